Context: an optimization exercise on an open-source flow, tuned for small area. The choices shown serve that exercise and are no tape-out recipe. The RTL was checked by simulation tests, not by an equivalence proof against the original design. Order is by start time. A run may have started before the one above it ended, and the first run may already hold edits. Some runs may be left out. An edit can pass the tests and still lose a function that they never use. Power is estimated from default activity; no workload was simulated.

## flow/run.sh

```bash
#!/bin/bash
# synth_recipe.tcl (not shown) runs the flow's synth.tcl, then flattens the netlist and writes it again
# the make line also repeats each setting of config.mk as NAME=value (left out here)
make -C /OpenROAD-flow-scripts/flow DESIGN_CONFIG=/design/flow/config.mk WORK_HOME=/design/flow/orfs CLKGATE_MAP_FILE= SYNTH_SCRIPT=/design/flow/synth_recipe.tcl finish
```

## flow/config.mk

```make
export PLATFORM = sky130hd
export DESIGN_NAME = pcie_app_7x
export DESIGN_NICKNAME = pcie_app_7x
export VERILOG_FILES = /design/flow/design.v
export SDC_FILE = /design/flow/constraint.sdc
export NUM_CORES = 4
export LEC_CHECK = 0
export CAP_MARGIN = 20
export CORE_MARGIN = 2
export CORE_UTILIZATION = 40
export SLEW_MARGIN = 20
```

## flow/constraint.sdc

```tcl
create_clock -name core_clock -period 10.0 [get_ports {user_clk}]
set_input_delay 2.0000 -clock core_clock [delete_from_list [all_inputs] [get_ports {user_clk}]]
set_output_delay 2.0000 -clock core_clock [all_outputs]
set_load 0.01 [all_outputs]
```

## flow/design.v

```verilog
`timescale 1ns / 1ps
module  pcie_app_7x#(
   parameter C_DATA_WIDTH = 128,             
   parameter KEEP_WIDTH = C_DATA_WIDTH / 8  ,              
   parameter REM_WIDTH  = (C_DATA_WIDTH == 128) ? 2 : 1  
)(
  input                         user_clk,
  input                         user_reset,
  input                         user_lnk_up, 
  input  [5:0]                  tx_buf_av,
  input                         tx_cfg_req,
  input                         tx_err_drop,
  output                        tx_cfg_gnt,
  input                         s_axis_tx_tready,
  output  [C_DATA_WIDTH-1:0]    s_axis_tx_tdata,
  output  [KEEP_WIDTH-1:0]      s_axis_tx_tkeep,
  output  [3:0]                 s_axis_tx_tuser,
  output                        s_axis_tx_tlast,
  output                        s_axis_tx_tvalid, 
  output                        rx_np_ok,
  output                        rx_np_req,
  input  [C_DATA_WIDTH-1:0]     m_axis_rx_tdata,
  input  [KEEP_WIDTH-1:0]       m_axis_rx_tkeep,
  input                         m_axis_rx_tlast,
  input                         m_axis_rx_tvalid,
  output                        m_axis_rx_tready,
  input    [21:0]               m_axis_rx_tuser,
  input  [11:0]                 fc_cpld,
  input  [7:0]                  fc_cplh,
  input  [11:0]                 fc_npd,
  input  [7:0]                  fc_nph,
  input  [11:0]                 fc_pd,
  input  [7:0]                  fc_ph,
  output [2:0]                  fc_sel,  
  input  [31:0]                 cfg_do,
  input                         cfg_rd_wr_done,
  output [31:0]                 cfg_di,
  output [3:0]                  cfg_byte_en,
  output [9:0]                  cfg_dwaddr,
  output                        cfg_wr_en,
  output                        cfg_rd_en,
  output                        cfg_err_cor,
  output                        cfg_err_ur,
  output                        cfg_err_ecrc,
  output                        cfg_err_cpl_timeout,
  output                        cfg_err_cpl_abort,
  output                        cfg_err_cpl_unexpect,
  output                        cfg_err_posted,
  output                        cfg_err_locked,
  output [47:0]                 cfg_err_tlp_cpl_header,
  input                         cfg_err_cpl_rdy,
  output                        cfg_interrupt,
  input                         cfg_interrupt_rdy,
  output                        cfg_interrupt_assert,
  output [7:0]                  cfg_interrupt_di,
  input  [7:0]                  cfg_interrupt_do,
  input  [2:0]                  cfg_interrupt_mmenable,
  input                         cfg_interrupt_msienable,
  input                         cfg_interrupt_msixenable,
  input                         cfg_interrupt_msixfm,
  output                        cfg_turnoff_ok,
  input                         cfg_to_turnoff,
  output                        cfg_trn_pending,
  output                        cfg_pm_wake,
  input   [7:0]                 cfg_bus_number,
  input   [4:0]                 cfg_device_number,
  input   [2:0]                 cfg_function_number,
  input  [15:0]                 cfg_status,
  input  [15:0]                 cfg_command,
  input  [15:0]                 cfg_dstatus,
  input  [15:0]                 cfg_dcommand,
  input  [15:0]                 cfg_lstatus,
  input  [15:0]                 cfg_lcommand,
  input  [15:0]                 cfg_dcommand2,
  input   [2:0]                 cfg_pcie_link_state,
  output [1:0]                  pl_directed_link_change,
  input  [5:0]                  pl_ltssm_state,
  output [1:0]                  pl_directed_link_width,
  output                        pl_directed_link_speed,
  output                        pl_directed_link_auton,
  output                        pl_upstream_prefer_deemph,
  input  [1:0]                  pl_sel_link_width,
  input                         pl_sel_link_rate,
  input                         pl_link_gen2_capable,
  input                         pl_link_partner_gen2_supported,
  input  [2:0]                  pl_initial_link_width,
  input                         pl_link_upcfg_capable,
  input  [1:0]                  pl_lane_reversal_mode,
  input                         pl_received_hot_rst,
  output [63:0]                 cfg_dsn
);
   wire [REM_WIDTH-1:0]    trn_trem_n;
   wire [REM_WIDTH-1:0]    trn_rrem;
   wire [C_DATA_WIDTH-1:0] trn_td;
   wire [C_DATA_WIDTH-1:0] trn_rd;
   wire                    trn_tsof_n;
   wire                    trn_teof_n;
   wire                    trn_tsrc_rdy_n;
   wire                    trn_tdst_rdy;
   wire                    trn_tstr_n;
   wire                    trn_rsof;
   wire                    trn_reof;
   wire                    trn_rsrc_rdy;
   wire                    trn_rdst_rdy_n;
   wire                    trn_rsrc_dsc;
   wire  [7:0]             trn_rbar_hit;
   wire                    trn_rnp_ok_n;
  assign fc_sel               = 3'b0; 
  assign rx_np_ok             = 1'b1;
  assign rx_np_req            = 1'b1; 
  assign tx_cfg_gnt           = 1'b1;
  assign cfg_err_cor          = 1'b0;
  assign cfg_err_ur           = 1'b0;
  assign cfg_err_ecrc         = 1'b0;
  assign cfg_err_cpl_timeout  = 1'b0;
  assign cfg_err_cpl_abort    = 1'b0;
  assign cfg_err_cpl_unexpect = 1'b0;
  assign cfg_err_posted       = 1'b0;
  assign cfg_err_locked       = 1'b0;
  assign cfg_pm_wake          = 1'b0;
  assign cfg_trn_pending      = 1'b0;
  assign pl_upstream_prefer_deemph = 1'b1;   
  assign cfg_interrupt_di          = 8'b0;
  assign cfg_err_tlp_cpl_header    = 47'h0;
  assign cfg_di                    = 0;
  assign cfg_byte_en               = 4'h0;
  assign cfg_wr_en                 = 0;
  assign cfg_dsn                   = {32'h00000001, {{8'h1},24'h000A35}};
  wire [15:0] cfg_completer_id        = { cfg_bus_number, cfg_device_number, cfg_function_number };
  wire        cfg_bus_mstr_enable     = cfg_command[2];  
  wire        cfg_rd_en_n;
  wire        cfg_interrupt_n;
  wire        cfg_interrupt_assert_n;
  wire        cfg_turnoff_ok_n;
  assign      cfg_rd_en               = ~cfg_rd_en_n;
  assign      cfg_interrupt           = ~cfg_interrupt_n;
  assign      cfg_interrupt_assert    = ~cfg_interrupt_assert_n;
  assign      cfg_turnoff_ok          = ~cfg_turnoff_ok_n;
  wire        cfg_ext_tag_en          = cfg_dcommand[8];
  wire        cfg_phant_func_en       = cfg_dcommand[9];
  wire  [1:0] cfg_phant_func_supported= cfg_dstatus[4:3];
  wire  [5:0] cfg_neg_max_lnk_width   = cfg_lstatus[9:4];
  wire  [2:0] cfg_prg_max_payload_size= cfg_dcommand[7:5];
  wire  [2:0] cfg_max_rd_req_size     = cfg_dcommand[14:12];
  wire        cfg_rd_comp_bound       = cfg_lcommand[3];
  BMD BMD (
        .trn_clk     ( user_clk ),                          
        .trn_reset_n ( ~user_reset ),                       
        .trn_lnk_up_n (~user_lnk_up ),                      
        .trn_td ( trn_td ),                                 
        .trn_trem_n ( trn_trem_n ),                         
        .trn_tsof_n ( trn_tsof_n ),                         
        .trn_teof_n ( trn_teof_n ),                         
        .trn_tsrc_rdy_n ( trn_tsrc_rdy_n ),                 
        .trn_tsrc_dsc_n ( trn_tsrc_dsc_n ),                 
        .trn_tdst_rdy_n ( ~trn_tdst_rdy ),                  
        .trn_tdst_dsc_n ( 1'b1 ),                           
        .trn_tbuf_av ( tx_buf_av ),                         
        .trn_tstr_n (trn_tstr_n ),                          
        .trn_rd ( trn_rd ),                                 
        .trn_rrem_n ( ~trn_rrem),                           
        .trn_rsof_n ( ~trn_rsof ),                          
        .trn_reof_n ( ~trn_reof ),                          
        .trn_rsrc_rdy_n ( ~trn_rsrc_rdy ),                  
        .trn_rsrc_dsc_n ( ~trn_rsrc_dsc ),                  
        .trn_rdst_rdy_n ( trn_rdst_rdy_n ),                 
        .trn_rbar_hit_n ( ~trn_rbar_hit[6:0] ),             
        .trn_rnp_ok_n ( trn_rnp_ok_n ),                     
        .cfg_to_turnoff_n ( ~cfg_to_turnoff ),              
        .cfg_turnoff_ok_n ( cfg_turnoff_ok_n ),             
        .cfg_interrupt_n(cfg_interrupt_n),                  
        .cfg_interrupt_rdy_n(~cfg_interrupt_rdy),           
        .cfg_interrupt_msienable(cfg_interrupt_msienable),  
        .cfg_interrupt_do(cfg_interrupt_do),                
        .cfg_interrupt_mmenable(cfg_interrupt_mmenable),    
        .cfg_interrupt_assert_n(cfg_interrupt_assert_n),    
        .cfg_ext_tag_en(cfg_ext_tag_en),                    
        .cfg_phant_func_en(cfg_phant_func_en),              
        .cfg_phant_func_supported(cfg_phant_func_supported),    
        .cfg_interrupt_di( ),                                   
        .cfg_neg_max_lnk_width(cfg_neg_max_lnk_width),          
        .cfg_prg_max_payload_size(cfg_prg_max_payload_size),    
        .cfg_max_rd_req_size(cfg_max_rd_req_size),              
        .cfg_rd_comp_bound(cfg_rd_comp_bound),                  
        .cfg_dwaddr(cfg_dwaddr),                                
        .cfg_rd_en_n(cfg_rd_en_n),                              
        .cfg_do(cfg_do),                                        
        .cfg_rd_wr_done_n(~cfg_rd_wr_done),                     
        .pl_initial_link_width( pl_initial_link_width ),        
        .pl_lane_reversal_mode( pl_lane_reversal_mode ),        
        .pl_link_gen2_capable( pl_link_gen2_capable ),          
        .pl_link_partner_gen2_supported( pl_link_partner_gen2_supported ),  
        .pl_link_upcfg_capable( pl_link_upcfg_capable ),                    
        .pl_ltssm_state( pl_ltssm_state ),                                  
        .pl_sel_link_width( pl_sel_link_width ),                            
        .pl_sel_link_rate( pl_sel_link_rate ),                              
        .pl_directed_link_auton( pl_directed_link_auton ),                  
        .pl_directed_link_change( pl_directed_link_change ),                
        .pl_directed_link_speed( pl_directed_link_speed ),                  
        .pl_directed_link_width( pl_directed_link_width ),                  
        .pl_upstream_preemph_src( ),                                        
        .cpld_data_size_hwm( ),                                             
        .cur_rd_count_hwm( ),                                               
        .cpld_size( ),                                                      
        .cur_mrd_count( ),                                                  
        .cfg_completer_id ( cfg_completer_id ),                             
        .cfg_bus_mstr_enable (cfg_bus_mstr_enable )                         
);
axi_trn_top #(
  .C_DATA_WIDTH     (C_DATA_WIDTH),                  
  .C_FAMILY         ("X7"),                
  .C_ROOT_PORT      ("FALSE"),             
  .C_PM_PRIORITY    ("FALSE")              
  ) axi_trn_top (
  .s_axis_tx_tdata          (s_axis_tx_tdata),           
  .s_axis_tx_tvalid         (s_axis_tx_tvalid),          
  .s_axis_tx_tready         (s_axis_tx_tready),          
  .s_axis_tx_tkeep          (s_axis_tx_tkeep),           
  .s_axis_tx_tlast          (s_axis_tx_tlast),           
  .s_axis_tx_tuser          (s_axis_tx_tuser),           
  .m_axis_rx_tdata          (m_axis_rx_tdata),           
  .m_axis_rx_tvalid         (m_axis_rx_tvalid),          
  .m_axis_rx_tready         (m_axis_rx_tready),          
  .m_axis_rx_tkeep          (m_axis_rx_tkeep),           
  .m_axis_rx_tlast          (m_axis_rx_tlast),           
  .m_axis_rx_tuser          (m_axis_rx_tuser),           
  .trn_td                   (trn_td),                    
  .trn_tsof                 (~trn_tsof_n),               
  .trn_teof                 (~trn_teof_n),               
  .trn_tsrc_rdy             (~trn_tsrc_rdy_n),           
  .trn_tdst_rdy             (trn_tdst_rdy),              
  .trn_tsrc_dsc             (~trn_tsrc_dsc_n),           
  .trn_trem                 (~trn_trem_n),               
  .trn_terrfwd              (0),                         
  .trn_tstr                 (~trn_tstr_n),               
  .trn_rd                   (trn_rd),                    
  .trn_rsof                 (trn_rsof),                  
  .trn_reof                 (trn_reof),                  
  .trn_rsrc_rdy             (trn_rsrc_rdy),              
  .trn_rdst_rdy             (~trn_rdst_rdy_n),           
  .trn_rsrc_dsc             (trn_rsrc_dsc),              
  .trn_rrem                 (trn_rrem),                  
  .trn_rbar_hit             (trn_rbar_hit),              
  .trn_lnk_up               (user_lnk_up),               
  .user_clk                 (user_clk),                  
  .user_rst                 (user_reset)                 
);
endmodule  
`timescale 1ps/1ps
module axi_trn_top #(
  parameter C_DATA_WIDTH = 64,             
  parameter C_FAMILY = "X7",               
  parameter C_ROOT_PORT = "FALSE",         
  parameter C_PM_PRIORITY = "FALSE",       
  parameter TCQ = 1,                       
  parameter REM_WIDTH  = (C_DATA_WIDTH == 128) ? 2 : 1,  
  parameter RBAR_WIDTH = (C_FAMILY == "X7") ? 8 : 7,     
  parameter KEEP_WIDTH = C_DATA_WIDTH / 8                
  ) (
  input                       s_axis_tx_tready,        
  output   [C_DATA_WIDTH-1:0] s_axis_tx_tdata,         
  output                      s_axis_tx_tvalid,        
  output     [KEEP_WIDTH-1:0] s_axis_tx_tkeep,         
  output                      s_axis_tx_tlast,         
  output                [3:0] s_axis_tx_tuser,         
  input  [C_DATA_WIDTH-1:0] m_axis_rx_tdata,         
  input                     m_axis_rx_tvalid,        
  output                    m_axis_rx_tready,        
  input    [KEEP_WIDTH-1:0] m_axis_rx_tkeep,         
  input                     m_axis_rx_tlast,         
  input              [21:0] m_axis_rx_tuser,         
  input [C_DATA_WIDTH-1:0] trn_td,                   
  input                    trn_tsof,                 
  input                    trn_teof,                 
  input                    trn_tsrc_rdy,             
  output                   trn_tdst_rdy,             
  input                    trn_tsrc_dsc,             
  input    [REM_WIDTH-1:0] trn_trem,                 
  input                    trn_terrfwd,              
  input                    trn_tstr,                 
  output  [C_DATA_WIDTH-1:0] trn_rd,                   
  output                     trn_rsof,                 
  output                     trn_reof,                 
  output                     trn_rsrc_rdy,             
  input                      trn_rdst_rdy,             
  output                     trn_rsrc_dsc,             
  output     [REM_WIDTH-1:0] trn_rrem,                 
  output    [RBAR_WIDTH-1:0] trn_rbar_hit,             
  input                       trn_lnk_up,              
  input                      user_clk,                 
  input                      user_rst                  
  );
  axi_trn_rx #(
    .C_DATA_WIDTH( C_DATA_WIDTH ),
    .C_FAMILY( C_FAMILY ),
    .REM_WIDTH( REM_WIDTH ),
    .RBAR_WIDTH( RBAR_WIDTH ),
    .KEEP_WIDTH( KEEP_WIDTH )
  ) rx_inst (
    .m_axis_rx_tdata( m_axis_rx_tdata ),
    .m_axis_rx_tvalid( m_axis_rx_tvalid ),
    .m_axis_rx_tready( m_axis_rx_tready ),
    .m_axis_rx_tkeep( m_axis_rx_tkeep ),
    .m_axis_rx_tlast( m_axis_rx_tlast ),
    .m_axis_rx_tuser( m_axis_rx_tuser ),
    .trn_rd( trn_rd ),
    .trn_rsof( trn_rsof ),
    .trn_reof( trn_reof ),
    .trn_rsrc_rdy( trn_rsrc_rdy ),
    .trn_rdst_rdy( trn_rdst_rdy ),
    .trn_rsrc_dsc( trn_rsrc_dsc ),
    .trn_rrem( trn_rrem ),
    .trn_rbar_hit( trn_rbar_hit ),
    .trn_rerrfwd(),
    .trn_lnk_up(trn_lnk_up),
    .user_clk( user_clk ),
    .user_rst( user_rst )
  );
  axi_trn_tx #(
    .C_DATA_WIDTH( C_DATA_WIDTH ),
    .C_FAMILY( C_FAMILY ),
    .C_ROOT_PORT( C_ROOT_PORT ),
    .C_PM_PRIORITY( C_PM_PRIORITY ),
    .REM_WIDTH( REM_WIDTH ),
    .KEEP_WIDTH( KEEP_WIDTH )
  ) tx_inst (
    .s_axis_tx_tdata( s_axis_tx_tdata ),
    .s_axis_tx_tvalid( s_axis_tx_tvalid ),
    .s_axis_tx_tready( s_axis_tx_tready ),
    .s_axis_tx_tkeep( s_axis_tx_tkeep ),
    .s_axis_tx_tlast( s_axis_tx_tlast ),
    .s_axis_tx_tuser( s_axis_tx_tuser ),
    .trn_td( trn_td ),
    .trn_tsof( trn_tsof ),
    .trn_teof( trn_teof ),
    .trn_tsrc_rdy( trn_tsrc_rdy ),
    .trn_tdst_rdy( trn_tdst_rdy ),
    .trn_tsrc_dsc( trn_tsrc_dsc ),
    .trn_trem( trn_trem ),
    .trn_terrfwd( trn_terrfwd ),
    .trn_tstr( trn_tstr ),
    .trn_lnk_up( trn_lnk_up ),
    .user_clk( user_clk ),
    .user_rst( user_rst )
  );
endmodule
`timescale 1ps/1ps
module axi_trn_rx #(
  parameter C_DATA_WIDTH = 128,            
  parameter C_FAMILY = "X7",               
  parameter C_ROOT_PORT = "FALSE",         
  parameter C_PM_PRIORITY = "FALSE",       
  parameter TCQ = 1,                       
  parameter REM_WIDTH  = (C_DATA_WIDTH == 128) ? 2 : 1,  
  parameter RBAR_WIDTH = (C_FAMILY == "X7") ? 8 : 7,     
  parameter KEEP_WIDTH = C_DATA_WIDTH / 8                
  ) (
  input  [C_DATA_WIDTH-1:0] m_axis_rx_tdata,         
  input                     m_axis_rx_tvalid,        
  output                    m_axis_rx_tready,        
  input    [KEEP_WIDTH-1:0] m_axis_rx_tkeep,         
  input                     m_axis_rx_tlast,         
  input              [21:0] m_axis_rx_tuser,         
  output  [C_DATA_WIDTH-1:0] trn_rd,                   
  output                     trn_rsof,                 
  output                     trn_reof,                 
  output                     trn_rsrc_rdy,             
  input                      trn_rdst_rdy,             
  output reg                 trn_rsrc_dsc,             
  output     [REM_WIDTH-1:0] trn_rrem,                 
  output                     trn_rerrfwd,              
  output    [RBAR_WIDTH-1:0] trn_rbar_hit,             
  input                     trn_lnk_up,               
  input                     user_clk,                 
  input                     user_rst                  
  );
reg                     trn_in_packet;
    assign trn_rbar_hit = m_axis_rx_tuser[9:2];
generate begin : m_axis_trn_rd
  if(C_DATA_WIDTH == 128) begin : rd_DW_swap_128
    assign trn_rd[127:0] = {m_axis_rx_tdata[31:0],
                     m_axis_rx_tdata[63:32],
                     m_axis_rx_tdata[95:64],
                     m_axis_rx_tdata[127:96]};
  end
  else if(C_DATA_WIDTH == 64) begin : rd_DW_swap_64
    assign trn_rd = {m_axis_rx_tdata[31:0], 
                     m_axis_rx_tdata[63:32]};
  end
 end  
endgenerate
always @(posedge user_clk) begin
  if(user_rst) begin
    trn_in_packet <= #TCQ 1'b0;
  end
  else begin
    if(m_axis_rx_tvalid && trn_rdst_rdy) begin
      trn_in_packet <= #TCQ !m_axis_rx_tlast;
    end
  end
end
generate begin : m_axis_to_trn_rsof
  if(C_DATA_WIDTH == 128) begin : rx_tuser_to_rsof 
    assign trn_rsof = m_axis_rx_tuser[14]; 
  end
  else begin : m_axis_to_trn_rsof
    assign trn_rsof = m_axis_rx_tvalid && !trn_in_packet;
  end
end  
endgenerate 
generate begin : m_axis_trn_rrem
  if(C_DATA_WIDTH == 128) begin : rkeep_to_rrem_128
    wire [4:0] is_sof  = m_axis_rx_tuser[14:10];
    wire [4:0] is_eof  = m_axis_rx_tuser[21:17];
        assign trn_rrem[1] = (is_eof[4] || is_sof[4] )  ?  ( (is_sof[4] && is_eof[4] && is_eof[3]) || 
                                                             (!is_sof[4] && is_eof[4] && is_eof[3]) || 
                                                             (is_sof[4] && !is_eof[4] && !is_sof[3]) )  
                                                        :   1'b1;
    assign trn_rrem[0] = is_eof[2];
  end
  else if(C_DATA_WIDTH == 64) begin : rkeep_to_rrem_64
    assign trn_rrem    = (m_axis_rx_tkeep[7:4] == 4'hF) ? 1 : 0;
  end
end  
endgenerate
generate begin : m_axis_to_trn_reof
  if(C_DATA_WIDTH == 128) begin : rx_tuser_to_reof 
    assign trn_reof = m_axis_rx_tuser[21]; 
  end
  else begin : m_axis_to_trn_teof
    assign trn_reof         = m_axis_rx_tlast;
  end
end  
endgenerate 
assign trn_recrc_gen    = m_axis_rx_tuser[0];
assign trn_rerrfwd      = m_axis_rx_tuser[1];
assign trn_rsrc_rdy     = m_axis_rx_tvalid;
assign m_axis_rx_tready = trn_rdst_rdy;
always @(posedge user_clk) begin
 if(user_rst) begin
  trn_rsrc_dsc     <= #TCQ 1'b0;
 end
 else begin 
   trn_rsrc_dsc     <= #TCQ trn_lnk_up;
   end
end
endmodule
`timescale 1ps/1ps
module axi_trn_tx #(
  parameter C_DATA_WIDTH = 64,             
  parameter C_FAMILY = "X7",               
  parameter C_ROOT_PORT = "FALSE",         
  parameter C_PM_PRIORITY = "FALSE",       
  parameter TCQ = 1,                       
  parameter REM_WIDTH  = (C_DATA_WIDTH == 128) ? 2 : 1,  
  parameter KEEP_WIDTH = C_DATA_WIDTH / 8                
  ) (
  output   [C_DATA_WIDTH-1:0] s_axis_tx_tdata,         
  output                      s_axis_tx_tvalid,        
  input                       s_axis_tx_tready,        
  output     [KEEP_WIDTH-1:0] s_axis_tx_tkeep,         
  output                      s_axis_tx_tlast,         
  output                [3:0] s_axis_tx_tuser,         
  input [C_DATA_WIDTH-1:0] trn_td,                   
  input                    trn_tsof,                 
  input                    trn_teof,                 
  input                    trn_tsrc_rdy,             
  output                   trn_tdst_rdy,             
  input                    trn_tsrc_dsc,             
  input    [REM_WIDTH-1:0] trn_trem,                 
  input                    trn_terrfwd,              
  input                    trn_tstr,                 
  input                     trn_lnk_up,              
  input                     user_clk,                 
  input                     user_rst                  
  );
wire   [KEEP_WIDTH-1:0] tkeep;
reg                     trn_in_packet;
generate begin : s_axis_tdata
  if(C_DATA_WIDTH == 128) begin : td_DW_swap_128
    assign s_axis_tx_tdata    = {trn_td[31:0],
                                trn_td[63:32],
                                trn_td[95:64],
                                trn_td[127:96]};
  end
  else if(C_DATA_WIDTH == 64) begin : td_DW_swap_64
    assign s_axis_tx_tdata    = {trn_td[31:0], trn_td[63:32]};
  end
  else if(C_DATA_WIDTH == 32) begin : td_DW_swap_32
    assign s_axis_tx_tdata = trn_td;
  end
end  
endgenerate
    assign s_axis_tx_tvalid = trn_tsrc_rdy ||
                             (trn_tsrc_dsc && trn_in_packet);
    assign s_axis_tx_tlast  = trn_teof;
    assign s_axis_tx_tkeep  = tkeep;
    assign s_axis_tx_tuser  = {trn_tsrc_dsc,
                              1'b0,  
                              trn_terrfwd,
                              1'b0};       
generate begin : s_axis_tkeep
  if(C_DATA_WIDTH == 128) begin : trem_to_tkeep_128
    assign tkeep      = (trn_trem[1:0] == 2'b11) ? 16'hFFFF : 
                        (trn_trem[1:0] == 2'b10) ? 16'h0FFF :
                        (trn_trem[1:0] == 2'b01) ? 16'h00FF :
                        (trn_trem[1:0] == 2'b00) ? 16'h000F : 0 ;
  end
  else if(C_DATA_WIDTH == 64) begin : trem_to_tkeep_64
    assign tkeep      = trn_trem      ? 8'hFF : 8'h0F;
  end
  else begin : trem_to_tkeep_32
    assign tkeep      = 4'hF;
  end
 end  
endgenerate
    assign trn_tdst_rdy = s_axis_tx_tready;
always @(posedge user_clk) begin
  if(user_rst) begin
    trn_in_packet <= #TCQ 1'b0;
  end
  else begin
    if(!trn_in_packet && trn_tsof && !trn_teof && trn_tsrc_rdy && trn_tdst_rdy)
    begin
      trn_in_packet <= 1'b1;
    end
    else if(trn_in_packet && trn_teof && !trn_tsof && trn_tsrc_rdy &&
                                                             trn_tdst_rdy) begin
      trn_in_packet <= 1'b0;
    end
  end
end
endmodule
`timescale 1ns/1ns
module BMD #( parameter NUM_GP_PORTS = 20 ) (
                  trn_clk,
                  trn_reset_n,
                  trn_lnk_up_n,
                  trn_td,
                  trn_trem_n,
                  trn_tsof_n,
                  trn_teof_n,
                  trn_tsrc_rdy_n,
                  trn_tsrc_dsc_n,
                  trn_tdst_rdy_n,
                  trn_tdst_dsc_n,
                  trn_tbuf_av,
                  trn_tstr_n,
                  trn_rd,
                  trn_rrem_n,
                  trn_rsof_n,
                  trn_reof_n,
                  trn_rsrc_rdy_n,
                  trn_rsrc_dsc_n,
                  trn_rdst_rdy_n,
                  trn_rbar_hit_n,
                  trn_rnp_ok_n,
                  cfg_to_turnoff_n,
                  cfg_turnoff_ok_n,
                  cfg_interrupt_n,
                  cfg_interrupt_rdy_n,
                  cfg_interrupt_msienable,
                  cfg_interrupt_do,
                  cfg_interrupt_mmenable,
                  cfg_interrupt_assert_n,
                  cfg_ext_tag_en,
                  cfg_phant_func_en,
                  cfg_phant_func_supported,
                  cfg_interrupt_di,
                  cfg_neg_max_lnk_width,
                  cfg_prg_max_payload_size,
                  cfg_max_rd_req_size,
                  cfg_rd_comp_bound,
                  cfg_dwaddr,
                  cfg_rd_en_n,
                  cfg_do,
                  cfg_rd_wr_done_n,
                  pl_initial_link_width,
                  pl_lane_reversal_mode,
                  pl_link_gen2_capable,
                  pl_link_partner_gen2_supported,
                  pl_link_upcfg_capable,
                  pl_ltssm_state,
                  pl_directed_link_width,
                  pl_sel_link_rate,
                  pl_directed_link_auton,
                  pl_directed_link_change,
                  pl_directed_link_speed,
                  pl_sel_link_width,
                  pl_upstream_preemph_src,
                  cpld_data_size_hwm,      
                  cur_rd_count_hwm,        
                  cpld_size,
                  cur_mrd_count,
                  cfg_completer_id,
                  cfg_bus_mstr_enable
                  );  
    input         trn_clk;         
    input         trn_reset_n;
    input         trn_lnk_up_n;
       output [127:0] trn_td;
       output [1:0]  trn_trem_n;
    output        trn_tsof_n;
    output        trn_teof_n;
    output        trn_tsrc_rdy_n;
    output        trn_tsrc_dsc_n;
    input         trn_tdst_rdy_n;
    input         trn_tdst_dsc_n;
    input  [5:0]  trn_tbuf_av;
    output        trn_tstr_n;
       input [127:0]  trn_rd;
       input [1:0]   trn_rrem_n;
    input         trn_rsof_n;
    input         trn_reof_n;
    input         trn_rsrc_rdy_n;
    input         trn_rsrc_dsc_n;
    output        trn_rdst_rdy_n;
    input [6:0]   trn_rbar_hit_n;
    output        trn_rnp_ok_n;
    input         cfg_to_turnoff_n;
    output        cfg_turnoff_ok_n;
    output        cfg_interrupt_n;
    input         cfg_interrupt_rdy_n;
    output        cfg_interrupt_assert_n;
    output  [7:0] cfg_interrupt_di;
    input   [7:0] cfg_interrupt_do;
    input   [2:0] cfg_interrupt_mmenable;
    input         cfg_interrupt_msienable;
    input [15:0]  cfg_completer_id;
    input         cfg_ext_tag_en;
    input         cfg_bus_mstr_enable;
    input [5:0]   cfg_neg_max_lnk_width;
    input [2:0]   cfg_prg_max_payload_size;
    input [2:0]   cfg_max_rd_req_size;
    input         cfg_rd_comp_bound;
    input         cfg_phant_func_en;
    input [1:0]   cfg_phant_func_supported;
    output [9:0]  cfg_dwaddr;
    output        cfg_rd_en_n;
    input  [31:0] cfg_do;
    input         cfg_rd_wr_done_n;
    output [1:0]  pl_directed_link_change;
    input  [5:0]  pl_ltssm_state;
    output [1:0]  pl_directed_link_width;
    output        pl_directed_link_speed;
    output        pl_directed_link_auton;
    output        pl_upstream_preemph_src;
    input  [1:0]  pl_sel_link_width;
    input         pl_sel_link_rate;
    input         pl_link_gen2_capable;
    input         pl_link_partner_gen2_supported;
    input  [2:0]  pl_initial_link_width;
    input         pl_link_upcfg_capable;
    input  [1:0]  pl_lane_reversal_mode;
    output [31:0] cpld_data_size_hwm;      
    output [15:0] cur_rd_count_hwm;        
    output [31:0] cpld_size;
    output [15:0] cur_mrd_count;
    wire   [(NUM_GP_PORTS*32-1):0] gp_data_upstream = 0;
    wire   [(NUM_GP_PORTS*32-1):0] gp_data_dnstream;
    wire          req_compl;
    wire          compl_done;
    wire          bmd_reset_n = trn_reset_n & ~trn_lnk_up_n;
    wire [5:0]    cfg_cap_max_lnk_width;
    wire [2:0]    cfg_cap_max_payload_size;
    BMD_EP #( .NUM_GP_PORTS(NUM_GP_PORTS) ) BMD_EP (
                  .clk  ( trn_clk ),                            
                  .rst_n ( bmd_reset_n ),                       
                  .trn_td ( trn_td ),                           
                  .trn_trem_n ( trn_trem_n ),                   
                  .trn_tsof_n ( trn_tsof_n ),                   
                  .trn_teof_n ( trn_teof_n ),                   
                  .trn_tsrc_rdy_n ( trn_tsrc_rdy_n ),           
                  .trn_tsrc_dsc_n ( trn_tsrc_dsc_n ),           
                  .trn_tdst_rdy_n ( trn_tdst_rdy_n ),           
                  .trn_tdst_dsc_n ( trn_tdst_dsc_n ),           
                  .trn_tbuf_av ( trn_tbuf_av ),                 
                  .trn_tstr_n ( trn_tstr_n ),                   
                  .trn_rd ( trn_rd ),                           
                  .trn_rrem_n ( trn_rrem_n ),                   
                  .trn_rsof_n ( trn_rsof_n ),                   
                  .trn_reof_n ( trn_reof_n ),                   
                  .trn_rsrc_rdy_n ( trn_rsrc_rdy_n ),           
                  .trn_rsrc_dsc_n ( trn_rsrc_dsc_n ),           
                  .trn_rdst_rdy_n ( trn_rdst_rdy_n ),           
                  .trn_rbar_hit_n ( trn_rbar_hit_n ),           
                  .trn_rnp_ok_n ( trn_rnp_ok_n ),               
                  .pl_directed_link_change( pl_directed_link_change ),
                  .pl_ltssm_state( pl_ltssm_state ),
                  .pl_directed_link_width( pl_directed_link_width ),
                  .pl_directed_link_speed( pl_directed_link_speed ),
                  .pl_directed_link_auton( pl_directed_link_auton ),
                  .pl_upstream_preemph_src( pl_upstream_preemph_src ),
                  .pl_sel_link_width( pl_sel_link_width ),
                  .pl_sel_link_rate( pl_sel_link_rate ),
                  .pl_link_gen2_capable( pl_link_gen2_capable ),
                  .pl_link_partner_gen2_supported( pl_link_partner_gen2_supported ),
                  .pl_initial_link_width( pl_initial_link_width ),
                  .pl_link_upcfg_capable( pl_link_upcfg_capable ),
                  .pl_lane_reversal_mode( pl_lane_reversal_mode ),
                  .req_compl_o(req_compl),                      
                  .compl_done_o(compl_done),                    
                  .cfg_interrupt_n(cfg_interrupt_n),            
                  .cfg_interrupt_rdy_n(cfg_interrupt_rdy_n),    
                  .cfg_interrupt_assert_n(cfg_interrupt_assert_n),  
                  .cfg_interrupt_di ( cfg_interrupt_di ),       
                  .cfg_interrupt_do ( cfg_interrupt_do ),       
                  .cfg_interrupt_mmenable ( cfg_interrupt_mmenable ),      
                  .cfg_interrupt_msienable ( cfg_interrupt_msienable ),    
                  .cfg_completer_id ( cfg_completer_id ),       
                  .cfg_ext_tag_en ( cfg_ext_tag_en ),               
                  .cfg_cap_max_lnk_width( cfg_cap_max_lnk_width ),  
                  .cfg_neg_max_lnk_width( cfg_neg_max_lnk_width ),  
                  .cfg_cap_max_payload_size( cfg_cap_max_payload_size ),  
                  .cfg_prg_max_payload_size( cfg_prg_max_payload_size ),  
                  .cfg_max_rd_req_size( cfg_max_rd_req_size ),            
                  .cfg_msi_enable(cfg_interrupt_msienable),               
                  .cfg_rd_comp_bound( cfg_rd_comp_bound ),                
                  .cfg_phant_func_en(cfg_phant_func_en),                  
                  .cfg_phant_func_supported(cfg_phant_func_supported),    
                  .cpld_data_size_hwm(cpld_data_size_hwm),
                  .cur_rd_count_hwm(cur_rd_count_hwm),       
                  .cpld_size(cpld_size),
                  .cur_mrd_count(cur_mrd_count),
                  .cfg_bus_mstr_enable ( cfg_bus_mstr_enable ),     
                  .gp_data_upstream ( gp_data_upstream ),           
                  .gp_data_dnstream ( gp_data_dnstream )            
                  );
    BMD_TO_CTRL BMD_TO  (
                  .clk( trn_clk ),                              
                  .rst_n( bmd_reset_n ),                        
                  .req_compl_i( req_compl ),                    
                  .compl_done_i( compl_done ),                  
                  .cfg_to_turnoff_n( cfg_to_turnoff_n ),        
                  .cfg_turnoff_ok_n( cfg_turnoff_ok_n )         
                  );
    BMD_CFG_CTRL BMD_CF  (
                  .clk( trn_clk ),                              
                  .rst_n( bmd_reset_n ),                        
                  .cfg_bus_mstr_enable( cfg_bus_mstr_enable ),  
                  .cfg_dwaddr( cfg_dwaddr ),                     
                  .cfg_rd_en_n( cfg_rd_en_n ),                   
                  .cfg_do( cfg_do ),                             
                  .cfg_rd_wr_done_n( cfg_rd_wr_done_n ),         
                  .cfg_cap_max_lnk_width( cfg_cap_max_lnk_width ),        
                  .cfg_cap_max_payload_size( cfg_cap_max_payload_size )   
                  );
endmodule  
`timescale 1ns/1ns
module BMD_EP #( parameter NUM_GP_PORTS = 20 ) (
                        clk,                 
                        rst_n,              
                        trn_td,
                        trn_trem_n,
                        trn_tsof_n,
                        trn_teof_n,
                        trn_tsrc_dsc_n,
                        trn_tsrc_rdy_n,
                        trn_tdst_dsc_n,
                        trn_tdst_rdy_n,
                        trn_tbuf_av,
                        trn_tstr_n,
                        trn_rd,
                        trn_rrem_n,
                        trn_rsof_n,
                        trn_reof_n,
                        trn_rsrc_rdy_n,
                        trn_rsrc_dsc_n,
                        trn_rdst_rdy_n,
                        trn_rbar_hit_n,
                        trn_rnp_ok_n,
                        pl_directed_link_change,
                        pl_ltssm_state,
                        pl_directed_link_width,
                        pl_directed_link_speed,
                        pl_directed_link_auton,
                        pl_upstream_preemph_src,
                        pl_sel_link_width,
                        pl_sel_link_rate,
                        pl_link_gen2_capable,
                        pl_link_partner_gen2_supported,
                        pl_initial_link_width,
                        pl_link_upcfg_capable,
                        pl_lane_reversal_mode,
                        req_compl_o,
                        compl_done_o,
                        cfg_interrupt_n,
                        cfg_interrupt_rdy_n,
                        cfg_interrupt_assert_n,
                        cfg_interrupt_di,
                        cfg_interrupt_do,
                        cfg_interrupt_mmenable,
                        cfg_interrupt_msienable,
                        cfg_completer_id,
                        cfg_ext_tag_en,
                        cfg_cap_max_lnk_width,
                        cfg_neg_max_lnk_width,
                        cfg_cap_max_payload_size,
                        cfg_prg_max_payload_size,
                        cfg_max_rd_req_size,
                        cfg_msi_enable,
                        cfg_rd_comp_bound,
                        cfg_phant_func_en,
                        cfg_phant_func_supported,
                        cpld_data_size_hwm,
                        cur_rd_count_hwm,
                        cpld_size,
                        cur_mrd_count,
                        cfg_bus_mstr_enable,
                        gp_data_upstream,
                        gp_data_dnstream
                       );
    input              clk;
    input              rst_n;
       output [127:0]     trn_td;
       output [1:0]      trn_trem_n;
    output            trn_tsof_n;
    output            trn_teof_n;
    output            trn_tsrc_dsc_n;
    output            trn_tsrc_rdy_n;
    input             trn_tdst_dsc_n;
    input             trn_tdst_rdy_n;
    input  [5:0]      trn_tbuf_av;
    output            trn_tstr_n;
       input [127:0]     trn_rd;
       input [1:0]       trn_rrem_n;
    input             trn_rsof_n;
    input             trn_reof_n;
    input             trn_rsrc_rdy_n;
    input             trn_rsrc_dsc_n;
    output            trn_rdst_rdy_n;
    input [6:0]       trn_rbar_hit_n;
    output            trn_rnp_ok_n;
    output [1:0]      pl_directed_link_change;
    input  [5:0]      pl_ltssm_state; 
    output [1:0]      pl_directed_link_width;
    output            pl_directed_link_speed;
    output            pl_directed_link_auton;
    output            pl_upstream_preemph_src;
    input  [1:0]      pl_sel_link_width;
    input             pl_sel_link_rate;
    input             pl_link_gen2_capable;
    input             pl_link_partner_gen2_supported;
    input  [2:0]      pl_initial_link_width;
    input             pl_link_upcfg_capable;
    input  [1:0]      pl_lane_reversal_mode;
    output            req_compl_o;
    output            compl_done_o;
    output            cfg_interrupt_n;
    input             cfg_interrupt_rdy_n;
    output            cfg_interrupt_assert_n;
    output [7:0]      cfg_interrupt_di;
    input  [7:0]      cfg_interrupt_do;
    input  [2:0]      cfg_interrupt_mmenable;
    input             cfg_interrupt_msienable;
    input [15:0]      cfg_completer_id;
    input             cfg_ext_tag_en;
    input             cfg_bus_mstr_enable;
    input [5:0]       cfg_cap_max_lnk_width;
    input [5:0]       cfg_neg_max_lnk_width;
    input [2:0]       cfg_cap_max_payload_size;
    input [2:0]       cfg_prg_max_payload_size;
    input [2:0]       cfg_max_rd_req_size;
    input             cfg_msi_enable;
    input             cfg_rd_comp_bound;
    input             cfg_phant_func_en;
    input [1:0]       cfg_phant_func_supported;
    output [31:0]     cpld_data_size_hwm;      
    output [15:0]     cur_rd_count_hwm;        
    output [31:0]     cpld_size;
    output [15:0]     cur_mrd_count;
    input  [(NUM_GP_PORTS*32-1):0] gp_data_upstream;
    output [(NUM_GP_PORTS*32-1):0] gp_data_dnstream;
    wire  [10:0]      rd_addr; 
    wire  [3:0]       rd_be; 
    wire  [31:0]      rd_data; 
    wire  [10:0]      req_addr; 
    wire  [7:0]       wr_be; 
    wire  [31:0]      wr_data; 
    wire              wr_en;
    wire              wr_busy;
    wire              req_compl;
    wire              compl_done;
    wire  [2:0]       req_tc;
    wire              req_td; 
    wire              req_ep; 
    wire  [1:0]       req_attr; 
    wire  [9:0]       req_len;
    wire  [15:0]      req_rid;
    wire  [7:0]       req_tag;
    wire  [7:0]       req_be;
    wire              init_rst;
    wire              mwr_start;
    wire              mwr_int_dis_o; 
    wire              mwr_done;
    wire  [31:0]      mwr_len;
    wire  [7:0]       mwr_tag;
    wire  [3:0]       mwr_lbe;
    wire  [3:0]       mwr_fbe;
    wire  [31:0]      mwr_addr;
    wire  [31:0]      mwr_count;
    wire  [31:0]      mwr_data;
    wire  [2:0]       mwr_tlp_tc_o;  
    wire              mwr_64b_en_o;
    wire              mwr_phant_func_en1;
    wire  [7:0]       mwr_up_addr_o;
    wire              mwr_relaxed_order;
    wire              mwr_nosnoop;
    wire  [7:0]       mwr_wrr_cnt;
    wire              mrd_start;
    wire              mrd_int_dis_o; 
    wire              mrd_done;
    wire  [31:0]      mrd_len;
    wire  [7:0]       mrd_tag;
    wire  [3:0]       mrd_lbe;
    wire  [3:0]       mrd_fbe;
    wire  [31:0]      mrd_addr;
    wire  [31:0]      mrd_count;
    wire  [2:0]       mrd_tlp_tc_o;  
    wire              mrd_64b_en_o;
    wire              mrd_phant_func_en1;
    wire  [7:0]       mrd_up_addr_o;
    wire              mrd_relaxed_order;
    wire              mrd_nosnoop;
    wire  [7:0]       mrd_wrr_cnt;
    wire              mwr_zerolen_en_o;
    wire  [7:0]       cpl_ur_found;
    wire  [7:0]       cpl_ur_tag;
    wire  [31:0]      cpld_data;
    wire  [31:0]      cpld_found;
    wire  [31:0]      cpld_size;
    wire              cpld_malformed;
    wire              cpld_data_err;
    wire              mrd_start_o;
    wire [15:0]       cur_mrd_count;
    wire              cpl_streaming;              
    wire              rd_metering;
    wire              trn_rnp_ok_n_o;
    wire              trn_tstr_n_o;
    wire              cfg_interrupt_legacyclr;
    wire [3:0]        trn_wait_count;
    wire [1:0]        pl_directed_link_change_o;
    wire [1:0]        pl_directed_link_width_o;
    wire              pl_directed_link_speed_o;
    wire              pl_directed_link_auton_o;
    reg  [5:0]        pl_ltssm_state_user; 
    reg  [1:0]        pl_sel_link_width_user;
    reg               pl_sel_link_rate_user;
    reg               pl_link_gen2_capable_user;
    reg               pl_link_partner_gen2_supported_user;
    reg  [2:0]        pl_initial_link_width_user;
    reg               pl_link_upcfg_capable_user;
    reg  [1:0]        pl_lane_reversal_mode_user;
    assign            trn_rnp_ok_n = trn_rnp_ok_n_o;
    assign            trn_tstr_n = trn_tstr_n_o;
   always @(posedge clk) begin
     if (!rst_n) begin
       pl_ltssm_state_user <= 6'b0; 
       pl_sel_link_width_user <= 2'b0;
       pl_sel_link_rate_user <= 1'b0;
       pl_link_gen2_capable_user <= 1'b0;
       pl_link_partner_gen2_supported_user <= 1'b0;
       pl_initial_link_width_user <= 3'b0;
       pl_link_upcfg_capable_user <= 1'b0;
       pl_lane_reversal_mode_user <= 2'b0;
     end else begin
       pl_ltssm_state_user <= pl_ltssm_state; 
       pl_sel_link_width_user <= pl_sel_link_width;
       pl_sel_link_rate_user <= pl_sel_link_rate;
       pl_link_gen2_capable_user <= pl_link_gen2_capable;
       pl_link_partner_gen2_supported_user <= pl_link_partner_gen2_supported;
       pl_initial_link_width_user <= pl_initial_link_width;
       pl_link_upcfg_capable_user <= pl_link_upcfg_capable;
       pl_lane_reversal_mode_user <= pl_lane_reversal_mode;
     end
   end
    BMD_EP_MEM_ACCESS #( .NUM_GP_PORTS(NUM_GP_PORTS) ) EP_MEM (
                   .clk(clk),                            
                   .rst_n(rst_n),                        
                   .cfg_cap_max_lnk_width(cfg_cap_max_lnk_width),  
                   .cfg_neg_max_lnk_width(cfg_neg_max_lnk_width),  
                   .cfg_cap_max_payload_size(cfg_cap_max_payload_size),  
                   .cfg_prg_max_payload_size(cfg_prg_max_payload_size),  
                   .cfg_max_rd_req_size(cfg_max_rd_req_size),            
                   .addr_i(req_addr[6:0]),               
                   .rd_be_i(rd_be),                      
                   .rd_data_o(rd_data),                  
                   .wr_be_i(wr_be),                      
                   .wr_data_i(wr_data),                  
                   .wr_en_i(wr_en),                      
                   .wr_busy_o(wr_busy),                  
                   .init_rst_o(init_rst),                
                   .mrd_start_o(mrd_start),              
                   .mrd_int_dis_o(mrd_int_dis_o),        
                   .mrd_done_o(mrd_done),                
                   .mrd_addr_o(mrd_addr),                
                   .mrd_len_o(mrd_len),                  
                   .mrd_count_o(mrd_count),              
                   .mrd_tlp_tc_o(mrd_tlp_tc_o),          
                   .mrd_64b_en_o(mrd_64b_en_o),          
                   .mrd_phant_func_dis1_o(mrd_phant_func_dis1),  
                   .mrd_up_addr_o(mrd_up_addr_o),        
                   .mrd_relaxed_order_o(mrd_relaxed_order),  
                   .mrd_nosnoop_o(mrd_nosnoop),          
                   .mrd_wrr_cnt_o(mrd_wrr_cnt),          
                   .mwr_start_o(mwr_start),              
                   .mwr_int_dis_o(mwr_int_dis_o),        
                   .mwr_done_i(mwr_done),                
                   .mwr_addr_o(mwr_addr),                
                   .mwr_len_o(mwr_len),                  
                   .mwr_count_o(mwr_count),              
                   .mwr_data_o(mwr_data),                
                   .mwr_tlp_tc_o(mwr_tlp_tc_o),          
                   .mwr_64b_en_o(mwr_64b_en_o),          
                   .mwr_phant_func_dis1_o(mwr_phant_func_dis1),  
                   .mwr_up_addr_o(mwr_up_addr_o),        
                   .mwr_relaxed_order_o(mwr_relaxed_order),  
                   .mwr_nosnoop_o(mwr_nosnoop),          
                   .mwr_wrr_cnt_o(mwr_wrr_cnt),          
                   .mwr_zerolen_en_o(mwr_zerolen_en_o),  
                   .cpl_ur_found_i(cpl_ur_found),        
                   .cpl_ur_tag_i(cpl_ur_tag),            
                   .pl_directed_link_change( pl_directed_link_change ),
                   .pl_ltssm_state( pl_ltssm_state_user ),
                   .pl_directed_link_width( pl_directed_link_width ),
                   .pl_directed_link_speed( pl_directed_link_speed ),
                   .pl_directed_link_auton( pl_directed_link_auton ),
                   .pl_upstream_preemph_src( pl_upstream_preemph_src ),
                   .pl_sel_link_width( pl_sel_link_width_user ),
                   .pl_sel_link_rate( pl_sel_link_rate_user ),
                   .pl_link_gen2_capable( pl_link_gen2_capable_user ),
                   .pl_link_partner_gen2_supported( pl_link_partner_gen2_supported_user ),
                   .pl_initial_link_width( pl_initial_link_width_user ),
                   .pl_link_upcfg_capable( pl_link_upcfg_capable_user ),
                   .pl_lane_reversal_mode( pl_lane_reversal_mode_user ),
                   .pl_width_change_err( pl_width_change_err ),
                   .pl_speed_change_err( pl_speed_change_err ),
                   .clr_pl_width_change_err( clr_pl_width_change_err ),
                   .clr_pl_speed_change_err( clr_pl_speed_change_err ),
                   .clear_directed_speed_change( clear_directed_speed_change ),
                   .cpld_data_o(cpld_data),              
                   .cpld_found_i(cpld_found),            
                   .cpld_data_size_i(cpld_size),         
                   .cpld_malformed_i(cpld_malformed),    
                   .cpld_data_err_i(cpld_data_err),      
                   .cpl_streaming_o(cpl_streaming),      
                   .rd_metering_o(rd_metering),          
                   .cfg_interrupt_di(cfg_interrupt_di),          
                   .cfg_interrupt_do(cfg_interrupt_do),          
                   .cfg_interrupt_mmenable(cfg_interrupt_mmenable),      
                   .cfg_interrupt_msienable(cfg_interrupt_msienable),    
                   .cfg_interrupt_legacyclr(cfg_interrupt_legacyclr),    
                   .trn_rnp_ok_n_o(trn_rnp_ok_n_o),       
                   .trn_tstr_n_o ( trn_tstr_n_o  ),       
                   .gp_data_upstream(gp_data_upstream),   
                   .gp_data_dnstream(gp_data_dnstream),   
                   .trn_wait_count(trn_wait_count)
                   );
   BMD_GEN2 BMD_GEN2_I (
                   .pl_directed_link_change(pl_directed_link_change),
                   .pl_directed_link_width(pl_directed_link_width),
                   .pl_directed_link_speed(pl_directed_link_speed),
                   .pl_directed_link_auton(pl_directed_link_auton),
                   .pl_sel_link_width(pl_sel_link_width_user),
                   .pl_sel_link_rate(pl_sel_link_rate_user),
                   .pl_ltssm_state( pl_ltssm_state_user ),
                   .clk(clk),
                   .rst_n(rst_n),
                   .pl_width_change_err(pl_width_change_err),
                   .pl_speed_change_err(pl_speed_change_err),
                   .clr_pl_width_change_err(clr_pl_width_change_err),
                   .clr_pl_speed_change_err(clr_pl_speed_change_err),
                   .clear_directed_speed_change(clear_directed_speed_change)
                   );
    BMD_128_RX_ENGINE EP_RX (
                   .clk(clk),                            
                   .rst_n(rst_n),                        
                   .init_rst_i(init_rst),                
                   .trn_rd(trn_rd),                      
                   .trn_rrem_n(trn_rrem_n),              
                   .trn_rsof_n(trn_rsof_n),              
                   .trn_reof_n(trn_reof_n),              
                   .trn_rsrc_rdy_n(trn_rsrc_rdy_n),      
                   .trn_rsrc_dsc_n(trn_rsrc_dsc_n),      
                   .trn_rdst_rdy_n(trn_rdst_rdy_n),      
                   .trn_rbar_hit_n (trn_rbar_hit_n),     
                   .req_compl_o(req_compl),              
                   .compl_done_i(compl_done),            
                   .addr_o(req_addr),                    
                   .req_tc_o(req_tc),                    
                   .req_td_o(req_td),                    
                   .req_ep_o(req_ep),                    
                   .req_attr_o(req_attr),                
                   .req_len_o(req_len),                  
                   .req_rid_o(req_rid),                  
                   .req_tag_o(req_tag),                  
                   .req_be_o(req_be),                    
                   .wr_be_o(wr_be),                      
                   .wr_data_o(wr_data),                  
                   .wr_en_o(wr_en),                      
                   .wr_busy_i(wr_busy),                  
                   .cpl_ur_found_o(cpl_ur_found),        
                   .cpl_ur_tag_o(cpl_ur_tag),            
                   .cpld_data_i(cpld_data),              
                   .cpld_found_o(cpld_found),            
                   .cpld_data_size_o(cpld_size),         
                   .cpld_malformed_o(cpld_malformed),    
                   .cpld_data_err_o(cpld_data_err)       
                   );
    BMD_128_TX_ENGINE EP_TX (
                   .clk(clk),                          
                   .rst_n(rst_n),                      
                   .trn_td(trn_td),                    
                   .trn_trem_n(trn_trem_n),            
                   .trn_tsof_n(trn_tsof_n),            
                   .trn_teof_n(trn_teof_n),            
                   .trn_tsrc_dsc_n(trn_tsrc_dsc_n),    
                   .trn_tsrc_rdy_n(trn_tsrc_rdy_n),    
                   .trn_tdst_dsc_n(trn_tdst_dsc_n),    
                   .trn_tdst_rdy_n(trn_tdst_rdy_n),    
                   .trn_tbuf_av(trn_tbuf_av),          
                   .req_compl_i(req_compl),            
                   .compl_done_o(compl_done),          
                   .req_tc_i(req_tc),                  
                   .req_td_i(req_td),                  
                   .req_ep_i(req_ep),                  
                   .req_attr_i(req_attr),              
                   .req_len_i(req_len),                
                   .req_rid_i(req_rid),                
                   .req_tag_i(req_tag),                
                   .req_be_i(req_be),                  
                   .req_addr_i(req_addr),              
                   .rd_addr_o(rd_addr[6:0]),          
                   .rd_be_o(rd_be),                   
                   .rd_data_i(rd_data),               
                   .init_rst_i(init_rst),             
                   .mwr_start_i(mwr_start),           
                   .mwr_int_dis_i(mwr_int_dis_o),     
                   .mwr_done_o(mwr_done),             
                   .mwr_addr_i(mwr_addr),             
                   .mwr_len_i(mwr_len),               
                   .mwr_count_i(mwr_count),           
                   .mwr_data_i(mwr_data),             
                   .mwr_tlp_tc_i(mwr_tlp_tc_o),       
                   .mwr_64b_en_i(mwr_64b_en_o),       
                   .mwr_phant_func_dis1_i(1'b1),      
                   .mwr_up_addr_i(mwr_up_addr_o),     
                   .mwr_lbe_i(4'hF),
                   .mwr_fbe_i(4'hF),
                   .mwr_tag_i(8'h0),
                   .mwr_relaxed_order_i(mwr_relaxed_order),  
                   .mwr_nosnoop_i(mwr_nosnoop),              
                   .mwr_wrr_cnt_i(mwr_wrr_cnt),        
                   .mwr_zerolen_en_i(mwr_zerolen_en_o),  
                   .mrd_start_i(mrd_start_o),         
                   .mrd_int_dis_i(mrd_int_dis_o),     
                   .mrd_done_i(mrd_done),             
                   .mrd_addr_i(mrd_addr),             
                   .mrd_len_i(mrd_len),               
                   .mrd_count_i(mrd_count),           
                   .mrd_tlp_tc_i(mrd_tlp_tc_o),       
                   .mrd_64b_en_i(mrd_64b_en_o),       
                   .mrd_phant_func_dis1_i(1'b1),      
                   .mrd_up_addr_i(mrd_up_addr_o),     
                   .mrd_lbe_i(4'hF),        
                   .mrd_fbe_i(4'hF),
                   .mrd_tag_i(8'h0),
                   .mrd_relaxed_order_i(mrd_relaxed_order),  
                   .mrd_nosnoop_i(mrd_nosnoop),              
                   .mrd_wrr_cnt_i(mrd_wrr_cnt),       
                   .cur_mrd_count_o(cur_mrd_count),   
                   .cur_wr_count_o( ),                
                   .cfg_msi_enable_i(cfg_msi_enable),             
                   .cfg_interrupt_n_o(cfg_interrupt_n),           
                   .cfg_interrupt_assert_n_o(cfg_interrupt_assert_n),  
                   .cfg_interrupt_rdy_n_i(cfg_interrupt_rdy_n),   
                   .cfg_interrupt_legacyclr(cfg_interrupt_legacyclr),   
                   .completer_id_i(cfg_completer_id),             
                   .cfg_ext_tag_en_i(cfg_ext_tag_en),             
                   .cfg_bus_mstr_enable_i(cfg_bus_mstr_enable),   
                   .cfg_phant_func_en_i(cfg_phant_func_en),                   
                   .cfg_phant_func_supported_i(cfg_phant_func_supported),      
                   .wait_trn_time(trn_wait_count)
                   );
    assign req_compl_o  = req_compl;
    assign compl_done_o = compl_done;
    BMD_RD_THROTTLE RD_THR (
                    .clk(clk),                            
                    .rst_n(rst_n),                        
                    .init_rst_i(init_rst),                
                    .mrd_start_i(mrd_start),              
                    .mrd_len_i(mrd_len),                  
                    .mrd_cur_rd_count_i(cur_mrd_count),   
                    .cpld_found_i(cpld_found),            
                    .cpld_data_size_i(cpld_size),         
                    .cpld_malformed_i(cpld_malformed),    
                    .cpld_data_err_i(cpld_data_err),      
                    .cpld_data_size_hwm(cpld_data_size_hwm),  
                    .cur_rd_count_hwm(cur_rd_count_hwm),      
                    .cfg_rd_comp_bound_i(cfg_rd_comp_bound),  
                    .rd_metering_i(1'b0),                     
                    .mrd_start_o(mrd_start_o)                 
                    );
endmodule  
`timescale 1ns/1ns
module BMD_128_RX_ENGINE (
                        clk,
                        rst_n,
                        init_rst_i,
                        trn_rd,  
                        trn_rrem_n,
                        trn_rsof_n,
                        trn_reof_n,
                        trn_rsrc_rdy_n,
                        trn_rsrc_dsc_n,
                        trn_rdst_rdy_n,
                        trn_rbar_hit_n,
                        req_compl_o,
                        compl_done_i,
                        addr_o,                     
                        req_tc_o,                   
                        req_td_o,                   
                        req_ep_o,                   
                        req_attr_o,                 
                        req_len_o,                  
                        req_rid_o,                  
                        req_tag_o,                  
                        req_be_o,                   
                        wr_be_o,                    
                        wr_data_o,                  
                        wr_en_o,                    
                        wr_busy_i,                   
                        cpl_ur_found_o,
                        cpl_ur_tag_o,
                        cpld_data_i,
                        cpld_found_o,
                        cpld_data_size_o,
                        cpld_malformed_o,
                        cpld_data_err_o
                       );
    input              clk;
    input              rst_n;
    input              init_rst_i;
    input [127:0]      trn_rd;
    input [1:0]        trn_rrem_n;
    input              trn_rsof_n;
    input              trn_reof_n;
    input              trn_rsrc_rdy_n;
    input              trn_rsrc_dsc_n;
    output             trn_rdst_rdy_n;
    input [6:0]        trn_rbar_hit_n;
    output             req_compl_o;
    input              compl_done_i;
    output [10:0]      addr_o;
    output [2:0]       req_tc_o;
    output             req_td_o;
    output             req_ep_o;
    output [1:0]       req_attr_o;
    output [9:0]       req_len_o;
    output [15:0]      req_rid_o;
    output [7:0]       req_tag_o;
    output [7:0]       req_be_o;
    output [7:0]       wr_be_o;
    output [31:0]      wr_data_o;
    output             wr_en_o;
    input              wr_busy_i;
    output [7:0]       cpl_ur_found_o;
    output [7:0]       cpl_ur_tag_o;
    input  [31:0]      cpld_data_i;
    output [31:0]      cpld_found_o;
    output [31:0]      cpld_data_size_o;
    output             cpld_malformed_o;
    output             cpld_data_err_o;
    wire   [31:0]      cpld_data_i_sw = {cpld_data_i[07:00],
                                         cpld_data_i[15:08],
                                         cpld_data_i[23:16],
                                         cpld_data_i[31:24]};
    reg [7:0]          bmd_128_rx_state;
    reg [7:0]          prev_bmd_128_rx_state;
    reg [7:0]          strad_bmd_128_rx_state;
    reg                trn_rdst_rdy_n;
    reg                req_compl_o;
    reg [2:0]          req_tc_o;
    reg                req_td_o;
    reg                req_ep_o;
    reg [1:0]          req_attr_o;
    reg [9:0]          req_len_o;
    reg [15:0]         req_rid_o;
    reg [7:0]          req_tag_o;
    reg [7:0]          req_be_o;
    reg [10:0]         addr_o;
    reg [7:0]          wr_be_o;
    reg [31:0]         wr_data_o;
    reg                wr_en_o;
    reg [7:0]          cpl_ur_found_o;
    reg [7:0]          cpl_ur_tag_o;
    reg [31:0]         cpld_found_o;
    reg [31:0]         cpld_data_size_o;
    reg                cpld_malformed_o;
    reg                cpld_data_err_o;
    reg [6:0]          cpld_real_size;
    reg [6:0]          cpld_tlp_size;
    reg [11:0]         cpld_tlp_bytecount;
    reg [1:0]          cpld_tlp_addr;
    reg [7:0]          bmd_128_rx_state_q;
    reg [127:0]         trn_rd_q;
    reg [1:0]          trn_rrem_n_q;
    reg                trn_reof_n_q;
    reg                trn_rsof_n_q;
    reg                trn_rsrc_rdy_n_q;
    always @ ( posedge clk ) begin
        if (!rst_n ) begin
          bmd_128_rx_state   <= 8'b00000001;
          prev_bmd_128_rx_state   <= 8'b00000001;
          strad_bmd_128_rx_state   <= 8'b00000001;
          trn_rdst_rdy_n <= 1'b0;
          req_compl_o    <= 1'b0;
          req_tc_o       <= 2'b0;
          req_td_o       <= 1'b0;
          req_ep_o       <= 1'b0;
          req_attr_o     <= 2'b0;
          req_len_o      <= 10'b0;
          req_rid_o      <= 16'b0;
          req_tag_o      <= 8'b0;
          req_be_o       <= 8'b0;
          addr_o         <= 31'b0;
          wr_be_o        <= 8'b0;
          wr_data_o      <= 31'b0;
          wr_en_o        <= 1'b0;
          cpl_ur_found_o   <= 8'b0;
          cpl_ur_tag_o     <= 8'b0;
          cpld_found_o     <= 32'b0;
          cpld_data_size_o <= 32'b0;
          cpld_malformed_o <= 1'b0;
          cpld_real_size   <= 7'b0;
          cpld_tlp_size    <= 7'b0;
          cpld_tlp_bytecount <=12'b0;
          cpld_tlp_addr    <= 2'b0;
          bmd_128_rx_state_q <= 8'b00000001;
          trn_rd_q          <= 127'b0;
          trn_rrem_n_q      <= 2'b0;
          trn_reof_n_q      <= 1'b1;
          trn_rsrc_rdy_n_q  <= 1'b1;
        end else begin
          wr_en_o        <= 1'b0;
          req_compl_o    <= 1'b0;
          trn_rdst_rdy_n <= 1'b0;
          if (init_rst_i) begin
            bmd_128_rx_state  <= 8'b00000001;
            cpl_ur_found_o   <= 8'b0;
            cpl_ur_tag_o     <= 8'b0;
            cpld_found_o     <= 32'b0;
            cpld_data_size_o <= 32'b0;
            cpld_malformed_o <= 1'b0;
            cpld_real_size   <= 7'b0;
            cpld_tlp_size    <= 7'b0;
            cpld_tlp_bytecount <= 12'b0;
            cpld_tlp_addr    <= 2'b0;
            bmd_128_rx_state_q <= 8'b00000001;
            prev_bmd_128_rx_state   <= 8'b00000001;
            strad_bmd_128_rx_state   <= 8'b00000001;
            trn_rd_q          <= 127'b0;
            trn_rrem_n_q      <= 2'b0;
            trn_reof_n_q      <= 1'b1;
            trn_reof_n_q      <= 1'b0;
            trn_rsrc_rdy_n_q  <= 1'b1;
         end
         bmd_128_rx_state_q <= 8'b00000001;
         trn_rd_q          <= 127'b0;
         trn_rrem_n_q      <= 2'b0;
         trn_reof_n_q      <= 1'b1;
         trn_rsof_n_q      <= 1'b1;
         trn_rsrc_rdy_n_q  <= 1'b1;
         case (bmd_128_rx_state)
           8'b00000001 : begin    
                if ((!trn_rsrc_rdy_n) &&
                (!trn_rdst_rdy_n) &&
                (!trn_rsof_n) && 
                (trn_reof_n) && 
                (trn_rrem_n[1]))  begin  
                case (trn_rd[62:56])   
                        7'b00_00000 : begin
                                if (trn_rd[41:32] == 10'b1) begin
                                req_tc_o     <= trn_rd[54:52];  
                                req_td_o     <= trn_rd[47];
                                req_ep_o     <= trn_rd[46]; 
                                req_attr_o   <= trn_rd[45:44]; 
                                req_len_o    <= trn_rd[41:32]; 
                                req_rid_o    <= trn_rd[31:16]; 
                                req_tag_o    <= trn_rd[15:08]; 
                                req_be_o     <= trn_rd[07:00];
                                bmd_128_rx_state <= 8'b00000010;   
                                end else
                                bmd_128_rx_state <= 8'b00000001;
                        end
                        7'b10_00000 : begin
                                if (trn_rd[41:32] == 10'b1) begin   
                                wr_be_o      <= trn_rd[07:00];    
                                bmd_128_rx_state <= 8'b00001000 ;
                                end else
                                bmd_128_rx_state <= 8'b00000001;
                        end
                        7'b00_01010 : begin
                                if (trn_rd[15:12] != 3'b000) begin
                                cpl_ur_found_o <= cpl_ur_found_o + 1'b1;
                                bmd_128_rx_state   <= 8'b00100000;
                                end else
                                bmd_128_rx_state   <= 8'b00000001;
                        end
                        7'b10_01010 : begin
                                cpld_tlp_size    <= trn_rd[38:32];
                                cpld_tlp_bytecount <=trn_rd[11:0];
                                if(trn_rd[11:0]!=12'h1) begin
                                  cpld_data_size_o <= cpld_data_size_o + trn_rd[41:32];
                                  cpld_found_o     <= cpld_found_o  + 1'b1;
                                  cpld_real_size   <= 7'b0;
                                end
                                bmd_128_rx_state  <= 8'b01000000;
                        end
                        default : begin
                                bmd_128_rx_state   <= 8'b00000001;
                        end
                        endcase
                end else if ((!trn_rsrc_rdy_n) &&
                            (!trn_rdst_rdy_n) &&
                            (!trn_rsof_n) && 
                            (trn_reof_n) && 
                            (trn_rrem_n == 2'b00))  begin  
                             if ( trn_rd[126:120] == 7'b1001010 ) begin 
                                cpld_tlp_size    <= trn_rd[102:96];
                                cpld_tlp_bytecount <= trn_rd[75:64];
                                cpld_tlp_addr    <= trn_rd[33:32];
                                if(trn_rd[75:64]!=12'h1) begin
                                  cpld_data_size_o <= cpld_data_size_o + trn_rd[105:96];
                                  cpld_found_o     <= cpld_found_o  + 1'b1;
                                  bmd_128_rx_state_q <= bmd_128_rx_state;
                                  cpld_real_size   <= 1'b1;  
                                end
                                trn_rd_q          <= trn_rd;
                                trn_rrem_n_q      <= trn_rrem_n;
                                trn_reof_n_q     <= trn_reof_n; 
                                trn_rsof_n_q     <= trn_rsof_n;
                                bmd_128_rx_state  <= 8'b10000000;
                             end else begin
                                     bmd_128_rx_state <= 8'b00000001;
                             end
                end else if ((!trn_rsrc_rdy_n) &&
                            (!trn_rdst_rdy_n) &&
                            (!trn_rsof_n) && 
                            (!trn_reof_n) && 
                            (trn_rrem_n == 2'b00)) begin  
                case (trn_rd[126:120])   
                        7'b10_00000 : begin
                                if (trn_rd[105:96] == 10'b0000000001) begin   
                                wr_be_o      <= trn_rd[71:64];    
                                addr_o           <= trn_rd[44:34];
                                wr_data_o        <= trn_rd[31:00];
                                wr_en_o          <= 1'b1;
                                trn_rdst_rdy_n   <= 1'b1;
                                bmd_128_rx_state  <= 8'b00010000;
                                prev_bmd_128_rx_state <= 8'b00000001;       
                                end else begin
                                bmd_128_rx_state <= 8'b00000001;  
                                end
                        end
                        7'b10_01010 : begin   
                                cpld_tlp_size    <= trn_rd[102:96];
                                cpld_tlp_bytecount <=trn_rd[75:64];
                                cpld_tlp_addr    <= trn_rd[33:32];
                                if( trn_rd[75:64]!=12'h1) begin
                                  cpld_data_size_o <= cpld_data_size_o + trn_rd[105:96];
                                  cpld_found_o     <= cpld_found_o  + 1'b1;
                                  bmd_128_rx_state_q <= bmd_128_rx_state;
                                  cpld_real_size   <= 7'b1;
                                end
                                trn_rd_q          <= trn_rd;
                                trn_rrem_n_q      <= trn_rrem_n;
                                trn_reof_n_q     <= trn_reof_n;
                                trn_rsof_n_q     <= trn_rsof_n; 
                                bmd_128_rx_state  <= 8'b00000001;  
                        end
                        default : begin
                                bmd_128_rx_state   <= 8'b00000001;
                        end
                endcase
                end else if ((!trn_rsrc_rdy_n) &&
                            (!trn_rdst_rdy_n) &&
                            (!trn_rsof_n) && 
                            (!trn_reof_n) && 
                            (trn_rrem_n == 2'b01)) begin  
                case (trn_rd[126:120])
                        7'b00_00000 : begin
                                if (trn_rd[105:96] == 10'b1) begin
                                req_tc_o     <= trn_rd[118:116];  
                                req_td_o     <= trn_rd[111];
                                req_ep_o     <= trn_rd[110]; 
                                req_attr_o   <= trn_rd[109:108]; 
                                req_len_o    <= trn_rd[105:96]; 
                                req_rid_o    <= trn_rd[95:80]; 
                                req_tag_o    <= trn_rd[79:72]; 
                                req_be_o     <= trn_rd[71:64];
                                addr_o            <= trn_rd[63:34];
                                req_compl_o       <= 1'b1;
                                trn_rdst_rdy_n    <= 1'b1;
                                bmd_128_rx_state   <= 8'b00000100;
                                prev_bmd_128_rx_state <= 8'b00000001; 
                                end else begin
                                bmd_128_rx_state <= 8'b00000001;
                                end
                        end
                        7'b00_01010 : begin
                                if (trn_rd[79:76] != 3'b000) begin
                                cpl_ur_found_o <= cpl_ur_found_o + 1'b1;
                                cpl_ur_tag_o     <= trn_rd[47:40];
                                bmd_128_rx_state  <= 8'b00000001;
                                end else begin
                                bmd_128_rx_state   <= 8'b00000001;
                                end
                        end
                        default : begin
                                bmd_128_rx_state   <= 8'b00000001;
                        end
                        endcase
                end else if ((!trn_rsrc_rdy_n) &&
                            (!trn_rdst_rdy_n) &&
                            (!trn_rsof_n) && 
                            (!trn_reof_n) && 
                            (trn_rrem_n[1] == 1'b1 )) begin  
                        case (trn_rd[62:56])   
                        7'b00_00000 : begin
                                if (trn_rd[41:32] == 10'b1) begin
                                req_tc_o     <= trn_rd[54:52];  
                                req_td_o     <= trn_rd[47];
                                req_ep_o     <= trn_rd[46]; 
                                req_attr_o   <= trn_rd[45:44]; 
                                req_len_o    <= trn_rd[41:32]; 
                                req_rid_o    <= trn_rd[31:16]; 
                                req_tag_o    <= trn_rd[15:08]; 
                                req_be_o     <= trn_rd[07:00];
                                bmd_128_rx_state <= 8'b00000010;   
                                end else
                                bmd_128_rx_state <= 8'b00000001;
                        end
                        7'b10_00000 : begin
                                if (trn_rd[41:32] == 10'b1) begin   
                                wr_be_o      <= trn_rd[07:00];    
                                bmd_128_rx_state <= 8'b00001000 ;
                                end else
                                bmd_128_rx_state <= 8'b00000001;
                        end
                        7'b00_01010 : begin
                                if (trn_rd[15:12] != 3'b000) begin
                                cpl_ur_found_o <= cpl_ur_found_o + 1'b1;
                                bmd_128_rx_state   <= 8'b00100000;
                                end else
                                bmd_128_rx_state   <= 8'b00000001;
                        end
                        7'b10_01010 : begin
                                cpld_tlp_size    <= trn_rd[38:32];
                                cpld_tlp_bytecount <=trn_rd[11:0];
                                if(trn_rd[11:0]!=12'h1) begin
                                  cpld_found_o     <= cpld_found_o  + 1'b1;
                                  cpld_data_size_o <= cpld_data_size_o + trn_rd[41:32];
                                  cpld_real_size   <= 7'b0;
                                end
                                bmd_128_rx_state  <= 8'b01000000;
                        end
                        default : begin
                                bmd_128_rx_state   <= 8'b00000001;
                        end
                        endcase
                end else begin
                                bmd_128_rx_state   <= 8'b00000001;
                end
                end     
           8'b00000010 : begin  
               prev_bmd_128_rx_state <= 8'b00000010; 
             if ((!trn_reof_n) && 
                 (!trn_rsrc_rdy_n) && 
                 (!trn_rsof_n) &&   
                 (!trn_rdst_rdy_n)) begin   
               addr_o            <= trn_rd[127:98];
               req_compl_o       <= 1'b1;
               trn_rdst_rdy_n    <= 1'b1;
               bmd_128_rx_state   <= 8'b00000100;
               case (trn_rd[62:56])   
                        7'b00_00000 : begin
                                if (trn_rd[41:32] == 10'b1) begin
                                req_tc_o     <= trn_rd[54:52];  
                                req_td_o     <= trn_rd[47];
                                req_ep_o     <= trn_rd[46]; 
                                req_attr_o   <= trn_rd[45:44]; 
                                req_len_o    <= trn_rd[41:32]; 
                                req_rid_o    <= trn_rd[31:16]; 
                                req_tag_o    <= trn_rd[15:08]; 
                                req_be_o     <= trn_rd[07:00];
                                strad_bmd_128_rx_state <= 8'b00000010; 
                                end else
                                strad_bmd_128_rx_state <= 8'b00000001;
                        end
                        7'b10_00000 : begin
                                if (trn_rd[41:32] == 10'b1) begin   
                                wr_be_o      <= trn_rd[07:00];    
                                strad_bmd_128_rx_state <= 8'b00001000;
                                end else
                                strad_bmd_128_rx_state <= 8'b00000001;
                        end
                        7'b00_01010 : begin
                                if (trn_rd[15:12] != 3'b000) begin
                                cpl_ur_found_o <= cpl_ur_found_o + 1'b1;
                                strad_bmd_128_rx_state   <= 8'b00100000;
                                end else
                                strad_bmd_128_rx_state   <= 8'b00000001;
                        end
                        7'b10_01010 : begin
                                cpld_tlp_size    <= trn_rd[38:32];
                                cpld_tlp_bytecount <=trn_rd[11:0];
                                if(trn_rd[11:0]!=12'h1) begin
                                  cpld_found_o     <= cpld_found_o  + 1'b1;
                                  cpld_data_size_o <= cpld_data_size_o + trn_rd[41:32];
                                  cpld_real_size   <= 7'b0;
                                end
                                strad_bmd_128_rx_state  <= 8'b01000000;
                        end
                        default : begin
                                strad_bmd_128_rx_state   <= 8'b00000001;
                        end
                        endcase
             end else if ((!trn_reof_n) && 
                 (!trn_rsrc_rdy_n) && 
                 (trn_rsof_n) &&   
                 (!trn_rdst_rdy_n)) begin   
                                addr_o            <= trn_rd[127:98];
                                req_compl_o       <= 1'b1;
                                trn_rdst_rdy_n    <= 1'b1;
                                bmd_128_rx_state   <= 8'b00000100;
                                strad_bmd_128_rx_state   <= 8'b00000001;
             end else
               bmd_128_rx_state   <= 8'b00000010;
           end
           8'b00000100: begin 
             trn_rdst_rdy_n <= 1'b1;
             if (prev_bmd_128_rx_state == 8'b00000001) begin   
                if (compl_done_i)
                        bmd_128_rx_state   <= 8'b00000001;
                 else begin
                        req_compl_o       <= 1'b1;
                        trn_rdst_rdy_n    <= 1'b1;
                        bmd_128_rx_state   <= 8'b00000100;
                end
                end else if (prev_bmd_128_rx_state == 8'b00000010) begin  
                if (compl_done_i)
                        bmd_128_rx_state   <= strad_bmd_128_rx_state;
                 else begin
                        req_compl_o       <= 1'b1;
                        trn_rdst_rdy_n    <= 1'b1;
                        bmd_128_rx_state   <= 8'b00000100;
                end
                end else begin
                        bmd_128_rx_state   <= 8'b00000001;
                end
           end
           8'b00001000 : begin 
               prev_bmd_128_rx_state <= 8'b00000010; 
             if ((!trn_reof_n) && 
                 (!trn_rsrc_rdy_n) && 
                 (!trn_rsof_n) &&   
                 (!trn_rdst_rdy_n)) begin  
               addr_o           <= trn_rd[108:98];
               wr_data_o        <= trn_rd[95:64];
               wr_en_o          <= 1'b1;
               trn_rdst_rdy_n   <= 1'b1;
               bmd_128_rx_state  <= 8'b00010000;
                case (trn_rd[62:56])   
                        7'b00_00000 : begin
                                if (trn_rd[41:32] == 10'b1) begin
                                req_tc_o     <= trn_rd[54:52];  
                                req_td_o     <= trn_rd[47];
                                req_ep_o     <= trn_rd[46]; 
                                req_attr_o   <= trn_rd[45:44]; 
                                req_len_o    <= trn_rd[41:32]; 
                                req_rid_o    <= trn_rd[31:16]; 
                                req_tag_o    <= trn_rd[15:08]; 
                                req_be_o     <= trn_rd[07:00];
                                strad_bmd_128_rx_state <= 8'b00000010; 
                                end else
                                strad_bmd_128_rx_state <= 8'b00000001;
                        end
                        7'b10_00000 : begin
                                if (trn_rd[41:32] == 10'b1) begin   
                                wr_be_o      <= trn_rd[07:00];    
                                strad_bmd_128_rx_state <= 8'b00001000;
                                end else
                                strad_bmd_128_rx_state <= 8'b00000001;
                        end
                        7'b00_01010 : begin
                                if (trn_rd[15:12] != 3'b000) begin
                                cpl_ur_found_o <= cpl_ur_found_o + 1'b1;
                                strad_bmd_128_rx_state   <= 8'b00100000;
                                end else
                                strad_bmd_128_rx_state   <= 8'b00000001;
                        end
                        7'b10_01010 : begin
                                cpld_tlp_size    <= trn_rd[38:32];
                                cpld_tlp_bytecount <=trn_rd[11:0];
                                if(trn_rd[11:0]!=12'h1) begin
                                  cpld_found_o     <= cpld_found_o  + 1'b1;
                                  cpld_data_size_o <= cpld_data_size_o + trn_rd[41:32];
                                  cpld_real_size   <= 7'b0;
                                end
                                strad_bmd_128_rx_state  <= 8'b01000000;
                        end
                        default : begin
                                strad_bmd_128_rx_state   <= 8'b00000001;
                        end
                        endcase
           end else if  ((!trn_rsrc_rdy_n) && 
                        (trn_rsof_n) &&   
                        (!trn_rdst_rdy_n)) begin
                                addr_o           <= trn_rd[108:98];
                                wr_data_o        <= trn_rd[95:64];
                                wr_en_o          <= 1'b1;
                                trn_rdst_rdy_n   <= 1'b1;
                                bmd_128_rx_state  <= 8'b00010000;
                                strad_bmd_128_rx_state   <= 8'b00000001;
             end else
               bmd_128_rx_state  <= 8'b00001000;
           end
           8'b00010000: begin
             trn_rdst_rdy_n <= 1'b1;
                if (prev_bmd_128_rx_state == 8'b00000001) begin   
                        if (!wr_busy_i)
                                bmd_128_rx_state  <= 8'b00000001;
                        else
                                bmd_128_rx_state  <= 8'b00010000;
                end else if (prev_bmd_128_rx_state == 8'b00001000) begin  
                        if (!wr_busy_i)
                                bmd_128_rx_state  <= strad_bmd_128_rx_state;
                        else
                                bmd_128_rx_state  <= 8'b00010000;
                end else 
                                bmd_128_rx_state  <= 8'b00000001;   
           end
           8'b00100000 : begin
             if ((!trn_reof_n) && 
                 (!trn_rsrc_rdy_n) &&
                 (trn_rsof_n) &&   
                 (!trn_rdst_rdy_n)) begin
               cpl_ur_tag_o     <= trn_rd[111:104];
               bmd_128_rx_state  <= 8'b00000001;
             end else if ((!trn_reof_n) && 
                 (!trn_rsrc_rdy_n) &&
                 (!trn_rsof_n) &&  
                 (!trn_rdst_rdy_n)) begin
                cpl_ur_tag_o     <= trn_rd[111:104];
                        case (trn_rd[62:56])   
                        7'b00_00000 : begin
                                if (trn_rd[41:32] == 10'b1) begin
                                req_tc_o     <= trn_rd[54:52];  
                                req_td_o     <= trn_rd[47];
                                req_ep_o     <= trn_rd[46]; 
                                req_attr_o   <= trn_rd[45:44]; 
                                req_len_o    <= trn_rd[41:32]; 
                                req_rid_o    <= trn_rd[31:16]; 
                                req_tag_o    <= trn_rd[15:08]; 
                                req_be_o     <= trn_rd[07:00];
                                bmd_128_rx_state <= 8'b00000010;   
                                end else
                                bmd_128_rx_state <= 8'b00000001;
                        end
                        7'b10_00000 : begin
                                if (trn_rd[41:32] == 10'b1) begin   
                                wr_be_o      <= trn_rd[07:00];    
                                bmd_128_rx_state <= 8'b00001000;
                                end else
                                bmd_128_rx_state <= 8'b00000001;
                        end
                        7'b00_01010 : begin
                                if (trn_rd[15:12] != 3'b000) begin
                                cpl_ur_found_o <= cpl_ur_found_o + 1'b1;
                                bmd_128_rx_state   <= 8'b00100000;
                                end else
                                bmd_128_rx_state   <= 8'b00000001;
                        end
                        7'b10_01010 : begin
                                cpld_tlp_size    <= trn_rd[38:32];
                                cpld_tlp_bytecount <=trn_rd[11:0];
                                if(trn_rd != 12'h1) begin
                                  cpld_data_size_o <= cpld_data_size_o + trn_rd[41:32];
                                  cpld_found_o     <= cpld_found_o  + 1'b1;
                                end
                                cpld_real_size   <= 7'b0;
                                bmd_128_rx_state  <= 8'b01000000;
                        end
                        default : begin
                                bmd_128_rx_state   <= 8'b00000001;
                        end
                        endcase
             end else
               bmd_128_rx_state  <= 8'b00100000;
           end
           8'b01000000 : begin
             bmd_128_rx_state_q <= bmd_128_rx_state;
             trn_rd_q          <= trn_rd;
             trn_rrem_n_q      <= trn_rrem_n;
             trn_reof_n_q      <= trn_reof_n;
             trn_rsof_n_q      <= trn_rsof_n;
             trn_rsrc_rdy_n_q  <= trn_rsrc_rdy_n;
             if ((!trn_reof_n) &&
                 (trn_rsof_n) &&
                 (!trn_rsrc_rdy_n) && 
                 (!trn_rdst_rdy_n)) begin
                 if(cpld_tlp_bytecount!=12'h1) begin
                   if ( trn_rrem_n == 2'b10 ) begin  
                     cpld_real_size   <= cpld_real_size  + 1'h1;
                     if (cpld_tlp_size  != cpld_real_size  + 1'h1)
                       cpld_malformed_o <= 1'b1;
                     end else if ( trn_rrem_n == 2'b01 ) begin  
                       cpld_real_size   <= cpld_real_size  + 2'h2;
                     if (cpld_tlp_size  != cpld_real_size  + 2'h2)
                       cpld_malformed_o <= 1'b1;
                   end else if ( trn_rrem_n == 2'b11 ) begin  
                     cpld_real_size   <= cpld_real_size  + 3'h3;
                     if (cpld_tlp_size  != cpld_real_size  + 3'h3)
                       cpld_malformed_o <= 1'b1;
                   end
                 end
                 bmd_128_rx_state   <= 8'b00000001;
             end else if ((!trn_rsrc_rdy_n) && 
                         (!trn_rsof_n) &&  
                         (!trn_reof_n) && 
                         (!trn_rdst_rdy_n)) begin  
                        case (trn_rd[62:56])   
                        7'b00_00000 : begin
                                if (trn_rd[41:32] == 10'b1) begin
                                req_tc_o     <= trn_rd[54:52];  
                                req_td_o     <= trn_rd[47];
                                req_ep_o     <= trn_rd[46]; 
                                req_attr_o   <= trn_rd[45:44]; 
                                req_len_o    <= trn_rd[41:32]; 
                                req_rid_o    <= trn_rd[31:16]; 
                                req_tag_o    <= trn_rd[15:08]; 
                                req_be_o     <= trn_rd[07:00];
                                bmd_128_rx_state <= 8'b00000010;   
                                end else
                                bmd_128_rx_state <= 8'b00000001;
                        end
                        7'b10_00000 : begin
                                if (trn_rd[41:32] == 10'b1) begin   
                                wr_be_o      <= trn_rd[07:00];    
                                bmd_128_rx_state <= 8'b00001000;
                                end else
                                bmd_128_rx_state <= 8'b00000001;
                        end
                        7'b00_01010 : begin
                                if (trn_rd[15:12] != 3'b000) begin
                                cpl_ur_found_o <= cpl_ur_found_o + 1'b1;
                                bmd_128_rx_state   <= 8'b00100000;
                                end else
                                bmd_128_rx_state   <= 8'b00000001;
                        end
                        7'b10_01010 : begin
                                cpld_tlp_size    <= trn_rd[38:32];
                                cpld_tlp_bytecount <=trn_rd[11:0];
                                if(trn_rd[11:0]!=12'h1) begin
                                  cpld_data_size_o <= cpld_data_size_o + trn_rd[41:32];
                                  cpld_found_o     <= cpld_found_o  + 1'b1;
                                  cpld_real_size   <= 7'b0;   
                                end
                                bmd_128_rx_state  <= 8'b01000000;
                        end
                        default : begin
                                bmd_128_rx_state   <= 8'b00000001;
                        end
                        endcase
                                cpld_real_size   <= cpld_real_size  + 1'h1;
                        if (cpld_tlp_size  != cpld_real_size  + 1'h1)
                                cpld_malformed_o <= 1'b1;
           end else if ((!trn_rsrc_rdy_n) && 
                       (!trn_rdst_rdy_n) &&
                       (trn_reof_n) &&  
                       (trn_rsof_n)) begin  
                                cpld_real_size   <= cpld_real_size  + 3'h3;
                                bmd_128_rx_state  <= 8'b10000000;
             end else
               bmd_128_rx_state   <= 8'b01000000;
           end
           8'b10000000 : begin 
             bmd_128_rx_state_q <= bmd_128_rx_state;
             trn_rd_q          <= trn_rd;
             trn_rrem_n_q      <= trn_rrem_n;
             trn_reof_n_q      <= trn_reof_n;
             trn_rsof_n_q      <= trn_rsof_n;
             trn_rsrc_rdy_n_q  <= trn_rsrc_rdy_n;
             if ((!trn_reof_n) && 
                 (!trn_rsrc_rdy_n) && 
                 (!trn_rsof_n) &&  
                 (!trn_rdst_rdy_n)) begin 
               if ( trn_rrem_n == 2'b11 ) begin  
                        case (trn_rd[62:56])   
                        7'b00_00000 : begin
                                if (trn_rd[41:32] == 10'b1) begin
                                req_tc_o     <= trn_rd[54:52];  
                                req_td_o     <= trn_rd[47];
                                req_ep_o     <= trn_rd[46]; 
                                req_attr_o   <= trn_rd[45:44]; 
                                req_len_o    <= trn_rd[41:32]; 
                                req_rid_o    <= trn_rd[31:16]; 
                                req_tag_o    <= trn_rd[15:08]; 
                                req_be_o     <= trn_rd[07:00];
                                bmd_128_rx_state <= 8'b00000010;   
                                end else
                                bmd_128_rx_state <= 8'b00000001;
                        end
                        7'b10_00000 : begin
                                if (trn_rd[41:32] == 10'b1) begin   
                                wr_be_o      <= trn_rd[07:00];    
                                bmd_128_rx_state <= 8'b00001000;
                                end else
                                bmd_128_rx_state <= 8'b00000001;
                        end
                        7'b00_01010 : begin
                                if (trn_rd[15:12] != 3'b000) begin
                                cpl_ur_found_o <= cpl_ur_found_o + 1'b1;
                                bmd_128_rx_state   <= 8'b00100000;
                                end else
                                bmd_128_rx_state   <= 8'b00000001;
                        end
                        7'b10_01010 : begin
                                cpld_tlp_bytecount   <= trn_rd[11:0];
                                cpld_tlp_size    <= trn_rd[38:32];
                                if(trn_rd[11:0] != 12'h1) begin
                                  cpld_data_size_o <= cpld_data_size_o + trn_rd[41:32];
                                  cpld_found_o     <= cpld_found_o  + 1'b1;
                                  cpld_real_size   <= 7'b0;
                                end
                                bmd_128_rx_state  <= 8'b01000000;
                        end
                        default : begin
                                bmd_128_rx_state   <= 8'b00000001;
                        end
                        endcase
                 cpld_real_size   <= cpld_real_size  + 1'h1;
                 if (cpld_tlp_size  != cpld_real_size  + 1'h1)
                   cpld_malformed_o <= 1'b1;
               end else if (trn_rrem_n[0] == 1'b0 && trn_rrem_n[1] == 1'b1) begin  
                        case (trn_rd[62:56])   
                        7'b00_00000 : begin
                                if (trn_rd[41:32] == 10'b1) begin
                                req_tc_o     <= trn_rd[54:52];  
                                req_td_o     <= trn_rd[47];
                                req_ep_o     <= trn_rd[46]; 
                                req_attr_o   <= trn_rd[45:44]; 
                                req_len_o    <= trn_rd[41:32]; 
                                req_rid_o    <= trn_rd[31:16]; 
                                req_tag_o    <= trn_rd[15:08]; 
                                req_be_o     <= trn_rd[07:00];
                                bmd_128_rx_state <= 8'b00000010;   
                                end else
                                bmd_128_rx_state <= 8'b00000001;
                        end
                        7'b10_00000 : begin
                                if (trn_rd[41:32] == 10'b1) begin   
                                wr_be_o      <= trn_rd[07:00];    
                                bmd_128_rx_state <= 8'b00001000;
                                end else
                                bmd_128_rx_state <= 8'b00000001;
                        end
                        7'b00_01010 : begin
                                if (trn_rd[15:12] != 3'b000) begin
                                cpl_ur_found_o <= cpl_ur_found_o + 1'b1;
                                bmd_128_rx_state   <= 8'b00100000;
                                end else
                                bmd_128_rx_state   <= 8'b00000001;
                        end
                        7'b10_01010 : begin
                                cpld_tlp_bytecount   <= trn_rd[11:0];
                                cpld_tlp_size    <= trn_rd[38:32];
                                if(trn_rd[11:0] != 12'h1) begin
                                  cpld_data_size_o <= cpld_data_size_o + trn_rd[41:32];
                                  cpld_found_o     <= cpld_found_o  + 1'b1;
                                  cpld_real_size   <= 7'b0;
                                end
                                bmd_128_rx_state  <= 8'b01000000;
                        end
                        default : begin
                                bmd_128_rx_state   <= 8'b00000001;
                        end
                        endcase
                 cpld_real_size   <= cpld_real_size  + 2'h2;
                 if (cpld_tlp_size  != cpld_real_size  + 2'h2)
                   cpld_malformed_o <= 1'b1;
                end 
             end else if ((!trn_reof_n) && 
                         (!trn_rsrc_rdy_n) && 
                         (trn_rsof_n) &&  
                         (!trn_rdst_rdy_n)) begin
                 if (trn_rrem_n[0] == 1'b0 && trn_rrem_n[1] == 1'b1) begin  
                 cpld_real_size   <= cpld_real_size  + 2'h2;
                 if (cpld_tlp_size  != cpld_real_size  + 2'h2)
                   cpld_malformed_o <= 1'b1;
                 end else if (trn_rrem_n[0] == 1'b1 && trn_rrem_n[1] == 1'b1) begin  
                 cpld_real_size   <= cpld_real_size  + 1'h1;
                 if (cpld_tlp_size  != cpld_real_size  + 1'h1)
                   cpld_malformed_o <= 1'b1;
                 end else if (trn_rrem_n[0] == 1'b1 && trn_rrem_n[1] == 1'b0) begin  
                  cpld_real_size   <= cpld_real_size  + 3'h3;
                 if (cpld_tlp_size  != cpld_real_size  + 3'h3)
                   cpld_malformed_o <= 1'b1;
                 end else if (trn_rrem_n[0] == 1'b1 && trn_rrem_n[1] == 1'b1) begin  
                  cpld_real_size   <= cpld_real_size  + 4'h4;
                 if (cpld_tlp_size  != cpld_real_size  + 4'h4)
                   cpld_malformed_o <= 1'b1;
                 end
                 bmd_128_rx_state   <= 8'b00000001;
             end else if ((trn_reof_n) &&  
                         (!trn_rsrc_rdy_n) && 
                         (trn_rsof_n) &&  
                         (!trn_rdst_rdy_n)) begin
                 bmd_128_rx_state   <= 8'b10000000;
                 cpld_real_size   <= cpld_real_size  + 4'h4;
             end else begin
               bmd_128_rx_state   <= 8'b10000000;
             end
     end
             default : begin
                bmd_128_rx_state <= 8'b00000001;
                end
        endcase
      end   
    end       
    always @ ( posedge clk ) begin
      if (!rst_n ) begin
                cpld_data_err_o <= 1'b0;
      end else if (cpld_found_o == 1'b0 || init_rst_i == 1'b1 ) begin
                cpld_data_err_o <= 1'b0;
      end else begin
          case (bmd_128_rx_state_q)
            8'b00000001 : begin
              if ( trn_rsrc_rdy_n_q == 1'b0 && trn_rsof_n_q == 1'b0 && trn_reof_n_q ==  1'b1 && trn_rrem_n_q == 2'b00) begin   
                      if ( trn_rd_q[126:120] != 7'b1001010 ) begin
                                        cpld_data_err_o <= cpld_data_err_o;
                      end else if ( cpld_data_err_o == 1'b0 && trn_rd_q[31:00] != cpld_data_i_sw && trn_rd_q[75:64]!=12'h1) begin
                                        cpld_data_err_o <= 1'b1;
                      end else begin
                                        cpld_data_err_o <= cpld_data_err_o; 
                      end
              end else if ( trn_rsrc_rdy_n_q == 1'b0 && trn_rsof_n_q == 1'b0 && trn_reof_n_q ==  1'b0 && trn_rrem_n_q == 2'b00) begin   
                      if ( trn_rd_q[126:120] != 7'b1001010 ) begin
                                        cpld_data_err_o <= cpld_data_err_o;
                      end else if ( cpld_data_err_o == 1'b0 && trn_rd_q[31:00] != cpld_data_i_sw && trn_rd_q[75:64]!=12'h1) begin
                                        cpld_data_err_o <= 1'b1;
                      end else begin
                                        cpld_data_err_o <= cpld_data_err_o; 
                      end
              end else begin
                                        cpld_data_err_o <= cpld_data_err_o;
              end
            end
            8'b01000000 : begin
              if ( trn_rsrc_rdy_n_q == 1'b0 && trn_rsof_n_q == 1'b1 && trn_reof_n_q == 1'b0 && trn_rrem_n_q == 2'b00) begin  
                      if (cpld_data_err_o == 1'b0 && trn_rd_q[95:00] != {cpld_data_i_sw, cpld_data_i_sw, cpld_data_i_sw}  && (cpld_tlp_bytecount != 12'h1)) begin
                                        cpld_data_err_o <= 1'b1;
                      end else begin
                                        cpld_data_err_o <= cpld_data_err_o;
                      end       
              end else if ( trn_rsrc_rdy_n_q == 1'b0 && trn_rsof_n_q == 1'b1 && trn_reof_n_q == 1'b0 && trn_rrem_n_q == 2'b01 ) begin  
                      if (cpld_data_err_o == 1'b0 && trn_rd_q[95:32] != {cpld_data_i_sw, cpld_data_i_sw} && (cpld_tlp_bytecount != 12'h1)) begin
                                        cpld_data_err_o <= 1'b1;
                      end else begin
                                        cpld_data_err_o <= cpld_data_err_o;
                      end
              end else if ( trn_rsrc_rdy_n_q == 1'b0 && trn_rsof_n_q == 1'b1 && trn_reof_n_q == 1'b0 && trn_rrem_n_q == 2'b10 ) begin  
                      if (cpld_data_err_o == 1'b0 && trn_rd_q[95:64] != cpld_data_i_sw && (cpld_tlp_bytecount != 12'h1)) begin
                                        cpld_data_err_o <= 1'b1;
                      end else begin
                                        cpld_data_err_o <= cpld_data_err_o;
                      end
              end else if ( trn_rsrc_rdy_n_q == 1'b0 && trn_rsof_n_q == 1'b1 && trn_reof_n_q == 1'b1 && trn_rrem_n_q == 2'b00 ) begin  
                      if (cpld_data_err_o == 1'b0 && trn_rd_q[95:00] != {cpld_data_i_sw, cpld_data_i_sw, cpld_data_i_sw } && (cpld_tlp_bytecount != 12'h1)) begin
                                        cpld_data_err_o <= 1'b1;
                      end else begin
                                        cpld_data_err_o <= cpld_data_err_o;
                      end
              end else if ( trn_rsrc_rdy_n_q == 1'b0 && trn_rsof_n_q == 1'b1 && trn_reof_n_q == 1'b0 && trn_rrem_n_q == 2'b11 && (cpld_tlp_bytecount!= 12'h1)) begin  
                                        cpld_data_err_o <= 1'b1;
              end else begin
                                        cpld_data_err_o <= cpld_data_err_o;
              end
             end
            8'b10000000 : begin
                if ( trn_rsrc_rdy_n_q == 1'b0 && trn_rsof_n_q == 1'b1 && trn_reof_n_q == 1'b1 && trn_rrem_n_q == 2'b00 ) begin  
                        if (cpld_data_err_o == 1'b0 && trn_rd_q[127:00] != {cpld_data_i_sw, cpld_data_i_sw, cpld_data_i_sw, cpld_data_i_sw} && (cpld_tlp_bytecount != 12'h1)) begin
                                        cpld_data_err_o <= 1'b1;
                        end else begin
                                        cpld_data_err_o <= cpld_data_err_o;
                        end
                end else if ( trn_rsrc_rdy_n_q == 1'b0 && trn_rsof_n_q == 1'b1 && trn_reof_n_q == 1'b0 && trn_rrem_n_q == 2'b00 ) begin  
                        if (cpld_data_err_o == 1'b0 && trn_rd_q[127:00] != {cpld_data_i_sw, cpld_data_i_sw, cpld_data_i_sw, cpld_data_i_sw} && (cpld_tlp_bytecount != 12'h1)) begin
                                        cpld_data_err_o <= 1'b1;
                        end else begin
                                        cpld_data_err_o <= cpld_data_err_o;
                        end
                end else if ( trn_rsrc_rdy_n_q == 1'b0 && trn_rsof_n_q == 1'b1 && trn_reof_n_q == 1'b0 && trn_rrem_n_q == 2'b01 ) begin  
                        if (cpld_data_err_o == 1'b0 && trn_rd_q[127:32] != {cpld_data_i_sw, cpld_data_i_sw, cpld_data_i_sw} && (cpld_tlp_bytecount != 12'h1)) begin
                                        cpld_data_err_o <= 1'b1;
                        end else begin
                                        cpld_data_err_o <= cpld_data_err_o;
                        end
                end else if ( trn_rsrc_rdy_n_q == 1'b0 && trn_rsof_n_q == 1'b1 && trn_reof_n_q == 1'b0 && trn_rrem_n_q == 2'b10 ) begin  
                        if (cpld_data_err_o == 1'b0 && trn_rd_q[127:64] != {cpld_data_i_sw, cpld_data_i_sw} && (cpld_tlp_bytecount != 12'h1)) begin
                                        cpld_data_err_o <= 1'b1;
                        end else begin
                                        cpld_data_err_o <= cpld_data_err_o;
                        end
                end else if ( trn_rsrc_rdy_n_q == 1'b0 && trn_rsof_n_q == 1'b1 && trn_reof_n_q == 1'b0 && trn_rrem_n_q == 2'b11 ) begin  
                        if (cpld_data_err_o == 1'b0 && trn_rd_q[127:96] != cpld_data_i_sw && (cpld_tlp_bytecount != 12'h1)) begin
                                        cpld_data_err_o <= 1'b1;
                        end else begin
                                        cpld_data_err_o <= cpld_data_err_o;
                        end
                end else if ( trn_rsrc_rdy_n_q == 1'b0 && trn_rsof_n_q == 1'b0 && trn_reof_n_q == 1'b0 && trn_rrem_n_q == 2'b10 ) begin  
                        if (cpld_data_err_o == 1'b0 && trn_rd_q[127:64] != {cpld_data_i_sw, cpld_data_i_sw} && (cpld_tlp_bytecount != 12'h1)) begin
                                        cpld_data_err_o <= 1'b1;
                        end else begin
                                        cpld_data_err_o <= cpld_data_err_o;
                        end
                end else if ( trn_rsrc_rdy_n_q == 1'b0 && trn_rsof_n_q == 1'b0 && trn_reof_n_q == 1'b0 && trn_rrem_n_q == 2'b11 ) begin  
                        if (cpld_data_err_o == 1'b0 && trn_rd_q[127:96] != cpld_data_i_sw && (cpld_tlp_bytecount != 12'h1)) begin
                                        cpld_data_err_o <= 1'b1;
                        end else begin
                                        cpld_data_err_o <= cpld_data_err_o;
                        end
                end else begin 
                                        cpld_data_err_o <= cpld_data_err_o ;
                end
            end
          endcase
        end
      end
endmodule  
`timescale 1ns/1ns
module BMD_128_TX_ENGINE (
                        clk,
                        rst_n,
                        trn_td,
                        trn_trem_n,
                        trn_tsof_n,
                        trn_teof_n,
                        trn_tsrc_rdy_n,
                        trn_tsrc_dsc_n,
                        trn_tdst_rdy_n,
                        trn_tdst_dsc_n,
                        trn_tbuf_av,
                        req_compl_i,    
                        compl_done_o,  
                        req_tc_i,     
                        req_td_i,    
                        req_ep_i,   
                        req_attr_i,
                        req_len_i,         
                        req_rid_i,        
                        req_tag_i,       
                        req_be_i,
                        req_addr_i,     
                        rd_addr_o,   
                        rd_be_o,    
                        rd_data_i,
                        init_rst_i,
                        mwr_start_i,
                        mwr_int_dis_i,
                        mwr_len_i,
                        mwr_tag_i,
                        mwr_lbe_i,
                        mwr_fbe_i,
                        mwr_addr_i,
                        mwr_data_i,
                        mwr_count_i,
                        mwr_done_o,
                        mwr_tlp_tc_i,
                        mwr_64b_en_i,
                        mwr_phant_func_dis1_i,
                        mwr_up_addr_i,
                        mwr_relaxed_order_i,
                        mwr_nosnoop_i,
                        mwr_wrr_cnt_i,
                        mwr_zerolen_en_i,
                        mrd_start_i,
                        mrd_int_dis_i,
                        mrd_done_i,
                        mrd_addr_i,
                        mrd_len_i,
                        mrd_count_i,
                        mrd_tlp_tc_i,
                        mrd_64b_en_i,
                        mrd_phant_func_dis1_i,
                        mrd_up_addr_i,
                        mrd_lbe_i,
                        mrd_fbe_i,
                        mrd_tag_i,
                        mrd_relaxed_order_i,
                        mrd_nosnoop_i,
                        mrd_wrr_cnt_i,
                        cur_mrd_count_o,
                        cur_wr_count_o,
                        cfg_msi_enable_i,
                        cfg_interrupt_n_o,
                        cfg_interrupt_assert_n_o,
                        cfg_interrupt_rdy_n_i,
                        cfg_interrupt_legacyclr,
                        completer_id_i,
                        cfg_ext_tag_en_i,
                        cfg_bus_mstr_enable_i,
                        cfg_phant_func_en_i,
                        cfg_phant_func_supported_i,
                        wait_trn_time
                        );
    input               clk;
    input               rst_n;
    output [127:0]       trn_td;
    output [1:0]        trn_trem_n;
    output              trn_tsof_n;
    output              trn_teof_n;
    output              trn_tsrc_rdy_n;
    output              trn_tsrc_dsc_n;
    input               trn_tdst_rdy_n;
    input               trn_tdst_dsc_n;
    input [5:0]         trn_tbuf_av;
    input               req_compl_i;
    output              compl_done_o;
    input [2:0]         req_tc_i;
    input               req_td_i;
    input               req_ep_i;
    input [1:0]         req_attr_i;
    input [9:0]         req_len_i;
    input [15:0]        req_rid_i;
    input [7:0]         req_tag_i;
    input [7:0]         req_be_i;
    input [10:0]        req_addr_i;
    output [6:0]        rd_addr_o;
    output [3:0]        rd_be_o;
    input  [31:0]       rd_data_i;
    input               init_rst_i;
    input               mwr_start_i;
    input               mwr_int_dis_i;
    input  [31:0]       mwr_len_i;
    input  [7:0]        mwr_tag_i;
    input  [3:0]        mwr_lbe_i;
    input  [3:0]        mwr_fbe_i;
    input  [31:0]       mwr_addr_i;
    input  [31:0]       mwr_data_i;
    input  [31:0]       mwr_count_i;
    output              mwr_done_o;
    input  [2:0]        mwr_tlp_tc_i;
    input               mwr_64b_en_i;
    input               mwr_phant_func_dis1_i;
    input  [7:0]        mwr_up_addr_i;
    input               mwr_relaxed_order_i;
    input               mwr_nosnoop_i;
    input  [7:0]        mwr_wrr_cnt_i;
    input               mrd_start_i;
    input               mrd_int_dis_i;
    input  [31:0]       mrd_len_i;
    input  [7:0]        mrd_tag_i;
    input  [3:0]        mrd_lbe_i;
    input  [3:0]        mrd_fbe_i;
    input  [31:0]       mrd_addr_i;
    input  [31:0]       mrd_count_i;
    input               mrd_done_i;
    input  [2:0]        mrd_tlp_tc_i;
    input               mrd_64b_en_i;
    input               mrd_phant_func_dis1_i;
    input  [7:0]        mrd_up_addr_i;
    input               mrd_relaxed_order_i;
    input               mrd_nosnoop_i;
    input  [7:0]        mrd_wrr_cnt_i;
    input               mwr_zerolen_en_i;
    output [15:0]       cur_mrd_count_o;
    output [15:0]       cur_wr_count_o;
    input               cfg_msi_enable_i;
    output              cfg_interrupt_n_o;
    output              cfg_interrupt_assert_n_o;
    input               cfg_interrupt_rdy_n_i;
    input               cfg_interrupt_legacyclr;
    input [15:0]        completer_id_i;
    input               cfg_ext_tag_en_i;
    input               cfg_bus_mstr_enable_i;
    input               cfg_phant_func_en_i;
    input [1:0]         cfg_phant_func_supported_i;
    input [3:0]         wait_trn_time;
    reg [3:0]           wait_trn_count;
    reg [127:0]          trn_td;
    reg [1:0]           trn_trem_n;
    reg                 trn_tsof_n;
    reg                 trn_teof_n;
    reg                 trn_tsrc_rdy_n;
    reg                 trn_tsrc_dsc_n;
    reg [11:0]          byte_count;
    reg [06:0]          lower_addr;
    reg                 req_compl_q;                 
    reg [2:0]           bmd_128_tx_state;
    reg                 compl_done_o;
    reg                 mwr_done_o;
    reg                 mrd_done;
    reg [15:0]          cur_wr_count;
    reg [15:0]          cur_rd_count;
    reg [9:0]           cur_mwr_dw_count;
    reg [12:0]          mwr_len_byte;
    reg [12:0]          mrd_len_byte;
    reg [31:0]          pmwr_addr;
    reg [31:0]          pmrd_addr;
    reg [31:0]          tmwr_addr;
    reg [31:0]          tmrd_addr;
    reg [15:0]          rmwr_count;
    reg [15:0]          rmrd_count;
    reg                 serv_mwr;
    reg                 serv_mrd;
    reg  [7:0]          tmwr_wrr_cnt;
    reg  [7:0]          tmrd_wrr_cnt;
    wire [15:0]         cur_mrd_count_o = cur_rd_count;
    wire [15:0]         cur_wr_count_o = cur_wr_count; 
    wire                cfg_bm_en = cfg_bus_mstr_enable_i;
    wire [31:0]         mwr_addr  = mwr_addr_i;
    wire [31:0]         mrd_addr  = mrd_addr_i;
    wire [31:0]         mwr_data_i_sw = {mwr_data_i[07:00],
                                         mwr_data_i[15:08],
                                         mwr_data_i[23:16],
                                         mwr_data_i[31:24]};
    wire  [2:0]         mwr_func_num = (!mwr_phant_func_dis1_i && cfg_phant_func_en_i) ? 
                                       ((cfg_phant_func_supported_i == 2'b00) ? 3'b000 : 
                                        (cfg_phant_func_supported_i == 2'b01) ? {cur_wr_count[8], 2'b00} : 
                                        (cfg_phant_func_supported_i == 2'b10) ? {cur_wr_count[9:8], 1'b0} : 
                                        (cfg_phant_func_supported_i == 2'b11) ? {cur_wr_count[10:8]} : 3'b000) : 3'b000;
    wire  [2:0]         mrd_func_num = (!mrd_phant_func_dis1_i && cfg_phant_func_en_i) ? 
                                       ((cfg_phant_func_supported_i == 2'b00) ? 3'b000 : 
                                        (cfg_phant_func_supported_i == 2'b01) ? {cur_rd_count[8], 2'b00} : 
                                        (cfg_phant_func_supported_i == 2'b10) ? {cur_rd_count[9:8], 1'b0} : 
                                        (cfg_phant_func_supported_i == 2'b11) ? {cur_rd_count[10:8]} : 3'b000) : 3'b000;
    assign rd_addr_o = req_addr_i[10:2];
    assign rd_be_o =   req_be_i[3:0];
    always @ (rd_be_o) begin
      casex (rd_be_o[3:0])
        4'b1xx1 : byte_count = 12'h004;
        4'b01x1 : byte_count = 12'h003;
        4'b1x10 : byte_count = 12'h003;
        4'b0011 : byte_count = 12'h002;
        4'b0110 : byte_count = 12'h002;
        4'b1100 : byte_count = 12'h002;
        4'b0001 : byte_count = 12'h001;
        4'b0010 : byte_count = 12'h001;
        4'b0100 : byte_count = 12'h001;
        4'b1000 : byte_count = 12'h001;
        4'b0000 : byte_count = 12'h001;
      endcase
    end
    always @ (rd_be_o or req_addr_i) begin
      casex (rd_be_o[3:0])
        4'b0000 : lower_addr = {req_addr_i[4:0], 2'b00};
        4'bxxx1 : lower_addr = {req_addr_i[4:0], 2'b00};
        4'bxx10 : lower_addr = {req_addr_i[4:0], 2'b01};
        4'bx100 : lower_addr = {req_addr_i[4:0], 2'b10};
        4'b1000 : lower_addr = {req_addr_i[4:0], 2'b11};
      endcase
    end
    always @ ( posedge clk ) begin
        if (!rst_n ) begin
          req_compl_q <= 1'b0;
        end else begin 
          req_compl_q <= req_compl_i;
        end
    end
    BMD_INTR_CTRL BMD_INTR_CTRL  (
      .clk(clk),                                      
      .rst_n(rst_n),                                  
      .init_rst_i(init_rst_i),                        
      .mrd_done_i(mrd_done_i & !mrd_int_dis_i),       
      .mwr_done_i(mwr_done_o & !mwr_int_dis_i),       
      .msi_on(cfg_msi_enable_i),                      
      .cfg_interrupt_rdy_n_i(cfg_interrupt_rdy_n_i),  
      .cfg_interrupt_assert_n_o(cfg_interrupt_assert_n_o),  
      .cfg_interrupt_n_o(cfg_interrupt_n_o),         
      .cfg_interrupt_legacyclr(cfg_interrupt_legacyclr)  
    );
    always @ ( posedge clk ) begin
      if (!rst_n ) begin
        trn_tsof_n        <= 1'b1;
        trn_teof_n        <= 1'b1;
        trn_tsrc_rdy_n    <= 1'b1;
        trn_tsrc_dsc_n    <= 1'b1;
        trn_td            <= 127'b0;
        trn_trem_n        <= 2'b0;
        cur_mwr_dw_count  <= 10'b0;
        compl_done_o      <= 1'b0;
        mwr_done_o        <= 1'b0;
        mrd_done          <= 1'b0;
        cur_wr_count      <= 16'b0;
        cur_rd_count      <= 16'b1;
        mwr_len_byte      <= 13'b0;
        mrd_len_byte      <= 13'b0;
        pmwr_addr         <= 32'b0;
        pmrd_addr         <= 32'b0;
        rmwr_count        <= 16'b0;
        rmrd_count        <= 16'b0;
        serv_mwr          <= 1'b1;
        serv_mrd          <= 1'b1;
        tmwr_wrr_cnt      <= 8'h00;
        tmrd_wrr_cnt      <= 8'h00;
        bmd_128_tx_state   <= 3'b001;
        wait_trn_count     <= 4'h1;
      end else begin 
        if (init_rst_i ) begin
          trn_tsof_n        <= 1'b1;
          trn_teof_n        <= 1'b1;
          trn_tsrc_rdy_n    <= 1'b1;
          trn_tsrc_dsc_n    <= 1'b1;
          trn_td            <= 127'b0;
          trn_trem_n        <= 2'b0;
          cur_mwr_dw_count  <= 10'b0;
          compl_done_o      <= 1'b0;
          mwr_done_o        <= 1'b0;
          mrd_done          <= 1'b0;
          cur_wr_count      <= 16'b0;
          cur_rd_count      <= 16'b1;
          mwr_len_byte      <= 13'b0;
          mrd_len_byte      <= 13'b0;
          pmwr_addr         <= 32'b0;
          pmrd_addr         <= 32'b0;
          rmwr_count        <= 16'b0;
          rmrd_count        <= 16'b0;
          serv_mwr          <= 1'b1;
          serv_mrd          <= 1'b1;
          tmwr_wrr_cnt      <= 8'h00;
          tmrd_wrr_cnt      <= 8'h00;
          bmd_128_tx_state   <= 3'b001;
        end
        if(!trn_tdst_rdy_n) begin
          mwr_len_byte        <= 4 * mwr_len_i[10:0];
          mrd_len_byte        <= 4 * mrd_len_i[10:0];
          rmwr_count          <= mwr_count_i[15:0];
          rmrd_count          <= mrd_count_i[15:0];
          case ( bmd_128_tx_state ) 
            3'b011 : begin
              trn_tsof_n        <= 1'b1;
              trn_teof_n        <= 1'b1;
              trn_tsrc_rdy_n    <= 1'b1;
              trn_tsrc_dsc_n    <= 1'b1;
              if(!trn_tdst_rdy_n) begin
                wait_trn_count<=wait_trn_count+1;
              end
              if(wait_trn_count==wait_trn_time) begin
                wait_trn_count<=4'h1;
                bmd_128_tx_state   <= 3'b001;
              end
            end
            3'b001 : begin
              compl_done_o       <= 1'b0;
              if (req_compl_q && !compl_done_o && !trn_tdst_rdy_n ) begin
                trn_tsof_n       <= 1'b0;
                trn_teof_n       <= 1'b0;  
                trn_tsrc_rdy_n   <= 1'b0;
                trn_td           <= { {1'b0}, 
                                   7'b10_01010, 
                                   {1'b0}, 
                                   req_tc_i, 
                                   {4'b0}, 
                                   req_td_i, 
                                   req_ep_i, 
                                   req_attr_i, 
                                   {2'b0}, 
                                   req_len_i,
                                   completer_id_i, 
                                   {3'b0}, 
                                   {1'b0}, 
                                   byte_count,
                                   req_rid_i, 
                                   req_tag_i, 
                                   {1'b0}, 
                                   lower_addr,
                                   rd_data_i
                                   }; 
                compl_done_o      <= 1'b1;
                trn_trem_n        <= 2'b00;  
                bmd_128_tx_state   <= 3'b010;
              end else if (mwr_start_i && !mwr_done_o && serv_mwr && !trn_tdst_rdy_n &&  cfg_bm_en) begin
                trn_tsof_n       <= 1'b0;
                trn_tsrc_rdy_n   <= 1'b0;
                if (mwr_64b_en_i) begin  
                  if (cur_wr_count == 0) begin
                    tmwr_addr       = mwr_addr;
                  end else begin
                    tmwr_addr       = pmwr_addr + mwr_len_byte;
                  end
                  pmwr_addr        <= tmwr_addr;
                  trn_teof_n       <= 1'b1;
                  trn_td           <= { {1'b0}, 
                                        {mwr_64b_en_i ? 
                                        7'b11_00000 :  
                                        7'b10_00000}, 
                                        {1'b0}, 
                                        mwr_tlp_tc_i, 
                                        {4'b0}, 
                                        1'b0, 
                                        1'b0, 
                                        {mwr_relaxed_order_i, mwr_nosnoop_i},  
                                        {2'b0}, 
                                        mwr_len_i[9:0],
                                        {completer_id_i[15:3], mwr_func_num}, 
                                        cfg_ext_tag_en_i ? cur_wr_count[7:0] : {3'b0, cur_wr_count[4:0]},
                                        (mwr_len_i[9:0] == 1'b1) ? 4'b0 : mwr_lbe_i,
                                        mwr_fbe_i,
                                        {24'b0},
                                        mwr_up_addr_i,
                                        tmwr_addr[31:2],
                                        {2'b0}
                                        };
                  trn_trem_n        <= 2'b00;   
                  cur_mwr_dw_count  <= mwr_len_i[9:0];
                  cur_wr_count <= cur_wr_count + 1'b1;
                  bmd_128_tx_state  <= 3'b100;
                end else begin  
                  if (cur_wr_count == 0) begin
                    tmwr_addr       = mwr_addr;
                  end else begin
                    tmwr_addr       = pmwr_addr + mwr_len_byte;
                  end
                  pmwr_addr        <= tmwr_addr;
                  trn_td           <= { {1'b0}, 
                                      {mwr_64b_en_i ? 
                                      7'b11_00000 :  
                                      7'b10_00000}, 
                                      {1'b0}, 
                                      mwr_tlp_tc_i, 
                                      {4'b0}, 
                                      1'b0, 
                                      1'b0, 
                                      {mwr_relaxed_order_i, mwr_nosnoop_i},  
                                      {2'b0}, 
                                      mwr_len_i[9:0],
                                      {completer_id_i[15:3], mwr_func_num}, 
                                      cfg_ext_tag_en_i ? cur_wr_count[7:0] : {3'b0, cur_wr_count[4:0]},
                                      (mwr_len_i[9:0] == 1'b1) ? 4'b0 : mwr_lbe_i,
                                      mwr_fbe_i,
                                      tmwr_addr[31:2],
                                      {2'b00}, 
                                      mwr_data_i_sw
                                      };
                  trn_trem_n        <= 2'b00;
                  cur_wr_count <= cur_wr_count + 1'b1;
                  if (mwr_len_i[9:0] == 1'h1) begin 
                    trn_teof_n       <= 1'b0;
                    cur_mwr_dw_count <= mwr_len_i[9:0] - 1'h1;
                    if (mwr_zerolen_en_i)
                      bmd_128_tx_state  <= 3'b110;
                    else if (wait_trn_time == 4'b0) 
                      bmd_128_tx_state  <= 3'b001;
                    else
                      bmd_128_tx_state  <= 3'b011;
                    if (cur_wr_count == (rmwr_count - 1'b1)) begin
                      cur_wr_count <= 1'b0; 
                      mwr_done_o <= 1'b1; 
                    end
                  end else begin
                    cur_mwr_dw_count <= mwr_len_i[9:0] - 1'h1; 
                    bmd_128_tx_state  <= 3'b100;
                    trn_teof_n       <= 1'b1;
                  end
                end
                if (mwr_start_i && !mwr_done_o && (tmwr_wrr_cnt != mwr_wrr_cnt_i)) begin
                  serv_mwr        <= 1'b1;
                  serv_mrd        <= 1'b0;
                  tmwr_wrr_cnt    <= tmwr_wrr_cnt + 1'b1;
                end else if (mrd_start_i && !mrd_done) begin
                  serv_mwr        <= 1'b0;
                  serv_mrd        <= 1'b1;
                  tmwr_wrr_cnt    <= 8'h00;
                end else begin
                  serv_mwr        <= 1'b0;
                  serv_mrd        <= 1'b0;
                  tmwr_wrr_cnt    <= 8'h00;
                end             
              end else if (mrd_start_i && 
                           !mrd_done &&
                           serv_mrd &&
                           !trn_tdst_rdy_n &&
                           cfg_bm_en) 
              begin
                trn_tsof_n       <= 1'b0;
                trn_teof_n       <= 1'b0;
                trn_tsrc_rdy_n   <= 1'b0;
                if (cur_rd_count == 1) begin
                  tmrd_addr       = mrd_addr;
                end else begin                  
                  tmrd_addr       = {pmrd_addr[31:24], pmrd_addr[23:0] + mrd_len_byte};
                end
                pmrd_addr        <= tmrd_addr;
                if (mrd_64b_en_i) begin
                  trn_td           <= { {1'b0}, 
                                        {mrd_64b_en_i ? 
                                        7'b01_00000 : 
                                        7'b00_00000}, 
                                        {1'b0}, 
                                        mrd_tlp_tc_i, 
                                        {4'b0}, 
                                        1'b0, 
                                        1'b0, 
                                        {mrd_relaxed_order_i, mrd_nosnoop_i},  
                                        {2'b0}, 
                                        mrd_len_i[9:0],
                                        {completer_id_i[15:3], mrd_func_num}, 
                                        cfg_ext_tag_en_i ? cur_rd_count[7:0] : {3'b0, cur_rd_count[4:0]},
                                        (mrd_len_i[9:0] == 1'b1) ? 4'b0 : mrd_lbe_i,
                                        mrd_fbe_i,
                                        {24'b0},
                                        {mrd_up_addr_i},
                                        tmrd_addr[31:2],
                                        {2'b0}
                                        };
                  trn_trem_n        <= 2'b00;
                end else begin
                  trn_td           <= { {1'b0}, 
                                        {mrd_64b_en_i ? 
                                        7'b01_00000 : 
                                        7'b00_00000}, 
                                        {1'b0}, 
                                        mrd_tlp_tc_i, 
                                        {4'b0}, 
                                        1'b0, 
                                        1'b0, 
                                        {mrd_relaxed_order_i, mrd_nosnoop_i},  
                                        {2'b0}, 
                                        mrd_len_i[9:0],
                                        {completer_id_i[15:3], mrd_func_num}, 
                                        cfg_ext_tag_en_i ? cur_rd_count[7:0] : {3'b0, cur_rd_count[4:0]},
                                        (mrd_len_i[9:0] == 1'b1) ? 4'b0 : mrd_lbe_i,
                                        mrd_fbe_i,
                                        {tmrd_addr[31:2], 2'b00},
                                        32'hd0_da_d0_da};
                  trn_trem_n        <= 2'b01;  
                end
                if (cur_rd_count == rmrd_count) begin
                  cur_rd_count   <= 0; 
                  mrd_done       <= 1'b1;
                end else begin 
                  cur_rd_count <= cur_rd_count + 1'b1;
                end
                if (wait_trn_time == 4'b0) 
                  bmd_128_tx_state  <= 3'b001;
                else
                  bmd_128_tx_state  <= 3'b011;
                if (mrd_start_i && !mrd_done && (tmrd_wrr_cnt != mrd_wrr_cnt_i)) begin
                  serv_mrd        <= 1'b1;
                  serv_mwr        <= 1'b0;
                  tmrd_wrr_cnt    <= tmrd_wrr_cnt + 1'b1;
                end else if (mwr_start_i && !mwr_done_o) begin
                  serv_mrd        <= 1'b0;
                  serv_mwr        <= 1'b1;
                  tmrd_wrr_cnt    <= 8'h00;
                end else begin
                  serv_mrd        <= 1'b0;
                  serv_mwr        <= 1'b0;
                  tmrd_wrr_cnt    <= 8'h00;
                end
              end else begin
                if (!trn_tdst_rdy_n) begin
                  trn_tsof_n        <= 1'b1;
                  trn_teof_n        <= 1'b1;
                  trn_tsrc_rdy_n    <= 1'b1;
                  trn_tsrc_dsc_n    <= 1'b1;
                  trn_td            <= 64'b0;
                  trn_trem_n        <= 2'b0;
                  serv_mwr          <= ~serv_mwr;
                  serv_mrd          <= ~serv_mrd;
                end
                bmd_128_tx_state   <= 3'b001;
              end
            end
            3'b010 : begin
              if ( !trn_tdst_rdy_n  ) begin
                trn_tsof_n       <= 1'b1;
                trn_teof_n       <= 1'b1;
                trn_tsrc_rdy_n   <= 1'b1;
                trn_tsrc_dsc_n   <= 1'b1;
                if (wait_trn_time == 4'b0) 
                  bmd_128_tx_state  <= 3'b001;
                else
                  bmd_128_tx_state  <= 3'b011;
              end else
                bmd_128_tx_state  <= 3'b010;
            end
            3'b110: begin
              if (!trn_tdst_rdy_n) begin
                trn_tsof_n       <= 1'b0;
                trn_teof_n       <= 1'b0;
                trn_tsrc_rdy_n   <= 1'b0;
                if (mwr_64b_en_i) begin
                  trn_td  <= { {1'b0}, 
                               {mrd_64b_en_i ? 
                               7'b01_00000 : 
                               7'b00_00000}, 
                               {1'b0}, 
                               mrd_tlp_tc_i, 
                               {4'b0}, 
                               1'b0, 
                               1'b0, 
                               {mrd_relaxed_order_i, mrd_nosnoop_i},  
                               {2'b0}, 
                               10'h1,
                               {completer_id_i[15:3], mrd_func_num}, 
                               8'b0,
                               4'b0,
                               4'b0,
                               {24'b0},
                               {mwr_up_addr_i},
                               pmwr_addr[31:2],
                               {2'b0}
                             };
                  trn_trem_n        <= 2'b00;
                end else begin
                  trn_td <=  { {1'b0}, 
                               {mrd_64b_en_i ? 
                               7'b01_00000 : 
                               7'b00_00000}, 
                               {1'b0}, 
                               mrd_tlp_tc_i, 
                               {4'b0}, 
                               1'b0, 
                               1'b0, 
                               {mrd_relaxed_order_i, mrd_nosnoop_i},  
                               {2'b0}, 
                               10'h1,
                               {completer_id_i[15:3], mrd_func_num}, 
                               8'b0,
                               4'b0,
                               4'b0,
                               {pmwr_addr[31:2], 2'b00},
                               32'hd0_da_d0_da};
                  trn_trem_n        <= 2'b01;  
                end
                if (wait_trn_time == 4'b0) 
                  bmd_128_tx_state  <= 3'b001;
                else
                  bmd_128_tx_state  <= 3'b011;
              end else begin
                bmd_128_tx_state  <= 3'b110; 
              end
            end
            3'b100 : begin
              if (!trn_tdst_rdy_n ) begin
                trn_tsrc_rdy_n   <= 1'b0;
                trn_tsof_n      <= 1'b1;            
                if (cur_mwr_dw_count == 1'h1) begin
                  trn_td           <= {mwr_data_i_sw, 32'hd0_da_d0_da, 32'hd0_da_d0_da, 32'hd0_da_d0_da};
                  trn_trem_n       <= 2'b11;  
                  trn_teof_n       <= 1'b0;
                  cur_mwr_dw_count <= cur_mwr_dw_count - 1'h1; 
                  if (mwr_zerolen_en_i)
                    bmd_128_tx_state  <= 3'b110;
                  else if (wait_trn_time == 4'b0) 
                    bmd_128_tx_state  <= 3'b001;
                  else
                    bmd_128_tx_state  <= 3'b011;
                  if (cur_wr_count == rmwr_count)  begin
                    cur_wr_count <= 0; 
                    mwr_done_o   <= 1'b1;
                  end 
                end else if (cur_mwr_dw_count == 2'h2) begin
                  trn_td           <= {mwr_data_i_sw, mwr_data_i_sw, 32'hd0_da_d0_da, 32'hd0_da_d0_da};
                  trn_trem_n       <= 2'b10;
                  trn_teof_n       <= 1'b0;
                  cur_mwr_dw_count <= cur_mwr_dw_count - 2'h2; 
                  if (mwr_zerolen_en_i)
                    bmd_128_tx_state  <= 3'b110;
                  else if (wait_trn_time == 4'b0) 
                      bmd_128_tx_state  <= 3'b001;
                  else
                    bmd_128_tx_state  <= 3'b011;
                  if (cur_wr_count == rmwr_count)  begin
                    cur_wr_count <= 0; 
                    mwr_done_o   <= 1'b1;
                  end
                end else if (cur_mwr_dw_count == 3'h3) begin
                  trn_td           <= {mwr_data_i_sw, mwr_data_i_sw, mwr_data_i_sw, 32'hd0_da_d0_da};
                  trn_trem_n       <= 2'b01;
                  trn_teof_n       <= 1'b0;
                  cur_mwr_dw_count <= cur_mwr_dw_count - 3'h3; 
                  if (mwr_zerolen_en_i)
                    bmd_128_tx_state  <= 3'b110;
                  else if (wait_trn_time == 4'b0) 
                    bmd_128_tx_state  <= 3'b001;
                  else
                    bmd_128_tx_state  <= 3'b011;
                  if (cur_wr_count == rmwr_count)  begin
                    cur_wr_count <= 0; 
                    mwr_done_o   <= 1'b1;
                  end
                end else if (cur_mwr_dw_count == 4'h4) begin
                  trn_td           <= {mwr_data_i_sw, mwr_data_i_sw, mwr_data_i_sw, mwr_data_i_sw};
                  trn_trem_n       <= 2'b00;
                  trn_teof_n       <= 1'b0;
                  cur_mwr_dw_count <= cur_mwr_dw_count - 4'h4; 
                  if (mwr_zerolen_en_i)
                    bmd_128_tx_state  <= 3'b110;
                  else if (wait_trn_time == 4'b0) 
                    bmd_128_tx_state  <= 3'b001;
                  else
                    bmd_128_tx_state  <= 3'b011;
                  if (cur_wr_count == rmwr_count)  begin
                    cur_wr_count <= 0; 
                    mwr_done_o   <= 1'b1;
                  end
                end else begin
                  trn_td           <= {mwr_data_i_sw, mwr_data_i_sw, mwr_data_i_sw, mwr_data_i_sw};
                  trn_trem_n       <= 2'b00;
                  cur_mwr_dw_count <= cur_mwr_dw_count - 4'h4; 
                  bmd_128_tx_state  <= 3'b100;
                end
              end else
              bmd_128_tx_state    <= 3'b100;
            end
          endcase
        end
      end
    end
endmodule 
`timescale 1ns/1ns
module BMD_EP_MEM_ACCESS #( parameter NUM_GP_PORTS = 20 ) (
                     clk,
                     rst_n,
                     cfg_cap_max_lnk_width,  
                     cfg_neg_max_lnk_width,  
                     cfg_cap_max_payload_size,   
                     cfg_prg_max_payload_size,   
                     cfg_max_rd_req_size,        
                     addr_i,         
                     rd_be_i,        
                     rd_data_o,      
                     wr_be_i,        
                     wr_data_i,      
                     wr_en_i,        
                     wr_busy_o,      
                     init_rst_o,     
                     mrd_start_o,    
                     mrd_int_dis_o,  
                     mrd_done_o,     
                     mrd_addr_o,     
                     mrd_len_o,      
                     mrd_count_o,    
                     mrd_tlp_tc_o,   
                     mrd_64b_en_o,   
                     mrd_phant_func_dis1_o,  
                     mrd_up_addr_o,  
                     mrd_relaxed_order_o,    
                     mrd_nosnoop_o,          
                     mrd_wrr_cnt_o,          
                     mwr_start_o,    
                     mwr_int_dis_o,  
                     mwr_done_i,     
                     mwr_addr_o,     
                     mwr_len_o,      
                     mwr_count_o,    
                     mwr_data_o,     
                     mwr_tlp_tc_o,   
                     mwr_64b_en_o,   
                     mwr_phant_func_dis1_o,  
                     mwr_up_addr_o,  
                     mwr_relaxed_order_o,    
                     mwr_nosnoop_o,          
                     mwr_wrr_cnt_o,          
                     mwr_zerolen_en_o,       
                     pl_directed_link_change,
                     pl_ltssm_state,
                     pl_directed_link_width,
                     pl_directed_link_speed,
                     pl_directed_link_auton,
                     pl_upstream_preemph_src,
                     pl_sel_link_width,
                     pl_sel_link_rate,
                     pl_link_gen2_capable,
                     pl_link_partner_gen2_supported,
                     pl_initial_link_width,
                     pl_link_upcfg_capable,
                     pl_lane_reversal_mode,
                     pl_width_change_err,
                     pl_speed_change_err,
                     clr_pl_width_change_err,
                     clr_pl_speed_change_err,
                     clear_directed_speed_change,
                     cpl_ur_found_i,      
                     cpl_ur_tag_i,        
                     cpld_data_o,         
                     cpld_found_i,        
                     cpld_data_size_i,    
                     cpld_malformed_i,    
                     cpld_data_err_i,     
                     cpl_streaming_o,     
                     rd_metering_o,       
                     cfg_interrupt_di,    
                     cfg_interrupt_do,    
                     cfg_interrupt_mmenable,     
                     cfg_interrupt_msienable,    
                     cfg_interrupt_legacyclr,    
                     trn_rnp_ok_n_o,             
                     trn_tstr_n_o,               
                     gp_data_upstream,    
                     gp_data_dnstream,    
                     trn_wait_count
                     );
    input            clk;
    input            rst_n;
    input [5:0]      cfg_cap_max_lnk_width;
    input [5:0]      cfg_neg_max_lnk_width;
    input [2:0]      cfg_cap_max_payload_size;
    input [2:0]      cfg_prg_max_payload_size;
    input [2:0]      cfg_max_rd_req_size;
    input  [6:0]     addr_i;
    input  [3:0]     rd_be_i;
    output [31:0]    rd_data_o;
    input  [7:0]     wr_be_i;
    input  [31:0]    wr_data_i;
    input            wr_en_i;
    output           wr_busy_o;
    output           init_rst_o;
    output           mrd_start_o;
    output           mrd_int_dis_o;
    output           mrd_done_o;
    output [31:0]    mrd_addr_o;
    output [31:0]    mrd_len_o;
    output [2:0]     mrd_tlp_tc_o;
    output           mrd_64b_en_o;
    output           mrd_phant_func_dis1_o;
    output [7:0]     mrd_up_addr_o;
    output [31:0]    mrd_count_o;
    output           mrd_relaxed_order_o;
    output           mrd_nosnoop_o;
    output [7:0]     mrd_wrr_cnt_o;
    output           mwr_start_o;
    output           mwr_int_dis_o;
    input            mwr_done_i;
    output [31:0]    mwr_addr_o;
    output [31:0]    mwr_len_o;
    output [31:0]    mwr_count_o;
    output [31:0]    mwr_data_o;
    output [2:0]     mwr_tlp_tc_o;
    output           mwr_64b_en_o;
    output           mwr_phant_func_dis1_o;
    output [7:0]     mwr_up_addr_o;
    output           mwr_relaxed_order_o;
    output           mwr_nosnoop_o;
    output [7:0]     mwr_wrr_cnt_o;
    output           mwr_zerolen_en_o;
    input  [7:0]     cpl_ur_found_i;
    input  [7:0]     cpl_ur_tag_i;
    output [31:0]    cpld_data_o;
    input  [31:0]    cpld_found_i;
    input  [31:0]    cpld_data_size_i;
    input            cpld_malformed_i;
    input            cpld_data_err_i;
    output           cpl_streaming_o;
    output           rd_metering_o;
    output           trn_rnp_ok_n_o;
    output           trn_tstr_n_o;
    output [7:0]     cfg_interrupt_di;
    input  [7:0]     cfg_interrupt_do;
    input  [2:0]     cfg_interrupt_mmenable;
    input            cfg_interrupt_msienable;
    output           cfg_interrupt_legacyclr;
    output [1:0]     pl_directed_link_change;
    input  [5:0]     pl_ltssm_state;
    output [1:0]     pl_directed_link_width;
    output           pl_directed_link_speed;
    output           pl_directed_link_auton;
    output           pl_upstream_preemph_src;
    input  [1:0]     pl_sel_link_width;
    input            pl_sel_link_rate;
    input            pl_link_gen2_capable;
    input            pl_link_partner_gen2_supported;
    input  [2:0]     pl_initial_link_width;
    input            pl_link_upcfg_capable;
    input  [1:0]     pl_lane_reversal_mode;
    input            pl_width_change_err;
    input            pl_speed_change_err;
    output           clr_pl_width_change_err;
    output           clr_pl_speed_change_err;
    input            clear_directed_speed_change;
    input  [(NUM_GP_PORTS*32-1):0] gp_data_upstream;
    output [(NUM_GP_PORTS*32-1):0] gp_data_dnstream;
    output [3:0] trn_wait_count;
    wire [31:0]      mem_rd_data;
    wire [31:0]      w_pre_wr_data;
    reg              mem_write_en;
    reg   [31:0]     pre_wr_data;
    reg   [31:0]     mem_wr_data;
    reg    [3:0]     wr_mem_state;  
    wire [6:0]       mem_addr = addr_i; 
    wire  [7:0]      w_pre_wr_data_b3 = pre_wr_data[31:24];
    wire  [7:0]      w_pre_wr_data_b2 = pre_wr_data[23:16];
    wire  [7:0]      w_pre_wr_data_b1 = pre_wr_data[15:08];
    wire  [7:0]      w_pre_wr_data_b0 = pre_wr_data[07:00];
    wire  [7:0]      w_wr_data_b3 = wr_data_i[07:00];
    wire  [7:0]      w_wr_data_b2 = wr_data_i[15:08];
    wire  [7:0]      w_wr_data_b1 = wr_data_i[23:16];
    wire  [7:0]      w_wr_data_b0 = wr_data_i[31:24];
    always @(posedge clk ) begin
        if ( !rst_n ) begin
          pre_wr_data    <= 32'b0;
          mem_write_en   <= 1'b0;
          mem_wr_data    <= 32'b0;
          wr_mem_state <= 3'b000;
        end else begin
          case ( wr_mem_state )
            3'b000 : begin
              mem_write_en <= 1'b0;
              if (wr_en_i) begin  
                wr_mem_state <= 3'b010 ;
              end else begin
                wr_mem_state <= 3'b000;
              end
            end
            3'b010 : begin
              mem_write_en <= 1'b0;
              pre_wr_data  <= mem_rd_data; 
              wr_mem_state <= 3'b100;
            end
            3'b100 : begin
              mem_wr_data  <= {{wr_be_i[3] ? w_wr_data_b3 : w_pre_wr_data_b3},
                               {wr_be_i[2] ? w_wr_data_b2 : w_pre_wr_data_b2},
                               {wr_be_i[1] ? w_wr_data_b1 : w_pre_wr_data_b1},
                               {wr_be_i[0] ? w_wr_data_b0 : w_pre_wr_data_b0}};
              mem_write_en <= 1'b1;
              wr_mem_state <= 3'b000;
            end
          endcase
        end
    end
    assign wr_busy_o = wr_en_i | (wr_mem_state != 3'b000);
    assign rd_data_o = {{rd_be_i[0] ? mem_rd_data[07:00] : 8'h0},
                        {rd_be_i[1] ? mem_rd_data[15:08] : 8'h0}, 
                        {rd_be_i[2] ? mem_rd_data[23:16] : 8'h0}, 
                        {rd_be_i[3] ? mem_rd_data[31:24] : 8'h0}};
    BMD_EP_MEM #( .NUM_GP_PORTS(NUM_GP_PORTS) ) EP_MEM (
                      .clk(clk),
                      .rst_n(rst_n),
                      .cfg_cap_max_lnk_width(cfg_cap_max_lnk_width),  
                      .cfg_neg_max_lnk_width(cfg_neg_max_lnk_width),  
                      .cfg_cap_max_payload_size(cfg_cap_max_payload_size),  
                      .cfg_prg_max_payload_size(cfg_prg_max_payload_size),  
                      .cfg_max_rd_req_size(cfg_max_rd_req_size),            
                      .a_i(mem_addr[6:0]),                   
                      .wr_en_i(mem_write_en),                
                      .rd_d_o(mem_rd_data),                  
                      .wr_d_i(mem_wr_data),                  
                      .init_rst_o(init_rst_o),               
                      .mrd_start_o(mrd_start_o),             
                      .mrd_int_dis_o(mrd_int_dis_o),         
                      .mrd_done_o(mrd_done_o),               
                      .mrd_addr_o(mrd_addr_o),               
                      .mrd_len_o(mrd_len_o),                 
                      .mrd_count_o(mrd_count_o),             
                      .mrd_tlp_tc_o(mrd_tlp_tc_o),           
                      .mrd_64b_en_o(mrd_64b_en_o),           
                      .mrd_phant_func_dis1_o(mrd_phant_func_dis1_o),  
                      .mrd_up_addr_o(mrd_up_addr_o),         
                      .mrd_relaxed_order_o(mrd_relaxed_order_o),  
                      .mrd_nosnoop_o(mrd_nosnoop_o),         
                      .mrd_wrr_cnt_o(mrd_wrr_cnt_o),         
                      .mwr_start_o(mwr_start_o),             
                      .mwr_int_dis_o(mwr_int_dis_o),         
                      .mwr_done_i(mwr_done_i),               
                      .mwr_addr_o(mwr_addr_o),               
                      .mwr_len_o(mwr_len_o),                 
                      .mwr_count_o(mwr_count_o),             
                      .mwr_data_o(mwr_data_o),               
                      .mwr_tlp_tc_o(mwr_tlp_tc_o),           
                      .mwr_64b_en_o(mwr_64b_en_o),           
                      .mwr_phant_func_dis1_o(mwr_phant_func_dis1_o),  
                      .mwr_up_addr_o(mwr_up_addr_o),         
                      .mwr_relaxed_order_o(mwr_relaxed_order_o),  
                      .mwr_nosnoop_o(mwr_nosnoop_o),         
                      .mwr_wrr_cnt_o(mwr_wrr_cnt_o),         
                      .mwr_zerolen_en_o(mwr_zerolen_en_o),   
                      .pl_directed_link_change( pl_directed_link_change ),
                      .pl_ltssm_state( pl_ltssm_state ),
                      .pl_directed_link_width( pl_directed_link_width ),
                      .pl_directed_link_speed( pl_directed_link_speed ),
                      .pl_directed_link_auton( pl_directed_link_auton ),
                      .pl_upstream_preemph_src( pl_upstream_preemph_src ),
                      .pl_sel_link_width( pl_sel_link_width ),
                      .pl_sel_link_rate( pl_sel_link_rate ),
                      .pl_link_gen2_capable( pl_link_gen2_capable ),
                      .pl_link_partner_gen2_supported( pl_link_partner_gen2_supported ),
                      .pl_initial_link_width( pl_initial_link_width ),
                      .pl_link_upcfg_capable( pl_link_upcfg_capable ),
                      .pl_lane_reversal_mode( pl_lane_reversal_mode ),
                      .pl_speed_change_err_i(pl_speed_change_err),
                      .pl_width_change_err_i(pl_width_change_err),
                      .clr_pl_width_change_err(clr_pl_width_change_err),
                      .clr_pl_speed_change_err(clr_pl_speed_change_err),
                      .clear_directed_speed_change_i( clear_directed_speed_change ),
                      .cpl_ur_found_i(cpl_ur_found_i),       
                      .cpl_ur_tag_i(cpl_ur_tag_i),           
                      .cpld_data_o(cpld_data_o),             
                      .cpld_found_i(cpld_found_i),           
                      .cpld_data_size_i(cpld_data_size_i),   
                      .cpld_malformed_i(cpld_malformed_i),   
                      .cpld_data_err_i(cpld_data_err_i),     
                      .cpl_streaming_o(cpl_streaming_o),     
                      .rd_metering_o(rd_metering_o),         
                      .cfg_interrupt_di(cfg_interrupt_di),   
                      .cfg_interrupt_do(cfg_interrupt_do),   
                      .cfg_interrupt_mmenable(cfg_interrupt_mmenable),     
                      .cfg_interrupt_msienable(cfg_interrupt_msienable),   
                      .cfg_interrupt_legacyclr(cfg_interrupt_legacyclr),   
                      .trn_rnp_ok_n_o(trn_rnp_ok_n_o),                     
                      .trn_tstr_n_o (trn_tstr_n_o),                        
                      .gp_data_upstream(gp_data_upstream),   
                      .gp_data_dnstream(gp_data_dnstream),    
                      .trn_wait_count(trn_wait_count)
                    );
endmodule
`timescale 1ns/1ns
module BMD_EP_MEM  #( parameter NUM_GP_PORTS = 20 ) (
                      clk,                    
                      rst_n,                  
                      cfg_cap_max_lnk_width,  
                      cfg_neg_max_lnk_width,  
                      cfg_cap_max_payload_size,   
                      cfg_prg_max_payload_size,   
                      cfg_max_rd_req_size,    
                      a_i,                    
                      wr_en_i,                
                      rd_d_o,                 
                      wr_d_i,                 
                      init_rst_o,             
                      mrd_start_o,            
                      mrd_int_dis_o,          
                      mrd_done_o,             
                      mrd_addr_o,             
                      mrd_len_o,              
                      mrd_tlp_tc_o,           
                      mrd_64b_en_o,           
                      mrd_phant_func_dis1_o,   
                      mrd_up_addr_o,          
                      mrd_count_o,            
                      mrd_relaxed_order_o,    
                      mrd_nosnoop_o,          
                      mrd_wrr_cnt_o,          
                      mwr_start_o,            
                      mwr_int_dis_o,          
                      mwr_done_i,             
                      mwr_addr_o,             
                      mwr_len_o,              
                      mwr_tlp_tc_o,           
                      mwr_64b_en_o,           
                      mwr_phant_func_dis1_o,  
                      mwr_up_addr_o,          
                      mwr_count_o,            
                      mwr_data_o,             
                      mwr_relaxed_order_o,    
                      mwr_nosnoop_o,          
                      mwr_wrr_cnt_o,          
                      mwr_zerolen_en_o,       
                      cpl_ur_found_i,         
                      cpl_ur_tag_i,           
                      cpld_data_o,            
                      cpld_found_i,           
                      cpld_data_size_i,       
                      cpld_malformed_i,       
                      cpld_data_err_i,        
                      cpl_streaming_o,        
                      rd_metering_o,          
                      cfg_interrupt_di,       
                      cfg_interrupt_do,       
                      cfg_interrupt_mmenable,    
                      cfg_interrupt_msienable,   
                      cfg_interrupt_legacyclr,   
                      pl_directed_link_change,
                      pl_ltssm_state,
                      pl_directed_link_width,
                      pl_directed_link_speed,
                      pl_directed_link_auton,
                      pl_upstream_preemph_src,
                      pl_sel_link_width,
                      pl_sel_link_rate,
                      pl_link_gen2_capable,
                      pl_link_partner_gen2_supported,
                      pl_initial_link_width,
                      pl_link_upcfg_capable,
                      pl_lane_reversal_mode,
                      pl_width_change_err_i,
                      pl_speed_change_err_i,
                      clr_pl_width_change_err,
                      clr_pl_speed_change_err,
                      clear_directed_speed_change_i,
                      trn_rnp_ok_n_o,
                      trn_tstr_n_o,
                      gp_data_upstream,
                      gp_data_dnstream,
                      trn_wait_count
                    );
    input             clk;
    input             rst_n;
    input [5:0]       cfg_cap_max_lnk_width;
    input [5:0]       cfg_neg_max_lnk_width;
    input [2:0]       cfg_cap_max_payload_size;
    input [2:0]       cfg_prg_max_payload_size;
    input [2:0]       cfg_max_rd_req_size;
    input [6:0]       a_i;
    input             wr_en_i;
    output [31:0]     rd_d_o;
    input  [31:0]     wr_d_i;
    output            init_rst_o;
    output            mrd_start_o;
    output            mrd_int_dis_o;
    output            mrd_done_o;
    output [31:0]     mrd_addr_o;
    output [31:0]     mrd_len_o;
    output [2:0]      mrd_tlp_tc_o;
    output            mrd_64b_en_o;
    output            mrd_phant_func_dis1_o;
    output [7:0]      mrd_up_addr_o;
    output [31:0]     mrd_count_o;
    output            mrd_relaxed_order_o;
    output            mrd_nosnoop_o;
    output [7:0]      mrd_wrr_cnt_o;
    output            mwr_start_o;
    output            mwr_int_dis_o;
    input             mwr_done_i;
    output [31:0]     mwr_addr_o;
    output [31:0]     mwr_len_o;
    output [2:0]      mwr_tlp_tc_o;
    output            mwr_64b_en_o;
    output            mwr_phant_func_dis1_o;
    output [7:0]      mwr_up_addr_o;
    output [31:0]     mwr_count_o;
    output [31:0]     mwr_data_o;
    output            mwr_relaxed_order_o;
    output            mwr_nosnoop_o;
    output [7:0]      mwr_wrr_cnt_o;
    output            mwr_zerolen_en_o;
    input  [7:0]      cpl_ur_found_i;
    input  [7:0]      cpl_ur_tag_i;
    output [31:0]     cpld_data_o;
    input  [31:0]     cpld_found_i;
    input  [31:0]     cpld_data_size_i;
    input             cpld_malformed_i;
    input             cpld_data_err_i;
    output            cpl_streaming_o;
    output            rd_metering_o;
    output            trn_rnp_ok_n_o;
    output            trn_tstr_n_o;
    output [7:0]      cfg_interrupt_di;
    input  [7:0]      cfg_interrupt_do;
    input  [2:0]      cfg_interrupt_mmenable;
    input             cfg_interrupt_msienable;
    output            cfg_interrupt_legacyclr;
    output [1:0]      pl_directed_link_change;
    input  [5:0]      pl_ltssm_state;
    output [1:0]      pl_directed_link_width;
    output            pl_directed_link_speed;
    output            pl_directed_link_auton;
    output            pl_upstream_preemph_src;
    input  [1:0]      pl_sel_link_width;
    input             pl_sel_link_rate;
    input             pl_link_gen2_capable;
    input             pl_link_partner_gen2_supported;
    input  [2:0]      pl_initial_link_width;
    input             pl_link_upcfg_capable;
    input  [1:0]      pl_lane_reversal_mode;
    input             pl_width_change_err_i;
    input             pl_speed_change_err_i;
    output            clr_pl_width_change_err;
    output            clr_pl_speed_change_err;
    input             clear_directed_speed_change_i;
    input  [(NUM_GP_PORTS*32-1):0] gp_data_upstream;
    output [(NUM_GP_PORTS*32-1):0] gp_data_dnstream;
    output [3:0] trn_wait_count;
    reg [31:0]        rd_d_o  ; 
    reg               init_rst_o;
    reg               mrd_start_o;
    reg               mrd_int_dis_o;
    reg [31:0]        mrd_addr_o;
    reg [31:0]        mrd_len_o;
    reg [31:0]        mrd_count_o;
    reg [2:0]         mrd_tlp_tc_o;
    reg               mrd_64b_en_o;
    reg               mrd_phant_func_dis1_o;
    reg [7:0]         mrd_up_addr_o;
    reg               mrd_relaxed_order_o;
    reg               mrd_nosnoop_o;
    reg [7:0]         mrd_wrr_cnt_o;
    reg               mwr_start_o;
    reg               mwr_int_dis_o;
    reg [31:0]        mwr_addr_o;
    reg [31:0]        mwr_len_o;
    reg [31:0]        mwr_count_o;
    reg [31:0]        mwr_data_o;
    reg [2:0]         mwr_tlp_tc_o;
    reg               mwr_64b_en_o;
    reg               mwr_phant_func_dis1_o;
    reg [7:0]         mwr_up_addr_o;
    reg               mwr_relaxed_order_o;
    reg               mwr_nosnoop_o;
    reg [7:0]         mwr_wrr_cnt_o;
    reg               mwr_zerolen_en_o;
    reg [3:0]         trn_wait_count;
    reg [31:0]        mrd_perf;
    reg [31:0]        mwr_perf;
    reg               mrd_done_o;
    reg [31:0]        cpld_data_o;
    reg [20:0]        expect_cpld_data_size;   
    reg [20:0]        cpld_data_size;          
    reg               cpld_done;
    reg               cpl_streaming_o;
    reg               rd_metering_o;
    reg               trn_rnp_ok_n_o;
    reg               trn_tstr_n_o;
    reg [7:0]         INTDI;
    reg               LEGACYCLR;
    reg [1:0]         pl_directed_link_change;
    reg [1:0]         pl_directed_link_width;
    wire              pl_directed_link_speed;
    reg [1:0]         pl_directed_link_speed_binary;
    reg               pl_directed_link_auton;
    reg               pl_upstream_preemph_src;
    reg               pl_width_change_err;
    reg               pl_speed_change_err;
    reg               clr_pl_width_change_err;
    reg               clr_pl_speed_change_err;
    wire [1:0]        pl_sel_link_rate_binary;
    wire [7:0]        fpga_family;
    wire [3:0]        interface_type;
    wire [7:0]        version_number;
    assign version_number = 8'h16;
    assign interface_type = 4'b0001;
assign fpga_family = 8'h14;
assign cfg_interrupt_di[7:0] = INTDI[7:0];
assign cfg_interrupt_legacyclr = LEGACYCLR;
   assign pl_sel_link_rate_binary = (pl_sel_link_rate == 0) ? 2'b01 : 2'b10;
   assign pl_directed_link_speed = (pl_directed_link_speed_binary == 2'b01) ?
                                                0 : 1;
   reg  [31:0]   gp_data_dn0;
   reg  [31:0]   gp_data_dn1;
   reg  [31:0]   gp_data_dn2;
   reg  [31:0]   gp_data_dn3;
   reg  [31:0]   gp_data_dn4;
   reg  [31:0]   gp_data_dn5;
   reg  [31:0]   gp_data_dn6;
   reg  [31:0]   gp_data_dn7;
   reg  [31:0]   gp_data_dn8;
   reg  [31:0]   gp_data_dn9;
   reg  [31:0]   gp_data_dn10;
   reg  [31:0]   gp_data_dn11;
   reg  [31:0]   gp_data_dn12;
   reg  [31:0]   gp_data_dn13;
   reg  [31:0]   gp_data_dn14;
   reg  [31:0]   gp_data_dn15;
   reg  [31:0]   gp_data_dn16;
   reg  [31:0]   gp_data_dn17;
   reg  [31:0]   gp_data_dn18;
   reg  [31:0]   gp_data_dn19;
   assign gp_data_dnstream = {gp_data_dn19, gp_data_dn18, gp_data_dn17, gp_data_dn16,
                              gp_data_dn15, gp_data_dn14, gp_data_dn13, gp_data_dn12,
                              gp_data_dn11, gp_data_dn10, gp_data_dn9,  gp_data_dn8, 
                              gp_data_dn7,  gp_data_dn6,  gp_data_dn5,  gp_data_dn4, 
                              gp_data_dn3,  gp_data_dn2,  gp_data_dn1,  gp_data_dn0};
   wire [31:0]  gp_data_up0  = gp_data_upstream[31:0];
   wire [31:0]  gp_data_up1  = gp_data_upstream[63:32];
   wire [31:0]  gp_data_up2  = gp_data_upstream[95:64];
   wire [31:0]  gp_data_up3  = gp_data_upstream[127:96];
   wire [31:0]  gp_data_up4  = gp_data_upstream[159:128];
   wire [31:0]  gp_data_up5  = gp_data_upstream[191:160];
   wire [31:0]  gp_data_up6  = gp_data_upstream[223:192];
   wire [31:0]  gp_data_up7  = gp_data_upstream[255:224];
   wire [31:0]  gp_data_up8  = gp_data_upstream[287:256];
   wire [31:0]  gp_data_up9  = gp_data_upstream[319:288];
   wire [31:0]  gp_data_up10 = gp_data_upstream[351:320];
   wire [31:0]  gp_data_up11 = gp_data_upstream[383:352];
   wire [31:0]  gp_data_up12 = gp_data_upstream[415:384];
   wire [31:0]  gp_data_up13 = gp_data_upstream[447:416];
   wire [31:0]  gp_data_up14 = gp_data_upstream[479:448];
   wire [31:0]  gp_data_up15 = gp_data_upstream[511:480];
   wire [31:0]  gp_data_up16 = gp_data_upstream[543:512];
   wire [31:0]  gp_data_up17 = gp_data_upstream[575:544];
   wire [31:0]  gp_data_up18 = gp_data_upstream[607:576];
   wire [31:0]  gp_data_up19 = gp_data_upstream[639:608];
    always @(posedge clk ) begin
        if ( !rst_n ) begin
          init_rst_o  <= 1'b0;
          trn_wait_count<=4'b0;
          mrd_start_o <= 1'b0;
          mrd_int_dis_o <= 1'b0;
          mrd_addr_o  <= 32'b0;
          mrd_len_o   <= 32'b0;
          mrd_count_o <= 32'b0;
          mrd_tlp_tc_o <= 3'b0;
          mrd_64b_en_o <= 1'b0;
          mrd_up_addr_o <= 8'b0;
          mrd_relaxed_order_o <= 1'b0;
          mrd_nosnoop_o <= 1'b0;
          mwr_start_o <= 1'b0;
          mwr_int_dis_o <= 1'b0;
          mwr_addr_o  <= 32'b0;
          mwr_len_o   <= 32'b0;
          mwr_count_o <= 32'b0;
          mwr_data_o  <= 32'b0;
          mwr_tlp_tc_o <= 3'b0;
          mwr_64b_en_o <= 1'b0;
          mwr_up_addr_o <= 8'b0;
          mwr_phant_func_dis1_o <= 1'b0;
          mrd_phant_func_dis1_o <= 1'b0;
          mwr_zerolen_en_o <= 1'b0;
          mwr_relaxed_order_o <= 1'b0;
          mwr_nosnoop_o <= 1'b0;
          cpld_data_o <= 32'b0;
          cpl_streaming_o <= 1'b1;
          rd_metering_o <= 1'b0;
          trn_rnp_ok_n_o <= 1'b0;
          trn_tstr_n_o <= 1'b0;
          mwr_wrr_cnt_o <= 8'h08;
          mrd_wrr_cnt_o <= 8'h08;
          clr_pl_width_change_err <= 1'b0;
          clr_pl_speed_change_err <= 1'b0;
          pl_directed_link_change <= 2'h0;
          pl_directed_link_width  <= 2'h0;
          pl_directed_link_speed_binary  <= 2'b0; 
          pl_directed_link_auton  <= 1'b0;
          pl_upstream_preemph_src <= 1'b0;
          pl_width_change_err     <= 0;
          pl_speed_change_err     <= 0;
          INTDI   <= 8'h00;
          LEGACYCLR  <=  1'b0;     
          gp_data_dn0  <= 0; 
          gp_data_dn1  <= 0; 
          gp_data_dn2  <= 0; 
          gp_data_dn3  <= 0; 
          gp_data_dn4  <= 0; 
          gp_data_dn5  <= 0; 
          gp_data_dn6  <= 0; 
          gp_data_dn7  <= 0; 
          gp_data_dn8  <= 0; 
          gp_data_dn9  <= 0; 
          gp_data_dn10 <= 0; 
          gp_data_dn11 <= 0; 
          gp_data_dn12 <= 0; 
          gp_data_dn13 <= 0; 
          gp_data_dn14 <= 0; 
          gp_data_dn15 <= 0; 
          gp_data_dn16 <= 0; 
          gp_data_dn17 <= 0; 
          gp_data_dn18 <= 0; 
          gp_data_dn19 <= 0; 
        end else begin
         if (a_i[6:0] != 7'b010011)    
         begin
            pl_width_change_err <= pl_width_change_err_i;
            pl_speed_change_err <= pl_speed_change_err_i;
            pl_directed_link_change <=
                        clear_directed_speed_change_i ? 0 :     
                        pl_directed_link_change;                
         end
          case (a_i[6:0])
            7'b0000000: begin
              if (wr_en_i)
                init_rst_o  <= wr_d_i[0];
              rd_d_o <= {fpga_family, {4'b0}, interface_type, version_number, {7'b0}, init_rst_o};
              if (init_rst_o) begin
                mwr_start_o <= 1'b0;
                mrd_start_o <= 1'b0;
              end
            end
            7'b0000001: begin
              if (wr_en_i) begin
                mwr_start_o  <= wr_d_i[0];
                mwr_relaxed_order_o <=  wr_d_i[5];
                mwr_nosnoop_o <= wr_d_i[6];
                mwr_int_dis_o <= wr_d_i[7];
                mrd_start_o  <= wr_d_i[16];
                mrd_relaxed_order_o <=  wr_d_i[21];
                mrd_nosnoop_o <= wr_d_i[22];
                mrd_int_dis_o <= wr_d_i[23];
              end 
              rd_d_o <= {cpld_data_err_i, 6'b0, mrd_done_o,
                         mrd_int_dis_o, 4'b0, mrd_nosnoop_o, mrd_relaxed_order_o, mrd_start_o, 
                         7'b0, mwr_done_i,
                         mwr_int_dis_o, 4'b0, mwr_nosnoop_o, mwr_relaxed_order_o, mwr_start_o};
            end
            7'b0000010: begin
              if (wr_en_i)
                mwr_addr_o  <= wr_d_i;
              rd_d_o <= mwr_addr_o;
            end
            7'b0000011: begin
              if (wr_en_i) begin
                mwr_len_o  <= wr_d_i[15:0];
                mwr_tlp_tc_o  <= wr_d_i[18:16];
                mwr_64b_en_o <= wr_d_i[19];
                mwr_phant_func_dis1_o <= wr_d_i[20];
                mwr_up_addr_o <= wr_d_i[31:24];
                mwr_zerolen_en_o <= wr_d_i[21];
              end
              rd_d_o <= {mwr_up_addr_o, 
                          2'b0, mwr_zerolen_en_o, mwr_phant_func_dis1_o, mwr_64b_en_o, mwr_tlp_tc_o, 
                          mwr_len_o[15:0]};
            end
            7'b0000100: begin
              if (wr_en_i) begin
                mwr_count_o  <= wr_d_i[15:0];
                trn_wait_count<=wr_d_i[19:16];
              end
              rd_d_o <= {12'h0,trn_wait_count[3:0], 
                         mwr_count_o[15:0]};
            end
            7'b000101: begin
              if (wr_en_i)
                mwr_data_o  <= wr_d_i;
              rd_d_o <= mwr_data_o;
            end
            7'b000110: begin
              if (wr_en_i)
                cpld_data_o  <= wr_d_i;
              rd_d_o <= cpld_data_o;
            end
            7'b000111: begin
              if (wr_en_i)
                mrd_addr_o  <= wr_d_i;
              rd_d_o <= mrd_addr_o;
            end
            7'b001000: begin
              if (wr_en_i) begin
                mrd_len_o  <= wr_d_i[15:0];
                mrd_tlp_tc_o  <= wr_d_i[18:16];
                mrd_64b_en_o <= wr_d_i[19];
                mrd_phant_func_dis1_o <= wr_d_i[20];
                mrd_up_addr_o <= wr_d_i[31:24];
              end
              rd_d_o <= {mrd_up_addr_o, 
                         3'b0, mrd_phant_func_dis1_o, mrd_64b_en_o, mrd_tlp_tc_o, 
                         mrd_len_o[15:0]};
            end
            7'b001001: begin
              if (wr_en_i)
                mrd_count_o  <= wr_d_i;
              rd_d_o <= mrd_count_o;
            end
            7'b001010: begin
              rd_d_o <= mwr_perf;
            end
            7'b001011: begin
              rd_d_o <= mrd_perf;
            end
            7'b001100: begin
              rd_d_o <= {{15'b0}, cpld_malformed_i, cpl_ur_tag_i, cpl_ur_found_i};
            end
            7'b001101: begin
              rd_d_o <= {cpld_found_i};
            end
            7'b001110: begin
              rd_d_o <= {cpld_data_size_i};
            end
            7'b001111: begin
              rd_d_o <= {16'b0, 
                         2'b0, cfg_neg_max_lnk_width, 
                         2'b0, cfg_cap_max_lnk_width};
            end
            7'b010000: begin
              rd_d_o <= {8'b0,
                         5'b0, cfg_max_rd_req_size, 
                         5'b0, cfg_prg_max_payload_size, 
                         5'b0, cfg_cap_max_payload_size};
            end
            7'b010001: begin
              if (wr_en_i) begin
                cpl_streaming_o <= wr_d_i[0];
                rd_metering_o <= wr_d_i[1];
                trn_rnp_ok_n_o <= wr_d_i[8];
                trn_tstr_n_o <= wr_d_i[9];
                mwr_wrr_cnt_o <= wr_d_i[23:16];
                mrd_wrr_cnt_o <= wr_d_i[31:24];
              end
              rd_d_o <= {mrd_wrr_cnt_o, 
                         mwr_wrr_cnt_o, 
                         6'b0, trn_tstr_n_o, trn_rnp_ok_n_o, 
                         6'b0, rd_metering_o, cpl_streaming_o};
            end
            7'b010010: begin
               if (wr_en_i) begin
                  INTDI[7:0] <= wr_d_i[7:0];  
                  LEGACYCLR <= wr_d_i[8];
               end
               rd_d_o <= {4'h0, 
                          cfg_interrupt_msienable,
                          cfg_interrupt_mmenable[2:0],
                          cfg_interrupt_do[7:0],
                          7'h0,
                          LEGACYCLR,
                          INTDI[7:0]};
            end
            7'b010011: begin
               if (wr_en_i) begin
                   clr_pl_width_change_err       <= wr_d_i[29];
                   clr_pl_speed_change_err       <= wr_d_i[28];
                   pl_upstream_preemph_src       <= wr_d_i[15];     
                   pl_directed_link_auton        <= wr_d_i[14];     
                   pl_directed_link_speed_binary <= wr_d_i[13:12];  
                   pl_directed_link_width        <= wr_d_i[9:8];    
                   pl_directed_link_change       <= wr_d_i[1:0];    
               end else
               begin
                   clr_pl_width_change_err          <= 1'b0;
                   clr_pl_speed_change_err          <= 1'b0;
                   pl_directed_link_change <= clear_directed_speed_change_i ?
                                      0 : pl_directed_link_change;  
               end
               rd_d_o <= { 
                  pl_lane_reversal_mode[1:0],              
                  pl_width_change_err,                     
                  pl_speed_change_err,                     
                  pl_link_upcfg_capable,                   
                  pl_initial_link_width[2:0],              
                  pl_link_partner_gen2_supported,          
                  pl_link_gen2_capable,                    
                  pl_sel_link_rate_binary[1:0],            
                  2'b0,                                    
                  pl_sel_link_width[1:0],                  
                  pl_upstream_preemph_src,                 
                  pl_directed_link_auton,                  
                  pl_directed_link_speed_binary[1:0],      
                  2'b0,                                    
                  pl_directed_link_width[1:0],             
                  pl_ltssm_state[5:0],                     
                  pl_directed_link_change[1:0]             
                          };
            end
            7'b011001: begin
              if (wr_en_i) gp_data_dn0 <= wr_d_i;
              rd_d_o <= gp_data_up0;
            end
            7'b011010: begin
              if (wr_en_i) gp_data_dn1 <= wr_d_i;
              rd_d_o <= gp_data_up1;
            end
            7'b011011: begin
              if (wr_en_i) gp_data_dn2 <= wr_d_i;
              rd_d_o <= gp_data_up2;
            end
            7'b011100: begin
              if (wr_en_i) gp_data_dn3 <= wr_d_i;
              rd_d_o <= gp_data_up3;
            end
            7'b011101: begin
              if (wr_en_i) gp_data_dn4 <= wr_d_i;
              rd_d_o <= gp_data_up4;
            end
            7'b011110: begin
              if (wr_en_i) gp_data_dn5 <= wr_d_i;
              rd_d_o <= gp_data_up5;
            end
            7'b011111: begin
              if (wr_en_i) gp_data_dn6 <= wr_d_i;
              rd_d_o <= gp_data_up6;
            end
            7'b100000: begin
              if (wr_en_i) gp_data_dn7 <= wr_d_i;
              rd_d_o <= gp_data_up7;
            end
            7'b100001: begin
              if (wr_en_i) gp_data_dn8 <= wr_d_i;
              rd_d_o <= gp_data_up8;
            end
            7'b100010: begin
              if (wr_en_i) gp_data_dn9 <= wr_d_i;
              rd_d_o <= gp_data_up9;
            end
            7'b100011: begin
              if (wr_en_i) gp_data_dn10 <= wr_d_i;
              rd_d_o <= gp_data_up10;
            end
            7'b100100: begin
              if (wr_en_i) gp_data_dn11 <= wr_d_i;
              rd_d_o <= gp_data_up11;
            end
            7'b100101: begin
              if (wr_en_i) gp_data_dn12 <= wr_d_i;
              rd_d_o <= gp_data_up12;
            end
            7'b100110: begin
              if (wr_en_i) gp_data_dn13 <= wr_d_i;
              rd_d_o <= gp_data_up13;
            end
            7'b100111: begin
              if (wr_en_i) gp_data_dn14 <= wr_d_i;
              rd_d_o <= gp_data_up14;
            end
            7'b101000: begin
              if (wr_en_i) gp_data_dn15 <= wr_d_i;
              rd_d_o <= gp_data_up15;
            end
            7'b101001: begin
              if (wr_en_i) gp_data_dn16 <= wr_d_i;
              rd_d_o <= gp_data_up16;
            end
            7'b101010: begin
              if (wr_en_i) gp_data_dn17 <= wr_d_i;
              rd_d_o <= gp_data_up17;
            end
            7'b101011: begin
              if (wr_en_i) gp_data_dn18 <= wr_d_i;
              rd_d_o <= gp_data_up18;
            end
            7'b101100: begin
              if (wr_en_i) gp_data_dn19 <= wr_d_i;
              rd_d_o <= gp_data_up19;
            end
            7'b101101: begin
              rd_d_o <= {cpld_found_i};
            end
            default: begin
              rd_d_o <= 32'b0;
            end
          endcase
        end
    end
    always @(posedge clk ) begin
        if ( !rst_n ) begin
          mwr_perf <= 32'b0;
        end else begin
          if (init_rst_o)
            mwr_perf <= 32'b0;
          else if (mwr_start_o && !mwr_done_i)
            mwr_perf <= mwr_perf + 1'b1;
        end
    end
    always @(posedge clk ) begin
        if ( !rst_n ) begin
          mrd_perf <= 32'b0;
        end else begin
          if (init_rst_o)
            mrd_perf <= 32'b0;
          else if (mrd_start_o && !mrd_done_o)
            mrd_perf <= mrd_perf + 1'b1;
        end
    end
    always @(posedge clk ) begin
        if ( !rst_n ) begin
          expect_cpld_data_size  <=  21'b0;
          cpld_data_size         <=  21'b0;
          cpld_done              <=  1'b0;
        end else begin
          if (init_rst_o) begin
            expect_cpld_data_size <=  21'b0;
            cpld_data_size        <=  21'b0;
            cpld_done             <=  1'b0;
          end else begin
            expect_cpld_data_size <= mrd_len_o[15:0] * mrd_count_o[15:0];
            cpld_data_size        <= cpld_data_size_i[20:0];
            cpld_done             <= (expect_cpld_data_size == cpld_data_size);
          end
        end
    end
    always @(posedge clk ) begin
        if ( !rst_n )
          mrd_done_o <= 1'b0;
        else
          if (init_rst_o)
            mrd_done_o <= 1'b0;
          else if ( (mrd_start_o) && (!mrd_done_o) && (cpld_done) )
            mrd_done_o <= 1'b1;
    end
endmodule
`timescale 1ns/1ns
module BMD_TO_CTRL    (
                        clk,
                        rst_n,
                        req_compl_i,    
                        compl_done_i,  
                        cfg_to_turnoff_n,
                        cfg_turnoff_ok_n
                        );
    input               clk;
    input               rst_n;
    input               req_compl_i;
    input               compl_done_i;
    input               cfg_to_turnoff_n;
    output              cfg_turnoff_ok_n;
    reg                 trn_pending;
    reg                 cfg_turnoff_ok_n;
    always @ ( posedge clk ) begin
      if (!rst_n ) begin
        trn_pending <= 0;
      end else begin 
        if (!trn_pending && req_compl_i)
          trn_pending <= 1'b1;
        else if (compl_done_i)
          trn_pending <= 1'b0;
      end
    end
    always @ ( posedge clk ) begin
      if (!rst_n ) begin
        cfg_turnoff_ok_n <= 1'b1;
      end else begin
        if ( !cfg_to_turnoff_n  && !trn_pending ) 
          cfg_turnoff_ok_n <= 1'b0;
        else 
          cfg_turnoff_ok_n <= 1'b1;
      end
    end
endmodule  
`timescale 1ns/1ns
module BMD_CFG_CTRL (
                    clk,
                    rst_n,
                    cfg_bus_mstr_enable,
                    cfg_dwaddr,
                    cfg_rd_en_n,
                    cfg_do,
                    cfg_rd_wr_done_n,
                    cfg_cap_max_lnk_width,
                    cfg_cap_max_payload_size
                    );
input               clk;
input               rst_n;
input               cfg_bus_mstr_enable;
output [9:0]        cfg_dwaddr;
output              cfg_rd_en_n;
input  [31:0]       cfg_do;
input               cfg_rd_wr_done_n;
output [5:0]        cfg_cap_max_lnk_width;
output [2:0]        cfg_cap_max_payload_size;
reg [4:0]           cfg_intf_state;
reg                 cfg_bme_state;
reg [9:0]           cfg_dwaddr;
reg                 cfg_rd_en_n;
reg [15:0]          cfg_msi_control;
reg [5:0]           cfg_cap_max_lnk_width;
reg [2:0]           cfg_cap_max_payload_size;
always @(posedge clk ) begin
  if ( !rst_n ) begin
    cfg_dwaddr <= 0;
    cfg_rd_en_n <= 1'b1;
    cfg_msi_control <= 16'b0;
    cfg_cap_max_lnk_width <= 6'b0;
    cfg_cap_max_payload_size <= 3'b0;
    cfg_intf_state <= 5'b00001;
    cfg_bme_state <= cfg_bus_mstr_enable;
  end else begin
    case ( cfg_intf_state )
      5'b00001 : begin
        cfg_bme_state <= cfg_bus_mstr_enable;
        if (cfg_rd_wr_done_n == 1'b1 && cfg_bus_mstr_enable) begin
          cfg_dwaddr <= 10'h012;
          cfg_rd_en_n <= 1'b0;
          cfg_intf_state <= 5'b00010;
        end else begin
          cfg_intf_state <= 5'b00001;
          cfg_rd_en_n <= 1'b1;
        end
      end
      5'b00010 : begin
        if (cfg_rd_wr_done_n == 1'b0) begin
          cfg_msi_control <= cfg_do[31:16];
          cfg_dwaddr <= 10'h017;
          cfg_rd_en_n <= 1'b0;
          cfg_intf_state <= 5'b00100;
        end else begin
          cfg_intf_state <= 5'b00010;
        end
      end
      5'b00100 : begin
        if (cfg_rd_wr_done_n == 1'b0) begin
          cfg_cap_max_payload_size <= cfg_do[2:0];
          cfg_dwaddr <= 10'h019;
          cfg_rd_en_n <= 1'b0;
          cfg_intf_state <= 5'b01000;
        end else begin
          cfg_intf_state <= 5'b00100;
        end
      end
      5'b01000 : begin
        if (cfg_rd_wr_done_n == 1'b0) begin
          cfg_cap_max_lnk_width <= cfg_do[9:4];
          cfg_intf_state <= 5'b10000;
        end else begin
          cfg_intf_state <= 5'b01000;
        end
      end
      5'b10000 : begin
        cfg_dwaddr <= 0;
        cfg_rd_en_n <= 1'b1; 
        if (cfg_bme_state != cfg_bus_mstr_enable)
          cfg_intf_state <= 5'b00001;
        else
          cfg_intf_state <= 5'b10000;
      end
    endcase
  end
end
endmodule  
`timescale 1ns/1ns
module BMD_INTR_CTRL (
                      clk,                    
                      rst_n,                  
                      init_rst_i,             
                      mrd_done_i,             
                      mwr_done_i,             
                      msi_on,                 
                      cfg_interrupt_assert_n_o,  
                      cfg_interrupt_rdy_n_i,     
                      cfg_interrupt_n_o,         
                      cfg_interrupt_legacyclr    
                      );
    input             clk;
    input             rst_n;
    input             init_rst_i;
    input             mrd_done_i;
    input             mwr_done_i;
    input             msi_on;
    output            cfg_interrupt_assert_n_o;
    input             cfg_interrupt_rdy_n_i;
    output            cfg_interrupt_n_o;
    input             cfg_interrupt_legacyclr;
    reg [2:0]         intr_state;
    reg [2:0]         next_intr_state;
    reg [3:0]         rd_intr_state;
    reg [3:0]         next_rd_intr_state;
    reg [3:0]         wr_intr_state;
    reg [3:0]         next_wr_intr_state;
    reg               rd_intr_n;
    reg               rd_intr_assert_n;
    reg               wr_intr_n;
    reg               wr_intr_assert_n;
    reg               mrd_done;
    reg               mwr_done;
    wire              mrd_exp;
    wire              mwr_exp;
    parameter         Tcq = 1;
    assign cfg_interrupt_n_o = rd_intr_n  & wr_intr_n;
    assign cfg_interrupt_assert_n_o = rd_intr_assert_n & wr_intr_assert_n;
    always @(mrd_done_i or mwr_done_i or rd_intr_state or intr_state or rd_intr_state or wr_intr_state) begin
      case (intr_state)    
        3'b001 : begin
          if (mrd_done_i)  begin
            mrd_done = 1'b1;
            mwr_done = 1'b0;
            next_intr_state = 3'b010;
          end else if (mwr_done_i) begin
            mrd_done = 1'b0;
            mwr_done = 1'b1;
            next_intr_state = 3'b100;
          end else begin
            mrd_done = 1'b0;
            mwr_done = 1'b0;
            next_intr_state = 3'b001;
          end
        end
        3'b010 : begin
          if (mwr_done_i && (rd_intr_state == 4'b1000)) begin
            mwr_done = 1'b1;
            mrd_done = 1'b1;
          end else begin
            mwr_done = 1'b0;
            mrd_done = 1'b1;
          end
          next_intr_state = 3'b010;
        end
        3'b100 : begin
          if (mrd_done_i && (wr_intr_state == 4'b1000)) begin
            mrd_done = 1'b1;
            mwr_done = 1'b1;
          end else begin
            mrd_done = 1'b0;
            mwr_done = 1'b1;
          end
          next_intr_state = 3'b100;
        end
        default : begin
          mrd_done = 1'b0;
          mwr_done = 1'b0;
          next_intr_state = 3'b001;
        end
      endcase
    end
    always @(rd_intr_state or mrd_done or cfg_interrupt_rdy_n_i or mrd_exp or msi_on or cfg_interrupt_legacyclr) begin
      case (rd_intr_state)    
        4'b0001 : begin
          if (mrd_done) begin
            rd_intr_n = 1'b0;
            rd_intr_assert_n = 1'b0;
            if (!cfg_interrupt_rdy_n_i)
               next_rd_intr_state = 4'b0010;
            else
               next_rd_intr_state = 4'b0001;
          end else begin
            rd_intr_n = 1'b1;
            rd_intr_assert_n = 1'b1;
            next_rd_intr_state = 4'b0001;
          end
        end
        4'b0010 : begin
          if (msi_on) begin
            rd_intr_n = 1'b1;
            rd_intr_assert_n = 1'b1;
            next_rd_intr_state = 4'b1000;
          end else begin
            rd_intr_n = 1'b1;
            rd_intr_assert_n = 1'b1;
            next_rd_intr_state = 4'b0100;
          end
        end
        4'b0100 : begin
          if (cfg_interrupt_legacyclr) begin
            rd_intr_n = 1'b0;
            rd_intr_assert_n = 1'b1;
            if (!cfg_interrupt_rdy_n_i)
               next_rd_intr_state = 4'b1000;
            else
               next_rd_intr_state = 4'b0100;
          end else begin
            rd_intr_n = 1'b1;
            rd_intr_assert_n = 1'b1;
            next_rd_intr_state = 4'b0100;
          end
        end
        4'b1000 : begin
          rd_intr_n = 1'b1;
          rd_intr_assert_n = 1'b1;
          next_rd_intr_state = 4'b1000;
        end
        default : begin
          rd_intr_n = 1'b1;
          rd_intr_assert_n = 1'b1;
          next_rd_intr_state = 4'b0001;
        end
      endcase
    end
    always @(wr_intr_state or mwr_done or cfg_interrupt_rdy_n_i or cfg_interrupt_legacyclr or msi_on) begin
      case (wr_intr_state)    
        4'b0001 : begin
          if (mwr_done) begin
            wr_intr_n = 1'b0;
            wr_intr_assert_n = 1'b0;
            if (!cfg_interrupt_rdy_n_i)
               next_wr_intr_state = 4'b0010;
            else
               next_wr_intr_state = 4'b0001;
          end else begin
            wr_intr_n = 1'b1;
            wr_intr_assert_n = 1'b1;
            next_wr_intr_state = 4'b0001;
          end
        end
        4'b0010 : begin
          if (msi_on) begin
            wr_intr_n = 1'b1;
            wr_intr_assert_n = 1'b1;
            next_wr_intr_state = 4'b1000;
          end else begin
            wr_intr_n = 1'b1;
            wr_intr_assert_n = 1'b1;
            next_wr_intr_state = 4'b0100;
          end
        end
        4'b0100 : begin
          if (cfg_interrupt_legacyclr) begin
            wr_intr_n = 1'b0;
            wr_intr_assert_n = 1'b1;
            if (!cfg_interrupt_rdy_n_i)
               next_wr_intr_state = 4'b1000;
            else
               next_wr_intr_state = 4'b0100;
          end else begin
            wr_intr_n = 1'b1;
            wr_intr_assert_n = 1'b1;
            next_wr_intr_state = 4'b0100;
          end
        end
        4'b1000 : begin
          wr_intr_n = 1'b1;
          wr_intr_assert_n = 1'b1;
          next_wr_intr_state = 4'b1000;
        end
        default : begin
          wr_intr_n = 1'b1;
          wr_intr_assert_n = 1'b1;
          next_wr_intr_state = 4'b0001;
        end
      endcase
    end
    always @(posedge clk ) begin
        if ( !rst_n ) begin
          rd_intr_state <= #(Tcq) 4'b0001;
          wr_intr_state <= #(Tcq) 4'b0001;
          intr_state    <= #(Tcq) 3'b001;
        end else begin
          if (init_rst_i) begin
            rd_intr_state <= #(Tcq) 4'b0001;
            wr_intr_state <= #(Tcq) 4'b0001;
            intr_state    <= #(Tcq) 3'b001;
          end else begin
            rd_intr_state <= #(Tcq) next_rd_intr_state;
            wr_intr_state <= #(Tcq) next_wr_intr_state;
            intr_state <= #(Tcq) next_intr_state;
          end
        end
    end
endmodule
`timescale 1ns/1ns
module BMD_RD_THROTTLE (
                         clk,
                         rst_n,
                         init_rst_i,
                         mrd_start_i,
                         mrd_len_i,
                         mrd_cur_rd_count_i,
                         cpld_found_i,               
                         cpld_data_size_i,           
                         cpld_malformed_i,
                         cpld_data_err_i,
                         cfg_rd_comp_bound_i,
                         cpld_data_size_hwm,
                         cur_rd_count_hwm,
                         rd_metering_i,
                         mrd_start_o    
                       );
input                    clk;
input                    rst_n;
input                    init_rst_i;
input                    mrd_start_i;             
input [31:0]             mrd_len_i;               
input [15:0]             mrd_cur_rd_count_i;      
input [31:0]             cpld_found_i;            
input [31:0]             cpld_data_size_i;        
input                    cpld_malformed_i;        
input                    cpld_data_err_i;         
input                    cfg_rd_comp_bound_i;     
output [31:0]            cpld_data_size_hwm;      
output [15:0]            cur_rd_count_hwm;        
input                    rd_metering_i;
output                   mrd_start_o;             
parameter                Tcq = 1;
wire                     mrd_start_o;
reg   [31:0]             cpld_data_size_hwm;      
reg   [15:0]             cur_rd_count_hwm;        
reg                      cpld_found;                 
always @ ( posedge clk ) begin
  if (!rst_n ) begin
    cpld_found <= #(Tcq) 1'b0;
  end else begin
    if (init_rst_i)
      cpld_found <= #(Tcq) 1'b0;
    else if ((mrd_cur_rd_count_i == (cur_rd_count_hwm + 1'b1)) &&
             (cpld_data_size_i >= cpld_data_size_hwm))
      cpld_found <= #(Tcq) 1'b1;
    else
      cpld_found <= #(Tcq) 1'b0;
  end
end
always @ ( posedge clk ) begin
  if (!rst_n ) begin
    cpld_data_size_hwm <= #(Tcq) 32'hFFFF_FFFF;
    cur_rd_count_hwm <= #(Tcq) 15'h0;
  end else begin    
    if (init_rst_i) begin
      cpld_data_size_hwm <= #(Tcq) 32'hFFFF_FFFF;
      cur_rd_count_hwm <= #(Tcq) 15'h0;
    end else begin
      if (mrd_start_i) begin
        if (cur_rd_count_hwm == 15'h0) begin    
          if (!cfg_rd_comp_bound_i) begin                    
            if ((mrd_len_i[10:0] == 1)) begin
              cur_rd_count_hwm <= #(Tcq) 8;
              cpld_data_size_hwm <= #(Tcq) mrd_len_i[10:0]; 
            end else if ((mrd_len_i[10:0] > 1) &&            
                         (mrd_len_i[10:0] <= 16))  begin     
              cur_rd_count_hwm <= #(Tcq) 8/2;
              cpld_data_size_hwm <= #(Tcq) mrd_len_i[10:0]; 
            end else if ((mrd_len_i[10:0] > 16) &&           
                         (mrd_len_i[10:0] <= 32))  begin     
              cur_rd_count_hwm <= #(Tcq) 8/4;
              cpld_data_size_hwm <= #(Tcq) mrd_len_i[10:0];
            end else if ((mrd_len_i[10:0] > 32) &&           
                         (mrd_len_i[10:0] <= 64))  begin     
              cur_rd_count_hwm <= #(Tcq) 8/4;
              cpld_data_size_hwm <= #(Tcq) mrd_len_i[10:0]; 
            end else if ((mrd_len_i[10:0] > 64) &&           
                         (mrd_len_i[10:0] <= 128))  begin    
              cur_rd_count_hwm <= #(Tcq) 8/8;
              cpld_data_size_hwm <= #(Tcq) mrd_len_i[10:0];
            end else begin
              cur_rd_count_hwm <= #(Tcq) 8/8;
              cpld_data_size_hwm <= #(Tcq) mrd_len_i[10:0];
            end
          end else begin                                   
            if ((mrd_len_i[10:0] == 1)) begin
              cur_rd_count_hwm <= #(Tcq) 8;
              cpld_data_size_hwm <= #(Tcq) mrd_len_i[10:0]; 
            end else if ((mrd_len_i[10:0] > 1) &&            
                         (mrd_len_i[10:0] <= 32))  begin     
              cur_rd_count_hwm <= #(Tcq) 8/2;
              cpld_data_size_hwm <= #(Tcq) mrd_len_i[10:0]; 
            end else if ((mrd_len_i[10:0] > 32) &&         
                         (mrd_len_i[10:0] <= 64))  begin   
              cur_rd_count_hwm <= #(Tcq) 8/4;
              cpld_data_size_hwm <= #(Tcq) mrd_len_i[10:0];
            end else if ((mrd_len_i[10:0] > 64) &&         
                         (mrd_len_i[10:0] <= 128))  begin  
              cur_rd_count_hwm <= #(Tcq) 8/4;
              cpld_data_size_hwm <= #(Tcq) mrd_len_i[10:0];
            end else begin
              cur_rd_count_hwm <= #(Tcq) 8/8;
              cpld_data_size_hwm <= #(Tcq) mrd_len_i[10:0];
            end
          end
        end else begin   
          if (cpld_malformed_i || cpld_data_err_i) begin
            cpld_data_size_hwm <= #(Tcq) 32'hFFFF_FFFF;
            cur_rd_count_hwm <= #(Tcq) 15'h0;
          end else if (cpld_found == 1'b1) begin
            cur_rd_count_hwm <= #(Tcq) cur_rd_count_hwm + 1'b1;
            cpld_data_size_hwm <= #(Tcq) cpld_data_size_hwm + mrd_len_i[10:0];
          end
        end
      end
    end
  end
end
assign mrd_start_o = mrd_start_i;
endmodule  
`timescale 1ns/1ns
module BMD_GEN2 (
                      pl_directed_link_change,
                      pl_directed_link_width,
                      pl_directed_link_speed,
                      pl_directed_link_auton,
                      pl_sel_link_width,
                      pl_sel_link_rate,
                      pl_ltssm_state,
                      clk,
                      rst_n,
                      pl_speed_change_err,
                      pl_width_change_err,
                      clr_pl_width_change_err,
                      clr_pl_speed_change_err,
                      clear_directed_speed_change
);
input  [1:0]          pl_directed_link_change;
input  [1:0]          pl_directed_link_width;
input                 pl_directed_link_speed;
input                 pl_directed_link_auton;
input  [1:0]          pl_sel_link_width;
input                 pl_sel_link_rate;
input  [5:0]          pl_ltssm_state;
input                 clk;
input                 rst_n;
output                pl_speed_change_err;
output                pl_width_change_err;
input                 clr_pl_width_change_err;
input                 clr_pl_speed_change_err;
output                clear_directed_speed_change;
reg [2:0]             bmd_gen2_fsm;
reg                   pl_speed_change_err;
reg                   pl_width_change_err;
reg [1:0]             pl_sel_link_width_save;
reg                   pl_sel_link_rate_save;
reg                   polling_start;
reg                   clear_directed_WSC;
wire                  polling_exp;
wire                  clear_directed_speed_change;
reg [7:0]             poll_cntr_7_0;
reg [7:0]             poll_cntr_15_8;
reg [3:0]             poll_cntr_20_16;
assign polling_exp = poll_cntr_20_16[3] ? 1 : 0;
assign clear_directed_speed_change = polling_exp | clear_directed_WSC;
always @(posedge clk) begin
  if (!rst_n) begin
    pl_sel_link_width_save      <= 2'b0;
    pl_sel_link_rate_save       <= 1'b0;
    pl_speed_change_err         <= 1'b0;
    pl_width_change_err         <= 1'b0;
    polling_start               <= 1'b0;
    bmd_gen2_fsm                <= 3'b001;
    poll_cntr_7_0               <= 8'h0;
    poll_cntr_15_8              <= 8'h0;
    poll_cntr_20_16             <= 4'h0;
    clear_directed_WSC          <= 1'b0;
  end else begin
    if (polling_start == 1) begin
      poll_cntr_7_0    <=  poll_cntr_7_0 + 1'b1;
      poll_cntr_15_8   <=  (poll_cntr_7_0 == 8'hff) ?  (poll_cntr_15_8 + 1'b1) : poll_cntr_15_8;
      poll_cntr_20_16  <=  ((poll_cntr_15_8 == 8'hff) & (poll_cntr_7_0 == 8'hff)) ?  (poll_cntr_20_16 + 1'b1) : poll_cntr_20_16;
    end else begin
      poll_cntr_7_0         <= 8'h0;
      poll_cntr_15_8        <= 8'h0;
      poll_cntr_20_16       <= 4'h0;
    end
    case (bmd_gen2_fsm)
      3'b001: begin
        pl_sel_link_rate_save    <= pl_sel_link_rate;
        pl_sel_link_width_save   <= pl_sel_link_width;
        clear_directed_WSC       <= 0;
        if (!clear_directed_WSC && (pl_ltssm_state == 6'h16)) begin
          if (pl_directed_link_change == 2'h01) begin   
            polling_start         <= 1;
            bmd_gen2_fsm          <= 3'b100;
          end else if (pl_directed_link_change != 2'h00) begin   
            polling_start         <= 1;
            bmd_gen2_fsm          <= 3'b010;
          end else begin
            if (clr_pl_width_change_err)
              pl_width_change_err <= 0;
            if (clr_pl_speed_change_err)
              pl_speed_change_err <= 0;
            polling_start         <= 0;
          end
        end
      end
      3'b010: begin
        if (polling_exp == 0) begin
          if ((pl_sel_link_rate != pl_sel_link_rate_save) && 
              (pl_ltssm_state == 6'h20)) begin
            if (pl_directed_link_change == 2'b10)  begin  
              pl_speed_change_err          <= 1'b0;
              pl_width_change_err          <= 1'b0;
              clear_directed_WSC           <= 1;
              bmd_gen2_fsm                 <= 3'b001;
            end else if (pl_directed_link_change == 2'b11) begin  
              pl_speed_change_err          <= 1'b0;
              pl_width_change_err          <= 1'b0;
              clear_directed_WSC           <= 0;
              bmd_gen2_fsm                 <= 3'b100;
            end
          end
        end else begin  
          if (pl_directed_link_change == 2'b10)  begin  
            pl_speed_change_err    <= 1'b1;
            pl_width_change_err    <= 1'b0;
          end else if (pl_directed_link_change == 2'b11) begin  
            pl_speed_change_err    <= 1'b1;
            pl_width_change_err    <= 1'b1;
          end
          polling_start             <= 0;
          clear_directed_WSC        <= 1;
          bmd_gen2_fsm              <= 3'b001;
        end
      end
      3'b100: begin
        if (polling_exp == 0) begin
          if ((pl_sel_link_width != pl_sel_link_width_save) &&
              (pl_ltssm_state == 6'h15)) begin
            pl_speed_change_err           <= 1'b0;
            pl_width_change_err           <= 1'b0;
            clear_directed_WSC            <= 1;
            bmd_gen2_fsm                  <= 3'b001;
          end  
        end else begin  
          pl_speed_change_err           <= 1'b0;
          pl_width_change_err           <= 1'b1;
          polling_start                 <= 0;
          clear_directed_WSC            <= 0;
          bmd_gen2_fsm                  <= 3'b100;
        end
      end
    endcase
  end
end
endmodule
```

==> impl_metrics.ini, run 1 <==
[status]
outcome = finished clean

[sta]
worstMarginPinSlew_ns = 1.36
clock_skew_ns = 0.0601
drv_slew = 0
period_share_pct = 63.3
rsz0062_at_grt = false
layout_min_cycle_time_ns = 6.33
finalHoldViolCount = 0
clock.fmax_mhz = 158
slew_headroom_pct = 9.49
tns_ns = 0
setup_viol = 0
hold_slack_ns = 0.447

[cts]
path_clk_slew_ns = 0.06
cts_resized = 0
cts_setup_buffers = 0
cts_made_buffers = 150
cts.sinks = 1261
h-tree-depth = 4
clk_latency_ns = 0.88
cts_tree = built
holdBufCountCts = 0
cts-root-buf = clkbuf_16
clock_path_buffers = 3

[critical_path]
regToRegStartpoint = BMD.BMD_EP.EP_MEM.EP_MEM.mrd_len_o[4]
cp-end-kind = register
cp_max_fo = 18
startpoint_type = register
crit_arrival_ns = 7.02
critical_path_class = reg2reg
worstSetupStartpoint = BMD.BMD_EP.EP_MEM.EP_MEM.mrd_len_o[4]
worstPathRequired_ns = 10.69

[synthesis]
ys_ff_latch = 1261
postSynthCellCount = 9696
synth_edf_count = 34
synth_area_um2 = 75000
yosysSeqAreaShare_pct = 34.1
synthDistinctLibCells = 93
synth-main-ff-cell = dfxtp_1
async_flop_share_pct = 0
synth.avg_cell_area_um2 = 7.73
yosys_warnings = 22

[place]
place_congestion = 1.08
numPortBuffers = 367
hpwl_um = 328000

[die]
ios = 784
fp.dieW_um = 437
rows = 158
initial_core_util_pct = 40.4
core-area_um2 = 186000
die_h_um = 437
dieArea_um2 = 191000

[final_layout]
nNetsFinal = 10400
layout-drive-gt1-share_pct = 6.68
area_delta_synth_final_pct = 14.4
final_util_pct = 46.2

[run]
cap_viol_max_count = 0

[global_route]
gr-total-overflow = 0
antenna_found_initial = 55
grt_first_pass_wirelength_um = 600000
met2_usage_pct = 62.3
met3_usage_pct = 14.2
grt_pass1_vias = 72700
grt_busiest_layer = met2
grt.total_usage_pct = 44.6
grt_max_degree = 172
use_met1_pct = 57.7

[drt]
routed_wl_um = 443000
vias_per_cell = 6.51
post-route-drc-count = 0
drt-initial-drc-count = 13300
firstDrtPassIters = 10
drt.antenna.violating_nets = 0
wl_per_cell_um = 35.8
vias = 80400

[worst_hold_path]
hold_start = BMD.BMD_EP.BMD_GEN2_I.poll_cntr_7_0[0]
hold_path.class = reg2reg

[pwr]
power_density_nw_per_um2 = 134
p_leak_nw = 31.7
max-vdd-ir-drop_v = 0.000138
## logic make-up after synthesis
kind of cell / Yosys count / share of synthesized area, %
adders and majority gates: 284 / 6.20
AOI/OAI and AO/OA: 2542 / 21.4
muxes: 210 / 2.86
buffers and inverters: 1227 / 7.15
xor gates and xnor gates: 470 / 5.49
and+or+nand+nor: 3700 / 22.8
DFF: 1261 / 34.1
other: 2 / 0.0100
## registers in the layout (all words and copies together), names as in the netlist, 21 cells and up
signal / cells
BMD.BMD_EP.EP_RX.wr_data_o: 32
BMD.BMD_EP.EP_MEM.EP_MEM.mrd_perf: 32
BMD.BMD_EP.EP_MEM.EP_MEM.mwr_addr_o: 32
BMD.BMD_EP.EP_MEM.EP_MEM.rd_d_o: 32
BMD.BMD_EP.EP_RX.cpld_found_o: 32
BMD.BMD_EP.EP_MEM.EP_MEM.cpld_data_size: 21
BMD.BMD_EP.EP_MEM.EP_MEM.mwr_data_o: 32
BMD.BMD_EP.EP_RX.trn_rd_q: 128
BMD.BMD_EP.EP_MEM.EP_MEM.mrd_count_o: 32
BMD.BMD_EP.EP_MEM.pre_wr_data: 32
BMD.BMD_EP.EP_TX.pmrd_addr: 30
BMD.BMD_EP.EP_TX.pmwr_addr: 30
BMD.BMD_EP.EP_MEM.EP_MEM.mwr_perf: 32
BMD.BMD_EP.EP_MEM.EP_MEM.expect_cpld_data_size: 21
BMD.BMD_EP.EP_TX.trn_td: 128
BMD.BMD_EP.EP_MEM.mem_wr_data: 32
BMD.BMD_EP.EP_MEM.EP_MEM.cpld_data_o: 32
BMD.BMD_EP.EP_RX.cpld_data_size_o: 32
BMD.BMD_EP.EP_MEM.EP_MEM.mrd_addr_o: 32
## layer usage
metal,up-vias,part of all wire [%]
met5,-,0.050
met4,30,8.2
met3,1308,13
met2,6019,40
met1,39200,39
li1,33800,-
## area by class of cell
type,instances,area [µm²]
Inverter,267,1010
Antenna cell,39,97.6
Multi-Input combinational cell,7397,45100
Sequential cell,1261,25600
Timing Repair Buffer,633,5730
Fill cell,18500,100000
Tap cell,2480,3100
Clock buffer,209,4280
Clock inverter,63,896
## synthesized netlist by cell type (44+ instances only)
library cell / count / area, µm²
or3_1: 44 / 275
buf_4: 198 / 1490
dfxtp_1: 1227 / 24600
xnor2_1: 175 / 1530
o22ai_1: 52 / 325
buf_1: 54 / 203
nand3_1: 260 / 1300
o221ai_1: 44 / 385
a211oi_1: 123 / 923
nand2_1: 1381 / 5180
ha_1: 138 / 1730
nor3_1: 179 / 896
nand4_1: 94 / 588
a22o_1: 62 / 543
a21oi_1: 944 / 4720
fa_1: 146 / 2920
and2_1: 268 / 1680
a22oi_1: 137 / 1030
o211ai_1: 78 / 586
o21ai_0: 499 / 2500
a311oi_1: 49 / 429
inv_1: 264 / 991
nor4_1: 117 / 732
xor2_1: 295 / 2580
mux2i_1: 185 / 1850
nor2_1: 940 / 3530
and3_1: 167 / 1040
a31oi_1: 100 / 626
a221oi_1: 119 / 1040
clkbuf_1: 704 / 2640
nor2b_1: 60 / 375
## critical path, cell delays in order, from the launching register on
cell and delay [ns]:
dfxtp_2 0.44, buf_4 0.29, and2_1 0.22, fa_1 0.54
inv_1 0.06, fa_1 0.42, inv_1 0.08, fa_1 0.40
inv_1 0.07, fa_1 0.43, fa_1 0.54, fa_1 0.56
inv_1 0.04, ha_1 0.33, and2_1 0.16, o21ai_0 0.28
a21boi_0 0.45, a211oi_1 0.15, nor3_1 0.32, a21oi_1 0.14
xnor2_1 0.16, nor2_1 0.06
## power breakdown
group	total [mW]	leakage, nW	internal (mW)	switching (mW)
Clock	5.85	2.50	3.25	2.60
Sequential	5.09	10.2	5.06	0.0306
Combinational	0.580	19.0	0.155	0.425
Total	11.5	31.7	8.47	3.05
## per-stage QoR
step	cells	setup slack, ns	total power, mW	instance area (µm²)
2_1_floorplan	9885	4.05	5.48	75700
3_3_place_gp	12000	3.49	5.74	80400
3_5_place_dp	12000	3.44	5.74	80500
4_1_cts	12300	3.74	11.5	85600
5_1_grt	12300	3.28	11.7	85700
6_report	12300	3.67	11.5	85800
## layout by cell type (no fill, tap or decap), types with 174 or more instances in the layout
master / instances
nor3_1: 174
nand2_1: 1372
and2_1: 265
inv_1: 262
conb_1: 191
nand3_1: 260
dfxtp_1: 1210
nor2_1: 914
mux2i_1: 185
buf_4: 258
clkdlybuf4s50_1: 366
xor2_1: 295
o21ai_0: 497
a21oi_1: 941
xnor2_1: 175
## worst paths after layout
| kind | end | slack [ns] | depth (start not counted) |
|---|---|---|---|
| setup / recovery | register | 3.67 | 21 |
| hold / removal | BMD.BMD_EP.BMD_GEN2_I.poll_cntr_7_0[0] | 0.45 | 1 |
| setup reg to reg | register | 3.67 | 21 |
| hold reg to reg | BMD.BMD_EP.BMD_GEN2_I.poll_cntr_7_0[0] | 0.45 | 1 |
## Run 2: large edit since run 1, in outline
flow/design.v: 4365 -> 3016 lines; modules unchanged: 11
  BMD_128_RX_ENGINE: edited, 936 -> 316 lines
  BMD_128_TX_ENGINE: edited, 682 -> 301 lines, shown in part
  BMD_EP_MEM_ACCESS: edited, 294 -> 293 lines
  BMD_EP_MEM: edited, 649 -> 302 lines
==> module BMD_128_RX_ENGINE as of run 2 <==
module BMD_128_RX_ENGINE (
    input              clk,
    input              rst_n,
    input              init_rst_i,
    input [127:0]      trn_rd,
    input [1:0]        trn_rrem_n,
    input              trn_rsof_n,
    input              trn_reof_n,
    input              trn_rsrc_rdy_n,
    input              trn_rsrc_dsc_n,
    output reg         trn_rdst_rdy_n,
    input [6:0]        trn_rbar_hit_n,
    output reg         req_compl_o,
    input              compl_done_i,
    output reg [10:0]  addr_o,
    output reg [2:0]   req_tc_o,
    output reg         req_td_o,
    output reg         req_ep_o,
    output reg [1:0]   req_attr_o,
    output reg [9:0]   req_len_o,
    output reg [15:0]  req_rid_o,
    output reg [7:0]   req_tag_o,
    output reg [7:0]   req_be_o,
    output reg [7:0]   wr_be_o,
    output reg [31:0]  wr_data_o,
    output reg         wr_en_o,
    input              wr_busy_i,
    output reg [7:0]   cpl_ur_found_o,
    output reg [7:0]   cpl_ur_tag_o,
    input  [31:0]      cpld_data_i,
    output reg [31:0]  cpld_found_o,
    output reg [31:0]  cpld_data_size_o,
    output reg         cpld_malformed_o,
    output reg         cpld_data_err_o
);
    localparam [2:0] S_RST        = 3'd0,
                     S_RD_STRAD   = 3'd1,
                     S_RD_WT      = 3'd2,
                     S_WR_STRAD   = 3'd3,
                     S_WR_WT      = 3'd4,
                     S_CPL_STRAD  = 3'd5,
                     S_CPLD_STRAD = 3'd6,
                     S_CPLD_QWN   = 3'd7;
    localparam [6:0] FT_MRD  = 7'b0000000,
                     FT_MWR  = 7'b1000000,
                     FT_CPL  = 7'b0001010,
                     FT_CPLD = 7'b1001010;
    reg [2:0]  state;
    reg [2:0]  strad_state;
    reg        prev_strad;           
    reg [6:0]  cpld_real_size;
    reg [6:0]  cpld_tlp_size;
    reg [11:0] cpld_tlp_bytecount;
    reg        mism_q;               
    wire [31:0] pat = {cpld_data_i[7:0], cpld_data_i[15:8], cpld_data_i[23:16], cpld_data_i[31:24]};
    wire [3:0]  eq  = {trn_rd[127:96] == pat, trn_rd[95:64] == pat,
                       trn_rd[63:32] == pat, trn_rd[31:0] == pat};
    wire v   = !trn_rsrc_rdy_n && !trn_rdst_rdy_n;
    wire sof = !trn_rsof_n;
    wire eof = !trn_reof_n;
    wire [1:0] rr = trn_rrem_n;
    wire [6:0] ft_lo   = trn_rd[62:56];
    wire       len1_lo = trn_rd[41:32] == 10'd1;
    wire       bc1_lo  = trn_rd[11:0] == 12'd1;
    wire       h_mrd   = ft_lo == FT_MRD && len1_lo;
    wire       h_mwr   = ft_lo == FT_MWR && len1_lo;
    wire       h_cpl   = ft_lo == FT_CPL && trn_rd[15:12] != 4'd0;
    wire       h_cpld  = ft_lo == FT_CPLD;
    wire [2:0] h_tgt   = h_mrd ? S_RD_STRAD : h_mwr ? S_WR_STRAD : h_cpl ? S_CPL_STRAD :
                         h_cpld ? S_CPLD_STRAD : S_RST;
    wire [6:0] ft_hi   = trn_rd[126:120];
    wire       len1_hi = trn_rd[105:96] == 10'd1;
    wire       bc1_hi  = trn_rd[75:64] == 12'd1;
    reg [2:0] n_state;  reg st_ld;           
    reg [2:0] n_strad;  reg strad_ld;
    reg       n_prev;   reg prev_ld;
    reg       n_wr_en, n_req_compl, n_rdst;
    reg       h_en;                           
    reg       h_alt;                          
    reg       h_to_strad;                     
    reg       ld_req_hi;
    reg       ld_addr_lo, ld_addr_hi;
    reg       ld_wr_hi;                       
    reg       ld_wd_hi;                       
    reg       ur_inc_hi, ld_urtag_lo, ld_urtag_hi;
    reg       cpld_hi;                        
    reg       real_add; reg [2:0] real_k; reg real_chk;
    always @(*) begin
      n_state = state; st_ld = 1'b1;
      n_strad = strad_state; strad_ld = 1'b0;
      n_prev = prev_strad; prev_ld = 1'b0;
      n_wr_en = 1'b0; n_req_compl = 1'b0; n_rdst = 1'b0;
      h_en = 1'b0; h_alt = 1'b0; h_to_strad = 1'b0;
      ld_req_hi = 1'b0; ld_addr_lo = 1'b0; ld_addr_hi = 1'b0;
      ld_wr_hi = 1'b0; ld_wd_hi = 1'b0;
      ur_inc_hi = 1'b0; ld_urtag_lo = 1'b0; ld_urtag_hi = 1'b0;
      cpld_hi = 1'b0;
      real_add = 1'b0; real_k = 3'd0; real_chk = 1'b0;
      case (state)
        S_RST: begin
          n_state = S_RST;
          if (v && sof && rr[1]) begin
            h_en = 1'b1;
          end else if (v && sof && !eof && rr == 2'b00) begin
            if (ft_hi == FT_CPLD) begin
              cpld_hi = 1'b1;
              n_state = S_CPLD_QWN;
            end
          end else if (v && sof && eof && rr == 2'b00) begin
            if (ft_hi == FT_MWR && len1_hi) begin
              ld_wr_hi = 1'b1; ld_addr_lo = 1'b1;
              n_wr_en = 1'b1; n_rdst = 1'b1;
              n_state = S_WR_WT; n_prev = 1'b0; prev_ld = 1'b1;
            end else if (ft_hi == FT_CPLD) begin
              cpld_hi = 1'b1;
            end
          end else if (v && sof && eof && rr == 2'b01) begin
            if (ft_hi == FT_MRD && len1_hi) begin
              ld_req_hi = 1'b1; ld_addr_lo = 1'b1;
              n_req_compl = 1'b1; n_rdst = 1'b1;
              n_state = S_RD_WT; n_prev = 1'b0; prev_ld = 1'b1;
            end else if (ft_hi == FT_CPL && trn_rd[79:76] != 4'd0) begin
              ur_inc_hi = 1'b1; ld_urtag_lo = 1'b1;
            end
          end
        end
        S_RD_STRAD: begin
          n_prev = 1'b1; prev_ld = 1'b1;
          if (eof && v) begin
            ld_addr_hi = 1'b1; n_req_compl = 1'b1; n_rdst = 1'b1;
            n_state = S_RD_WT; strad_ld = 1'b1;
            if (sof) h_en = 1'b1; else n_strad = S_RST;
            h_to_strad = 1'b1;
          end
        end
        S_RD_WT: begin
          n_rdst = 1'b1;
          if (compl_done_i) n_state = prev_strad ? strad_state : S_RST;
          else n_req_compl = 1'b1;
        end
        S_WR_STRAD: begin
          n_prev = 1'b1; prev_ld = 1'b1;
          if ((eof && v && sof) || (v && !sof)) begin
            ld_addr_hi = 1'b1; ld_wd_hi = 1'b1; n_wr_en = 1'b1; n_rdst = 1'b1;
            n_state = S_WR_WT; strad_ld = 1'b1;
            if (sof) h_en = 1'b1; else n_strad = S_RST;
            h_to_strad = 1'b1;
          end
        end
        S_WR_WT: begin
          n_rdst = 1'b1;
          if (prev_strad || !wr_busy_i) n_state = S_RST;
        end
        S_CPL_STRAD: begin
          if (eof && v) begin
            ld_urtag_hi = 1'b1;
            if (sof) begin h_en = 1'b1; h_alt = 1'b1; end
            else n_state = S_RST;
          end
        end
        S_CPLD_STRAD: begin
          if (eof && !sof && v) begin
            n_state = S_RST;
            if (cpld_tlp_bytecount != 12'd1 && rr != 2'b00) begin
              real_add = 1'b1; real_chk = 1'b1;
              real_k = (rr == 2'b10) ? 3'd1 : (rr == 2'b01) ? 3'd2 : 3'd3;
            end
          end else if (v && sof && eof) begin
            h_en = 1'b1;
            real_add = 1'b1; real_k = 3'd1; real_chk = 1'b1;
          end else if (v && !eof && !sof) begin
            real_add = 1'b1; real_k = 3'd3;
            n_state = S_CPLD_QWN;
          end
        end
        S_CPLD_QWN: begin
          if (eof && v && sof) begin
            if (rr == 2'b11) begin
              h_en = 1'b1; real_add = 1'b1; real_k = 3'd1; real_chk = 1'b1;
            end else if (rr == 2'b10) begin
              h_en = 1'b1; real_add = 1'b1; real_k = 3'd2; real_chk = 1'b1;
            end else
              st_ld = 1'b0;
          end else if (eof && v && !sof) begin
            n_state = S_RST;
            if (rr != 2'b00) begin
              real_add = 1'b1; real_chk = 1'b1;
              real_k = (rr == 2'b10) ? 3'd2 : (rr == 2'b11) ? 3'd1 : 3'd3;
            end
          end else if (!eof && v && !sof) begin
            real_add = 1'b1; real_k = 3'd4;
          end
        end
      endcase
      if (h_en) begin
        if (h_to_strad) n_strad = h_tgt;
        else            n_state = h_tgt;
      end
    end
    wire h_req    = h_en && h_mrd;
    wire h_wbe    = h_en && h_mwr;
    wire h_ur     = h_en && h_cpl;
    wire h_cpldhd = h_en && h_cpld;
    wire h_nz     = h_alt ? (trn_rd != 128'd1) : !bc1_lo;
    wire h_acc    = h_cpldhd && h_nz;
    wire hi_acc   = cpld_hi && !bc1_hi;
    wire        acc      = h_acc || hi_acc;
    wire [9:0]  acc_len  = cpld_hi ? trn_rd[105:96] : trn_rd[41:32];
    wire [6:0]  real_sum = cpld_real_size + {4'd0, real_k};
    always @(posedge clk) begin
      if (!rst_n) begin
        state            <= S_RST;
        strad_state      <= S_RST;
        prev_strad       <= 1'b0;
        trn_rdst_rdy_n   <= 1'b0;
        req_compl_o      <= 1'b0;
        wr_en_o          <= 1'b0;
        addr_o           <= 11'b0;
        req_len_o        <= 10'b0;
        cpl_ur_found_o   <= 8'b0;
        cpl_ur_tag_o     <= 8'b0;
        cpld_found_o     <= 32'b0;
        cpld_data_size_o <= 32'b0;
        cpld_malformed_o <= 1'b0;
        cpld_real_size   <= 7'b0;
        cpld_tlp_size    <= 7'b0;
        cpld_tlp_bytecount <= 12'b0;
        mism_q           <= 1'b0;
      end else begin
        trn_rdst_rdy_n <= n_rdst;
        req_compl_o    <= n_req_compl;
        wr_en_o        <= n_wr_en;
        if (st_ld)         state <= n_state;
        else if (init_rst_i) state <= S_RST;
        if (strad_ld)        strad_state <= n_strad;
        else if (init_rst_i) strad_state <= S_RST;
        if (prev_ld)         prev_strad <= n_prev;
        else if (init_rst_i) prev_strad <= 1'b0;
        if (ld_addr_lo)      addr_o <= trn_rd[44:34];
        else if (ld_addr_hi) addr_o <= trn_rd[108:98];
        if (h_req || ld_req_hi) req_len_o <= 10'd1;
        if (h_ur || ur_inc_hi)  cpl_ur_found_o <= cpl_ur_found_o + 1'b1;
        else if (init_rst_i)    cpl_ur_found_o <= 8'b0;
        if (ld_urtag_lo)        cpl_ur_tag_o <= trn_rd[47:40];
        else if (ld_urtag_hi)   cpl_ur_tag_o <= trn_rd[111:104];
        else if (init_rst_i)    cpl_ur_tag_o <= 8'b0;
        if (acc) begin
          cpld_found_o     <= cpld_found_o + 1'b1;
          cpld_data_size_o <= cpld_data_size_o + acc_len;
        end else if (init_rst_i) begin
          cpld_found_o     <= 32'b0;
          cpld_data_size_o <= 32'b0;
        end
        if (cpld_hi) begin
          cpld_tlp_size      <= trn_rd[102:96];
          cpld_tlp_bytecount <= trn_rd[75:64];
        end else if (h_cpldhd) begin
          cpld_tlp_size      <= trn_rd[38:32];
          cpld_tlp_bytecount <= trn_rd[11:0];
        end else if (init_rst_i) begin
          cpld_tlp_size      <= 7'b0;
          cpld_tlp_bytecount <= 12'b0;
        end
        if (real_add)                    cpld_real_size <= real_sum;
        else if (hi_acc)                 cpld_real_size <= 7'd1;
        else if (h_acc || (h_cpldhd && h_alt)) cpld_real_size <= 7'd0;
        else if (init_rst_i)             cpld_real_size <= 7'b0;
        if (real_chk && cpld_tlp_size != real_sum) cpld_malformed_o <= 1'b1;
        else if (init_rst_i)                       cpld_malformed_o <= 1'b0;
        mism_q <= !trn_rsrc_rdy_n && (
          (state == S_CPLD_STRAD && (
             ( trn_rsof_n && !trn_reof_n && rr == 2'b00 && !(&eq[2:0])) ||
             ( trn_rsof_n && !trn_reof_n && rr == 2'b01 && !(&eq[2:1])) ||
             ( trn_rsof_n && !trn_reof_n && rr == 2'b10 && !eq[2]) ||
             ( trn_rsof_n &&  trn_reof_n && rr == 2'b00 && !(&eq[2:0])) ||
             ( trn_rsof_n && !trn_reof_n && rr == 2'b11))) ||
          (state == S_CPLD_QWN && (
             ( trn_rsof_n &&  trn_reof_n && rr == 2'b00 && !(&eq)) ||
             ( trn_rsof_n && !trn_reof_n && rr == 2'b00 && !(&eq)) ||
             ( trn_rsof_n && !trn_reof_n && rr == 2'b01 && !(&eq[3:1])) ||
             (               !trn_reof_n && rr == 2'b10 && !(&eq[3:2])) ||
             (               !trn_reof_n && rr == 2'b11 && !eq[3]))));
      end
    end
    always @(posedge clk) begin
      if (ld_req_hi) begin
        req_tc_o   <= trn_rd[118:116];
        req_td_o   <= trn_rd[111];
        req_ep_o   <= trn_rd[110];
        req_attr_o <= trn_rd[109:108];
        req_rid_o  <= trn_rd[95:80];
        req_tag_o  <= trn_rd[79:72];
        req_be_o   <= trn_rd[71:64];
      end else if (h_req) begin
        req_tc_o   <= trn_rd[54:52];
        req_td_o   <= trn_rd[47];
        req_ep_o   <= trn_rd[46];
        req_attr_o <= trn_rd[45:44];
        req_rid_o  <= trn_rd[31:16];
        req_tag_o  <= trn_rd[15:8];
        req_be_o   <= trn_rd[7:0];
      end
      if (ld_wr_hi)   wr_be_o <= trn_rd[71:64];
      else if (h_wbe) wr_be_o <= trn_rd[7:0];
      if (ld_wr_hi)   wr_data_o <= trn_rd[31:0];
      else if (ld_wd_hi) wr_data_o <= trn_rd[95:64];
    end
    always @(posedge clk) begin
      if (!rst_n)
        cpld_data_err_o <= 1'b0;
      else if (cpld_found_o == 32'b0 || init_rst_i)
        cpld_data_err_o <= 1'b0;
      else if (mism_q && cpld_tlp_bytecount != 12'h1)
        cpld_data_err_o <= 1'b1;
    end
endmodule
==> module BMD_128_TX_ENGINE as of run 2, first 49 of 301 lines <==
module BMD_128_TX_ENGINE (
    input               clk,
    input               rst_n,
    output reg [127:0]  trn_td,
    output reg [1:0]    trn_trem_n,
    output              trn_tsof_n,
    output reg          trn_teof_n,
    output reg          trn_tsrc_rdy_n,
    output              trn_tsrc_dsc_n,
    input               trn_tdst_rdy_n,
    input               trn_tdst_dsc_n,
    input [5:0]         trn_tbuf_av,
    input               req_compl_i,
    output reg          compl_done_o,
    input [2:0]         req_tc_i,
    input               req_td_i,
    input               req_ep_i,
    input [1:0]         req_attr_i,
    input [9:0]         req_len_i,
    input [15:0]        req_rid_i,
    input [7:0]         req_tag_i,
    input [7:0]         req_be_i,
    input [10:0]        req_addr_i,
    output [6:0]        rd_addr_o,
    output [3:0]        rd_be_o,
    input  [31:0]       rd_data_i,
    input               init_rst_i,
    input               mwr_start_i,
    input               mwr_int_dis_i,
    input  [31:0]       mwr_len_i,
    input  [7:0]        mwr_tag_i,
    input  [3:0]        mwr_lbe_i,
    input  [3:0]        mwr_fbe_i,
    input  [31:0]       mwr_addr_i,
    input  [31:0]       mwr_data_i,
    input  [31:0]       mwr_count_i,
    output reg          mwr_done_o,
    input  [2:0]        mwr_tlp_tc_i,
    input               mwr_64b_en_i,
    input               mwr_phant_func_dis1_i,
    input  [7:0]        mwr_up_addr_i,
    input               mwr_relaxed_order_i,
    input               mwr_nosnoop_i,
    input  [7:0]        mwr_wrr_cnt_i,
    input               mrd_start_i,
    input               mrd_int_dis_i,
    input  [31:0]       mrd_len_i,
    input  [7:0]        mrd_tag_i,
    input  [3:0]        mrd_lbe_i,
==> module BMD_EP_MEM_ACCESS, changes in run 2 <==
@@ -177,35 +177,34 @@
     wire  [7:0]      w_wr_data_b0 = wr_data_i[31:24];
     always @(posedge clk ) begin
         if ( !rst_n ) begin
-          pre_wr_data    <= 32'b0;
-          mem_write_en   <= 1'b0;
-          mem_wr_data    <= 32'b0;
+          mem_write_en <= 1'b0;
           wr_mem_state <= 3'b000;
         end else begin
           case ( wr_mem_state )
             3'b000 : begin
               mem_write_en <= 1'b0;
-              if (wr_en_i) begin  
-                wr_mem_state <= 3'b010 ;
-              end else begin
-                wr_mem_state <= 3'b000;
-              end
+              if (wr_en_i)
+                wr_mem_state <= 3'b010;
             end
             3'b010 : begin
               mem_write_en <= 1'b0;
-              pre_wr_data  <= mem_rd_data; 
               wr_mem_state <= 3'b100;
             end
             3'b100 : begin
-              mem_wr_data  <= {{wr_be_i[3] ? w_wr_data_b3 : w_pre_wr_data_b3},
-                               {wr_be_i[2] ? w_wr_data_b2 : w_pre_wr_data_b2},
-                               {wr_be_i[1] ? w_wr_data_b1 : w_pre_wr_data_b1},
-                               {wr_be_i[0] ? w_wr_data_b0 : w_pre_wr_data_b0}};
               mem_write_en <= 1'b1;
               wr_mem_state <= 3'b000;
             end
           endcase
         end
+    end
+    always @(posedge clk ) begin
+        if (wr_mem_state == 3'b010)
+          pre_wr_data <= mem_rd_data;
+        if (wr_mem_state == 3'b100)
+          mem_wr_data <= {{wr_be_i[3] ? w_wr_data_b3 : w_pre_wr_data_b3},
+                          {wr_be_i[2] ? w_wr_data_b2 : w_pre_wr_data_b2},
+                          {wr_be_i[1] ? w_wr_data_b1 : w_pre_wr_data_b1},
+                          {wr_be_i[0] ? w_wr_data_b0 : w_pre_wr_data_b0}};
     end
     assign wr_busy_o = wr_en_i | (wr_mem_state != 3'b000);
     assign rd_data_o = {{rd_be_i[0] ? mem_rd_data[07:00] : 8'h0},
==> module BMD_EP_MEM as of run 2 <==
module BMD_EP_MEM #( parameter NUM_GP_PORTS = 20 ) (
    input             clk,
    input             rst_n,
    input [5:0]       cfg_cap_max_lnk_width,
    input [5:0]       cfg_neg_max_lnk_width,
    input [2:0]       cfg_cap_max_payload_size,
    input [2:0]       cfg_prg_max_payload_size,
    input [2:0]       cfg_max_rd_req_size,
    input [6:0]       a_i,
    input             wr_en_i,
    output reg [31:0] rd_d_o,
    input  [31:0]     wr_d_i,
    output reg        init_rst_o,
    output reg        mrd_start_o,
    output reg        mrd_int_dis_o,
    output reg        mrd_done_o,
    output reg [31:0] mrd_addr_o,
    output [31:0]     mrd_len_o,
    output reg [2:0]  mrd_tlp_tc_o,
    output reg        mrd_64b_en_o,
    output reg        mrd_phant_func_dis1_o,
    output reg [7:0]  mrd_up_addr_o,
    output reg [31:0] mrd_count_o,
    output reg        mrd_relaxed_order_o,
    output reg        mrd_nosnoop_o,
    output reg [7:0]  mrd_wrr_cnt_o,
    output reg        mwr_start_o,
    output reg        mwr_int_dis_o,
    input             mwr_done_i,
    output reg [31:0] mwr_addr_o,
    output [31:0]     mwr_len_o,
    output [31:0]     mwr_count_o,
    output reg [31:0] mwr_data_o,
    output reg [2:0]  mwr_tlp_tc_o,
    output reg        mwr_64b_en_o,
    output reg        mwr_phant_func_dis1_o,
    output reg [7:0]  mwr_up_addr_o,
    output reg        mwr_relaxed_order_o,
    output reg        mwr_nosnoop_o,
    output reg [7:0]  mwr_wrr_cnt_o,
    output reg        mwr_zerolen_en_o,
    input  [7:0]      cpl_ur_found_i,
    input  [7:0]      cpl_ur_tag_i,
    output [31:0]     cpld_data_o,
    input  [31:0]     cpld_found_i,
    input  [31:0]     cpld_data_size_i,
    input             cpld_malformed_i,
    input             cpld_data_err_i,
    output reg        cpl_streaming_o,
    output reg        rd_metering_o,
    output reg        trn_rnp_ok_n_o,
    output reg        trn_tstr_n_o,
    output [7:0]      cfg_interrupt_di,
    input  [7:0]      cfg_interrupt_do,
    input  [2:0]      cfg_interrupt_mmenable,
    input             cfg_interrupt_msienable,
    output            cfg_interrupt_legacyclr,
    output reg [1:0]  pl_directed_link_change,
    input  [5:0]      pl_ltssm_state,
    output reg [1:0]  pl_directed_link_width,
    output            pl_directed_link_speed,
    output reg        pl_directed_link_auton,
    output reg        pl_upstream_preemph_src,
    input  [1:0]      pl_sel_link_width,
    input             pl_sel_link_rate,
    input             pl_link_gen2_capable,
    input             pl_link_partner_gen2_supported,
    input  [2:0]      pl_initial_link_width,
    input             pl_link_upcfg_capable,
    input  [1:0]      pl_lane_reversal_mode,
    input             pl_width_change_err_i,
    input             pl_speed_change_err_i,
    output reg        clr_pl_width_change_err,
    output reg        clr_pl_speed_change_err,
    input             clear_directed_speed_change_i,
    input  [(NUM_GP_PORTS*32-1):0] gp_data_upstream,
    output [(NUM_GP_PORTS*32-1):0] gp_data_dnstream,
    output reg [3:0]  trn_wait_count
);
    reg [15:0] mrd_len_r;
    reg [15:0] mwr_len_r;
    reg [15:0] mwr_count_r;
    reg [31:0] cpld_data_r;
    reg [31:0] mwr_perf;
    reg [31:0] mrd_perf;
    reg [7:0]  INTDI;
    reg        LEGACYCLR;
    reg [1:0]  pl_directed_link_speed_binary;
    reg        pl_width_change_err;
    reg        pl_speed_change_err;
    reg        cpld_eq_q;
    reg        cpld_done;
    assign mrd_len_o   = {16'b0, mrd_len_r};
    assign mwr_len_o   = {16'b0, mwr_len_r};
    assign mwr_count_o = {16'b0, mwr_count_r};
    assign cfg_interrupt_di        = INTDI;
    assign cfg_interrupt_legacyclr = LEGACYCLR;
    assign pl_directed_link_speed  = pl_directed_link_speed_binary != 2'b01;
    assign gp_data_dnstream        = {(NUM_GP_PORTS*32){1'b0}};
    wire [1:0] pl_sel_link_rate_binary = pl_sel_link_rate ? 2'b10 : 2'b01;
    wire w = wr_en_i;
    wire wa0  = w && a_i == 7'd0;
    wire wa1  = w && a_i == 7'd1;
    wire wa2  = w && a_i == 7'd2;
    wire wa3  = w && a_i == 7'd3;
    wire wa4  = w && a_i == 7'd4;
    wire wa5  = w && a_i == 7'd5;
    wire wa6  = w && a_i == 7'd6;
    wire wa7  = w && a_i == 7'd7;
    wire wa8  = w && a_i == 7'd8;
    wire wa9  = w && a_i == 7'd9;
    wire wa17 = w && a_i == 7'd17;
    wire wa18 = w && a_i == 7'd18;
    wire a19  = a_i == 7'd19;
    wire wa19 = w && a19;
    assign cpld_data_o = wa6 ? wr_d_i : cpld_data_r;
    reg [31:0] rd_next;
    always @(*) begin
      case (a_i)
        7'd0:  rd_next = {8'h14, 4'b0, 4'b0001, 8'h16, 7'b0, init_rst_o};
        7'd1:  rd_next = {cpld_data_err_i, 6'b0, mrd_done_o,
                          mrd_int_dis_o, 4'b0, mrd_nosnoop_o, mrd_relaxed_order_o, mrd_start_o,
                          7'b0, mwr_done_i,
                          mwr_int_dis_o, 4'b0, mwr_nosnoop_o, mwr_relaxed_order_o, mwr_start_o};
        7'd2:  rd_next = mwr_addr_o;
        7'd3:  rd_next = {mwr_up_addr_o, 2'b0, mwr_zerolen_en_o, mwr_phant_func_dis1_o,
                          mwr_64b_en_o, mwr_tlp_tc_o, mwr_len_r};
        7'd4:  rd_next = {12'h0, trn_wait_count, mwr_count_r};
        7'd5:  rd_next = mwr_data_o;
        7'd6:  rd_next = cpld_data_r;
        7'd7:  rd_next = mrd_addr_o;
        7'd8:  rd_next = {mrd_up_addr_o, 3'b0, mrd_phant_func_dis1_o, mrd_64b_en_o,
                          mrd_tlp_tc_o, mrd_len_r};
        7'd9:  rd_next = mrd_count_o;
        7'd10: rd_next = mwr_perf;
        7'd11: rd_next = mrd_perf;
        7'd12: rd_next = {15'b0, cpld_malformed_i, cpl_ur_tag_i, cpl_ur_found_i};
        7'd13, 7'd45: rd_next = cpld_found_i;
        7'd14: rd_next = cpld_data_size_i;
        7'd15: rd_next = {16'b0, 2'b0, cfg_neg_max_lnk_width, 2'b0, cfg_cap_max_lnk_width};
        7'd16: rd_next = {8'b0, 5'b0, cfg_max_rd_req_size, 5'b0, cfg_prg_max_payload_size,
                          5'b0, cfg_cap_max_payload_size};
        7'd17: rd_next = {mrd_wrr_cnt_o, mwr_wrr_cnt_o, 6'b0, trn_tstr_n_o, trn_rnp_ok_n_o,
                          6'b0, rd_metering_o, cpl_streaming_o};
        7'd18: rd_next = {4'h0, cfg_interrupt_msienable, cfg_interrupt_mmenable,
                          cfg_interrupt_do, 7'h0, LEGACYCLR, INTDI};
        7'd19: rd_next = {pl_lane_reversal_mode, pl_width_change_err, pl_speed_change_err,
                          pl_link_upcfg_capable, pl_initial_link_width,
                          pl_link_partner_gen2_supported, pl_link_gen2_capable,
                          pl_sel_link_rate_binary, 2'b0, pl_sel_link_width,
                          pl_upstream_preemph_src, pl_directed_link_auton,
                          pl_directed_link_speed_binary, 2'b0, pl_directed_link_width,
                          pl_ltssm_state, pl_directed_link_change};
        default: rd_next = 32'b0;
      endcase
    end
    always @(posedge clk)
      rd_d_o <= rd_next;
    always @(posedge clk) begin
      if (!rst_n) begin
        init_rst_o            <= 1'b0;
        trn_wait_count        <= 4'b0;
        mrd_start_o           <= 1'b0;
        mrd_int_dis_o         <= 1'b0;
        mrd_addr_o            <= 32'b0;
        mrd_len_r             <= 16'b0;
        mrd_count_o           <= 32'b0;
        mrd_tlp_tc_o          <= 3'b0;
        mrd_64b_en_o          <= 1'b0;
        mrd_up_addr_o         <= 8'b0;
        mrd_relaxed_order_o   <= 1'b0;
        mrd_nosnoop_o         <= 1'b0;
        mwr_start_o           <= 1'b0;
        mwr_int_dis_o         <= 1'b0;
        mwr_addr_o            <= 32'b0;
        mwr_len_r             <= 16'b0;
        mwr_count_r           <= 16'b0;
        mwr_data_o            <= 32'b0;
        mwr_tlp_tc_o          <= 3'b0;
        mwr_64b_en_o          <= 1'b0;
        mwr_up_addr_o         <= 8'b0;
        mwr_phant_func_dis1_o <= 1'b0;
        mrd_phant_func_dis1_o <= 1'b0;
        mwr_zerolen_en_o      <= 1'b0;
        mwr_relaxed_order_o   <= 1'b0;
        mwr_nosnoop_o         <= 1'b0;
        cpld_data_r           <= 32'b0;
        cpl_streaming_o       <= 1'b1;
        rd_metering_o         <= 1'b0;
        trn_rnp_ok_n_o        <= 1'b0;
        trn_tstr_n_o          <= 1'b0;
        mwr_wrr_cnt_o         <= 8'h08;
        mrd_wrr_cnt_o         <= 8'h08;
        clr_pl_width_change_err       <= 1'b0;
        clr_pl_speed_change_err       <= 1'b0;
        pl_directed_link_change       <= 2'h0;
        pl_directed_link_width        <= 2'h0;
        pl_directed_link_speed_binary <= 2'b0;
        pl_directed_link_auton        <= 1'b0;
        pl_upstream_preemph_src       <= 1'b0;
        pl_width_change_err           <= 1'b0;
        pl_speed_change_err           <= 1'b0;
        INTDI                 <= 8'h00;
        LEGACYCLR             <= 1'b0;
      end else begin
        if (wa0) init_rst_o <= wr_d_i[0];
        if (wa1) begin
          mwr_start_o         <= wr_d_i[0];
          mwr_relaxed_order_o <= wr_d_i[5];
          mwr_nosnoop_o       <= wr_d_i[6];
          mwr_int_dis_o       <= wr_d_i[7];
          mrd_start_o         <= wr_d_i[16];
          mrd_relaxed_order_o <= wr_d_i[21];
          mrd_nosnoop_o       <= wr_d_i[22];
          mrd_int_dis_o       <= wr_d_i[23];
        end else if (a_i == 7'd0 && init_rst_o) begin
          mwr_start_o <= 1'b0;
          mrd_start_o <= 1'b0;
        end
        if (wa2) mwr_addr_o <= wr_d_i;
        if (wa3) begin
          mwr_len_r             <= wr_d_i[15:0];
          mwr_tlp_tc_o          <= wr_d_i[18:16];
          mwr_64b_en_o          <= wr_d_i[19];
          mwr_phant_func_dis1_o <= wr_d_i[20];
          mwr_zerolen_en_o      <= wr_d_i[21];
          mwr_up_addr_o         <= wr_d_i[31:24];
        end
        if (wa4) begin
          mwr_count_r    <= wr_d_i[15:0];
          trn_wait_count <= wr_d_i[19:16];
        end
        if (wa5) mwr_data_o  <= wr_d_i;
        if (wa6) cpld_data_r <= wr_d_i;
        if (wa7) mrd_addr_o  <= wr_d_i;
        if (wa8) begin
          mrd_len_r             <= wr_d_i[15:0];
          mrd_tlp_tc_o          <= wr_d_i[18:16];
          mrd_64b_en_o          <= wr_d_i[19];
          mrd_phant_func_dis1_o <= wr_d_i[20];
          mrd_up_addr_o         <= wr_d_i[31:24];
        end
        if (wa9) mrd_count_o <= wr_d_i;
        if (wa17) begin
          cpl_streaming_o <= wr_d_i[0];
          rd_metering_o   <= wr_d_i[1];
          trn_rnp_ok_n_o  <= wr_d_i[8];
          trn_tstr_n_o    <= wr_d_i[9];
          mwr_wrr_cnt_o   <= wr_d_i[23:16];
          mrd_wrr_cnt_o   <= wr_d_i[31:24];
        end
        if (wa18) begin
          INTDI     <= wr_d_i[7:0];
          LEGACYCLR <= wr_d_i[8];
        end
        if (!a19) begin
          pl_width_change_err <= pl_width_change_err_i;
          pl_speed_change_err <= pl_speed_change_err_i;
        end
        if (a19) begin
          clr_pl_width_change_err <= w && wr_d_i[29];
          clr_pl_speed_change_err <= w && wr_d_i[28];
        end
        if (wa19) begin
          pl_upstream_preemph_src       <= wr_d_i[15];
          pl_directed_link_auton        <= wr_d_i[14];
          pl_directed_link_speed_binary <= wr_d_i[13:12];
          pl_directed_link_width        <= wr_d_i[9:8];
        end
        if (wa19)                               pl_directed_link_change <= wr_d_i[1:0];
        else if (clear_directed_speed_change_i) pl_directed_link_change <= 2'h0;
      end
    end
    always @(posedge clk) begin
      if (!rst_n || init_rst_o)
        mwr_perf <= 32'b0;
      else if (mwr_start_o && !mwr_done_i)
        mwr_perf <= mwr_perf + 1'b1;
    end
    always @(posedge clk) begin
      if (!rst_n || init_rst_o)
        mrd_perf <= 32'b0;
      else if (mrd_start_o && !mrd_done_o)
        mrd_perf <= mrd_perf + 1'b1;
    end
    wire [20:0] expect_cpld_data_size = mrd_len_r * mrd_count_o[15:0];
    always @(posedge clk) begin
      if (!rst_n || init_rst_o) begin
        cpld_eq_q <= 1'b1;
        cpld_done <= 1'b0;
      end else begin
        cpld_eq_q <= (expect_cpld_data_size == cpld_data_size_i[20:0]);
        cpld_done <= cpld_eq_q;
      end
    end
    always @(posedge clk) begin
      if (!rst_n || init_rst_o)
        mrd_done_o <= 1'b0;
      else if (mrd_start_o && !mrd_done_o && cpld_done)
        mrd_done_o <= 1'b1;
    end
endmodule
removed: flow/run.sh
==> flow/flow/run.sh (new file) <==
#!/bin/bash
# The standard layout (standard.sh) with these changes:
#  - synthesis: synth_recipe.tcl unchanged, but ABC maps with an area script
#    (flow/abc_area.script) instead of ORFS's delay script;
#  - input/output port buffers use the smallest buffer (buf_1); the resizer
#    still upsizes any that need it;
#  - clock tree synthesis without dummy loads, with larger sink clusters
#    driven by clkbuf_8;
#  - constant outputs keep the tie cells of synthesis (no per-load tie copies).
# Each step's full output goes to a log file in this folder; ORFS also keeps
# its per-step logs under orfs/logs.
set -euo pipefail
here=$(pwd)
export AREA_ABC_SCRIPT="$here/flow/abc_area.script"
export FLOW_SYNTH_TCL="$here/synth_recipe.tcl"
export BUFFER_PORTS_ARGS="-buffer_cell sky130_fd_sc_hd__buf_1"
export SKIP_REPAIR_TIE_FANOUT=1
export CTS_ARGS="-sink_clustering_enable -sink_clustering_size 14 -sink_clustering_max_diameter 60 -sink_clustering_buffer sky130_fd_sc_hd__clkbuf_8 -repair_clock_nets -dont_use_dummy_load -buf_list {sky130_fd_sc_hd__clkbuf_4 sky130_fd_sc_hd__clkbuf_8}"
# standard.sh with only the synthesis script swapped
sed "s#'\?SYNTH_SCRIPT=[^ ]*#SYNTH_SCRIPT=$here/flow/synth_area.tcl#" standard.sh > area_standard.sh
grep -q "SYNTH_SCRIPT=$here/flow/synth_area.tcl" area_standard.sh
bash area_standard.sh synth > synth_step.log 2>&1
bash area_standard.sh > layout_steps.log 2>&1
==> flow/flow/abc_area.script (new file) <==
strash
dc2
dch -f
map -a
mfs2
strash
dc2
dch -f
map -a
mfs2
strash
dch -f
map -a
topo
dnsize
==> flow/flow/synth_area.tcl (new file) <==
proc abc {args} {
  set i [lsearch -exact $args -script]
  if {$i >= 0} {
    lset args [expr {$i + 1}] $::env(AREA_ABC_SCRIPT)
  }
  yosys abc {*}$args
}
source $::env(FLOW_SYNTH_TCL)
==> flow/standard.sh (new file) <==
#!/bin/bash
# synth_recipe.tcl (not shown) runs the flow's synth.tcl, then flattens the netlist and writes it again
# the make line also repeats each setting of config.mk as NAME=value (left out here)
make -C /OpenROAD-flow-scripts/flow DESIGN_CONFIG=/design/flow/config.mk WORK_HOME=/design/flow/orfs CLKGATE_MAP_FILE= SYNTH_SCRIPT=/design/flow/synth_recipe.tcl "${@:-finish}"
--- a/flow/config.mk
+++ b/flow/config.mk
@@ -7,5 +7,5 @@
 export LEC_CHECK = 0
 export CAP_MARGIN = 20
 export CORE_MARGIN = 2
-export CORE_UTILIZATION = 40
+export CORE_UTILIZATION = 50
 export SLEW_MARGIN = 20
==> impl_metrics.ini, run 2 <==
[cts]
cts_tree = built
h-tree-depth = 3
path_clk_slew_ns = 0.09
cts_made_buffers = 109
cts_setup_buffers = 0
cts.sinks = 1051
holdBufCountCts = 0
cts-root-buf = clkbuf_8
clock_path_buffers = 3
clk_latency_ns = 0.88
cts_resized = 0

[synthesis]
yosys_warnings = 22
yosysSeqAreaShare_pct = 42.6
synth_edf_count = 267
synthDistinctLibCells = 49
yosysMostFrequentCell = clkinv_1
synth.avg_cell_area_um2 = 8.20
synth_top_area_share_pct = 28.2
ys_ff_latch = 1051
synth_area_um2 = 55700
synth_commonest_cells = clkinv_1, nor2_1, nand2_1, dfxtp_1, o21ai_0
synth_top_cells_by_area = dfxtp_1, edfxtp_1, clkinv_1, o21ai_0, nor2_1
synth-main-ff-cell = dfxtp_1
async_flop_share_pct = 0
postSynthCellCount = 6794
yosys.area.top_type = dfxtp_1

[global_route]
grt_pass1_vias = 50100
grt_first_pass_wirelength_um = 372000
gr-total-overflow = 0
grt_max_degree = 172
grt.total_usage_pct = 46.3
antenna_found_initial = 24

[sta]
layout_min_cycle_time_ns = 8.03
clock_skew_ns = 0.136
slew_headroom_pct = 12.8
setup_viol = 0
drv_slew = 0
finalHoldViolCount = 0
rsz0062_at_grt = false
clock.fmax_mhz = 125
period_share_pct = 80.3
worstMarginPinSlew_ns = 1.29

[drt]
drt.antenna.violating_nets = 0
routed_wl_um = 271000
vias = 55500
vias_per_cell = 6.37
post-route-drc-count = 0
wl_per_cell_um = 31.1
firstDrtPassIters = 7
drt-initial-drc-count = 8667

[critical_path]
startpoint_type = primary input
worstPathRequired_ns = 10.55
cp_max_fo = 25
critPathMostFrequentCell = nor2_1
cp-end-kind = register
crit_arrival_ns = 8.58
critical_path_class = in2reg
r2r_slack_ns = 2.27
worst_path_max_delay_cell = a2111oi_1
max_stage_delay_ns = 0.51

[die]
initial_core_util_pct = 50.4
ios = 784
rows = 122
fp.dieW_um = 338
core-area_um2 = 111000
die_h_um = 338
dieArea_um2 = 114000

[final_layout]
final_area_um2 = 60300
regMostFlops = BMD.BMD_EP.EP_TX.trn_td
nNetsFinal = 7923
layout-drive-gt1-share_pct = 4.85
final_util_pct = 54.6
largest_reg_flops = 128
area_delta_synth_final_pct = 8.27
layout_common_cells = clkinv_1, nand2_1, nor2_1
layout_commonest_cell = clkinv_1
nFillCells = 10800

[status]
outcome = finished clean

[pwr]
p_leak_nw = 19.4
max-vdd-ir-drop_v = 0.000165
power_density_nw_per_um2 = 119

[place]
numPortBuffers = 366
placed_cell_area_um2 = 58800
place_congestion = 1.04
hpwl_um = 207000

[run]
cap_viol_max_count = 0

[worst_hold_path]
hold_path.class = reg2reg
## run 2: through the flow
stage | total power, mW | TNS (ns) | hold slack, ns | instances | setup slack (ns)
after floorplan | 4.67 | -401.02 | 0.388 | 6794 | -3.06
after global placement | 4.79 | 0 | 0.433 | 8598 | 1.31
after detailed placement | 4.79 | 0 | 0.445 | 8599 | 1.30
after CTS | 7.16 | 0 | 0.412 | 8708 | 2.16
after global routing | 7.35 | 0 | 0.412 | 8711 | 1.23
final | 7.20 | 0 | 0.380 | 8715 | 1.97
## run 2: worst max-delay path, delay by kind of cell
family,cells,cell delay [ns]
AO/OA/AOI/OAI,11,1.94
adder cells (fa/ha/maj),3,0.68
buffers and inverters,11,1.28
AND/OR/NAND/NOR,19,2.67
## run 2: path summary, 6_finish.rpt
kind                                                            start                                  to  depth (start not counted)
worst max-delay path                                   cfg_command[2]         BMD.BMD_EP.EP_TX.trn_td[28]                         44
worst min-delay path               BMD.BMD_EP.EP_MEM.EP_MEM.cpld_eq_q  BMD.BMD_EP.EP_MEM.EP_MEM.cpld_done                          2
worst max register to register  BMD.BMD_EP.EP_MEM.EP_MEM.mrd_len_r[4]  BMD.BMD_EP.EP_MEM.EP_MEM.cpld_eq_q                         29
worst min register to register     BMD.BMD_EP.EP_MEM.EP_MEM.cpld_eq_q  BMD.BMD_EP.EP_MEM.EP_MEM.cpld_done                          2
## run 2: layer usage
layer  vias to the layer above  track usage [%]  share of wire [%]
met5                         -                0              0.025
met1                     26200             59.9                 37
met3                       864             12.6                 13
met4                        10             35.3                9.0
met2                      4155             65.7                 40
li1                      24300                -                  -
## run 2: final cells by class
type / count / area [µm²] / area share, %
multi-input cells: 4588 / 27100 / 44.9
flip-flops and latches: 1051 / 23700 / 39.3
inverters: 959 / 3630 / 6.02
repair buffers: 514 / 2500 / 4.14
well taps: 1488 / 1860 / 3.09
clock buffers: 109 / 1500 / 2.49
diodes: 6 / 15.0 / 0.0249
## run 2: logic make-up (layout without fill, tap and decap cells)
logic type                 count (synthesis)  count (layout)  share of synthesized area (%)
AOI/OAI and AO/OA                       1980            1980                           21.1
muxes                                     34              34                          0.683
DFF                                     1051            1051                           42.6
xor gates and xnor gates                 171             171                           2.69
other                                      2               8                         0.0135
and+or+nand+nor                         2140            2140                           16.0
adders and majority gates                261             261                           7.82
buffers and inverters                   1155            1582                           9.10
## run 2: where the power goes
| part | total (mW) | switching (mW) | internal, mW |
|---|---|---|---|
| Combinational | 0.353 | 0.280 | 0.0731 |
| Sequential | 4.36 | 0.0111 | 4.35 |
| Clock | 2.49 | 1.53 | 0.961 |
| Total | 7.20 | 1.82 | 5.38 |
==> run 3, diff against run 2 <==
==> flow/flow/run.sh (replaced) <==
#!/bin/bash
set -euo pipefail
export BUFFER_PORTS_ARGS="-buffer_cell sky130_fd_sc_hd__buf_1"
export CTS_ARGS="-sink_clustering_enable -repair_clock_nets -dont_use_dummy_load -buf_list {sky130_fd_sc_hd__clkbuf_4 sky130_fd_sc_hd__clkbuf_8}"
bash standard.sh > standard_flow.log 2>&1
removed: flow/flow/abc_area.script
removed: flow/flow/synth_area.tcl
==> impl_metrics.ini, run 3 <==
[status]
outcome = finished clean

[cts]
h-tree-depth = 4
cts_made_buffers = 181
path_clk_slew_ns = 0.06
cts_setup_buffers = 0
cts-root-buf = clkbuf_8
clk_latency_ns = 0.97
clock_path_buffers = 3
cts.sinks = 1051
cts_tree = built
holdBufCountCts = 0
cts_resized = 0

[sta]
clock.fmax_mhz = 129
period_share_pct = 77.5
drv_slew = 0
rsz0062_at_grt = false
slew_headroom_pct = 12.7
layout_setup_ws_ns = 2.25
finalHoldViolCount = 0
clock_skew_ns = 0.138
worstMarginPinSlew_ns = 1.28
setup_viol = 0
tns_ns = 0
hold_slack_ns = 0.442
layout_min_cycle_time_ns = 7.75

[global_route]
grt_first_pass_wirelength_um = 410000
antenna_found_initial = 33
gr-total-overflow = 0
grt.total_usage_pct = 46.1
grt_max_degree = 221
grt_pass1_vias = 53300

[die]
rows = 128
die_h_um = 353
ios = 784
initial_core_util_pct = 50.3
dieArea_um2 = 125000
fp.dieW_um = 353
core-area_um2 = 121000

[critical_path]
crit_arrival_ns = 8.52
crit_family = simple AND/OR/NAND/NOR gates
critical_path_class = in2reg
startpoint_type = primary input
max_stage_delay_ns = 0.77
cp_max_fo = 20
worst_path_max_delay_cell = o31ai_1
path_cells = buf_1 > and4b_1 > nand2_1 > nor2_1 > buf_4 > nand2_1 > a21oi_1 > ha_1 > fa_1 > a21o_1 > nand4_1 > and3_1 > or3_1 > a21o_1 > nor2_1 > ha_1 > ha_1 > nand3_1 > o31a_1 > o31ai_1 > a21oi_1 > a21oi_1
worstSetupStartpoint = cfg_command[2]
cp-end-kind = register
worstPathRequired_ns = 10.77
crit_buf_inv = 2
regToRegStartpoint = BMD.BMD_EP.EP_TX.state[0]

[drt]
routed_wl_um = 299000
vias_per_cell = 6.62
firstDrtPassIters = 11
drt-initial-drc-count = 9711
post-route-drc-count = 0
drt.antenna.violating_nets = 0
vias = 59800
wl_per_cell_um = 33.1

[place]
hpwl_um = 221000
numPortBuffers = 366
place_congestion = 1.05
pre_cts_ws_ns = 1.48

[synthesis]
yosysMostFrequentCell = nand2_1
postSynthCellCount = 7193
synth_top_area_share_pct = 25.7
synth_commonest_cells = nand2_1, dfxtp_1, a21oi_1, nor2_1, clkbuf_1
async_flop_share_pct = 0
yosys.area.top_type = dfxtp_1
yosysSeqAreaShare_pct = 38.9
synth_area_um2 = 61000
synth.avg_cell_area_um2 = 8.48
synth_top_cells_by_area = dfxtp_1, edfxtp_1, nand2_1, a21oi_1, fa_1
synth-main-ff-cell = dfxtp_1
synthDistinctLibCells = 98
yosys_warnings = 22
ys_ff_latch = 1051
synth_edf_count = 267

[final_layout]
largest_reg_flops = 128
layout-drive-gt1-share_pct = 7.28
nNetsFinal = 8080
area_delta_synth_final_pct = 7.66
nFillCells = 11500
layout_common_cells = nand2_1, dfxtp_1, a21oi_1
final_util_pct = 54.1
regMostFlops = BMD.BMD_EP.EP_TX.trn_td
layout_commonest_cell = nand2_1

[pwr]
max-vdd-ir-drop_v = 0.000139
p_switching_mw = 1.99
clkPwrFrac_pct = 41.1
power_frac_comb_pct = 4.4
p_sw_share_pct = 24.9
p_leak_nw = 23.6
p_seq_share_pct = 54.4
p_total_mw = 8.00
power_density_nw_per_um2 = 122
p_int_mw = 6.01

[worst_hold_path]
hold_path.class = reg2reg
hold_start = BMD.BMD_EP.BMD_GEN2_I.poll_cntr_7_0[0]

[run]
cap_viol_max_count = 0
==> run 3: changes by cell type in the layout (fill, tap and decap cells not counted), moves of 140 or more <==
cell      previous run  this run
o21ai_0            618       210
inv_1                0       316
clkinv_1           954         1
nor2_1             805       539
conb_1               2       187
nand2_1            807      1111
xnor2_1             50       190
==> run 3: metal layers <==
metal	track usage [%]	vias up	routed length, µm
met5	0	-	152
met2	62.2	4756	118000
li1	-	25200	-
met4	27.6	24	20400
met1	62.7	29000	116000
met3	16.6	819	43900
==> run 3: cell type report <==
| type | instances | area [µm²] | area share, % |
|---|---|---|---|
| inverters | 318 | 1190 | 1.82 |
| well taps | 1625 | 2030 | 3.09 |
| clock buffers | 181 | 2490 | 3.79 |
| flip-flops and latches | 1051 | 23700 | 36.1 |
| diodes | 22 | 55.1 | 0.0838 |
| multi-input cells | 5305 | 33600 | 51.2 |
| repair buffers | 523 | 2590 | 3.94 |
==> run 3: cells by family (layout without fill, tap and decap cells) <==
family	Yosys count	in the layout	synth area share, %
buffers and inverters	1022	1022	7.59
multiplexers	193	193	3.42
AND/OR/NAND/NOR	2700	2700	20.7
other	2	209	0.0123
AO/OA/AOI/OAI	1599	1599	17.1
adder cells (fa/ha/maj)	261	261	7.13
XOR/XNOR	365	365	5.24
flip-flops	1051	1051	38.9
==> run 3: worst paths after layout <==
| check | slack (ns) | depth (start not counted) | end |
|---|---|---|---|
| worst max-delay path | 2.25 | 22 | BMD.BMD_EP.EP_TX.trn_td[30] |
| worst min-delay path | 0.44 | 1 | BMD.BMD_EP.BMD_GEN2_I.poll_cntr_7_0[0] |
| worst max register to register | 2.89 | 21 | BMD.BMD_EP.EP_TX.trn_td[30] |
| worst min register to register | 0.44 | 1 | BMD.BMD_EP.BMD_GEN2_I.poll_cntr_7_0[0] |
==> run 3: through the flow <==
stage	instances	area (µm²)
floorplan	7378	61700
global placement	8821	63100
detailed placement	8822	63100
CTS	9003	65600
global route	9008	65700
finish	9025	65700
==> run 3: worst register-to-register path, stage by stage (launching register included) <==
cell and delay [ns]:
dfxtp_1 0.50, nor3b_2 0.69, nand2_1 0.87, nor2_1 0.46
buf_4 0.32, nand2_1 0.09, a21oi_1 0.14, ha_1 0.24
fa_1 0.23, a21o_1 0.14, nand4_1 0.15, and3_1 0.23
or3_1 0.54, a21o_1 0.25, nor2_1 0.15, ha_1 0.25
ha_1 0.20, nand3_1 0.13, o31a_1 0.32, o31ai_1 0.77
a21oi_1 0.14, a21oi_1 0.15
==> run 3: power groups by stage <==
stage	Combinational [mW]	Clock, mW	Sequential [mW]
global placement	0.332	0	4.45
CTS	0.333	3.28	4.36
finish	0.356	3.29	4.36
global route	0.360	3.46	4.35
floorplan	0.218	0	4.44
detailed placement	0.332	0	4.45
==> run 4, diff against run 3 <==
--- a/flow/design.v
+++ b/flow/design.v
@@ -1255,7 +1255,7 @@
     reg        prev_strad;           
     reg [6:0]  cpld_real_size;
     reg [6:0]  cpld_tlp_size;
-    reg [11:0] cpld_tlp_bytecount;
+    reg        cpld_bc1;             
     reg        mism_q;               
     wire [31:0] pat = {cpld_data_i[7:0], cpld_data_i[15:8], cpld_data_i[23:16], cpld_data_i[31:24]};
     wire [3:0]  eq  = {trn_rd[127:96] == pat, trn_rd[95:64] == pat,
@@ -1366,7 +1366,7 @@
         S_CPLD_STRAD: begin
           if (eof && !sof && v) begin
             n_state = S_RST;
-            if (cpld_tlp_bytecount != 12'd1 && rr != 2'b00) begin
+            if (!cpld_bc1 && rr != 2'b00) begin
               real_add = 1'b1; real_chk = 1'b1;
               real_k = (rr == 2'b10) ? 3'd1 : (rr == 2'b01) ? 3'd2 : 3'd3;
             end
@@ -1429,7 +1429,7 @@
         cpld_malformed_o <= 1'b0;
         cpld_real_size   <= 7'b0;
         cpld_tlp_size    <= 7'b0;
-        cpld_tlp_bytecount <= 12'b0;
+        cpld_bc1         <= 1'b0;
         mism_q           <= 1'b0;
       end else begin
         trn_rdst_rdy_n <= n_rdst;
@@ -1458,13 +1458,13 @@
         end
         if (cpld_hi) begin
           cpld_tlp_size      <= trn_rd[102:96];
-          cpld_tlp_bytecount <= trn_rd[75:64];
+          cpld_bc1           <= bc1_hi;
         end else if (h_cpldhd) begin
           cpld_tlp_size      <= trn_rd[38:32];
-          cpld_tlp_bytecount <= trn_rd[11:0];
+          cpld_bc1           <= bc1_lo;
         end else if (init_rst_i) begin
           cpld_tlp_size      <= 7'b0;
-          cpld_tlp_bytecount <= 12'b0;
+          cpld_bc1           <= 1'b0;
         end
         if (real_add)                    cpld_real_size <= real_sum;
         else if (hi_acc)                 cpld_real_size <= 7'd1;
@@ -1515,7 +1515,7 @@
         cpld_data_err_o <= 1'b0;
       else if (cpld_found_o == 32'b0 || init_rst_i)
         cpld_data_err_o <= 1'b0;
-      else if (mism_q && cpld_tlp_bytecount != 12'h1)
+      else if (mism_q && !cpld_bc1)
         cpld_data_err_o <= 1'b1;
     end
 endmodule
==> flow/flow/run.sh (replaced) <==
#!/bin/bash
# The standard layout (standard.sh) with these changes:
#  - synthesis: synth_recipe.tcl unchanged, but ABC maps with an area script
#    (flow/abc_area.script) instead of ORFS's delay script;
#  - input/output port buffers use the smallest buffer (buf_1); the resizer
#    still upsizes any that need it;
#  - clock tree synthesis without dummy loads, with larger sink clusters
#    driven by clkbuf_8;
#  - constant outputs keep the tie cells of synthesis (no per-load tie copies).
# Each step's full output goes to a log file in this folder; ORFS also keeps
# its per-step logs under orfs/logs.
set -euo pipefail
here=$(pwd)
export AREA_ABC_SCRIPT="$here/flow/abc_area.script"
export FLOW_SYNTH_TCL="$here/synth_recipe.tcl"
export BUFFER_PORTS_ARGS="-buffer_cell sky130_fd_sc_hd__buf_1"
export SKIP_REPAIR_TIE_FANOUT=1
export CTS_ARGS="-sink_clustering_enable -sink_clustering_size 14 -sink_clustering_max_diameter 60 -sink_clustering_buffer sky130_fd_sc_hd__clkbuf_8 -repair_clock_nets -dont_use_dummy_load -buf_list {sky130_fd_sc_hd__clkbuf_4 sky130_fd_sc_hd__clkbuf_8}"
# standard.sh with only the synthesis script swapped
sed "s#'\?SYNTH_SCRIPT=[^ ]*#SYNTH_SCRIPT=$here/flow/synth_area.tcl#" standard.sh > area_standard.sh
grep -q "SYNTH_SCRIPT=$here/flow/synth_area.tcl" area_standard.sh
bash area_standard.sh synth > synth_step.log 2>&1
bash area_standard.sh > layout_steps.log 2>&1
==> flow/flow/abc_area.script (new file) <==
strash
dc2
dch -f
map -a
mfs2
strash
dc2
dch -f
map -a
mfs2
strash
dch -f
map -a
topo
dnsize
==> flow/flow/synth_area.tcl (new file) <==
proc abc {args} {
  set i [lsearch -exact $args -script]
  if {$i >= 0} {
    lset args [expr {$i + 1}] $::env(AREA_ABC_SCRIPT)
  }
  yosys abc {*}$args
}
source $::env(FLOW_SYNTH_TCL)
==> impl_metrics.ini, run 4 <==
[worst_hold_path]
holdPathStages = 2
hold_path.class = reg2reg

[cts]
cts_tree = built
clk_latency_ns = 0.85
cts_resized = 0
holdBufCountCts = 0
cts-root-buf = clkbuf_8
cts_made_buffers = 106
h-tree-depth = 3
cts.sinks = 1040
cts_setup_buffers = 0
path_clk_slew_ns = 0.10
clock_path_buffers = 3

[drt]
wl_met1_um = 101000
vias_per_cell = 6.36
firstDrtPassIters = 9
dr_wl_met3_um = 37300
post-route-drc-count = 0
routed_wl_um = 269000
wl_per_cell_um = 31.1
met2_length_um = 107000
drt.antenna.violating_nets = 0
highest_layer = met5
vias = 54900
drt-initial-drc-count = 8165

[synthesis]
synth_commonest_cells = clkinv_1, nor2_1, dfxtp_1, nand2_1, o21ai_0
yosys_warnings = 22
synth_top_cells_by_area = dfxtp_1, edfxtp_1, clkinv_1, o21ai_0, nor2_1
synth_edf_count = 267
yosysMostFrequentCell = clkinv_1
async_flop_share_pct = 0
synth_area_um2 = 55200
yosys.area.top_type = dfxtp_1
synth-main-ff-cell = dfxtp_1
synth.avg_cell_area_um2 = 8.21
synthDistinctLibCells = 51
ys_ff_latch = 1040
postSynthCellCount = 6724
synth_top_area_share_pct = 28.0
yosysSeqAreaShare_pct = 42.6

[final_layout]
layout-drive-gt1-share_pct = 4.71
final_cells = 8624
area_delta_synth_final_pct = 8.17
final_area_um2 = 59700
nNetsFinal = 7838
layout_commonest_cell = clkinv_1
largest_reg_flops = 128
regMostFlops = BMD.BMD_EP.EP_TX.trn_td
layout_common_cells = clkinv_1, nor2_1, dfxtp_1

[sta]
rsz0062_at_grt = false
layout_min_cycle_time_ns = 8.58
tns_ns = 0
period_share_pct = 85.8
drv_slew = 0
clock_skew_ns = 0.143
finalHoldViolCount = 0
clock.fmax_mhz = 117
worstMarginPinSlew_ns = 1.32
slew_headroom_pct = 10.9
setup_viol = 0

[global_route]
gr-total-overflow = 0
grt_first_pass_wirelength_um = 370000
grt.total_usage_pct = 46.5
antenna_found_initial = 22
grt_max_degree = 172
grt_pass1_vias = 49300

[critical_path]
crit_arrival_ns = 9.14
worstPathRequired_ns = 10.56
crit_family = simple AND/OR/NAND/NOR gates
ff2ff_path_depth = 43
cp_max_fo = 33
worst_path_max_delay_cell = clkinv_1
crit_buf_inv = 10
startpoint_type = register
cp-end-kind = register
critPathMostFrequentCell = nor2_1
cp.depth = 43
critical_path_class = reg2reg
max_stage_delay_ns = 0.49

[pwr]
max-vdd-ir-drop_v = 0.000133
p_leak_nw = 19.2
power_density_nw_per_um2 = 119

[die]
ios = 784
initial_core_util_pct = 50.6
dieArea_um2 = 113000
die_h_um = 336
core-area_um2 = 109000
fp.dieW_um = 336
rows = 121

[place]
dp.cells = 8507
place_congestion = 1.07
numPortBuffers = 366
placed_cell_area_um2 = 58200
hpwl_um = 207000

[run]
cap_viol_max_count = 0

[status]
outcome = finished clean
[run 4: metal layers]
metal,up-vias,global-route usage (%)
li1,24100,-
met1,26100,59.8
met2,3889,64.5
met3,829,16.1
met4,16,33.2
met5,-,1.45
[run 4: metrics by stage]
step	total power [mW]	util, %	setup WS [ns]	hold slack, ns
after global routing	7.24	54.7	0.835	0.413
after floorplan	4.61	-	-2.98	0.388
final	7.11	54.7	1.42	0.409
after CTS	7.06	54.7	1.77	0.399
after global placement	4.73	53.3	1.10	0.430
after detailed placement	4.73	53.3	1.04	0.436
[run 4: cells by family (layout without fill, tap and decap cells)]
kind of cell             Yosys count  after routing  synth area share (%)
flip-flops                      1040           1040                  42.6
other                              2             13                0.0136
XOR/XNOR                         154            154                  2.44
buffers and inverters           1177           1590                  9.34
AO/OA/AOI/OAI                   1944           1944                  21.1
AND/OR/NAND/NOR                 2114           2114                  16.0
adder cells (fa/ha/maj)          260            260                  7.87
multiplexers                      33             33                 0.671
[run 4: tightest hold or removal path: stages, from the launching register on]
cell	delay [ns]
dfxtp_1	0.30
clkinv_1	0.12
nor2_1	0.07
[run 4: where the power goes]
part	leakage (nW)	internal, mW	switching (mW)	total (mW)
clock network	0.762	0.936	1.52	2.46
logic	9.78	0.0689	0.267	0.336
registers	8.67	4.30	0.00912	4.31
total	19.2	5.31	1.80	7.11
[run 4: final timing paths]
kind | from | end | slack, ns
hold reg to reg | BMD.BMD_EP.EP_MEM.EP_MEM.cpld_eq_q | BMD.BMD_EP.EP_MEM.EP_MEM.cpld_done | 0.41
hold / removal | BMD.BMD_EP.EP_MEM.EP_MEM.cpld_eq_q | BMD.BMD_EP.EP_MEM.EP_MEM.cpld_done | 0.41
setup / recovery | BMD.BMD_EP.EP_TX.compl_done_o | BMD.BMD_EP.EP_TX.trn_td[29] | 1.42
setup reg to reg | BMD.BMD_EP.EP_TX.compl_done_o | BMD.BMD_EP.EP_TX.trn_td[29] | 1.42
[run 4: layout make-up]
cell class | instances | area (µm²)
Fill cell | 10600 | 49400
Inverter | 981 | 3710
Clock buffer | 106 | 1460
Antenna cell | 11 | 27.5
Timing Repair Buffer | 503 | 2430
Sequential cell | 1040 | 23500
Multi-Input combinational cell | 4507 | 26700
Tap cell | 1476 | 1850
==> run 5, diff against run 4 <==
--- a/flow/design.v
+++ b/flow/design.v
@@ -2401,7 +2401,8 @@
       else if (mrd_start_o && !mrd_done_o)
         mrd_perf <= mrd_perf + 1'b1;
     end
-    wire [20:0] expect_cpld_data_size = mrd_len_r * mrd_count_o[15:0];
+    wire [20:0] expect_cpld_data_size;    
+    BMD_MUL21 expect_mul (.a(mrd_len_r), .b(mrd_count_o[15:0]), .p(expect_cpld_data_size));
     always @(posedge clk) begin
       if (!rst_n || init_rst_o) begin
         cpld_eq_q <= 1'b1;
@@ -2418,6 +2419,36 @@
         mrd_done_o <= 1'b1;
     end
 endmodule
+module BMD_MUL21 (
+    input  [15:0] a,
+    input  [15:0] b,
+    output [20:0] p
+);
+    wire [18:0] bz = {2'b00, b, 1'b0};    
+    wire [20:0] ax = {5'b0, a};
+    reg  [20:0] acc;
+    reg  [20:0] pp;
+    reg  [20:0] corr;
+    reg         b1, b0, bm, one, two, neg;
+    integer i;
+    always @(*) begin
+      acc  = 21'd0;
+      corr = 21'd0;
+      for (i = 0; i < 9; i = i + 1) begin
+        b1   = bz[2*i+2];
+        b0   = bz[2*i+1];
+        bm   = bz[2*i];
+        one  = b0 ^ bm;
+        two  = (b1 & !b0 & !bm) | (!b1 & b0 & bm);
+        neg  = b1 & !(b0 & bm);
+        pp   = one ? ax : two ? (ax << 1) : 21'd0;
+        pp   = neg ? ~pp : pp;
+        acc  = acc + (pp << (2*i));
+        corr = corr | ({20'd0, neg} << (2*i));
+      end
+    end
+    assign p = acc + corr;
+endmodule
 `timescale 1ns/1ns
 module BMD_TO_CTRL    (
                         clk,
@@ -2548,210 +2579,56 @@
 endmodule  
 `timescale 1ns/1ns
 module BMD_INTR_CTRL (
-                      clk,                    
-                      rst_n,                  
-                      init_rst_i,             
-                      mrd_done_i,             
-                      mwr_done_i,             
-                      msi_on,                 
-                      cfg_interrupt_assert_n_o,  
-                      cfg_interrupt_rdy_n_i,     
-                      cfg_interrupt_n_o,         
-                      cfg_interrupt_legacyclr    
-                      );
-    input             clk;
-    input             rst_n;
-    input             init_rst_i;
-    input             mrd_done_i;
-    input             mwr_done_i;
-    input             msi_on;
-    output            cfg_interrupt_assert_n_o;
-    input             cfg_interrupt_rdy_n_i;
-    output            cfg_interrupt_n_o;
-    input             cfg_interrupt_legacyclr;
-    reg [2:0]         intr_state;
-    reg [2:0]         next_intr_state;
-    reg [3:0]         rd_intr_state;
-    reg [3:0]         next_rd_intr_state;
-    reg [3:0]         wr_intr_state;
-    reg [3:0]         next_wr_intr_state;
-    reg               rd_intr_n;
-    reg               rd_intr_assert_n;
-    reg               wr_intr_n;
-    reg               wr_intr_assert_n;
-    reg               mrd_done;
-    reg               mwr_done;
-    wire              mrd_exp;
-    wire              mwr_exp;
-    parameter         Tcq = 1;
-    assign cfg_interrupt_n_o = rd_intr_n  & wr_intr_n;
-    assign cfg_interrupt_assert_n_o = rd_intr_assert_n & wr_intr_assert_n;
-    always @(mrd_done_i or mwr_done_i or rd_intr_state or intr_state or rd_intr_state or wr_intr_state) begin
-      case (intr_state)    
-        3'b001 : begin
-          if (mrd_done_i)  begin
-            mrd_done = 1'b1;
-            mwr_done = 1'b0;
-            next_intr_state = 3'b010;
-          end else if (mwr_done_i) begin
-            mrd_done = 1'b0;
-            mwr_done = 1'b1;
-            next_intr_state = 3'b100;
-          end else begin
-            mrd_done = 1'b0;
-            mwr_done = 1'b0;
-            next_intr_state = 3'b001;
-          end
-        end
-        3'b010 : begin
-          if (mwr_done_i && (rd_intr_state == 4'b1000)) begin
-            mwr_done = 1'b1;
-            mrd_done = 1'b1;
-          end else begin
-            mwr_done = 1'b0;
-            mrd_done = 1'b1;
-          end
-          next_intr_state = 3'b010;
-        end
-        3'b100 : begin
-          if (mrd_done_i && (wr_intr_state == 4'b1000)) begin
-            mrd_done = 1'b1;
-            mwr_done = 1'b1;
-          end else begin
-            mrd_done = 1'b0;
-            mwr_done = 1'b1;
-          end
-          next_intr_state = 3'b100;
-        end
-        default : begin
-          mrd_done = 1'b0;
-          mwr_done = 1'b0;
-          next_intr_state = 3'b001;
-        end
-      endcase
-    end
-    always @(rd_intr_state or mrd_done or cfg_interrupt_rdy_n_i or mrd_exp or msi_on or cfg_interrupt_legacyclr) begin
-      case (rd_intr_state)    
-        4'b0001 : begin
-          if (mrd_done) begin
-            rd_intr_n = 1'b0;
-            rd_intr_assert_n = 1'b0;
-            if (!cfg_interrupt_rdy_n_i)
-               next_rd_intr_state = 4'b0010;
-            else
-               next_rd_intr_state = 4'b0001;
-          end else begin
-            rd_intr_n = 1'b1;
-            rd_intr_assert_n = 1'b1;
-            next_rd_intr_state = 4'b0001;
-          end
-        end
-        4'b0010 : begin
-          if (msi_on) begin
-            rd_intr_n = 1'b1;
-            rd_intr_assert_n = 1'b1;
-            next_rd_intr_state = 4'b1000;
-          end else begin
-            rd_intr_n = 1'b1;
-            rd_intr_assert_n = 1'b1;
-            next_rd_intr_state = 4'b0100;
-          end
-        end
-        4'b0100 : begin
-          if (cfg_interrupt_legacyclr) begin
-            rd_intr_n = 1'b0;
-            rd_intr_assert_n = 1'b1;
-            if (!cfg_interrupt_rdy_n_i)
-               next_rd_intr_state = 4'b1000;
-            else
-               next_rd_intr_state = 4'b0100;
-          end else begin
-            rd_intr_n = 1'b1;
-            rd_intr_assert_n = 1'b1;
-            next_rd_intr_state = 4'b0100;
-          end
-        end
-        4'b1000 : begin
-          rd_intr_n = 1'b1;
-          rd_intr_assert_n = 1'b1;
-          next_rd_intr_state = 4'b1000;
-        end
-        default : begin
-          rd_intr_n = 1'b1;
-          rd_intr_assert_n = 1'b1;
-          next_rd_intr_state = 4'b0001;
-        end
-      endcase
-    end
-    always @(wr_intr_state or mwr_done or cfg_interrupt_rdy_n_i or cfg_interrupt_legacyclr or msi_on) begin
-      case (wr_intr_state)    
-        4'b0001 : begin
-          if (mwr_done) begin
-            wr_intr_n = 1'b0;
-            wr_intr_assert_n = 1'b0;
-            if (!cfg_interrupt_rdy_n_i)
-               next_wr_intr_state = 4'b0010;
-            else
-               next_wr_intr_state = 4'b0001;
-          end else begin
-            wr_intr_n = 1'b1;
-            wr_intr_assert_n = 1'b1;
-            next_wr_intr_state = 4'b0001;
-          end
-        end
-        4'b0010 : begin
-          if (msi_on) begin
-            wr_intr_n = 1'b1;
-            wr_intr_assert_n = 1'b1;
-            next_wr_intr_state = 4'b1000;
-          end else begin
-            wr_intr_n = 1'b1;
-            wr_intr_assert_n = 1'b1;
-            next_wr_intr_state = 4'b0100;
-          end
-        end
-        4'b0100 : begin
-          if (cfg_interrupt_legacyclr) begin
-            wr_intr_n = 1'b0;
-            wr_intr_assert_n = 1'b1;
-            if (!cfg_interrupt_rdy_n_i)
-               next_wr_intr_state = 4'b1000;
-            else
-               next_wr_intr_state = 4'b0100;
-          end else begin
-            wr_intr_n = 1'b1;
-            wr_intr_assert_n = 1'b1;
-            next_wr_intr_state = 4'b0100;
-          end
-        end
-        4'b1000 : begin
-          wr_intr_n = 1'b1;
-          wr_intr_assert_n = 1'b1;
-          next_wr_intr_state = 4'b1000;
-        end
-        default : begin
-          wr_intr_n = 1'b1;
-          wr_intr_assert_n = 1'b1;
-          next_wr_intr_state = 4'b0001;
-        end
-      endcase
-    end
-    always @(posedge clk ) begin
-        if ( !rst_n ) begin
-          rd_intr_state <= #(Tcq) 4'b0001;
-          wr_intr_state <= #(Tcq) 4'b0001;
-          intr_state    <= #(Tcq) 3'b001;
-        end else begin
-          if (init_rst_i) begin
-            rd_intr_state <= #(Tcq) 4'b0001;
-            wr_intr_state <= #(Tcq) 4'b0001;
-            intr_state    <= #(Tcq) 3'b001;
-          end else begin
-            rd_intr_state <= #(Tcq) next_rd_intr_state;
-            wr_intr_state <= #(Tcq) next_wr_intr_state;
-            intr_state <= #(Tcq) next_intr_state;
-          end
-        end
+    input      clk,
+    input      rst_n,
+    input      init_rst_i,
+    input      mrd_done_i,
+    input      mwr_done_i,
+    input      msi_on,
+    output     cfg_interrupt_assert_n_o,
+    input      cfg_interrupt_rdy_n_i,
+    output     cfg_interrupt_n_o,
+    input      cfg_interrupt_legacyclr
+);
+    localparam [1:0] I_RST = 2'd0, I_RD = 2'd1, I_WR = 2'd2;
+    localparam [1:0] S_RST = 2'd0, S_ACT = 2'd1, S_ACT2 = 2'd2, S_DUN = 2'd3;
+    reg [1:0] intr_state;
+    reg [1:0] rd_state;
+    reg [1:0] wr_state;
+    wire i_rst = intr_state == I_RST;
+    wire i_rd  = intr_state == I_RD;
+    wire i_wr  = intr_state == I_WR;
+    wire mrd_done = (i_rst && mrd_done_i) || i_rd || (i_wr && mrd_done_i && wr_state == S_DUN);
+    wire mwr_done = (i_rst && !mrd_done_i && mwr_done_i) || i_wr || (i_rd && mwr_done_i && rd_state == S_DUN);
+    wire rdy = !cfg_interrupt_rdy_n_i;
+    function [3:0] step;    
+      input [1:0] st;
+      input       done;
+      begin
+        case (st)
+          S_RST:   step = done ? {(rdy ? S_ACT : S_RST), 2'b00} : {S_RST, 2'b11};
+          S_ACT:   step = {(msi_on ? S_DUN : S_ACT2), 2'b11};
+          S_ACT2:  step = cfg_interrupt_legacyclr ? {(rdy ? S_DUN : S_ACT2), 2'b01}
+                                                  : {S_ACT2, 2'b11};
+          default: step = {S_DUN, 2'b11};
+        endcase
+      end
+    endfunction
+    wire [3:0] rd_step = step(rd_state, mrd_done);
+    wire [3:0] wr_step = step(wr_state, mwr_done);
+    assign cfg_interrupt_n_o        = rd_step[1] & wr_step[1];
+    assign cfg_interrupt_assert_n_o = rd_step[0] & wr_step[0];
+    wire [1:0] intr_next = !i_rst ? intr_state : mrd_done_i ? I_RD : mwr_done_i ? I_WR : I_RST;
+    always @(posedge clk) begin
+      if (!rst_n || init_rst_i) begin
+        intr_state <= I_RST;
+        rd_state   <= S_RST;
+        wr_state   <= S_RST;
+      end else begin
+        intr_state <= intr_next;
+        rd_state   <= rd_step[3:2];
+        wr_state   <= wr_step[3:2];
+      end
     end
 endmodule
 `timescale 1ns/1ns
--- a/flow/config.mk
+++ b/flow/config.mk
@@ -5,7 +5,7 @@
 export SDC_FILE = /design/flow/constraint.sdc
 export NUM_CORES = 4
 export LEC_CHECK = 0
-export CAP_MARGIN = 20
+export CAP_MARGIN = 40
 export CORE_MARGIN = 2
 export CORE_UTILIZATION = 50
-export SLEW_MARGIN = 20
+export SLEW_MARGIN = 40
==> impl_metrics.ini, run 5 <==
[global_route]
antenna_found_initial = 32
grt_max_degree = 188
grt.total_usage_pct = 46.6
gr-total-overflow = 0
grt_first_pass_wirelength_um = 369000
grt_pass1_vias = 49600

[critical_path]
startpoint_type = primary input
cp_max_fo = 21
critPathMostFrequentCell = nor2_1
crit_family = simple AND/OR/NAND/NOR gates
max_stage_delay_ns = 0.62
crit_arrival_ns = 8.95
worst_path_max_delay_cell = clkinv_1
cp-end-kind = register
critical_path_class = in2reg
worstPathRequired_ns = 10.67
crit_buf_inv = 9

[pwr]
p_switching_mw = 1.86
p_leak_nw = 18.7
p_int_mw = 5.27
clkPwrFrac_pct = 33.7
power_frac_comb_pct = 5.7
p_sw_share_pct = 26.1
p_total_mw = 7.13
power_density_nw_per_um2 = 122
max-vdd-ir-drop_v = 0.000186
p_seq_share_pct = 60.7

[place]
numPortBuffers = 366
hpwl_um = 205000
dp.cells = 8283
place_congestion = 1.06

[status]
outcome = finished clean

[cts]
cts_resized = 0
cts-root-buf = clkbuf_8
clk_latency_ns = 0.88
cts_setup_buffers = 0
cts_tree = built
cts.sinks = 1035
holdBufCountCts = 0
path_clk_slew_ns = 0.09
h-tree-depth = 3
cts_made_buffers = 101
clock_path_buffers = 3

[synthesis]
yosys_warnings = 23
synth_edf_count = 267
synth_top_area_share_pct = 28.5
synth_area_um2 = 54000
ys_ff_latch = 1035
synth_top_cells_by_area = dfxtp_1, edfxtp_1, o21ai_0, clkinv_1, a21oi_1
synth.avg_cell_area_um2 = 8.20
yosysMostFrequentCell = clkinv_1
yosys.area.top_type = dfxtp_1
synth_commonest_cells = clkinv_1, dfxtp_1, o21ai_0, nor2_1, nand2_1
async_flop_share_pct = 0
postSynthCellCount = 6587
synthDistinctLibCells = 51
yosysSeqAreaShare_pct = 43.3
synth-main-ff-cell = dfxtp_1

[die]
fp.dieW_um = 333
core-area_um2 = 107000
die_h_um = 333
dieArea_um2 = 111000
rows = 120
ios = 784
initial_core_util_pct = 50.4

[final_layout]
final_cells = 8405
layout_commonest_cell = clkinv_1
nFillCells = 10400
layout_common_cells = clkinv_1, dfxtp_1, o21ai_0
regMostFlops = BMD.BMD_EP.EP_TX.trn_td
layout-drive-gt1-share_pct = 4.80
largest_reg_flops = 128
nNetsFinal = 7615
area_delta_synth_final_pct = 8.14

[drt]
post-route-drc-count = 0
vias_per_cell = 6.58
drt-initial-drc-count = 8863
vias = 55300
drt.antenna.violating_nets = 0
routed_wl_um = 266000
wl_per_cell_um = 31.7
firstDrtPassIters = 9

[sta]
clock.fmax_mhz = 121
layout_min_cycle_time_ns = 8.28
rsz0062_at_grt = false
worstMarginPinSlew_ns = 1.04
finalHoldViolCount = 0
setup_viol = 0
drv_slew = 0
slew_headroom_pct = 30.4
hold_slack_ns = 0.431
period_share_pct = 82.8
clock_skew_ns = 0.104

[run]
cap_viol_max_count = 0

[worst_hold_path]
hold_path.class = reg2reg
-- run 5: cell count changes after synthesis, sizes merged, moves of 32 or more --
cell	previous run	this run
clkinv	981	880
xnor2	42	74
o22ai	149	221
a211oi	88	56
fa	145	76
o21ai	632	723
xor2	112	162
a22oi	222	119
nor2	830	719
a21oi	556	652
nand2	768	655
-- run 5: power by group through the flow --
| stage | registers (mW) | clock network, mW | logic, mW |
|---|---|---|---|
| after global placement | 4.42 | 0 | 0.381 |
| final | 4.33 | 2.40 | 0.404 |
| after global routing | 4.33 | 2.51 | 0.415 |
| after detailed placement | 4.42 | 0 | 0.382 |
| after floorplan | 4.40 | 0 | 0.233 |
| after CTS | 4.32 | 2.37 | 0.383 |
-- run 5: through the flow --
step | worst slack [ns] | utilization (%) | setup TNS, ns | instance area (µm²)
after floorplan | -1.81 | - | -234.41 | 54100
after global placement | 1.19 | 53.0 | 0 | 56800
after detailed placement | 1.12 | 53.1 | 0 | 56900
final | 1.72 | 54.5 | 0 | 58400
after CTS | 1.93 | 54.4 | 0 | 58300
after global routing | 1.03 | 54.5 | 0 | 58400
-- run 5: area by class of cell --
type	instances	area, µm²	share of cell area (%)
clock buffers	101	1390	2.38
flip-flops and latches	1035	23400	40.0
multi-input cells	4476	26100	44.7
repair buffers	490	2370	4.05
inverters	880	3340	5.71
well taps	1403	1760	3.00
diodes	20	50.0	0.0856
-- run 5: cell families (layout without fill, tap and decap cells) --
family / after synthesis / after routing / share of synthesized area (%)
DFF: 1035 / 1035 / 43.3
and+or+nand+nor: 1896 / 1896 / 14.8
other: 2 / 22 / 0.0139
buffers and inverters: 1076 / 1471 / 8.84
muxes: 35 / 35 / 0.722
xor gates and xnor gates: 236 / 236 / 3.83
AOI/OAI and AO/OA: 2115 / 2115 / 23.0
adders and majority gates: 192 / 192 / 5.50
-- run 5: path summary, 6_finish.rpt --
kind                            cells after the start                               startpoint  slack [ns]                                 end
worst max-delay path                               42                           cfg_command[2]        1.72         BMD.BMD_EP.EP_TX.trn_td[30]
worst max register to register                     27  BMD.BMD_EP.EP_MEM.EP_MEM.mrd_count_o[1]        1.84  BMD.BMD_EP.EP_MEM.EP_MEM.cpld_eq_q
worst min-delay path                                2             BMD.BMD_EP.EP_RX.req_compl_o        0.43        BMD.BMD_EP.EP_TX.req_compl_q
worst min register to register                      2             BMD.BMD_EP.EP_RX.req_compl_o        0.43        BMD.BMD_EP.EP_TX.req_compl_q
-- run 5: per-layer routing --
layer	GRT usage, %	vias up	routed length, µm
met2	65.6	4258	106000
met5	1.52	-	450
met3	16.7	962	38700
met4	31.8	30	22800
li1	-	24000	-
met1	59.6	26100	98600
-- run 5: worst register-to-register path: cells and delay by family (launching register included) --
kind                       cells  cell delay (ns)
and+or+nand+nor                2             0.63
DFF                            1             0.75
buffers and inverters          3             0.96
adders and majority gates      5             2.10
xor gates and xnor gates       2             0.35
AOI/OAI and AO/OA             15             3.30
==> run 6, diff against run 5 <==
--- a/flow/flow/run.sh
+++ b/flow/flow/run.sh
@@ -15,7 +15,7 @@
 export FLOW_SYNTH_TCL="$here/synth_recipe.tcl"
 export BUFFER_PORTS_ARGS="-buffer_cell sky130_fd_sc_hd__buf_1"
 export SKIP_REPAIR_TIE_FANOUT=1
-export CTS_ARGS="-sink_clustering_enable -sink_clustering_size 14 -sink_clustering_max_diameter 60 -sink_clustering_buffer sky130_fd_sc_hd__clkbuf_8 -repair_clock_nets -dont_use_dummy_load -buf_list {sky130_fd_sc_hd__clkbuf_4 sky130_fd_sc_hd__clkbuf_8}"
+export CTS_ARGS="-sink_clustering_enable -sink_clustering_size 14 -sink_clustering_max_diameter 80 -sink_clustering_buffer sky130_fd_sc_hd__clkbuf_8 -repair_clock_nets -dont_use_dummy_load -buf_list {sky130_fd_sc_hd__clkbuf_4 sky130_fd_sc_hd__clkbuf_8}"
 # standard.sh with only the synthesis script swapped
 sed "s#'\?SYNTH_SCRIPT=[^ ]*#SYNTH_SCRIPT=$here/flow/synth_area.tcl#" standard.sh > area_standard.sh
 grep -q "SYNTH_SCRIPT=$here/flow/synth_area.tcl" area_standard.sh
==> impl_metrics.ini, run 6 <==
[sta]
finalHoldViolCount = 0
worstMarginPinSlew_ns = 1.03
layout_min_cycle_time_ns = 8.33
drv_slew = 0
setup_viol = 0
tns_ns = 0
clock.fmax_mhz = 120
rsz0062_at_grt = false
clock_skew_ns = 0.0747
slew_headroom_pct = 31.4
period_share_pct = 83.3

[cts]
cts_setup_buffers = 0
clk_latency_ns = 0.82
cts_tree = built
cts_resized = 0
clock_path_buffers = 3
h-tree-depth = 3
cts-root-buf = clkbuf_8
cts.sinks = 1035
cts_made_buffers = 87
path_clk_slew_ns = 0.10
holdBufCountCts = 0

[synthesis]
synth_top_area_share_pct = 28.5
yosys.area.top_type = dfxtp_1
yosysMostFrequentCell = clkinv_1
yosysSeqAreaShare_pct = 43.3
synth.avg_cell_area_um2 = 8.20
synth_area_um2 = 54000
ys_ff_latch = 1035
postSynthCellCount = 6587
synth_commonest_cells = clkinv_1, dfxtp_1, o21ai_0, nor2_1, nand2_1
synth_top_cells_by_area = dfxtp_1, edfxtp_1, o21ai_0, clkinv_1, a21oi_1
synth-main-ff-cell = dfxtp_1
synthDistinctLibCells = 51
yosys_warnings = 23
synth_edf_count = 267
async_flop_share_pct = 0

[critical_path]
crit_arrival_ns = 8.85
worstPathRequired_ns = 10.51
worst_path_max_delay_cell = clkinv_1
critical_path_class = in2reg
max_stage_delay_ns = 0.63
startpoint_type = primary input
cp-end-kind = register
critPathMostFrequentCell = nor2_1
cp_max_fo = 21

[die]
fp.dieW_um = 333
rows = 120
die_h_um = 333
initial_core_util_pct = 50.4
core-area_um2 = 107000
ios = 784
dieArea_um2 = 111000

[place]
numPortBuffers = 366
place_congestion = 1.06
hpwl_um = 205000
placed_cell_area_um2 = 56900

[status]
outcome = finished clean

[global_route]
grt_first_pass_wirelength_um = 369000
gr-total-overflow = 0
antenna_found_initial = 35
grt_max_degree = 188
grt.total_usage_pct = 46.6
grt_pass1_vias = 49500

[final_layout]
seq_area_um2 = 23400
nNetsFinal = 7601
final_util_pct = 54.3
final_area_um2 = 58200
regMostFlops = BMD.BMD_EP.EP_TX.trn_td
layout_commonest_cell = clkinv_1
layout-drive-gt1-share_pct = 4.64
nFillCells = 10400
largest_reg_flops = 128
multi_input_area_um2 = 26100
layout_common_cells = clkinv_1, dfxtp_1, o21ai_0
area_delta_synth_final_pct = 7.74

[worst_hold_path]
hold_path.class = reg2reg

[pwr]
p_leak_nw = 18.6
p_switching_mw = 1.83
p_sw_share_pct = 26.2
power_frac_comb_pct = 5.8
p_seq_share_pct = 62.0
p_int_mw = 5.15
max-vdd-ir-drop_v = 0.000187
clkPwrFrac_pct = 32.2
power_density_nw_per_um2 = 120

[drt]
routed_wl_um = 266000
vias = 54900
drt-initial-drc-count = 8826
vias_per_cell = 6.55
post-route-drc-count = 0
drt.antenna.violating_nets = 0
firstDrtPassIters = 9
wl_per_cell_um = 31.7

[run]
cap_viol_max_count = 0
-- run 6: cell counts after synthesis --
No cell type changed its count.
-- run 6: stage by stage --
| step | power [mW] | setup slack, ns | hold slack, ns | cells |
|---|---|---|---|---|
| 3_3_place_gp | 4.80 | 1.19 | 0.417 | 8281 |
| 4_1_cts | 6.93 | 1.91 | 0.435 | 8370 |
| 3_5_place_dp | 4.80 | 1.12 | 0.422 | 8283 |
| 6_report | 6.98 | 1.67 | 0.429 | 8380 |
| 5_1_grt | 7.10 | 1.03 | 0.443 | 8374 |
| 2_1_floorplan | 4.63 | -1.81 | 0.388 | 6587 |
-- run 6: path summary, 6_finish.rpt --
path,from,end,depth (start not counted),slack (ns)
max,cfg_command[2],BMD.BMD_EP.EP_TX.trn_td[29],40,1.67
min,BMD.BMD_EP.EP_RX.req_compl_o,BMD.BMD_EP.EP_TX.req_compl_q,2,0.43
max reg2reg,BMD.BMD_EP.EP_MEM.EP_MEM.mrd_count_o[1],BMD.BMD_EP.EP_MEM.EP_MEM.cpld_eq_q,27,1.85
min reg2reg,BMD.BMD_EP.EP_RX.req_compl_o,BMD.BMD_EP.EP_TX.req_compl_q,2,0.43
-- run 6: cells by family (layout without fill, tap and decap cells) --
| family | count (synthesis) | count (layout) | share of synthesized area, % |
|---|---|---|---|
| compound gates | 2115 | 2115 | 23.0 |
| xor+xnor | 236 | 236 | 3.83 |
| fa+ha+maj | 192 | 192 | 5.50 |
| buf+inv | 1076 | 1457 | 8.84 |
| flops | 1035 | 1035 | 43.3 |
| mux | 35 | 35 | 0.722 |
| other cells | 2 | 11 | 0.0139 |
| simple gates | 1896 | 1896 | 14.8 |
-- run 6: power groups by stage --
stage                     clock network (mW)  registers, mW  logic [mW]
after floorplan                            0           4.40       0.233
after global placement                     0           4.42       0.381
after detailed placement                   0           4.42       0.382
after CTS                               2.22           4.32       0.383
after global routing                    2.36           4.33       0.415
final                                   2.25           4.33       0.404
-- run 6: area by class of cell --
cell class	count	area share, %
diodes	9	0.0387
repair buffers	490	4.06
flip-flops and latches	1035	40.2
clock buffers	87	2.06
well taps	1403	3.02
multi-input cells	4476	44.9
inverters	880	5.74
-- run 6: layer usage --
layer | global-route usage [%] | wire length [µm] | up-vias | part of all wire, %
met5 | 1.52 | 489 | - | 0.18
met4 | 32.3 | 22100 | 40 | 8.3
met3 | 16.9 | 39000 | 892 | 15
met2 | 65.2 | 106000 | 4165 | 40
met1 | 59.5 | 98400 | 25900 | 37
li1 | - | - | 23900 | -
-- run 6: critical path, delay by kind of cell --
| kind | cells | cell delay [ns] |
|---|---|---|
| buffers and inverters | 7 | 1.36 |
| and+or+nand+nor | 20 | 2.88 |
| adders and majority gates | 2 | 0.55 |
| AOI/OAI and AO/OA | 11 | 2.04 |
==> run 7, diff against run 6 <==
--- a/flow/flow/run.sh
+++ b/flow/flow/run.sh
@@ -15,7 +15,7 @@
 export FLOW_SYNTH_TCL="$here/synth_recipe.tcl"
 export BUFFER_PORTS_ARGS="-buffer_cell sky130_fd_sc_hd__buf_1"
 export SKIP_REPAIR_TIE_FANOUT=1
-export CTS_ARGS="-sink_clustering_enable -sink_clustering_size 14 -sink_clustering_max_diameter 80 -sink_clustering_buffer sky130_fd_sc_hd__clkbuf_8 -repair_clock_nets -dont_use_dummy_load -buf_list {sky130_fd_sc_hd__clkbuf_4 sky130_fd_sc_hd__clkbuf_8}"
+export CTS_ARGS="-sink_clustering_enable -sink_clustering_size 14 -sink_clustering_max_diameter 60 -sink_clustering_buffer sky130_fd_sc_hd__clkbuf_8 -repair_clock_nets -dont_use_dummy_load -buf_list {sky130_fd_sc_hd__clkbuf_4 sky130_fd_sc_hd__clkbuf_8}"
 # standard.sh with only the synthesis script swapped
 sed "s#'\?SYNTH_SCRIPT=[^ ]*#SYNTH_SCRIPT=$here/flow/synth_area.tcl#" standard.sh > area_standard.sh
 grep -q "SYNTH_SCRIPT=$here/flow/synth_area.tcl" area_standard.sh
--- a/flow/config.mk
+++ b/flow/config.mk
@@ -7,5 +7,5 @@
 export LEC_CHECK = 0
 export CAP_MARGIN = 40
 export CORE_MARGIN = 2
-export CORE_UTILIZATION = 50
+export CORE_UTILIZATION = 58
 export SLEW_MARGIN = 40
==> impl_metrics.ini, run 7 <==
[status]
outcome = finished clean

[synthesis]
yosysSeqAreaShare_pct = 43.3
synth.avg_cell_area_um2 = 8.20
yosysMostFrequentCell = clkinv_1
yosys.area.top_type = dfxtp_1
postSynthCellCount = 6587
synth-main-ff-cell = dfxtp_1
synthDistinctLibCells = 51
synth_top_cells_by_area = dfxtp_1, edfxtp_1, o21ai_0, clkinv_1, a21oi_1
synth_edf_count = 267
synth_area_um2 = 54000
async_flop_share_pct = 0
ys_ff_latch = 1035
synth_top_area_share_pct = 28.5
yosys_warnings = 23
synth_commonest_cells = clkinv_1, dfxtp_1, o21ai_0, nor2_1, nand2_1

[final_layout]
largest_reg_flops = 128
layout-drive-gt1-share_pct = 4.85
layout_common_cells = clkinv_1, dfxtp_1, o21ai_0
nNetsFinal = 7620
nFillCells = 8184
regMostFlops = BMD.BMD_EP.EP_TX.trn_td
area_delta_synth_final_pct = 7.73
final_area_um2 = 58200
final_util_pct = 63.3
layout_commonest_cell = clkinv_1

[run]
cap_viol_max_count = 0

[cts]
clock_path_buffers = 3
cts-root-buf = clkbuf_8
holdBufCountCts = 0
cts_tree = built
cts_made_buffers = 94
cts_resized = 0
cts_setup_buffers = 0
path_clk_slew_ns = 0.10
cts.sinks = 1035
h-tree-depth = 3
clk_latency_ns = 0.87

[drt]
post-route-drc-count = 0
routed_wl_um = 256000
drt-initial-drc-count = 10600
wl_per_cell_um = 31.1
drt.antenna.violating_nets = 0
wl_met1_um = 89000
vias_per_cell = 6.81
highest_layer = met5
met2_length_um = 98600
vias = 56200
dr_wl_met3_um = 44300
firstDrtPassIters = 10

[sta]
finalHoldViolCount = 0
layout_min_cycle_time_ns = 8.64
period_share_pct = 86.4
setup_viol = 0
worstMarginPinSlew_ns = 1.04
clock_skew_ns = 0.127
rsz0062_at_grt = false
slew_headroom_pct = 30.1
layout_setup_ws_ns = 1.36
clock.fmax_mhz = 116
drv_slew = 0

[critical_path]
critical_path_class = in2reg
cp_max_fo = 13
critPathMostFrequentCell = nor2_1
cp-end-kind = register
regToRegStartpoint = BMD.BMD_EP.EP_MEM.EP_MEM.mrd_count_o[5]
startpoint_type = primary input
crit_arrival_ns = 9.21
worstPathRequired_ns = 10.57
worst_path_max_delay_cell = buf_1
worstSetupStartpoint = cfg_command[2]
max_stage_delay_ns = 0.59

[pwr]
p_total_mw = 7.03
max-vdd-ir-drop_v = 0.000113
power_density_nw_per_um2 = 121
p_leak_nw = 18.7

[die]
dieArea_um2 = 95600
ios = 784
die_h_um = 309
initial_core_util_pct = 58.8
rows = 111
fp.dieW_um = 309
core-area_um2 = 91900

[place]
place_congestion = 1.12
placed_cell_area_um2 = 56800
numPortBuffers = 366
hpwl_um = 194000
pre_cts_ws_ns = 0.837

[global_route]
antenna_found_initial = 37
grt_first_pass_wirelength_um = 355000
grt.total_usage_pct = 52.2
grt_max_degree = 172
gr-total-overflow = 0
grt_pass1_vias = 50000

[worst_hold_path]
hold_path.class = reg2reg
hold_start = BMD.BMD_EP.EP_MEM.EP_MEM.cpld_eq_q
## run 7: cell counts after synthesis
Identical to the previous run, type by type.
## run 7: worst max-delay path, delay by kind of cell
family / cells / cell delay (ns)
buffers and inverters: 7 / 1.53
adders and majority gates: 2 / 0.53
and+or+nand+nor: 20 / 3.11
AOI/OAI and AO/OA: 10 / 2.01
## run 7: power by group
part           internal [mW]  total (mW)  leakage, nW  switching, mW
Clock                  0.835        2.30        0.676           1.47
Sequential              4.29        4.33         8.62         0.0361
Combinational         0.0819       0.398         9.40          0.316
Total                   5.21        7.03         18.7           1.82
## run 7: metrics by stage
step,setup TNS [ns],hold WS [ns],cells
final,0,0.319,8251
after global routing,0,0.341,8232
after CTS,0,0.341,8230
after detailed placement,0,0.403,8136
after global placement,0,0.398,8131
after floorplan,-234.41,0.388,6587
## run 7: layout make-up
class	instances	area (µm²)	area share, %
Multi-Input combinational cell	4476	26100	44.9
Sequential cell	1035	23400	40.2
Inverter	880	3340	5.73
Timing Repair Buffer	502	2460	4.23
Tap cell	1243	1560	2.67
Clock buffer	94	1290	2.22
Antenna cell	21	52.6	0.0903
## run 7: worst paths after layout
check / endpoint / slack (ns) / depth (start not counted)
max: BMD.BMD_EP.EP_TX.trn_td[29] / 1.36 / 39
min: BMD.BMD_EP.EP_MEM.EP_MEM.cpld_done / 0.32 / 2
max reg2reg: BMD.BMD_EP.EP_MEM.EP_MEM.cpld_eq_q / 1.80 / 26
min reg2reg: BMD.BMD_EP.EP_MEM.EP_MEM.cpld_done / 0.32 / 2
## run 7: routing by layer
metal / global-route usage, % / vias to the layer above
li1: - / 24000
met1: 65.4 / 25900
met2: 71.1 / 5084
met3: 22.8 / 1231
met4: 37.5 / 46
met5: 1.37 / -
## run 7: cell families after synthesis
kind of cell | synth area share [%]
adder cells (fa/ha/maj) | 5.50
XOR/XNOR | 3.83
other | 0.0139
AND/OR/NAND/NOR | 14.8
buffers and inverters | 8.84
multiplexers | 0.722
AO/OA/AOI/OAI | 23.0
flip-flops | 43.3
==> run 8, diff against run 7 <==
--- a/flow/flow/run.sh
+++ b/flow/flow/run.sh
@@ -15,7 +15,7 @@
 export FLOW_SYNTH_TCL="$here/synth_recipe.tcl"
 export BUFFER_PORTS_ARGS="-buffer_cell sky130_fd_sc_hd__buf_1"
 export SKIP_REPAIR_TIE_FANOUT=1
-export CTS_ARGS="-sink_clustering_enable -sink_clustering_size 14 -sink_clustering_max_diameter 60 -sink_clustering_buffer sky130_fd_sc_hd__clkbuf_8 -repair_clock_nets -dont_use_dummy_load -buf_list {sky130_fd_sc_hd__clkbuf_4 sky130_fd_sc_hd__clkbuf_8}"
+export CTS_ARGS="-sink_clustering_enable -sink_clustering_size 14 -sink_clustering_max_diameter 70 -sink_clustering_buffer sky130_fd_sc_hd__clkbuf_8 -repair_clock_nets -dont_use_dummy_load -buf_list {sky130_fd_sc_hd__clkbuf_4 sky130_fd_sc_hd__clkbuf_8}"
 # standard.sh with only the synthesis script swapped
 sed "s#'\?SYNTH_SCRIPT=[^ ]*#SYNTH_SCRIPT=$here/flow/synth_area.tcl#" standard.sh > area_standard.sh
 grep -q "SYNTH_SCRIPT=$here/flow/synth_area.tcl" area_standard.sh
==> flow/config.mk (replaced) <==
export PLATFORM = sky130hd
export DESIGN_NAME = pcie_app_7x
export DESIGN_NICKNAME = pcie_app_7x
export VERILOG_FILES = /design/flow/design.v
export SDC_FILE = /design/flow/constraint.sdc
export NUM_CORES = 4
export LEC_CHECK = 0
export CAP_MARGIN = 30
export CORE_MARGIN = 2
export CORE_UTILIZATION = 50
export SLEW_MARGIN = 30
==> impl_metrics.ini, run 8 <==
[critical_path]
regToRegStartpoint = BMD.BMD_EP.EP_MEM.EP_MEM.mrd_count_o[1]
crit_arrival_ns = 8.81
max_stage_delay_ns = 0.62
cp_max_fo = 21
critPathMostFrequentCell = nor2_1
critical_path_class = in2reg
cp-end-kind = register
worstPathRequired_ns = 10.56
startpoint_type = primary input
worstSetupStartpoint = cfg_command[2]
worst_path_max_delay_cell = clkinv_1

[final_layout]
layout_common_cells = clkinv_1, dfxtp_1, o21ai_0
layout-drive-gt1-share_pct = 4.45
nNetsFinal = 7603
area_delta_synth_final_pct = 7.62
largest_reg_flops = 128
layout_commonest_cell = clkinv_1
regMostFlops = BMD.BMD_EP.EP_TX.trn_td

[drt]
vias = 55300
routed_wl_um = 267000
drt.antenna.violating_nets = 0
drt-initial-drc-count = 9061
post-route-drc-count = 0
firstDrtPassIters = 10
wl_per_cell_um = 31.9
vias_per_cell = 6.60

[synthesis]
synth-main-ff-cell = dfxtp_1
synth_top_cells_by_area = dfxtp_1, edfxtp_1, o21ai_0, clkinv_1, a21oi_1
synth_commonest_cells = clkinv_1, dfxtp_1, o21ai_0, nor2_1, nand2_1
synthDistinctLibCells = 51
yosys.area.top_type = dfxtp_1
yosysSeqAreaShare_pct = 43.3
postSynthCellCount = 6587
synth_area_um2 = 54000
yosysMostFrequentCell = clkinv_1
synth.avg_cell_area_um2 = 8.20
ys_ff_latch = 1035
async_flop_share_pct = 0
synth_edf_count = 267
synth_top_area_share_pct = 28.5
yosys_warnings = 23

[pwr]
p_leak_nw = 18.6
max-vdd-ir-drop_v = 0.000145
p_sw_share_pct = 26.1
power_density_nw_per_um2 = 121
power_frac_comb_pct = 5.7
p_int_mw = 5.19
p_seq_share_pct = 61.5
p_switching_mw = 1.84
clkPwrFrac_pct = 32.7

[die]
initial_core_util_pct = 50.4
rows = 120
ios = 784
fp.dieW_um = 333
die_h_um = 333
dieArea_um2 = 111000
core-area_um2 = 107000

[place]
hpwl_um = 206000
numPortBuffers = 366
place_congestion = 1.06
pre_cts_ws_ns = 1.14

[cts]
cts.sinks = 1035
path_clk_slew_ns = 0.09
cts_setup_buffers = 0
clk_latency_ns = 0.85
cts_resized = 0
cts_made_buffers = 92
h-tree-depth = 3
cts_tree = built
clock_path_buffers = 3
cts-root-buf = clkbuf_8
holdBufCountCts = 0

[status]
outcome = finished clean

[global_route]
antenna_found_initial = 26
grt.total_usage_pct = 46.8
grt_pass1_vias = 49500
grt_max_degree = 188
gr-total-overflow = 0
grt_first_pass_wirelength_um = 370000

[sta]
rsz0062_at_grt = false
worstMarginPinSlew_ns = 1.17
setup_viol = 0
slew_headroom_pct = 22.2
clock_skew_ns = 0.108
tns_ns = 0
hold_slack_ns = 0.435
drv_slew = 0
finalHoldViolCount = 0
layout_min_cycle_time_ns = 8.25
layout_setup_ws_ns = 1.75
period_share_pct = 82.5
clock.fmax_mhz = 121

[run]
cap_viol_max_count = 0

[worst_hold_path]
hold_start = BMD.BMD_EP.EP_RX.req_compl_o
hold_path.class = reg2reg
[run 8: worst paths after layout]
| check | to | slack (ns) | cells past startpoint |
|---|---|---|---|
| worst max-delay path | BMD.BMD_EP.EP_TX.trn_td[29] | 1.75 | 40 |
| worst min-delay path | BMD.BMD_EP.EP_TX.req_compl_q | 0.44 | 2 |
| worst max register to register | BMD.BMD_EP.EP_MEM.EP_MEM.cpld_eq_q | 1.90 | 27 |
| worst min register to register | BMD.BMD_EP.EP_TX.req_compl_q | 0.44 | 2 |
[run 8: final cells by class]
cell class                      instances  area, µm²
Timing Repair Buffer                  487       2290
Clock buffer                           92       1270
Antenna cell                            6       15.0
Multi-Input combinational cell       4476      26100
Fill cell                           10500      49000
Tap cell                             1403       1760
Inverter                              880       3340
Sequential cell                      1035      23400
[run 8: power by group through the flow]
| stage | registers, mW | logic (mW) | clock network, mW |
|---|---|---|---|
| 6_report | 4.33 | 0.403 | 2.30 |
| 5_1_grt | 4.33 | 0.414 | 2.40 |
| 4_1_cts | 4.32 | 0.382 | 2.28 |
| 3_5_place_dp | 4.42 | 0.381 | 0 |
| 3_3_place_gp | 4.42 | 0.381 | 0 |
| 2_1_floorplan | 4.40 | 0.233 | 0 |
[run 8: critical path, delay by kind of cell]
family	cells	cell delay (ns)
buf+inv	7	1.34
simple gates	20	2.83
fa+ha+maj	2	0.55
compound gates	11	2.06
[run 8: cells by family after synthesis]
group	share of synthesized area [%]
other cells	0.0139
simple gates	14.8
xor+xnor	3.83
flops	43.3
fa+ha+maj	5.50
buf+inv	8.84
compound gates	23.0
mux	0.722
[run 8: routing by layer]
| layer | vias to the layer above | part of all wire (%) | track usage, % | wire length (µm) |
|---|---|---|---|---|
| met3 | 864 | 14 | 15.3 | 38200 |
| met1 | 26200 | 37 | 60.6 | 99700 |
| met4 | 24 | 8.3 | 31.5 | 22200 |
| met5 | - | 0.11 | 0 | 293 |
| met2 | 4326 | 40 | 66.1 | 107000 |
| li1 | 23900 | - | - | - |
[run 8: metrics by stage]
stage | utilization [%] | power [mW] | instance area, µm² | cells
after detailed placement | 53.0 | 4.80 | 56900 | 8281
after global placement | 53.0 | 4.80 | 56800 | 8281
after CTS | 54.2 | 6.98 | 58100 | 8373
final | 54.2 | 7.03 | 58200 | 8379
after floorplan | - | 4.63 | 54100 | 6587
after global routing | 54.2 | 7.14 | 58100 | 8376

static timing again, ports no longer ideal:
Ports are ideal in the flow. The routed layouts listed here were re-timed in OpenROAD. Step 1, drivers: a clkbuf_16 drives user_clk and a buf_2 each remaining input, both assumed. Step 2 also shifts input and output timing later by t, the mid clock arrival at the registers, as if the neighbouring blocks saw the same clock. Slacks: ideal / step 1 / step 2; pairs: ideal / step 1.
| run | shift t [ns] | setup WS [ns] | worst hold slack (ns) | worst setup path at the end |
|---|---|---|---|---|
| run 1 | 0.942 | 3.668 / 3.668 / 3.141 | 0.447 / 0.447 / 0.447 | input to register |
| run 2 | 0.871 | 1.975 / 2.007 / 1.136 | 0.380 / 0.380 / 0.380 | input to register |
| run 3 | 0.971 | 2.248 / 2.290 / 1.319 | 0.442 / 0.442 / 0.442 | input to register |
| run 4 | 0.873 | 1.418 / 1.418 / 0.768 | 0.409 / 0.409 / 0.409 | input to register |
| run 5 | 0.916 | 1.721 / 1.781 / 0.865 | 0.431 / 0.431 / 0.431 | input to register |
| run 6 | 0.870 | 1.665 / 1.729 / 0.859 | 0.429 / 0.429 / 0.429 | input to register |
| run 7 | 0.893 | 1.363 / 1.421 / 0.528 | 0.319 / 0.319 / 0.319 | input to register |
| run 8 | 0.877 | 1.747 / 1.808 / 0.931 | 0.435 / 0.435 / 0.435 | input to register |
After both steps every run listed still meets setup and hold. For run 3, which loses most, drivers alone change the setup slack by +0.042 ns; drivers and shift together by -0.929 ns.
